Background: an optimization exercise with open tools, aiming at small area. Do not read the settings as production practice.
Function was checked by simulation only, so behaviour that the tests miss may differ from the original.
The runs stand in the order in which they began. Some may have run side by side, so a run need not build on the results above it, and the first need not be the original design.
Not every run is shown, and edits may drop behaviour that the tests do not exercise.

## design.v

```verilog
module da_sel_n (
    input  a,
    input  b,
    input  c,
    input  x,
    input  y,
    input  z,
    output o
);
    assign o = ~((a & x) | (b & y) | (c & z));
endmodule
module pair_add (
    input  [11:0] a,
    input  [11:0] b,
    output [12:0] s
);
    wire [12:0] c;
    ha_cell h0 (.a(a[0]), .b(b[0]), .s(s[0]), .co(c[1]));
    genvar i;
    generate
        for (i = 1; i < 12; i = i + 1) begin : fa
            fa_cell f (.a(a[i]), .b(b[i]), .c(c[i]), .s(s[i]), .co(c[i+1]));
        end
    endgenerate
    assign s[12] = a[11] ^ b[11] ^ c[12];
endmodule
module fa_cell (
    input  a,
    input  b,
    input  c,
    output s,
    output co
);
    assign s  = a ^ b ^ c;
    assign co = (a & b) | (a & c) | (b & c);
endmodule
module ha_cell (
    input  a,
    input  b,
    output s,
    output co
);
    assign s  = a ^ b;
    assign co = a & b;
endmodule
module rx_beamformer (
    input         clk,
    input         rst,
    input         adc_valid,
    input  [11:0] adc_ch1,
    input  [11:0] adc_ch2,
    input  [11:0] adc_ch3,
    input  [11:0] adc_ch4,
    input  [11:0] adc_ch5,
    input  [11:0] adc_ch6,
    input  [11:0] adc_ch7,
    input  [11:0] adc_ch8,
    input  [7:0]  beam_no,
    input  [1:0]  decim_factor,
    input  [7:0]  focal_point,
    output [15:0] bf_data,
    output        bf_valid
);
    reg [95:0] in_reg;
    always @(posedge clk) begin
        in_reg <= {adc_ch8, adc_ch7, adc_ch6, adc_ch5,
                   adc_ch4, adc_ch3, adc_ch2, adc_ch1};
    end
    reg rfirst;
    always @(posedge clk or posedge rst) begin
        if (rst) rfirst <= 1'b1;
        else     rfirst <= 1'b0;
    end
    reg       rot_hit;
    reg [2:0] rot;
    always @(*) begin
        rot_hit = 1'b0;
        rot     = 3'd0;
        if (beam_no >= 8'h01 && beam_no <= 8'h81 && beam_no[2:0] == 3'd1) begin
            rot_hit = 1'b1; rot = 3'd0;
        end else if (beam_no >= 8'h02 && beam_no <= 8'h72 && beam_no[2:0] == 3'd2) begin
            rot_hit = 1'b1; rot = 3'd1;
        end else if (beam_no >= 8'h03 && beam_no <= 8'h73 && beam_no[2:0] == 3'd3) begin
            rot_hit = 1'b1; rot = 3'd2;
        end else if (beam_no >= 8'h04 && beam_no <= 8'h74 && beam_no[2:0] == 3'd4) begin
            rot_hit = 1'b1; rot = 3'd3;
        end else if (beam_no >= 8'h05 && beam_no <= 8'h75 && beam_no[2:0] == 3'd5) begin
            rot_hit = 1'b1; rot = 3'd4;
        end else if (beam_no >= 8'h06 && beam_no <= 8'h76 && beam_no[2:0] == 3'd6) begin
            rot_hit = 1'b1; rot = 3'd5;
        end else if (beam_no >= 8'h07 && beam_no <= 8'h77 && beam_no[2:0] == 3'd7) begin
            rot_hit = 1'b1; rot = 3'd6;
        end else if (beam_no >= 8'h08 && beam_no <= 8'h78 && beam_no[2:0] == 3'd0) begin
            rot_hit = 1'b1; rot = 3'd7;
        end
    end
    wire [95:0] rt1 = rot[0] ? {in_reg[83:0], in_reg[95:84]} : in_reg;
    wire [95:0] rt2 = rot[1] ? {rt1[71:0], rt1[95:72]} : rt1;
    wire [12:0] q0;
    pair_add pa0 (.a(rt2[0*12 +: 12]), .b(rt2[7*12 +: 12]), .s(q0));
    wire [12:0] q1;
    pair_add pa1 (.a(rt2[1*12 +: 12]), .b(rt2[6*12 +: 12]), .s(q1));
    wire [12:0] q2;
    pair_add pa2 (.a(rt2[2*12 +: 12]), .b(rt2[5*12 +: 12]), .s(q2));
    wire [12:0] q3;
    pair_add pa3 (.a(rt2[3*12 +: 12]), .b(rt2[4*12 +: 12]), .s(q3));
    wire [51:0] pr = rot[2] ? {q0, q1, q2, q3} : {q3, q2, q1, q0};
    reg        sw_vr;
    reg [51:0] out_pr;
    always @(posedge clk or posedge rst) begin
        if (rst) begin
            sw_vr  <= 1'b0;
            out_pr <= 52'd0;
        end else begin
            sw_vr <= adc_valid;
            if (adc_valid && rot_hit && !rfirst) out_pr <= pr;
        end
    end
    reg        sw_v;
    reg [51:0] adc_pr;
    always @(posedge clk) begin
        sw_v   <= sw_vr;
        adc_pr <= out_pr;
    end
    reg [1:0]  deci_cnt;
    reg        tick_d, deci_t, dvr, dp;
    reg [51:0] deci_pr;
    always @(posedge clk or posedge rst) begin
        if (rst) begin
            dvr <= 1'b0;
        end else begin
            case (decim_factor)
                2'b00:   dvr <= tick_d;
                2'b01:   dvr <= deci_t & tick_d;
                2'b10:   dvr <= (deci_cnt == 2'b00) ? tick_d : 1'b0;
                default: dvr <= 1'b0;
            endcase
        end
    end
    always @(posedge clk or posedge rst) begin
        if (rst) begin
            deci_cnt <= 2'b11;
            tick_d   <= 1'b0;
            deci_t   <= 1'b0;
            dp       <= 1'b0;
        end else begin
            tick_d <= sw_v;
            dp     <= dvr;
            if (decim_factor == 2'b01) begin
                if (sw_v) deci_t <= ~deci_t;
            end else if (decim_factor == 2'b10) begin
                if (sw_v) deci_cnt <= deci_cnt + 2'b01;
            end
        end
    end
    always @(posedge clk) deci_pr <= adc_pr;
    reg [51:0] ra, rb, rc;
    always @(posedge clk or posedge rst) begin
        if (rst) begin
            ra <= 52'd0; rb <= 52'd0; rc <= 52'd0;
        end else if (dp) begin
            ra <= deci_pr; rb <= ra; rc <= rb;
        end
    end
    reg        dpres, pbv;
    reg [1:0]  scnt;
    always @(posedge clk or posedge rst) begin
        if (rst) begin
            dpres <= 1'b0; pbv <= 1'b0; scnt <= 2'b00;
        end else begin
            dpres <= dp;
            if (dp && scnt != 2'b11) scnt <= scnt + 2'b01;
            if (scnt == 2'b11) pbv <= dpres;
        end
    end
    reg  [3:0] ci;
    always @(posedge clk or posedge rst) begin
        if (rst)                            ci <= 4'hF;
        else if (focal_point[3:0] < 4'd10) ci <= focal_point[3:0];
    end
    wire [3:0] cix = ci;
    wire [12:0] u1 = ra[ 0 +: 13], w1 = rc[ 0 +: 13];
    wire [12:0] u2 = ra[13 +: 13], w2 = rc[13 +: 13];
    wire [12:0] u3 = ra[26 +: 13], w3 = rc[26 +: 13];
    wire [12:0] u4 = ra[39 +: 13], w4 = rc[39 +: 13];
    reg [15:0] c2;
    always @(*) begin
        case (cix)
            4'd0: c2 = 16'h7FE6;
            4'd1: c2 = 16'h7FE6;
            4'd2: c2 = 16'h7F1C;
            4'd3: c2 = 16'h7F9A;
            4'd4: c2 = 16'h7F9A;
            4'd5: c2 = 16'h7F1C;
            4'd6: c2 = 16'h7E6B;
            4'd7: c2 = 16'h7B30;
            4'd8: c2 = 16'h79BA;
            4'd9: c2 = 16'h7640;
            default: c2 = 16'h0;
        endcase
    end
    reg [15:0] s2;
    always @(*) begin
        case (cix)
            4'd0: s2 = 16'h507;
            4'd1: s2 = 16'h507;
            4'd2: s2 = 16'hF0C;
            4'd3: s2 = 16'hA0B;
            4'd4: s2 = 16'hA0B;
            4'd5: s2 = 16'hF0C;
            4'd6: s2 = 16'h1407;
            4'd7: s2 = 16'h22C0;
            4'd8: s2 = 16'h2790;
            4'd9: s2 = 16'h30FE;
            default: s2 = 16'h0;
        endcase
    end
    reg [15:0] cs2;
    always @(*) begin
        case (cix)
            4'd0: cs2 = 16'h84ED;
            4'd1: cs2 = 16'h84ED;
            4'd2: cs2 = 16'h8E28;
            4'd3: cs2 = 16'h89A5;
            4'd4: cs2 = 16'h89A5;
            4'd5: cs2 = 16'h8E28;
            4'd6: cs2 = 16'h9272;
            4'd7: cs2 = 16'h9DF0;
            4'd8: cs2 = 16'hA14A;
            4'd9: cs2 = 16'hA73E;
            default: cs2 = 16'h0;
        endcase
    end
    wire ka2_0 = u2[0] & ~w2[0], kb2_0 = ~u2[0] & w2[0], kc2_0 = u2[0] & w2[0];
    wire tn2_0_0;
    da_sel_n tn2_0_0_i (.a(ka2_0), .b(kb2_0), .c(kc2_0), .x(c2[0]), .y(s2[0]), .z(cs2[0]), .o(tn2_0_0));
    wire tn2_0_1;
    da_sel_n tn2_0_1_i (.a(ka2_0), .b(kb2_0), .c(kc2_0), .x(c2[1]), .y(s2[1]), .z(cs2[1]), .o(tn2_0_1));
    wire tn2_0_2;
    da_sel_n tn2_0_2_i (.a(ka2_0), .b(kb2_0), .c(kc2_0), .x(c2[2]), .y(s2[2]), .z(cs2[2]), .o(tn2_0_2));
    wire tn2_0_3;
    da_sel_n tn2_0_3_i (.a(ka2_0), .b(kb2_0), .c(kc2_0), .x(c2[3]), .y(s2[3]), .z(cs2[3]), .o(tn2_0_3));
    wire tn2_0_4;
    da_sel_n tn2_0_4_i (.a(ka2_0), .b(kb2_0), .c(kc2_0), .x(c2[4]), .y(s2[4]), .z(cs2[4]), .o(tn2_0_4));
    wire tn2_0_5;
    da_sel_n tn2_0_5_i (.a(ka2_0), .b(kb2_0), .c(kc2_0), .x(c2[5]), .y(s2[5]), .z(cs2[5]), .o(tn2_0_5));
    wire tn2_0_6;
    da_sel_n tn2_0_6_i (.a(ka2_0), .b(kb2_0), .c(kc2_0), .x(c2[6]), .y(s2[6]), .z(cs2[6]), .o(tn2_0_6));
    wire tn2_0_7;
    da_sel_n tn2_0_7_i (.a(ka2_0), .b(kb2_0), .c(kc2_0), .x(c2[7]), .y(s2[7]), .z(cs2[7]), .o(tn2_0_7));
    wire tn2_0_8;
    da_sel_n tn2_0_8_i (.a(ka2_0), .b(kb2_0), .c(kc2_0), .x(c2[8]), .y(s2[8]), .z(cs2[8]), .o(tn2_0_8));
    wire tn2_0_9;
    da_sel_n tn2_0_9_i (.a(ka2_0), .b(kb2_0), .c(kc2_0), .x(c2[9]), .y(s2[9]), .z(cs2[9]), .o(tn2_0_9));
    wire tn2_0_10;
    da_sel_n tn2_0_10_i (.a(ka2_0), .b(kb2_0), .c(kc2_0), .x(c2[10]), .y(s2[10]), .z(cs2[10]), .o(tn2_0_10));
    wire tn2_0_11;
    da_sel_n tn2_0_11_i (.a(ka2_0), .b(kb2_0), .c(kc2_0), .x(c2[11]), .y(s2[11]), .z(cs2[11]), .o(tn2_0_11));
    wire tn2_0_12;
    da_sel_n tn2_0_12_i (.a(ka2_0), .b(kb2_0), .c(kc2_0), .x(c2[12]), .y(s2[12]), .z(cs2[12]), .o(tn2_0_12));
    wire tn2_0_13;
    da_sel_n tn2_0_13_i (.a(ka2_0), .b(kb2_0), .c(kc2_0), .x(c2[13]), .y(s2[13]), .z(cs2[13]), .o(tn2_0_13));
    wire tn2_0_14;
    da_sel_n tn2_0_14_i (.a(ka2_0), .b(kb2_0), .c(kc2_0), .x(c2[14]), .y(s2[14]), .z(cs2[14]), .o(tn2_0_14));
    wire tn2_0_15;
    da_sel_n tn2_0_15_i (.a(ka2_0), .b(kb2_0), .c(kc2_0), .x(c2[15]), .y(s2[15]), .z(cs2[15]), .o(tn2_0_15));
    wire ka2_1 = u2[1] & ~w2[1], kb2_1 = ~u2[1] & w2[1], kc2_1 = u2[1] & w2[1];
    wire tn2_1_0;
    da_sel_n tn2_1_0_i (.a(ka2_1), .b(kb2_1), .c(kc2_1), .x(c2[0]), .y(s2[0]), .z(cs2[0]), .o(tn2_1_0));
    wire tn2_1_1;
    da_sel_n tn2_1_1_i (.a(ka2_1), .b(kb2_1), .c(kc2_1), .x(c2[1]), .y(s2[1]), .z(cs2[1]), .o(tn2_1_1));
    wire tn2_1_2;
    da_sel_n tn2_1_2_i (.a(ka2_1), .b(kb2_1), .c(kc2_1), .x(c2[2]), .y(s2[2]), .z(cs2[2]), .o(tn2_1_2));
    wire tn2_1_3;
    da_sel_n tn2_1_3_i (.a(ka2_1), .b(kb2_1), .c(kc2_1), .x(c2[3]), .y(s2[3]), .z(cs2[3]), .o(tn2_1_3));
    wire tn2_1_4;
    da_sel_n tn2_1_4_i (.a(ka2_1), .b(kb2_1), .c(kc2_1), .x(c2[4]), .y(s2[4]), .z(cs2[4]), .o(tn2_1_4));
    wire tn2_1_5;
    da_sel_n tn2_1_5_i (.a(ka2_1), .b(kb2_1), .c(kc2_1), .x(c2[5]), .y(s2[5]), .z(cs2[5]), .o(tn2_1_5));
    wire tn2_1_6;
    da_sel_n tn2_1_6_i (.a(ka2_1), .b(kb2_1), .c(kc2_1), .x(c2[6]), .y(s2[6]), .z(cs2[6]), .o(tn2_1_6));
    wire tn2_1_7;
    da_sel_n tn2_1_7_i (.a(ka2_1), .b(kb2_1), .c(kc2_1), .x(c2[7]), .y(s2[7]), .z(cs2[7]), .o(tn2_1_7));
    wire tn2_1_8;
    da_sel_n tn2_1_8_i (.a(ka2_1), .b(kb2_1), .c(kc2_1), .x(c2[8]), .y(s2[8]), .z(cs2[8]), .o(tn2_1_8));
    wire tn2_1_9;
    da_sel_n tn2_1_9_i (.a(ka2_1), .b(kb2_1), .c(kc2_1), .x(c2[9]), .y(s2[9]), .z(cs2[9]), .o(tn2_1_9));
    wire tn2_1_10;
    da_sel_n tn2_1_10_i (.a(ka2_1), .b(kb2_1), .c(kc2_1), .x(c2[10]), .y(s2[10]), .z(cs2[10]), .o(tn2_1_10));
    wire tn2_1_11;
    da_sel_n tn2_1_11_i (.a(ka2_1), .b(kb2_1), .c(kc2_1), .x(c2[11]), .y(s2[11]), .z(cs2[11]), .o(tn2_1_11));
    wire tn2_1_12;
    da_sel_n tn2_1_12_i (.a(ka2_1), .b(kb2_1), .c(kc2_1), .x(c2[12]), .y(s2[12]), .z(cs2[12]), .o(tn2_1_12));
    wire tn2_1_13;
    da_sel_n tn2_1_13_i (.a(ka2_1), .b(kb2_1), .c(kc2_1), .x(c2[13]), .y(s2[13]), .z(cs2[13]), .o(tn2_1_13));
    wire tn2_1_14;
    da_sel_n tn2_1_14_i (.a(ka2_1), .b(kb2_1), .c(kc2_1), .x(c2[14]), .y(s2[14]), .z(cs2[14]), .o(tn2_1_14));
    wire tn2_1_15;
    da_sel_n tn2_1_15_i (.a(ka2_1), .b(kb2_1), .c(kc2_1), .x(c2[15]), .y(s2[15]), .z(cs2[15]), .o(tn2_1_15));
    wire ka2_2 = u2[2] & ~w2[2], kb2_2 = ~u2[2] & w2[2], kc2_2 = u2[2] & w2[2];
    wire tn2_2_0;
    da_sel_n tn2_2_0_i (.a(ka2_2), .b(kb2_2), .c(kc2_2), .x(c2[0]), .y(s2[0]), .z(cs2[0]), .o(tn2_2_0));
    wire tn2_2_1;
    da_sel_n tn2_2_1_i (.a(ka2_2), .b(kb2_2), .c(kc2_2), .x(c2[1]), .y(s2[1]), .z(cs2[1]), .o(tn2_2_1));
    wire tn2_2_2;
    da_sel_n tn2_2_2_i (.a(ka2_2), .b(kb2_2), .c(kc2_2), .x(c2[2]), .y(s2[2]), .z(cs2[2]), .o(tn2_2_2));
    wire tn2_2_3;
    da_sel_n tn2_2_3_i (.a(ka2_2), .b(kb2_2), .c(kc2_2), .x(c2[3]), .y(s2[3]), .z(cs2[3]), .o(tn2_2_3));
    wire tn2_2_4;
    da_sel_n tn2_2_4_i (.a(ka2_2), .b(kb2_2), .c(kc2_2), .x(c2[4]), .y(s2[4]), .z(cs2[4]), .o(tn2_2_4));
    wire tn2_2_5;
    da_sel_n tn2_2_5_i (.a(ka2_2), .b(kb2_2), .c(kc2_2), .x(c2[5]), .y(s2[5]), .z(cs2[5]), .o(tn2_2_5));
    wire tn2_2_6;
    da_sel_n tn2_2_6_i (.a(ka2_2), .b(kb2_2), .c(kc2_2), .x(c2[6]), .y(s2[6]), .z(cs2[6]), .o(tn2_2_6));
    wire tn2_2_7;
    da_sel_n tn2_2_7_i (.a(ka2_2), .b(kb2_2), .c(kc2_2), .x(c2[7]), .y(s2[7]), .z(cs2[7]), .o(tn2_2_7));
    wire tn2_2_8;
    da_sel_n tn2_2_8_i (.a(ka2_2), .b(kb2_2), .c(kc2_2), .x(c2[8]), .y(s2[8]), .z(cs2[8]), .o(tn2_2_8));
    wire tn2_2_9;
    da_sel_n tn2_2_9_i (.a(ka2_2), .b(kb2_2), .c(kc2_2), .x(c2[9]), .y(s2[9]), .z(cs2[9]), .o(tn2_2_9));
    wire tn2_2_10;
    da_sel_n tn2_2_10_i (.a(ka2_2), .b(kb2_2), .c(kc2_2), .x(c2[10]), .y(s2[10]), .z(cs2[10]), .o(tn2_2_10));
    wire tn2_2_11;
    da_sel_n tn2_2_11_i (.a(ka2_2), .b(kb2_2), .c(kc2_2), .x(c2[11]), .y(s2[11]), .z(cs2[11]), .o(tn2_2_11));
    wire tn2_2_12;
    da_sel_n tn2_2_12_i (.a(ka2_2), .b(kb2_2), .c(kc2_2), .x(c2[12]), .y(s2[12]), .z(cs2[12]), .o(tn2_2_12));
    wire tn2_2_13;
    da_sel_n tn2_2_13_i (.a(ka2_2), .b(kb2_2), .c(kc2_2), .x(c2[13]), .y(s2[13]), .z(cs2[13]), .o(tn2_2_13));
    wire tn2_2_14;
    da_sel_n tn2_2_14_i (.a(ka2_2), .b(kb2_2), .c(kc2_2), .x(c2[14]), .y(s2[14]), .z(cs2[14]), .o(tn2_2_14));
    wire tn2_2_15;
    da_sel_n tn2_2_15_i (.a(ka2_2), .b(kb2_2), .c(kc2_2), .x(c2[15]), .y(s2[15]), .z(cs2[15]), .o(tn2_2_15));
    wire ka2_3 = u2[3] & ~w2[3], kb2_3 = ~u2[3] & w2[3], kc2_3 = u2[3] & w2[3];
    wire tn2_3_0;
    da_sel_n tn2_3_0_i (.a(ka2_3), .b(kb2_3), .c(kc2_3), .x(c2[0]), .y(s2[0]), .z(cs2[0]), .o(tn2_3_0));
    wire tn2_3_1;
    da_sel_n tn2_3_1_i (.a(ka2_3), .b(kb2_3), .c(kc2_3), .x(c2[1]), .y(s2[1]), .z(cs2[1]), .o(tn2_3_1));
    wire tn2_3_2;
    da_sel_n tn2_3_2_i (.a(ka2_3), .b(kb2_3), .c(kc2_3), .x(c2[2]), .y(s2[2]), .z(cs2[2]), .o(tn2_3_2));
    wire tn2_3_3;
    da_sel_n tn2_3_3_i (.a(ka2_3), .b(kb2_3), .c(kc2_3), .x(c2[3]), .y(s2[3]), .z(cs2[3]), .o(tn2_3_3));
    wire tn2_3_4;
    da_sel_n tn2_3_4_i (.a(ka2_3), .b(kb2_3), .c(kc2_3), .x(c2[4]), .y(s2[4]), .z(cs2[4]), .o(tn2_3_4));
    wire tn2_3_5;
    da_sel_n tn2_3_5_i (.a(ka2_3), .b(kb2_3), .c(kc2_3), .x(c2[5]), .y(s2[5]), .z(cs2[5]), .o(tn2_3_5));
    wire tn2_3_6;
    da_sel_n tn2_3_6_i (.a(ka2_3), .b(kb2_3), .c(kc2_3), .x(c2[6]), .y(s2[6]), .z(cs2[6]), .o(tn2_3_6));
    wire tn2_3_7;
    da_sel_n tn2_3_7_i (.a(ka2_3), .b(kb2_3), .c(kc2_3), .x(c2[7]), .y(s2[7]), .z(cs2[7]), .o(tn2_3_7));
    wire tn2_3_8;
    da_sel_n tn2_3_8_i (.a(ka2_3), .b(kb2_3), .c(kc2_3), .x(c2[8]), .y(s2[8]), .z(cs2[8]), .o(tn2_3_8));
    wire tn2_3_9;
    da_sel_n tn2_3_9_i (.a(ka2_3), .b(kb2_3), .c(kc2_3), .x(c2[9]), .y(s2[9]), .z(cs2[9]), .o(tn2_3_9));
    wire tn2_3_10;
    da_sel_n tn2_3_10_i (.a(ka2_3), .b(kb2_3), .c(kc2_3), .x(c2[10]), .y(s2[10]), .z(cs2[10]), .o(tn2_3_10));
    wire tn2_3_11;
    da_sel_n tn2_3_11_i (.a(ka2_3), .b(kb2_3), .c(kc2_3), .x(c2[11]), .y(s2[11]), .z(cs2[11]), .o(tn2_3_11));
    wire tn2_3_12;
    da_sel_n tn2_3_12_i (.a(ka2_3), .b(kb2_3), .c(kc2_3), .x(c2[12]), .y(s2[12]), .z(cs2[12]), .o(tn2_3_12));
    wire tn2_3_13;
    da_sel_n tn2_3_13_i (.a(ka2_3), .b(kb2_3), .c(kc2_3), .x(c2[13]), .y(s2[13]), .z(cs2[13]), .o(tn2_3_13));
    wire tn2_3_14;
    da_sel_n tn2_3_14_i (.a(ka2_3), .b(kb2_3), .c(kc2_3), .x(c2[14]), .y(s2[14]), .z(cs2[14]), .o(tn2_3_14));
    wire tn2_3_15;
    da_sel_n tn2_3_15_i (.a(ka2_3), .b(kb2_3), .c(kc2_3), .x(c2[15]), .y(s2[15]), .z(cs2[15]), .o(tn2_3_15));
    wire ka2_4 = u2[4] & ~w2[4], kb2_4 = ~u2[4] & w2[4], kc2_4 = u2[4] & w2[4];
    wire tn2_4_0;
    da_sel_n tn2_4_0_i (.a(ka2_4), .b(kb2_4), .c(kc2_4), .x(c2[0]), .y(s2[0]), .z(cs2[0]), .o(tn2_4_0));
    wire tn2_4_1;
    da_sel_n tn2_4_1_i (.a(ka2_4), .b(kb2_4), .c(kc2_4), .x(c2[1]), .y(s2[1]), .z(cs2[1]), .o(tn2_4_1));
    wire tn2_4_2;
    da_sel_n tn2_4_2_i (.a(ka2_4), .b(kb2_4), .c(kc2_4), .x(c2[2]), .y(s2[2]), .z(cs2[2]), .o(tn2_4_2));
    wire tn2_4_3;
    da_sel_n tn2_4_3_i (.a(ka2_4), .b(kb2_4), .c(kc2_4), .x(c2[3]), .y(s2[3]), .z(cs2[3]), .o(tn2_4_3));
    wire tn2_4_4;
    da_sel_n tn2_4_4_i (.a(ka2_4), .b(kb2_4), .c(kc2_4), .x(c2[4]), .y(s2[4]), .z(cs2[4]), .o(tn2_4_4));
    wire tn2_4_5;
    da_sel_n tn2_4_5_i (.a(ka2_4), .b(kb2_4), .c(kc2_4), .x(c2[5]), .y(s2[5]), .z(cs2[5]), .o(tn2_4_5));
    wire tn2_4_6;
    da_sel_n tn2_4_6_i (.a(ka2_4), .b(kb2_4), .c(kc2_4), .x(c2[6]), .y(s2[6]), .z(cs2[6]), .o(tn2_4_6));
    wire tn2_4_7;
    da_sel_n tn2_4_7_i (.a(ka2_4), .b(kb2_4), .c(kc2_4), .x(c2[7]), .y(s2[7]), .z(cs2[7]), .o(tn2_4_7));
    wire tn2_4_8;
    da_sel_n tn2_4_8_i (.a(ka2_4), .b(kb2_4), .c(kc2_4), .x(c2[8]), .y(s2[8]), .z(cs2[8]), .o(tn2_4_8));
    wire tn2_4_9;
    da_sel_n tn2_4_9_i (.a(ka2_4), .b(kb2_4), .c(kc2_4), .x(c2[9]), .y(s2[9]), .z(cs2[9]), .o(tn2_4_9));
    wire tn2_4_10;
    da_sel_n tn2_4_10_i (.a(ka2_4), .b(kb2_4), .c(kc2_4), .x(c2[10]), .y(s2[10]), .z(cs2[10]), .o(tn2_4_10));
    wire tn2_4_11;
    da_sel_n tn2_4_11_i (.a(ka2_4), .b(kb2_4), .c(kc2_4), .x(c2[11]), .y(s2[11]), .z(cs2[11]), .o(tn2_4_11));
    wire tn2_4_12;
    da_sel_n tn2_4_12_i (.a(ka2_4), .b(kb2_4), .c(kc2_4), .x(c2[12]), .y(s2[12]), .z(cs2[12]), .o(tn2_4_12));
    wire tn2_4_13;
    da_sel_n tn2_4_13_i (.a(ka2_4), .b(kb2_4), .c(kc2_4), .x(c2[13]), .y(s2[13]), .z(cs2[13]), .o(tn2_4_13));
    wire tn2_4_14;
    da_sel_n tn2_4_14_i (.a(ka2_4), .b(kb2_4), .c(kc2_4), .x(c2[14]), .y(s2[14]), .z(cs2[14]), .o(tn2_4_14));
    wire tn2_4_15;
    da_sel_n tn2_4_15_i (.a(ka2_4), .b(kb2_4), .c(kc2_4), .x(c2[15]), .y(s2[15]), .z(cs2[15]), .o(tn2_4_15));
    wire ka2_5 = u2[5] & ~w2[5], kb2_5 = ~u2[5] & w2[5], kc2_5 = u2[5] & w2[5];
    wire tn2_5_0;
    da_sel_n tn2_5_0_i (.a(ka2_5), .b(kb2_5), .c(kc2_5), .x(c2[0]), .y(s2[0]), .z(cs2[0]), .o(tn2_5_0));
    wire tn2_5_1;
    da_sel_n tn2_5_1_i (.a(ka2_5), .b(kb2_5), .c(kc2_5), .x(c2[1]), .y(s2[1]), .z(cs2[1]), .o(tn2_5_1));
    wire tn2_5_2;
    da_sel_n tn2_5_2_i (.a(ka2_5), .b(kb2_5), .c(kc2_5), .x(c2[2]), .y(s2[2]), .z(cs2[2]), .o(tn2_5_2));
    wire tn2_5_3;
    da_sel_n tn2_5_3_i (.a(ka2_5), .b(kb2_5), .c(kc2_5), .x(c2[3]), .y(s2[3]), .z(cs2[3]), .o(tn2_5_3));
    wire tn2_5_4;
    da_sel_n tn2_5_4_i (.a(ka2_5), .b(kb2_5), .c(kc2_5), .x(c2[4]), .y(s2[4]), .z(cs2[4]), .o(tn2_5_4));
    wire tn2_5_5;
    da_sel_n tn2_5_5_i (.a(ka2_5), .b(kb2_5), .c(kc2_5), .x(c2[5]), .y(s2[5]), .z(cs2[5]), .o(tn2_5_5));
    wire tn2_5_6;
    da_sel_n tn2_5_6_i (.a(ka2_5), .b(kb2_5), .c(kc2_5), .x(c2[6]), .y(s2[6]), .z(cs2[6]), .o(tn2_5_6));
    wire tn2_5_7;
    da_sel_n tn2_5_7_i (.a(ka2_5), .b(kb2_5), .c(kc2_5), .x(c2[7]), .y(s2[7]), .z(cs2[7]), .o(tn2_5_7));
    wire tn2_5_8;
    da_sel_n tn2_5_8_i (.a(ka2_5), .b(kb2_5), .c(kc2_5), .x(c2[8]), .y(s2[8]), .z(cs2[8]), .o(tn2_5_8));
    wire tn2_5_9;
    da_sel_n tn2_5_9_i (.a(ka2_5), .b(kb2_5), .c(kc2_5), .x(c2[9]), .y(s2[9]), .z(cs2[9]), .o(tn2_5_9));
    wire tn2_5_10;
    da_sel_n tn2_5_10_i (.a(ka2_5), .b(kb2_5), .c(kc2_5), .x(c2[10]), .y(s2[10]), .z(cs2[10]), .o(tn2_5_10));
    wire tn2_5_11;
    da_sel_n tn2_5_11_i (.a(ka2_5), .b(kb2_5), .c(kc2_5), .x(c2[11]), .y(s2[11]), .z(cs2[11]), .o(tn2_5_11));
    wire tn2_5_12;
    da_sel_n tn2_5_12_i (.a(ka2_5), .b(kb2_5), .c(kc2_5), .x(c2[12]), .y(s2[12]), .z(cs2[12]), .o(tn2_5_12));
    wire tn2_5_13;
    da_sel_n tn2_5_13_i (.a(ka2_5), .b(kb2_5), .c(kc2_5), .x(c2[13]), .y(s2[13]), .z(cs2[13]), .o(tn2_5_13));
    wire tn2_5_14;
    da_sel_n tn2_5_14_i (.a(ka2_5), .b(kb2_5), .c(kc2_5), .x(c2[14]), .y(s2[14]), .z(cs2[14]), .o(tn2_5_14));
    wire tn2_5_15;
    da_sel_n tn2_5_15_i (.a(ka2_5), .b(kb2_5), .c(kc2_5), .x(c2[15]), .y(s2[15]), .z(cs2[15]), .o(tn2_5_15));
    wire ka2_6 = u2[6] & ~w2[6], kb2_6 = ~u2[6] & w2[6], kc2_6 = u2[6] & w2[6];
    wire tn2_6_0;
    da_sel_n tn2_6_0_i (.a(ka2_6), .b(kb2_6), .c(kc2_6), .x(c2[0]), .y(s2[0]), .z(cs2[0]), .o(tn2_6_0));
    wire tn2_6_1;
    da_sel_n tn2_6_1_i (.a(ka2_6), .b(kb2_6), .c(kc2_6), .x(c2[1]), .y(s2[1]), .z(cs2[1]), .o(tn2_6_1));
    wire tn2_6_2;
    da_sel_n tn2_6_2_i (.a(ka2_6), .b(kb2_6), .c(kc2_6), .x(c2[2]), .y(s2[2]), .z(cs2[2]), .o(tn2_6_2));
    wire tn2_6_3;
    da_sel_n tn2_6_3_i (.a(ka2_6), .b(kb2_6), .c(kc2_6), .x(c2[3]), .y(s2[3]), .z(cs2[3]), .o(tn2_6_3));
    wire tn2_6_4;
    da_sel_n tn2_6_4_i (.a(ka2_6), .b(kb2_6), .c(kc2_6), .x(c2[4]), .y(s2[4]), .z(cs2[4]), .o(tn2_6_4));
    wire tn2_6_5;
    da_sel_n tn2_6_5_i (.a(ka2_6), .b(kb2_6), .c(kc2_6), .x(c2[5]), .y(s2[5]), .z(cs2[5]), .o(tn2_6_5));
    wire tn2_6_6;
    da_sel_n tn2_6_6_i (.a(ka2_6), .b(kb2_6), .c(kc2_6), .x(c2[6]), .y(s2[6]), .z(cs2[6]), .o(tn2_6_6));
    wire tn2_6_7;
    da_sel_n tn2_6_7_i (.a(ka2_6), .b(kb2_6), .c(kc2_6), .x(c2[7]), .y(s2[7]), .z(cs2[7]), .o(tn2_6_7));
    wire tn2_6_8;
    da_sel_n tn2_6_8_i (.a(ka2_6), .b(kb2_6), .c(kc2_6), .x(c2[8]), .y(s2[8]), .z(cs2[8]), .o(tn2_6_8));
    wire tn2_6_9;
    da_sel_n tn2_6_9_i (.a(ka2_6), .b(kb2_6), .c(kc2_6), .x(c2[9]), .y(s2[9]), .z(cs2[9]), .o(tn2_6_9));
    wire tn2_6_10;
    da_sel_n tn2_6_10_i (.a(ka2_6), .b(kb2_6), .c(kc2_6), .x(c2[10]), .y(s2[10]), .z(cs2[10]), .o(tn2_6_10));
    wire tn2_6_11;
    da_sel_n tn2_6_11_i (.a(ka2_6), .b(kb2_6), .c(kc2_6), .x(c2[11]), .y(s2[11]), .z(cs2[11]), .o(tn2_6_11));
    wire tn2_6_12;
    da_sel_n tn2_6_12_i (.a(ka2_6), .b(kb2_6), .c(kc2_6), .x(c2[12]), .y(s2[12]), .z(cs2[12]), .o(tn2_6_12));
    wire tn2_6_13;
    da_sel_n tn2_6_13_i (.a(ka2_6), .b(kb2_6), .c(kc2_6), .x(c2[13]), .y(s2[13]), .z(cs2[13]), .o(tn2_6_13));
    wire tn2_6_14;
    da_sel_n tn2_6_14_i (.a(ka2_6), .b(kb2_6), .c(kc2_6), .x(c2[14]), .y(s2[14]), .z(cs2[14]), .o(tn2_6_14));
    wire tn2_6_15;
    da_sel_n tn2_6_15_i (.a(ka2_6), .b(kb2_6), .c(kc2_6), .x(c2[15]), .y(s2[15]), .z(cs2[15]), .o(tn2_6_15));
    wire ka2_7 = u2[7] & ~w2[7], kb2_7 = ~u2[7] & w2[7], kc2_7 = u2[7] & w2[7];
    wire tn2_7_0;
    da_sel_n tn2_7_0_i (.a(ka2_7), .b(kb2_7), .c(kc2_7), .x(c2[0]), .y(s2[0]), .z(cs2[0]), .o(tn2_7_0));
    wire tn2_7_1;
    da_sel_n tn2_7_1_i (.a(ka2_7), .b(kb2_7), .c(kc2_7), .x(c2[1]), .y(s2[1]), .z(cs2[1]), .o(tn2_7_1));
    wire tn2_7_2;
    da_sel_n tn2_7_2_i (.a(ka2_7), .b(kb2_7), .c(kc2_7), .x(c2[2]), .y(s2[2]), .z(cs2[2]), .o(tn2_7_2));
    wire tn2_7_3;
    da_sel_n tn2_7_3_i (.a(ka2_7), .b(kb2_7), .c(kc2_7), .x(c2[3]), .y(s2[3]), .z(cs2[3]), .o(tn2_7_3));
    wire tn2_7_4;
    da_sel_n tn2_7_4_i (.a(ka2_7), .b(kb2_7), .c(kc2_7), .x(c2[4]), .y(s2[4]), .z(cs2[4]), .o(tn2_7_4));
    wire tn2_7_5;
    da_sel_n tn2_7_5_i (.a(ka2_7), .b(kb2_7), .c(kc2_7), .x(c2[5]), .y(s2[5]), .z(cs2[5]), .o(tn2_7_5));
    wire tn2_7_6;
    da_sel_n tn2_7_6_i (.a(ka2_7), .b(kb2_7), .c(kc2_7), .x(c2[6]), .y(s2[6]), .z(cs2[6]), .o(tn2_7_6));
    wire tn2_7_7;
    da_sel_n tn2_7_7_i (.a(ka2_7), .b(kb2_7), .c(kc2_7), .x(c2[7]), .y(s2[7]), .z(cs2[7]), .o(tn2_7_7));
    wire tn2_7_8;
    da_sel_n tn2_7_8_i (.a(ka2_7), .b(kb2_7), .c(kc2_7), .x(c2[8]), .y(s2[8]), .z(cs2[8]), .o(tn2_7_8));
    wire tn2_7_9;
    da_sel_n tn2_7_9_i (.a(ka2_7), .b(kb2_7), .c(kc2_7), .x(c2[9]), .y(s2[9]), .z(cs2[9]), .o(tn2_7_9));
    wire tn2_7_10;
    da_sel_n tn2_7_10_i (.a(ka2_7), .b(kb2_7), .c(kc2_7), .x(c2[10]), .y(s2[10]), .z(cs2[10]), .o(tn2_7_10));
    wire tn2_7_11;
    da_sel_n tn2_7_11_i (.a(ka2_7), .b(kb2_7), .c(kc2_7), .x(c2[11]), .y(s2[11]), .z(cs2[11]), .o(tn2_7_11));
    wire tn2_7_12;
    da_sel_n tn2_7_12_i (.a(ka2_7), .b(kb2_7), .c(kc2_7), .x(c2[12]), .y(s2[12]), .z(cs2[12]), .o(tn2_7_12));
    wire tn2_7_13;
    da_sel_n tn2_7_13_i (.a(ka2_7), .b(kb2_7), .c(kc2_7), .x(c2[13]), .y(s2[13]), .z(cs2[13]), .o(tn2_7_13));
    wire tn2_7_14;
    da_sel_n tn2_7_14_i (.a(ka2_7), .b(kb2_7), .c(kc2_7), .x(c2[14]), .y(s2[14]), .z(cs2[14]), .o(tn2_7_14));
    wire tn2_7_15;
    da_sel_n tn2_7_15_i (.a(ka2_7), .b(kb2_7), .c(kc2_7), .x(c2[15]), .y(s2[15]), .z(cs2[15]), .o(tn2_7_15));
    wire ka2_8 = u2[8] & ~w2[8], kb2_8 = ~u2[8] & w2[8], kc2_8 = u2[8] & w2[8];
    wire tn2_8_0;
    da_sel_n tn2_8_0_i (.a(ka2_8), .b(kb2_8), .c(kc2_8), .x(c2[0]), .y(s2[0]), .z(cs2[0]), .o(tn2_8_0));
    wire tn2_8_1;
    da_sel_n tn2_8_1_i (.a(ka2_8), .b(kb2_8), .c(kc2_8), .x(c2[1]), .y(s2[1]), .z(cs2[1]), .o(tn2_8_1));
    wire tn2_8_2;
    da_sel_n tn2_8_2_i (.a(ka2_8), .b(kb2_8), .c(kc2_8), .x(c2[2]), .y(s2[2]), .z(cs2[2]), .o(tn2_8_2));
    wire tn2_8_3;
    da_sel_n tn2_8_3_i (.a(ka2_8), .b(kb2_8), .c(kc2_8), .x(c2[3]), .y(s2[3]), .z(cs2[3]), .o(tn2_8_3));
    wire tn2_8_4;
    da_sel_n tn2_8_4_i (.a(ka2_8), .b(kb2_8), .c(kc2_8), .x(c2[4]), .y(s2[4]), .z(cs2[4]), .o(tn2_8_4));
    wire tn2_8_5;
    da_sel_n tn2_8_5_i (.a(ka2_8), .b(kb2_8), .c(kc2_8), .x(c2[5]), .y(s2[5]), .z(cs2[5]), .o(tn2_8_5));
    wire tn2_8_6;
    da_sel_n tn2_8_6_i (.a(ka2_8), .b(kb2_8), .c(kc2_8), .x(c2[6]), .y(s2[6]), .z(cs2[6]), .o(tn2_8_6));
    wire tn2_8_7;
    da_sel_n tn2_8_7_i (.a(ka2_8), .b(kb2_8), .c(kc2_8), .x(c2[7]), .y(s2[7]), .z(cs2[7]), .o(tn2_8_7));
    wire tn2_8_8;
    da_sel_n tn2_8_8_i (.a(ka2_8), .b(kb2_8), .c(kc2_8), .x(c2[8]), .y(s2[8]), .z(cs2[8]), .o(tn2_8_8));
    wire tn2_8_9;
    da_sel_n tn2_8_9_i (.a(ka2_8), .b(kb2_8), .c(kc2_8), .x(c2[9]), .y(s2[9]), .z(cs2[9]), .o(tn2_8_9));
    wire tn2_8_10;
    da_sel_n tn2_8_10_i (.a(ka2_8), .b(kb2_8), .c(kc2_8), .x(c2[10]), .y(s2[10]), .z(cs2[10]), .o(tn2_8_10));
    wire tn2_8_11;
    da_sel_n tn2_8_11_i (.a(ka2_8), .b(kb2_8), .c(kc2_8), .x(c2[11]), .y(s2[11]), .z(cs2[11]), .o(tn2_8_11));
    wire tn2_8_12;
    da_sel_n tn2_8_12_i (.a(ka2_8), .b(kb2_8), .c(kc2_8), .x(c2[12]), .y(s2[12]), .z(cs2[12]), .o(tn2_8_12));
    wire tn2_8_13;
    da_sel_n tn2_8_13_i (.a(ka2_8), .b(kb2_8), .c(kc2_8), .x(c2[13]), .y(s2[13]), .z(cs2[13]), .o(tn2_8_13));
    wire tn2_8_14;
    da_sel_n tn2_8_14_i (.a(ka2_8), .b(kb2_8), .c(kc2_8), .x(c2[14]), .y(s2[14]), .z(cs2[14]), .o(tn2_8_14));
    wire tn2_8_15;
    da_sel_n tn2_8_15_i (.a(ka2_8), .b(kb2_8), .c(kc2_8), .x(c2[15]), .y(s2[15]), .z(cs2[15]), .o(tn2_8_15));
    wire ka2_9 = u2[9] & ~w2[9], kb2_9 = ~u2[9] & w2[9], kc2_9 = u2[9] & w2[9];
    wire tn2_9_0;
    da_sel_n tn2_9_0_i (.a(ka2_9), .b(kb2_9), .c(kc2_9), .x(c2[0]), .y(s2[0]), .z(cs2[0]), .o(tn2_9_0));
    wire tn2_9_1;
    da_sel_n tn2_9_1_i (.a(ka2_9), .b(kb2_9), .c(kc2_9), .x(c2[1]), .y(s2[1]), .z(cs2[1]), .o(tn2_9_1));
    wire tn2_9_2;
    da_sel_n tn2_9_2_i (.a(ka2_9), .b(kb2_9), .c(kc2_9), .x(c2[2]), .y(s2[2]), .z(cs2[2]), .o(tn2_9_2));
    wire tn2_9_3;
    da_sel_n tn2_9_3_i (.a(ka2_9), .b(kb2_9), .c(kc2_9), .x(c2[3]), .y(s2[3]), .z(cs2[3]), .o(tn2_9_3));
    wire tn2_9_4;
    da_sel_n tn2_9_4_i (.a(ka2_9), .b(kb2_9), .c(kc2_9), .x(c2[4]), .y(s2[4]), .z(cs2[4]), .o(tn2_9_4));
    wire tn2_9_5;
    da_sel_n tn2_9_5_i (.a(ka2_9), .b(kb2_9), .c(kc2_9), .x(c2[5]), .y(s2[5]), .z(cs2[5]), .o(tn2_9_5));
    wire tn2_9_6;
    da_sel_n tn2_9_6_i (.a(ka2_9), .b(kb2_9), .c(kc2_9), .x(c2[6]), .y(s2[6]), .z(cs2[6]), .o(tn2_9_6));
    wire tn2_9_7;
    da_sel_n tn2_9_7_i (.a(ka2_9), .b(kb2_9), .c(kc2_9), .x(c2[7]), .y(s2[7]), .z(cs2[7]), .o(tn2_9_7));
    wire tn2_9_8;
    da_sel_n tn2_9_8_i (.a(ka2_9), .b(kb2_9), .c(kc2_9), .x(c2[8]), .y(s2[8]), .z(cs2[8]), .o(tn2_9_8));
    wire tn2_9_9;
    da_sel_n tn2_9_9_i (.a(ka2_9), .b(kb2_9), .c(kc2_9), .x(c2[9]), .y(s2[9]), .z(cs2[9]), .o(tn2_9_9));
    wire tn2_9_10;
    da_sel_n tn2_9_10_i (.a(ka2_9), .b(kb2_9), .c(kc2_9), .x(c2[10]), .y(s2[10]), .z(cs2[10]), .o(tn2_9_10));
    wire tn2_9_11;
    da_sel_n tn2_9_11_i (.a(ka2_9), .b(kb2_9), .c(kc2_9), .x(c2[11]), .y(s2[11]), .z(cs2[11]), .o(tn2_9_11));
    wire tn2_9_12;
    da_sel_n tn2_9_12_i (.a(ka2_9), .b(kb2_9), .c(kc2_9), .x(c2[12]), .y(s2[12]), .z(cs2[12]), .o(tn2_9_12));
    wire tn2_9_13;
    da_sel_n tn2_9_13_i (.a(ka2_9), .b(kb2_9), .c(kc2_9), .x(c2[13]), .y(s2[13]), .z(cs2[13]), .o(tn2_9_13));
    wire tn2_9_14;
    da_sel_n tn2_9_14_i (.a(ka2_9), .b(kb2_9), .c(kc2_9), .x(c2[14]), .y(s2[14]), .z(cs2[14]), .o(tn2_9_14));
    wire tn2_9_15;
    da_sel_n tn2_9_15_i (.a(ka2_9), .b(kb2_9), .c(kc2_9), .x(c2[15]), .y(s2[15]), .z(cs2[15]), .o(tn2_9_15));
    wire ka2_10 = u2[10] & ~w2[10], kb2_10 = ~u2[10] & w2[10], kc2_10 = u2[10] & w2[10];
    wire tn2_10_0;
    da_sel_n tn2_10_0_i (.a(ka2_10), .b(kb2_10), .c(kc2_10), .x(c2[0]), .y(s2[0]), .z(cs2[0]), .o(tn2_10_0));
    wire tn2_10_1;
    da_sel_n tn2_10_1_i (.a(ka2_10), .b(kb2_10), .c(kc2_10), .x(c2[1]), .y(s2[1]), .z(cs2[1]), .o(tn2_10_1));
    wire tn2_10_2;
    da_sel_n tn2_10_2_i (.a(ka2_10), .b(kb2_10), .c(kc2_10), .x(c2[2]), .y(s2[2]), .z(cs2[2]), .o(tn2_10_2));
    wire tn2_10_3;
    da_sel_n tn2_10_3_i (.a(ka2_10), .b(kb2_10), .c(kc2_10), .x(c2[3]), .y(s2[3]), .z(cs2[3]), .o(tn2_10_3));
    wire tn2_10_4;
    da_sel_n tn2_10_4_i (.a(ka2_10), .b(kb2_10), .c(kc2_10), .x(c2[4]), .y(s2[4]), .z(cs2[4]), .o(tn2_10_4));
    wire tn2_10_5;
    da_sel_n tn2_10_5_i (.a(ka2_10), .b(kb2_10), .c(kc2_10), .x(c2[5]), .y(s2[5]), .z(cs2[5]), .o(tn2_10_5));
    wire tn2_10_6;
    da_sel_n tn2_10_6_i (.a(ka2_10), .b(kb2_10), .c(kc2_10), .x(c2[6]), .y(s2[6]), .z(cs2[6]), .o(tn2_10_6));
    wire tn2_10_7;
    da_sel_n tn2_10_7_i (.a(ka2_10), .b(kb2_10), .c(kc2_10), .x(c2[7]), .y(s2[7]), .z(cs2[7]), .o(tn2_10_7));
    wire tn2_10_8;
    da_sel_n tn2_10_8_i (.a(ka2_10), .b(kb2_10), .c(kc2_10), .x(c2[8]), .y(s2[8]), .z(cs2[8]), .o(tn2_10_8));
    wire tn2_10_9;
    da_sel_n tn2_10_9_i (.a(ka2_10), .b(kb2_10), .c(kc2_10), .x(c2[9]), .y(s2[9]), .z(cs2[9]), .o(tn2_10_9));
    wire tn2_10_10;
    da_sel_n tn2_10_10_i (.a(ka2_10), .b(kb2_10), .c(kc2_10), .x(c2[10]), .y(s2[10]), .z(cs2[10]), .o(tn2_10_10));
    wire tn2_10_11;
    da_sel_n tn2_10_11_i (.a(ka2_10), .b(kb2_10), .c(kc2_10), .x(c2[11]), .y(s2[11]), .z(cs2[11]), .o(tn2_10_11));
    wire tn2_10_12;
    da_sel_n tn2_10_12_i (.a(ka2_10), .b(kb2_10), .c(kc2_10), .x(c2[12]), .y(s2[12]), .z(cs2[12]), .o(tn2_10_12));
    wire tn2_10_13;
    da_sel_n tn2_10_13_i (.a(ka2_10), .b(kb2_10), .c(kc2_10), .x(c2[13]), .y(s2[13]), .z(cs2[13]), .o(tn2_10_13));
    wire tn2_10_14;
    da_sel_n tn2_10_14_i (.a(ka2_10), .b(kb2_10), .c(kc2_10), .x(c2[14]), .y(s2[14]), .z(cs2[14]), .o(tn2_10_14));
    wire tn2_10_15;
    da_sel_n tn2_10_15_i (.a(ka2_10), .b(kb2_10), .c(kc2_10), .x(c2[15]), .y(s2[15]), .z(cs2[15]), .o(tn2_10_15));
    wire ka2_11 = u2[11] & ~w2[11], kb2_11 = ~u2[11] & w2[11], kc2_11 = u2[11] & w2[11];
    wire tn2_11_0;
    da_sel_n tn2_11_0_i (.a(ka2_11), .b(kb2_11), .c(kc2_11), .x(c2[0]), .y(s2[0]), .z(cs2[0]), .o(tn2_11_0));
    wire tn2_11_1;
    da_sel_n tn2_11_1_i (.a(ka2_11), .b(kb2_11), .c(kc2_11), .x(c2[1]), .y(s2[1]), .z(cs2[1]), .o(tn2_11_1));
    wire tn2_11_2;
    da_sel_n tn2_11_2_i (.a(ka2_11), .b(kb2_11), .c(kc2_11), .x(c2[2]), .y(s2[2]), .z(cs2[2]), .o(tn2_11_2));
    wire tn2_11_3;
    da_sel_n tn2_11_3_i (.a(ka2_11), .b(kb2_11), .c(kc2_11), .x(c2[3]), .y(s2[3]), .z(cs2[3]), .o(tn2_11_3));
    wire tn2_11_4;
    da_sel_n tn2_11_4_i (.a(ka2_11), .b(kb2_11), .c(kc2_11), .x(c2[4]), .y(s2[4]), .z(cs2[4]), .o(tn2_11_4));
    wire tn2_11_5;
    da_sel_n tn2_11_5_i (.a(ka2_11), .b(kb2_11), .c(kc2_11), .x(c2[5]), .y(s2[5]), .z(cs2[5]), .o(tn2_11_5));
    wire tn2_11_6;
    da_sel_n tn2_11_6_i (.a(ka2_11), .b(kb2_11), .c(kc2_11), .x(c2[6]), .y(s2[6]), .z(cs2[6]), .o(tn2_11_6));
    wire tn2_11_7;
    da_sel_n tn2_11_7_i (.a(ka2_11), .b(kb2_11), .c(kc2_11), .x(c2[7]), .y(s2[7]), .z(cs2[7]), .o(tn2_11_7));
    wire tn2_11_8;
    da_sel_n tn2_11_8_i (.a(ka2_11), .b(kb2_11), .c(kc2_11), .x(c2[8]), .y(s2[8]), .z(cs2[8]), .o(tn2_11_8));
    wire tn2_11_9;
    da_sel_n tn2_11_9_i (.a(ka2_11), .b(kb2_11), .c(kc2_11), .x(c2[9]), .y(s2[9]), .z(cs2[9]), .o(tn2_11_9));
    wire tn2_11_10;
    da_sel_n tn2_11_10_i (.a(ka2_11), .b(kb2_11), .c(kc2_11), .x(c2[10]), .y(s2[10]), .z(cs2[10]), .o(tn2_11_10));
    wire tn2_11_11;
    da_sel_n tn2_11_11_i (.a(ka2_11), .b(kb2_11), .c(kc2_11), .x(c2[11]), .y(s2[11]), .z(cs2[11]), .o(tn2_11_11));
    wire tn2_11_12;
    da_sel_n tn2_11_12_i (.a(ka2_11), .b(kb2_11), .c(kc2_11), .x(c2[12]), .y(s2[12]), .z(cs2[12]), .o(tn2_11_12));
    wire tn2_11_13;
    da_sel_n tn2_11_13_i (.a(ka2_11), .b(kb2_11), .c(kc2_11), .x(c2[13]), .y(s2[13]), .z(cs2[13]), .o(tn2_11_13));
    wire tn2_11_14;
    da_sel_n tn2_11_14_i (.a(ka2_11), .b(kb2_11), .c(kc2_11), .x(c2[14]), .y(s2[14]), .z(cs2[14]), .o(tn2_11_14));
    wire tn2_11_15;
    da_sel_n tn2_11_15_i (.a(ka2_11), .b(kb2_11), .c(kc2_11), .x(c2[15]), .y(s2[15]), .z(cs2[15]), .o(tn2_11_15));
    wire ka2_12 = u2[12] & ~w2[12], kb2_12 = ~u2[12] & w2[12], kc2_12 = u2[12] & w2[12];
    wire tp2_12_0 = (ka2_12 & c2[0]) | (kb2_12 & s2[0]) | (kc2_12 & cs2[0]);
    wire tp2_12_1 = (ka2_12 & c2[1]) | (kb2_12 & s2[1]) | (kc2_12 & cs2[1]);
    wire tp2_12_2 = (ka2_12 & c2[2]) | (kb2_12 & s2[2]) | (kc2_12 & cs2[2]);
    wire tp2_12_3 = (ka2_12 & c2[3]) | (kb2_12 & s2[3]) | (kc2_12 & cs2[3]);
    wire tp2_12_4 = (ka2_12 & c2[4]) | (kb2_12 & s2[4]) | (kc2_12 & cs2[4]);
    wire tp2_12_5 = (ka2_12 & c2[5]) | (kb2_12 & s2[5]) | (kc2_12 & cs2[5]);
    wire tp2_12_6 = (ka2_12 & c2[6]) | (kb2_12 & s2[6]) | (kc2_12 & cs2[6]);
    wire tp2_12_7 = (ka2_12 & c2[7]) | (kb2_12 & s2[7]) | (kc2_12 & cs2[7]);
    wire tp2_12_8 = (ka2_12 & c2[8]) | (kb2_12 & s2[8]) | (kc2_12 & cs2[8]);
    wire tp2_12_9 = (ka2_12 & c2[9]) | (kb2_12 & s2[9]) | (kc2_12 & cs2[9]);
    wire tp2_12_10 = (ka2_12 & c2[10]) | (kb2_12 & s2[10]) | (kc2_12 & cs2[10]);
    wire tp2_12_11 = (ka2_12 & c2[11]) | (kb2_12 & s2[11]) | (kc2_12 & cs2[11]);
    wire tp2_12_12 = (ka2_12 & c2[12]) | (kb2_12 & s2[12]) | (kc2_12 & cs2[12]);
    wire tp2_12_13 = (ka2_12 & c2[13]) | (kb2_12 & s2[13]) | (kc2_12 & cs2[13]);
    wire tp2_12_14 = (ka2_12 & c2[14]) | (kb2_12 & s2[14]) | (kc2_12 & cs2[14]);
    wire tp2_12_15 = (ka2_12 & c2[15]) | (kb2_12 & s2[15]) | (kc2_12 & cs2[15]);
    reg [15:0] c3;
    always @(*) begin
        case (cix)
            4'd0: c3 = 16'h61;
            4'd1: c3 = 16'h97;
            4'd2: c3 = 16'h128;
            4'd3: c3 = 16'h182;
            4'd4: c3 = 16'h3CE6;
            4'd5: c3 = 16'h3F4;
            4'd6: c3 = 16'h595;
            4'd7: c3 = 16'h857;
            4'd8: c3 = 16'hB13;
            4'd9: c3 = 16'hF61;
            default: c3 = 16'h0;
        endcase
    end
    reg [15:0] s3;
    always @(*) begin
        case (cix)
            4'd0: s3 = 16'hDE3;
            4'd1: s3 = 16'h1155;
            4'd2: s3 = 16'h1835;
            4'd3: s3 = 16'h1BA2;
            4'd4: s3 = 16'h275D;
            4'd5: s3 = 16'hD3B6;
            4'd6: s3 = 16'h3449;
            4'd7: s3 = 16'h3F30;
            4'd8: s3 = 16'h47F8;
            4'd9: s3 = 16'h533D;
            default: s3 = 16'h0;
        endcase
    end
    reg [15:0] cs3;
    always @(*) begin
        case (cix)
            4'd0: cs3 = 16'hE44;
            4'd1: cs3 = 16'h11EC;
            4'd2: cs3 = 16'h195D;
            4'd3: cs3 = 16'h1D24;
            4'd4: cs3 = 16'h6443;
            4'd5: cs3 = 16'hD7AA;
            4'd6: cs3 = 16'h39DE;
            4'd7: cs3 = 16'h4787;
            4'd8: cs3 = 16'h530B;
            4'd9: cs3 = 16'h629E;
            default: cs3 = 16'h0;
        endcase
    end
    wire ka3_0 = u3[0] & ~w3[0], kb3_0 = ~u3[0] & w3[0], kc3_0 = u3[0] & w3[0];
    wire tn3_0_0;
    da_sel_n tn3_0_0_i (.a(ka3_0), .b(kb3_0), .c(kc3_0), .x(c3[0]), .y(s3[0]), .z(cs3[0]), .o(tn3_0_0));
    wire tn3_0_1;
    da_sel_n tn3_0_1_i (.a(ka3_0), .b(kb3_0), .c(kc3_0), .x(c3[1]), .y(s3[1]), .z(cs3[1]), .o(tn3_0_1));
    wire tn3_0_2;
    da_sel_n tn3_0_2_i (.a(ka3_0), .b(kb3_0), .c(kc3_0), .x(c3[2]), .y(s3[2]), .z(cs3[2]), .o(tn3_0_2));
    wire tn3_0_3;
    da_sel_n tn3_0_3_i (.a(ka3_0), .b(kb3_0), .c(kc3_0), .x(c3[3]), .y(s3[3]), .z(cs3[3]), .o(tn3_0_3));
    wire tn3_0_4;
    da_sel_n tn3_0_4_i (.a(ka3_0), .b(kb3_0), .c(kc3_0), .x(c3[4]), .y(s3[4]), .z(cs3[4]), .o(tn3_0_4));
    wire tn3_0_5;
    da_sel_n tn3_0_5_i (.a(ka3_0), .b(kb3_0), .c(kc3_0), .x(c3[5]), .y(s3[5]), .z(cs3[5]), .o(tn3_0_5));
    wire tn3_0_6;
    da_sel_n tn3_0_6_i (.a(ka3_0), .b(kb3_0), .c(kc3_0), .x(c3[6]), .y(s3[6]), .z(cs3[6]), .o(tn3_0_6));
    wire tn3_0_7;
    da_sel_n tn3_0_7_i (.a(ka3_0), .b(kb3_0), .c(kc3_0), .x(c3[7]), .y(s3[7]), .z(cs3[7]), .o(tn3_0_7));
    wire tn3_0_8;
    da_sel_n tn3_0_8_i (.a(ka3_0), .b(kb3_0), .c(kc3_0), .x(c3[8]), .y(s3[8]), .z(cs3[8]), .o(tn3_0_8));
    wire tn3_0_9;
    da_sel_n tn3_0_9_i (.a(ka3_0), .b(kb3_0), .c(kc3_0), .x(c3[9]), .y(s3[9]), .z(cs3[9]), .o(tn3_0_9));
    wire tn3_0_10;
    da_sel_n tn3_0_10_i (.a(ka3_0), .b(kb3_0), .c(kc3_0), .x(c3[10]), .y(s3[10]), .z(cs3[10]), .o(tn3_0_10));
    wire tn3_0_11;
    da_sel_n tn3_0_11_i (.a(ka3_0), .b(kb3_0), .c(kc3_0), .x(c3[11]), .y(s3[11]), .z(cs3[11]), .o(tn3_0_11));
    wire tn3_0_12;
    da_sel_n tn3_0_12_i (.a(ka3_0), .b(kb3_0), .c(kc3_0), .x(c3[12]), .y(s3[12]), .z(cs3[12]), .o(tn3_0_12));
    wire tn3_0_13;
    da_sel_n tn3_0_13_i (.a(ka3_0), .b(kb3_0), .c(kc3_0), .x(c3[13]), .y(s3[13]), .z(cs3[13]), .o(tn3_0_13));
    wire tn3_0_14;
    da_sel_n tn3_0_14_i (.a(ka3_0), .b(kb3_0), .c(kc3_0), .x(c3[14]), .y(s3[14]), .z(cs3[14]), .o(tn3_0_14));
    wire tp3_0_15 = (ka3_0 & c3[15]) | (kb3_0 & s3[15]) | (kc3_0 & cs3[15]);
    wire ka3_1 = u3[1] & ~w3[1], kb3_1 = ~u3[1] & w3[1], kc3_1 = u3[1] & w3[1];
    wire tn3_1_0;
    da_sel_n tn3_1_0_i (.a(ka3_1), .b(kb3_1), .c(kc3_1), .x(c3[0]), .y(s3[0]), .z(cs3[0]), .o(tn3_1_0));
    wire tn3_1_1;
    da_sel_n tn3_1_1_i (.a(ka3_1), .b(kb3_1), .c(kc3_1), .x(c3[1]), .y(s3[1]), .z(cs3[1]), .o(tn3_1_1));
    wire tn3_1_2;
    da_sel_n tn3_1_2_i (.a(ka3_1), .b(kb3_1), .c(kc3_1), .x(c3[2]), .y(s3[2]), .z(cs3[2]), .o(tn3_1_2));
    wire tn3_1_3;
    da_sel_n tn3_1_3_i (.a(ka3_1), .b(kb3_1), .c(kc3_1), .x(c3[3]), .y(s3[3]), .z(cs3[3]), .o(tn3_1_3));
    wire tn3_1_4;
    da_sel_n tn3_1_4_i (.a(ka3_1), .b(kb3_1), .c(kc3_1), .x(c3[4]), .y(s3[4]), .z(cs3[4]), .o(tn3_1_4));
    wire tn3_1_5;
    da_sel_n tn3_1_5_i (.a(ka3_1), .b(kb3_1), .c(kc3_1), .x(c3[5]), .y(s3[5]), .z(cs3[5]), .o(tn3_1_5));
    wire tn3_1_6;
    da_sel_n tn3_1_6_i (.a(ka3_1), .b(kb3_1), .c(kc3_1), .x(c3[6]), .y(s3[6]), .z(cs3[6]), .o(tn3_1_6));
    wire tn3_1_7;
    da_sel_n tn3_1_7_i (.a(ka3_1), .b(kb3_1), .c(kc3_1), .x(c3[7]), .y(s3[7]), .z(cs3[7]), .o(tn3_1_7));
    wire tn3_1_8;
    da_sel_n tn3_1_8_i (.a(ka3_1), .b(kb3_1), .c(kc3_1), .x(c3[8]), .y(s3[8]), .z(cs3[8]), .o(tn3_1_8));
    wire tn3_1_9;
    da_sel_n tn3_1_9_i (.a(ka3_1), .b(kb3_1), .c(kc3_1), .x(c3[9]), .y(s3[9]), .z(cs3[9]), .o(tn3_1_9));
    wire tn3_1_10;
    da_sel_n tn3_1_10_i (.a(ka3_1), .b(kb3_1), .c(kc3_1), .x(c3[10]), .y(s3[10]), .z(cs3[10]), .o(tn3_1_10));
    wire tn3_1_11;
    da_sel_n tn3_1_11_i (.a(ka3_1), .b(kb3_1), .c(kc3_1), .x(c3[11]), .y(s3[11]), .z(cs3[11]), .o(tn3_1_11));
    wire tn3_1_12;
    da_sel_n tn3_1_12_i (.a(ka3_1), .b(kb3_1), .c(kc3_1), .x(c3[12]), .y(s3[12]), .z(cs3[12]), .o(tn3_1_12));
    wire tn3_1_13;
    da_sel_n tn3_1_13_i (.a(ka3_1), .b(kb3_1), .c(kc3_1), .x(c3[13]), .y(s3[13]), .z(cs3[13]), .o(tn3_1_13));
    wire tn3_1_14;
    da_sel_n tn3_1_14_i (.a(ka3_1), .b(kb3_1), .c(kc3_1), .x(c3[14]), .y(s3[14]), .z(cs3[14]), .o(tn3_1_14));
    wire tp3_1_15 = (ka3_1 & c3[15]) | (kb3_1 & s3[15]) | (kc3_1 & cs3[15]);
    wire ka3_2 = u3[2] & ~w3[2], kb3_2 = ~u3[2] & w3[2], kc3_2 = u3[2] & w3[2];
    wire tn3_2_0;
    da_sel_n tn3_2_0_i (.a(ka3_2), .b(kb3_2), .c(kc3_2), .x(c3[0]), .y(s3[0]), .z(cs3[0]), .o(tn3_2_0));
    wire tn3_2_1;
    da_sel_n tn3_2_1_i (.a(ka3_2), .b(kb3_2), .c(kc3_2), .x(c3[1]), .y(s3[1]), .z(cs3[1]), .o(tn3_2_1));
    wire tn3_2_2;
    da_sel_n tn3_2_2_i (.a(ka3_2), .b(kb3_2), .c(kc3_2), .x(c3[2]), .y(s3[2]), .z(cs3[2]), .o(tn3_2_2));
    wire tn3_2_3;
    da_sel_n tn3_2_3_i (.a(ka3_2), .b(kb3_2), .c(kc3_2), .x(c3[3]), .y(s3[3]), .z(cs3[3]), .o(tn3_2_3));
    wire tn3_2_4;
    da_sel_n tn3_2_4_i (.a(ka3_2), .b(kb3_2), .c(kc3_2), .x(c3[4]), .y(s3[4]), .z(cs3[4]), .o(tn3_2_4));
    wire tn3_2_5;
    da_sel_n tn3_2_5_i (.a(ka3_2), .b(kb3_2), .c(kc3_2), .x(c3[5]), .y(s3[5]), .z(cs3[5]), .o(tn3_2_5));
    wire tn3_2_6;
    da_sel_n tn3_2_6_i (.a(ka3_2), .b(kb3_2), .c(kc3_2), .x(c3[6]), .y(s3[6]), .z(cs3[6]), .o(tn3_2_6));
    wire tn3_2_7;
    da_sel_n tn3_2_7_i (.a(ka3_2), .b(kb3_2), .c(kc3_2), .x(c3[7]), .y(s3[7]), .z(cs3[7]), .o(tn3_2_7));
    wire tn3_2_8;
    da_sel_n tn3_2_8_i (.a(ka3_2), .b(kb3_2), .c(kc3_2), .x(c3[8]), .y(s3[8]), .z(cs3[8]), .o(tn3_2_8));
    wire tn3_2_9;
    da_sel_n tn3_2_9_i (.a(ka3_2), .b(kb3_2), .c(kc3_2), .x(c3[9]), .y(s3[9]), .z(cs3[9]), .o(tn3_2_9));
    wire tn3_2_10;
    da_sel_n tn3_2_10_i (.a(ka3_2), .b(kb3_2), .c(kc3_2), .x(c3[10]), .y(s3[10]), .z(cs3[10]), .o(tn3_2_10));
    wire tn3_2_11;
    da_sel_n tn3_2_11_i (.a(ka3_2), .b(kb3_2), .c(kc3_2), .x(c3[11]), .y(s3[11]), .z(cs3[11]), .o(tn3_2_11));
    wire tn3_2_12;
    da_sel_n tn3_2_12_i (.a(ka3_2), .b(kb3_2), .c(kc3_2), .x(c3[12]), .y(s3[12]), .z(cs3[12]), .o(tn3_2_12));
    wire tn3_2_13;
    da_sel_n tn3_2_13_i (.a(ka3_2), .b(kb3_2), .c(kc3_2), .x(c3[13]), .y(s3[13]), .z(cs3[13]), .o(tn3_2_13));
    wire tn3_2_14;
    da_sel_n tn3_2_14_i (.a(ka3_2), .b(kb3_2), .c(kc3_2), .x(c3[14]), .y(s3[14]), .z(cs3[14]), .o(tn3_2_14));
    wire tp3_2_15 = (ka3_2 & c3[15]) | (kb3_2 & s3[15]) | (kc3_2 & cs3[15]);
    wire ka3_3 = u3[3] & ~w3[3], kb3_3 = ~u3[3] & w3[3], kc3_3 = u3[3] & w3[3];
    wire tn3_3_0;
    da_sel_n tn3_3_0_i (.a(ka3_3), .b(kb3_3), .c(kc3_3), .x(c3[0]), .y(s3[0]), .z(cs3[0]), .o(tn3_3_0));
    wire tn3_3_1;
    da_sel_n tn3_3_1_i (.a(ka3_3), .b(kb3_3), .c(kc3_3), .x(c3[1]), .y(s3[1]), .z(cs3[1]), .o(tn3_3_1));
    wire tn3_3_2;
    da_sel_n tn3_3_2_i (.a(ka3_3), .b(kb3_3), .c(kc3_3), .x(c3[2]), .y(s3[2]), .z(cs3[2]), .o(tn3_3_2));
    wire tn3_3_3;
    da_sel_n tn3_3_3_i (.a(ka3_3), .b(kb3_3), .c(kc3_3), .x(c3[3]), .y(s3[3]), .z(cs3[3]), .o(tn3_3_3));
    wire tn3_3_4;
    da_sel_n tn3_3_4_i (.a(ka3_3), .b(kb3_3), .c(kc3_3), .x(c3[4]), .y(s3[4]), .z(cs3[4]), .o(tn3_3_4));
    wire tn3_3_5;
    da_sel_n tn3_3_5_i (.a(ka3_3), .b(kb3_3), .c(kc3_3), .x(c3[5]), .y(s3[5]), .z(cs3[5]), .o(tn3_3_5));
    wire tn3_3_6;
    da_sel_n tn3_3_6_i (.a(ka3_3), .b(kb3_3), .c(kc3_3), .x(c3[6]), .y(s3[6]), .z(cs3[6]), .o(tn3_3_6));
    wire tn3_3_7;
    da_sel_n tn3_3_7_i (.a(ka3_3), .b(kb3_3), .c(kc3_3), .x(c3[7]), .y(s3[7]), .z(cs3[7]), .o(tn3_3_7));
    wire tn3_3_8;
    da_sel_n tn3_3_8_i (.a(ka3_3), .b(kb3_3), .c(kc3_3), .x(c3[8]), .y(s3[8]), .z(cs3[8]), .o(tn3_3_8));
    wire tn3_3_9;
    da_sel_n tn3_3_9_i (.a(ka3_3), .b(kb3_3), .c(kc3_3), .x(c3[9]), .y(s3[9]), .z(cs3[9]), .o(tn3_3_9));
    wire tn3_3_10;
    da_sel_n tn3_3_10_i (.a(ka3_3), .b(kb3_3), .c(kc3_3), .x(c3[10]), .y(s3[10]), .z(cs3[10]), .o(tn3_3_10));
    wire tn3_3_11;
    da_sel_n tn3_3_11_i (.a(ka3_3), .b(kb3_3), .c(kc3_3), .x(c3[11]), .y(s3[11]), .z(cs3[11]), .o(tn3_3_11));
    wire tn3_3_12;
    da_sel_n tn3_3_12_i (.a(ka3_3), .b(kb3_3), .c(kc3_3), .x(c3[12]), .y(s3[12]), .z(cs3[12]), .o(tn3_3_12));
    wire tn3_3_13;
    da_sel_n tn3_3_13_i (.a(ka3_3), .b(kb3_3), .c(kc3_3), .x(c3[13]), .y(s3[13]), .z(cs3[13]), .o(tn3_3_13));
    wire tn3_3_14;
    da_sel_n tn3_3_14_i (.a(ka3_3), .b(kb3_3), .c(kc3_3), .x(c3[14]), .y(s3[14]), .z(cs3[14]), .o(tn3_3_14));
    wire tp3_3_15 = (ka3_3 & c3[15]) | (kb3_3 & s3[15]) | (kc3_3 & cs3[15]);
    wire ka3_4 = u3[4] & ~w3[4], kb3_4 = ~u3[4] & w3[4], kc3_4 = u3[4] & w3[4];
    wire tn3_4_0;
    da_sel_n tn3_4_0_i (.a(ka3_4), .b(kb3_4), .c(kc3_4), .x(c3[0]), .y(s3[0]), .z(cs3[0]), .o(tn3_4_0));
    wire tn3_4_1;
    da_sel_n tn3_4_1_i (.a(ka3_4), .b(kb3_4), .c(kc3_4), .x(c3[1]), .y(s3[1]), .z(cs3[1]), .o(tn3_4_1));
    wire tn3_4_2;
    da_sel_n tn3_4_2_i (.a(ka3_4), .b(kb3_4), .c(kc3_4), .x(c3[2]), .y(s3[2]), .z(cs3[2]), .o(tn3_4_2));
    wire tn3_4_3;
    da_sel_n tn3_4_3_i (.a(ka3_4), .b(kb3_4), .c(kc3_4), .x(c3[3]), .y(s3[3]), .z(cs3[3]), .o(tn3_4_3));
    wire tn3_4_4;
    da_sel_n tn3_4_4_i (.a(ka3_4), .b(kb3_4), .c(kc3_4), .x(c3[4]), .y(s3[4]), .z(cs3[4]), .o(tn3_4_4));
    wire tn3_4_5;
    da_sel_n tn3_4_5_i (.a(ka3_4), .b(kb3_4), .c(kc3_4), .x(c3[5]), .y(s3[5]), .z(cs3[5]), .o(tn3_4_5));
    wire tn3_4_6;
    da_sel_n tn3_4_6_i (.a(ka3_4), .b(kb3_4), .c(kc3_4), .x(c3[6]), .y(s3[6]), .z(cs3[6]), .o(tn3_4_6));
    wire tn3_4_7;
    da_sel_n tn3_4_7_i (.a(ka3_4), .b(kb3_4), .c(kc3_4), .x(c3[7]), .y(s3[7]), .z(cs3[7]), .o(tn3_4_7));
    wire tn3_4_8;
    da_sel_n tn3_4_8_i (.a(ka3_4), .b(kb3_4), .c(kc3_4), .x(c3[8]), .y(s3[8]), .z(cs3[8]), .o(tn3_4_8));
    wire tn3_4_9;
    da_sel_n tn3_4_9_i (.a(ka3_4), .b(kb3_4), .c(kc3_4), .x(c3[9]), .y(s3[9]), .z(cs3[9]), .o(tn3_4_9));
    wire tn3_4_10;
    da_sel_n tn3_4_10_i (.a(ka3_4), .b(kb3_4), .c(kc3_4), .x(c3[10]), .y(s3[10]), .z(cs3[10]), .o(tn3_4_10));
    wire tn3_4_11;
    da_sel_n tn3_4_11_i (.a(ka3_4), .b(kb3_4), .c(kc3_4), .x(c3[11]), .y(s3[11]), .z(cs3[11]), .o(tn3_4_11));
    wire tn3_4_12;
    da_sel_n tn3_4_12_i (.a(ka3_4), .b(kb3_4), .c(kc3_4), .x(c3[12]), .y(s3[12]), .z(cs3[12]), .o(tn3_4_12));
    wire tn3_4_13;
    da_sel_n tn3_4_13_i (.a(ka3_4), .b(kb3_4), .c(kc3_4), .x(c3[13]), .y(s3[13]), .z(cs3[13]), .o(tn3_4_13));
    wire tn3_4_14;
    da_sel_n tn3_4_14_i (.a(ka3_4), .b(kb3_4), .c(kc3_4), .x(c3[14]), .y(s3[14]), .z(cs3[14]), .o(tn3_4_14));
    wire tp3_4_15 = (ka3_4 & c3[15]) | (kb3_4 & s3[15]) | (kc3_4 & cs3[15]);
    wire ka3_5 = u3[5] & ~w3[5], kb3_5 = ~u3[5] & w3[5], kc3_5 = u3[5] & w3[5];
    wire tn3_5_0;
    da_sel_n tn3_5_0_i (.a(ka3_5), .b(kb3_5), .c(kc3_5), .x(c3[0]), .y(s3[0]), .z(cs3[0]), .o(tn3_5_0));
    wire tn3_5_1;
    da_sel_n tn3_5_1_i (.a(ka3_5), .b(kb3_5), .c(kc3_5), .x(c3[1]), .y(s3[1]), .z(cs3[1]), .o(tn3_5_1));
    wire tn3_5_2;
    da_sel_n tn3_5_2_i (.a(ka3_5), .b(kb3_5), .c(kc3_5), .x(c3[2]), .y(s3[2]), .z(cs3[2]), .o(tn3_5_2));
    wire tn3_5_3;
    da_sel_n tn3_5_3_i (.a(ka3_5), .b(kb3_5), .c(kc3_5), .x(c3[3]), .y(s3[3]), .z(cs3[3]), .o(tn3_5_3));
    wire tn3_5_4;
    da_sel_n tn3_5_4_i (.a(ka3_5), .b(kb3_5), .c(kc3_5), .x(c3[4]), .y(s3[4]), .z(cs3[4]), .o(tn3_5_4));
    wire tn3_5_5;
    da_sel_n tn3_5_5_i (.a(ka3_5), .b(kb3_5), .c(kc3_5), .x(c3[5]), .y(s3[5]), .z(cs3[5]), .o(tn3_5_5));
    wire tn3_5_6;
    da_sel_n tn3_5_6_i (.a(ka3_5), .b(kb3_5), .c(kc3_5), .x(c3[6]), .y(s3[6]), .z(cs3[6]), .o(tn3_5_6));
    wire tn3_5_7;
    da_sel_n tn3_5_7_i (.a(ka3_5), .b(kb3_5), .c(kc3_5), .x(c3[7]), .y(s3[7]), .z(cs3[7]), .o(tn3_5_7));
    wire tn3_5_8;
    da_sel_n tn3_5_8_i (.a(ka3_5), .b(kb3_5), .c(kc3_5), .x(c3[8]), .y(s3[8]), .z(cs3[8]), .o(tn3_5_8));
    wire tn3_5_9;
    da_sel_n tn3_5_9_i (.a(ka3_5), .b(kb3_5), .c(kc3_5), .x(c3[9]), .y(s3[9]), .z(cs3[9]), .o(tn3_5_9));
    wire tn3_5_10;
    da_sel_n tn3_5_10_i (.a(ka3_5), .b(kb3_5), .c(kc3_5), .x(c3[10]), .y(s3[10]), .z(cs3[10]), .o(tn3_5_10));
    wire tn3_5_11;
    da_sel_n tn3_5_11_i (.a(ka3_5), .b(kb3_5), .c(kc3_5), .x(c3[11]), .y(s3[11]), .z(cs3[11]), .o(tn3_5_11));
    wire tn3_5_12;
    da_sel_n tn3_5_12_i (.a(ka3_5), .b(kb3_5), .c(kc3_5), .x(c3[12]), .y(s3[12]), .z(cs3[12]), .o(tn3_5_12));
    wire tn3_5_13;
    da_sel_n tn3_5_13_i (.a(ka3_5), .b(kb3_5), .c(kc3_5), .x(c3[13]), .y(s3[13]), .z(cs3[13]), .o(tn3_5_13));
    wire tn3_5_14;
    da_sel_n tn3_5_14_i (.a(ka3_5), .b(kb3_5), .c(kc3_5), .x(c3[14]), .y(s3[14]), .z(cs3[14]), .o(tn3_5_14));
    wire tp3_5_15 = (ka3_5 & c3[15]) | (kb3_5 & s3[15]) | (kc3_5 & cs3[15]);
    wire ka3_6 = u3[6] & ~w3[6], kb3_6 = ~u3[6] & w3[6], kc3_6 = u3[6] & w3[6];
    wire tn3_6_0;
    da_sel_n tn3_6_0_i (.a(ka3_6), .b(kb3_6), .c(kc3_6), .x(c3[0]), .y(s3[0]), .z(cs3[0]), .o(tn3_6_0));
    wire tn3_6_1;
    da_sel_n tn3_6_1_i (.a(ka3_6), .b(kb3_6), .c(kc3_6), .x(c3[1]), .y(s3[1]), .z(cs3[1]), .o(tn3_6_1));
    wire tn3_6_2;
    da_sel_n tn3_6_2_i (.a(ka3_6), .b(kb3_6), .c(kc3_6), .x(c3[2]), .y(s3[2]), .z(cs3[2]), .o(tn3_6_2));
    wire tn3_6_3;
    da_sel_n tn3_6_3_i (.a(ka3_6), .b(kb3_6), .c(kc3_6), .x(c3[3]), .y(s3[3]), .z(cs3[3]), .o(tn3_6_3));
    wire tn3_6_4;
    da_sel_n tn3_6_4_i (.a(ka3_6), .b(kb3_6), .c(kc3_6), .x(c3[4]), .y(s3[4]), .z(cs3[4]), .o(tn3_6_4));
    wire tn3_6_5;
    da_sel_n tn3_6_5_i (.a(ka3_6), .b(kb3_6), .c(kc3_6), .x(c3[5]), .y(s3[5]), .z(cs3[5]), .o(tn3_6_5));
    wire tn3_6_6;
    da_sel_n tn3_6_6_i (.a(ka3_6), .b(kb3_6), .c(kc3_6), .x(c3[6]), .y(s3[6]), .z(cs3[6]), .o(tn3_6_6));
    wire tn3_6_7;
    da_sel_n tn3_6_7_i (.a(ka3_6), .b(kb3_6), .c(kc3_6), .x(c3[7]), .y(s3[7]), .z(cs3[7]), .o(tn3_6_7));
    wire tn3_6_8;
    da_sel_n tn3_6_8_i (.a(ka3_6), .b(kb3_6), .c(kc3_6), .x(c3[8]), .y(s3[8]), .z(cs3[8]), .o(tn3_6_8));
    wire tn3_6_9;
    da_sel_n tn3_6_9_i (.a(ka3_6), .b(kb3_6), .c(kc3_6), .x(c3[9]), .y(s3[9]), .z(cs3[9]), .o(tn3_6_9));
    wire tn3_6_10;
    da_sel_n tn3_6_10_i (.a(ka3_6), .b(kb3_6), .c(kc3_6), .x(c3[10]), .y(s3[10]), .z(cs3[10]), .o(tn3_6_10));
    wire tn3_6_11;
    da_sel_n tn3_6_11_i (.a(ka3_6), .b(kb3_6), .c(kc3_6), .x(c3[11]), .y(s3[11]), .z(cs3[11]), .o(tn3_6_11));
    wire tn3_6_12;
    da_sel_n tn3_6_12_i (.a(ka3_6), .b(kb3_6), .c(kc3_6), .x(c3[12]), .y(s3[12]), .z(cs3[12]), .o(tn3_6_12));
    wire tn3_6_13;
    da_sel_n tn3_6_13_i (.a(ka3_6), .b(kb3_6), .c(kc3_6), .x(c3[13]), .y(s3[13]), .z(cs3[13]), .o(tn3_6_13));
    wire tn3_6_14;
    da_sel_n tn3_6_14_i (.a(ka3_6), .b(kb3_6), .c(kc3_6), .x(c3[14]), .y(s3[14]), .z(cs3[14]), .o(tn3_6_14));
    wire tp3_6_15 = (ka3_6 & c3[15]) | (kb3_6 & s3[15]) | (kc3_6 & cs3[15]);
    wire ka3_7 = u3[7] & ~w3[7], kb3_7 = ~u3[7] & w3[7], kc3_7 = u3[7] & w3[7];
    wire tn3_7_0;
    da_sel_n tn3_7_0_i (.a(ka3_7), .b(kb3_7), .c(kc3_7), .x(c3[0]), .y(s3[0]), .z(cs3[0]), .o(tn3_7_0));
    wire tn3_7_1;
    da_sel_n tn3_7_1_i (.a(ka3_7), .b(kb3_7), .c(kc3_7), .x(c3[1]), .y(s3[1]), .z(cs3[1]), .o(tn3_7_1));
    wire tn3_7_2;
    da_sel_n tn3_7_2_i (.a(ka3_7), .b(kb3_7), .c(kc3_7), .x(c3[2]), .y(s3[2]), .z(cs3[2]), .o(tn3_7_2));
    wire tn3_7_3;
    da_sel_n tn3_7_3_i (.a(ka3_7), .b(kb3_7), .c(kc3_7), .x(c3[3]), .y(s3[3]), .z(cs3[3]), .o(tn3_7_3));
    wire tn3_7_4;
    da_sel_n tn3_7_4_i (.a(ka3_7), .b(kb3_7), .c(kc3_7), .x(c3[4]), .y(s3[4]), .z(cs3[4]), .o(tn3_7_4));
    wire tn3_7_5;
    da_sel_n tn3_7_5_i (.a(ka3_7), .b(kb3_7), .c(kc3_7), .x(c3[5]), .y(s3[5]), .z(cs3[5]), .o(tn3_7_5));
    wire tn3_7_6;
    da_sel_n tn3_7_6_i (.a(ka3_7), .b(kb3_7), .c(kc3_7), .x(c3[6]), .y(s3[6]), .z(cs3[6]), .o(tn3_7_6));
    wire tn3_7_7;
    da_sel_n tn3_7_7_i (.a(ka3_7), .b(kb3_7), .c(kc3_7), .x(c3[7]), .y(s3[7]), .z(cs3[7]), .o(tn3_7_7));
    wire tn3_7_8;
    da_sel_n tn3_7_8_i (.a(ka3_7), .b(kb3_7), .c(kc3_7), .x(c3[8]), .y(s3[8]), .z(cs3[8]), .o(tn3_7_8));
    wire tn3_7_9;
    da_sel_n tn3_7_9_i (.a(ka3_7), .b(kb3_7), .c(kc3_7), .x(c3[9]), .y(s3[9]), .z(cs3[9]), .o(tn3_7_9));
    wire tn3_7_10;
    da_sel_n tn3_7_10_i (.a(ka3_7), .b(kb3_7), .c(kc3_7), .x(c3[10]), .y(s3[10]), .z(cs3[10]), .o(tn3_7_10));
    wire tn3_7_11;
    da_sel_n tn3_7_11_i (.a(ka3_7), .b(kb3_7), .c(kc3_7), .x(c3[11]), .y(s3[11]), .z(cs3[11]), .o(tn3_7_11));
    wire tn3_7_12;
    da_sel_n tn3_7_12_i (.a(ka3_7), .b(kb3_7), .c(kc3_7), .x(c3[12]), .y(s3[12]), .z(cs3[12]), .o(tn3_7_12));
    wire tn3_7_13;
    da_sel_n tn3_7_13_i (.a(ka3_7), .b(kb3_7), .c(kc3_7), .x(c3[13]), .y(s3[13]), .z(cs3[13]), .o(tn3_7_13));
    wire tn3_7_14;
    da_sel_n tn3_7_14_i (.a(ka3_7), .b(kb3_7), .c(kc3_7), .x(c3[14]), .y(s3[14]), .z(cs3[14]), .o(tn3_7_14));
    wire tp3_7_15 = (ka3_7 & c3[15]) | (kb3_7 & s3[15]) | (kc3_7 & cs3[15]);
    wire ka3_8 = u3[8] & ~w3[8], kb3_8 = ~u3[8] & w3[8], kc3_8 = u3[8] & w3[8];
    wire tn3_8_0;
    da_sel_n tn3_8_0_i (.a(ka3_8), .b(kb3_8), .c(kc3_8), .x(c3[0]), .y(s3[0]), .z(cs3[0]), .o(tn3_8_0));
    wire tn3_8_1;
    da_sel_n tn3_8_1_i (.a(ka3_8), .b(kb3_8), .c(kc3_8), .x(c3[1]), .y(s3[1]), .z(cs3[1]), .o(tn3_8_1));
    wire tn3_8_2;
    da_sel_n tn3_8_2_i (.a(ka3_8), .b(kb3_8), .c(kc3_8), .x(c3[2]), .y(s3[2]), .z(cs3[2]), .o(tn3_8_2));
    wire tn3_8_3;
    da_sel_n tn3_8_3_i (.a(ka3_8), .b(kb3_8), .c(kc3_8), .x(c3[3]), .y(s3[3]), .z(cs3[3]), .o(tn3_8_3));
    wire tn3_8_4;
    da_sel_n tn3_8_4_i (.a(ka3_8), .b(kb3_8), .c(kc3_8), .x(c3[4]), .y(s3[4]), .z(cs3[4]), .o(tn3_8_4));
    wire tn3_8_5;
    da_sel_n tn3_8_5_i (.a(ka3_8), .b(kb3_8), .c(kc3_8), .x(c3[5]), .y(s3[5]), .z(cs3[5]), .o(tn3_8_5));
    wire tn3_8_6;
    da_sel_n tn3_8_6_i (.a(ka3_8), .b(kb3_8), .c(kc3_8), .x(c3[6]), .y(s3[6]), .z(cs3[6]), .o(tn3_8_6));
    wire tn3_8_7;
    da_sel_n tn3_8_7_i (.a(ka3_8), .b(kb3_8), .c(kc3_8), .x(c3[7]), .y(s3[7]), .z(cs3[7]), .o(tn3_8_7));
    wire tn3_8_8;
    da_sel_n tn3_8_8_i (.a(ka3_8), .b(kb3_8), .c(kc3_8), .x(c3[8]), .y(s3[8]), .z(cs3[8]), .o(tn3_8_8));
    wire tn3_8_9;
    da_sel_n tn3_8_9_i (.a(ka3_8), .b(kb3_8), .c(kc3_8), .x(c3[9]), .y(s3[9]), .z(cs3[9]), .o(tn3_8_9));
    wire tn3_8_10;
    da_sel_n tn3_8_10_i (.a(ka3_8), .b(kb3_8), .c(kc3_8), .x(c3[10]), .y(s3[10]), .z(cs3[10]), .o(tn3_8_10));
    wire tn3_8_11;
    da_sel_n tn3_8_11_i (.a(ka3_8), .b(kb3_8), .c(kc3_8), .x(c3[11]), .y(s3[11]), .z(cs3[11]), .o(tn3_8_11));
    wire tn3_8_12;
    da_sel_n tn3_8_12_i (.a(ka3_8), .b(kb3_8), .c(kc3_8), .x(c3[12]), .y(s3[12]), .z(cs3[12]), .o(tn3_8_12));
    wire tn3_8_13;
    da_sel_n tn3_8_13_i (.a(ka3_8), .b(kb3_8), .c(kc3_8), .x(c3[13]), .y(s3[13]), .z(cs3[13]), .o(tn3_8_13));
    wire tn3_8_14;
    da_sel_n tn3_8_14_i (.a(ka3_8), .b(kb3_8), .c(kc3_8), .x(c3[14]), .y(s3[14]), .z(cs3[14]), .o(tn3_8_14));
    wire tp3_8_15 = (ka3_8 & c3[15]) | (kb3_8 & s3[15]) | (kc3_8 & cs3[15]);
    wire ka3_9 = u3[9] & ~w3[9], kb3_9 = ~u3[9] & w3[9], kc3_9 = u3[9] & w3[9];
    wire tn3_9_0;
    da_sel_n tn3_9_0_i (.a(ka3_9), .b(kb3_9), .c(kc3_9), .x(c3[0]), .y(s3[0]), .z(cs3[0]), .o(tn3_9_0));
    wire tn3_9_1;
    da_sel_n tn3_9_1_i (.a(ka3_9), .b(kb3_9), .c(kc3_9), .x(c3[1]), .y(s3[1]), .z(cs3[1]), .o(tn3_9_1));
    wire tn3_9_2;
    da_sel_n tn3_9_2_i (.a(ka3_9), .b(kb3_9), .c(kc3_9), .x(c3[2]), .y(s3[2]), .z(cs3[2]), .o(tn3_9_2));
    wire tn3_9_3;
    da_sel_n tn3_9_3_i (.a(ka3_9), .b(kb3_9), .c(kc3_9), .x(c3[3]), .y(s3[3]), .z(cs3[3]), .o(tn3_9_3));
    wire tn3_9_4;
    da_sel_n tn3_9_4_i (.a(ka3_9), .b(kb3_9), .c(kc3_9), .x(c3[4]), .y(s3[4]), .z(cs3[4]), .o(tn3_9_4));
    wire tn3_9_5;
    da_sel_n tn3_9_5_i (.a(ka3_9), .b(kb3_9), .c(kc3_9), .x(c3[5]), .y(s3[5]), .z(cs3[5]), .o(tn3_9_5));
    wire tn3_9_6;
    da_sel_n tn3_9_6_i (.a(ka3_9), .b(kb3_9), .c(kc3_9), .x(c3[6]), .y(s3[6]), .z(cs3[6]), .o(tn3_9_6));
    wire tn3_9_7;
    da_sel_n tn3_9_7_i (.a(ka3_9), .b(kb3_9), .c(kc3_9), .x(c3[7]), .y(s3[7]), .z(cs3[7]), .o(tn3_9_7));
    wire tn3_9_8;
    da_sel_n tn3_9_8_i (.a(ka3_9), .b(kb3_9), .c(kc3_9), .x(c3[8]), .y(s3[8]), .z(cs3[8]), .o(tn3_9_8));
    wire tn3_9_9;
    da_sel_n tn3_9_9_i (.a(ka3_9), .b(kb3_9), .c(kc3_9), .x(c3[9]), .y(s3[9]), .z(cs3[9]), .o(tn3_9_9));
    wire tn3_9_10;
    da_sel_n tn3_9_10_i (.a(ka3_9), .b(kb3_9), .c(kc3_9), .x(c3[10]), .y(s3[10]), .z(cs3[10]), .o(tn3_9_10));
    wire tn3_9_11;
    da_sel_n tn3_9_11_i (.a(ka3_9), .b(kb3_9), .c(kc3_9), .x(c3[11]), .y(s3[11]), .z(cs3[11]), .o(tn3_9_11));
    wire tn3_9_12;
    da_sel_n tn3_9_12_i (.a(ka3_9), .b(kb3_9), .c(kc3_9), .x(c3[12]), .y(s3[12]), .z(cs3[12]), .o(tn3_9_12));
    wire tn3_9_13;
    da_sel_n tn3_9_13_i (.a(ka3_9), .b(kb3_9), .c(kc3_9), .x(c3[13]), .y(s3[13]), .z(cs3[13]), .o(tn3_9_13));
    wire tn3_9_14;
    da_sel_n tn3_9_14_i (.a(ka3_9), .b(kb3_9), .c(kc3_9), .x(c3[14]), .y(s3[14]), .z(cs3[14]), .o(tn3_9_14));
    wire tp3_9_15 = (ka3_9 & c3[15]) | (kb3_9 & s3[15]) | (kc3_9 & cs3[15]);
    wire ka3_10 = u3[10] & ~w3[10], kb3_10 = ~u3[10] & w3[10], kc3_10 = u3[10] & w3[10];
    wire tn3_10_0;
    da_sel_n tn3_10_0_i (.a(ka3_10), .b(kb3_10), .c(kc3_10), .x(c3[0]), .y(s3[0]), .z(cs3[0]), .o(tn3_10_0));
    wire tn3_10_1;
    da_sel_n tn3_10_1_i (.a(ka3_10), .b(kb3_10), .c(kc3_10), .x(c3[1]), .y(s3[1]), .z(cs3[1]), .o(tn3_10_1));
    wire tn3_10_2;
    da_sel_n tn3_10_2_i (.a(ka3_10), .b(kb3_10), .c(kc3_10), .x(c3[2]), .y(s3[2]), .z(cs3[2]), .o(tn3_10_2));
    wire tn3_10_3;
    da_sel_n tn3_10_3_i (.a(ka3_10), .b(kb3_10), .c(kc3_10), .x(c3[3]), .y(s3[3]), .z(cs3[3]), .o(tn3_10_3));
    wire tn3_10_4;
    da_sel_n tn3_10_4_i (.a(ka3_10), .b(kb3_10), .c(kc3_10), .x(c3[4]), .y(s3[4]), .z(cs3[4]), .o(tn3_10_4));
    wire tn3_10_5;
    da_sel_n tn3_10_5_i (.a(ka3_10), .b(kb3_10), .c(kc3_10), .x(c3[5]), .y(s3[5]), .z(cs3[5]), .o(tn3_10_5));
    wire tn3_10_6;
    da_sel_n tn3_10_6_i (.a(ka3_10), .b(kb3_10), .c(kc3_10), .x(c3[6]), .y(s3[6]), .z(cs3[6]), .o(tn3_10_6));
    wire tn3_10_7;
    da_sel_n tn3_10_7_i (.a(ka3_10), .b(kb3_10), .c(kc3_10), .x(c3[7]), .y(s3[7]), .z(cs3[7]), .o(tn3_10_7));
    wire tn3_10_8;
    da_sel_n tn3_10_8_i (.a(ka3_10), .b(kb3_10), .c(kc3_10), .x(c3[8]), .y(s3[8]), .z(cs3[8]), .o(tn3_10_8));
    wire tn3_10_9;
    da_sel_n tn3_10_9_i (.a(ka3_10), .b(kb3_10), .c(kc3_10), .x(c3[9]), .y(s3[9]), .z(cs3[9]), .o(tn3_10_9));
    wire tn3_10_10;
    da_sel_n tn3_10_10_i (.a(ka3_10), .b(kb3_10), .c(kc3_10), .x(c3[10]), .y(s3[10]), .z(cs3[10]), .o(tn3_10_10));
    wire tn3_10_11;
    da_sel_n tn3_10_11_i (.a(ka3_10), .b(kb3_10), .c(kc3_10), .x(c3[11]), .y(s3[11]), .z(cs3[11]), .o(tn3_10_11));
    wire tn3_10_12;
    da_sel_n tn3_10_12_i (.a(ka3_10), .b(kb3_10), .c(kc3_10), .x(c3[12]), .y(s3[12]), .z(cs3[12]), .o(tn3_10_12));
    wire tn3_10_13;
    da_sel_n tn3_10_13_i (.a(ka3_10), .b(kb3_10), .c(kc3_10), .x(c3[13]), .y(s3[13]), .z(cs3[13]), .o(tn3_10_13));
    wire tn3_10_14;
    da_sel_n tn3_10_14_i (.a(ka3_10), .b(kb3_10), .c(kc3_10), .x(c3[14]), .y(s3[14]), .z(cs3[14]), .o(tn3_10_14));
    wire tp3_10_15 = (ka3_10 & c3[15]) | (kb3_10 & s3[15]) | (kc3_10 & cs3[15]);
    wire ka3_11 = u3[11] & ~w3[11], kb3_11 = ~u3[11] & w3[11], kc3_11 = u3[11] & w3[11];
    wire tn3_11_0;
    da_sel_n tn3_11_0_i (.a(ka3_11), .b(kb3_11), .c(kc3_11), .x(c3[0]), .y(s3[0]), .z(cs3[0]), .o(tn3_11_0));
    wire tn3_11_1;
    da_sel_n tn3_11_1_i (.a(ka3_11), .b(kb3_11), .c(kc3_11), .x(c3[1]), .y(s3[1]), .z(cs3[1]), .o(tn3_11_1));
    wire tn3_11_2;
    da_sel_n tn3_11_2_i (.a(ka3_11), .b(kb3_11), .c(kc3_11), .x(c3[2]), .y(s3[2]), .z(cs3[2]), .o(tn3_11_2));
    wire tn3_11_3;
    da_sel_n tn3_11_3_i (.a(ka3_11), .b(kb3_11), .c(kc3_11), .x(c3[3]), .y(s3[3]), .z(cs3[3]), .o(tn3_11_3));
    wire tn3_11_4;
    da_sel_n tn3_11_4_i (.a(ka3_11), .b(kb3_11), .c(kc3_11), .x(c3[4]), .y(s3[4]), .z(cs3[4]), .o(tn3_11_4));
    wire tn3_11_5;
    da_sel_n tn3_11_5_i (.a(ka3_11), .b(kb3_11), .c(kc3_11), .x(c3[5]), .y(s3[5]), .z(cs3[5]), .o(tn3_11_5));
    wire tn3_11_6;
    da_sel_n tn3_11_6_i (.a(ka3_11), .b(kb3_11), .c(kc3_11), .x(c3[6]), .y(s3[6]), .z(cs3[6]), .o(tn3_11_6));
    wire tn3_11_7;
    da_sel_n tn3_11_7_i (.a(ka3_11), .b(kb3_11), .c(kc3_11), .x(c3[7]), .y(s3[7]), .z(cs3[7]), .o(tn3_11_7));
    wire tn3_11_8;
    da_sel_n tn3_11_8_i (.a(ka3_11), .b(kb3_11), .c(kc3_11), .x(c3[8]), .y(s3[8]), .z(cs3[8]), .o(tn3_11_8));
    wire tn3_11_9;
    da_sel_n tn3_11_9_i (.a(ka3_11), .b(kb3_11), .c(kc3_11), .x(c3[9]), .y(s3[9]), .z(cs3[9]), .o(tn3_11_9));
    wire tn3_11_10;
    da_sel_n tn3_11_10_i (.a(ka3_11), .b(kb3_11), .c(kc3_11), .x(c3[10]), .y(s3[10]), .z(cs3[10]), .o(tn3_11_10));
    wire tn3_11_11;
    da_sel_n tn3_11_11_i (.a(ka3_11), .b(kb3_11), .c(kc3_11), .x(c3[11]), .y(s3[11]), .z(cs3[11]), .o(tn3_11_11));
    wire tn3_11_12;
    da_sel_n tn3_11_12_i (.a(ka3_11), .b(kb3_11), .c(kc3_11), .x(c3[12]), .y(s3[12]), .z(cs3[12]), .o(tn3_11_12));
    wire tn3_11_13;
    da_sel_n tn3_11_13_i (.a(ka3_11), .b(kb3_11), .c(kc3_11), .x(c3[13]), .y(s3[13]), .z(cs3[13]), .o(tn3_11_13));
    wire tn3_11_14;
    da_sel_n tn3_11_14_i (.a(ka3_11), .b(kb3_11), .c(kc3_11), .x(c3[14]), .y(s3[14]), .z(cs3[14]), .o(tn3_11_14));
    wire tp3_11_15 = (ka3_11 & c3[15]) | (kb3_11 & s3[15]) | (kc3_11 & cs3[15]);
    wire ka3_12 = u3[12] & ~w3[12], kb3_12 = ~u3[12] & w3[12], kc3_12 = u3[12] & w3[12];
    wire tp3_12_0 = (ka3_12 & c3[0]) | (kb3_12 & s3[0]) | (kc3_12 & cs3[0]);
    wire tp3_12_1 = (ka3_12 & c3[1]) | (kb3_12 & s3[1]) | (kc3_12 & cs3[1]);
    wire tp3_12_2 = (ka3_12 & c3[2]) | (kb3_12 & s3[2]) | (kc3_12 & cs3[2]);
    wire tp3_12_3 = (ka3_12 & c3[3]) | (kb3_12 & s3[3]) | (kc3_12 & cs3[3]);
    wire tp3_12_4 = (ka3_12 & c3[4]) | (kb3_12 & s3[4]) | (kc3_12 & cs3[4]);
    wire tp3_12_5 = (ka3_12 & c3[5]) | (kb3_12 & s3[5]) | (kc3_12 & cs3[5]);
    wire tp3_12_6 = (ka3_12 & c3[6]) | (kb3_12 & s3[6]) | (kc3_12 & cs3[6]);
    wire tp3_12_7 = (ka3_12 & c3[7]) | (kb3_12 & s3[7]) | (kc3_12 & cs3[7]);
    wire tp3_12_8 = (ka3_12 & c3[8]) | (kb3_12 & s3[8]) | (kc3_12 & cs3[8]);
    wire tp3_12_9 = (ka3_12 & c3[9]) | (kb3_12 & s3[9]) | (kc3_12 & cs3[9]);
    wire tp3_12_10 = (ka3_12 & c3[10]) | (kb3_12 & s3[10]) | (kc3_12 & cs3[10]);
    wire tp3_12_11 = (ka3_12 & c3[11]) | (kb3_12 & s3[11]) | (kc3_12 & cs3[11]);
    wire tp3_12_12 = (ka3_12 & c3[12]) | (kb3_12 & s3[12]) | (kc3_12 & cs3[12]);
    wire tp3_12_13 = (ka3_12 & c3[13]) | (kb3_12 & s3[13]) | (kc3_12 & cs3[13]);
    wire tp3_12_14 = (ka3_12 & c3[14]) | (kb3_12 & s3[14]) | (kc3_12 & cs3[14]);
    wire tn3_12_15;
    da_sel_n tn3_12_15_i (.a(ka3_12), .b(kb3_12), .c(kc3_12), .x(c3[15]), .y(s3[15]), .z(cs3[15]), .o(tn3_12_15));
    reg [14:0] c4;
    always @(*) begin
        case (cix)
            4'd0: c4 = 15'h8B;
            4'd1: c4 = 15'hD9;
            4'd2: c4 = 15'h169;
            4'd3: c4 = 15'h22B;
            4'd4: c4 = 15'h973;
            4'd5: c4 = 15'h5AB;
            4'd6: c4 = 15'h7FD;
            4'd7: c4 = 15'hBE5;
            4'd8: c4 = 15'hFBE;
            4'd9: c4 = 15'h15BF;
            default: c4 = 15'h0;
        endcase
    end
    reg [14:0] s4;
    always @(*) begin
        case (cix)
            4'd0: s4 = 15'h10A7;
            4'd1: s4 = 15'h14C6;
            4'd2: s4 = 15'h1CF9;
            4'd3: s4 = 15'h210B;
            4'd4: s4 = 15'h2EE6;
            4'd5: s4 = 15'h34A9;
            4'd6: s4 = 15'h3DEC;
            4'd7: s4 = 15'h4A54;
            4'd8: s4 = 15'h5413;
            4'd9: s4 = 15'h6023;
            default: s4 = 15'h0;
        endcase
    end
    reg [14:0] cs4;
    always @(*) begin
        case (cix)
            4'd0: cs4 = 15'h1132;
            4'd1: cs4 = 15'h159F;
            4'd2: cs4 = 15'h1E62;
            4'd3: cs4 = 15'h2336;
            4'd4: cs4 = 15'h3859;
            4'd5: cs4 = 15'h3A54;
            4'd6: cs4 = 15'h45E9;
            4'd7: cs4 = 15'h5639;
            4'd8: cs4 = 15'h63D1;
            4'd9: cs4 = 15'h75E2;
            default: cs4 = 15'h0;
        endcase
    end
    wire ka4_0 = u4[0] & ~w4[0], kb4_0 = ~u4[0] & w4[0], kc4_0 = u4[0] & w4[0];
    wire tn4_0_0;
    da_sel_n tn4_0_0_i (.a(ka4_0), .b(kb4_0), .c(kc4_0), .x(c4[0]), .y(s4[0]), .z(cs4[0]), .o(tn4_0_0));
    wire tn4_0_1;
    da_sel_n tn4_0_1_i (.a(ka4_0), .b(kb4_0), .c(kc4_0), .x(c4[1]), .y(s4[1]), .z(cs4[1]), .o(tn4_0_1));
    wire tn4_0_2;
    da_sel_n tn4_0_2_i (.a(ka4_0), .b(kb4_0), .c(kc4_0), .x(c4[2]), .y(s4[2]), .z(cs4[2]), .o(tn4_0_2));
    wire tn4_0_3;
    da_sel_n tn4_0_3_i (.a(ka4_0), .b(kb4_0), .c(kc4_0), .x(c4[3]), .y(s4[3]), .z(cs4[3]), .o(tn4_0_3));
    wire tn4_0_4;
    da_sel_n tn4_0_4_i (.a(ka4_0), .b(kb4_0), .c(kc4_0), .x(c4[4]), .y(s4[4]), .z(cs4[4]), .o(tn4_0_4));
    wire tn4_0_5;
    da_sel_n tn4_0_5_i (.a(ka4_0), .b(kb4_0), .c(kc4_0), .x(c4[5]), .y(s4[5]), .z(cs4[5]), .o(tn4_0_5));
    wire tn4_0_6;
    da_sel_n tn4_0_6_i (.a(ka4_0), .b(kb4_0), .c(kc4_0), .x(c4[6]), .y(s4[6]), .z(cs4[6]), .o(tn4_0_6));
    wire tn4_0_7;
    da_sel_n tn4_0_7_i (.a(ka4_0), .b(kb4_0), .c(kc4_0), .x(c4[7]), .y(s4[7]), .z(cs4[7]), .o(tn4_0_7));
    wire tn4_0_8;
    da_sel_n tn4_0_8_i (.a(ka4_0), .b(kb4_0), .c(kc4_0), .x(c4[8]), .y(s4[8]), .z(cs4[8]), .o(tn4_0_8));
    wire tn4_0_9;
    da_sel_n tn4_0_9_i (.a(ka4_0), .b(kb4_0), .c(kc4_0), .x(c4[9]), .y(s4[9]), .z(cs4[9]), .o(tn4_0_9));
    wire tn4_0_10;
    da_sel_n tn4_0_10_i (.a(ka4_0), .b(kb4_0), .c(kc4_0), .x(c4[10]), .y(s4[10]), .z(cs4[10]), .o(tn4_0_10));
    wire tn4_0_11;
    da_sel_n tn4_0_11_i (.a(ka4_0), .b(kb4_0), .c(kc4_0), .x(c4[11]), .y(s4[11]), .z(cs4[11]), .o(tn4_0_11));
    wire tn4_0_12;
    da_sel_n tn4_0_12_i (.a(ka4_0), .b(kb4_0), .c(kc4_0), .x(c4[12]), .y(s4[12]), .z(cs4[12]), .o(tn4_0_12));
    wire tn4_0_13;
    da_sel_n tn4_0_13_i (.a(ka4_0), .b(kb4_0), .c(kc4_0), .x(c4[13]), .y(s4[13]), .z(cs4[13]), .o(tn4_0_13));
    wire tn4_0_14;
    da_sel_n tn4_0_14_i (.a(ka4_0), .b(kb4_0), .c(kc4_0), .x(c4[14]), .y(s4[14]), .z(cs4[14]), .o(tn4_0_14));
    wire ka4_1 = u4[1] & ~w4[1], kb4_1 = ~u4[1] & w4[1], kc4_1 = u4[1] & w4[1];
    wire tn4_1_0;
    da_sel_n tn4_1_0_i (.a(ka4_1), .b(kb4_1), .c(kc4_1), .x(c4[0]), .y(s4[0]), .z(cs4[0]), .o(tn4_1_0));
    wire tn4_1_1;
    da_sel_n tn4_1_1_i (.a(ka4_1), .b(kb4_1), .c(kc4_1), .x(c4[1]), .y(s4[1]), .z(cs4[1]), .o(tn4_1_1));
    wire tn4_1_2;
    da_sel_n tn4_1_2_i (.a(ka4_1), .b(kb4_1), .c(kc4_1), .x(c4[2]), .y(s4[2]), .z(cs4[2]), .o(tn4_1_2));
    wire tn4_1_3;
    da_sel_n tn4_1_3_i (.a(ka4_1), .b(kb4_1), .c(kc4_1), .x(c4[3]), .y(s4[3]), .z(cs4[3]), .o(tn4_1_3));
    wire tn4_1_4;
    da_sel_n tn4_1_4_i (.a(ka4_1), .b(kb4_1), .c(kc4_1), .x(c4[4]), .y(s4[4]), .z(cs4[4]), .o(tn4_1_4));
    wire tn4_1_5;
    da_sel_n tn4_1_5_i (.a(ka4_1), .b(kb4_1), .c(kc4_1), .x(c4[5]), .y(s4[5]), .z(cs4[5]), .o(tn4_1_5));
    wire tn4_1_6;
    da_sel_n tn4_1_6_i (.a(ka4_1), .b(kb4_1), .c(kc4_1), .x(c4[6]), .y(s4[6]), .z(cs4[6]), .o(tn4_1_6));
    wire tn4_1_7;
    da_sel_n tn4_1_7_i (.a(ka4_1), .b(kb4_1), .c(kc4_1), .x(c4[7]), .y(s4[7]), .z(cs4[7]), .o(tn4_1_7));
    wire tn4_1_8;
    da_sel_n tn4_1_8_i (.a(ka4_1), .b(kb4_1), .c(kc4_1), .x(c4[8]), .y(s4[8]), .z(cs4[8]), .o(tn4_1_8));
    wire tn4_1_9;
    da_sel_n tn4_1_9_i (.a(ka4_1), .b(kb4_1), .c(kc4_1), .x(c4[9]), .y(s4[9]), .z(cs4[9]), .o(tn4_1_9));
    wire tn4_1_10;
    da_sel_n tn4_1_10_i (.a(ka4_1), .b(kb4_1), .c(kc4_1), .x(c4[10]), .y(s4[10]), .z(cs4[10]), .o(tn4_1_10));
    wire tn4_1_11;
    da_sel_n tn4_1_11_i (.a(ka4_1), .b(kb4_1), .c(kc4_1), .x(c4[11]), .y(s4[11]), .z(cs4[11]), .o(tn4_1_11));
    wire tn4_1_12;
    da_sel_n tn4_1_12_i (.a(ka4_1), .b(kb4_1), .c(kc4_1), .x(c4[12]), .y(s4[12]), .z(cs4[12]), .o(tn4_1_12));
    wire tn4_1_13;
    da_sel_n tn4_1_13_i (.a(ka4_1), .b(kb4_1), .c(kc4_1), .x(c4[13]), .y(s4[13]), .z(cs4[13]), .o(tn4_1_13));
    wire tn4_1_14;
    da_sel_n tn4_1_14_i (.a(ka4_1), .b(kb4_1), .c(kc4_1), .x(c4[14]), .y(s4[14]), .z(cs4[14]), .o(tn4_1_14));
    wire ka4_2 = u4[2] & ~w4[2], kb4_2 = ~u4[2] & w4[2], kc4_2 = u4[2] & w4[2];
    wire tn4_2_0;
    da_sel_n tn4_2_0_i (.a(ka4_2), .b(kb4_2), .c(kc4_2), .x(c4[0]), .y(s4[0]), .z(cs4[0]), .o(tn4_2_0));
    wire tn4_2_1;
    da_sel_n tn4_2_1_i (.a(ka4_2), .b(kb4_2), .c(kc4_2), .x(c4[1]), .y(s4[1]), .z(cs4[1]), .o(tn4_2_1));
    wire tn4_2_2;
    da_sel_n tn4_2_2_i (.a(ka4_2), .b(kb4_2), .c(kc4_2), .x(c4[2]), .y(s4[2]), .z(cs4[2]), .o(tn4_2_2));
    wire tn4_2_3;
    da_sel_n tn4_2_3_i (.a(ka4_2), .b(kb4_2), .c(kc4_2), .x(c4[3]), .y(s4[3]), .z(cs4[3]), .o(tn4_2_3));
    wire tn4_2_4;
    da_sel_n tn4_2_4_i (.a(ka4_2), .b(kb4_2), .c(kc4_2), .x(c4[4]), .y(s4[4]), .z(cs4[4]), .o(tn4_2_4));
    wire tn4_2_5;
    da_sel_n tn4_2_5_i (.a(ka4_2), .b(kb4_2), .c(kc4_2), .x(c4[5]), .y(s4[5]), .z(cs4[5]), .o(tn4_2_5));
    wire tn4_2_6;
    da_sel_n tn4_2_6_i (.a(ka4_2), .b(kb4_2), .c(kc4_2), .x(c4[6]), .y(s4[6]), .z(cs4[6]), .o(tn4_2_6));
    wire tn4_2_7;
    da_sel_n tn4_2_7_i (.a(ka4_2), .b(kb4_2), .c(kc4_2), .x(c4[7]), .y(s4[7]), .z(cs4[7]), .o(tn4_2_7));
    wire tn4_2_8;
    da_sel_n tn4_2_8_i (.a(ka4_2), .b(kb4_2), .c(kc4_2), .x(c4[8]), .y(s4[8]), .z(cs4[8]), .o(tn4_2_8));
    wire tn4_2_9;
    da_sel_n tn4_2_9_i (.a(ka4_2), .b(kb4_2), .c(kc4_2), .x(c4[9]), .y(s4[9]), .z(cs4[9]), .o(tn4_2_9));
    wire tn4_2_10;
    da_sel_n tn4_2_10_i (.a(ka4_2), .b(kb4_2), .c(kc4_2), .x(c4[10]), .y(s4[10]), .z(cs4[10]), .o(tn4_2_10));
    wire tn4_2_11;
    da_sel_n tn4_2_11_i (.a(ka4_2), .b(kb4_2), .c(kc4_2), .x(c4[11]), .y(s4[11]), .z(cs4[11]), .o(tn4_2_11));
    wire tn4_2_12;
    da_sel_n tn4_2_12_i (.a(ka4_2), .b(kb4_2), .c(kc4_2), .x(c4[12]), .y(s4[12]), .z(cs4[12]), .o(tn4_2_12));
    wire tn4_2_13;
    da_sel_n tn4_2_13_i (.a(ka4_2), .b(kb4_2), .c(kc4_2), .x(c4[13]), .y(s4[13]), .z(cs4[13]), .o(tn4_2_13));
    wire tn4_2_14;
    da_sel_n tn4_2_14_i (.a(ka4_2), .b(kb4_2), .c(kc4_2), .x(c4[14]), .y(s4[14]), .z(cs4[14]), .o(tn4_2_14));
    wire ka4_3 = u4[3] & ~w4[3], kb4_3 = ~u4[3] & w4[3], kc4_3 = u4[3] & w4[3];
    wire tn4_3_0;
    da_sel_n tn4_3_0_i (.a(ka4_3), .b(kb4_3), .c(kc4_3), .x(c4[0]), .y(s4[0]), .z(cs4[0]), .o(tn4_3_0));
    wire tn4_3_1;
    da_sel_n tn4_3_1_i (.a(ka4_3), .b(kb4_3), .c(kc4_3), .x(c4[1]), .y(s4[1]), .z(cs4[1]), .o(tn4_3_1));
    wire tn4_3_2;
    da_sel_n tn4_3_2_i (.a(ka4_3), .b(kb4_3), .c(kc4_3), .x(c4[2]), .y(s4[2]), .z(cs4[2]), .o(tn4_3_2));
    wire tn4_3_3;
    da_sel_n tn4_3_3_i (.a(ka4_3), .b(kb4_3), .c(kc4_3), .x(c4[3]), .y(s4[3]), .z(cs4[3]), .o(tn4_3_3));
    wire tn4_3_4;
    da_sel_n tn4_3_4_i (.a(ka4_3), .b(kb4_3), .c(kc4_3), .x(c4[4]), .y(s4[4]), .z(cs4[4]), .o(tn4_3_4));
    wire tn4_3_5;
    da_sel_n tn4_3_5_i (.a(ka4_3), .b(kb4_3), .c(kc4_3), .x(c4[5]), .y(s4[5]), .z(cs4[5]), .o(tn4_3_5));
    wire tn4_3_6;
    da_sel_n tn4_3_6_i (.a(ka4_3), .b(kb4_3), .c(kc4_3), .x(c4[6]), .y(s4[6]), .z(cs4[6]), .o(tn4_3_6));
    wire tn4_3_7;
    da_sel_n tn4_3_7_i (.a(ka4_3), .b(kb4_3), .c(kc4_3), .x(c4[7]), .y(s4[7]), .z(cs4[7]), .o(tn4_3_7));
    wire tn4_3_8;
    da_sel_n tn4_3_8_i (.a(ka4_3), .b(kb4_3), .c(kc4_3), .x(c4[8]), .y(s4[8]), .z(cs4[8]), .o(tn4_3_8));
    wire tn4_3_9;
    da_sel_n tn4_3_9_i (.a(ka4_3), .b(kb4_3), .c(kc4_3), .x(c4[9]), .y(s4[9]), .z(cs4[9]), .o(tn4_3_9));
    wire tn4_3_10;
    da_sel_n tn4_3_10_i (.a(ka4_3), .b(kb4_3), .c(kc4_3), .x(c4[10]), .y(s4[10]), .z(cs4[10]), .o(tn4_3_10));
    wire tn4_3_11;
    da_sel_n tn4_3_11_i (.a(ka4_3), .b(kb4_3), .c(kc4_3), .x(c4[11]), .y(s4[11]), .z(cs4[11]), .o(tn4_3_11));
    wire tn4_3_12;
    da_sel_n tn4_3_12_i (.a(ka4_3), .b(kb4_3), .c(kc4_3), .x(c4[12]), .y(s4[12]), .z(cs4[12]), .o(tn4_3_12));
    wire tn4_3_13;
    da_sel_n tn4_3_13_i (.a(ka4_3), .b(kb4_3), .c(kc4_3), .x(c4[13]), .y(s4[13]), .z(cs4[13]), .o(tn4_3_13));
    wire tn4_3_14;
    da_sel_n tn4_3_14_i (.a(ka4_3), .b(kb4_3), .c(kc4_3), .x(c4[14]), .y(s4[14]), .z(cs4[14]), .o(tn4_3_14));
    wire ka4_4 = u4[4] & ~w4[4], kb4_4 = ~u4[4] & w4[4], kc4_4 = u4[4] & w4[4];
    wire tn4_4_0;
    da_sel_n tn4_4_0_i (.a(ka4_4), .b(kb4_4), .c(kc4_4), .x(c4[0]), .y(s4[0]), .z(cs4[0]), .o(tn4_4_0));
    wire tn4_4_1;
    da_sel_n tn4_4_1_i (.a(ka4_4), .b(kb4_4), .c(kc4_4), .x(c4[1]), .y(s4[1]), .z(cs4[1]), .o(tn4_4_1));
    wire tn4_4_2;
    da_sel_n tn4_4_2_i (.a(ka4_4), .b(kb4_4), .c(kc4_4), .x(c4[2]), .y(s4[2]), .z(cs4[2]), .o(tn4_4_2));
    wire tn4_4_3;
    da_sel_n tn4_4_3_i (.a(ka4_4), .b(kb4_4), .c(kc4_4), .x(c4[3]), .y(s4[3]), .z(cs4[3]), .o(tn4_4_3));
    wire tn4_4_4;
    da_sel_n tn4_4_4_i (.a(ka4_4), .b(kb4_4), .c(kc4_4), .x(c4[4]), .y(s4[4]), .z(cs4[4]), .o(tn4_4_4));
    wire tn4_4_5;
    da_sel_n tn4_4_5_i (.a(ka4_4), .b(kb4_4), .c(kc4_4), .x(c4[5]), .y(s4[5]), .z(cs4[5]), .o(tn4_4_5));
    wire tn4_4_6;
    da_sel_n tn4_4_6_i (.a(ka4_4), .b(kb4_4), .c(kc4_4), .x(c4[6]), .y(s4[6]), .z(cs4[6]), .o(tn4_4_6));
    wire tn4_4_7;
    da_sel_n tn4_4_7_i (.a(ka4_4), .b(kb4_4), .c(kc4_4), .x(c4[7]), .y(s4[7]), .z(cs4[7]), .o(tn4_4_7));
    wire tn4_4_8;
    da_sel_n tn4_4_8_i (.a(ka4_4), .b(kb4_4), .c(kc4_4), .x(c4[8]), .y(s4[8]), .z(cs4[8]), .o(tn4_4_8));
    wire tn4_4_9;
    da_sel_n tn4_4_9_i (.a(ka4_4), .b(kb4_4), .c(kc4_4), .x(c4[9]), .y(s4[9]), .z(cs4[9]), .o(tn4_4_9));
    wire tn4_4_10;
    da_sel_n tn4_4_10_i (.a(ka4_4), .b(kb4_4), .c(kc4_4), .x(c4[10]), .y(s4[10]), .z(cs4[10]), .o(tn4_4_10));
    wire tn4_4_11;
    da_sel_n tn4_4_11_i (.a(ka4_4), .b(kb4_4), .c(kc4_4), .x(c4[11]), .y(s4[11]), .z(cs4[11]), .o(tn4_4_11));
    wire tn4_4_12;
    da_sel_n tn4_4_12_i (.a(ka4_4), .b(kb4_4), .c(kc4_4), .x(c4[12]), .y(s4[12]), .z(cs4[12]), .o(tn4_4_12));
    wire tn4_4_13;
    da_sel_n tn4_4_13_i (.a(ka4_4), .b(kb4_4), .c(kc4_4), .x(c4[13]), .y(s4[13]), .z(cs4[13]), .o(tn4_4_13));
    wire tn4_4_14;
    da_sel_n tn4_4_14_i (.a(ka4_4), .b(kb4_4), .c(kc4_4), .x(c4[14]), .y(s4[14]), .z(cs4[14]), .o(tn4_4_14));
    wire ka4_5 = u4[5] & ~w4[5], kb4_5 = ~u4[5] & w4[5], kc4_5 = u4[5] & w4[5];
    wire tn4_5_0;
    da_sel_n tn4_5_0_i (.a(ka4_5), .b(kb4_5), .c(kc4_5), .x(c4[0]), .y(s4[0]), .z(cs4[0]), .o(tn4_5_0));
    wire tn4_5_1;
    da_sel_n tn4_5_1_i (.a(ka4_5), .b(kb4_5), .c(kc4_5), .x(c4[1]), .y(s4[1]), .z(cs4[1]), .o(tn4_5_1));
    wire tn4_5_2;
    da_sel_n tn4_5_2_i (.a(ka4_5), .b(kb4_5), .c(kc4_5), .x(c4[2]), .y(s4[2]), .z(cs4[2]), .o(tn4_5_2));
    wire tn4_5_3;
    da_sel_n tn4_5_3_i (.a(ka4_5), .b(kb4_5), .c(kc4_5), .x(c4[3]), .y(s4[3]), .z(cs4[3]), .o(tn4_5_3));
    wire tn4_5_4;
    da_sel_n tn4_5_4_i (.a(ka4_5), .b(kb4_5), .c(kc4_5), .x(c4[4]), .y(s4[4]), .z(cs4[4]), .o(tn4_5_4));
    wire tn4_5_5;
    da_sel_n tn4_5_5_i (.a(ka4_5), .b(kb4_5), .c(kc4_5), .x(c4[5]), .y(s4[5]), .z(cs4[5]), .o(tn4_5_5));
    wire tn4_5_6;
    da_sel_n tn4_5_6_i (.a(ka4_5), .b(kb4_5), .c(kc4_5), .x(c4[6]), .y(s4[6]), .z(cs4[6]), .o(tn4_5_6));
    wire tn4_5_7;
    da_sel_n tn4_5_7_i (.a(ka4_5), .b(kb4_5), .c(kc4_5), .x(c4[7]), .y(s4[7]), .z(cs4[7]), .o(tn4_5_7));
    wire tn4_5_8;
    da_sel_n tn4_5_8_i (.a(ka4_5), .b(kb4_5), .c(kc4_5), .x(c4[8]), .y(s4[8]), .z(cs4[8]), .o(tn4_5_8));
    wire tn4_5_9;
    da_sel_n tn4_5_9_i (.a(ka4_5), .b(kb4_5), .c(kc4_5), .x(c4[9]), .y(s4[9]), .z(cs4[9]), .o(tn4_5_9));
    wire tn4_5_10;
    da_sel_n tn4_5_10_i (.a(ka4_5), .b(kb4_5), .c(kc4_5), .x(c4[10]), .y(s4[10]), .z(cs4[10]), .o(tn4_5_10));
    wire tn4_5_11;
    da_sel_n tn4_5_11_i (.a(ka4_5), .b(kb4_5), .c(kc4_5), .x(c4[11]), .y(s4[11]), .z(cs4[11]), .o(tn4_5_11));
    wire tn4_5_12;
    da_sel_n tn4_5_12_i (.a(ka4_5), .b(kb4_5), .c(kc4_5), .x(c4[12]), .y(s4[12]), .z(cs4[12]), .o(tn4_5_12));
    wire tn4_5_13;
    da_sel_n tn4_5_13_i (.a(ka4_5), .b(kb4_5), .c(kc4_5), .x(c4[13]), .y(s4[13]), .z(cs4[13]), .o(tn4_5_13));
    wire tn4_5_14;
    da_sel_n tn4_5_14_i (.a(ka4_5), .b(kb4_5), .c(kc4_5), .x(c4[14]), .y(s4[14]), .z(cs4[14]), .o(tn4_5_14));
    wire ka4_6 = u4[6] & ~w4[6], kb4_6 = ~u4[6] & w4[6], kc4_6 = u4[6] & w4[6];
    wire tn4_6_0;
    da_sel_n tn4_6_0_i (.a(ka4_6), .b(kb4_6), .c(kc4_6), .x(c4[0]), .y(s4[0]), .z(cs4[0]), .o(tn4_6_0));
    wire tn4_6_1;
    da_sel_n tn4_6_1_i (.a(ka4_6), .b(kb4_6), .c(kc4_6), .x(c4[1]), .y(s4[1]), .z(cs4[1]), .o(tn4_6_1));
    wire tn4_6_2;
    da_sel_n tn4_6_2_i (.a(ka4_6), .b(kb4_6), .c(kc4_6), .x(c4[2]), .y(s4[2]), .z(cs4[2]), .o(tn4_6_2));
    wire tn4_6_3;
    da_sel_n tn4_6_3_i (.a(ka4_6), .b(kb4_6), .c(kc4_6), .x(c4[3]), .y(s4[3]), .z(cs4[3]), .o(tn4_6_3));
    wire tn4_6_4;
    da_sel_n tn4_6_4_i (.a(ka4_6), .b(kb4_6), .c(kc4_6), .x(c4[4]), .y(s4[4]), .z(cs4[4]), .o(tn4_6_4));
    wire tn4_6_5;
    da_sel_n tn4_6_5_i (.a(ka4_6), .b(kb4_6), .c(kc4_6), .x(c4[5]), .y(s4[5]), .z(cs4[5]), .o(tn4_6_5));
    wire tn4_6_6;
    da_sel_n tn4_6_6_i (.a(ka4_6), .b(kb4_6), .c(kc4_6), .x(c4[6]), .y(s4[6]), .z(cs4[6]), .o(tn4_6_6));
    wire tn4_6_7;
    da_sel_n tn4_6_7_i (.a(ka4_6), .b(kb4_6), .c(kc4_6), .x(c4[7]), .y(s4[7]), .z(cs4[7]), .o(tn4_6_7));
    wire tn4_6_8;
    da_sel_n tn4_6_8_i (.a(ka4_6), .b(kb4_6), .c(kc4_6), .x(c4[8]), .y(s4[8]), .z(cs4[8]), .o(tn4_6_8));
    wire tn4_6_9;
    da_sel_n tn4_6_9_i (.a(ka4_6), .b(kb4_6), .c(kc4_6), .x(c4[9]), .y(s4[9]), .z(cs4[9]), .o(tn4_6_9));
    wire tn4_6_10;
    da_sel_n tn4_6_10_i (.a(ka4_6), .b(kb4_6), .c(kc4_6), .x(c4[10]), .y(s4[10]), .z(cs4[10]), .o(tn4_6_10));
    wire tn4_6_11;
    da_sel_n tn4_6_11_i (.a(ka4_6), .b(kb4_6), .c(kc4_6), .x(c4[11]), .y(s4[11]), .z(cs4[11]), .o(tn4_6_11));
    wire tn4_6_12;
    da_sel_n tn4_6_12_i (.a(ka4_6), .b(kb4_6), .c(kc4_6), .x(c4[12]), .y(s4[12]), .z(cs4[12]), .o(tn4_6_12));
    wire tn4_6_13;
    da_sel_n tn4_6_13_i (.a(ka4_6), .b(kb4_6), .c(kc4_6), .x(c4[13]), .y(s4[13]), .z(cs4[13]), .o(tn4_6_13));
    wire tn4_6_14;
    da_sel_n tn4_6_14_i (.a(ka4_6), .b(kb4_6), .c(kc4_6), .x(c4[14]), .y(s4[14]), .z(cs4[14]), .o(tn4_6_14));
    wire ka4_7 = u4[7] & ~w4[7], kb4_7 = ~u4[7] & w4[7], kc4_7 = u4[7] & w4[7];
    wire tn4_7_0;
    da_sel_n tn4_7_0_i (.a(ka4_7), .b(kb4_7), .c(kc4_7), .x(c4[0]), .y(s4[0]), .z(cs4[0]), .o(tn4_7_0));
    wire tn4_7_1;
    da_sel_n tn4_7_1_i (.a(ka4_7), .b(kb4_7), .c(kc4_7), .x(c4[1]), .y(s4[1]), .z(cs4[1]), .o(tn4_7_1));
    wire tn4_7_2;
    da_sel_n tn4_7_2_i (.a(ka4_7), .b(kb4_7), .c(kc4_7), .x(c4[2]), .y(s4[2]), .z(cs4[2]), .o(tn4_7_2));
    wire tn4_7_3;
    da_sel_n tn4_7_3_i (.a(ka4_7), .b(kb4_7), .c(kc4_7), .x(c4[3]), .y(s4[3]), .z(cs4[3]), .o(tn4_7_3));
    wire tn4_7_4;
    da_sel_n tn4_7_4_i (.a(ka4_7), .b(kb4_7), .c(kc4_7), .x(c4[4]), .y(s4[4]), .z(cs4[4]), .o(tn4_7_4));
    wire tn4_7_5;
    da_sel_n tn4_7_5_i (.a(ka4_7), .b(kb4_7), .c(kc4_7), .x(c4[5]), .y(s4[5]), .z(cs4[5]), .o(tn4_7_5));
    wire tn4_7_6;
    da_sel_n tn4_7_6_i (.a(ka4_7), .b(kb4_7), .c(kc4_7), .x(c4[6]), .y(s4[6]), .z(cs4[6]), .o(tn4_7_6));
    wire tn4_7_7;
    da_sel_n tn4_7_7_i (.a(ka4_7), .b(kb4_7), .c(kc4_7), .x(c4[7]), .y(s4[7]), .z(cs4[7]), .o(tn4_7_7));
    wire tn4_7_8;
    da_sel_n tn4_7_8_i (.a(ka4_7), .b(kb4_7), .c(kc4_7), .x(c4[8]), .y(s4[8]), .z(cs4[8]), .o(tn4_7_8));
    wire tn4_7_9;
    da_sel_n tn4_7_9_i (.a(ka4_7), .b(kb4_7), .c(kc4_7), .x(c4[9]), .y(s4[9]), .z(cs4[9]), .o(tn4_7_9));
    wire tn4_7_10;
    da_sel_n tn4_7_10_i (.a(ka4_7), .b(kb4_7), .c(kc4_7), .x(c4[10]), .y(s4[10]), .z(cs4[10]), .o(tn4_7_10));
    wire tn4_7_11;
    da_sel_n tn4_7_11_i (.a(ka4_7), .b(kb4_7), .c(kc4_7), .x(c4[11]), .y(s4[11]), .z(cs4[11]), .o(tn4_7_11));
    wire tn4_7_12;
    da_sel_n tn4_7_12_i (.a(ka4_7), .b(kb4_7), .c(kc4_7), .x(c4[12]), .y(s4[12]), .z(cs4[12]), .o(tn4_7_12));
    wire tn4_7_13;
    da_sel_n tn4_7_13_i (.a(ka4_7), .b(kb4_7), .c(kc4_7), .x(c4[13]), .y(s4[13]), .z(cs4[13]), .o(tn4_7_13));
    wire tn4_7_14;
    da_sel_n tn4_7_14_i (.a(ka4_7), .b(kb4_7), .c(kc4_7), .x(c4[14]), .y(s4[14]), .z(cs4[14]), .o(tn4_7_14));
    wire ka4_8 = u4[8] & ~w4[8], kb4_8 = ~u4[8] & w4[8], kc4_8 = u4[8] & w4[8];
    wire tn4_8_0;
    da_sel_n tn4_8_0_i (.a(ka4_8), .b(kb4_8), .c(kc4_8), .x(c4[0]), .y(s4[0]), .z(cs4[0]), .o(tn4_8_0));
    wire tn4_8_1;
    da_sel_n tn4_8_1_i (.a(ka4_8), .b(kb4_8), .c(kc4_8), .x(c4[1]), .y(s4[1]), .z(cs4[1]), .o(tn4_8_1));
    wire tn4_8_2;
    da_sel_n tn4_8_2_i (.a(ka4_8), .b(kb4_8), .c(kc4_8), .x(c4[2]), .y(s4[2]), .z(cs4[2]), .o(tn4_8_2));
    wire tn4_8_3;
    da_sel_n tn4_8_3_i (.a(ka4_8), .b(kb4_8), .c(kc4_8), .x(c4[3]), .y(s4[3]), .z(cs4[3]), .o(tn4_8_3));
    wire tn4_8_4;
    da_sel_n tn4_8_4_i (.a(ka4_8), .b(kb4_8), .c(kc4_8), .x(c4[4]), .y(s4[4]), .z(cs4[4]), .o(tn4_8_4));
    wire tn4_8_5;
    da_sel_n tn4_8_5_i (.a(ka4_8), .b(kb4_8), .c(kc4_8), .x(c4[5]), .y(s4[5]), .z(cs4[5]), .o(tn4_8_5));
    wire tn4_8_6;
    da_sel_n tn4_8_6_i (.a(ka4_8), .b(kb4_8), .c(kc4_8), .x(c4[6]), .y(s4[6]), .z(cs4[6]), .o(tn4_8_6));
    wire tn4_8_7;
    da_sel_n tn4_8_7_i (.a(ka4_8), .b(kb4_8), .c(kc4_8), .x(c4[7]), .y(s4[7]), .z(cs4[7]), .o(tn4_8_7));
    wire tn4_8_8;
    da_sel_n tn4_8_8_i (.a(ka4_8), .b(kb4_8), .c(kc4_8), .x(c4[8]), .y(s4[8]), .z(cs4[8]), .o(tn4_8_8));
    wire tn4_8_9;
    da_sel_n tn4_8_9_i (.a(ka4_8), .b(kb4_8), .c(kc4_8), .x(c4[9]), .y(s4[9]), .z(cs4[9]), .o(tn4_8_9));
    wire tn4_8_10;
    da_sel_n tn4_8_10_i (.a(ka4_8), .b(kb4_8), .c(kc4_8), .x(c4[10]), .y(s4[10]), .z(cs4[10]), .o(tn4_8_10));
    wire tn4_8_11;
    da_sel_n tn4_8_11_i (.a(ka4_8), .b(kb4_8), .c(kc4_8), .x(c4[11]), .y(s4[11]), .z(cs4[11]), .o(tn4_8_11));
    wire tn4_8_12;
    da_sel_n tn4_8_12_i (.a(ka4_8), .b(kb4_8), .c(kc4_8), .x(c4[12]), .y(s4[12]), .z(cs4[12]), .o(tn4_8_12));
    wire tn4_8_13;
    da_sel_n tn4_8_13_i (.a(ka4_8), .b(kb4_8), .c(kc4_8), .x(c4[13]), .y(s4[13]), .z(cs4[13]), .o(tn4_8_13));
    wire tn4_8_14;
    da_sel_n tn4_8_14_i (.a(ka4_8), .b(kb4_8), .c(kc4_8), .x(c4[14]), .y(s4[14]), .z(cs4[14]), .o(tn4_8_14));
    wire ka4_9 = u4[9] & ~w4[9], kb4_9 = ~u4[9] & w4[9], kc4_9 = u4[9] & w4[9];
    wire tn4_9_0;
    da_sel_n tn4_9_0_i (.a(ka4_9), .b(kb4_9), .c(kc4_9), .x(c4[0]), .y(s4[0]), .z(cs4[0]), .o(tn4_9_0));
    wire tn4_9_1;
    da_sel_n tn4_9_1_i (.a(ka4_9), .b(kb4_9), .c(kc4_9), .x(c4[1]), .y(s4[1]), .z(cs4[1]), .o(tn4_9_1));
    wire tn4_9_2;
    da_sel_n tn4_9_2_i (.a(ka4_9), .b(kb4_9), .c(kc4_9), .x(c4[2]), .y(s4[2]), .z(cs4[2]), .o(tn4_9_2));
    wire tn4_9_3;
    da_sel_n tn4_9_3_i (.a(ka4_9), .b(kb4_9), .c(kc4_9), .x(c4[3]), .y(s4[3]), .z(cs4[3]), .o(tn4_9_3));
    wire tn4_9_4;
    da_sel_n tn4_9_4_i (.a(ka4_9), .b(kb4_9), .c(kc4_9), .x(c4[4]), .y(s4[4]), .z(cs4[4]), .o(tn4_9_4));
    wire tn4_9_5;
    da_sel_n tn4_9_5_i (.a(ka4_9), .b(kb4_9), .c(kc4_9), .x(c4[5]), .y(s4[5]), .z(cs4[5]), .o(tn4_9_5));
    wire tn4_9_6;
    da_sel_n tn4_9_6_i (.a(ka4_9), .b(kb4_9), .c(kc4_9), .x(c4[6]), .y(s4[6]), .z(cs4[6]), .o(tn4_9_6));
    wire tn4_9_7;
    da_sel_n tn4_9_7_i (.a(ka4_9), .b(kb4_9), .c(kc4_9), .x(c4[7]), .y(s4[7]), .z(cs4[7]), .o(tn4_9_7));
    wire tn4_9_8;
    da_sel_n tn4_9_8_i (.a(ka4_9), .b(kb4_9), .c(kc4_9), .x(c4[8]), .y(s4[8]), .z(cs4[8]), .o(tn4_9_8));
    wire tn4_9_9;
    da_sel_n tn4_9_9_i (.a(ka4_9), .b(kb4_9), .c(kc4_9), .x(c4[9]), .y(s4[9]), .z(cs4[9]), .o(tn4_9_9));
    wire tn4_9_10;
    da_sel_n tn4_9_10_i (.a(ka4_9), .b(kb4_9), .c(kc4_9), .x(c4[10]), .y(s4[10]), .z(cs4[10]), .o(tn4_9_10));
    wire tn4_9_11;
    da_sel_n tn4_9_11_i (.a(ka4_9), .b(kb4_9), .c(kc4_9), .x(c4[11]), .y(s4[11]), .z(cs4[11]), .o(tn4_9_11));
    wire tn4_9_12;
    da_sel_n tn4_9_12_i (.a(ka4_9), .b(kb4_9), .c(kc4_9), .x(c4[12]), .y(s4[12]), .z(cs4[12]), .o(tn4_9_12));
    wire tn4_9_13;
    da_sel_n tn4_9_13_i (.a(ka4_9), .b(kb4_9), .c(kc4_9), .x(c4[13]), .y(s4[13]), .z(cs4[13]), .o(tn4_9_13));
    wire tn4_9_14;
    da_sel_n tn4_9_14_i (.a(ka4_9), .b(kb4_9), .c(kc4_9), .x(c4[14]), .y(s4[14]), .z(cs4[14]), .o(tn4_9_14));
    wire ka4_10 = u4[10] & ~w4[10], kb4_10 = ~u4[10] & w4[10], kc4_10 = u4[10] & w4[10];
    wire tn4_10_0;
    da_sel_n tn4_10_0_i (.a(ka4_10), .b(kb4_10), .c(kc4_10), .x(c4[0]), .y(s4[0]), .z(cs4[0]), .o(tn4_10_0));
    wire tn4_10_1;
    da_sel_n tn4_10_1_i (.a(ka4_10), .b(kb4_10), .c(kc4_10), .x(c4[1]), .y(s4[1]), .z(cs4[1]), .o(tn4_10_1));
    wire tn4_10_2;
    da_sel_n tn4_10_2_i (.a(ka4_10), .b(kb4_10), .c(kc4_10), .x(c4[2]), .y(s4[2]), .z(cs4[2]), .o(tn4_10_2));
    wire tn4_10_3;
    da_sel_n tn4_10_3_i (.a(ka4_10), .b(kb4_10), .c(kc4_10), .x(c4[3]), .y(s4[3]), .z(cs4[3]), .o(tn4_10_3));
    wire tn4_10_4;
    da_sel_n tn4_10_4_i (.a(ka4_10), .b(kb4_10), .c(kc4_10), .x(c4[4]), .y(s4[4]), .z(cs4[4]), .o(tn4_10_4));
    wire tn4_10_5;
    da_sel_n tn4_10_5_i (.a(ka4_10), .b(kb4_10), .c(kc4_10), .x(c4[5]), .y(s4[5]), .z(cs4[5]), .o(tn4_10_5));
    wire tn4_10_6;
    da_sel_n tn4_10_6_i (.a(ka4_10), .b(kb4_10), .c(kc4_10), .x(c4[6]), .y(s4[6]), .z(cs4[6]), .o(tn4_10_6));
    wire tn4_10_7;
    da_sel_n tn4_10_7_i (.a(ka4_10), .b(kb4_10), .c(kc4_10), .x(c4[7]), .y(s4[7]), .z(cs4[7]), .o(tn4_10_7));
    wire tn4_10_8;
    da_sel_n tn4_10_8_i (.a(ka4_10), .b(kb4_10), .c(kc4_10), .x(c4[8]), .y(s4[8]), .z(cs4[8]), .o(tn4_10_8));
    wire tn4_10_9;
    da_sel_n tn4_10_9_i (.a(ka4_10), .b(kb4_10), .c(kc4_10), .x(c4[9]), .y(s4[9]), .z(cs4[9]), .o(tn4_10_9));
    wire tn4_10_10;
    da_sel_n tn4_10_10_i (.a(ka4_10), .b(kb4_10), .c(kc4_10), .x(c4[10]), .y(s4[10]), .z(cs4[10]), .o(tn4_10_10));
    wire tn4_10_11;
    da_sel_n tn4_10_11_i (.a(ka4_10), .b(kb4_10), .c(kc4_10), .x(c4[11]), .y(s4[11]), .z(cs4[11]), .o(tn4_10_11));
    wire tn4_10_12;
    da_sel_n tn4_10_12_i (.a(ka4_10), .b(kb4_10), .c(kc4_10), .x(c4[12]), .y(s4[12]), .z(cs4[12]), .o(tn4_10_12));
    wire tn4_10_13;
    da_sel_n tn4_10_13_i (.a(ka4_10), .b(kb4_10), .c(kc4_10), .x(c4[13]), .y(s4[13]), .z(cs4[13]), .o(tn4_10_13));
    wire tn4_10_14;
    da_sel_n tn4_10_14_i (.a(ka4_10), .b(kb4_10), .c(kc4_10), .x(c4[14]), .y(s4[14]), .z(cs4[14]), .o(tn4_10_14));
    wire ka4_11 = u4[11] & ~w4[11], kb4_11 = ~u4[11] & w4[11], kc4_11 = u4[11] & w4[11];
    wire tn4_11_0;
    da_sel_n tn4_11_0_i (.a(ka4_11), .b(kb4_11), .c(kc4_11), .x(c4[0]), .y(s4[0]), .z(cs4[0]), .o(tn4_11_0));
    wire tn4_11_1;
    da_sel_n tn4_11_1_i (.a(ka4_11), .b(kb4_11), .c(kc4_11), .x(c4[1]), .y(s4[1]), .z(cs4[1]), .o(tn4_11_1));
    wire tn4_11_2;
    da_sel_n tn4_11_2_i (.a(ka4_11), .b(kb4_11), .c(kc4_11), .x(c4[2]), .y(s4[2]), .z(cs4[2]), .o(tn4_11_2));
    wire tn4_11_3;
    da_sel_n tn4_11_3_i (.a(ka4_11), .b(kb4_11), .c(kc4_11), .x(c4[3]), .y(s4[3]), .z(cs4[3]), .o(tn4_11_3));
    wire tn4_11_4;
    da_sel_n tn4_11_4_i (.a(ka4_11), .b(kb4_11), .c(kc4_11), .x(c4[4]), .y(s4[4]), .z(cs4[4]), .o(tn4_11_4));
    wire tn4_11_5;
    da_sel_n tn4_11_5_i (.a(ka4_11), .b(kb4_11), .c(kc4_11), .x(c4[5]), .y(s4[5]), .z(cs4[5]), .o(tn4_11_5));
    wire tn4_11_6;
    da_sel_n tn4_11_6_i (.a(ka4_11), .b(kb4_11), .c(kc4_11), .x(c4[6]), .y(s4[6]), .z(cs4[6]), .o(tn4_11_6));
    wire tn4_11_7;
    da_sel_n tn4_11_7_i (.a(ka4_11), .b(kb4_11), .c(kc4_11), .x(c4[7]), .y(s4[7]), .z(cs4[7]), .o(tn4_11_7));
    wire tn4_11_8;
    da_sel_n tn4_11_8_i (.a(ka4_11), .b(kb4_11), .c(kc4_11), .x(c4[8]), .y(s4[8]), .z(cs4[8]), .o(tn4_11_8));
    wire tn4_11_9;
    da_sel_n tn4_11_9_i (.a(ka4_11), .b(kb4_11), .c(kc4_11), .x(c4[9]), .y(s4[9]), .z(cs4[9]), .o(tn4_11_9));
    wire tn4_11_10;
    da_sel_n tn4_11_10_i (.a(ka4_11), .b(kb4_11), .c(kc4_11), .x(c4[10]), .y(s4[10]), .z(cs4[10]), .o(tn4_11_10));
    wire tn4_11_11;
    da_sel_n tn4_11_11_i (.a(ka4_11), .b(kb4_11), .c(kc4_11), .x(c4[11]), .y(s4[11]), .z(cs4[11]), .o(tn4_11_11));
    wire tn4_11_12;
    da_sel_n tn4_11_12_i (.a(ka4_11), .b(kb4_11), .c(kc4_11), .x(c4[12]), .y(s4[12]), .z(cs4[12]), .o(tn4_11_12));
    wire tn4_11_13;
    da_sel_n tn4_11_13_i (.a(ka4_11), .b(kb4_11), .c(kc4_11), .x(c4[13]), .y(s4[13]), .z(cs4[13]), .o(tn4_11_13));
    wire tn4_11_14;
    da_sel_n tn4_11_14_i (.a(ka4_11), .b(kb4_11), .c(kc4_11), .x(c4[14]), .y(s4[14]), .z(cs4[14]), .o(tn4_11_14));
    wire ka4_12 = u4[12] & ~w4[12], kb4_12 = ~u4[12] & w4[12], kc4_12 = u4[12] & w4[12];
    wire tp4_12_0 = (ka4_12 & c4[0]) | (kb4_12 & s4[0]) | (kc4_12 & cs4[0]);
    wire tp4_12_1 = (ka4_12 & c4[1]) | (kb4_12 & s4[1]) | (kc4_12 & cs4[1]);
    wire tp4_12_2 = (ka4_12 & c4[2]) | (kb4_12 & s4[2]) | (kc4_12 & cs4[2]);
    wire tp4_12_3 = (ka4_12 & c4[3]) | (kb4_12 & s4[3]) | (kc4_12 & cs4[3]);
    wire tp4_12_4 = (ka4_12 & c4[4]) | (kb4_12 & s4[4]) | (kc4_12 & cs4[4]);
    wire tp4_12_5 = (ka4_12 & c4[5]) | (kb4_12 & s4[5]) | (kc4_12 & cs4[5]);
    wire tp4_12_6 = (ka4_12 & c4[6]) | (kb4_12 & s4[6]) | (kc4_12 & cs4[6]);
    wire tp4_12_7 = (ka4_12 & c4[7]) | (kb4_12 & s4[7]) | (kc4_12 & cs4[7]);
    wire tp4_12_8 = (ka4_12 & c4[8]) | (kb4_12 & s4[8]) | (kc4_12 & cs4[8]);
    wire tp4_12_9 = (ka4_12 & c4[9]) | (kb4_12 & s4[9]) | (kc4_12 & cs4[9]);
    wire tp4_12_10 = (ka4_12 & c4[10]) | (kb4_12 & s4[10]) | (kc4_12 & cs4[10]);
    wire tp4_12_11 = (ka4_12 & c4[11]) | (kb4_12 & s4[11]) | (kc4_12 & cs4[11]);
    wire tp4_12_12 = (ka4_12 & c4[12]) | (kb4_12 & s4[12]) | (kc4_12 & cs4[12]);
    wire tp4_12_13 = (ka4_12 & c4[13]) | (kb4_12 & s4[13]) | (kc4_12 & cs4[13]);
    wire tp4_12_14 = (ka4_12 & c4[14]) | (kb4_12 & s4[14]) | (kc4_12 & cs4[14]);
    wire x1 = ~tn2_0_8;
    wire x2 = tn2_0_8;
    wire x3 = ~(tn2_0_9 ^ tn2_1_8);
    wire x4 = tn2_0_9 | tn2_1_8;
    wire x5, x6;
    fa_cell x5_fa (.a(tn2_2_7), .b(tn2_3_6), .c(tn2_4_5), .s(x5), .co(x6));
    wire x7, x8;
    ha_cell x7_ha (.a(tn2_5_4), .b(tn2_6_3), .s(x7), .co(x8));
    wire x9 = ~(tn2_0_10 ^ tn2_1_9);
    wire x10 = tn2_0_10 | tn2_1_9;
    wire x11, x12;
    fa_cell x11_fa (.a(tn2_2_8), .b(tn2_3_7), .c(tn2_4_6), .s(x11), .co(x12));
    wire x13, x14;
    fa_cell x13_fa (.a(tn2_5_5), .b(tn2_6_4), .c(tn2_7_3), .s(x13), .co(x14));
    wire x15, x16;
    fa_cell x15_fa (.a(tn2_8_2), .b(tn2_9_1), .c(tn2_10_0), .s(x15), .co(x16));
    wire x17, x18;
    fa_cell x17_fa (.a(tn3_0_10), .b(tn3_1_9), .c(tn3_2_8), .s(x17), .co(x18));
    wire x19 = ~(tn2_0_11 ^ tn2_1_10);
    wire x20 = tn2_0_11 | tn2_1_10;
    wire x21, x22;
    fa_cell x21_fa (.a(tn2_2_9), .b(tn2_3_8), .c(tn2_4_7), .s(x21), .co(x22));
    wire x23, x24;
    fa_cell x23_fa (.a(tn2_5_6), .b(tn2_6_5), .c(tn2_7_4), .s(x23), .co(x24));
    wire x25, x26;
    fa_cell x25_fa (.a(tn2_8_3), .b(tn2_9_2), .c(tn2_10_1), .s(x25), .co(x26));
    wire x27, x28;
    fa_cell x27_fa (.a(tn2_11_0), .b(tn3_0_11), .c(tn3_1_10), .s(x27), .co(x28));
    wire x29, x30;
    fa_cell x29_fa (.a(tn3_2_9), .b(tn3_3_8), .c(tn3_4_7), .s(x29), .co(x30));
    wire x31, x32;
    fa_cell x31_fa (.a(tn3_5_6), .b(tn3_6_5), .c(tn3_7_4), .s(x31), .co(x32));
    wire x33, x34;
    ha_cell x33_ha (.a(tn3_8_3), .b(tn3_9_2), .s(x33), .co(x34));
    wire x35 = ~(tn2_0_12 ^ tn2_1_11);
    wire x36 = tn2_0_12 | tn2_1_11;
    wire x37, x38;
    fa_cell x37_fa (.a(tn2_2_10), .b(tn2_3_9), .c(tn2_4_8), .s(x37), .co(x38));
    wire x39, x40;
    fa_cell x39_fa (.a(tn2_5_7), .b(tn2_6_6), .c(tn2_7_5), .s(x39), .co(x40));
    wire x41, x42;
    fa_cell x41_fa (.a(tn2_8_4), .b(tn2_9_3), .c(tn2_10_2), .s(x41), .co(x42));
    wire x43, x44;
    fa_cell x43_fa (.a(tn2_11_1), .b(tp2_12_0), .c(tn3_0_12), .s(x43), .co(x44));
    wire x45, x46;
    fa_cell x45_fa (.a(tn3_1_11), .b(tn3_2_10), .c(tn3_3_9), .s(x45), .co(x46));
    wire x47, x48;
    fa_cell x47_fa (.a(tn3_4_8), .b(tn3_5_7), .c(tn3_6_6), .s(x47), .co(x48));
    wire x49, x50;
    fa_cell x49_fa (.a(tn3_7_5), .b(tn3_8_4), .c(tn3_9_3), .s(x49), .co(x50));
    wire x51, x52;
    fa_cell x51_fa (.a(tn3_10_2), .b(tn3_11_1), .c(tp3_12_0), .s(x51), .co(x52));
    wire x53, x54;
    fa_cell x53_fa (.a(tn4_0_12), .b(tn4_1_11), .c(tn4_2_10), .s(x53), .co(x54));
    wire x55, x56;
    ha_cell x55_ha (.a(tn4_3_9), .b(tn4_4_8), .s(x55), .co(x56));
    wire x57, x58;
    fa_cell x57_fa (.a(tn2_0_13), .b(tn2_1_12), .c(tn2_2_11), .s(x57), .co(x58));
    wire x59, x60;
    fa_cell x59_fa (.a(tn2_3_10), .b(tn2_4_9), .c(tn2_5_8), .s(x59), .co(x60));
    wire x61, x62;
    fa_cell x61_fa (.a(tn2_6_7), .b(tn2_7_6), .c(tn2_8_5), .s(x61), .co(x62));
    wire x63, x64;
    fa_cell x63_fa (.a(tn2_9_4), .b(tn2_10_3), .c(tn2_11_2), .s(x63), .co(x64));
    wire x65, x66;
    fa_cell x65_fa (.a(tp2_12_1), .b(tn3_0_13), .c(tn3_1_12), .s(x65), .co(x66));
    wire x67, x68;
    fa_cell x67_fa (.a(tn3_2_11), .b(tn3_3_10), .c(tn3_4_9), .s(x67), .co(x68));
    wire x69, x70;
    fa_cell x69_fa (.a(tn3_5_8), .b(tn3_6_7), .c(tn3_7_6), .s(x69), .co(x70));
    wire x71, x72;
    fa_cell x71_fa (.a(tn3_8_5), .b(tn3_9_4), .c(tn3_10_3), .s(x71), .co(x72));
    wire x73, x74;
    fa_cell x73_fa (.a(tn3_11_2), .b(tp3_12_1), .c(tn4_0_13), .s(x73), .co(x74));
    wire x75, x76;
    fa_cell x75_fa (.a(tn4_1_12), .b(tn4_2_11), .c(tn4_3_10), .s(x75), .co(x76));
    wire x77, x78;
    fa_cell x77_fa (.a(tn4_4_9), .b(tn4_5_8), .c(tn4_6_7), .s(x77), .co(x78));
    wire x79, x80;
    fa_cell x79_fa (.a(tn2_0_14), .b(tn2_1_13), .c(tn2_2_12), .s(x79), .co(x80));
    wire x81, x82;
    fa_cell x81_fa (.a(tn2_3_11), .b(tn2_4_10), .c(tn2_5_9), .s(x81), .co(x82));
    wire x83, x84;
    fa_cell x83_fa (.a(tn2_6_8), .b(tn2_7_7), .c(tn2_8_6), .s(x83), .co(x84));
    wire x85, x86;
    fa_cell x85_fa (.a(tn2_9_5), .b(tn2_10_4), .c(tn2_11_3), .s(x85), .co(x86));
    wire x87, x88;
    fa_cell x87_fa (.a(tp2_12_2), .b(tn3_0_14), .c(tn3_1_13), .s(x87), .co(x88));
    wire x89, x90;
    fa_cell x89_fa (.a(tn3_2_12), .b(tn3_3_11), .c(tn3_4_10), .s(x89), .co(x90));
    wire x91, x92;
    fa_cell x91_fa (.a(tn3_5_9), .b(tn3_6_8), .c(tn3_7_7), .s(x91), .co(x92));
    wire x93, x94;
    fa_cell x93_fa (.a(tn3_8_6), .b(tn3_9_5), .c(tn3_10_4), .s(x93), .co(x94));
    wire x95, x96;
    fa_cell x95_fa (.a(tn3_11_3), .b(tp3_12_2), .c(tn4_0_14), .s(x95), .co(x96));
    wire x97, x98;
    fa_cell x97_fa (.a(tn4_1_13), .b(tn4_2_12), .c(tn4_3_11), .s(x97), .co(x98));
    wire x99, x100;
    fa_cell x99_fa (.a(tn4_4_10), .b(tn4_5_9), .c(tn4_6_8), .s(x99), .co(x100));
    wire x101 = ~(tn2_0_15 ^ tn2_1_14);
    wire x102 = tn2_0_15 | tn2_1_14;
    wire x103, x104;
    fa_cell x103_fa (.a(tn2_2_13), .b(tn2_3_12), .c(tn2_4_11), .s(x103), .co(x104));
    wire x105, x106;
    fa_cell x105_fa (.a(tn2_5_10), .b(tn2_6_9), .c(tn2_7_8), .s(x105), .co(x106));
    wire x107, x108;
    fa_cell x107_fa (.a(tn2_8_7), .b(tn2_9_6), .c(tn2_10_5), .s(x107), .co(x108));
    wire x109, x110;
    fa_cell x109_fa (.a(tn2_11_4), .b(tp2_12_3), .c(tp3_0_15), .s(x109), .co(x110));
    wire x111, x112;
    fa_cell x111_fa (.a(tn3_1_14), .b(tn3_2_13), .c(tn3_3_12), .s(x111), .co(x112));
    wire x113, x114;
    fa_cell x113_fa (.a(tn3_4_11), .b(tn3_5_10), .c(tn3_6_9), .s(x113), .co(x114));
    wire x115, x116;
    fa_cell x115_fa (.a(tn3_7_8), .b(tn3_8_7), .c(tn3_9_6), .s(x115), .co(x116));
    wire x117, x118;
    fa_cell x117_fa (.a(tn3_10_5), .b(tn3_11_4), .c(tp3_12_3), .s(x117), .co(x118));
    wire x119, x120;
    fa_cell x119_fa (.a(tn4_1_14), .b(tn4_2_13), .c(tn4_3_12), .s(x119), .co(x120));
    wire x121, x122;
    fa_cell x121_fa (.a(tn4_4_11), .b(tn4_5_10), .c(tn4_6_9), .s(x121), .co(x122));
    wire x123, x124;
    ha_cell x123_ha (.a(tn4_7_8), .b(tn4_8_7), .s(x123), .co(x124));
    wire x125, x126;
    fa_cell x125_fa (.a(tn2_1_15), .b(tn2_2_14), .c(tn2_3_13), .s(x125), .co(x126));
    wire x127, x128;
    fa_cell x127_fa (.a(tn2_4_12), .b(tn2_5_11), .c(tn2_6_10), .s(x127), .co(x128));
    wire x129, x130;
    fa_cell x129_fa (.a(tn2_7_9), .b(tn2_8_8), .c(tn2_9_7), .s(x129), .co(x130));
    wire x131, x132;
    fa_cell x131_fa (.a(tn2_10_6), .b(tn2_11_5), .c(tp2_12_4), .s(x131), .co(x132));
    wire x133, x134;
    fa_cell x133_fa (.a(tp3_1_15), .b(tn3_2_14), .c(tn3_3_13), .s(x133), .co(x134));
    wire x135, x136;
    fa_cell x135_fa (.a(tn3_4_12), .b(tn3_5_11), .c(tn3_6_10), .s(x135), .co(x136));
    wire x137, x138;
    fa_cell x137_fa (.a(tn3_7_9), .b(tn3_8_8), .c(tn3_9_7), .s(x137), .co(x138));
    wire x139, x140;
    fa_cell x139_fa (.a(tn3_10_6), .b(tn3_11_5), .c(tp3_12_4), .s(x139), .co(x140));
    wire x141, x142;
    fa_cell x141_fa (.a(tn4_2_14), .b(tn4_3_13), .c(tn4_4_12), .s(x141), .co(x142));
    wire x143, x144;
    fa_cell x143_fa (.a(tn4_5_11), .b(tn4_6_10), .c(tn4_7_9), .s(x143), .co(x144));
    wire x145 = ~(tn2_2_15 ^ tn2_3_14);
    wire x146 = tn2_2_15 | tn2_3_14;
    wire x147, x148;
    fa_cell x147_fa (.a(tn2_4_13), .b(tn2_5_12), .c(tn2_6_11), .s(x147), .co(x148));
    wire x149, x150;
    fa_cell x149_fa (.a(tn2_7_10), .b(tn2_8_9), .c(tn2_9_8), .s(x149), .co(x150));
    wire x151, x152;
    fa_cell x151_fa (.a(tn2_10_7), .b(tn2_11_6), .c(tp2_12_5), .s(x151), .co(x152));
    wire x153, x154;
    fa_cell x153_fa (.a(tp3_2_15), .b(tn3_3_14), .c(tn3_4_13), .s(x153), .co(x154));
    wire x155, x156;
    fa_cell x155_fa (.a(tn3_5_12), .b(tn3_6_11), .c(tn3_7_10), .s(x155), .co(x156));
    wire x157, x158;
    fa_cell x157_fa (.a(tn3_8_9), .b(tn3_9_8), .c(tn3_10_7), .s(x157), .co(x158));
    wire x159, x160;
    fa_cell x159_fa (.a(tn3_11_6), .b(tp3_12_5), .c(tn4_3_14), .s(x159), .co(x160));
    wire x161, x162;
    fa_cell x161_fa (.a(tn2_3_15), .b(tn2_4_14), .c(tn2_5_13), .s(x161), .co(x162));
    wire x163, x164;
    fa_cell x163_fa (.a(tn2_6_12), .b(tn2_7_11), .c(tn2_8_10), .s(x163), .co(x164));
    wire x165, x166;
    fa_cell x165_fa (.a(tn2_9_9), .b(tn2_10_8), .c(tn2_11_7), .s(x165), .co(x166));
    wire x167, x168;
    fa_cell x167_fa (.a(tp2_12_6), .b(tp3_3_15), .c(tn3_4_14), .s(x167), .co(x168));
    wire x169, x170;
    fa_cell x169_fa (.a(tn3_5_13), .b(tn3_6_12), .c(tn3_7_11), .s(x169), .co(x170));
    wire x171, x172;
    fa_cell x171_fa (.a(tn2_4_15), .b(tn2_5_14), .c(tn2_6_13), .s(x171), .co(x172));
    wire x173, x174;
    fa_cell x173_fa (.a(tn2_7_12), .b(tn2_8_11), .c(tn2_9_10), .s(x173), .co(x174));
    wire x175 = ~tn2_0_5;
    wire x176 = tn2_0_5;
    wire x177 = ~(tn2_0_6 ^ tn2_1_5);
    wire x178 = tn2_0_6 | tn2_1_5;
    wire x179, x180;
    fa_cell x179_fa (.a(tn2_2_4), .b(tn2_3_3), .c(tn2_4_2), .s(x179), .co(x180));
    wire x181, x182;
    ha_cell x181_ha (.a(tn2_5_1), .b(tn2_6_0), .s(x181), .co(x182));
    wire x183 = ~(tn2_0_7 ^ tn2_1_6);
    wire x184 = tn2_0_7 | tn2_1_6;
    wire x185, x186;
    fa_cell x185_fa (.a(tn2_2_5), .b(tn2_3_4), .c(tn2_4_3), .s(x185), .co(x186));
    wire x187, x188;
    fa_cell x187_fa (.a(tn2_5_2), .b(tn2_6_1), .c(tn2_7_0), .s(x187), .co(x188));
    wire x189, x190;
    fa_cell x189_fa (.a(tn3_0_7), .b(tn3_1_6), .c(tn3_2_5), .s(x189), .co(x190));
    wire x191, x192;
    fa_cell x191_fa (.a(tn3_3_4), .b(tn3_4_3), .c(tn3_5_2), .s(x191), .co(x192));
    wire x193, x194;
    fa_cell x193_fa (.a(x1), .b(tn2_1_7), .c(tn2_2_6), .s(x193), .co(x194));
    wire x195, x196;
    fa_cell x195_fa (.a(tn2_3_5), .b(tn2_4_4), .c(tn2_5_3), .s(x195), .co(x196));
    wire x197, x198;
    fa_cell x197_fa (.a(tn2_6_2), .b(tn2_7_1), .c(tn2_8_0), .s(x197), .co(x198));
    wire x199, x200;
    fa_cell x199_fa (.a(tn3_0_8), .b(tn3_1_7), .c(tn3_2_6), .s(x199), .co(x200));
    wire x201, x202;
    fa_cell x201_fa (.a(tn3_3_5), .b(tn3_4_4), .c(tn3_5_3), .s(x201), .co(x202));
    wire x203, x204;
    fa_cell x203_fa (.a(tn3_6_2), .b(tn3_7_1), .c(tn3_8_0), .s(x203), .co(x204));
    wire x205, x206;
    fa_cell x205_fa (.a(tn4_0_8), .b(tn4_1_7), .c(tn4_2_6), .s(x205), .co(x206));
    wire x207, x208;
    fa_cell x207_fa (.a(x3), .b(x5), .c(x7), .s(x207), .co(x208));
    wire x209, x210;
    fa_cell x209_fa (.a(tn2_7_2), .b(tn2_8_1), .c(tn2_9_0), .s(x209), .co(x210));
    wire x211, x212;
    fa_cell x211_fa (.a(tn3_0_9), .b(tn3_1_8), .c(tn3_2_7), .s(x211), .co(x212));
    wire x213, x214;
    fa_cell x213_fa (.a(tn3_3_6), .b(tn3_4_5), .c(tn3_5_4), .s(x213), .co(x214));
    wire x215, x216;
    fa_cell x215_fa (.a(tn3_6_3), .b(tn3_7_2), .c(tn3_8_1), .s(x215), .co(x216));
    wire x217, x218;
    fa_cell x217_fa (.a(tn3_9_0), .b(tn4_0_9), .c(tn4_1_8), .s(x217), .co(x218));
    wire x219, x220;
    fa_cell x219_fa (.a(tn4_2_7), .b(tn4_3_6), .c(tn4_4_5), .s(x219), .co(x220));
    wire x221, x222;
    fa_cell x221_fa (.a(tn4_5_4), .b(tn4_6_3), .c(tn4_7_2), .s(x221), .co(x222));
    wire x223, x224;
    fa_cell x223_fa (.a(x9), .b(x11), .c(x13), .s(x223), .co(x224));
    wire x225, x226;
    fa_cell x225_fa (.a(x15), .b(x17), .c(tn3_3_7), .s(x225), .co(x226));
    wire x227, x228;
    fa_cell x227_fa (.a(tn3_4_6), .b(tn3_5_5), .c(tn3_6_4), .s(x227), .co(x228));
    wire x229, x230;
    fa_cell x229_fa (.a(tn3_7_3), .b(tn3_8_2), .c(tn3_9_1), .s(x229), .co(x230));
    wire x231, x232;
    fa_cell x231_fa (.a(tn3_10_0), .b(tn4_0_10), .c(tn4_1_9), .s(x231), .co(x232));
    wire x233, x234;
    fa_cell x233_fa (.a(tn4_2_8), .b(tn4_3_7), .c(tn4_4_6), .s(x233), .co(x234));
    wire x235, x236;
    fa_cell x235_fa (.a(tn4_5_5), .b(tn4_6_4), .c(tn4_7_3), .s(x235), .co(x236));
    wire x237, x238;
    fa_cell x237_fa (.a(tn4_8_2), .b(tn4_9_1), .c(tn4_10_0), .s(x237), .co(x238));
    wire x239, x240;
    ha_cell x239_ha (.a(u1[10]), .b(x4), .s(x239), .co(x240));
    wire x241, x242;
    fa_cell x241_fa (.a(x19), .b(x21), .c(x23), .s(x241), .co(x242));
    wire x243, x244;
    fa_cell x243_fa (.a(x25), .b(x27), .c(x29), .s(x243), .co(x244));
    wire x245, x246;
    fa_cell x245_fa (.a(x31), .b(x33), .c(tn3_10_1), .s(x245), .co(x246));
    wire x247, x248;
    fa_cell x247_fa (.a(tn3_11_0), .b(tn4_0_11), .c(tn4_1_10), .s(x247), .co(x248));
    wire x249, x250;
    fa_cell x249_fa (.a(tn4_2_9), .b(tn4_3_8), .c(tn4_4_7), .s(x249), .co(x250));
    wire x251, x252;
    fa_cell x251_fa (.a(tn4_5_6), .b(tn4_6_5), .c(tn4_7_4), .s(x251), .co(x252));
    wire x253, x254;
    fa_cell x253_fa (.a(tn4_8_3), .b(tn4_9_2), .c(tn4_10_1), .s(x253), .co(x254));
    wire x255, x256;
    fa_cell x255_fa (.a(tn4_11_0), .b(u1[11]), .c(x10), .s(x255), .co(x256));
    wire x257, x258;
    fa_cell x257_fa (.a(x12), .b(x14), .c(x16), .s(x257), .co(x258));
    wire x259, x260;
    fa_cell x259_fa (.a(x35), .b(x37), .c(x39), .s(x259), .co(x260));
    wire x261, x262;
    fa_cell x261_fa (.a(x41), .b(x43), .c(x45), .s(x261), .co(x262));
    wire x263, x264;
    fa_cell x263_fa (.a(x47), .b(x49), .c(x51), .s(x263), .co(x264));
    wire x265, x266;
    fa_cell x265_fa (.a(x53), .b(x55), .c(tn4_5_7), .s(x265), .co(x266));
    wire x267, x268;
    fa_cell x267_fa (.a(tn4_6_6), .b(tn4_7_5), .c(tn4_8_4), .s(x267), .co(x268));
    wire x269, x270;
    fa_cell x269_fa (.a(tn4_9_3), .b(tn4_10_2), .c(tn4_11_1), .s(x269), .co(x270));
    wire x271, x272;
    fa_cell x271_fa (.a(tp4_12_0), .b(~u1[12]), .c(x20), .s(x271), .co(x272));
    wire x273, x274;
    fa_cell x273_fa (.a(x22), .b(x24), .c(x26), .s(x273), .co(x274));
    wire x275, x276;
    fa_cell x275_fa (.a(x28), .b(x30), .c(x32), .s(x275), .co(x276));
    wire x277, x278;
    fa_cell x277_fa (.a(x57), .b(x59), .c(x61), .s(x277), .co(x278));
    wire x279, x280;
    fa_cell x279_fa (.a(x63), .b(x65), .c(x67), .s(x279), .co(x280));
    wire x281, x282;
    fa_cell x281_fa (.a(x69), .b(x71), .c(x73), .s(x281), .co(x282));
    wire x283, x284;
    fa_cell x283_fa (.a(x75), .b(x77), .c(tn4_7_6), .s(x283), .co(x284));
    wire x285, x286;
    fa_cell x285_fa (.a(tn4_8_5), .b(tn4_9_4), .c(tn4_10_3), .s(x285), .co(x286));
    wire x287, x288;
    fa_cell x287_fa (.a(tn4_11_2), .b(tp4_12_1), .c(x36), .s(x287), .co(x288));
    wire x289, x290;
    fa_cell x289_fa (.a(x38), .b(x40), .c(x42), .s(x289), .co(x290));
    wire x291, x292;
    fa_cell x291_fa (.a(x44), .b(x46), .c(x48), .s(x291), .co(x292));
    wire x293, x294;
    fa_cell x293_fa (.a(x50), .b(x52), .c(x54), .s(x293), .co(x294));
    wire x295, x296;
    fa_cell x295_fa (.a(x79), .b(x81), .c(x83), .s(x295), .co(x296));
    wire x297, x298;
    fa_cell x297_fa (.a(x85), .b(x87), .c(x89), .s(x297), .co(x298));
    wire x299, x300;
    fa_cell x299_fa (.a(x91), .b(x93), .c(x95), .s(x299), .co(x300));
    wire x301, x302;
    fa_cell x301_fa (.a(x97), .b(x99), .c(tn4_7_7), .s(x301), .co(x302));
    wire x303, x304;
    fa_cell x303_fa (.a(tn4_8_6), .b(tn4_9_5), .c(tn4_10_4), .s(x303), .co(x304));
    wire x305, x306;
    fa_cell x305_fa (.a(tn4_11_3), .b(tp4_12_2), .c(x58), .s(x305), .co(x306));
    wire x307, x308;
    fa_cell x307_fa (.a(x60), .b(x62), .c(x64), .s(x307), .co(x308));
    wire x309, x310;
    fa_cell x309_fa (.a(x66), .b(x68), .c(x70), .s(x309), .co(x310));
    wire x311, x312;
    fa_cell x311_fa (.a(x72), .b(x74), .c(x76), .s(x311), .co(x312));
    wire x313, x314;
    fa_cell x313_fa (.a(x101), .b(x103), .c(x105), .s(x313), .co(x314));
    wire x315, x316;
    fa_cell x315_fa (.a(x107), .b(x109), .c(x111), .s(x315), .co(x316));
    wire x317, x318;
    fa_cell x317_fa (.a(x113), .b(x115), .c(x117), .s(x317), .co(x318));
    wire x319, x320;
    fa_cell x319_fa (.a(x119), .b(x121), .c(x123), .s(x319), .co(x320));
    wire x321, x322;
    fa_cell x321_fa (.a(tn4_9_6), .b(tn4_10_5), .c(tn4_11_4), .s(x321), .co(x322));
    wire x323, x324;
    fa_cell x323_fa (.a(tp4_12_3), .b(~u1[0]), .c(x80), .s(x323), .co(x324));
    wire x325, x326;
    fa_cell x325_fa (.a(x82), .b(x84), .c(x86), .s(x325), .co(x326));
    wire x327, x328;
    fa_cell x327_fa (.a(x88), .b(x90), .c(x92), .s(x327), .co(x328));
    wire x329, x330;
    fa_cell x329_fa (.a(x94), .b(x96), .c(x98), .s(x329), .co(x330));
    wire x331, x332;
    fa_cell x331_fa (.a(x125), .b(x127), .c(x129), .s(x331), .co(x332));
    wire x333, x334;
    fa_cell x333_fa (.a(x131), .b(x133), .c(x135), .s(x333), .co(x334));
    wire x335, x336;
    fa_cell x335_fa (.a(x137), .b(x139), .c(x141), .s(x335), .co(x336));
    wire x337, x338;
    fa_cell x337_fa (.a(x143), .b(tn4_8_8), .c(tn4_9_7), .s(x337), .co(x338));
    wire x339, x340;
    fa_cell x339_fa (.a(tn4_10_6), .b(tn4_11_5), .c(tp4_12_4), .s(x339), .co(x340));
    wire x341, x342;
    fa_cell x341_fa (.a(~u1[1]), .b(x102), .c(x104), .s(x341), .co(x342));
    wire x343, x344;
    fa_cell x343_fa (.a(x106), .b(x108), .c(x110), .s(x343), .co(x344));
    wire x345, x346;
    fa_cell x345_fa (.a(x112), .b(x114), .c(x116), .s(x345), .co(x346));
    wire x347, x348;
    fa_cell x347_fa (.a(x118), .b(x120), .c(x122), .s(x347), .co(x348));
    wire x349, x350;
    fa_cell x349_fa (.a(x145), .b(x147), .c(x149), .s(x349), .co(x350));
    wire x351, x352;
    fa_cell x351_fa (.a(x151), .b(x153), .c(x155), .s(x351), .co(x352));
    wire x353, x354;
    fa_cell x353_fa (.a(x157), .b(x159), .c(tn4_4_13), .s(x353), .co(x354));
    wire x355, x356;
    fa_cell x355_fa (.a(tn4_5_12), .b(tn4_6_11), .c(tn4_7_10), .s(x355), .co(x356));
    wire x357, x358;
    fa_cell x357_fa (.a(tn4_8_9), .b(tn4_9_8), .c(tn4_10_7), .s(x357), .co(x358));
    wire x359, x360;
    fa_cell x359_fa (.a(tn4_11_6), .b(tp4_12_5), .c(~u1[2]), .s(x359), .co(x360));
    wire x361, x362;
    fa_cell x361_fa (.a(x126), .b(x128), .c(x130), .s(x361), .co(x362));
    wire x363, x364;
    fa_cell x363_fa (.a(x132), .b(x134), .c(x136), .s(x363), .co(x364));
    wire x365, x366;
    fa_cell x365_fa (.a(x138), .b(x140), .c(x142), .s(x365), .co(x366));
    wire x367, x368;
    fa_cell x367_fa (.a(x161), .b(x163), .c(x165), .s(x367), .co(x368));
    wire x369, x370;
    fa_cell x369_fa (.a(x167), .b(x169), .c(tn3_8_10), .s(x369), .co(x370));
    wire x371, x372;
    fa_cell x371_fa (.a(tn3_9_9), .b(tn3_10_8), .c(tn3_11_7), .s(x371), .co(x372));
    wire x373, x374;
    fa_cell x373_fa (.a(tp3_12_6), .b(tn4_4_14), .c(tn4_5_13), .s(x373), .co(x374));
    wire x375, x376;
    fa_cell x375_fa (.a(tn4_6_12), .b(tn4_7_11), .c(tn4_8_10), .s(x375), .co(x376));
    wire x377, x378;
    fa_cell x377_fa (.a(tn4_9_9), .b(tn4_10_8), .c(tn4_11_7), .s(x377), .co(x378));
    wire x379, x380;
    fa_cell x379_fa (.a(tp4_12_6), .b(~u1[3]), .c(x146), .s(x379), .co(x380));
    wire x381, x382;
    fa_cell x381_fa (.a(x148), .b(x150), .c(x152), .s(x381), .co(x382));
    wire x383, x384;
    fa_cell x383_fa (.a(x154), .b(x156), .c(x158), .s(x383), .co(x384));
    wire x385, x386;
    fa_cell x385_fa (.a(x171), .b(x173), .c(tn2_10_9), .s(x385), .co(x386));
    wire x387, x388;
    fa_cell x387_fa (.a(tn2_11_8), .b(tp2_12_7), .c(tp3_4_15), .s(x387), .co(x388));
    wire x389, x390;
    fa_cell x389_fa (.a(tn3_5_14), .b(tn3_6_13), .c(tn3_7_12), .s(x389), .co(x390));
    wire x391, x392;
    fa_cell x391_fa (.a(tn3_8_11), .b(tn3_9_10), .c(tn3_10_9), .s(x391), .co(x392));
    wire x393, x394;
    fa_cell x393_fa (.a(tn3_11_8), .b(tp3_12_7), .c(tn4_5_14), .s(x393), .co(x394));
    wire x395, x396;
    fa_cell x395_fa (.a(tn4_6_13), .b(tn4_7_12), .c(tn4_8_11), .s(x395), .co(x396));
    wire x397, x398;
    fa_cell x397_fa (.a(tn4_9_10), .b(tn4_10_9), .c(tn4_11_8), .s(x397), .co(x398));
    wire x399, x400;
    fa_cell x399_fa (.a(tp4_12_7), .b(~u1[4]), .c(x162), .s(x399), .co(x400));
    wire x401, x402;
    fa_cell x401_fa (.a(x164), .b(x166), .c(x168), .s(x401), .co(x402));
    wire x403, x404;
    fa_cell x403_fa (.a(tn2_5_15), .b(tn2_6_14), .c(tn2_7_13), .s(x403), .co(x404));
    wire x405, x406;
    fa_cell x405_fa (.a(tn2_8_12), .b(tn2_9_11), .c(tn2_10_10), .s(x405), .co(x406));
    wire x407, x408;
    fa_cell x407_fa (.a(tn2_11_9), .b(tp2_12_8), .c(tp3_5_15), .s(x407), .co(x408));
    wire x409, x410;
    fa_cell x409_fa (.a(tn3_6_14), .b(tn3_7_13), .c(tn3_8_12), .s(x409), .co(x410));
    wire x411, x412;
    fa_cell x411_fa (.a(tn3_9_11), .b(tn3_10_10), .c(tn3_11_9), .s(x411), .co(x412));
    wire x413, x414;
    fa_cell x413_fa (.a(tp3_12_8), .b(tn4_6_14), .c(tn4_7_13), .s(x413), .co(x414));
    wire x415, x416;
    fa_cell x415_fa (.a(tn4_8_12), .b(tn4_9_11), .c(tn4_10_10), .s(x415), .co(x416));
    wire x417, x418;
    fa_cell x417_fa (.a(tn4_11_9), .b(tp4_12_8), .c(~u1[5]), .s(x417), .co(x418));
    wire x419, x420;
    fa_cell x419_fa (.a(tn2_6_15), .b(tn2_7_14), .c(tn2_8_13), .s(x419), .co(x420));
    wire x421, x422;
    fa_cell x421_fa (.a(tn2_9_12), .b(tn2_10_11), .c(tn2_11_10), .s(x421), .co(x422));
    wire x423, x424;
    fa_cell x423_fa (.a(tp2_12_9), .b(tp3_6_15), .c(tn3_7_14), .s(x423), .co(x424));
    wire x425, x426;
    fa_cell x425_fa (.a(tn3_8_13), .b(tn3_9_12), .c(tn3_10_11), .s(x425), .co(x426));
    wire x427, x428;
    fa_cell x427_fa (.a(tn3_11_10), .b(tp3_12_9), .c(tn4_7_14), .s(x427), .co(x428));
    wire x429, x430;
    fa_cell x429_fa (.a(tn2_7_15), .b(tn2_8_14), .c(tn2_9_13), .s(x429), .co(x430));
    wire x431, x432;
    fa_cell x431_fa (.a(tn2_10_12), .b(tn2_11_11), .c(tp2_12_10), .s(x431), .co(x432));
    wire x433 = ~tn2_0_3;
    wire x434 = tn2_0_3;
    wire x435 = ~(tn2_0_4 ^ tn2_1_3);
    wire x436 = tn2_0_4 | tn2_1_3;
    wire x437, x438;
    fa_cell x437_fa (.a(tn2_2_2), .b(tn2_3_1), .c(tn2_4_0), .s(x437), .co(x438));
    wire x439, x440;
    ha_cell x439_ha (.a(tn3_0_4), .b(tn3_1_3), .s(x439), .co(x440));
    wire x441, x442;
    fa_cell x441_fa (.a(x175), .b(tn2_1_4), .c(tn2_2_3), .s(x441), .co(x442));
    wire x443, x444;
    fa_cell x443_fa (.a(tn2_3_2), .b(tn2_4_1), .c(tn2_5_0), .s(x443), .co(x444));
    wire x445, x446;
    fa_cell x445_fa (.a(tn3_0_5), .b(tn3_1_4), .c(tn3_2_3), .s(x445), .co(x446));
    wire x447, x448;
    fa_cell x447_fa (.a(tn3_3_2), .b(tn3_4_1), .c(tn3_5_0), .s(x447), .co(x448));
    wire x449, x450;
    ha_cell x449_ha (.a(tn4_0_5), .b(tn4_1_4), .s(x449), .co(x450));
    wire x451, x452;
    fa_cell x451_fa (.a(x177), .b(x179), .c(x181), .s(x451), .co(x452));
    wire x453, x454;
    fa_cell x453_fa (.a(tn3_0_6), .b(tn3_1_5), .c(tn3_2_4), .s(x453), .co(x454));
    wire x455, x456;
    fa_cell x455_fa (.a(tn3_3_3), .b(tn3_4_2), .c(tn3_5_1), .s(x455), .co(x456));
    wire x457, x458;
    fa_cell x457_fa (.a(tn3_6_0), .b(tn4_0_6), .c(tn4_1_5), .s(x457), .co(x458));
    wire x459, x460;
    fa_cell x459_fa (.a(tn4_2_4), .b(tn4_3_3), .c(tn4_4_2), .s(x459), .co(x460));
    wire x461, x462;
    ha_cell x461_ha (.a(tn4_5_1), .b(tn4_6_0), .s(x461), .co(x462));
    wire x463, x464;
    fa_cell x463_fa (.a(x183), .b(x185), .c(x187), .s(x463), .co(x464));
    wire x465, x466;
    fa_cell x465_fa (.a(x189), .b(x191), .c(tn3_6_1), .s(x465), .co(x466));
    wire x467, x468;
    fa_cell x467_fa (.a(tn3_7_0), .b(tn4_0_7), .c(tn4_1_6), .s(x467), .co(x468));
    wire x469, x470;
    fa_cell x469_fa (.a(tn4_2_5), .b(tn4_3_4), .c(tn4_4_3), .s(x469), .co(x470));
    wire x471, x472;
    fa_cell x471_fa (.a(tn4_5_2), .b(tn4_6_1), .c(tn4_7_0), .s(x471), .co(x472));
    wire x473, x474;
    fa_cell x473_fa (.a(u1[7]), .b(x178), .c(x180), .s(x473), .co(x474));
    wire x475, x476;
    fa_cell x475_fa (.a(x193), .b(x195), .c(x197), .s(x475), .co(x476));
    wire x477, x478;
    fa_cell x477_fa (.a(x199), .b(x201), .c(x203), .s(x477), .co(x478));
    wire x479, x480;
    fa_cell x479_fa (.a(x205), .b(tn4_3_5), .c(tn4_4_4), .s(x479), .co(x480));
    wire x481, x482;
    fa_cell x481_fa (.a(tn4_5_3), .b(tn4_6_2), .c(tn4_7_1), .s(x481), .co(x482));
    wire x483, x484;
    fa_cell x483_fa (.a(tn4_8_0), .b(u1[8]), .c(x184), .s(x483), .co(x484));
    wire x485, x486;
    fa_cell x485_fa (.a(x186), .b(x188), .c(x190), .s(x485), .co(x486));
    wire x487, x488;
    fa_cell x487_fa (.a(x207), .b(x209), .c(x211), .s(x487), .co(x488));
    wire x489, x490;
    fa_cell x489_fa (.a(x213), .b(x215), .c(x217), .s(x489), .co(x490));
    wire x491, x492;
    fa_cell x491_fa (.a(x219), .b(x221), .c(tn4_8_1), .s(x491), .co(x492));
    wire x493, x494;
    fa_cell x493_fa (.a(tn4_9_0), .b(u1[9]), .c(x2), .s(x493), .co(x494));
    wire x495, x496;
    fa_cell x495_fa (.a(x194), .b(x196), .c(x198), .s(x495), .co(x496));
    wire x497, x498;
    fa_cell x497_fa (.a(x200), .b(x202), .c(x204), .s(x497), .co(x498));
    wire x499, x500;
    fa_cell x499_fa (.a(x223), .b(x225), .c(x227), .s(x499), .co(x500));
    wire x501, x502;
    fa_cell x501_fa (.a(x229), .b(x231), .c(x233), .s(x501), .co(x502));
    wire x503, x504;
    fa_cell x503_fa (.a(x235), .b(x237), .c(x239), .s(x503), .co(x504));
    wire x505, x506;
    fa_cell x505_fa (.a(x6), .b(x8), .c(x208), .s(x505), .co(x506));
    wire x507, x508;
    fa_cell x507_fa (.a(x210), .b(x212), .c(x214), .s(x507), .co(x508));
    wire x509, x510;
    fa_cell x509_fa (.a(x216), .b(x218), .c(x220), .s(x509), .co(x510));
    wire x511, x512;
    fa_cell x511_fa (.a(x241), .b(x243), .c(x245), .s(x511), .co(x512));
    wire x513, x514;
    fa_cell x513_fa (.a(x247), .b(x249), .c(x251), .s(x513), .co(x514));
    wire x515, x516;
    fa_cell x515_fa (.a(x253), .b(x255), .c(x257), .s(x515), .co(x516));
    wire x517, x518;
    fa_cell x517_fa (.a(x18), .b(x224), .c(x226), .s(x517), .co(x518));
    wire x519, x520;
    fa_cell x519_fa (.a(x228), .b(x230), .c(x232), .s(x519), .co(x520));
    wire x521, x522;
    fa_cell x521_fa (.a(x234), .b(x236), .c(x238), .s(x521), .co(x522));
    wire x523, x524;
    fa_cell x523_fa (.a(x259), .b(x261), .c(x263), .s(x523), .co(x524));
    wire x525, x526;
    fa_cell x525_fa (.a(x265), .b(x267), .c(x269), .s(x525), .co(x526));
    wire x527, x528;
    fa_cell x527_fa (.a(x271), .b(x273), .c(x275), .s(x527), .co(x528));
    wire x529, x530;
    fa_cell x529_fa (.a(x34), .b(x242), .c(x244), .s(x529), .co(x530));
    wire x531, x532;
    fa_cell x531_fa (.a(x246), .b(x248), .c(x250), .s(x531), .co(x532));
    wire x533, x534;
    fa_cell x533_fa (.a(x252), .b(x254), .c(x256), .s(x533), .co(x534));
    wire x535, x536;
    fa_cell x535_fa (.a(x277), .b(x279), .c(x281), .s(x535), .co(x536));
    wire x537, x538;
    fa_cell x537_fa (.a(x283), .b(x285), .c(x287), .s(x537), .co(x538));
    wire x539, x540;
    fa_cell x539_fa (.a(x289), .b(x291), .c(x293), .s(x539), .co(x540));
    wire x541, x542;
    fa_cell x541_fa (.a(x56), .b(x260), .c(x262), .s(x541), .co(x542));
    wire x543, x544;
    fa_cell x543_fa (.a(x264), .b(x266), .c(x268), .s(x543), .co(x544));
    wire x545, x546;
    fa_cell x545_fa (.a(x270), .b(x272), .c(x274), .s(x545), .co(x546));
    wire x547, x548;
    fa_cell x547_fa (.a(x295), .b(x297), .c(x299), .s(x547), .co(x548));
    wire x549, x550;
    fa_cell x549_fa (.a(x301), .b(x303), .c(x305), .s(x549), .co(x550));
    wire x551, x552;
    fa_cell x551_fa (.a(x307), .b(x309), .c(x311), .s(x551), .co(x552));
    wire x553, x554;
    fa_cell x553_fa (.a(x78), .b(x278), .c(x280), .s(x553), .co(x554));
    wire x555, x556;
    fa_cell x555_fa (.a(x282), .b(x284), .c(x286), .s(x555), .co(x556));
    wire x557, x558;
    fa_cell x557_fa (.a(x288), .b(x290), .c(x292), .s(x557), .co(x558));
    wire x559, x560;
    fa_cell x559_fa (.a(x313), .b(x315), .c(x317), .s(x559), .co(x560));
    wire x561, x562;
    fa_cell x561_fa (.a(x319), .b(x321), .c(x323), .s(x561), .co(x562));
    wire x563, x564;
    fa_cell x563_fa (.a(x325), .b(x327), .c(x329), .s(x563), .co(x564));
    wire x565, x566;
    fa_cell x565_fa (.a(x100), .b(x296), .c(x298), .s(x565), .co(x566));
    wire x567, x568;
    fa_cell x567_fa (.a(x300), .b(x302), .c(x304), .s(x567), .co(x568));
    wire x569, x570;
    fa_cell x569_fa (.a(x306), .b(x308), .c(x310), .s(x569), .co(x570));
    wire x571, x572;
    fa_cell x571_fa (.a(x331), .b(x333), .c(x335), .s(x571), .co(x572));
    wire x573, x574;
    fa_cell x573_fa (.a(x337), .b(x339), .c(x341), .s(x573), .co(x574));
    wire x575, x576;
    fa_cell x575_fa (.a(x343), .b(x345), .c(x347), .s(x575), .co(x576));
    wire x577, x578;
    fa_cell x577_fa (.a(x124), .b(x314), .c(x316), .s(x577), .co(x578));
    wire x579, x580;
    fa_cell x579_fa (.a(x318), .b(x320), .c(x322), .s(x579), .co(x580));
    wire x581, x582;
    fa_cell x581_fa (.a(x324), .b(x326), .c(x328), .s(x581), .co(x582));
    wire x583, x584;
    fa_cell x583_fa (.a(x349), .b(x351), .c(x353), .s(x583), .co(x584));
    wire x585, x586;
    fa_cell x585_fa (.a(x355), .b(x357), .c(x359), .s(x585), .co(x586));
    wire x587, x588;
    fa_cell x587_fa (.a(x361), .b(x363), .c(x365), .s(x587), .co(x588));
    wire x589, x590;
    fa_cell x589_fa (.a(x144), .b(x332), .c(x334), .s(x589), .co(x590));
    wire x591, x592;
    fa_cell x591_fa (.a(x336), .b(x338), .c(x340), .s(x591), .co(x592));
    wire x593, x594;
    fa_cell x593_fa (.a(x342), .b(x344), .c(x346), .s(x593), .co(x594));
    wire x595, x596;
    fa_cell x595_fa (.a(x367), .b(x369), .c(x371), .s(x595), .co(x596));
    wire x597, x598;
    fa_cell x597_fa (.a(x373), .b(x375), .c(x377), .s(x597), .co(x598));
    wire x599, x600;
    fa_cell x599_fa (.a(x379), .b(x381), .c(x383), .s(x599), .co(x600));
    wire x601, x602;
    fa_cell x601_fa (.a(x160), .b(x350), .c(x352), .s(x601), .co(x602));
    wire x603, x604;
    fa_cell x603_fa (.a(x354), .b(x356), .c(x358), .s(x603), .co(x604));
    wire x605, x606;
    fa_cell x605_fa (.a(x360), .b(x362), .c(x364), .s(x605), .co(x606));
    wire x607, x608;
    fa_cell x607_fa (.a(x385), .b(x387), .c(x389), .s(x607), .co(x608));
    wire x609, x610;
    fa_cell x609_fa (.a(x391), .b(x393), .c(x395), .s(x609), .co(x610));
    wire x611, x612;
    fa_cell x611_fa (.a(x397), .b(x399), .c(x401), .s(x611), .co(x612));
    wire x613, x614;
    fa_cell x613_fa (.a(x170), .b(x368), .c(x370), .s(x613), .co(x614));
    wire x615, x616;
    fa_cell x615_fa (.a(x372), .b(x374), .c(x376), .s(x615), .co(x616));
    wire x617, x618;
    fa_cell x617_fa (.a(x378), .b(x380), .c(x382), .s(x617), .co(x618));
    wire x619, x620;
    fa_cell x619_fa (.a(x403), .b(x405), .c(x407), .s(x619), .co(x620));
    wire x621, x622;
    fa_cell x621_fa (.a(x409), .b(x411), .c(x413), .s(x621), .co(x622));
    wire x623, x624;
    fa_cell x623_fa (.a(x415), .b(x417), .c(x172), .s(x623), .co(x624));
    wire x625, x626;
    fa_cell x625_fa (.a(x174), .b(x386), .c(x388), .s(x625), .co(x626));
    wire x627, x628;
    fa_cell x627_fa (.a(x390), .b(x392), .c(x394), .s(x627), .co(x628));
    wire x629, x630;
    fa_cell x629_fa (.a(x396), .b(x398), .c(x400), .s(x629), .co(x630));
    wire x631, x632;
    fa_cell x631_fa (.a(x419), .b(x421), .c(x423), .s(x631), .co(x632));
    wire x633, x634;
    fa_cell x633_fa (.a(x425), .b(x427), .c(tn4_8_13), .s(x633), .co(x634));
    wire x635, x636;
    fa_cell x635_fa (.a(tn4_9_12), .b(tn4_10_11), .c(tn4_11_10), .s(x635), .co(x636));
    wire x637, x638;
    fa_cell x637_fa (.a(tp4_12_9), .b(~u1[6]), .c(x404), .s(x637), .co(x638));
    wire x639, x640;
    fa_cell x639_fa (.a(x406), .b(x408), .c(x410), .s(x639), .co(x640));
    wire x641, x642;
    fa_cell x641_fa (.a(x412), .b(x414), .c(x416), .s(x641), .co(x642));
    wire x643, x644;
    fa_cell x643_fa (.a(x429), .b(x431), .c(tp3_7_15), .s(x643), .co(x644));
    wire x645, x646;
    fa_cell x645_fa (.a(tn3_8_14), .b(tn3_9_13), .c(tn3_10_12), .s(x645), .co(x646));
    wire x647, x648;
    fa_cell x647_fa (.a(tn3_11_11), .b(tp3_12_10), .c(tn4_8_14), .s(x647), .co(x648));
    wire x649, x650;
    fa_cell x649_fa (.a(tn4_9_13), .b(tn4_10_12), .c(tn4_11_11), .s(x649), .co(x650));
    wire x651, x652;
    fa_cell x651_fa (.a(tp4_12_10), .b(~u1[7]), .c(x420), .s(x651), .co(x652));
    wire x653, x654;
    fa_cell x653_fa (.a(x422), .b(x424), .c(x426), .s(x653), .co(x654));
    wire x655, x656;
    fa_cell x655_fa (.a(tn2_8_15), .b(tn2_9_14), .c(tn2_10_13), .s(x655), .co(x656));
    wire x657, x658;
    fa_cell x657_fa (.a(tn2_11_12), .b(tp2_12_11), .c(tp3_8_15), .s(x657), .co(x658));
    wire x659, x660;
    fa_cell x659_fa (.a(tn3_9_14), .b(tn3_10_13), .c(tn3_11_12), .s(x659), .co(x660));
    wire x661, x662;
    fa_cell x661_fa (.a(tp3_12_11), .b(tn4_9_14), .c(tn4_10_13), .s(x661), .co(x662));
    wire x663, x664;
    fa_cell x663_fa (.a(tn4_11_12), .b(tp4_12_11), .c(~u1[8]), .s(x663), .co(x664));
    wire x665, x666;
    fa_cell x665_fa (.a(tn2_9_15), .b(tn2_10_14), .c(tn2_11_13), .s(x665), .co(x666));
    wire x667, x668;
    fa_cell x667_fa (.a(tp2_12_12), .b(tp3_9_15), .c(tn3_10_14), .s(x667), .co(x668));
    wire x669 = ~(tn2_0_2 ^ tn2_1_1);
    wire x670 = tn2_0_2 | tn2_1_1;
    wire x671, x672;
    fa_cell x671_fa (.a(x433), .b(tn2_1_2), .c(tn2_2_1), .s(x671), .co(x672));
    wire x673, x674;
    fa_cell x673_fa (.a(tn2_3_0), .b(tn3_0_3), .c(tn3_1_2), .s(x673), .co(x674));
    wire x675, x676;
    ha_cell x675_ha (.a(tn3_2_1), .b(tn3_3_0), .s(x675), .co(x676));
    wire x677, x678;
    fa_cell x677_fa (.a(x435), .b(x437), .c(x439), .s(x677), .co(x678));
    wire x679, x680;
    fa_cell x679_fa (.a(tn3_2_2), .b(tn3_3_1), .c(tn3_4_0), .s(x679), .co(x680));
    wire x681, x682;
    fa_cell x681_fa (.a(tn4_0_4), .b(tn4_1_3), .c(tn4_2_2), .s(x681), .co(x682));
    wire x683, x684;
    ha_cell x683_ha (.a(tn4_3_1), .b(tn4_4_0), .s(x683), .co(x684));
    wire x685, x686;
    fa_cell x685_fa (.a(x441), .b(x443), .c(x445), .s(x685), .co(x686));
    wire x687, x688;
    fa_cell x687_fa (.a(x447), .b(x449), .c(tn4_2_3), .s(x687), .co(x688));
    wire x689, x690;
    fa_cell x689_fa (.a(tn4_3_2), .b(tn4_4_1), .c(tn4_5_0), .s(x689), .co(x690));
    wire x691, x692;
    fa_cell x691_fa (.a(u1[5]), .b(x436), .c(x438), .s(x691), .co(x692));
    wire x693, x694;
    fa_cell x693_fa (.a(x451), .b(x453), .c(x455), .s(x693), .co(x694));
    wire x695, x696;
    fa_cell x695_fa (.a(x457), .b(x459), .c(x461), .s(x695), .co(x696));
    wire x697, x698;
    fa_cell x697_fa (.a(u1[6]), .b(x176), .c(x442), .s(x697), .co(x698));
    wire x699, x700;
    fa_cell x699_fa (.a(x444), .b(x446), .c(x448), .s(x699), .co(x700));
    wire x701, x702;
    fa_cell x701_fa (.a(x463), .b(x465), .c(x467), .s(x701), .co(x702));
    wire x703, x704;
    fa_cell x703_fa (.a(x469), .b(x471), .c(x473), .s(x703), .co(x704));
    wire x705, x706;
    fa_cell x705_fa (.a(x182), .b(x452), .c(x454), .s(x705), .co(x706));
    wire x707, x708;
    fa_cell x707_fa (.a(x456), .b(x458), .c(x460), .s(x707), .co(x708));
    wire x709, x710;
    fa_cell x709_fa (.a(x475), .b(x477), .c(x479), .s(x709), .co(x710));
    wire x711, x712;
    fa_cell x711_fa (.a(x481), .b(x483), .c(x485), .s(x711), .co(x712));
    wire x713, x714;
    fa_cell x713_fa (.a(x192), .b(x464), .c(x466), .s(x713), .co(x714));
    wire x715, x716;
    fa_cell x715_fa (.a(x468), .b(x470), .c(x472), .s(x715), .co(x716));
    wire x717, x718;
    fa_cell x717_fa (.a(x487), .b(x489), .c(x491), .s(x717), .co(x718));
    wire x719, x720;
    fa_cell x719_fa (.a(x493), .b(x495), .c(x497), .s(x719), .co(x720));
    wire x721, x722;
    fa_cell x721_fa (.a(x206), .b(x476), .c(x478), .s(x721), .co(x722));
    wire x723, x724;
    fa_cell x723_fa (.a(x480), .b(x482), .c(x484), .s(x723), .co(x724));
    wire x725, x726;
    fa_cell x725_fa (.a(x499), .b(x501), .c(x503), .s(x725), .co(x726));
    wire x727, x728;
    fa_cell x727_fa (.a(x505), .b(x507), .c(x509), .s(x727), .co(x728));
    wire x729, x730;
    fa_cell x729_fa (.a(x222), .b(x488), .c(x490), .s(x729), .co(x730));
    wire x731, x732;
    fa_cell x731_fa (.a(x492), .b(x494), .c(x496), .s(x731), .co(x732));
    wire x733, x734;
    fa_cell x733_fa (.a(x511), .b(x513), .c(x515), .s(x733), .co(x734));
    wire x735, x736;
    fa_cell x735_fa (.a(x517), .b(x519), .c(x521), .s(x735), .co(x736));
    wire x737, x738;
    fa_cell x737_fa (.a(x240), .b(x500), .c(x502), .s(x737), .co(x738));
    wire x739, x740;
    fa_cell x739_fa (.a(x504), .b(x506), .c(x508), .s(x739), .co(x740));
    wire x741, x742;
    fa_cell x741_fa (.a(x523), .b(x525), .c(x527), .s(x741), .co(x742));
    wire x743, x744;
    fa_cell x743_fa (.a(x529), .b(x531), .c(x533), .s(x743), .co(x744));
    wire x745, x746;
    fa_cell x745_fa (.a(x258), .b(x512), .c(x514), .s(x745), .co(x746));
    wire x747, x748;
    fa_cell x747_fa (.a(x516), .b(x518), .c(x520), .s(x747), .co(x748));
    wire x749, x750;
    fa_cell x749_fa (.a(x535), .b(x537), .c(x539), .s(x749), .co(x750));
    wire x751, x752;
    fa_cell x751_fa (.a(x541), .b(x543), .c(x545), .s(x751), .co(x752));
    wire x753, x754;
    fa_cell x753_fa (.a(x276), .b(x524), .c(x526), .s(x753), .co(x754));
    wire x755, x756;
    fa_cell x755_fa (.a(x528), .b(x530), .c(x532), .s(x755), .co(x756));
    wire x757, x758;
    fa_cell x757_fa (.a(x547), .b(x549), .c(x551), .s(x757), .co(x758));
    wire x759, x760;
    fa_cell x759_fa (.a(x553), .b(x555), .c(x557), .s(x759), .co(x760));
    wire x761, x762;
    fa_cell x761_fa (.a(x294), .b(x536), .c(x538), .s(x761), .co(x762));
    wire x763, x764;
    fa_cell x763_fa (.a(x540), .b(x542), .c(x544), .s(x763), .co(x764));
    wire x765, x766;
    fa_cell x765_fa (.a(x559), .b(x561), .c(x563), .s(x765), .co(x766));
    wire x767, x768;
    fa_cell x767_fa (.a(x565), .b(x567), .c(x569), .s(x767), .co(x768));
    wire x769, x770;
    fa_cell x769_fa (.a(x312), .b(x548), .c(x550), .s(x769), .co(x770));
    wire x771, x772;
    fa_cell x771_fa (.a(x552), .b(x554), .c(x556), .s(x771), .co(x772));
    wire x773, x774;
    fa_cell x773_fa (.a(x571), .b(x573), .c(x575), .s(x773), .co(x774));
    wire x775, x776;
    fa_cell x775_fa (.a(x577), .b(x579), .c(x581), .s(x775), .co(x776));
    wire x777, x778;
    fa_cell x777_fa (.a(x330), .b(x560), .c(x562), .s(x777), .co(x778));
    wire x779, x780;
    fa_cell x779_fa (.a(x564), .b(x566), .c(x568), .s(x779), .co(x780));
    wire x781, x782;
    fa_cell x781_fa (.a(x583), .b(x585), .c(x587), .s(x781), .co(x782));
    wire x783, x784;
    fa_cell x783_fa (.a(x589), .b(x591), .c(x593), .s(x783), .co(x784));
    wire x785, x786;
    fa_cell x785_fa (.a(x348), .b(x572), .c(x574), .s(x785), .co(x786));
    wire x787, x788;
    fa_cell x787_fa (.a(x576), .b(x578), .c(x580), .s(x787), .co(x788));
    wire x789, x790;
    fa_cell x789_fa (.a(x595), .b(x597), .c(x599), .s(x789), .co(x790));
    wire x791, x792;
    fa_cell x791_fa (.a(x601), .b(x603), .c(x605), .s(x791), .co(x792));
    wire x793, x794;
    fa_cell x793_fa (.a(x366), .b(x584), .c(x586), .s(x793), .co(x794));
    wire x795, x796;
    fa_cell x795_fa (.a(x588), .b(x590), .c(x592), .s(x795), .co(x796));
    wire x797, x798;
    fa_cell x797_fa (.a(x607), .b(x609), .c(x611), .s(x797), .co(x798));
    wire x799, x800;
    fa_cell x799_fa (.a(x613), .b(x615), .c(x617), .s(x799), .co(x800));
    wire x801, x802;
    fa_cell x801_fa (.a(x384), .b(x596), .c(x598), .s(x801), .co(x802));
    wire x803, x804;
    fa_cell x803_fa (.a(x600), .b(x602), .c(x604), .s(x803), .co(x804));
    wire x805, x806;
    fa_cell x805_fa (.a(x619), .b(x621), .c(x623), .s(x805), .co(x806));
    wire x807, x808;
    fa_cell x807_fa (.a(x625), .b(x627), .c(x629), .s(x807), .co(x808));
    wire x809, x810;
    fa_cell x809_fa (.a(x402), .b(x608), .c(x610), .s(x809), .co(x810));
    wire x811, x812;
    fa_cell x811_fa (.a(x612), .b(x614), .c(x616), .s(x811), .co(x812));
    wire x813, x814;
    fa_cell x813_fa (.a(x631), .b(x633), .c(x635), .s(x813), .co(x814));
    wire x815, x816;
    fa_cell x815_fa (.a(x637), .b(x639), .c(x641), .s(x815), .co(x816));
    wire x817, x818;
    fa_cell x817_fa (.a(x418), .b(x620), .c(x622), .s(x817), .co(x818));
    wire x819, x820;
    fa_cell x819_fa (.a(x624), .b(x626), .c(x628), .s(x819), .co(x820));
    wire x821, x822;
    fa_cell x821_fa (.a(x643), .b(x645), .c(x647), .s(x821), .co(x822));
    wire x823, x824;
    fa_cell x823_fa (.a(x649), .b(x651), .c(x653), .s(x823), .co(x824));
    wire x825, x826;
    fa_cell x825_fa (.a(x428), .b(x632), .c(x634), .s(x825), .co(x826));
    wire x827, x828;
    fa_cell x827_fa (.a(x636), .b(x638), .c(x640), .s(x827), .co(x828));
    wire x829, x830;
    fa_cell x829_fa (.a(x655), .b(x657), .c(x659), .s(x829), .co(x830));
    wire x831, x832;
    fa_cell x831_fa (.a(x661), .b(x663), .c(x430), .s(x831), .co(x832));
    wire x833, x834;
    fa_cell x833_fa (.a(x432), .b(x644), .c(x646), .s(x833), .co(x834));
    wire x835, x836;
    fa_cell x835_fa (.a(x648), .b(x650), .c(x652), .s(x835), .co(x836));
    wire x837, x838;
    fa_cell x837_fa (.a(x665), .b(x667), .c(tn3_11_13), .s(x837), .co(x838));
    wire x839, x840;
    fa_cell x839_fa (.a(tp3_12_12), .b(tn4_10_14), .c(tn4_11_13), .s(x839), .co(x840));
    wire x841, x842;
    fa_cell x841_fa (.a(tp4_12_12), .b(~u1[9]), .c(x656), .s(x841), .co(x842));
    wire x843, x844;
    fa_cell x843_fa (.a(x658), .b(x660), .c(x662), .s(x843), .co(x844));
    wire x845, x846;
    fa_cell x845_fa (.a(tn2_10_15), .b(tn2_11_14), .c(tp2_12_13), .s(x845), .co(x846));
    wire x847, x848;
    fa_cell x847_fa (.a(tp3_10_15), .b(tn3_11_14), .c(tp3_12_13), .s(x847), .co(x848));
    wire x849, x850;
    fa_cell x849_fa (.a(tn4_11_14), .b(tp4_12_13), .c(~u1[10]), .s(x849), .co(x850));
    wire x851, x852;
    ha_cell x851_ha (.a(tn2_0_1), .b(tn2_1_0), .s(x851), .co(x852));
    wire x853, x854;
    fa_cell x853_fa (.a(x669), .b(tn2_2_0), .c(tn3_0_2), .s(x853), .co(x854));
    wire x855, x856;
    fa_cell x855_fa (.a(tn3_1_1), .b(tn3_2_0), .c(tn4_0_2), .s(x855), .co(x856));
    wire x857, x858;
    fa_cell x857_fa (.a(x671), .b(x673), .c(x675), .s(x857), .co(x858));
    wire x859, x860;
    fa_cell x859_fa (.a(tn4_0_3), .b(tn4_1_2), .c(tn4_2_1), .s(x859), .co(x860));
    wire x861, x862;
    ha_cell x861_ha (.a(tn4_3_0), .b(u1[3]), .s(x861), .co(x862));
    wire x863, x864;
    fa_cell x863_fa (.a(x677), .b(x679), .c(x681), .s(x863), .co(x864));
    wire x865, x866;
    fa_cell x865_fa (.a(x683), .b(u1[4]), .c(x434), .s(x865), .co(x866));
    wire x867, x868;
    fa_cell x867_fa (.a(x672), .b(x674), .c(x676), .s(x867), .co(x868));
    wire x869, x870;
    fa_cell x869_fa (.a(x685), .b(x687), .c(x689), .s(x869), .co(x870));
    wire x871, x872;
    fa_cell x871_fa (.a(x691), .b(x440), .c(x678), .s(x871), .co(x872));
    wire x873, x874;
    fa_cell x873_fa (.a(x680), .b(x682), .c(x684), .s(x873), .co(x874));
    wire x875, x876;
    fa_cell x875_fa (.a(x693), .b(x695), .c(x697), .s(x875), .co(x876));
    wire x877, x878;
    fa_cell x877_fa (.a(x699), .b(x450), .c(x686), .s(x877), .co(x878));
    wire x879, x880;
    fa_cell x879_fa (.a(x688), .b(x690), .c(x692), .s(x879), .co(x880));
    wire x881, x882;
    fa_cell x881_fa (.a(x701), .b(x703), .c(x705), .s(x881), .co(x882));
    wire x883, x884;
    fa_cell x883_fa (.a(x707), .b(x462), .c(x694), .s(x883), .co(x884));
    wire x885, x886;
    fa_cell x885_fa (.a(x696), .b(x698), .c(x700), .s(x885), .co(x886));
    wire x887, x888;
    fa_cell x887_fa (.a(x709), .b(x711), .c(x713), .s(x887), .co(x888));
    wire x889, x890;
    fa_cell x889_fa (.a(x715), .b(x474), .c(x702), .s(x889), .co(x890));
    wire x891, x892;
    fa_cell x891_fa (.a(x704), .b(x706), .c(x708), .s(x891), .co(x892));
    wire x893, x894;
    fa_cell x893_fa (.a(x717), .b(x719), .c(x721), .s(x893), .co(x894));
    wire x895, x896;
    fa_cell x895_fa (.a(x723), .b(x486), .c(x710), .s(x895), .co(x896));
    wire x897, x898;
    fa_cell x897_fa (.a(x712), .b(x714), .c(x716), .s(x897), .co(x898));
    wire x899, x900;
    fa_cell x899_fa (.a(x725), .b(x727), .c(x729), .s(x899), .co(x900));
    wire x901, x902;
    fa_cell x901_fa (.a(x731), .b(x498), .c(x718), .s(x901), .co(x902));
    wire x903, x904;
    fa_cell x903_fa (.a(x720), .b(x722), .c(x724), .s(x903), .co(x904));
    wire x905, x906;
    fa_cell x905_fa (.a(x733), .b(x735), .c(x737), .s(x905), .co(x906));
    wire x907, x908;
    fa_cell x907_fa (.a(x739), .b(x510), .c(x726), .s(x907), .co(x908));
    wire x909, x910;
    fa_cell x909_fa (.a(x728), .b(x730), .c(x732), .s(x909), .co(x910));
    wire x911, x912;
    fa_cell x911_fa (.a(x741), .b(x743), .c(x745), .s(x911), .co(x912));
    wire x913, x914;
    fa_cell x913_fa (.a(x747), .b(x522), .c(x734), .s(x913), .co(x914));
    wire x915, x916;
    fa_cell x915_fa (.a(x736), .b(x738), .c(x740), .s(x915), .co(x916));
    wire x917, x918;
    fa_cell x917_fa (.a(x749), .b(x751), .c(x753), .s(x917), .co(x918));
    wire x919, x920;
    fa_cell x919_fa (.a(x755), .b(x534), .c(x742), .s(x919), .co(x920));
    wire x921, x922;
    fa_cell x921_fa (.a(x744), .b(x746), .c(x748), .s(x921), .co(x922));
    wire x923, x924;
    fa_cell x923_fa (.a(x757), .b(x759), .c(x761), .s(x923), .co(x924));
    wire x925, x926;
    fa_cell x925_fa (.a(x763), .b(x546), .c(x750), .s(x925), .co(x926));
    wire x927, x928;
    fa_cell x927_fa (.a(x752), .b(x754), .c(x756), .s(x927), .co(x928));
    wire x929, x930;
    fa_cell x929_fa (.a(x765), .b(x767), .c(x769), .s(x929), .co(x930));
    wire x931, x932;
    fa_cell x931_fa (.a(x771), .b(x558), .c(x758), .s(x931), .co(x932));
    wire x933, x934;
    fa_cell x933_fa (.a(x760), .b(x762), .c(x764), .s(x933), .co(x934));
    wire x935, x936;
    fa_cell x935_fa (.a(x773), .b(x775), .c(x777), .s(x935), .co(x936));
    wire x937, x938;
    fa_cell x937_fa (.a(x779), .b(x570), .c(x766), .s(x937), .co(x938));
    wire x939, x940;
    fa_cell x939_fa (.a(x768), .b(x770), .c(x772), .s(x939), .co(x940));
    wire x941, x942;
    fa_cell x941_fa (.a(x781), .b(x783), .c(x785), .s(x941), .co(x942));
    wire x943, x944;
    fa_cell x943_fa (.a(x787), .b(x582), .c(x774), .s(x943), .co(x944));
    wire x945, x946;
    fa_cell x945_fa (.a(x776), .b(x778), .c(x780), .s(x945), .co(x946));
    wire x947, x948;
    fa_cell x947_fa (.a(x789), .b(x791), .c(x793), .s(x947), .co(x948));
    wire x949, x950;
    fa_cell x949_fa (.a(x795), .b(x594), .c(x782), .s(x949), .co(x950));
    wire x951, x952;
    fa_cell x951_fa (.a(x784), .b(x786), .c(x788), .s(x951), .co(x952));
    wire x953, x954;
    fa_cell x953_fa (.a(x797), .b(x799), .c(x801), .s(x953), .co(x954));
    wire x955, x956;
    fa_cell x955_fa (.a(x803), .b(x606), .c(x790), .s(x955), .co(x956));
    wire x957, x958;
    fa_cell x957_fa (.a(x792), .b(x794), .c(x796), .s(x957), .co(x958));
    wire x959, x960;
    fa_cell x959_fa (.a(x805), .b(x807), .c(x809), .s(x959), .co(x960));
    wire x961, x962;
    fa_cell x961_fa (.a(x811), .b(x618), .c(x798), .s(x961), .co(x962));
    wire x963, x964;
    fa_cell x963_fa (.a(x800), .b(x802), .c(x804), .s(x963), .co(x964));
    wire x965, x966;
    fa_cell x965_fa (.a(x813), .b(x815), .c(x817), .s(x965), .co(x966));
    wire x967, x968;
    fa_cell x967_fa (.a(x819), .b(x630), .c(x806), .s(x967), .co(x968));
    wire x969, x970;
    fa_cell x969_fa (.a(x808), .b(x810), .c(x812), .s(x969), .co(x970));
    wire x971, x972;
    fa_cell x971_fa (.a(x821), .b(x823), .c(x825), .s(x971), .co(x972));
    wire x973, x974;
    fa_cell x973_fa (.a(x827), .b(x642), .c(x814), .s(x973), .co(x974));
    wire x975, x976;
    fa_cell x975_fa (.a(x816), .b(x818), .c(x820), .s(x975), .co(x976));
    wire x977, x978;
    fa_cell x977_fa (.a(x829), .b(x831), .c(x833), .s(x977), .co(x978));
    wire x979, x980;
    fa_cell x979_fa (.a(x835), .b(x654), .c(x822), .s(x979), .co(x980));
    wire x981, x982;
    fa_cell x981_fa (.a(x824), .b(x826), .c(x828), .s(x981), .co(x982));
    wire x983, x984;
    fa_cell x983_fa (.a(x837), .b(x839), .c(x841), .s(x983), .co(x984));
    wire x985, x986;
    fa_cell x985_fa (.a(x843), .b(x664), .c(x830), .s(x985), .co(x986));
    wire x987, x988;
    fa_cell x987_fa (.a(x832), .b(x834), .c(x836), .s(x987), .co(x988));
    wire x989, x990;
    fa_cell x989_fa (.a(x845), .b(x847), .c(x849), .s(x989), .co(x990));
    wire x991, x992;
    fa_cell x991_fa (.a(x666), .b(x668), .c(x838), .s(x991), .co(x992));
    wire x993, x994;
    fa_cell x993_fa (.a(x840), .b(x842), .c(x844), .s(x993), .co(x994));
    wire x995, x996;
    fa_cell x995_fa (.a(tn2_11_15), .b(tp2_12_14), .c(tp3_11_15), .s(x995), .co(x996));
    wire x997, x998;
    fa_cell x997_fa (.a(tp3_12_14), .b(tp4_12_14), .c(~u1[11]), .s(x997), .co(x998));
    wire x999, x1000;
    fa_cell x999_fa (.a(x846), .b(x848), .c(x850), .s(x999), .co(x1000));
    wire x1001, x1002;
    fa_cell x1001_fa (.a(x851), .b(tn3_0_1), .c(tn3_1_0), .s(x1001), .co(x1002));
    wire x1003, x1004;
    fa_cell x1003_fa (.a(x853), .b(x855), .c(tn4_1_1), .s(x1003), .co(x1004));
    wire x1005, x1006;
    ha_cell x1005_ha (.a(tn4_2_0), .b(u1[2]), .s(x1005), .co(x1006));
    wire x1007, x1008;
    fa_cell x1007_fa (.a(x857), .b(x859), .c(x861), .s(x1007), .co(x1008));
    wire x1009, x1010;
    fa_cell x1009_fa (.a(x670), .b(x854), .c(x856), .s(x1009), .co(x1010));
    wire x1011, x1012;
    fa_cell x1011_fa (.a(x863), .b(x865), .c(x867), .s(x1011), .co(x1012));
    wire x1013, x1014;
    fa_cell x1013_fa (.a(x858), .b(x860), .c(x862), .s(x1013), .co(x1014));
    wire x1015, x1016;
    fa_cell x1015_fa (.a(x869), .b(x871), .c(x873), .s(x1015), .co(x1016));
    wire x1017, x1018;
    fa_cell x1017_fa (.a(x864), .b(x866), .c(x868), .s(x1017), .co(x1018));
    wire x1019, x1020;
    fa_cell x1019_fa (.a(x875), .b(x877), .c(x879), .s(x1019), .co(x1020));
    wire x1021, x1022;
    fa_cell x1021_fa (.a(x870), .b(x872), .c(x874), .s(x1021), .co(x1022));
    wire x1023, x1024;
    fa_cell x1023_fa (.a(x881), .b(x883), .c(x885), .s(x1023), .co(x1024));
    wire x1025, x1026;
    fa_cell x1025_fa (.a(x876), .b(x878), .c(x880), .s(x1025), .co(x1026));
    wire x1027, x1028;
    fa_cell x1027_fa (.a(x887), .b(x889), .c(x891), .s(x1027), .co(x1028));
    wire x1029, x1030;
    fa_cell x1029_fa (.a(x882), .b(x884), .c(x886), .s(x1029), .co(x1030));
    wire x1031, x1032;
    fa_cell x1031_fa (.a(x893), .b(x895), .c(x897), .s(x1031), .co(x1032));
    wire x1033, x1034;
    fa_cell x1033_fa (.a(x888), .b(x890), .c(x892), .s(x1033), .co(x1034));
    wire x1035, x1036;
    fa_cell x1035_fa (.a(x899), .b(x901), .c(x903), .s(x1035), .co(x1036));
    wire x1037, x1038;
    fa_cell x1037_fa (.a(x894), .b(x896), .c(x898), .s(x1037), .co(x1038));
    wire x1039, x1040;
    fa_cell x1039_fa (.a(x905), .b(x907), .c(x909), .s(x1039), .co(x1040));
    wire x1041, x1042;
    fa_cell x1041_fa (.a(x900), .b(x902), .c(x904), .s(x1041), .co(x1042));
    wire x1043, x1044;
    fa_cell x1043_fa (.a(x911), .b(x913), .c(x915), .s(x1043), .co(x1044));
    wire x1045, x1046;
    fa_cell x1045_fa (.a(x906), .b(x908), .c(x910), .s(x1045), .co(x1046));
    wire x1047, x1048;
    fa_cell x1047_fa (.a(x917), .b(x919), .c(x921), .s(x1047), .co(x1048));
    wire x1049, x1050;
    fa_cell x1049_fa (.a(x912), .b(x914), .c(x916), .s(x1049), .co(x1050));
    wire x1051, x1052;
    fa_cell x1051_fa (.a(x923), .b(x925), .c(x927), .s(x1051), .co(x1052));
    wire x1053, x1054;
    fa_cell x1053_fa (.a(x918), .b(x920), .c(x922), .s(x1053), .co(x1054));
    wire x1055, x1056;
    fa_cell x1055_fa (.a(x929), .b(x931), .c(x933), .s(x1055), .co(x1056));
    wire x1057, x1058;
    fa_cell x1057_fa (.a(x924), .b(x926), .c(x928), .s(x1057), .co(x1058));
    wire x1059, x1060;
    fa_cell x1059_fa (.a(x935), .b(x937), .c(x939), .s(x1059), .co(x1060));
    wire x1061, x1062;
    fa_cell x1061_fa (.a(x930), .b(x932), .c(x934), .s(x1061), .co(x1062));
    wire x1063, x1064;
    fa_cell x1063_fa (.a(x941), .b(x943), .c(x945), .s(x1063), .co(x1064));
    wire x1065, x1066;
    fa_cell x1065_fa (.a(x936), .b(x938), .c(x940), .s(x1065), .co(x1066));
    wire x1067, x1068;
    fa_cell x1067_fa (.a(x947), .b(x949), .c(x951), .s(x1067), .co(x1068));
    wire x1069, x1070;
    fa_cell x1069_fa (.a(x942), .b(x944), .c(x946), .s(x1069), .co(x1070));
    wire x1071, x1072;
    fa_cell x1071_fa (.a(x953), .b(x955), .c(x957), .s(x1071), .co(x1072));
    wire x1073, x1074;
    fa_cell x1073_fa (.a(x948), .b(x950), .c(x952), .s(x1073), .co(x1074));
    wire x1075, x1076;
    fa_cell x1075_fa (.a(x959), .b(x961), .c(x963), .s(x1075), .co(x1076));
    wire x1077, x1078;
    fa_cell x1077_fa (.a(x954), .b(x956), .c(x958), .s(x1077), .co(x1078));
    wire x1079, x1080;
    fa_cell x1079_fa (.a(x965), .b(x967), .c(x969), .s(x1079), .co(x1080));
    wire x1081, x1082;
    fa_cell x1081_fa (.a(x960), .b(x962), .c(x964), .s(x1081), .co(x1082));
    wire x1083, x1084;
    fa_cell x1083_fa (.a(x971), .b(x973), .c(x975), .s(x1083), .co(x1084));
    wire x1085, x1086;
    fa_cell x1085_fa (.a(x966), .b(x968), .c(x970), .s(x1085), .co(x1086));
    wire x1087, x1088;
    fa_cell x1087_fa (.a(x977), .b(x979), .c(x981), .s(x1087), .co(x1088));
    wire x1089, x1090;
    fa_cell x1089_fa (.a(x972), .b(x974), .c(x976), .s(x1089), .co(x1090));
    wire x1091, x1092;
    fa_cell x1091_fa (.a(x983), .b(x985), .c(x987), .s(x1091), .co(x1092));
    wire x1093, x1094;
    fa_cell x1093_fa (.a(x978), .b(x980), .c(x982), .s(x1093), .co(x1094));
    wire x1095, x1096;
    fa_cell x1095_fa (.a(x989), .b(x991), .c(x993), .s(x1095), .co(x1096));
    wire x1097, x1098;
    fa_cell x1097_fa (.a(x984), .b(x986), .c(x988), .s(x1097), .co(x1098));
    wire x1099, x1100;
    fa_cell x1099_fa (.a(x995), .b(x997), .c(x999), .s(x1099), .co(x1100));
    wire x1101, x1102;
    fa_cell x1101_fa (.a(x990), .b(x992), .c(x994), .s(x1101), .co(x1102));
    wire x1103, x1104;
    fa_cell x1103_fa (.a(tp2_12_15), .b(tn3_12_15), .c(u1[12]), .s(x1103), .co(x1104));
    wire x1105, x1106;
    fa_cell x1105_fa (.a(x996), .b(x998), .c(x1000), .s(x1105), .co(x1106));
    wire x1107, x1108;
    ha_cell x1107_ha (.a(tn2_0_0), .b(tn3_0_0), .s(x1107), .co(x1108));
    wire x1109, x1110;
    fa_cell x1109_fa (.a(x1001), .b(tn4_0_1), .c(tn4_1_0), .s(x1109), .co(x1110));
    wire x1111, x1112;
    fa_cell x1111_fa (.a(x1003), .b(x1005), .c(x852), .s(x1111), .co(x1112));
    wire x1113, x1114;
    fa_cell x1113_fa (.a(x1007), .b(x1009), .c(x1004), .s(x1113), .co(x1114));
    wire x1115, x1116;
    fa_cell x1115_fa (.a(x1011), .b(x1013), .c(x1008), .s(x1115), .co(x1116));
    wire x1117, x1118;
    fa_cell x1117_fa (.a(x1015), .b(x1017), .c(x1012), .s(x1117), .co(x1118));
    wire x1119, x1120;
    fa_cell x1119_fa (.a(x1019), .b(x1021), .c(x1016), .s(x1119), .co(x1120));
    wire x1121, x1122;
    fa_cell x1121_fa (.a(x1023), .b(x1025), .c(x1020), .s(x1121), .co(x1122));
    wire x1123, x1124;
    fa_cell x1123_fa (.a(x1027), .b(x1029), .c(x1024), .s(x1123), .co(x1124));
    wire x1125, x1126;
    fa_cell x1125_fa (.a(x1031), .b(x1033), .c(x1028), .s(x1125), .co(x1126));
    wire x1127, x1128;
    fa_cell x1127_fa (.a(x1035), .b(x1037), .c(x1032), .s(x1127), .co(x1128));
    wire x1129, x1130;
    fa_cell x1129_fa (.a(x1039), .b(x1041), .c(x1036), .s(x1129), .co(x1130));
    wire x1131, x1132;
    fa_cell x1131_fa (.a(x1043), .b(x1045), .c(x1040), .s(x1131), .co(x1132));
    wire x1133, x1134;
    fa_cell x1133_fa (.a(x1047), .b(x1049), .c(x1044), .s(x1133), .co(x1134));
    wire x1135, x1136;
    fa_cell x1135_fa (.a(x1051), .b(x1053), .c(x1048), .s(x1135), .co(x1136));
    wire x1137, x1138;
    fa_cell x1137_fa (.a(x1055), .b(x1057), .c(x1052), .s(x1137), .co(x1138));
    wire x1139, x1140;
    fa_cell x1139_fa (.a(x1059), .b(x1061), .c(x1056), .s(x1139), .co(x1140));
    wire x1141, x1142;
    fa_cell x1141_fa (.a(x1063), .b(x1065), .c(x1060), .s(x1141), .co(x1142));
    wire x1143, x1144;
    fa_cell x1143_fa (.a(x1067), .b(x1069), .c(x1064), .s(x1143), .co(x1144));
    wire x1145, x1146;
    fa_cell x1145_fa (.a(x1071), .b(x1073), .c(x1068), .s(x1145), .co(x1146));
    wire x1147, x1148;
    fa_cell x1147_fa (.a(x1075), .b(x1077), .c(x1072), .s(x1147), .co(x1148));
    wire x1149, x1150;
    fa_cell x1149_fa (.a(x1079), .b(x1081), .c(x1076), .s(x1149), .co(x1150));
    wire x1151, x1152;
    fa_cell x1151_fa (.a(x1083), .b(x1085), .c(x1080), .s(x1151), .co(x1152));
    wire x1153, x1154;
    fa_cell x1153_fa (.a(x1087), .b(x1089), .c(x1084), .s(x1153), .co(x1154));
    wire x1155, x1156;
    fa_cell x1155_fa (.a(x1091), .b(x1093), .c(x1088), .s(x1155), .co(x1156));
    wire x1157, x1158;
    fa_cell x1157_fa (.a(x1095), .b(x1097), .c(x1092), .s(x1157), .co(x1158));
    wire x1159, x1160;
    fa_cell x1159_fa (.a(x1099), .b(x1101), .c(x1096), .s(x1159), .co(x1160));
    wire x1161, x1162;
    fa_cell x1161_fa (.a(x1103), .b(x1105), .c(x1100), .s(x1161), .co(x1162));
    wire x1163 = ~x1104;
    wire x1164 = x1104;
    wire x1165, x1166;
    ha_cell x1165_ha (.a(x1107), .b(tn4_0_0), .s(x1165), .co(x1166));
    wire x1167, x1168;
    fa_cell x1167_fa (.a(x1109), .b(u1[1]), .c(x1108), .s(x1167), .co(x1168));
    wire x1169, x1170;
    fa_cell x1169_fa (.a(x1111), .b(x1002), .c(x1110), .s(x1169), .co(x1170));
    wire x1171, x1172;
    fa_cell x1171_fa (.a(x1113), .b(x1006), .c(x1112), .s(x1171), .co(x1172));
    wire x1173, x1174;
    fa_cell x1173_fa (.a(x1115), .b(x1010), .c(x1114), .s(x1173), .co(x1174));
    wire x1175, x1176;
    fa_cell x1175_fa (.a(x1117), .b(x1014), .c(x1116), .s(x1175), .co(x1176));
    wire x1177, x1178;
    fa_cell x1177_fa (.a(x1119), .b(x1018), .c(x1118), .s(x1177), .co(x1178));
    wire x1179, x1180;
    fa_cell x1179_fa (.a(x1121), .b(x1022), .c(x1120), .s(x1179), .co(x1180));
    wire x1181, x1182;
    fa_cell x1181_fa (.a(x1123), .b(x1026), .c(x1122), .s(x1181), .co(x1182));
    wire x1183, x1184;
    fa_cell x1183_fa (.a(x1125), .b(x1030), .c(x1124), .s(x1183), .co(x1184));
    wire x1185, x1186;
    fa_cell x1185_fa (.a(x1127), .b(x1034), .c(x1126), .s(x1185), .co(x1186));
    wire x1187, x1188;
    fa_cell x1187_fa (.a(x1129), .b(x1038), .c(x1128), .s(x1187), .co(x1188));
    wire x1189, x1190;
    fa_cell x1189_fa (.a(x1131), .b(x1042), .c(x1130), .s(x1189), .co(x1190));
    wire x1191, x1192;
    fa_cell x1191_fa (.a(x1133), .b(x1046), .c(x1132), .s(x1191), .co(x1192));
    wire x1193, x1194;
    fa_cell x1193_fa (.a(x1135), .b(x1050), .c(x1134), .s(x1193), .co(x1194));
    wire x1195, x1196;
    fa_cell x1195_fa (.a(x1137), .b(x1054), .c(x1136), .s(x1195), .co(x1196));
    wire x1197, x1198;
    fa_cell x1197_fa (.a(x1139), .b(x1058), .c(x1138), .s(x1197), .co(x1198));
    wire x1199, x1200;
    fa_cell x1199_fa (.a(x1141), .b(x1062), .c(x1140), .s(x1199), .co(x1200));
    wire x1201, x1202;
    fa_cell x1201_fa (.a(x1143), .b(x1066), .c(x1142), .s(x1201), .co(x1202));
    wire x1203, x1204;
    fa_cell x1203_fa (.a(x1145), .b(x1070), .c(x1144), .s(x1203), .co(x1204));
    wire x1205, x1206;
    fa_cell x1205_fa (.a(x1147), .b(x1074), .c(x1146), .s(x1205), .co(x1206));
    wire x1207, x1208;
    fa_cell x1207_fa (.a(x1149), .b(x1078), .c(x1148), .s(x1207), .co(x1208));
    wire x1209, x1210;
    fa_cell x1209_fa (.a(x1151), .b(x1082), .c(x1150), .s(x1209), .co(x1210));
    wire x1211, x1212;
    fa_cell x1211_fa (.a(x1153), .b(x1086), .c(x1152), .s(x1211), .co(x1212));
    wire x1213, x1214;
    fa_cell x1213_fa (.a(x1155), .b(x1090), .c(x1154), .s(x1213), .co(x1214));
    wire x1215, x1216;
    fa_cell x1215_fa (.a(x1157), .b(x1094), .c(x1156), .s(x1215), .co(x1216));
    wire x1217, x1218;
    fa_cell x1217_fa (.a(x1159), .b(x1098), .c(x1158), .s(x1217), .co(x1218));
    wire x1219, x1220;
    fa_cell x1219_fa (.a(x1161), .b(x1102), .c(x1160), .s(x1219), .co(x1220));
    wire x1221, x1222;
    fa_cell x1221_fa (.a(x1163), .b(x1106), .c(x1162), .s(x1221), .co(x1222));
    wire [28:0] za = {x1221, x1219, x1217, x1215, x1213, x1211, x1209, x1207, x1205, x1203, x1201, x1199, x1197, x1195, x1193, x1191, x1189, x1187, x1185, x1183, x1181, x1179, x1177, x1175, x1173, x1171, x1169, x1167, x1165};
    wire [28:0] zb = {x1220, x1218, x1216, x1214, x1212, x1210, x1208, x1206, x1204, x1202, x1200, x1198, x1196, x1194, x1192, x1190, x1188, x1186, x1184, x1182, x1180, x1178, x1176, x1174, x1172, x1170, x1168, x1166, u1[0]};
    wire [13:0] tlow = {1'b0, za[12:0]} + {1'b0, zb[12:0]};
    reg  [15:0] ya, yb;
    reg         yc;
    always @(posedge clk) begin
        ya <= za[28:13];
        yb <= zb[28:13];
        yc <= tlow[13];
    end
    wire [16:0] yk;
    wire [15:0] ysum;
    assign yk[0] = yc;
    genvar g;
    generate
        for (g = 0; g < 15; g = g + 1) begin : yadd
            fa_cell f (.a(ya[g]), .b(yb[g]), .c(yk[g]), .s(ysum[g]), .co(yk[g+1]));
        end
    endgenerate
    assign ysum[15] = ya[15] ^ yb[15] ^ yk[15];
    reg [15:0] y1, y2, y3;
    always @(posedge clk) begin
        y1 <= ~ysum;
        y2 <= y1;
        y3 <= y2;
    end
    reg        v1, v2, v3, v4, v5, v6;
    always @(posedge clk) begin
        if (rst) begin
            v1 <= 1'b0; v2 <= 1'b0; v3 <= 1'b0; v4 <= 1'b0; v5 <= 1'b0; v6 <= 1'b0;
        end else begin
            v1 <= pbv; v2 <= v1; v3 <= v2; v4 <= v3; v5 <= v4; v6 <= v5;
        end
    end
    reg [15:0] st1, st2, st3;
    always @(posedge clk) begin
        if (pbv) st1 <= y3;
        if (v2)  st2 <= st1;
        if (v4)  st3 <= st2;
    end
    assign bf_data  = st3;
    assign bf_valid = v6;
endmodule
```

## run.sh

```bash
#!/bin/bash
# synth_recipe.tcl (not shown) runs the flow's synth.tcl, then flattens the netlist and writes it again
# the make line also repeats each setting of config.mk as NAME=value (left out here)
make -C /OpenROAD-flow-scripts/flow DESIGN_CONFIG=/design/flow/config.mk WORK_HOME=/design/flow/orfs CLKGATE_MAP_FILE= SYNTH_SCRIPT=/design/flow/synth_recipe.tcl finish
```

## config.mk

```make
export PLATFORM = sky130hd
export DESIGN_NAME = rx_beamformer
export DESIGN_NICKNAME = rx_beamformer
export VERILOG_FILES = /design/flow/design.v
export SDC_FILE = /design/flow/constraint.sdc
export NUM_CORES = 4
export LEC_CHECK = 0
export CAP_MARGIN = 20
export CORE_MARGIN = 2
export CORE_UTILIZATION = 40
export PLACE_DENSITY = 0.6
export SLEW_MARGIN = 20
export SYNTH_HIERARCHICAL = 1
export SYNTH_MINIMUM_KEEP_SIZE = 0
```

## constraint.sdc

```tcl
create_clock -name core_clock -period 10.0 [get_ports {clk}]
set_input_delay 2.0000 -clock core_clock [delete_from_list [all_inputs] [get_ports {clk}]]
set_output_delay 2.0000 -clock core_clock [all_outputs]
set_load 0.01 [all_outputs]
```

==> results of run 1 <==
==> path summary, 6_finish.rpt <==
kind	startpoint	endpoint	slack, ps	depth (start not counted)
max	beam_no[4]	out_pr[12]$_DFFE_PP0P_	1070	22
min	adc_pr[4]$_DFF_P_	deci_pr[4]$_DFF_P_	320	0
max reg2reg	ci[0]$_DFFE_PP1N_	yc$_DFF_P_	1360	20
min reg2reg	adc_pr[4]$_DFF_P_	deci_pr[4]$_DFF_P_	320	0
max in group asynchronous	rst	rb[44]$_DFFE_PP0P_	6810	3
min in group asynchronous	rst	rc[51]$_DFFE_PP0P_	1990	2
==> placed cells by master, fill, tap and decap left out, types with 8 or more instances in the layout <==
cell type and count:
ha_1 62, a21o_1 11, clkbuf_8 12, clkbuf_16 57, o21ai_0 62, a21oi_2 9
clkdlybuf4s50_1 129, mux2i_1 68, dfxtp_1 288, a22o_1 11, edfxtp_1 48, dfrtp_1 190
a21oi_1 92, o22ai_1 8, nor2b_2 35, buf_4 187, a222oi_1 553, mux2_2 122
nor2_1 87, nand3_1 9, nor2b_1 57, nand2b_1 16, clkbuf_1 12, conb_1 86
and2_1 50, nand2_1 101, fa_1 640, mux4_2 96, inv_1 99
==> cells by family after synthesis <==
| logic type | after synthesis | synth area share [%] |
|---|---|---|
| compound gates | 784 | 17.3 |
| xor+xnor | 10 | 0.372 |
| fa+ha+maj | 702 | 34.2 |
| buf+inv | 195 | 1.98 |
| flops | 534 | 30.6 |
| mux | 286 | 10.6 |
| other cells | 1 | 0.00944 |
| simple gates | 383 | 4.84 |
==> modules after synthesis, one instance, submodules excluded <==
module / times used / flops+latches
ha_cell: 20 / 0
fa_cell: 640 / 0
rx_beamformer: 1 / 534
da_sel_n: 553 / 0
pair_add: 4 / 0
==> critical path: stages <==
cell and delay, ps:
clkdlybuf4s50_1 440, nand4_1 200, mux2i_1 100, or3_1 360, a21oi_4 420, buf_4 270, buf_4 290, mux4_2 360
fa_1 450, fa_1 400, fa_1 400, fa_1 390, fa_1 420, fa_1 410, fa_1 420, fa_1 420
fa_1 420, fa_1 400, fa_1 380, xor3_1 210, mux2i_1 140, a21oi_1 90
==> stage by stage <==
| step | std cells | setup WS [ps] | hold WS (ps) | area, um^2 | utilization (%) |
|---|---|---|---|---|---|
| 4_1_cts | 4599 | 1050 | 324 | 46100 | 46.9 |
| 6_report | 4601 | 1070 | 322 | 46100 | 46.9 |
| 3_3_place_gp | 4493 | 384 | 310 | 44200 | 44.9 |
| 5_1_grt | 4601 | 753 | 327 | 46100 | 46.9 |
| 3_5_place_dp | 4493 | 360 | 312 | 44200 | 44.9 |
| 2_1_floorplan | 2980 | 1470 | 310 | 40000 | - |
==> layer usage <==
layer / up-vias / wire, um
met5: - / 13
met4: 2 / 11200
met3: 702 / 23400
met2: 2798 / 66100
met1: 16200 / 56300
li1: 12400 / -
==> synthesized netlist by cell type, drive strengths merged, types with 9 or more instances <==
| library cell | count | area (um^2) |
|---|---|---|
| a21o | 11 | 82.6 |
| nor2 | 87 | 327 |
| dfxtp | 288 | 5770 |
| nand2b | 16 | 100 |
| clkbuf | 61 | 229 |
| mux4 | 96 | 2160 |
| and2 | 50 | 313 |
| ha | 62 | 776 |
| a21oi | 104 | 524 |
| mux2i | 68 | 681 |
| dfrtp | 191 | 4780 |
| o21ai | 66 | 330 |
| a22o | 11 | 96.3 |
| nor2b | 92 | 576 |
| buf | 31 | 171 |
| nand2 | 101 | 379 |
| mux2 | 122 | 1370 |
| fa | 640 | 12800 |
| nand3 | 9 | 45.0 |
| inv | 101 | 379 |
| a222oi | 553 | 5540 |
| edfxtp | 48 | 1440 |
==> final cells by class <==
| type | instances | area [um^2] |
|---|---|---|
| clock inverters | 25 | 344 |
| well taps | 1287 | 1610 |
| diodes | 1 | 2.50 |
| flip-flops and latches | 534 | 12200 |
| clock buffers | 81 | 1640 |
| inverters | 103 | 394 |
| repair buffers | 319 | 2740 |
| multi-input cells | 2251 | 27200 |
| fillers | 9009 | 52300 |
==> impl_metrics.py, run 1 <==
metrics = {
    "critical_path": {
        "path_class": "in2reg",
        "cp_max_fo": 18,
        "worst_ep_required_time_ps": 10500,
        "startpoint_type": "primary input",
        "critPathArrivalTime_ps": 9430,
        "end_kind": "flip-flop",
    },
    "clock_tree": {
        "clkLatencyLatePin_ps": 690,
        "cts_hold_buf": 0,
        "cts_inserted_buffers": 56,
        "h-tree-depth": 2,
        "postCtsSetupBuffers": 0,
        "tritoncts": "yes",
        "cts.sink_count": 534,
        "clkTransAtPathRegs_ps": 60,
        "postCtsResizedCells": 0,
        "root_buffer": "clkbuf_16",
        "cts.path.max_buffers": 3,
    },
    "die": {
        "fp.dieH_um": 319,
        "core_um2": 98400,
        "rows": 115,
        "io_pins": 134,
        "die-area_um2": 102000,
        "die_x_um": 319,
        "initial_utilization_pct": 40.3,
    },
    "timing": {
        "finalHoldViolCount": 0,
        "rsz0062_at_grt": "false",
        "timing.setup.tns_ps": 0,
        "finalMaxSlewViolations": 0,
        "slew_headroom_pct": 19.8,
        "period_needed_ps": 8930,
        "fmax_mhz": 112,
        "setup_violations": 0,
        "worst_slew_pin_slew_ps": 1200,
        "clock_skew_ps": 61.7,
        "period_share_pct": 89.3,
    },
    "yosys": {
        "synth_warnings": 7,
        "synth_edf_count": 48,
        "avgSynthCellArea_um2": 13.7,
        "ys_seq_area_share_pct": 30.6,
        "syn_inst": 2895,
        "ys_seq_elements": 534,
        "synth.distinct_cells": 57,
        "async_reset_ff_share_pct": 37.1,
        "ys.flop_type": "dfxtp_1",
        "synth_area_um2": 39700,
    },
    "job": {
        "drv_cap": 0,
    },
    "placement": {
        "gp_congestion": 1.08,
        "dp_hpwl_mm": 116,
        "port_buffers": 129,
    },
    "cells_and_area": {
        "area.growth.synth_to_final_pct": 16.2,
        "drive_gt1_share_pct": 17.3,
        "finalNetCount": 4084,
        "largest_reg_flops": 96,
    },
    "route": {
        "viasPerCell": 6.96,
        "dr.pass1.iters": 17,
        "vias": 32000,
        "wl_per_cell_um": 34.1,
        "drtAntennaViolNets": 0,
        "drc_errors": 0,
        "drt_wl_total_mm": 157,
        "drtIter0Drc": 7402,
    },
    "global_route": {
        "grt_pass1_vias": 33000,
        "grtUsageMet1_pct": 38.1,
        "grt_pass1_wl_mm": 228,
        "globalRouteMet3Util_pct": 12.9,
        "grt-ovfl-total": 0,
        "antenna_found_initial": 4,
        "grt.total_usage_pct": 30.6,
        "top_usage_layer": "met2",
        "grt_start_max_net_pins": 141,
        "grt_use_met2_pct": 44.7,
    },
    "status": {
        "outcome": "no timing/DRC/antenna violations",
    },
    "hold_path": {
        "min_path_type": "reg2reg",
    },
}
Power of run 1 is not shown: default switching activity piles up to over one toggle a cycle in this logic, so the estimate is an artifact.
==> run 2: changes to the inputs <==
--- a/design.v
+++ b/design.v
@@ -155,10 +155,8 @@
     end
     always @(posedge clk) deci_pr <= adc_pr;
     reg [51:0] ra, rb, rc;
-    always @(posedge clk or posedge rst) begin
-        if (rst) begin
-            ra <= 52'd0; rb <= 52'd0; rc <= 52'd0;
-        end else if (dp) begin
+    always @(posedge clk) begin
+        if (dp) begin
             ra <= deci_pr; rb <= ra; rc <= rb;
         end
     end
@@ -179,10 +177,13 @@
         else if (focal_point[3:0] < 4'd10) ci <= focal_point[3:0];
     end
     wire [3:0] cix = ci;
-    wire [12:0] u1 = ra[ 0 +: 13], w1 = rc[ 0 +: 13];
-    wire [12:0] u2 = ra[13 +: 13], w2 = rc[13 +: 13];
-    wire [12:0] u3 = ra[26 +: 13], w3 = rc[26 +: 13];
-    wire [12:0] u4 = ra[39 +: 13], w4 = rc[39 +: 13];
+    wire       mu = (scnt != 2'b00), mw = (scnt == 2'b11);
+    wire [51:0] rau = ra & {52{mu}};
+    wire [51:0] rcw = rc & {52{mw}};
+    wire [12:0] u1 = rau[ 0 +: 13];
+    wire [12:0] u2 = rau[13 +: 13], w2 = rcw[13 +: 13];
+    wire [12:0] u3 = rau[26 +: 13], w3 = rcw[26 +: 13];
+    wire [12:0] u4 = rau[39 +: 13], w4 = rcw[39 +: 13];
     reg [15:0] c2;
     always @(*) begin
         case (cix)
==> run 2 against run 1 <==
Die area is 1.5% lower. Critical endpoint unchanged. Critical path depth down 2. Core utilization increased by 0.16 points. Largest cell class unchanged.
==> impl_metrics.py, run 2 <==
metrics = {
    "timing": {
        "finalHoldViolCount": 0,
        "setup_violations": 0,
        "clock_skew_ps": 60.2,
        "slew_headroom_pct": 15.1,
        "timing.setup.tns_ps": 0,
        "rsz0062_at_grt": "false",
        "period_share_pct": 91.2,
        "fmax_mhz": 110,
        "finalMaxSlewViolations": 0,
        "period_needed_ps": 9120,
        "worst_slew_pin_slew_ps": 1270,
    },
    "hold_path": {
        "holdPathStages": 0,
        "hp-start": "adc_pr[37]$_DFF_P_",
        "min_to": "deci_pr[37]$_DFF_P_",
        "min_path_type": "reg2reg",
    },
    "status": {
        "outcome": "no timing/DRC/antenna violations",
    },
    "yosys": {
        "synth.distinct_cells": 60,
        "async_reset_ff_share_pct": 12.7,
        "synth_edf_count": 178,
        "synthTopCellsByCount": "fa_1, a222oi_1, dfxtp_1",
        "avgSynthCellArea_um2": 13.8,
        "ys.flop_type": "dfxtp_1",
        "synth_warnings": 7,
        "synth_top_area_share_pct": 32.8,
        "ys_seq_elements": 534,
        "syn_inst": 2824,
        "yosysMostFrequentCell": "fa_1",
        "synth_top_area_cell": "fa_1",
        "synth_area_um2": 39100,
        "synth.area.top_cells": "fa_1, dfxtp_1, a222oi_1",
        "ys_seq_area_share_pct": 32.8,
    },
    "critical_path": {
        "r2r_end": "yc$_DFF_P_",
        "critPathArrivalTime_ps": 9650,
        "path_class": "in2reg",
        "end_kind": "flip-flop",
        "reg2reg_slack_ps": 1470,
        "cp_max_fo": 11,
        "startpoint_type": "primary input",
        "critical_path.startpoint": "beam_no[2]",
        "reg2reg_depth": 18,
        "worst_ep_required_time_ps": 10520,
        "crit-reg2reg-launch": "ci[1]$_DFFE_PP1N_",
    },
    "clock_tree": {
        "clkTransAtPathRegs_ps": 70,
        "cts.sink_count": 534,
        "cts.path.max_buffers": 3,
        "cts_inserted_buffers": 54,
        "postCtsSetupBuffers": 0,
        "root_buffer": "clkbuf_16",
        "tritoncts": "yes",
        "cts_hold_buf": 0,
        "h-tree-depth": 2,
        "clkLatencyLatePin_ps": 650,
        "postCtsResizedCells": 0,
    },
    "placement": {
        "dpl.cell_count": 4442,
        "port_buffers": 129,
        "dp_hpwl_mm": 121,
        "gp_congestion": 1.12,
    },
    "route": {
        "wl_per_cell_um": 35.3,
        "drtIter0Drc": 8238,
        "drt_wl_total_mm": 160,
        "drtAntennaViolNets": 0,
        "drc_errors": 0,
        "viasPerCell": 6.92,
        "dr.pass1.iters": 22,
        "vias": 31500,
    },
    "cells_and_area": {
        "final_common_cell": "fa_1",
        "finalNetCount": 4052,
        "largest_reg_flops": 96,
        "drive_gt1_share_pct": 14.1,
        "stdcell_count": 4548,
        "layout_common_cells": "fa_1, a222oi_1, dfxtp_1, buf_4, mux2i_1",
        "area.growth.synth_to_final_pct": 16.5,
    },
    "die": {
        "io_pins": 134,
        "fp.dieH_um": 317,
        "core_um2": 96900,
        "rows": 114,
        "die_x_um": 317,
        "die-area_um2": 100000,
        "initial_utilization_pct": 40.4,
    },
    "global_route": {
        "grt_pass1_wl_mm": 227,
        "grt_start_max_net_pins": 78,
        "grt-ovfl-total": 0,
        "grt_pass1_vias": 31700,
        "antenna_found_initial": 7,
        "grt.total_usage_pct": 31.7,
    },
    "job": {
        "drv_cap": 0,
    },
}
## run 2: cell count changes in the layout (fill, tap and decap cells not counted), sizes merged, moves of 45 or more
cell	delta
and2	-45
and3	+73
dfrtp	-130
edfxtp	+130
mux2i	+127
mux4	-96
nor2b	-74
## run 2: kinds of logic (layout without fill, tap and decap cells)
kind of cell             after synthesis  count (layout)  synth area share [%]
XOR/XNOR                              12              12                 0.422
flip-flops                           534             534                  32.8
other                                  1              89               0.00959
multiplexers                         303             303                  8.23
AND/OR/NAND/NOR                      323             323                  3.95
buffers and inverters                189             549                  2.23
adder cells (fa/ha/maj)              712             712                  35.1
AO/OA/AOI/OAI                        750             750                  17.3
## run 2: how the worst max path moves through the flow
stage | end | slack (ps) | cells after the start
3_3_place_gp | out_pr[51]$_DFFE_PP0P_ | 230 | 20
2_1_floorplan | out_pr[51]$_DFFE_PP0P_ | 1360 | 22
5_1_grt | out_pr[12]$_DFFE_PP0P_ | 620 | 20
6_report | out_pr[12]$_DFFE_PP0P_ | 880 | 20
3_5_place_dp | out_pr[51]$_DFFE_PP0P_ | 190 | 20
4_1_cts | out_pr[51]$_DFFE_PP0P_ | 850 | 20
## run 2: routing by layer
layer  track usage [%]  share of wire (%)  vias up
met5                 0              0.036        -
met4              23.1                9.6        8
met3              11.6                 14      727
met2              45.8                 41     2831
met1              39.0                 35    15600
li1                  -                  -    12300
## run 2: final cells by class
class / instances / area, um^2
fill: 8775 / 51300
multi-input combinational: 2186 / 25900
sequential: 534 / 12800
timing repair buffer: 338 / 2880
clock buffer: 75 / 1610
tap: 1276 / 1600
inverter: 109 / 410
clock inverter: 27 / 329
antenna: 3 / 7.51
## run 2: per-stage QoR
stage          util (%)  setup slack (ps)  hold slack (ps)  area, um^2
2_1_floorplan         -              1360              310       39400
3_3_place_gp       45.0               231              310       43600
3_5_place_dp       45.0               187              312       43600
4_1_cts            47.0               852              323       45500
5_1_grt            47.0               616              323       45600
6_report           47.1               876              319       45600
## run 2: per-module statistics from Yosys (local to each module, per instance)
module | times used | flops+latches
rx_beamformer | 1 | 534
pair_add | 4 | 0
fa_cell | 640 | 0
ha_cell | 20 | 0
da_sel_n | 553 | 0
## run 2: critical path: stages
cell and delay, ps:
clkdlybuf4s50_1 520, or4_4 630, a31oi_4 470, mux2i_1 310
mux2i_1 120, ha_1 250, fa_1 380, fa_1 420
fa_1 420, fa_1 440, fa_1 430, fa_1 450
fa_1 400, fa_1 400, fa_1 430, fa_1 430
fa_1 380, xor3_1 210, mux2_2 270, mux2_2 260
Power of run 2 is left out for the same reason.
==> run 3: changes to the inputs <==
--- a/design.v
+++ b/design.v
@@ -9,6 +9,22 @@
 );
     assign o = ~((a & x) | (b & y) | (c & z));
 endmodule
+module mux2i_cell #(
+    parameter W = 1
+) (
+    input          s,
+    input  [W-1:0] a,
+    input  [W-1:0] b,
+    output [W-1:0] y
+);
+    assign y = ~(s ? b : a);
+endmodule
+module inv_cell (
+    input  a,
+    output y
+);
+    assign y = ~a;
+endmodule
 module pair_add (
     input  [11:0] a,
     input  [11:0] b,
@@ -94,8 +110,19 @@
             rot_hit = 1'b1; rot = 3'd7;
         end
     end
-    wire [95:0] rt1 = rot[0] ? {in_reg[83:0], in_reg[95:84]} : in_reg;
-    wire [95:0] rt2 = rot[1] ? {rt1[71:0], rt1[95:72]} : rt1;
+    wire [95:0] rt1, rt2;
+    wire [95:0] in_r1 = {in_reg[83:0], in_reg[95:84]};
+    wire [95:0] rt1_r2 = {rt1[71:0], rt1[95:72]};
+    genvar gc;
+    generate
+        for (gc = 0; gc < 8; gc = gc + 1) begin : rsel
+            wire s0n, s1n;
+            inv_cell i0 (.a(rot[0]), .y(s0n));
+            inv_cell i1 (.a(rot[1]), .y(s1n));
+            mux2i_cell #(.W(12)) m1 (.s(s0n), .a(in_r1[gc*12 +: 12]), .b(in_reg[gc*12 +: 12]), .y(rt1[gc*12 +: 12]));
+            mux2i_cell #(.W(12)) m2 (.s(s1n), .a(rt1_r2[gc*12 +: 12]), .b(rt1[gc*12 +: 12]), .y(rt2[gc*12 +: 12]));
+        end
+    endgenerate
     wire [12:0] q0;
     pair_add pa0 (.a(rt2[0*12 +: 12]), .b(rt2[7*12 +: 12]), .s(q0));
     wire [12:0] q1;
@@ -261,10 +288,8 @@
     da_sel_n tn2_0_12_i (.a(ka2_0), .b(kb2_0), .c(kc2_0), .x(c2[12]), .y(s2[12]), .z(cs2[12]), .o(tn2_0_12));
     wire tn2_0_13;
     da_sel_n tn2_0_13_i (.a(ka2_0), .b(kb2_0), .c(kc2_0), .x(c2[13]), .y(s2[13]), .z(cs2[13]), .o(tn2_0_13));
-    wire tn2_0_14;
-    da_sel_n tn2_0_14_i (.a(ka2_0), .b(kb2_0), .c(kc2_0), .x(c2[14]), .y(s2[14]), .z(cs2[14]), .o(tn2_0_14));
-    wire tn2_0_15;
-    da_sel_n tn2_0_15_i (.a(ka2_0), .b(kb2_0), .c(kc2_0), .x(c2[15]), .y(s2[15]), .z(cs2[15]), .o(tn2_0_15));
+    wire tn2_0_14 = ~((ka2_0 & c2[14]));
+    wire tn2_0_15 = ~((kc2_0 & cs2[15]));
     wire ka2_1 = u2[1] & ~w2[1], kb2_1 = ~u2[1] & w2[1], kc2_1 = u2[1] & w2[1];
     wire tn2_1_0;
     da_sel_n tn2_1_0_i (.a(ka2_1), .b(kb2_1), .c(kc2_1), .x(c2[0]), .y(s2[0]), .z(cs2[0]), .o(tn2_1_0));
@@ -294,10 +319,8 @@
     da_sel_n tn2_1_12_i (.a(ka2_1), .b(kb2_1), .c(kc2_1), .x(c2[12]), .y(s2[12]), .z(cs2[12]), .o(tn2_1_12));
     wire tn2_1_13;
     da_sel_n tn2_1_13_i (.a(ka2_1), .b(kb2_1), .c(kc2_1), .x(c2[13]), .y(s2[13]), .z(cs2[13]), .o(tn2_1_13));
-    wire tn2_1_14;
-    da_sel_n tn2_1_14_i (.a(ka2_1), .b(kb2_1), .c(kc2_1), .x(c2[14]), .y(s2[14]), .z(cs2[14]), .o(tn2_1_14));
-    wire tn2_1_15;
-    da_sel_n tn2_1_15_i (.a(ka2_1), .b(kb2_1), .c(kc2_1), .x(c2[15]), .y(s2[15]), .z(cs2[15]), .o(tn2_1_15));
+    wire tn2_1_14 = ~((ka2_1 & c2[14]));
+    wire tn2_1_15 = ~((kc2_1 & cs2[15]));
     wire ka2_2 = u2[2] & ~w2[2], kb2_2 = ~u2[2] & w2[2], kc2_2 = u2[2] & w2[2];
     wire tn2_2_0;
     da_sel_n tn2_2_0_i (.a(ka2_2), .b(kb2_2), .c(kc2_2), .x(c2[0]), .y(s2[0]), .z(cs2[0]), .o(tn2_2_0));
@@ -327,10 +350,8 @@
     da_sel_n tn2_2_12_i (.a(ka2_2), .b(kb2_2), .c(kc2_2), .x(c2[12]), .y(s2[12]), .z(cs2[12]), .o(tn2_2_12));
     wire tn2_2_13;
     da_sel_n tn2_2_13_i (.a(ka2_2), .b(kb2_2), .c(kc2_2), .x(c2[13]), .y(s2[13]), .z(cs2[13]), .o(tn2_2_13));
-    wire tn2_2_14;
-    da_sel_n tn2_2_14_i (.a(ka2_2), .b(kb2_2), .c(kc2_2), .x(c2[14]), .y(s2[14]), .z(cs2[14]), .o(tn2_2_14));
-    wire tn2_2_15;
-    da_sel_n tn2_2_15_i (.a(ka2_2), .b(kb2_2), .c(kc2_2), .x(c2[15]), .y(s2[15]), .z(cs2[15]), .o(tn2_2_15));
+    wire tn2_2_14 = ~((ka2_2 & c2[14]));
+    wire tn2_2_15 = ~((kc2_2 & cs2[15]));
     wire ka2_3 = u2[3] & ~w2[3], kb2_3 = ~u2[3] & w2[3], kc2_3 = u2[3] & w2[3];
     wire tn2_3_0;
     da_sel_n tn2_3_0_i (.a(ka2_3), .b(kb2_3), .c(kc2_3), .x(c2[0]), .y(s2[0]), .z(cs2[0]), .o(tn2_3_0));
@@ -360,10 +381,8 @@
     da_sel_n tn2_3_12_i (.a(ka2_3), .b(kb2_3), .c(kc2_3), .x(c2[12]), .y(s2[12]), .z(cs2[12]), .o(tn2_3_12));
     wire tn2_3_13;
     da_sel_n tn2_3_13_i (.a(ka2_3), .b(kb2_3), .c(kc2_3), .x(c2[13]), .y(s2[13]), .z(cs2[13]), .o(tn2_3_13));
-    wire tn2_3_14;
-    da_sel_n tn2_3_14_i (.a(ka2_3), .b(kb2_3), .c(kc2_3), .x(c2[14]), .y(s2[14]), .z(cs2[14]), .o(tn2_3_14));
-    wire tn2_3_15;
-    da_sel_n tn2_3_15_i (.a(ka2_3), .b(kb2_3), .c(kc2_3), .x(c2[15]), .y(s2[15]), .z(cs2[15]), .o(tn2_3_15));
+    wire tn2_3_14 = ~((ka2_3 & c2[14]));
+    wire tn2_3_15 = ~((kc2_3 & cs2[15]));
     wire ka2_4 = u2[4] & ~w2[4], kb2_4 = ~u2[4] & w2[4], kc2_4 = u2[4] & w2[4];
     wire tn2_4_0;
     da_sel_n tn2_4_0_i (.a(ka2_4), .b(kb2_4), .c(kc2_4), .x(c2[0]), .y(s2[0]), .z(cs2[0]), .o(tn2_4_0));
@@ -393,10 +412,8 @@
     da_sel_n tn2_4_12_i (.a(ka2_4), .b(kb2_4), .c(kc2_4), .x(c2[12]), .y(s2[12]), .z(cs2[12]), .o(tn2_4_12));
     wire tn2_4_13;
     da_sel_n tn2_4_13_i (.a(ka2_4), .b(kb2_4), .c(kc2_4), .x(c2[13]), .y(s2[13]), .z(cs2[13]), .o(tn2_4_13));
-    wire tn2_4_14;
-    da_sel_n tn2_4_14_i (.a(ka2_4), .b(kb2_4), .c(kc2_4), .x(c2[14]), .y(s2[14]), .z(cs2[14]), .o(tn2_4_14));
-    wire tn2_4_15;
-    da_sel_n tn2_4_15_i (.a(ka2_4), .b(kb2_4), .c(kc2_4), .x(c2[15]), .y(s2[15]), .z(cs2[15]), .o(tn2_4_15));
+    wire tn2_4_14 = ~((ka2_4 & c2[14]));
+    wire tn2_4_15 = ~((kc2_4 & cs2[15]));
     wire ka2_5 = u2[5] & ~w2[5], kb2_5 = ~u2[5] & w2[5], kc2_5 = u2[5] & w2[5];
     wire tn2_5_0;
     da_sel_n tn2_5_0_i (.a(ka2_5), .b(kb2_5), .c(kc2_5), .x(c2[0]), .y(s2[0]), .z(cs2[0]), .o(tn2_5_0));
@@ -426,10 +443,8 @@
     da_sel_n tn2_5_12_i (.a(ka2_5), .b(kb2_5), .c(kc2_5), .x(c2[12]), .y(s2[12]), .z(cs2[12]), .o(tn2_5_12));
     wire tn2_5_13;
     da_sel_n tn2_5_13_i (.a(ka2_5), .b(kb2_5), .c(kc2_5), .x(c2[13]), .y(s2[13]), .z(cs2[13]), .o(tn2_5_13));
-    wire tn2_5_14;
-    da_sel_n tn2_5_14_i (.a(ka2_5), .b(kb2_5), .c(kc2_5), .x(c2[14]), .y(s2[14]), .z(cs2[14]), .o(tn2_5_14));
-    wire tn2_5_15;
-    da_sel_n tn2_5_15_i (.a(ka2_5), .b(kb2_5), .c(kc2_5), .x(c2[15]), .y(s2[15]), .z(cs2[15]), .o(tn2_5_15));
+    wire tn2_5_14 = ~((ka2_5 & c2[14]));
+    wire tn2_5_15 = ~((kc2_5 & cs2[15]));
     wire ka2_6 = u2[6] & ~w2[6], kb2_6 = ~u2[6] & w2[6], kc2_6 = u2[6] & w2[6];
     wire tn2_6_0;
     da_sel_n tn2_6_0_i (.a(ka2_6), .b(kb2_6), .c(kc2_6), .x(c2[0]), .y(s2[0]), .z(cs2[0]), .o(tn2_6_0));
@@ -459,10 +474,8 @@
     da_sel_n tn2_6_12_i (.a(ka2_6), .b(kb2_6), .c(kc2_6), .x(c2[12]), .y(s2[12]), .z(cs2[12]), .o(tn2_6_12));
     wire tn2_6_13;
     da_sel_n tn2_6_13_i (.a(ka2_6), .b(kb2_6), .c(kc2_6), .x(c2[13]), .y(s2[13]), .z(cs2[13]), .o(tn2_6_13));
-    wire tn2_6_14;
-    da_sel_n tn2_6_14_i (.a(ka2_6), .b(kb2_6), .c(kc2_6), .x(c2[14]), .y(s2[14]), .z(cs2[14]), .o(tn2_6_14));
-    wire tn2_6_15;
-    da_sel_n tn2_6_15_i (.a(ka2_6), .b(kb2_6), .c(kc2_6), .x(c2[15]), .y(s2[15]), .z(cs2[15]), .o(tn2_6_15));
+    wire tn2_6_14 = ~((ka2_6 & c2[14]));
+    wire tn2_6_15 = ~((kc2_6 & cs2[15]));
     wire ka2_7 = u2[7] & ~w2[7], kb2_7 = ~u2[7] & w2[7], kc2_7 = u2[7] & w2[7];
     wire tn2_7_0;
     da_sel_n tn2_7_0_i (.a(ka2_7), .b(kb2_7), .c(kc2_7), .x(c2[0]), .y(s2[0]), .z(cs2[0]), .o(tn2_7_0));
@@ -492,10 +505,8 @@
     da_sel_n tn2_7_12_i (.a(ka2_7), .b(kb2_7), .c(kc2_7), .x(c2[12]), .y(s2[12]), .z(cs2[12]), .o(tn2_7_12));
     wire tn2_7_13;
     da_sel_n tn2_7_13_i (.a(ka2_7), .b(kb2_7), .c(kc2_7), .x(c2[13]), .y(s2[13]), .z(cs2[13]), .o(tn2_7_13));
-    wire tn2_7_14;
-    da_sel_n tn2_7_14_i (.a(ka2_7), .b(kb2_7), .c(kc2_7), .x(c2[14]), .y(s2[14]), .z(cs2[14]), .o(tn2_7_14));
-    wire tn2_7_15;
-    da_sel_n tn2_7_15_i (.a(ka2_7), .b(kb2_7), .c(kc2_7), .x(c2[15]), .y(s2[15]), .z(cs2[15]), .o(tn2_7_15));
+    wire tn2_7_14 = ~((ka2_7 & c2[14]));
+    wire tn2_7_15 = ~((kc2_7 & cs2[15]));
     wire ka2_8 = u2[8] & ~w2[8], kb2_8 = ~u2[8] & w2[8], kc2_8 = u2[8] & w2[8];
     wire tn2_8_0;
     da_sel_n tn2_8_0_i (.a(ka2_8), .b(kb2_8), .c(kc2_8), .x(c2[0]), .y(s2[0]), .z(cs2[0]), .o(tn2_8_0));
@@ -525,10 +536,8 @@
     da_sel_n tn2_8_12_i (.a(ka2_8), .b(kb2_8), .c(kc2_8), .x(c2[12]), .y(s2[12]), .z(cs2[12]), .o(tn2_8_12));
     wire tn2_8_13;
     da_sel_n tn2_8_13_i (.a(ka2_8), .b(kb2_8), .c(kc2_8), .x(c2[13]), .y(s2[13]), .z(cs2[13]), .o(tn2_8_13));
-    wire tn2_8_14;
-    da_sel_n tn2_8_14_i (.a(ka2_8), .b(kb2_8), .c(kc2_8), .x(c2[14]), .y(s2[14]), .z(cs2[14]), .o(tn2_8_14));
-    wire tn2_8_15;
-    da_sel_n tn2_8_15_i (.a(ka2_8), .b(kb2_8), .c(kc2_8), .x(c2[15]), .y(s2[15]), .z(cs2[15]), .o(tn2_8_15));
+    wire tn2_8_14 = ~((ka2_8 & c2[14]));
+    wire tn2_8_15 = ~((kc2_8 & cs2[15]));
     wire ka2_9 = u2[9] & ~w2[9], kb2_9 = ~u2[9] & w2[9], kc2_9 = u2[9] & w2[9];
     wire tn2_9_0;
     da_sel_n tn2_9_0_i (.a(ka2_9), .b(kb2_9), .c(kc2_9), .x(c2[0]), .y(s2[0]), .z(cs2[0]), .o(tn2_9_0));
@@ -558,10 +567,8 @@
     da_sel_n tn2_9_12_i (.a(ka2_9), .b(kb2_9), .c(kc2_9), .x(c2[12]), .y(s2[12]), .z(cs2[12]), .o(tn2_9_12));
     wire tn2_9_13;
     da_sel_n tn2_9_13_i (.a(ka2_9), .b(kb2_9), .c(kc2_9), .x(c2[13]), .y(s2[13]), .z(cs2[13]), .o(tn2_9_13));
-    wire tn2_9_14;
-    da_sel_n tn2_9_14_i (.a(ka2_9), .b(kb2_9), .c(kc2_9), .x(c2[14]), .y(s2[14]), .z(cs2[14]), .o(tn2_9_14));
-    wire tn2_9_15;
-    da_sel_n tn2_9_15_i (.a(ka2_9), .b(kb2_9), .c(kc2_9), .x(c2[15]), .y(s2[15]), .z(cs2[15]), .o(tn2_9_15));
+    wire tn2_9_14 = ~((ka2_9 & c2[14]));
+    wire tn2_9_15 = ~((kc2_9 & cs2[15]));
     wire ka2_10 = u2[10] & ~w2[10], kb2_10 = ~u2[10] & w2[10], kc2_10 = u2[10] & w2[10];
     wire tn2_10_0;
     da_sel_n tn2_10_0_i (.a(ka2_10), .b(kb2_10), .c(kc2_10), .x(c2[0]), .y(s2[0]), .z(cs2[0]), .o(tn2_10_0));
@@ -591,10 +598,8 @@
     da_sel_n tn2_10_12_i (.a(ka2_10), .b(kb2_10), .c(kc2_10), .x(c2[12]), .y(s2[12]), .z(cs2[12]), .o(tn2_10_12));
     wire tn2_10_13;
     da_sel_n tn2_10_13_i (.a(ka2_10), .b(kb2_10), .c(kc2_10), .x(c2[13]), .y(s2[13]), .z(cs2[13]), .o(tn2_10_13));
-    wire tn2_10_14;
-    da_sel_n tn2_10_14_i (.a(ka2_10), .b(kb2_10), .c(kc2_10), .x(c2[14]), .y(s2[14]), .z(cs2[14]), .o(tn2_10_14));
-    wire tn2_10_15;
-    da_sel_n tn2_10_15_i (.a(ka2_10), .b(kb2_10), .c(kc2_10), .x(c2[15]), .y(s2[15]), .z(cs2[15]), .o(tn2_10_15));
+    wire tn2_10_14 = ~((ka2_10 & c2[14]));
+    wire tn2_10_15 = ~((kc2_10 & cs2[15]));
     wire ka2_11 = u2[11] & ~w2[11], kb2_11 = ~u2[11] & w2[11], kc2_11 = u2[11] & w2[11];
     wire tn2_11_0;
     da_sel_n tn2_11_0_i (.a(ka2_11), .b(kb2_11), .c(kc2_11), .x(c2[0]), .y(s2[0]), .z(cs2[0]), .o(tn2_11_0));
@@ -624,10 +629,8 @@
     da_sel_n tn2_11_12_i (.a(ka2_11), .b(kb2_11), .c(kc2_11), .x(c2[12]), .y(s2[12]), .z(cs2[12]), .o(tn2_11_12));
     wire tn2_11_13;
     da_sel_n tn2_11_13_i (.a(ka2_11), .b(kb2_11), .c(kc2_11), .x(c2[13]), .y(s2[13]), .z(cs2[13]), .o(tn2_11_13));
-    wire tn2_11_14;
-    da_sel_n tn2_11_14_i (.a(ka2_11), .b(kb2_11), .c(kc2_11), .x(c2[14]), .y(s2[14]), .z(cs2[14]), .o(tn2_11_14));
-    wire tn2_11_15;
-    da_sel_n tn2_11_15_i (.a(ka2_11), .b(kb2_11), .c(kc2_11), .x(c2[15]), .y(s2[15]), .z(cs2[15]), .o(tn2_11_15));
+    wire tn2_11_14 = ~((ka2_11 & c2[14]));
+    wire tn2_11_15 = ~((kc2_11 & cs2[15]));
     wire ka2_12 = u2[12] & ~w2[12], kb2_12 = ~u2[12] & w2[12], kc2_12 = u2[12] & w2[12];
     wire tp2_12_0 = (ka2_12 & c2[0]) | (kb2_12 & s2[0]) | (kc2_12 & cs2[0]);
     wire tp2_12_1 = (ka2_12 & c2[1]) | (kb2_12 & s2[1]) | (kc2_12 & cs2[1]);
@@ -722,8 +725,7 @@
     da_sel_n tn3_0_12_i (.a(ka3_0), .b(kb3_0), .c(kc3_0), .x(c3[12]), .y(s3[12]), .z(cs3[12]), .o(tn3_0_12));
     wire tn3_0_13;
     da_sel_n tn3_0_13_i (.a(ka3_0), .b(kb3_0), .c(kc3_0), .x(c3[13]), .y(s3[13]), .z(cs3[13]), .o(tn3_0_13));
-    wire tn3_0_14;
-    da_sel_n tn3_0_14_i (.a(ka3_0), .b(kb3_0), .c(kc3_0), .x(c3[14]), .y(s3[14]), .z(cs3[14]), .o(tn3_0_14));
+    wire tn3_0_14 = ~((kb3_0 & s3[14]) | (kc3_0 & cs3[14]));
     wire tp3_0_15 = (ka3_0 & c3[15]) | (kb3_0 & s3[15]) | (kc3_0 & cs3[15]);
     wire ka3_1 = u3[1] & ~w3[1], kb3_1 = ~u3[1] & w3[1], kc3_1 = u3[1] & w3[1];
     wire tn3_1_0;
@@ -754,8 +756,7 @@
     da_sel_n tn3_1_12_i (.a(ka3_1), .b(kb3_1), .c(kc3_1), .x(c3[12]), .y(s3[12]), .z(cs3[12]), .o(tn3_1_12));
     wire tn3_1_13;
     da_sel_n tn3_1_13_i (.a(ka3_1), .b(kb3_1), .c(kc3_1), .x(c3[13]), .y(s3[13]), .z(cs3[13]), .o(tn3_1_13));
-    wire tn3_1_14;
-    da_sel_n tn3_1_14_i (.a(ka3_1), .b(kb3_1), .c(kc3_1), .x(c3[14]), .y(s3[14]), .z(cs3[14]), .o(tn3_1_14));
+    wire tn3_1_14 = ~((kb3_1 & s3[14]) | (kc3_1 & cs3[14]));
     wire tp3_1_15 = (ka3_1 & c3[15]) | (kb3_1 & s3[15]) | (kc3_1 & cs3[15]);
     wire ka3_2 = u3[2] & ~w3[2], kb3_2 = ~u3[2] & w3[2], kc3_2 = u3[2] & w3[2];
     wire tn3_2_0;
@@ -786,8 +787,7 @@
     da_sel_n tn3_2_12_i (.a(ka3_2), .b(kb3_2), .c(kc3_2), .x(c3[12]), .y(s3[12]), .z(cs3[12]), .o(tn3_2_12));
     wire tn3_2_13;
     da_sel_n tn3_2_13_i (.a(ka3_2), .b(kb3_2), .c(kc3_2), .x(c3[13]), .y(s3[13]), .z(cs3[13]), .o(tn3_2_13));
-    wire tn3_2_14;
-    da_sel_n tn3_2_14_i (.a(ka3_2), .b(kb3_2), .c(kc3_2), .x(c3[14]), .y(s3[14]), .z(cs3[14]), .o(tn3_2_14));
+    wire tn3_2_14 = ~((kb3_2 & s3[14]) | (kc3_2 & cs3[14]));
     wire tp3_2_15 = (ka3_2 & c3[15]) | (kb3_2 & s3[15]) | (kc3_2 & cs3[15]);
     wire ka3_3 = u3[3] & ~w3[3], kb3_3 = ~u3[3] & w3[3], kc3_3 = u3[3] & w3[3];
     wire tn3_3_0;
@@ -818,8 +818,7 @@
     da_sel_n tn3_3_12_i (.a(ka3_3), .b(kb3_3), .c(kc3_3), .x(c3[12]), .y(s3[12]), .z(cs3[12]), .o(tn3_3_12));
     wire tn3_3_13;
     da_sel_n tn3_3_13_i (.a(ka3_3), .b(kb3_3), .c(kc3_3), .x(c3[13]), .y(s3[13]), .z(cs3[13]), .o(tn3_3_13));
-    wire tn3_3_14;
-    da_sel_n tn3_3_14_i (.a(ka3_3), .b(kb3_3), .c(kc3_3), .x(c3[14]), .y(s3[14]), .z(cs3[14]), .o(tn3_3_14));
+    wire tn3_3_14 = ~((kb3_3 & s3[14]) | (kc3_3 & cs3[14]));
     wire tp3_3_15 = (ka3_3 & c3[15]) | (kb3_3 & s3[15]) | (kc3_3 & cs3[15]);
     wire ka3_4 = u3[4] & ~w3[4], kb3_4 = ~u3[4] & w3[4], kc3_4 = u3[4] & w3[4];
     wire tn3_4_0;
@@ -850,8 +849,7 @@
     da_sel_n tn3_4_12_i (.a(ka3_4), .b(kb3_4), .c(kc3_4), .x(c3[12]), .y(s3[12]), .z(cs3[12]), .o(tn3_4_12));
     wire tn3_4_13;
     da_sel_n tn3_4_13_i (.a(ka3_4), .b(kb3_4), .c(kc3_4), .x(c3[13]), .y(s3[13]), .z(cs3[13]), .o(tn3_4_13));
-    wire tn3_4_14;
-    da_sel_n tn3_4_14_i (.a(ka3_4), .b(kb3_4), .c(kc3_4), .x(c3[14]), .y(s3[14]), .z(cs3[14]), .o(tn3_4_14));
+    wire tn3_4_14 = ~((kb3_4 & s3[14]) | (kc3_4 & cs3[14]));
     wire tp3_4_15 = (ka3_4 & c3[15]) | (kb3_4 & s3[15]) | (kc3_4 & cs3[15]);
     wire ka3_5 = u3[5] & ~w3[5], kb3_5 = ~u3[5] & w3[5], kc3_5 = u3[5] & w3[5];
     wire tn3_5_0;
@@ -882,8 +880,7 @@
     da_sel_n tn3_5_12_i (.a(ka3_5), .b(kb3_5), .c(kc3_5), .x(c3[12]), .y(s3[12]), .z(cs3[12]), .o(tn3_5_12));
     wire tn3_5_13;
     da_sel_n tn3_5_13_i (.a(ka3_5), .b(kb3_5), .c(kc3_5), .x(c3[13]), .y(s3[13]), .z(cs3[13]), .o(tn3_5_13));
-    wire tn3_5_14;
-    da_sel_n tn3_5_14_i (.a(ka3_5), .b(kb3_5), .c(kc3_5), .x(c3[14]), .y(s3[14]), .z(cs3[14]), .o(tn3_5_14));
+    wire tn3_5_14 = ~((kb3_5 & s3[14]) | (kc3_5 & cs3[14]));
     wire tp3_5_15 = (ka3_5 & c3[15]) | (kb3_5 & s3[15]) | (kc3_5 & cs3[15]);
     wire ka3_6 = u3[6] & ~w3[6], kb3_6 = ~u3[6] & w3[6], kc3_6 = u3[6] & w3[6];
     wire tn3_6_0;
@@ -914,8 +911,7 @@
     da_sel_n tn3_6_12_i (.a(ka3_6), .b(kb3_6), .c(kc3_6), .x(c3[12]), .y(s3[12]), .z(cs3[12]), .o(tn3_6_12));
     wire tn3_6_13;
     da_sel_n tn3_6_13_i (.a(ka3_6), .b(kb3_6), .c(kc3_6), .x(c3[13]), .y(s3[13]), .z(cs3[13]), .o(tn3_6_13));
-    wire tn3_6_14;
-    da_sel_n tn3_6_14_i (.a(ka3_6), .b(kb3_6), .c(kc3_6), .x(c3[14]), .y(s3[14]), .z(cs3[14]), .o(tn3_6_14));
+    wire tn3_6_14 = ~((kb3_6 & s3[14]) | (kc3_6 & cs3[14]));
     wire tp3_6_15 = (ka3_6 & c3[15]) | (kb3_6 & s3[15]) | (kc3_6 & cs3[15]);
     wire ka3_7 = u3[7] & ~w3[7], kb3_7 = ~u3[7] & w3[7], kc3_7 = u3[7] & w3[7];
     wire tn3_7_0;
@@ -946,8 +942,7 @@
     da_sel_n tn3_7_12_i (.a(ka3_7), .b(kb3_7), .c(kc3_7), .x(c3[12]), .y(s3[12]), .z(cs3[12]), .o(tn3_7_12));
     wire tn3_7_13;
     da_sel_n tn3_7_13_i (.a(ka3_7), .b(kb3_7), .c(kc3_7), .x(c3[13]), .y(s3[13]), .z(cs3[13]), .o(tn3_7_13));
-    wire tn3_7_14;
-    da_sel_n tn3_7_14_i (.a(ka3_7), .b(kb3_7), .c(kc3_7), .x(c3[14]), .y(s3[14]), .z(cs3[14]), .o(tn3_7_14));
+    wire tn3_7_14 = ~((kb3_7 & s3[14]) | (kc3_7 & cs3[14]));
     wire tp3_7_15 = (ka3_7 & c3[15]) | (kb3_7 & s3[15]) | (kc3_7 & cs3[15]);
     wire ka3_8 = u3[8] & ~w3[8], kb3_8 = ~u3[8] & w3[8], kc3_8 = u3[8] & w3[8];
     wire tn3_8_0;
@@ -978,8 +973,7 @@
     da_sel_n tn3_8_12_i (.a(ka3_8), .b(kb3_8), .c(kc3_8), .x(c3[12]), .y(s3[12]), .z(cs3[12]), .o(tn3_8_12));
     wire tn3_8_13;
     da_sel_n tn3_8_13_i (.a(ka3_8), .b(kb3_8), .c(kc3_8), .x(c3[13]), .y(s3[13]), .z(cs3[13]), .o(tn3_8_13));
-    wire tn3_8_14;
-    da_sel_n tn3_8_14_i (.a(ka3_8), .b(kb3_8), .c(kc3_8), .x(c3[14]), .y(s3[14]), .z(cs3[14]), .o(tn3_8_14));
+    wire tn3_8_14 = ~((kb3_8 & s3[14]) | (kc3_8 & cs3[14]));
     wire tp3_8_15 = (ka3_8 & c3[15]) | (kb3_8 & s3[15]) | (kc3_8 & cs3[15]);
     wire ka3_9 = u3[9] & ~w3[9], kb3_9 = ~u3[9] & w3[9], kc3_9 = u3[9] & w3[9];
     wire tn3_9_0;
@@ -1010,8 +1004,7 @@
     da_sel_n tn3_9_12_i (.a(ka3_9), .b(kb3_9), .c(kc3_9), .x(c3[12]), .y(s3[12]), .z(cs3[12]), .o(tn3_9_12));
     wire tn3_9_13;
     da_sel_n tn3_9_13_i (.a(ka3_9), .b(kb3_9), .c(kc3_9), .x(c3[13]), .y(s3[13]), .z(cs3[13]), .o(tn3_9_13));
-    wire tn3_9_14;
-    da_sel_n tn3_9_14_i (.a(ka3_9), .b(kb3_9), .c(kc3_9), .x(c3[14]), .y(s3[14]), .z(cs3[14]), .o(tn3_9_14));
+    wire tn3_9_14 = ~((kb3_9 & s3[14]) | (kc3_9 & cs3[14]));
     wire tp3_9_15 = (ka3_9 & c3[15]) | (kb3_9 & s3[15]) | (kc3_9 & cs3[15]);
     wire ka3_10 = u3[10] & ~w3[10], kb3_10 = ~u3[10] & w3[10], kc3_10 = u3[10] & w3[10];
     wire tn3_10_0;
@@ -1042,8 +1035,7 @@
     da_sel_n tn3_10_12_i (.a(ka3_10), .b(kb3_10), .c(kc3_10), .x(c3[12]), .y(s3[12]), .z(cs3[12]), .o(tn3_10_12));
     wire tn3_10_13;
     da_sel_n tn3_10_13_i (.a(ka3_10), .b(kb3_10), .c(kc3_10), .x(c3[13]), .y(s3[13]), .z(cs3[13]), .o(tn3_10_13));
-    wire tn3_10_14;
-    da_sel_n tn3_10_14_i (.a(ka3_10), .b(kb3_10), .c(kc3_10), .x(c3[14]), .y(s3[14]), .z(cs3[14]), .o(tn3_10_14));
+    wire tn3_10_14 = ~((kb3_10 & s3[14]) | (kc3_10 & cs3[14]));
     wire tp3_10_15 = (ka3_10 & c3[15]) | (kb3_10 & s3[15]) | (kc3_10 & cs3[15]);
     wire ka3_11 = u3[11] & ~w3[11], kb3_11 = ~u3[11] & w3[11], kc3_11 = u3[11] & w3[11];
     wire tn3_11_0;
@@ -1074,8 +1066,7 @@
     da_sel_n tn3_11_12_i (.a(ka3_11), .b(kb3_11), .c(kc3_11), .x(c3[12]), .y(s3[12]), .z(cs3[12]), .o(tn3_11_12));
     wire tn3_11_13;
     da_sel_n tn3_11_13_i (.a(ka3_11), .b(kb3_11), .c(kc3_11), .x(c3[13]), .y(s3[13]), .z(cs3[13]), .o(tn3_11_13));
-    wire tn3_11_14;
-    da_sel_n tn3_11_14_i (.a(ka3_11), .b(kb3_11), .c(kc3_11), .x(c3[14]), .y(s3[14]), .z(cs3[14]), .o(tn3_11_14));
+    wire tn3_11_14 = ~((kb3_11 & s3[14]) | (kc3_11 & cs3[14]));
     wire tp3_11_15 = (ka3_11 & c3[15]) | (kb3_11 & s3[15]) | (kc3_11 & cs3[15]);
     wire ka3_12 = u3[12] & ~w3[12], kb3_12 = ~u3[12] & w3[12], kc3_12 = u3[12] & w3[12];
     wire tp3_12_0 = (ka3_12 & c3[0]) | (kb3_12 & s3[0]) | (kc3_12 & cs3[0]);
@@ -1093,8 +1084,7 @@
     wire tp3_12_12 = (ka3_12 & c3[12]) | (kb3_12 & s3[12]) | (kc3_12 & cs3[12]);
     wire tp3_12_13 = (ka3_12 & c3[13]) | (kb3_12 & s3[13]) | (kc3_12 & cs3[13]);
     wire tp3_12_14 = (ka3_12 & c3[14]) | (kb3_12 & s3[14]) | (kc3_12 & cs3[14]);
-    wire tn3_12_15;
-    da_sel_n tn3_12_15_i (.a(ka3_12), .b(kb3_12), .c(kc3_12), .x(c3[15]), .y(s3[15]), .z(cs3[15]), .o(tn3_12_15));
+    wire tn3_12_15 = ~((kb3_12 & s3[15]) | (kc3_12 & cs3[15]));
     reg [14:0] c4;
     always @(*) begin
         case (cix)
@@ -1170,10 +1160,8 @@
     da_sel_n tn4_0_11_i (.a(ka4_0), .b(kb4_0), .c(kc4_0), .x(c4[11]), .y(s4[11]), .z(cs4[11]), .o(tn4_0_11));
     wire tn4_0_12;
     da_sel_n tn4_0_12_i (.a(ka4_0), .b(kb4_0), .c(kc4_0), .x(c4[12]), .y(s4[12]), .z(cs4[12]), .o(tn4_0_12));
-    wire tn4_0_13;
-    da_sel_n tn4_0_13_i (.a(ka4_0), .b(kb4_0), .c(kc4_0), .x(c4[13]), .y(s4[13]), .z(cs4[13]), .o(tn4_0_13));
-    wire tn4_0_14;
-    da_sel_n tn4_0_14_i (.a(ka4_0), .b(kb4_0), .c(kc4_0), .x(c4[14]), .y(s4[14]), .z(cs4[14]), .o(tn4_0_14));
+    wire tn4_0_13 = ~((kb4_0 & s4[13]) | (kc4_0 & cs4[13]));
+    wire tn4_0_14 = ~((kb4_0 & s4[14]) | (kc4_0 & cs4[14]));
     wire ka4_1 = u4[1] & ~w4[1], kb4_1 = ~u4[1] & w4[1], kc4_1 = u4[1] & w4[1];
     wire tn4_1_0;
     da_sel_n tn4_1_0_i (.a(ka4_1), .b(kb4_1), .c(kc4_1), .x(c4[0]), .y(s4[0]), .z(cs4[0]), .o(tn4_1_0));
@@ -1201,10 +1189,8 @@
     da_sel_n tn4_1_11_i (.a(ka4_1), .b(kb4_1), .c(kc4_1), .x(c4[11]), .y(s4[11]), .z(cs4[11]), .o(tn4_1_11));
     wire tn4_1_12;
     da_sel_n tn4_1_12_i (.a(ka4_1), .b(kb4_1), .c(kc4_1), .x(c4[12]), .y(s4[12]), .z(cs4[12]), .o(tn4_1_12));
-    wire tn4_1_13;
-    da_sel_n tn4_1_13_i (.a(ka4_1), .b(kb4_1), .c(kc4_1), .x(c4[13]), .y(s4[13]), .z(cs4[13]), .o(tn4_1_13));
-    wire tn4_1_14;
-    da_sel_n tn4_1_14_i (.a(ka4_1), .b(kb4_1), .c(kc4_1), .x(c4[14]), .y(s4[14]), .z(cs4[14]), .o(tn4_1_14));
+    wire tn4_1_13 = ~((kb4_1 & s4[13]) | (kc4_1 & cs4[13]));
+    wire tn4_1_14 = ~((kb4_1 & s4[14]) | (kc4_1 & cs4[14]));
     wire ka4_2 = u4[2] & ~w4[2], kb4_2 = ~u4[2] & w4[2], kc4_2 = u4[2] & w4[2];
     wire tn4_2_0;
     da_sel_n tn4_2_0_i (.a(ka4_2), .b(kb4_2), .c(kc4_2), .x(c4[0]), .y(s4[0]), .z(cs4[0]), .o(tn4_2_0));
@@ -1232,10 +1218,8 @@
     da_sel_n tn4_2_11_i (.a(ka4_2), .b(kb4_2), .c(kc4_2), .x(c4[11]), .y(s4[11]), .z(cs4[11]), .o(tn4_2_11));
     wire tn4_2_12;
     da_sel_n tn4_2_12_i (.a(ka4_2), .b(kb4_2), .c(kc4_2), .x(c4[12]), .y(s4[12]), .z(cs4[12]), .o(tn4_2_12));
-    wire tn4_2_13;
-    da_sel_n tn4_2_13_i (.a(ka4_2), .b(kb4_2), .c(kc4_2), .x(c4[13]), .y(s4[13]), .z(cs4[13]), .o(tn4_2_13));
-    wire tn4_2_14;
-    da_sel_n tn4_2_14_i (.a(ka4_2), .b(kb4_2), .c(kc4_2), .x(c4[14]), .y(s4[14]), .z(cs4[14]), .o(tn4_2_14));
+    wire tn4_2_13 = ~((kb4_2 & s4[13]) | (kc4_2 & cs4[13]));
+    wire tn4_2_14 = ~((kb4_2 & s4[14]) | (kc4_2 & cs4[14]));
     wire ka4_3 = u4[3] & ~w4[3], kb4_3 = ~u4[3] & w4[3], kc4_3 = u4[3] & w4[3];
     wire tn4_3_0;
     da_sel_n tn4_3_0_i (.a(ka4_3), .b(kb4_3), .c(kc4_3), .x(c4[0]), .y(s4[0]), .z(cs4[0]), .o(tn4_3_0));
@@ -1263,10 +1247,8 @@
     da_sel_n tn4_3_11_i (.a(ka4_3), .b(kb4_3), .c(kc4_3), .x(c4[11]), .y(s4[11]), .z(cs4[11]), .o(tn4_3_11));
     wire tn4_3_12;
     da_sel_n tn4_3_12_i (.a(ka4_3), .b(kb4_3), .c(kc4_3), .x(c4[12]), .y(s4[12]), .z(cs4[12]), .o(tn4_3_12));
-    wire tn4_3_13;
-    da_sel_n tn4_3_13_i (.a(ka4_3), .b(kb4_3), .c(kc4_3), .x(c4[13]), .y(s4[13]), .z(cs4[13]), .o(tn4_3_13));
-    wire tn4_3_14;
-    da_sel_n tn4_3_14_i (.a(ka4_3), .b(kb4_3), .c(kc4_3), .x(c4[14]), .y(s4[14]), .z(cs4[14]), .o(tn4_3_14));
+    wire tn4_3_13 = ~((kb4_3 & s4[13]) | (kc4_3 & cs4[13]));
+    wire tn4_3_14 = ~((kb4_3 & s4[14]) | (kc4_3 & cs4[14]));
     wire ka4_4 = u4[4] & ~w4[4], kb4_4 = ~u4[4] & w4[4], kc4_4 = u4[4] & w4[4];
     wire tn4_4_0;
     da_sel_n tn4_4_0_i (.a(ka4_4), .b(kb4_4), .c(kc4_4), .x(c4[0]), .y(s4[0]), .z(cs4[0]), .o(tn4_4_0));
@@ -1294,10 +1276,8 @@
     da_sel_n tn4_4_11_i (.a(ka4_4), .b(kb4_4), .c(kc4_4), .x(c4[11]), .y(s4[11]), .z(cs4[11]), .o(tn4_4_11));
     wire tn4_4_12;
     da_sel_n tn4_4_12_i (.a(ka4_4), .b(kb4_4), .c(kc4_4), .x(c4[12]), .y(s4[12]), .z(cs4[12]), .o(tn4_4_12));
-    wire tn4_4_13;
-    da_sel_n tn4_4_13_i (.a(ka4_4), .b(kb4_4), .c(kc4_4), .x(c4[13]), .y(s4[13]), .z(cs4[13]), .o(tn4_4_13));
-    wire tn4_4_14;
-    da_sel_n tn4_4_14_i (.a(ka4_4), .b(kb4_4), .c(kc4_4), .x(c4[14]), .y(s4[14]), .z(cs4[14]), .o(tn4_4_14));
+    wire tn4_4_13 = ~((kb4_4 & s4[13]) | (kc4_4 & cs4[13]));
+    wire tn4_4_14 = ~((kb4_4 & s4[14]) | (kc4_4 & cs4[14]));
     wire ka4_5 = u4[5] & ~w4[5], kb4_5 = ~u4[5] & w4[5], kc4_5 = u4[5] & w4[5];
     wire tn4_5_0;
     da_sel_n tn4_5_0_i (.a(ka4_5), .b(kb4_5), .c(kc4_5), .x(c4[0]), .y(s4[0]), .z(cs4[0]), .o(tn4_5_0));
@@ -1325,10 +1305,8 @@
     da_sel_n tn4_5_11_i (.a(ka4_5), .b(kb4_5), .c(kc4_5), .x(c4[11]), .y(s4[11]), .z(cs4[11]), .o(tn4_5_11));
     wire tn4_5_12;
     da_sel_n tn4_5_12_i (.a(ka4_5), .b(kb4_5), .c(kc4_5), .x(c4[12]), .y(s4[12]), .z(cs4[12]), .o(tn4_5_12));
-    wire tn4_5_13;
-    da_sel_n tn4_5_13_i (.a(ka4_5), .b(kb4_5), .c(kc4_5), .x(c4[13]), .y(s4[13]), .z(cs4[13]), .o(tn4_5_13));
-    wire tn4_5_14;
-    da_sel_n tn4_5_14_i (.a(ka4_5), .b(kb4_5), .c(kc4_5), .x(c4[14]), .y(s4[14]), .z(cs4[14]), .o(tn4_5_14));
+    wire tn4_5_13 = ~((kb4_5 & s4[13]) | (kc4_5 & cs4[13]));
+    wire tn4_5_14 = ~((kb4_5 & s4[14]) | (kc4_5 & cs4[14]));
     wire ka4_6 = u4[6] & ~w4[6], kb4_6 = ~u4[6] & w4[6], kc4_6 = u4[6] & w4[6];
     wire tn4_6_0;
     da_sel_n tn4_6_0_i (.a(ka4_6), .b(kb4_6), .c(kc4_6), .x(c4[0]), .y(s4[0]), .z(cs4[0]), .o(tn4_6_0));
@@ -1356,10 +1334,8 @@
     da_sel_n tn4_6_11_i (.a(ka4_6), .b(kb4_6), .c(kc4_6), .x(c4[11]), .y(s4[11]), .z(cs4[11]), .o(tn4_6_11));
     wire tn4_6_12;
     da_sel_n tn4_6_12_i (.a(ka4_6), .b(kb4_6), .c(kc4_6), .x(c4[12]), .y(s4[12]), .z(cs4[12]), .o(tn4_6_12));
-    wire tn4_6_13;
-    da_sel_n tn4_6_13_i (.a(ka4_6), .b(kb4_6), .c(kc4_6), .x(c4[13]), .y(s4[13]), .z(cs4[13]), .o(tn4_6_13));
-    wire tn4_6_14;
-    da_sel_n tn4_6_14_i (.a(ka4_6), .b(kb4_6), .c(kc4_6), .x(c4[14]), .y(s4[14]), .z(cs4[14]), .o(tn4_6_14));
+    wire tn4_6_13 = ~((kb4_6 & s4[13]) | (kc4_6 & cs4[13]));
+    wire tn4_6_14 = ~((kb4_6 & s4[14]) | (kc4_6 & cs4[14]));
     wire ka4_7 = u4[7] & ~w4[7], kb4_7 = ~u4[7] & w4[7], kc4_7 = u4[7] & w4[7];
     wire tn4_7_0;
     da_sel_n tn4_7_0_i (.a(ka4_7), .b(kb4_7), .c(kc4_7), .x(c4[0]), .y(s4[0]), .z(cs4[0]), .o(tn4_7_0));
@@ -1387,10 +1363,8 @@
     da_sel_n tn4_7_11_i (.a(ka4_7), .b(kb4_7), .c(kc4_7), .x(c4[11]), .y(s4[11]), .z(cs4[11]), .o(tn4_7_11));
     wire tn4_7_12;
     da_sel_n tn4_7_12_i (.a(ka4_7), .b(kb4_7), .c(kc4_7), .x(c4[12]), .y(s4[12]), .z(cs4[12]), .o(tn4_7_12));
-    wire tn4_7_13;
-    da_sel_n tn4_7_13_i (.a(ka4_7), .b(kb4_7), .c(kc4_7), .x(c4[13]), .y(s4[13]), .z(cs4[13]), .o(tn4_7_13));
-    wire tn4_7_14;
-    da_sel_n tn4_7_14_i (.a(ka4_7), .b(kb4_7), .c(kc4_7), .x(c4[14]), .y(s4[14]), .z(cs4[14]), .o(tn4_7_14));
+    wire tn4_7_13 = ~((kb4_7 & s4[13]) | (kc4_7 & cs4[13]));
+    wire tn4_7_14 = ~((kb4_7 & s4[14]) | (kc4_7 & cs4[14]));
     wire ka4_8 = u4[8] & ~w4[8], kb4_8 = ~u4[8] & w4[8], kc4_8 = u4[8] & w4[8];
     wire tn4_8_0;
     da_sel_n tn4_8_0_i (.a(ka4_8), .b(kb4_8), .c(kc4_8), .x(c4[0]), .y(s4[0]), .z(cs4[0]), .o(tn4_8_0));
@@ -1418,10 +1392,8 @@
     da_sel_n tn4_8_11_i (.a(ka4_8), .b(kb4_8), .c(kc4_8), .x(c4[11]), .y(s4[11]), .z(cs4[11]), .o(tn4_8_11));
     wire tn4_8_12;
     da_sel_n tn4_8_12_i (.a(ka4_8), .b(kb4_8), .c(kc4_8), .x(c4[12]), .y(s4[12]), .z(cs4[12]), .o(tn4_8_12));
-    wire tn4_8_13;
-    da_sel_n tn4_8_13_i (.a(ka4_8), .b(kb4_8), .c(kc4_8), .x(c4[13]), .y(s4[13]), .z(cs4[13]), .o(tn4_8_13));
-    wire tn4_8_14;
-    da_sel_n tn4_8_14_i (.a(ka4_8), .b(kb4_8), .c(kc4_8), .x(c4[14]), .y(s4[14]), .z(cs4[14]), .o(tn4_8_14));
+    wire tn4_8_13 = ~((kb4_8 & s4[13]) | (kc4_8 & cs4[13]));
+    wire tn4_8_14 = ~((kb4_8 & s4[14]) | (kc4_8 & cs4[14]));
     wire ka4_9 = u4[9] & ~w4[9], kb4_9 = ~u4[9] & w4[9], kc4_9 = u4[9] & w4[9];
     wire tn4_9_0;
     da_sel_n tn4_9_0_i (.a(ka4_9), .b(kb4_9), .c(kc4_9), .x(c4[0]), .y(s4[0]), .z(cs4[0]), .o(tn4_9_0));
@@ -1449,10 +1421,8 @@
     da_sel_n tn4_9_11_i (.a(ka4_9), .b(kb4_9), .c(kc4_9), .x(c4[11]), .y(s4[11]), .z(cs4[11]), .o(tn4_9_11));
     wire tn4_9_12;
     da_sel_n tn4_9_12_i (.a(ka4_9), .b(kb4_9), .c(kc4_9), .x(c4[12]), .y(s4[12]), .z(cs4[12]), .o(tn4_9_12));
-    wire tn4_9_13;
-    da_sel_n tn4_9_13_i (.a(ka4_9), .b(kb4_9), .c(kc4_9), .x(c4[13]), .y(s4[13]), .z(cs4[13]), .o(tn4_9_13));
-    wire tn4_9_14;
-    da_sel_n tn4_9_14_i (.a(ka4_9), .b(kb4_9), .c(kc4_9), .x(c4[14]), .y(s4[14]), .z(cs4[14]), .o(tn4_9_14));
+    wire tn4_9_13 = ~((kb4_9 & s4[13]) | (kc4_9 & cs4[13]));
+    wire tn4_9_14 = ~((kb4_9 & s4[14]) | (kc4_9 & cs4[14]));
     wire ka4_10 = u4[10] & ~w4[10], kb4_10 = ~u4[10] & w4[10], kc4_10 = u4[10] & w4[10];
     wire tn4_10_0;
     da_sel_n tn4_10_0_i (.a(ka4_10), .b(kb4_10), .c(kc4_10), .x(c4[0]), .y(s4[0]), .z(cs4[0]), .o(tn4_10_0));
@@ -1480,10 +1450,8 @@
     da_sel_n tn4_10_11_i (.a(ka4_10), .b(kb4_10), .c(kc4_10), .x(c4[11]), .y(s4[11]), .z(cs4[11]), .o(tn4_10_11));
     wire tn4_10_12;
     da_sel_n tn4_10_12_i (.a(ka4_10), .b(kb4_10), .c(kc4_10), .x(c4[12]), .y(s4[12]), .z(cs4[12]), .o(tn4_10_12));
-    wire tn4_10_13;
-    da_sel_n tn4_10_13_i (.a(ka4_10), .b(kb4_10), .c(kc4_10), .x(c4[13]), .y(s4[13]), .z(cs4[13]), .o(tn4_10_13));
-    wire tn4_10_14;
-    da_sel_n tn4_10_14_i (.a(ka4_10), .b(kb4_10), .c(kc4_10), .x(c4[14]), .y(s4[14]), .z(cs4[14]), .o(tn4_10_14));
+    wire tn4_10_13 = ~((kb4_10 & s4[13]) | (kc4_10 & cs4[13]));
+    wire tn4_10_14 = ~((kb4_10 & s4[14]) | (kc4_10 & cs4[14]));
     wire ka4_11 = u4[11] & ~w4[11], kb4_11 = ~u4[11] & w4[11], kc4_11 = u4[11] & w4[11];
     wire tn4_11_0;
     da_sel_n tn4_11_0_i (.a(ka4_11), .b(kb4_11), .c(kc4_11), .x(c4[0]), .y(s4[0]), .z(cs4[0]), .o(tn4_11_0));
@@ -1511,10 +1479,8 @@
     da_sel_n tn4_11_11_i (.a(ka4_11), .b(kb4_11), .c(kc4_11), .x(c4[11]), .y(s4[11]), .z(cs4[11]), .o(tn4_11_11));
     wire tn4_11_12;
     da_sel_n tn4_11_12_i (.a(ka4_11), .b(kb4_11), .c(kc4_11), .x(c4[12]), .y(s4[12]), .z(cs4[12]), .o(tn4_11_12));
-    wire tn4_11_13;
-    da_sel_n tn4_11_13_i (.a(ka4_11), .b(kb4_11), .c(kc4_11), .x(c4[13]), .y(s4[13]), .z(cs4[13]), .o(tn4_11_13));
-    wire tn4_11_14;
-    da_sel_n tn4_11_14_i (.a(ka4_11), .b(kb4_11), .c(kc4_11), .x(c4[14]), .y(s4[14]), .z(cs4[14]), .o(tn4_11_14));
+    wire tn4_11_13 = ~((kb4_11 & s4[13]) | (kc4_11 & cs4[13]));
+    wire tn4_11_14 = ~((kb4_11 & s4[14]) | (kc4_11 & cs4[14]));
     wire ka4_12 = u4[12] & ~w4[12], kb4_12 = ~u4[12] & w4[12], kc4_12 = u4[12] & w4[12];
     wire tp4_12_0 = (ka4_12 & c4[0]) | (kb4_12 & s4[0]) | (kc4_12 & cs4[0]);
     wire tp4_12_1 = (ka4_12 & c4[1]) | (kb4_12 & s4[1]) | (kc4_12 & cs4[1]);
==> flow/run.sh (new file) <==
#!/bin/bash
# The standard layout (standard.sh, ORFS from synthesis to the final layout),
# with these changes in how it is made:
#  - the port buffers are the smallest buffer, buf_1;
#  - clock tree synthesis inserts no dummy loads and clusters up to 20
#    flip-flops per leaf buffer;
#  - timing-driven global placement does not keep the buffers of its
#    trial repairs (the later repair steps still fix every violation);
#  - after global routing, gates off the critical paths are downsized
#    (ORFS's RECOVER_POWER step).
# make's full output goes to flow_make.log; ORFS keeps each tool's log under
# orfs/logs/.
set -euo pipefail
bash standard.sh \
  "BUFFER_PORTS_ARGS=-buffer_cell sky130_fd_sc_hd__buf_1" \
  "CTS_ARGS=-sink_clustering_enable -repair_clock_nets -dont_use_dummy_load -sink_clustering_size 20 -sink_clustering_max_diameter 80" \
  "RECOVER_POWER=100" \
  "GPL_KEEP_OVERFLOW=0" \
  finish > flow_make.log 2>&1
==> standard.sh (new file) <==
#!/bin/bash
# synth_recipe.tcl (not shown) runs the flow's synth.tcl, then flattens the netlist and writes it again
# the make line also repeats each setting of config.mk as NAME=value (left out here)
make -C /OpenROAD-flow-scripts/flow DESIGN_CONFIG=/design/flow/config.mk WORK_HOME=/design/flow/orfs CLKGATE_MAP_FILE= SYNTH_SCRIPT=/design/flow/synth_recipe.tcl "${@:-finish}"
--- a/config.mk
+++ b/config.mk
@@ -5,10 +5,11 @@
 export SDC_FILE = /design/flow/constraint.sdc
 export NUM_CORES = 4
 export LEC_CHECK = 0
-export CAP_MARGIN = 20
+export CAP_MARGIN = 0
 export CORE_MARGIN = 2
 export CORE_UTILIZATION = 40
 export PLACE_DENSITY = 0.6
-export SLEW_MARGIN = 20
+export SETUP_SLACK_MARGIN = 0.15
+export SLEW_MARGIN = 0
 export SYNTH_HIERARCHICAL = 1
 export SYNTH_MINIMUM_KEEP_SIZE = 0
removed: run.sh
==> run 3 against run 2 <==
Now fails the layout checks on max-capacitance violations, max-slew violations. Critical path type is now reg2reg. Critical path depth shrank 3. Flip-flop and latch count is the same. Clock-buffer cell count shrank 37. Worst hold slack lost 13 ps. Sequential share of layout area grew 1.5 points. Cell area shrank 5.1%. Fmax shrank 6.5%. Register-to-register slack lost 1200 ps.
==> impl_metrics.py, run 3 <==
metrics = {
    "status": {
        "outcome": "failed layout checks",
        "checkFailReasons": "max-capacitance violations, max-slew violations",
    },
    "cells_and_area": {
        "diodes": 0,
        "largest_reg_flops": 96,
        "area.growth.synth_to_final_pct": 9.77,
        "finalNetCount": 3944,
        "drive_gt1_share_pct": 7.07,
        "final_common_cell": "fa_1",
        "layout_common_cells": "fa_1, a222oi_1, dfxtp_1, mux2i_1, edfxtp_1",
        "utilization_pct": 44.1,
        "stdcell_count": 4400,
    },
    "timing": {
        "slew_headroom_pct": -161,
        "timing.hold.ws_ps": 305,
        "period_share_pct": 97.6,
        "clock_skew_ps": 111,
        "rsz0062_at_grt": "true",
        "setup_ws_ps": 242,
        "worst_slew_pin_slew_ps": 3910,
        "setup_violations": 0,
        "period_needed_ps": 9760,
        "finalMaxSlewViolations": 255,
        "fmax_mhz": 102,
        "finalHoldViolCount": 0,
    },
    "yosys": {
        "ys_seq_area_share_pct": 32.6,
        "synth_warnings": 7,
        "synth.distinct_cells": 65,
        "synth_edf_count": 178,
        "avgSynthCellArea_um2": 13.2,
        "syn_inst": 2988,
        "async_reset_ff_share_pct": 12.7,
        "synthTopCellsByCount": "fa_1, a222oi_1, dfxtp_1",
        "synth_top_area_share_pct": 32.5,
        "synth_top_area_cell": "fa_1",
        "ys.flop_type": "dfxtp_1",
        "ys_seq_elements": 534,
        "synth_area_um2": 39400,
        "yosysMostFrequentCell": "fa_1",
        "synth.area.top_cells": "fa_1, dfxtp_1, edfxtp_1",
    },
    "hold_path": {
        "min_path_type": "reg2reg",
    },
    "route": {
        "drt_wl_total_mm": 165,
        "dr.pass1.iters": 21,
        "wl_met3_mm": 23.9,
        "wirelength_met1_mm": 58.2,
        "drtAntennaViolNets": 0,
        "viasPerCell": 7.32,
        "vias": 32200,
        "wl_met2_mm": 67.5,
        "highest_layer": "met4",
        "wl_per_cell_um": 37.5,
        "drc_errors": 0,
        "drtIter0Drc": 8161,
    },
    "global_route": {
        "antenna_found_initial": 0,
        "grt_pass1_vias": 32600,
        "grt_start_max_net_pins": 74,
        "grt.total_usage_pct": 32.3,
        "grt_pass1_wl_mm": 237,
        "grt-ovfl-total": 0,
    },
    "placement": {
        "dpl.cell_count": 4347,
        "dp_slack_ps": -590,
        "dp_hpwl_mm": 120,
        "port_buffers": 129,
        "gp_congestion": 1.10,
    },
    "critical_path": {
        "end_kind": "flip-flop",
        "critPathArrivalTime_ps": 10280,
        "startpoint_type": "flip-flop",
        "worst_ep_required_time_ps": 10520,
        "cp_max_fo": 55,
        "path_class": "reg2reg",
    },
    "clock_tree": {
        "cts_hold_buf": 0,
        "cts.path.max_buffers": 3,
        "root_buffer": "clkbuf_16",
        "tritoncts": "yes",
        "cts.sink_count": 534,
        "clkTransAtPathRegs_ps": 80,
        "cts_inserted_buffers": 38,
        "h-tree-depth": 2,
        "clkLatencyLatePin_ps": 640,
    },
    "die": {
        "die-area_um2": 101000,
        "die_x_um": 318,
        "rows": 115,
        "fp.dieH_um": 318,
        "io_pins": 134,
        "core_um2": 98000,
        "initial_utilization_pct": 40.2,
    },
    "job": {
        "drv_cap": 8,
    },
}
-- run 3: changes by cell type after synthesis, moves of 14 or more --
cell and change:
clkbuf_1 +33, inv_1 +14, nand4_1 +53, nand2b_1 +14
a2bb2oi_1 +52, mux2_4 -14, mux2_2 -89, o211ai_1 +55
nand2_1 +30, a222oi_1 -63, a22oi_1 +29
-- run 3: kinds of logic (layout without fill, tap and decap cells) --
group / after synthesis / count (layout) / synth area share [%]
compound gates: 824 / 824 / 18.4
fa+ha+maj: 712 / 712 / 34.8
flops: 534 / 534 / 32.6
simple gates: 455 / 455 / 5.83
buf+inv: 241 / 366 / 2.67
mux: 211 / 211 / 5.38
xor+xnor: 10 / 10 / 0.375
other cells: 1 / 1 / 0.00952
-- run 3: per-layer routing --
| metal | vias up | track usage [%] |
|---|---|---|
| met3 | 811 | 13.0 |
| met4 | 0 | 22.3 |
| li1 | 12200 | - |
| met2 | 3068 | 45.9 |
| met1 | 16100 | 40.1 |
| met5 | - | 0.331 |
-- run 3: critical path: stages, from the launching register on --
cell,delay [ps]
dfstp_4,980
inv_1,490
ha_1,390
nand2_1,730
nand3_1,1110
a222oi_1,740
fa_1,540
fa_1,650
fa_1,470
fa_1,520
fa_1,520
fa_1,540
fa_1,570
fa_1,520
ha_1,310
nand4_1,170
a211o_1,270
o211ai_1,80
-- run 3: stage by stage --
stage | TNS [ps] | cell area (um^2)
floorplan | 0 | 39400
global placement | -25290 | 40900
detailed placement | -1530 | 42100
CTS | 0 | 43100
global route | 0 | 43200
finish | 0 | 43200
-- run 3: area by class of cell --
type,count,area (um^2)
multi-input combinational,2213,25900
timing repair buffer,203,1450
inverter,122,474
clock buffer,38,951
sequential,534,12800
tap,1287,1610
timing repair inverter,3,15.0
fill,8982,54800
-- run 3: per-module statistics from Yosys (local to each module, per instance), excerpt --
| module | times used | cells inside | area [um^2] | flops+latches |
|---|---|---|---|---|
| da_sel_n | 492 | 1 | 10.0 | 0 |
| fa_cell | 640 | 1 | 20.0 | 0 |
| ha_cell | 20 | 1 | 12.5 | 0 |
| inv_cell | 16 | 1 | 3.75 | 0 |
| pair_add | 4 | 1 | 23.8 | 0 |
| rx_beamformer | 1 | 1608 | 19100 | 534 |
-- run 3: repair_timing --
action                     4_1_cts  5_1_grt
resized for setup                3        5
cloned                           1        2
setup buffers                    0        9
pin swaps                        0        0
setup endpoints to repair       12        4
-- run 3: path summary, 6_finish.rpt --
path                                   start                     end  slack (ps)  cells past startpoint
max                        ci[2]$_DFFE_PP1N_              yc$_DFF_P_         240                     17
min reg2reg                adc_pr[1]$_DFF_P_      deci_pr[1]$_DFF_P_         310                      0
max reg2reg                ci[2]$_DFFE_PP1N_              yc$_DFF_P_         240                     17
min in group asynchronous                rst     scnt[0]$_DFFE_PP0P_        1490                      2
max in group asynchronous                rst  out_pr[20]$_DFFE_PP0P_        4650                      3
min                        adc_pr[1]$_DFF_P_      deci_pr[1]$_DFF_P_         310                      0
Power of run 3 is left out for the same reason.
==> run 4: changes to the inputs <==
==> run.sh (new file) <==
#!/bin/bash
# synth_recipe.tcl (not shown) runs the flow's synth.tcl, then flattens the netlist and writes it again
# the make line also repeats each setting of config.mk as NAME=value (left out here)
make -C /OpenROAD-flow-scripts/flow DESIGN_CONFIG=/design/flow/config.mk WORK_HOME=/design/flow/orfs CLKGATE_MAP_FILE= SYNTH_SCRIPT=/design/flow/synth_recipe.tcl finish
--- a/config.mk
+++ b/config.mk
@@ -5,11 +5,12 @@
 export SDC_FILE = /design/flow/constraint.sdc
 export NUM_CORES = 4
 export LEC_CHECK = 0
-export CAP_MARGIN = 0
+export CAP_MARGIN = 20
 export CORE_MARGIN = 2
 export CORE_UTILIZATION = 40
+export CTS_CLUSTER_DIAMETER = 80
+export CTS_CLUSTER_SIZE = 20
 export PLACE_DENSITY = 0.6
-export SETUP_SLACK_MARGIN = 0.15
-export SLEW_MARGIN = 0
+export SLEW_MARGIN = 20
 export SYNTH_HIERARCHICAL = 1
 export SYNTH_MINIMUM_KEEP_SIZE = 0
removed: flow/run.sh
removed: standard.sh
==> run 4 against run 3 <==
Cell area up 4.0%. First-iteration DRC count down 1.5%. Cell count up 4.5%. Largest cell class unchanged. Sequential share of layout area down 1.1 points. Critical path type is now in2reg. Clock-buffer cell count up 15. Critical path depth up 7. The run now finishes clean.
==> impl_metrics.py, run 4 <==
metrics = {
    "cells_and_area": {
        "layout_common_cells": "fa_1, a222oi_1, dfxtp_1, buf_4, mux2i_1",
        "largest_reg_flops": 96,
        "finalNetCount": 4107,
        "final_common_cell": "fa_1",
        "register_area_um2": 12800,
        "multi_input_area_um2": 25700,
        "drive_gt1_share_pct": 10.8,
        "num-fill-cells": 9000,
        "utilization_pct": 45.9,
        "area.growth.synth_to_final_pct": 14.1,
    },
    "clock_tree": {
        "cts.sink_count": 534,
        "h-tree-depth": 2,
        "postCtsSetupBuffers": 0,
        "clkLatencyLatePin_ps": 640,
        "root_buffer": "clkbuf_16",
        "postCtsResizedCells": 0,
        "cts_hold_buf": 0,
        "cts.path.max_buffers": 3,
        "cts_inserted_buffers": 38,
        "tritoncts": "yes",
        "clkTransAtPathRegs_ps": 80,
    },
    "yosys": {
        "synthTopCellsByCount": "fa_1, a222oi_1, dfxtp_1",
        "synth.distinct_cells": 65,
        "ys_seq_area_share_pct": 32.6,
        "avgSynthCellArea_um2": 13.2,
        "synth.area.top_cells": "fa_1, dfxtp_1, edfxtp_1",
        "async_reset_ff_share_pct": 12.7,
        "ys_seq_elements": 534,
        "synth_warnings": 7,
        "synth_top_area_cell": "fa_1",
        "synth_top_area_share_pct": 32.5,
        "ys.flop_type": "dfxtp_1",
        "synth_edf_count": 178,
        "yosysMostFrequentCell": "fa_1",
        "synth_area_um2": 39400,
        "syn_inst": 2988,
    },
    "critical_path": {
        "cp_common_cell": "fa_1",
        "critPathArrivalTime_ps": 9570,
        "cpPeakStageDelay_ps": 510,
        "cpMaxStageDelayCell": "clkdlybuf4s50_1",
        "path_class": "in2reg",
        "path_cells": "clkdlybuf4s50_1 > nor2_1 > nor2_1 > a2111oi_2 > buf_4 > inv_1 > mux2i_1 > mux2i_1 > ha_1 > fa_1 > fa_1 > fa_1 > fa_1 > fa_1 > fa_1 > fa_1 > fa_1 > fa_1 > fa_1 > fa_1 > xor3_1 > nand2_1 > a2bb2oi_1 > o211ai_1",
        "end_kind": "flip-flop",
        "cp_max_fo": 8,
        "worst_ep_required_time_ps": 10470,
        "startpoint_type": "primary input",
    },
    "route": {
        "wl_per_cell_um": 37.8,
        "viasPerCell": 7.12,
        "drtIter0Drc": 8041,
        "drc_errors": 0,
        "dr.pass1.iters": 21,
        "drt_wl_total_mm": 174,
        "drtAntennaViolNets": 0,
        "vias": 32800,
    },
    "die": {
        "die_x_um": 318,
        "initial_utilization_pct": 40.2,
        "fp.dieH_um": 318,
        "die-area_um2": 101000,
        "io_pins": 134,
        "rows": 115,
        "core_um2": 98000,
    },
    "placement": {
        "port_buffers": 129,
        "dp_hpwl_mm": 131,
        "gp_congestion": 1.13,
    },
    "timing": {
        "rsz0062_at_grt": "false",
        "finalMaxSlewViolations": 0,
        "timing.setup.tns_ps": 0,
        "clock_skew_ps": 50.3,
        "slew_headroom_pct": 8.91,
        "finalHoldViolCount": 0,
        "period_share_pct": 91.0,
        "worst_slew_pin_slew_ps": 1370,
        "setup_violations": 0,
        "period_needed_ps": 9100,
        "fmax_mhz": 110,
    },
    "hold_path": {
        "min_path_type": "reg2reg",
    },
    "job": {
        "drv_cap": 0,
    },
    "global_route": {
        "grt_use_met2_pct": 49.7,
        "grt_start_max_net_pins": 99,
        "antenna_found_initial": 7,
        "top_usage_layer": "met2",
        "grt_pass1_wl_mm": 246,
        "grt_pass1_vias": 33700,
        "grt-ovfl-total": 0,
        "globalRouteMet3Util_pct": 13.5,
        "grt.total_usage_pct": 33.9,
        "grtUsageMet1_pct": 40.4,
    },
    "status": {
        "outcome": "no timing/DRC/antenna violations",
    },
}
## run 4: cell counts after synthesis
Identical to the previous run, type by type.
## run 4: critical path, delay by kind of cell
| kind | cells | cell delay [ps] |
|---|---|---|
| XOR/XNOR | 1 | 180 |
| AND/OR/NAND/NOR | 3 | 550 |
| adder cells (fa/ha/maj) | 12 | 4910 |
| AO/OA/AOI/OAI | 3 | 650 |
| multiplexers | 2 | 390 |
| buffers and inverters | 3 | 870 |
## run 4: per-module statistics from Yosys, one instance, submodules excluded, excerpt
module / cells / cell area (um^2)
rx_beamformer: 1608 / 19100
pair_add: 1 / 23.8
fa_cell: 1 / 20.0
ha_cell: 1 / 12.5
da_sel_n: 1 / 10.0
inv_cell: 1 / 3.75
## run 4: kinds of logic (layout without fill, tap and decap cells)
| family | after synthesis | in the layout | synth area share [%] |
|---|---|---|---|
| adders and majority gates | 712 | 712 | 34.8 |
| buffers and inverters | 241 | 561 | 2.67 |
| and+or+nand+nor | 455 | 455 | 5.83 |
| other | 1 | 6 | 0.00952 |
| DFF | 534 | 534 | 32.6 |
| xor gates and xnor gates | 10 | 10 | 0.375 |
| AOI/OAI and AO/OA | 824 | 824 | 18.4 |
| muxes | 211 | 211 | 5.38 |
## run 4: worst paths after layout
path	startpoint	endpoint	slack [ps]	cells past startpoint
setup / recovery	beam_no[2]	out_pr[51]$_DFFE_PP0P_	900	24
hold / removal	y2[1]$_DFF_P_	y3[1]$_DFF_P_	320	0
setup reg to reg	ci[0]$_DFFE_PP1N_	yc$_DFF_P_	940	18
hold reg to reg	y2[1]$_DFF_P_	y3[1]$_DFF_P_	320	0
max in group asynchronous	rst	dp$_DFF_PP0_	7070	3
min in group asynchronous	rst	dpres$_DFF_PP0_	1800	2
## run 4: metrics by stage
stage	setup slack, ps	hold slack, ps	instances	instance area [um^2]
final	905	319	4600	44900
after global routing	606	320	4595	44900
after CTS	845	321	4594	44900
after detailed placement	207	312	4524	43700
after global placement	220	310	4524	43700
after floorplan	950	310	2988	39400
## run 4: cell type report
type                            count  share of cell area [%]
Sequential cell                   534                    28.5
Timing Repair Buffer              369                    6.94
Inverter                          122                    1.02
Tap cell                         1287                    3.58
Antenna cell                        5                  0.0278
Clock inverter                     17                   0.445
Clock buffer                       53                    2.24
Multi-Input combinational cell   2213                    57.2
## run 4: per-layer routing
metal	share of wire (%)	vias up
met5	0.075	-
met4	9.0	10
met3	14	729
met2	42	2917
met1	35	16500
li1	-	12600
Power of run 4 is left out for the same reason.
==> run 5: changes to the inputs <==
--- a/config.mk
+++ b/config.mk
@@ -8,8 +8,8 @@
 export CAP_MARGIN = 20
 export CORE_MARGIN = 2
 export CORE_UTILIZATION = 40
-export CTS_CLUSTER_DIAMETER = 80
-export CTS_CLUSTER_SIZE = 20
+export CTS_CLUSTER_DIAMETER = 120
+export CTS_CLUSTER_SIZE = 30
 export PLACE_DENSITY = 0.6
 export SLEW_MARGIN = 20
 export SYNTH_HIERARCHICAL = 1
==> run 5 against run 4 <==
Flip-flop and latch count is the same. Fmax shrank 0.17%. Wire length shrank 0.50%. Core utilization fell by 0.36 points. Die area unchanged. Via count is 0.63% lower. Non-clock buffer count unchanged. Sequential share of layout area up 0.23 points. Worst hold slack lost 60 ps. Register-to-register slack got worse by 50 ps. Synthesized cell count did not move. First-iteration DRC count decreased by 4.6%.
==> impl_metrics.py, run 5 <==
metrics = {
    "route": {
        "vias": 32600,
        "wl_per_cell_um": 37.8,
        "wl_met3_mm": 24.0,
        "dr.pass1.iters": 17,
        "drt_wl_total_mm": 173,
        "drc_errors": 0,
        "drtAntennaViolNets": 0,
        "viasPerCell": 7.11,
        "wl_met2_mm": 72.7,
        "drtIter0Drc": 7675,
        "highest_layer": "met5",
        "wirelength_met1_mm": 60.3,
    },
    "global_route": {
        "grt_start_max_net_pins": 99,
        "grt_pass1_vias": 33600,
        "grt_pass1_wl_mm": 245,
        "grt-ovfl-total": 0,
        "antenna_found_initial": 10,
        "grt.total_usage_pct": 33.7,
    },
    "clock_tree": {
        "h-tree-depth": 1,
        "cts.path.max_buffers": 3,
        "tritoncts": "yes",
        "cts_inserted_buffers": 25,
        "postCtsSetupBuffers": 0,
        "cts.sink_count": 534,
        "postCtsResizedCells": 0,
        "root_buffer": "clkbuf_16",
        "clkTransAtPathRegs_ps": 110,
        "clkLatencyLatePin_ps": 670,
        "cts_hold_buf": 0,
    },
    "critical_path": {
        "critPathArrivalTime_ps": 9680,
        "cpMaxStageDelayCell": "a222oi_1",
        "path_cells": "inv_1 > ha_1 > and3b_1 > nor2_1 > inv_1 > a222oi_1 > fa_1 > fa_1 > fa_1 > fa_1 > fa_1 > fa_1 > fa_1 > fa_1 > ha_1 > nand4_1 > a211o_1 > o211ai_1",
        "crit_family": "adder cells",
        "cp_max_fo": 15,
        "path_class": "reg2reg",
        "cpPeakStageDelay_ps": 1090,
        "cp_num_buf_inv": 2,
        "startpoint_type": "flip-flop",
        "end_kind": "flip-flop",
        "cp_common_cell": "fa_1",
        "worst_ep_required_time_ps": 10570,
    },
    "yosys": {
        "ys_seq_area_share_pct": 32.6,
        "ys.flop_type": "dfxtp_1",
        "async_reset_ff_share_pct": 12.7,
        "synth_top_area_share_pct": 32.5,
        "synth_top_area_cell": "fa_1",
        "avgSynthCellArea_um2": 13.2,
        "synth_edf_count": 178,
        "synth_warnings": 7,
        "synth.area.top_cells": "fa_1, dfxtp_1, edfxtp_1",
        "yosysMostFrequentCell": "fa_1",
        "synth.distinct_cells": 65,
        "synthTopCellsByCount": "fa_1, a222oi_1, dfxtp_1",
        "ys_seq_elements": 534,
        "syn_inst": 2988,
        "synth_area_um2": 39400,
    },
    "timing": {
        "fmax_mhz": 110,
        "timing.setup.tns_ps": 0,
        "setup_violations": 0,
        "finalMaxSlewViolations": 0,
        "slew_headroom_pct": 11.6,
        "period_needed_ps": 9110,
        "finalHoldViolCount": 0,
        "period_share_pct": 91.1,
        "worst_slew_pin_slew_ps": 1330,
        "clock_skew_ps": 102,
        "rsz0062_at_grt": "false",
    },
    "placement": {
        "gp_congestion": 1.13,
        "dpl.cell_count": 4524,
        "port_buffers": 129,
        "dp_hpwl_mm": 131,
    },
    "die": {
        "fp.dieH_um": 318,
        "io_pins": 134,
        "rows": 115,
        "die_x_um": 318,
        "die-area_um2": 101000,
        "initial_utilization_pct": 40.2,
        "core_um2": 98000,
    },
    "cells_and_area": {
        "area.growth.synth_to_final_pct": 13.2,
        "layout_common_cells": "fa_1, a222oi_1, dfxtp_1, buf_4, mux2i_1",
        "drive_gt1_share_pct": 10.2,
        "stdcell_count": 4576,
        "largest_reg_flops": 96,
        "finalNetCount": 4094,
        "final_common_cell": "fa_1",
    },
    "job": {
        "drv_cap": 0,
    },
    "hold_path": {
        "min_path_type": "reg2reg",
    },
    "status": {
        "outcome": "no timing/DRC/antenna violations",
    },
}
==> run 5: kinds of logic after synthesis <==
logic type,Yosys count,share of synthesized area [%]
fa+ha+maj,712,34.8
buf+inv,241,2.67
compound gates,824,18.4
simple gates,455,5.83
flops,534,32.6
mux,211,5.38
other cells,1,0.00952
xor+xnor,10,0.375
==> run 5: Yosys stat by module (local to each module, per instance), excerpt <==
| module | flip-flops and latches | times used | cells inside | cell area (um^2) |
|---|---|---|---|---|
| rx_beamformer | 534 | 1 | 1608 | 19100 |
| pair_add | 0 | 4 | 1 | 23.8 |
| fa_cell | 0 | 640 | 1 | 20.0 |
| ha_cell | 0 | 20 | 1 | 12.5 |
| da_sel_n | 0 | 492 | 1 | 10.0 |
| inv_cell | 0 | 16 | 1 | 3.75 |
==> run 5: worst paths after layout <==
check                                   startpoint             endpoint  slack, ps  depth (start not counted)
worst max-delay path             ci[0]$_DFFE_PP1N_           yc$_DFF_P_        890                         18
worst min-delay path            adc_pr[24]$_DFF_P_  deci_pr[24]$_DFF_P_        260                          0
worst max register to register   ci[0]$_DFFE_PP1N_           yc$_DFF_P_        890                         18
worst min register to register  adc_pr[24]$_DFF_P_  deci_pr[24]$_DFF_P_        260                          0
max in group asynchronous                      rst         dp$_DFF_PP0_       7050                          3
min in group asynchronous                      rst      dpres$_DFF_PP0_       1810                          2
==> run 5: cell type report <==
| type | instances | area (um^2) |
|---|---|---|
| clock inverter | 8 | 156 |
| inverter | 122 | 459 |
| fill | 9015 | 53400 |
| multi-input combinational | 2213 | 25700 |
| tap | 1287 | 1610 |
| antenna | 5 | 12.5 |
| timing repair buffer | 369 | 3120 |
| sequential | 534 | 12800 |
| clock buffer | 38 | 696 |
==> run 5: layer usage <==
| metal | vias up | track usage (%) |
|---|---|---|
| met1 | 16400 | 40.0 |
| met2 | 2867 | 49.9 |
| met3 | 772 | 14.2 |
| li1 | 12600 | - |
| met5 | - | 0.189 |
| met4 | 14 | 23.0 |
==> run 5: metrics by stage <==
step	hold WS [ps]	utilization (%)	setup WS (ps)	area [um^2]
after detailed placement	312	44.6	207	43700
after CTS	267	45.5	846	44500
after global placement	310	44.6	220	43700
final	259	45.5	889	44600
after floorplan	310	-	950	39400
after global routing	279	45.5	612	44600
Power of run 5 is left out for the same reason.

[what the ideal ports hide]
The flow's constraints put no driver on any port. The routed layouts listed below were extracted and timed again, unchanged, in two steps. Step 1: set_driving_cell puts a clkbuf_16 on clk and a buf_2 on each other input, an assumption about the parent block. Step 2, shift: input delay + t, output delay - t, t = (earliest + latest rising clock arrival at the registers) / 2. This alone moves slack from input paths to output paths. a / b / c = ideal / step 1 / step 2; a / b = the first two.
run	shift t [ns]	slack for setup (ns)	worst setup path at the end	worst register clock-pin slew, ns
run 1	0.728	1.065 / 1.117 / 0.389	input to register	0.07 / 0.07
run 2	0.686	0.876 / 0.924 / 0.237	input to register	0.07 / 0.07
run 3	0.659	0.242 / 0.242 / -0.001	input to register	0.08 / 0.08
run 4	0.695	0.905 / 0.942 / 0.266	input to register	0.08 / 0.08
run 5	0.687	0.889 / 0.889 / 0.255	input to register	0.12 / 0.12
For run 1, which loses most, drivers alone change the setup slack by +0.052 ns; drivers and shift together by -0.676 ns.
